From an optimization exercise on the open Yosys and OpenROAD flow, aimed at small area, a short achievable clock period and few clock cycles; shortcuts taken in it are not production practice. Where RTL was checked, it was by simulation tests only, not by an equivalence proof against the original. Runs are listed by start time; runs that overlapped did not see each other's results, and the first one shown may already differ from the original design. Not every run is shown, and edits may drop behaviour that the tests do not exercise. Only the layout flow was run in runs 3 to 11, 16 and 20; the RTL was not checked for function there.

==> flow/design.v <==
module _and2(a, b, y);		 
	input a, b;
	output y;
	assign y = a & b;
endmodule
module _nand2(a, b, y);		 
	input a, b;
	output y;
	assign y = ~(a & b);
endmodule
module _or2(a, b, y);		 
	input a, b;
	output y;
	assign y = a | b;
endmodule
module _inv(a, y);		 
	input a;
	output y;
	assign y = ~a;
endmodule
module _xor2(a, b, y);		 
	input a, b;
	output y;
	wire inv_a, inv_b;
	wire w0, w1;
	_inv inv0(.a(a), .y(inv_a));
	_inv inv1(.a(b), .y(inv_b));
	_and2 ad20(a, inv_b, w0);
	_and2 ad21(b, inv_a, w1);
	_or2 or20(w0, w1, y);
endmodule
module _and3(a, b, c, y);		 
	input a, b, c;
	output y;
	assign y = a & b & c;
endmodule
module _and4(a, b, c, d, y);		 
	input a, b, c, d;
	output y;
	assign y = a & b & c & d;
endmodule
module _and5(a, b, c, d, e, y);		 
	input a, b, c, d, e;
	output y;
	assign y = a & b & c & d & e;
endmodule
module _or3(a, b, c, y);		 
	input a, b, c;
	output y;
	assign y = a | b | c;
endmodule
module _or4(a, b, c, d, y);		 
	input a, b, c, d;
	output y;
	assign y = a | b | c | d;
endmodule
module _or5(a, b, c, d, e, y);		 
	input a, b, c, d, e;
	output y;
	assign y = a | b | c | d | e;
endmodule
module _inv_4bits(a, y);		 
	input [3:0] a;
	output [3:0] y;
	assign y = ~a;
endmodule
module _and2_4bits(a, b, y);		 
	input [3:0] a, b;
	output [3:0] y;
	assign y = a & b;
endmodule
module _or2_4bits(a, b, y);		 
	input [3:0] a, b;
	output [3:0] y;
	assign y = a | b;
endmodule
module _xor2_4bits(a, b, y);		 
	input [3:0] a, b;
	output [3:0] y;
	_xor2 xor20(.a(a[0]), .b(b[0]), .y(y[0]));
	_xor2 xor21(.a(a[1]), .b(b[1]), .y(y[1]));
	_xor2 xor22(.a(a[2]), .b(b[2]), .y(y[2]));
	_xor2 xor23(.a(a[3]), .b(b[3]), .y(y[3]));
endmodule
module _xnor2_4bits(a, b, y);		 
	input [3:0] a, b;
	output [3:0] y;
	wire [3:0] w;
	_xor2_4bits xor20_4bits(.a(a), .b(b), .y(w));
	_inv_4bits inv_bits(.a(w), .y(y));
endmodule
module _inv_32bits(a, y);		 
	input [31:0] a;
	output [31:0] y;
	assign y = ~a;
endmodule
module _and2_32bits(a, b, y);		 
	input [31:0] a, b;
	output [31:0] y;
	assign y = a & b;
endmodule
module _or2_32bits(a, b, y);		 
	input [31:0] a, b;
	output [31:0] y;
	assign y = a | b;
endmodule
module _xor2_32bits(a, b, y);		 
	input [31:0] a, b;
	output [31:0] y;
	_xor2_4bits X0_xor2_4bits(.a(a[3:0]), .b(b[3:0]), .y(y[3:0]));
	_xor2_4bits X1_xor2_4bits(.a(a[7:4]), .b(b[7:4]), .y(y[7:4]));
	_xor2_4bits X2_xor2_4bits(.a(a[11:8]), .b(b[11:8]), .y(y[11:8]));
	_xor2_4bits X3_xor2_4bits(.a(a[15:12]), .b(b[15:12]), .y(y[15:12]));
	_xor2_4bits X4_xor2_4bits(.a(a[19:16]), .b(b[19:16]), .y(y[19:16]));
	_xor2_4bits X5_xor2_4bits(.a(a[23:20]), .b(b[23:20]), .y(y[23:20]));
	_xor2_4bits X6_xor2_4bits(.a(a[27:24]), .b(b[27:24]), .y(y[27:24]));
	_xor2_4bits X7_xor2_4bits(.a(a[31:28]), .b(b[31:28]), .y(y[31:28]));
endmodule
module _xnor2_32bits(a, b, y);		 
	input [31:0] a, b;
	output [31:0] y;
	_xnor2_4bits XN0_xnor2_4bits(.a(a[3:0]), .b(b[3:0]), .y(y[3:0]));
	_xnor2_4bits XN1_xnor2_4bits(.a(a[7:4]), .b(b[7:4]), .y(y[7:4]));
	_xnor2_4bits XN2_xnor2_4bits(.a(a[11:8]), .b(b[11:8]), .y(y[11:8]));
	_xnor2_4bits XN3_xnor2_4bits(.a(a[15:12]), .b(b[15:12]), .y(y[15:12]));
	_xnor2_4bits xN4_xnor2_4bits(.a(a[19:16]), .b(b[19:16]), .y(y[19:16]));
	_xnor2_4bits XN5_xnor2_4bits(.a(a[23:20]), .b(b[23:20]), .y(y[23:20]));
	_xnor2_4bits XN6_xnor2_4bits(.a(a[27:24]), .b(b[27:24]), .y(y[27:24]));
	_xnor2_4bits XN7_xnor2_4bits(.a(a[31:28]), .b(b[31:28]), .y(y[31:28]));
endmodule
module fa_v2(a, b, ci, s);
	input a, b, ci;
	output s;
	wire w0;
	_xor2 fa_xor20(.a(a), .b(b), .y(w0));
	_xor2 fa_xor21(.a(ci), .b(w0), .y(s));
endmodule
module clb4(a, b, ci, c1, c2 ,c3 ,co);
	input [3:0] a, b;
	input ci;
	output c1, c2, c3, co;
	wire [3:0] g, p;
	wire w0_c1;
	wire w0_c2, w1_c2;
	wire w0_c3, w1_c3, w2_c3;
	wire w0_co, w1_co, w2_co, w3_co;
	_and2 clb_and20(.a(a[0]), .b(b[0]), .y(g[0]));
	_and2 clb_and21(.a(a[1]), .b(b[1]), .y(g[1]));
	_and2 clb_and22(.a(a[2]), .b(b[2]), .y(g[2]));
	_and2 clb_and23(.a(a[3]), .b(b[3]), .y(g[3]));
	_or2 clb_or20(.a(a[0]), .b(b[0]), .y(p[0]));
	_or2 clb_or21(.a(a[1]), .b(b[1]), .y(p[1]));
	_or2 clb_or22(.a(a[2]), .b(b[2]), .y(p[2]));
	_or2 clb_or23(.a(a[3]), .b(b[3]), .y(p[3]));
	_and2 c1_and20(.a(p[0]), .b(ci), .y(w0_c1));
	_or2 c1_or20(.a(g[0]), .b(w0_c1), .y(c1));
	_and2 c2_and20(.a(p[1]), .b(g[0]), .y(w0_c2));
	_and3 c2_and30(.a(p[1]), .b(p[0]), .c(ci), .y(w1_c2));
	_or3 c2_or30(.a(g[1]), .b(w0_c2), .c(w1_c2), .y(c2));
	_and2 c3_and20(.a(p[2]), .b(g[1]), .y(w0_c3));
	_and3 c3_and30(.a(p[2]), .b(p[1]), .c(g[0]), .y(w1_c3));
	_and4 c3_and40(.a(p[2]), .b(p[1]), .c(p[0]), .d(ci), .y(w2_c3));
	_or4 c3_or40(.a(g[2]), .b(w0_c3), .c(w1_c3), .d(w2_c3), .y(c3));
	_and2 co_and20(.a(p[3]), .b(g[2]), .y(w0_co));
	_and3 co_and30(.a(p[3]), .b(p[2]), .c(g[1]), .y(w1_co));
	_and4 co_and40(.a(p[3]), .b(p[2]), .c(p[1]), .d(g[0]), .y(w2_co));
	_and5 co_and50(.a(p[3]), .b(p[2]), .c(p[1]), .d(p[0]), .e(ci), .y(w3_co));
	_or5 co_or50(.a(g[3]), .b(w0_co), .c(w1_co), .d(w2_co), .e(w3_co), .y(co));
endmodule
module cla4(a, b, ci, co, s);
	input [3:0] a, b;
	input ci;
	output co;
	output [3:0] s;
	wire [2:0] c;
	fa_v2 cla_fa0 (.a(a[0]), .b(b[0]), .ci(ci), .s(s[0]));
	fa_v2 cla_fa1 (.a(a[1]), .b(b[1]), .ci(c[0]), .s(s[1]));
	fa_v2 cla_fa2 (.a(a[2]), .b(b[2]), .ci(c[1]), .s(s[2]));
	fa_v2 cla_fa3 (.a(a[3]), .b(b[3]), .ci(c[2]), .s(s[3]));
	clb4 clb40(.a(a), .b(b), .ci(ci), .c1(c[0]), .c2(c[1]), .c3(c[2]), .co(co));
endmodule
module cla8(a, b, ci, co, s);
	input [7:0] a, b;
	input ci;
	output co;
	output [7:0] s;
	cla4 U0_cla4(.a(a[3:0]), .b(b[3:0]), .ci(ci), .co(c), .s(s[3:0]));
	cla4 U1_cla4(.a(a[7:4]), .b(b[7:4]), .ci(c), .co(co), .s(s[7:4]));
endmodule
module cla32(a, b, ci, co, s);
	input [31:0] a, b;
	input ci;
	output co;
	output [31:0] s;
	wire [6:0] c;
	cla4 cla40(.a(a[3:0]), .b(b[3:0]), .ci(ci), .co(c[0]), .s(s[3:0]));
	cla4 cla41(.a(a[7:4]), .b(b[7:4]), .ci(c[0]), .co(c[1]), .s(s[7:4]));
	cla4 cla42(.a(a[11:8]), .b(b[11:8]), .ci(c[1]), .co(c[2]), .s(s[11:8]));
	cla4 cla43(.a(a[15:12]), .b(b[15:12]), .ci(c[2]), .co(c[3]), .s(s[15:12]));
	cla4 cla44(.a(a[19:16]), .b(b[19:16]), .ci(c[3]), .co(c[4]), .s(s[19:16]));
	cla4 cla45(.a(a[23:20]), .b(b[23:20]), .ci(c[4]), .co(c[5]), .s(s[23:20]));
	cla4 cla46(.a(a[27:24]), .b(b[27:24]), .ci(c[5]), .co(c[6]), .s(s[27:24]));
	cla4 cla47(.a(a[31:28]), .b(b[31:28]), .ci(c[6]), .co(co), .s(s[31:28]));
endmodule
module cla64(a, b, ci, co, s);
	input [63:0] a, b;
	input ci;
	output co;
	output [63:0] s;
	wire c;
	cla32 U0_cla32(.a(a[31:0]), .b(b[31:0]), .ci(ci), .co(c), .s(s[31:0]));
	cla32 U1_cla32(.a(a[63:32]), .b(b[63:32]), .ci(c), .co(co), .s(s[63:32]));
endmodule
module ns_logic(clk, reset_n, op_start, op_clear, op_done, state, count);
	input clk, reset_n, op_start, op_clear, op_done;
	output state;
	output [6:0] count;
	reg state, next_state;
	reg [6:0] count, next_count;
	wire [7:0] added_cla;
	parameter IDLE_STATE = 1'b0;
	parameter MUL_STATE = 1'b1;
	cla8 U0_cla8(.a({1'b0, count}), .b(8'b0000_0001), .ci(1'b0), .s(added_cla));		 
	always @ (*) begin
		case(state)
		IDLE_STATE: begin
			if (op_start == 1'b1 && op_clear == 1'b0 && op_done == 1'b0) begin
				next_state = MUL_STATE;
				next_count = 7'b0;
			end
			else begin
				next_state = IDLE_STATE;
				next_count = count;
			end
			if (op_clear == 1'b1) begin
				next_state = IDLE_STATE;
				next_count = 7'b0;
			end
		end
		MUL_STATE: begin
			if (op_clear == 1'b1) begin
				next_state = IDLE_STATE;
				next_count = 7'b0;
			end
			else begin
				if (count == 7'b1000000) begin
					next_state = MUL_STATE;
					next_count = count;
				end
				else begin
					next_state = MUL_STATE;
					next_count = added_cla[6:0];
				end
			end
		end
		default: begin
			next_state = IDLE_STATE;
			next_count = 7'b0;
		end
		endcase
	end
	always @ (posedge clk or negedge reset_n) begin
		if(reset_n == 0) begin
			state <= IDLE_STATE;
			count <= 7'b0;
		end
		else begin
			state <= next_state;
			count <= next_count;
		end
	end
endmodule
module os_logic(clk, reset_n, op_clear, multiplier, multiplicand, count, state, op_done, result);
	input clk, reset_n, op_clear;
	input [63:0] multiplier, multiplicand;
	input [6:0] count;
	input state;
	output op_done;
	output [127:0] result;
	reg op_done;
	reg [127:0] result;
	reg [127:0] next_result, temp_result;		 
	reg m_bit, next_m_bit, sign_bit;		 
	reg [63:0] add, sub;		 
	reg add_sign, sub_sign;		 
	wire [63:0] w_add, w_sub;		 
	wire co_add, co_sub;		 
	parameter IDLE_STATE = 1'b0;
	parameter MUL_STATE = 1'b1;
	cla64 U0_cla64(.a(next_result[127:64]), .b(multiplicand[63:0]), .ci(1'b0), .co(co_add), .s(w_add));
	cla64 U1_cla64(.a(next_result[127:64]), .b(~multiplicand[63:0]), .ci(1'b1), .co(co_sub), .s(w_sub));
	always @ (posedge clk or negedge reset_n) begin
		if (reset_n == 0) begin
			result <= 128'b0;
			add <= 64'b0;
			sub <= 64'b0;
			add_sign <= 1'b0;
			sub_sign <= 1'b0;
			m_bit <= 1'b0;
		end
		else begin
			if (op_clear == 1) result <= 128'b0;
			else result <= next_result;
			add <= w_add;
			sub <= w_sub;
			add_sign <= next_result[127] ^ multiplicand[63] ^ co_add;		 
			sub_sign <= next_result[127] ^ ~multiplicand[63] ^ co_sub;		 
			m_bit <= next_m_bit;
		end
	end
	always @ (*) begin
		op_done = 1'b0;
		temp_result = 128'b0;
		sign_bit = 1'b0;
		next_m_bit = 1'b0;
		next_result = 128'b0;
		case (state)
		IDLE_STATE: begin
			op_done = 1'b0;
			if (op_clear == 1) next_result = 128'b0;		 
			else next_result = {64'b0, multiplier};		 
			temp_result = 128'b0;
			next_m_bit = 1'b0;
			sign_bit = 1'b0;
		end
		MUL_STATE: begin
			if (count == 7'b1000000) begin
				op_done = 1'b1;
				next_result = result;
				temp_result = 128'b0;
				next_m_bit = m_bit;
				sign_bit = 1'b0;
			end
			else begin	
				case ({result[0], m_bit})
				{1'b0, 1'b0}: begin
					temp_result = result;		 
					next_m_bit = result[0];		 
					sign_bit = temp_result[127];		 
					next_result = {sign_bit, temp_result[127:1]};		 
				end
				{1'b0, 1'b1}: begin
					temp_result[127:64] = add;
					temp_result[63:0] = result[63:0];
					next_m_bit = result[0];		 
					sign_bit = add_sign;		 
					next_result = {sign_bit, temp_result[127:1]};		 
				end
				{1'b1, 1'b0}: begin
					temp_result[127:64] = sub;
					temp_result[63:0] = result[63:0];
					next_m_bit = result[0];		 
					sign_bit = sub_sign;		 
					next_result = {sign_bit, temp_result[127:1]};		 
				end
				default: begin
					temp_result = result;		 
					next_m_bit = result[0];		 
					sign_bit = temp_result[127];		 
					next_result = {sign_bit, temp_result[127:1]};		 
				end
				endcase
			end
		end
		endcase
	end
endmodule
module booth_multiplier(clk, reset_n, multiplier, multiplicand, op_start, op_clear, op_done, result);
	input clk, reset_n, op_start, op_clear;
	input [63:0] multiplier, multiplicand;
	output op_done;
	output [127:0] result;
	wire state;
	wire [6:0] count;
	ns_logic Unit_ns_logic(.clk(clk), .reset_n(reset_n), .count(count), .op_start(op_start), .op_clear(op_clear), .op_done(op_done), .state(state));
	os_logic Unit_os_logic(.clk(clk), .reset_n(reset_n), .op_clear(op_clear), .multiplier(multiplier), .multiplicand(multiplicand), .count(count), .op_done(op_done), .state(state), .result(result));
endmodule
==> flow/run.sh <==
#!/bin/bash
# synth_recipe.tcl (not shown) runs the flow's synth.tcl, then flattens the netlist and writes it again
# the make line also repeats each setting of config.mk as NAME=value (left out here)
make -C /OpenROAD-flow-scripts/flow DESIGN_CONFIG=/design/flow/config.mk WORK_HOME=/design/flow/orfs CLKGATE_MAP_FILE= SYNTH_SCRIPT=/design/flow/synth_recipe.tcl finish
==> flow/config.mk <==
export PLATFORM = sky130hd
export DESIGN_NAME = booth_multiplier
export DESIGN_NICKNAME = booth_multiplier
export VERILOG_FILES = /design/flow/design.v
export SDC_FILE = /design/flow/constraint.sdc
export NUM_CORES = 4
export LEC_CHECK = 0
export CAP_MARGIN = 20
export CORE_MARGIN = 2
export CORE_UTILIZATION = 40
export PLACE_DENSITY = 0.6
export SLEW_MARGIN = 20
==> flow/constraint.sdc <==
create_clock -name core_clock -period 5.5 [get_ports {clk}]
set_input_delay 1.1000 -clock core_clock [delete_from_list [all_inputs] [get_ports {clk}]]
set_output_delay 1.1000 -clock core_clock [all_outputs]
set_load 0.01 [all_outputs]
==> impl_metrics.ini, run 1 <==
[outcome]
status = finished clean

[global_route]
grt_use_total_pct = 22.0
largest_net_degree_at_the_start_of_global_routing = 112
grt-ovfl-total = 0
grt_first_pass_wirelength_mm = 83.2
first_global_vias = 15242
antenna_violations_before_repair = 4

[logic_synthesis]
syn-instance-count = 2068
synth-edff-count = 0
synthTopCellsByCount = 269 x sky130_fd_sc_hd__nor2_1, 267 x sky130_fd_sc_hd__nand2_1, 266 x sky130_fd_sc_hd__dfrtp_1
synth_top_area_share_pct = 36.1
netlist_top_cells_area = sky130_fd_sc_hd__dfrtp_1 36%, sky130_fd_sc_hd__ha_1 18%, sky130_fd_sc_hd__nor2_1 5.5%, sky130_fd_sc_hd__nand2_1 5.4%, sky130_fd_sc_hd__inv_1 4.6%
post_synth_num_cell_types = 71
synth.yosys.seq_area_share_pct = 36.1
synth_area_leader_cell = sky130_fd_sc_hd__dfrtp_1
synth_area_mm2 = 0.0184
synth-async-reset-ratio_pct = 100
yosys_warnings = 3
yosys_register_bits = 266
synth_most_common_cell = sky130_fd_sc_hd__nor2_1
dominantRegCellSynth = sky130_fd_sc_hd__dfrtp_1
synth.avg_cell_area_um2 = 8.92

[finish]
final_net_count = 2741
synthToLayoutAreaGrowth_pct = 25.1
drive_above_1_share_pct = 6.11

[floorplan]
die_area_mm2 = 0.0478
initial_core_util_pct = 40.5
rows = 78
floorplan.die.width_um = 219
core-area_mm2 = 0.0455
floorplan.die.height_um = 219
io-pin-count = 261

[setup_path]
crit_path_max_fanout = 22
worst-endpoint-arrival_ns = 5.64
cp-startpoint = Unit_ns_logic.count[3]
setup.worst_path.start_class = flop
worst_setup_path_end_kind = flop
critPathKind = flop to flop
timing.critical_path.required_ns = 5.91
crit-reg2reg-launch = Unit_ns_logic.count[3]
reg2reg_depth = 19

[routing]
via_cell_ratio = 5.15
route.detailed.drc = 0
drt_pass1_iterations = 5
ant_nets = 0
routed_wl_per_cell_um = 18.1
totalWireLength_mm = 53.4
dr.first_iter.drc_count = 872
vias = 15146

[sta]
clock-skew-final_ns = 0.0187
worst_pin_slew_ns = 0.920
max_freq_ghz = 0.191
timing.final.crit_period_ns = 5.23
slew_violations = 0
final-setup-viol-count = 0
finalWorstSetupSlack_ns = 0.271
fin_crit_sh_pct = 95.1
slew_headroom_pct = 38.7
finalHoldViolations = 0
fin_setup_tns_ns = 0

[hold_path]
hold-path-cell-count = 2
worst_hold_path_type = flop to flop
hold_path_start = Unit_os_logic.result[27]

[clocking]
tritoncts_sinks = 266
clk_pin_slew_ns = 0.06
ctsRootBufferMaster = sky130_fd_sc_hd__clkbuf_16
tritoncts = done
clock_tree.htree_level_count = 2
clk-insertion-delay-late_ns = 0.54
hold_buffers = 0
cts_inserted_buffers = 35
clock_path_buffers = 3

[flow_run]
count_of_max_cap_constraint_violations = 0

[placed_design]
routabilityCongestion = 0.872
worst_setup_timing_slack_at_the_placement_stage_ns = 0.159
buffer_ports.inserted = 260
hpwl_mm = 38.2
==> state kept, by name, indices dropped and copies added (netlist names) <==
signal and cells:
Unit_os_logic.result 128, Unit_os_logic.add 64, Unit_os_logic.sub 63, Unit_ns_logic.count 7, Unit_ns_logic.state 1, Unit_os_logic.add_sign 1
Unit_os_logic.m_bit 1, Unit_os_logic.sub_sign 1
==> critical path, stage by stage, from the launching register on <==
cell and delay, ns:
sky130_fd_sc_hd__dfrtp_1 0.43, sky130_fd_sc_hd__nor4_4 0.52, sky130_fd_sc_hd__and3_2 0.66, sky130_fd_sc_hd__nand2_1 0.10
sky130_fd_sc_hd__o21ai_0 0.11, sky130_fd_sc_hd__nand2_1 0.12, sky130_fd_sc_hd__ha_1 0.27, sky130_fd_sc_hd__nor2b_1 0.17
sky130_fd_sc_hd__o21a_1 0.22, sky130_fd_sc_hd__o41ai_4 0.41, sky130_fd_sc_hd__a2111oi_4 0.16, sky130_fd_sc_hd__a211oi_2 0.34
sky130_fd_sc_hd__nor4b_1 0.12, sky130_fd_sc_hd__o21a_1 0.26, sky130_fd_sc_hd__o21a_2 0.28, sky130_fd_sc_hd__o22a_1 0.20
sky130_fd_sc_hd__nand2b_1 0.12, sky130_fd_sc_hd__a21oi_1 0.09, sky130_fd_sc_hd__fa_1 0.38, sky130_fd_sc_hd__xor2_1 0.15
==> cells by family after synthesis <==
family	Yosys count	synth area share (%)
buffers and inverters	319	6.50
xor gates and xnor gates	100	4.75
DFF	266	36.1
and+or+nand+nor	634	14.7
AOI/OAI and AO/OA	458	17.0
adders and majority gates	291	21.0
==> repair_timing <==
action | in CTS | in global routing
setup endpoints to repair | 0 | 5
gates resized for setup | 0 | 3
setup buffers | 0 | 1
==> routing by layer <==
metal / global-route usage (%) / vias to the layer above / wire, um
li1: - / 7351 / -
met1: 29.3 / 7336 / 24300
met2: 36.4 / 391 / 24600
met3: 3.74 / 68 / 3200
met4: 6.82 / 0 / 1270
met5: 0 / - / 0
==> worst paths after layout <==
| kind | slack, ns | end |
|---|---|---|
| setup / recovery | 0.27 | Unit_os_logic.sub[61] |
| hold / removal | 0.57 | Unit_os_logic.result[26] |
| setup reg to reg | 0.27 | Unit_os_logic.sub[61] |
| hold reg to reg | 0.57 | Unit_os_logic.result[26] |
| max in group asynchronous | 3.73 | Unit_os_logic.result[106] |
| min in group asynchronous | 0.61 | Unit_os_logic.result[40] |
==> cell type report <==
class                      instances  area [um2]
fill                            4273       22400
multi-input combinational       1485       10600
sequential                       266        6660
timing repair buffer             306        3000
clock buffer                      50        1050
inverter                         224         841
tap                              600         751
clock inverter                     8         115
antenna                            4        10.0
==> placed cells by master (no fill, tap or decap), types with 3 or more instances in the layout <==
master                              n
sky130_fd_sc_hd__o21bai_1          30
sky130_fd_sc_hd__xor2_1            72
sky130_fd_sc_hd__buf_4             43
sky130_fd_sc_hd__diode_2            4
sky130_fd_sc_hd__clkbuf_16         37
sky130_fd_sc_hd__dfrtp_1          265
sky130_fd_sc_hd__clkbuf_8           8
sky130_fd_sc_hd__a22oi_1           64
sky130_fd_sc_hd__a21boi_0           3
sky130_fd_sc_hd__nand2b_1           7
sky130_fd_sc_hd__o21ai_1            4
sky130_fd_sc_hd__o21ai_0           82
sky130_fd_sc_hd__nor2_1           269
sky130_fd_sc_hd__a311oi_1          63
sky130_fd_sc_hd__a211oi_1           3
sky130_fd_sc_hd__bufinv_16          3
sky130_fd_sc_hd__buf_12             4
sky130_fd_sc_hd__o211ai_1           7
sky130_fd_sc_hd__or2_2              4
sky130_fd_sc_hd__clkbuf_1           5
sky130_fd_sc_hd__o31ai_1            6
sky130_fd_sc_hd__clkinv_2           5
sky130_fd_sc_hd__fa_1              31
sky130_fd_sc_hd__nand2_1          267
sky130_fd_sc_hd__or3_1              5
sky130_fd_sc_hd__nand3_2            3
sky130_fd_sc_hd__nor3b_1            5
sky130_fd_sc_hd__ha_1             258
sky130_fd_sc_hd__nand3_1            8
sky130_fd_sc_hd__nor4_1             8
sky130_fd_sc_hd__o21a_1             6
sky130_fd_sc_hd__nor2b_1           16
sky130_fd_sc_hd__or4_1              8
sky130_fd_sc_hd__xnor2_1           28
sky130_fd_sc_hd__nor3_1            18
sky130_fd_sc_hd__a21oi_1          146
sky130_fd_sc_hd__a21o_1            10
sky130_fd_sc_hd__clkdlybuf4s50_1  258
sky130_fd_sc_hd__inv_1            224
==> through the flow <==
step | instances | area (um2) | hold slack [ns] | utilization (%)
after global routing | 2941 | 23100 | 0.596 | 50.7
after floorplan | 2068 | 18400 | 0.528 | -
after detailed placement | 2878 | 21800 | 0.557 | 48.0
final | 2943 | 23100 | 0.565 | 50.7
after CTS | 2936 | 23000 | 0.571 | 50.6
after global placement | 2878 | 21800 | 0.556 | 48.0
Testbench counts, summed over its fixed seeds: cycles 25,344.
Power of run 1 is not shown: the default activity estimate is doubtful for this run.
==> run 2, diff against run 1 <==
==> flow/design.v (replaced) <==
module booth_multiplier(clk, reset_n, multiplier, multiplicand, op_start, op_clear, op_done, result);
	input clk, reset_n, op_start, op_clear;
	input [63:0] multiplier, multiplicand;
	output op_done;
	output [127:0] result;
	reg run, done;
	reg [3:0] cnt;
	reg [63:0] a;             
	reg [3:0] one, two, neg;  
	reg [65:0] S, C;         
	reg [7:0] L0, L1;       
	reg n3;                    
	reg [1:0] lc;              
	reg [63:0] rlo;            
	assign op_done = done;
	assign result = {S[63:0], rlo};
	wire step = run & ~cnt[3];
	always @(posedge clk or negedge reset_n) begin
		if (!reset_n) begin
			run <= 1'b0;
			done <= 1'b0;
		end else if (op_clear) begin
			run <= 1'b0;
			done <= 1'b0;
		end else if (!run) begin
			run <= op_start;
		end else if (cnt[3]) begin
			done <= 1'b1;
		end
	end
	wire [2:0] m = run ? cnt[2:0] + 3'd1 : 3'd0;
	wire [64:0] bx = {multiplier, 1'b0};
	wire [8:0] chunk = bx[{m, 3'b000} +: 9];
	reg [3:0] one_n, two_n, neg_n;
	integer i;
	always @(*) begin
		for (i = 0; i < 4; i = i + 1) begin
			one_n[i] = chunk[2*i+1] ^ chunk[2*i];
			two_n[i] = (chunk[2*i+2] & ~chunk[2*i+1] & ~chunk[2*i]) | (~chunk[2*i+2] & chunk[2*i+1] & chunk[2*i]);
			neg_n[i] = chunk[2*i+2];
		end
	end
	wire [64:0] ae = {a[63], a};
	wire [65:0] ae1 = {a[63], a, 1'b0};
	wire [65:0] pp0;
	assign pp0[64:0] = (({65{one[0]}} & ae) | ({65{two[0]}} & ae1[64:0])) ^ {65{neg[0]}};
	assign pp0[65] = ~pp0[64];
	wire [65:0] pp1;
	assign pp1[64:0] = (({65{one[1]}} & ae) | ({65{two[1]}} & ae1[64:0])) ^ {65{neg[1]}};
	assign pp1[65] = ~pp1[64];
	wire [65:0] pp2;
	assign pp2[64:0] = (({65{one[2]}} & ae) | ({65{two[2]}} & ae1[64:0])) ^ {65{neg[2]}};
	assign pp2[65] = ~pp2[64];
	wire [65:0] pp3;
	assign pp3[64:0] = (({65{one[3]}} & ae) | ({65{two[3]}} & ae1[64:0])) ^ {65{neg[3]}};
	assign pp3[65] = ~pp3[64];
	wire fs0, fc0;
	assign fs0 = pp0[2] ^ pp1[0];
	assign fc0 = pp0[2] & pp1[0];
	wire fs1, fc1;
	assign fs1 = pp0[3] ^ pp1[1];
	assign fc1 = pp0[3] & pp1[1];
	wire fs2, fc2;
	assign fs2 = pp0[4] ^ pp1[2] ^ pp2[0];
	assign fc2 = (pp0[4] & pp1[2]) | (pp2[0] & (pp0[4] ^ pp1[2]));
	wire fs3, fc3;
	assign fs3 = neg[2] ^ S[4];
	assign fc3 = neg[2] & S[4];
	wire fs4, fc4;
	assign fs4 = pp0[5] ^ pp1[3] ^ pp2[1];
	assign fc4 = (pp0[5] & pp1[3]) | (pp2[1] & (pp0[5] ^ pp1[3]));
	wire fs5, fc5;
	assign fs5 = S[5] ^ C[5];
	assign fc5 = S[5] & C[5];
	wire fs6, fc6;
	assign fs6 = pp0[6] ^ pp1[4] ^ pp2[2];
	assign fc6 = (pp0[6] & pp1[4]) | (pp2[2] & (pp0[6] ^ pp1[4]));
	wire fs7, fc7;
	assign fs7 = pp3[0] ^ S[6] ^ C[6];
	assign fc7 = (pp3[0] & S[6]) | (C[6] & (pp3[0] ^ S[6]));
	wire fs8, fc8;
	assign fs8 = pp0[7] ^ pp1[5] ^ pp2[3];
	assign fc8 = (pp0[7] & pp1[5]) | (pp2[3] & (pp0[7] ^ pp1[5]));
	wire fs9, fc9;
	assign fs9 = pp3[1] ^ S[7] ^ C[7];
	assign fc9 = (pp3[1] & S[7]) | (C[7] & (pp3[1] ^ S[7]));
	wire fs10, fc10;
	assign fs10 = pp0[8] ^ pp1[6] ^ pp2[4];
	assign fc10 = (pp0[8] & pp1[6]) | (pp2[4] & (pp0[8] ^ pp1[6]));
	wire fs11, fc11;
	assign fs11 = pp3[2] ^ S[8] ^ C[8];
	assign fc11 = (pp3[2] & S[8]) | (C[8] & (pp3[2] ^ S[8]));
	wire fs12, fc12;
	assign fs12 = pp0[9] ^ pp1[7] ^ pp2[5];
	assign fc12 = (pp0[9] & pp1[7]) | (pp2[5] & (pp0[9] ^ pp1[7]));
	wire fs13, fc13;
	assign fs13 = pp3[3] ^ S[9] ^ C[9];
	assign fc13 = (pp3[3] & S[9]) | (C[9] & (pp3[3] ^ S[9]));
	wire fs14, fc14;
	assign fs14 = pp0[10] ^ pp1[8] ^ pp2[6];
	assign fc14 = (pp0[10] & pp1[8]) | (pp2[6] & (pp0[10] ^ pp1[8]));
	wire fs15, fc15;
	assign fs15 = pp3[4] ^ S[10] ^ C[10];
	assign fc15 = (pp3[4] & S[10]) | (C[10] & (pp3[4] ^ S[10]));
	wire fs16, fc16;
	assign fs16 = pp0[11] ^ pp1[9] ^ pp2[7];
	assign fc16 = (pp0[11] & pp1[9]) | (pp2[7] & (pp0[11] ^ pp1[9]));
	wire fs17, fc17;
	assign fs17 = pp3[5] ^ S[11] ^ C[11];
	assign fc17 = (pp3[5] & S[11]) | (C[11] & (pp3[5] ^ S[11]));
	wire fs18, fc18;
	assign fs18 = pp0[12] ^ pp1[10] ^ pp2[8];
	assign fc18 = (pp0[12] & pp1[10]) | (pp2[8] & (pp0[12] ^ pp1[10]));
	wire fs19, fc19;
	assign fs19 = pp3[6] ^ S[12] ^ C[12];
	assign fc19 = (pp3[6] & S[12]) | (C[12] & (pp3[6] ^ S[12]));
	wire fs20, fc20;
	assign fs20 = pp0[13] ^ pp1[11] ^ pp2[9];
	assign fc20 = (pp0[13] & pp1[11]) | (pp2[9] & (pp0[13] ^ pp1[11]));
	wire fs21, fc21;
	assign fs21 = pp3[7] ^ S[13] ^ C[13];
	assign fc21 = (pp3[7] & S[13]) | (C[13] & (pp3[7] ^ S[13]));
	wire fs22, fc22;
	assign fs22 = pp0[14] ^ pp1[12] ^ pp2[10];
	assign fc22 = (pp0[14] & pp1[12]) | (pp2[10] & (pp0[14] ^ pp1[12]));
	wire fs23, fc23;
	assign fs23 = pp3[8] ^ S[14] ^ C[14];
	assign fc23 = (pp3[8] & S[14]) | (C[14] & (pp3[8] ^ S[14]));
	wire fs24, fc24;
	assign fs24 = pp0[15] ^ pp1[13] ^ pp2[11];
	assign fc24 = (pp0[15] & pp1[13]) | (pp2[11] & (pp0[15] ^ pp1[13]));
	wire fs25, fc25;
	assign fs25 = pp3[9] ^ S[15] ^ C[15];
	assign fc25 = (pp3[9] & S[15]) | (C[15] & (pp3[9] ^ S[15]));
	wire fs26, fc26;
	assign fs26 = pp0[16] ^ pp1[14] ^ pp2[12];
	assign fc26 = (pp0[16] & pp1[14]) | (pp2[12] & (pp0[16] ^ pp1[14]));
	wire fs27, fc27;
	assign fs27 = pp3[10] ^ S[16] ^ C[16];
	assign fc27 = (pp3[10] & S[16]) | (C[16] & (pp3[10] ^ S[16]));
	wire fs28, fc28;
	assign fs28 = pp0[17] ^ pp1[15] ^ pp2[13];
	assign fc28 = (pp0[17] & pp1[15]) | (pp2[13] & (pp0[17] ^ pp1[15]));
	wire fs29, fc29;
	assign fs29 = pp3[11] ^ S[17] ^ C[17];
	assign fc29 = (pp3[11] & S[17]) | (C[17] & (pp3[11] ^ S[17]));
	wire fs30, fc30;
	assign fs30 = pp0[18] ^ pp1[16] ^ pp2[14];
	assign fc30 = (pp0[18] & pp1[16]) | (pp2[14] & (pp0[18] ^ pp1[16]));
	wire fs31, fc31;
	assign fs31 = pp3[12] ^ S[18] ^ C[18];
	assign fc31 = (pp3[12] & S[18]) | (C[18] & (pp3[12] ^ S[18]));
	wire fs32, fc32;
	assign fs32 = pp0[19] ^ pp1[17] ^ pp2[15];
	assign fc32 = (pp0[19] & pp1[17]) | (pp2[15] & (pp0[19] ^ pp1[17]));
	wire fs33, fc33;
	assign fs33 = pp3[13] ^ S[19] ^ C[19];
	assign fc33 = (pp3[13] & S[19]) | (C[19] & (pp3[13] ^ S[19]));
	wire fs34, fc34;
	assign fs34 = pp0[20] ^ pp1[18] ^ pp2[16];
	assign fc34 = (pp0[20] & pp1[18]) | (pp2[16] & (pp0[20] ^ pp1[18]));
	wire fs35, fc35;
	assign fs35 = pp3[14] ^ S[20] ^ C[20];
	assign fc35 = (pp3[14] & S[20]) | (C[20] & (pp3[14] ^ S[20]));
	wire fs36, fc36;
	assign fs36 = pp0[21] ^ pp1[19] ^ pp2[17];
	assign fc36 = (pp0[21] & pp1[19]) | (pp2[17] & (pp0[21] ^ pp1[19]));
	wire fs37, fc37;
	assign fs37 = pp3[15] ^ S[21] ^ C[21];
	assign fc37 = (pp3[15] & S[21]) | (C[21] & (pp3[15] ^ S[21]));
	wire fs38, fc38;
	assign fs38 = pp0[22] ^ pp1[20] ^ pp2[18];
	assign fc38 = (pp0[22] & pp1[20]) | (pp2[18] & (pp0[22] ^ pp1[20]));
	wire fs39, fc39;
	assign fs39 = pp3[16] ^ S[22] ^ C[22];
	assign fc39 = (pp3[16] & S[22]) | (C[22] & (pp3[16] ^ S[22]));
	wire fs40, fc40;
	assign fs40 = pp0[23] ^ pp1[21] ^ pp2[19];
	assign fc40 = (pp0[23] & pp1[21]) | (pp2[19] & (pp0[23] ^ pp1[21]));
	wire fs41, fc41;
	assign fs41 = pp3[17] ^ S[23] ^ C[23];
	assign fc41 = (pp3[17] & S[23]) | (C[23] & (pp3[17] ^ S[23]));
	wire fs42, fc42;
	assign fs42 = pp0[24] ^ pp1[22] ^ pp2[20];
	assign fc42 = (pp0[24] & pp1[22]) | (pp2[20] & (pp0[24] ^ pp1[22]));
	wire fs43, fc43;
	assign fs43 = pp3[18] ^ S[24] ^ C[24];
	assign fc43 = (pp3[18] & S[24]) | (C[24] & (pp3[18] ^ S[24]));
	wire fs44, fc44;
	assign fs44 = pp0[25] ^ pp1[23] ^ pp2[21];
	assign fc44 = (pp0[25] & pp1[23]) | (pp2[21] & (pp0[25] ^ pp1[23]));
	wire fs45, fc45;
	assign fs45 = pp3[19] ^ S[25] ^ C[25];
	assign fc45 = (pp3[19] & S[25]) | (C[25] & (pp3[19] ^ S[25]));
	wire fs46, fc46;
	assign fs46 = pp0[26] ^ pp1[24] ^ pp2[22];
	assign fc46 = (pp0[26] & pp1[24]) | (pp2[22] & (pp0[26] ^ pp1[24]));
	wire fs47, fc47;
	assign fs47 = pp3[20] ^ S[26] ^ C[26];
	assign fc47 = (pp3[20] & S[26]) | (C[26] & (pp3[20] ^ S[26]));
	wire fs48, fc48;
	assign fs48 = pp0[27] ^ pp1[25] ^ pp2[23];
	assign fc48 = (pp0[27] & pp1[25]) | (pp2[23] & (pp0[27] ^ pp1[25]));
	wire fs49, fc49;
	assign fs49 = pp3[21] ^ S[27] ^ C[27];
	assign fc49 = (pp3[21] & S[27]) | (C[27] & (pp3[21] ^ S[27]));
	wire fs50, fc50;
	assign fs50 = pp0[28] ^ pp1[26] ^ pp2[24];
	assign fc50 = (pp0[28] & pp1[26]) | (pp2[24] & (pp0[28] ^ pp1[26]));
	wire fs51, fc51;
	assign fs51 = pp3[22] ^ S[28] ^ C[28];
	assign fc51 = (pp3[22] & S[28]) | (C[28] & (pp3[22] ^ S[28]));
	wire fs52, fc52;
	assign fs52 = pp0[29] ^ pp1[27] ^ pp2[25];
	assign fc52 = (pp0[29] & pp1[27]) | (pp2[25] & (pp0[29] ^ pp1[27]));
	wire fs53, fc53;
	assign fs53 = pp3[23] ^ S[29] ^ C[29];
	assign fc53 = (pp3[23] & S[29]) | (C[29] & (pp3[23] ^ S[29]));
	wire fs54, fc54;
	assign fs54 = pp0[30] ^ pp1[28] ^ pp2[26];
	assign fc54 = (pp0[30] & pp1[28]) | (pp2[26] & (pp0[30] ^ pp1[28]));
	wire fs55, fc55;
	assign fs55 = pp3[24] ^ S[30] ^ C[30];
	assign fc55 = (pp3[24] & S[30]) | (C[30] & (pp3[24] ^ S[30]));
	wire fs56, fc56;
	assign fs56 = pp0[31] ^ pp1[29] ^ pp2[27];
	assign fc56 = (pp0[31] & pp1[29]) | (pp2[27] & (pp0[31] ^ pp1[29]));
	wire fs57, fc57;
	assign fs57 = pp3[25] ^ S[31] ^ C[31];
	assign fc57 = (pp3[25] & S[31]) | (C[31] & (pp3[25] ^ S[31]));
	wire fs58, fc58;
	assign fs58 = pp0[32] ^ pp1[30] ^ pp2[28];
	assign fc58 = (pp0[32] & pp1[30]) | (pp2[28] & (pp0[32] ^ pp1[30]));
	wire fs59, fc59;
	assign fs59 = pp3[26] ^ S[32] ^ C[32];
	assign fc59 = (pp3[26] & S[32]) | (C[32] & (pp3[26] ^ S[32]));
	wire fs60, fc60;
	assign fs60 = pp0[33] ^ pp1[31] ^ pp2[29];
	assign fc60 = (pp0[33] & pp1[31]) | (pp2[29] & (pp0[33] ^ pp1[31]));
	wire fs61, fc61;
	assign fs61 = pp3[27] ^ S[33] ^ C[33];
	assign fc61 = (pp3[27] & S[33]) | (C[33] & (pp3[27] ^ S[33]));
	wire fs62, fc62;
	assign fs62 = pp0[34] ^ pp1[32] ^ pp2[30];
	assign fc62 = (pp0[34] & pp1[32]) | (pp2[30] & (pp0[34] ^ pp1[32]));
	wire fs63, fc63;
	assign fs63 = pp3[28] ^ S[34] ^ C[34];
	assign fc63 = (pp3[28] & S[34]) | (C[34] & (pp3[28] ^ S[34]));
	wire fs64, fc64;
	assign fs64 = pp0[35] ^ pp1[33] ^ pp2[31];
	assign fc64 = (pp0[35] & pp1[33]) | (pp2[31] & (pp0[35] ^ pp1[33]));
	wire fs65, fc65;
	assign fs65 = pp3[29] ^ S[35] ^ C[35];
	assign fc65 = (pp3[29] & S[35]) | (C[35] & (pp3[29] ^ S[35]));
	wire fs66, fc66;
	assign fs66 = pp0[36] ^ pp1[34] ^ pp2[32];
	assign fc66 = (pp0[36] & pp1[34]) | (pp2[32] & (pp0[36] ^ pp1[34]));
	wire fs67, fc67;
	assign fs67 = pp3[30] ^ S[36] ^ C[36];
	assign fc67 = (pp3[30] & S[36]) | (C[36] & (pp3[30] ^ S[36]));
	wire fs68, fc68;
	assign fs68 = pp0[37] ^ pp1[35] ^ pp2[33];
	assign fc68 = (pp0[37] & pp1[35]) | (pp2[33] & (pp0[37] ^ pp1[35]));
	wire fs69, fc69;
	assign fs69 = pp3[31] ^ S[37] ^ C[37];
	assign fc69 = (pp3[31] & S[37]) | (C[37] & (pp3[31] ^ S[37]));
	wire fs70, fc70;
	assign fs70 = pp0[38] ^ pp1[36] ^ pp2[34];
	assign fc70 = (pp0[38] & pp1[36]) | (pp2[34] & (pp0[38] ^ pp1[36]));
	wire fs71, fc71;
	assign fs71 = pp3[32] ^ S[38] ^ C[38];
	assign fc71 = (pp3[32] & S[38]) | (C[38] & (pp3[32] ^ S[38]));
	wire fs72, fc72;
	assign fs72 = pp0[39] ^ pp1[37] ^ pp2[35];
	assign fc72 = (pp0[39] & pp1[37]) | (pp2[35] & (pp0[39] ^ pp1[37]));
	wire fs73, fc73;
	assign fs73 = pp3[33] ^ S[39] ^ C[39];
	assign fc73 = (pp3[33] & S[39]) | (C[39] & (pp3[33] ^ S[39]));
	wire fs74, fc74;
	assign fs74 = pp0[40] ^ pp1[38] ^ pp2[36];
	assign fc74 = (pp0[40] & pp1[38]) | (pp2[36] & (pp0[40] ^ pp1[38]));
	wire fs75, fc75;
	assign fs75 = pp3[34] ^ S[40] ^ C[40];
	assign fc75 = (pp3[34] & S[40]) | (C[40] & (pp3[34] ^ S[40]));
	wire fs76, fc76;
	assign fs76 = pp0[41] ^ pp1[39] ^ pp2[37];
	assign fc76 = (pp0[41] & pp1[39]) | (pp2[37] & (pp0[41] ^ pp1[39]));
	wire fs77, fc77;
	assign fs77 = pp3[35] ^ S[41] ^ C[41];
	assign fc77 = (pp3[35] & S[41]) | (C[41] & (pp3[35] ^ S[41]));
	wire fs78, fc78;
	assign fs78 = pp0[42] ^ pp1[40] ^ pp2[38];
	assign fc78 = (pp0[42] & pp1[40]) | (pp2[38] & (pp0[42] ^ pp1[40]));
	wire fs79, fc79;
	assign fs79 = pp3[36] ^ S[42] ^ C[42];
	assign fc79 = (pp3[36] & S[42]) | (C[42] & (pp3[36] ^ S[42]));
	wire fs80, fc80;
	assign fs80 = pp0[43] ^ pp1[41] ^ pp2[39];
	assign fc80 = (pp0[43] & pp1[41]) | (pp2[39] & (pp0[43] ^ pp1[41]));
	wire fs81, fc81;
	assign fs81 = pp3[37] ^ S[43] ^ C[43];
	assign fc81 = (pp3[37] & S[43]) | (C[43] & (pp3[37] ^ S[43]));
	wire fs82, fc82;
	assign fs82 = pp0[44] ^ pp1[42] ^ pp2[40];
	assign fc82 = (pp0[44] & pp1[42]) | (pp2[40] & (pp0[44] ^ pp1[42]));
	wire fs83, fc83;
	assign fs83 = pp3[38] ^ S[44] ^ C[44];
	assign fc83 = (pp3[38] & S[44]) | (C[44] & (pp3[38] ^ S[44]));
	wire fs84, fc84;
	assign fs84 = pp0[45] ^ pp1[43] ^ pp2[41];
	assign fc84 = (pp0[45] & pp1[43]) | (pp2[41] & (pp0[45] ^ pp1[43]));
	wire fs85, fc85;
	assign fs85 = pp3[39] ^ S[45] ^ C[45];
	assign fc85 = (pp3[39] & S[45]) | (C[45] & (pp3[39] ^ S[45]));
	wire fs86, fc86;
	assign fs86 = pp0[46] ^ pp1[44] ^ pp2[42];
	assign fc86 = (pp0[46] & pp1[44]) | (pp2[42] & (pp0[46] ^ pp1[44]));
	wire fs87, fc87;
	assign fs87 = pp3[40] ^ S[46] ^ C[46];
	assign fc87 = (pp3[40] & S[46]) | (C[46] & (pp3[40] ^ S[46]));
	wire fs88, fc88;
	assign fs88 = pp0[47] ^ pp1[45] ^ pp2[43];
	assign fc88 = (pp0[47] & pp1[45]) | (pp2[43] & (pp0[47] ^ pp1[45]));
	wire fs89, fc89;
	assign fs89 = pp3[41] ^ S[47] ^ C[47];
	assign fc89 = (pp3[41] & S[47]) | (C[47] & (pp3[41] ^ S[47]));
	wire fs90, fc90;
	assign fs90 = pp0[48] ^ pp1[46] ^ pp2[44];
	assign fc90 = (pp0[48] & pp1[46]) | (pp2[44] & (pp0[48] ^ pp1[46]));
	wire fs91, fc91;
	assign fs91 = pp3[42] ^ S[48] ^ C[48];
	assign fc91 = (pp3[42] & S[48]) | (C[48] & (pp3[42] ^ S[48]));
	wire fs92, fc92;
	assign fs92 = pp0[49] ^ pp1[47] ^ pp2[45];
	assign fc92 = (pp0[49] & pp1[47]) | (pp2[45] & (pp0[49] ^ pp1[47]));
	wire fs93, fc93;
	assign fs93 = pp3[43] ^ S[49] ^ C[49];
	assign fc93 = (pp3[43] & S[49]) | (C[49] & (pp3[43] ^ S[49]));
	wire fs94, fc94;
	assign fs94 = pp0[50] ^ pp1[48] ^ pp2[46];
	assign fc94 = (pp0[50] & pp1[48]) | (pp2[46] & (pp0[50] ^ pp1[48]));
	wire fs95, fc95;
	assign fs95 = pp3[44] ^ S[50] ^ C[50];
	assign fc95 = (pp3[44] & S[50]) | (C[50] & (pp3[44] ^ S[50]));
	wire fs96, fc96;
	assign fs96 = pp0[51] ^ pp1[49] ^ pp2[47];
	assign fc96 = (pp0[51] & pp1[49]) | (pp2[47] & (pp0[51] ^ pp1[49]));
	wire fs97, fc97;
	assign fs97 = pp3[45] ^ S[51] ^ C[51];
	assign fc97 = (pp3[45] & S[51]) | (C[51] & (pp3[45] ^ S[51]));
	wire fs98, fc98;
	assign fs98 = pp0[52] ^ pp1[50] ^ pp2[48];
	assign fc98 = (pp0[52] & pp1[50]) | (pp2[48] & (pp0[52] ^ pp1[50]));
	wire fs99, fc99;
	assign fs99 = pp3[46] ^ S[52] ^ C[52];
	assign fc99 = (pp3[46] & S[52]) | (C[52] & (pp3[46] ^ S[52]));
	wire fs100, fc100;
	assign fs100 = pp0[53] ^ pp1[51] ^ pp2[49];
	assign fc100 = (pp0[53] & pp1[51]) | (pp2[49] & (pp0[53] ^ pp1[51]));
	wire fs101, fc101;
	assign fs101 = pp3[47] ^ S[53] ^ C[53];
	assign fc101 = (pp3[47] & S[53]) | (C[53] & (pp3[47] ^ S[53]));
	wire fs102, fc102;
	assign fs102 = pp0[54] ^ pp1[52] ^ pp2[50];
	assign fc102 = (pp0[54] & pp1[52]) | (pp2[50] & (pp0[54] ^ pp1[52]));
	wire fs103, fc103;
	assign fs103 = pp3[48] ^ S[54] ^ C[54];
	assign fc103 = (pp3[48] & S[54]) | (C[54] & (pp3[48] ^ S[54]));
	wire fs104, fc104;
	assign fs104 = pp0[55] ^ pp1[53] ^ pp2[51];
	assign fc104 = (pp0[55] & pp1[53]) | (pp2[51] & (pp0[55] ^ pp1[53]));
	wire fs105, fc105;
	assign fs105 = pp3[49] ^ S[55] ^ C[55];
	assign fc105 = (pp3[49] & S[55]) | (C[55] & (pp3[49] ^ S[55]));
	wire fs106, fc106;
	assign fs106 = pp0[56] ^ pp1[54] ^ pp2[52];
	assign fc106 = (pp0[56] & pp1[54]) | (pp2[52] & (pp0[56] ^ pp1[54]));
	wire fs107, fc107;
	assign fs107 = pp3[50] ^ S[56] ^ C[56];
	assign fc107 = (pp3[50] & S[56]) | (C[56] & (pp3[50] ^ S[56]));
	wire fs108, fc108;
	assign fs108 = pp0[57] ^ pp1[55] ^ pp2[53];
	assign fc108 = (pp0[57] & pp1[55]) | (pp2[53] & (pp0[57] ^ pp1[55]));
	wire fs109, fc109;
	assign fs109 = pp3[51] ^ S[57] ^ C[57];
	assign fc109 = (pp3[51] & S[57]) | (C[57] & (pp3[51] ^ S[57]));
	wire fs110, fc110;
	assign fs110 = pp0[58] ^ pp1[56] ^ pp2[54];
	assign fc110 = (pp0[58] & pp1[56]) | (pp2[54] & (pp0[58] ^ pp1[56]));
	wire fs111, fc111;
	assign fs111 = pp3[52] ^ S[58] ^ C[58];
	assign fc111 = (pp3[52] & S[58]) | (C[58] & (pp3[52] ^ S[58]));
	wire fs112, fc112;
	assign fs112 = pp0[59] ^ pp1[57] ^ pp2[55];
	assign fc112 = (pp0[59] & pp1[57]) | (pp2[55] & (pp0[59] ^ pp1[57]));
	wire fs113, fc113;
	assign fs113 = pp3[53] ^ S[59] ^ C[59];
	assign fc113 = (pp3[53] & S[59]) | (C[59] & (pp3[53] ^ S[59]));
	wire fs114, fc114;
	assign fs114 = pp0[60] ^ pp1[58] ^ pp2[56];
	assign fc114 = (pp0[60] & pp1[58]) | (pp2[56] & (pp0[60] ^ pp1[58]));
	wire fs115, fc115;
	assign fs115 = pp3[54] ^ S[60] ^ C[60];
	assign fc115 = (pp3[54] & S[60]) | (C[60] & (pp3[54] ^ S[60]));
	wire fs116, fc116;
	assign fs116 = pp0[61] ^ pp1[59] ^ pp2[57];
	assign fc116 = (pp0[61] & pp1[59]) | (pp2[57] & (pp0[61] ^ pp1[59]));
	wire fs117, fc117;
	assign fs117 = pp3[55] ^ S[61] ^ C[61];
	assign fc117 = (pp3[55] & S[61]) | (C[61] & (pp3[55] ^ S[61]));
	wire fs118, fc118;
	assign fs118 = pp0[62] ^ pp1[60] ^ pp2[58];
	assign fc118 = (pp0[62] & pp1[60]) | (pp2[58] & (pp0[62] ^ pp1[60]));
	wire fs119, fc119;
	assign fs119 = pp3[56] ^ S[62] ^ C[62];
	assign fc119 = (pp3[56] & S[62]) | (C[62] & (pp3[56] ^ S[62]));
	wire fs120, fc120;
	assign fs120 = pp0[63] ^ pp1[61] ^ pp2[59];
	assign fc120 = (pp0[63] & pp1[61]) | (pp2[59] & (pp0[63] ^ pp1[61]));
	wire fs121, fc121;
	assign fs121 = pp3[57] ^ S[63] ^ C[63];
	assign fc121 = (pp3[57] & S[63]) | (C[63] & (pp3[57] ^ S[63]));
	wire fs122, fc122;
	assign fs122 = pp0[64] ^ pp1[62] ^ pp2[60];
	assign fc122 = (pp0[64] & pp1[62]) | (pp2[60] & (pp0[64] ^ pp1[62]));
	wire fs123, fc123;
	assign fs123 = pp3[58] ^ S[64];
	assign fc123 = pp3[58] & S[64];
	wire fs124, fc124;
	assign fs124 = pp0[65] ^ pp1[63] ^ pp2[61];
	assign fc124 = (pp0[65] & pp1[63]) | (pp2[61] & (pp0[65] ^ pp1[63]));
	wire fs125, fc125;
	assign fs125 = pp3[59] ^ S[65];
	assign fc125 = pp3[59] & S[65];
	wire fs126, fc126;
	assign fs126 = 1'b1 ^ pp1[64] ^ pp2[62];
	assign fc126 = (1'b1 & pp1[64]) | (pp2[62] & (1'b1 ^ pp1[64]));
	wire fs127, fc127;
	assign fs127 = pp0[0] ^ neg[0];
	assign fc127 = pp0[0] & neg[0];
	wire fs128, fc128;
	assign fs128 = pp0[1] ^ S[1];
	assign fc128 = pp0[1] & S[1];
	wire fs129, fc129;
	assign fs129 = fs0 ^ neg[1] ^ S[2];
	assign fc129 = (fs0 & neg[1]) | (S[2] & (fs0 ^ neg[1]));
	wire fs130, fc130;
	assign fs130 = fs1 ^ S[3] ^ C[3];
	assign fc130 = (fs1 & S[3]) | (C[3] & (fs1 ^ S[3]));
	wire fs131, fc131;
	assign fs131 = fs2 ^ fs3 ^ C[4];
	assign fc131 = (fs2 & fs3) | (C[4] & (fs2 ^ fs3));
	wire fs132, fc132;
	assign fs132 = fs4 ^ fs5 ^ fc2;
	assign fc132 = (fs4 & fs5) | (fc2 & (fs4 ^ fs5));
	wire fs133, fc133;
	assign fs133 = fs6 ^ fs7 ^ fc4;
	assign fc133 = (fs6 & fs7) | (fc4 & (fs6 ^ fs7));
	wire fs134, fc134;
	assign fs134 = fs8 ^ fs9 ^ fc6;
	assign fc134 = (fs8 & fs9) | (fc6 & (fs8 ^ fs9));
	wire fs135, fc135;
	assign fs135 = fs10 ^ fs11 ^ fc8;
	assign fc135 = (fs10 & fs11) | (fc8 & (fs10 ^ fs11));
	wire fs136, fc136;
	assign fs136 = fs12 ^ fs13 ^ fc10;
	assign fc136 = (fs12 & fs13) | (fc10 & (fs12 ^ fs13));
	wire fs137, fc137;
	assign fs137 = fs14 ^ fs15 ^ fc12;
	assign fc137 = (fs14 & fs15) | (fc12 & (fs14 ^ fs15));
	wire fs138, fc138;
	assign fs138 = fs16 ^ fs17 ^ fc14;
	assign fc138 = (fs16 & fs17) | (fc14 & (fs16 ^ fs17));
	wire fs139, fc139;
	assign fs139 = fs18 ^ fs19 ^ fc16;
	assign fc139 = (fs18 & fs19) | (fc16 & (fs18 ^ fs19));
	wire fs140, fc140;
	assign fs140 = fs20 ^ fs21 ^ fc18;
	assign fc140 = (fs20 & fs21) | (fc18 & (fs20 ^ fs21));
	wire fs141, fc141;
	assign fs141 = fs22 ^ fs23 ^ fc20;
	assign fc141 = (fs22 & fs23) | (fc20 & (fs22 ^ fs23));
	wire fs142, fc142;
	assign fs142 = fs24 ^ fs25 ^ fc22;
	assign fc142 = (fs24 & fs25) | (fc22 & (fs24 ^ fs25));
	wire fs143, fc143;
	assign fs143 = fs26 ^ fs27 ^ fc24;
	assign fc143 = (fs26 & fs27) | (fc24 & (fs26 ^ fs27));
	wire fs144, fc144;
	assign fs144 = fs28 ^ fs29 ^ fc26;
	assign fc144 = (fs28 & fs29) | (fc26 & (fs28 ^ fs29));
	wire fs145, fc145;
	assign fs145 = fs30 ^ fs31 ^ fc28;
	assign fc145 = (fs30 & fs31) | (fc28 & (fs30 ^ fs31));
	wire fs146, fc146;
	assign fs146 = fs32 ^ fs33 ^ fc30;
	assign fc146 = (fs32 & fs33) | (fc30 & (fs32 ^ fs33));
	wire fs147, fc147;
	assign fs147 = fs34 ^ fs35 ^ fc32;
	assign fc147 = (fs34 & fs35) | (fc32 & (fs34 ^ fs35));
	wire fs148, fc148;
	assign fs148 = fs36 ^ fs37 ^ fc34;
	assign fc148 = (fs36 & fs37) | (fc34 & (fs36 ^ fs37));
	wire fs149, fc149;
	assign fs149 = fs38 ^ fs39 ^ fc36;
	assign fc149 = (fs38 & fs39) | (fc36 & (fs38 ^ fs39));
	wire fs150, fc150;
	assign fs150 = fs40 ^ fs41 ^ fc38;
	assign fc150 = (fs40 & fs41) | (fc38 & (fs40 ^ fs41));
	wire fs151, fc151;
	assign fs151 = fs42 ^ fs43 ^ fc40;
	assign fc151 = (fs42 & fs43) | (fc40 & (fs42 ^ fs43));
	wire fs152, fc152;
	assign fs152 = fs44 ^ fs45 ^ fc42;
	assign fc152 = (fs44 & fs45) | (fc42 & (fs44 ^ fs45));
	wire fs153, fc153;
	assign fs153 = fs46 ^ fs47 ^ fc44;
	assign fc153 = (fs46 & fs47) | (fc44 & (fs46 ^ fs47));
	wire fs154, fc154;
	assign fs154 = fs48 ^ fs49 ^ fc46;
	assign fc154 = (fs48 & fs49) | (fc46 & (fs48 ^ fs49));
	wire fs155, fc155;
	assign fs155 = fs50 ^ fs51 ^ fc48;
	assign fc155 = (fs50 & fs51) | (fc48 & (fs50 ^ fs51));
	wire fs156, fc156;
	assign fs156 = fs52 ^ fs53 ^ fc50;
	assign fc156 = (fs52 & fs53) | (fc50 & (fs52 ^ fs53));
	wire fs157, fc157;
	assign fs157 = fs54 ^ fs55 ^ fc52;
	assign fc157 = (fs54 & fs55) | (fc52 & (fs54 ^ fs55));
	wire fs158, fc158;
	assign fs158 = fs56 ^ fs57 ^ fc54;
	assign fc158 = (fs56 & fs57) | (fc54 & (fs56 ^ fs57));
	wire fs159, fc159;
	assign fs159 = fs58 ^ fs59 ^ fc56;
	assign fc159 = (fs58 & fs59) | (fc56 & (fs58 ^ fs59));
	wire fs160, fc160;
	assign fs160 = fs60 ^ fs61 ^ fc58;
	assign fc160 = (fs60 & fs61) | (fc58 & (fs60 ^ fs61));
	wire fs161, fc161;
	assign fs161 = fs62 ^ fs63 ^ fc60;
	assign fc161 = (fs62 & fs63) | (fc60 & (fs62 ^ fs63));
	wire fs162, fc162;
	assign fs162 = fs64 ^ fs65 ^ fc62;
	assign fc162 = (fs64 & fs65) | (fc62 & (fs64 ^ fs65));
	wire fs163, fc163;
	assign fs163 = fs66 ^ fs67 ^ fc64;
	assign fc163 = (fs66 & fs67) | (fc64 & (fs66 ^ fs67));
	wire fs164, fc164;
	assign fs164 = fs68 ^ fs69 ^ fc66;
	assign fc164 = (fs68 & fs69) | (fc66 & (fs68 ^ fs69));
	wire fs165, fc165;
	assign fs165 = fs70 ^ fs71 ^ fc68;
	assign fc165 = (fs70 & fs71) | (fc68 & (fs70 ^ fs71));
	wire fs166, fc166;
	assign fs166 = fs72 ^ fs73 ^ fc70;
	assign fc166 = (fs72 & fs73) | (fc70 & (fs72 ^ fs73));
	wire fs167, fc167;
	assign fs167 = fs74 ^ fs75 ^ fc72;
	assign fc167 = (fs74 & fs75) | (fc72 & (fs74 ^ fs75));
	wire fs168, fc168;
	assign fs168 = fs76 ^ fs77 ^ fc74;
	assign fc168 = (fs76 & fs77) | (fc74 & (fs76 ^ fs77));
	wire fs169, fc169;
	assign fs169 = fs78 ^ fs79 ^ fc76;
	assign fc169 = (fs78 & fs79) | (fc76 & (fs78 ^ fs79));
	wire fs170, fc170;
	assign fs170 = fs80 ^ fs81 ^ fc78;
	assign fc170 = (fs80 & fs81) | (fc78 & (fs80 ^ fs81));
	wire fs171, fc171;
	assign fs171 = fs82 ^ fs83 ^ fc80;
	assign fc171 = (fs82 & fs83) | (fc80 & (fs82 ^ fs83));
	wire fs172, fc172;
	assign fs172 = fs84 ^ fs85 ^ fc82;
	assign fc172 = (fs84 & fs85) | (fc82 & (fs84 ^ fs85));
	wire fs173, fc173;
	assign fs173 = fs86 ^ fs87 ^ fc84;
	assign fc173 = (fs86 & fs87) | (fc84 & (fs86 ^ fs87));
	wire fs174, fc174;
	assign fs174 = fs88 ^ fs89 ^ fc86;
	assign fc174 = (fs88 & fs89) | (fc86 & (fs88 ^ fs89));
	wire fs175, fc175;
	assign fs175 = fs90 ^ fs91 ^ fc88;
	assign fc175 = (fs90 & fs91) | (fc88 & (fs90 ^ fs91));
	wire fs176, fc176;
	assign fs176 = fs92 ^ fs93 ^ fc90;
	assign fc176 = (fs92 & fs93) | (fc90 & (fs92 ^ fs93));
	wire fs177, fc177;
	assign fs177 = fs94 ^ fs95 ^ fc92;
	assign fc177 = (fs94 & fs95) | (fc92 & (fs94 ^ fs95));
	wire fs178, fc178;
	assign fs178 = fs96 ^ fs97 ^ fc94;
	assign fc178 = (fs96 & fs97) | (fc94 & (fs96 ^ fs97));
	wire fs179, fc179;
	assign fs179 = fs98 ^ fs99 ^ fc96;
	assign fc179 = (fs98 & fs99) | (fc96 & (fs98 ^ fs99));
	wire fs180, fc180;
	assign fs180 = fs100 ^ fs101 ^ fc98;
	assign fc180 = (fs100 & fs101) | (fc98 & (fs100 ^ fs101));
	wire fs181, fc181;
	assign fs181 = fs102 ^ fs103 ^ fc100;
	assign fc181 = (fs102 & fs103) | (fc100 & (fs102 ^ fs103));
	wire fs182, fc182;
	assign fs182 = fs104 ^ fs105 ^ fc102;
	assign fc182 = (fs104 & fs105) | (fc102 & (fs104 ^ fs105));
	wire fs183, fc183;
	assign fs183 = fs106 ^ fs107 ^ fc104;
	assign fc183 = (fs106 & fs107) | (fc104 & (fs106 ^ fs107));
	wire fs184, fc184;
	assign fs184 = fs108 ^ fs109 ^ fc106;
	assign fc184 = (fs108 & fs109) | (fc106 & (fs108 ^ fs109));
	wire fs185, fc185;
	assign fs185 = fs110 ^ fs111 ^ fc108;
	assign fc185 = (fs110 & fs111) | (fc108 & (fs110 ^ fs111));
	wire fs186, fc186;
	assign fs186 = fs112 ^ fs113 ^ fc110;
	assign fc186 = (fs112 & fs113) | (fc110 & (fs112 ^ fs113));
	wire fs187, fc187;
	assign fs187 = fs114 ^ fs115 ^ fc112;
	assign fc187 = (fs114 & fs115) | (fc112 & (fs114 ^ fs115));
	wire fs188, fc188;
	assign fs188 = fs116 ^ fs117 ^ fc114;
	assign fc188 = (fs116 & fs117) | (fc114 & (fs116 ^ fs117));
	wire fs189, fc189;
	assign fs189 = fs118 ^ fs119 ^ fc116;
	assign fc189 = (fs118 & fs119) | (fc116 & (fs118 ^ fs119));
	wire fs190, fc190;
	assign fs190 = fs120 ^ fs121 ^ fc118;
	assign fc190 = (fs120 & fs121) | (fc118 & (fs120 ^ fs121));
	wire fs191, fc191;
	assign fs191 = fs122 ^ fs123 ^ fc120;
	assign fc191 = (fs122 & fs123) | (fc120 & (fs122 ^ fs123));
	wire fs192, fc192;
	assign fs192 = fs124 ^ fs125 ^ fc122;
	assign fc192 = (fs124 & fs125) | (fc122 & (fs124 ^ fs125));
	wire fs193, fc193;
	assign fs193 = fs126 ^ pp3[60] ^ fc124;
	assign fc193 = (fs126 & pp3[60]) | (fc124 & (fs126 ^ pp3[60]));
	wire fs194, fc194;
	assign fs194 = pp1[65] ^ pp2[63] ^ pp3[61];
	assign fc194 = (pp1[65] & pp2[63]) | (pp3[61] & (pp1[65] ^ pp2[63]));
	wire fs195, fc195;
	assign fs195 = 1'b1 ^ pp2[64];
	assign fc195 = 1'b1 & pp2[64];
	wire fs196, fc196;
	assign fs196 = fs127 ^ S[0];
	assign fc196 = fs127 & S[0];
	wire fs197, fc197;
	assign fs197 = fs128 ^ C[1] ^ fc127;
	assign fc197 = (fs128 & C[1]) | (fc127 & (fs128 ^ C[1]));
	wire fs198, fc198;
	assign fs198 = fs129 ^ C[2] ^ fc128;
	assign fc198 = (fs129 & C[2]) | (fc128 & (fs129 ^ C[2]));
	wire fs199, fc199;
	assign fs199 = fs130 ^ fc0 ^ fc129;
	assign fc199 = (fs130 & fc0) | (fc129 & (fs130 ^ fc0));
	wire fs200, fc200;
	assign fs200 = fs131 ^ fc1 ^ fc130;
	assign fc200 = (fs131 & fc1) | (fc130 & (fs131 ^ fc1));
	wire fs201, fc201;
	assign fs201 = fs132 ^ fc3 ^ fc131;
	assign fc201 = (fs132 & fc3) | (fc131 & (fs132 ^ fc3));
	wire fs202, fc202;
	assign fs202 = fs133 ^ fc5 ^ fc132;
	assign fc202 = (fs133 & fc5) | (fc132 & (fs133 ^ fc5));
	wire fs203, fc203;
	assign fs203 = fs134 ^ fc7 ^ fc133;
	assign fc203 = (fs134 & fc7) | (fc133 & (fs134 ^ fc7));
	wire fs204, fc204;
	assign fs204 = fs135 ^ fc9 ^ fc134;
	assign fc204 = (fs135 & fc9) | (fc134 & (fs135 ^ fc9));
	wire fs205, fc205;
	assign fs205 = fs136 ^ fc11 ^ fc135;
	assign fc205 = (fs136 & fc11) | (fc135 & (fs136 ^ fc11));
	wire fs206, fc206;
	assign fs206 = fs137 ^ fc13 ^ fc136;
	assign fc206 = (fs137 & fc13) | (fc136 & (fs137 ^ fc13));
	wire fs207, fc207;
	assign fs207 = fs138 ^ fc15 ^ fc137;
	assign fc207 = (fs138 & fc15) | (fc137 & (fs138 ^ fc15));
	wire fs208, fc208;
	assign fs208 = fs139 ^ fc17 ^ fc138;
	assign fc208 = (fs139 & fc17) | (fc138 & (fs139 ^ fc17));
	wire fs209, fc209;
	assign fs209 = fs140 ^ fc19 ^ fc139;
	assign fc209 = (fs140 & fc19) | (fc139 & (fs140 ^ fc19));
	wire fs210, fc210;
	assign fs210 = fs141 ^ fc21 ^ fc140;
	assign fc210 = (fs141 & fc21) | (fc140 & (fs141 ^ fc21));
	wire fs211, fc211;
	assign fs211 = fs142 ^ fc23 ^ fc141;
	assign fc211 = (fs142 & fc23) | (fc141 & (fs142 ^ fc23));
	wire fs212, fc212;
	assign fs212 = fs143 ^ fc25 ^ fc142;
	assign fc212 = (fs143 & fc25) | (fc142 & (fs143 ^ fc25));
	wire fs213, fc213;
	assign fs213 = fs144 ^ fc27 ^ fc143;
	assign fc213 = (fs144 & fc27) | (fc143 & (fs144 ^ fc27));
	wire fs214, fc214;
	assign fs214 = fs145 ^ fc29 ^ fc144;
	assign fc214 = (fs145 & fc29) | (fc144 & (fs145 ^ fc29));
	wire fs215, fc215;
	assign fs215 = fs146 ^ fc31 ^ fc145;
	assign fc215 = (fs146 & fc31) | (fc145 & (fs146 ^ fc31));
	wire fs216, fc216;
	assign fs216 = fs147 ^ fc33 ^ fc146;
	assign fc216 = (fs147 & fc33) | (fc146 & (fs147 ^ fc33));
	wire fs217, fc217;
	assign fs217 = fs148 ^ fc35 ^ fc147;
	assign fc217 = (fs148 & fc35) | (fc147 & (fs148 ^ fc35));
	wire fs218, fc218;
	assign fs218 = fs149 ^ fc37 ^ fc148;
	assign fc218 = (fs149 & fc37) | (fc148 & (fs149 ^ fc37));
	wire fs219, fc219;
	assign fs219 = fs150 ^ fc39 ^ fc149;
	assign fc219 = (fs150 & fc39) | (fc149 & (fs150 ^ fc39));
	wire fs220, fc220;
	assign fs220 = fs151 ^ fc41 ^ fc150;
	assign fc220 = (fs151 & fc41) | (fc150 & (fs151 ^ fc41));
	wire fs221, fc221;
	assign fs221 = fs152 ^ fc43 ^ fc151;
	assign fc221 = (fs152 & fc43) | (fc151 & (fs152 ^ fc43));
	wire fs222, fc222;
	assign fs222 = fs153 ^ fc45 ^ fc152;
	assign fc222 = (fs153 & fc45) | (fc152 & (fs153 ^ fc45));
	wire fs223, fc223;
	assign fs223 = fs154 ^ fc47 ^ fc153;
	assign fc223 = (fs154 & fc47) | (fc153 & (fs154 ^ fc47));
	wire fs224, fc224;
	assign fs224 = fs155 ^ fc49 ^ fc154;
	assign fc224 = (fs155 & fc49) | (fc154 & (fs155 ^ fc49));
	wire fs225, fc225;
	assign fs225 = fs156 ^ fc51 ^ fc155;
	assign fc225 = (fs156 & fc51) | (fc155 & (fs156 ^ fc51));
	wire fs226, fc226;
	assign fs226 = fs157 ^ fc53 ^ fc156;
	assign fc226 = (fs157 & fc53) | (fc156 & (fs157 ^ fc53));
	wire fs227, fc227;
	assign fs227 = fs158 ^ fc55 ^ fc157;
	assign fc227 = (fs158 & fc55) | (fc157 & (fs158 ^ fc55));
	wire fs228, fc228;
	assign fs228 = fs159 ^ fc57 ^ fc158;
	assign fc228 = (fs159 & fc57) | (fc158 & (fs159 ^ fc57));
	wire fs229, fc229;
	assign fs229 = fs160 ^ fc59 ^ fc159;
	assign fc229 = (fs160 & fc59) | (fc159 & (fs160 ^ fc59));
	wire fs230, fc230;
	assign fs230 = fs161 ^ fc61 ^ fc160;
	assign fc230 = (fs161 & fc61) | (fc160 & (fs161 ^ fc61));
	wire fs231, fc231;
	assign fs231 = fs162 ^ fc63 ^ fc161;
	assign fc231 = (fs162 & fc63) | (fc161 & (fs162 ^ fc63));
	wire fs232, fc232;
	assign fs232 = fs163 ^ fc65 ^ fc162;
	assign fc232 = (fs163 & fc65) | (fc162 & (fs163 ^ fc65));
	wire fs233, fc233;
	assign fs233 = fs164 ^ fc67 ^ fc163;
	assign fc233 = (fs164 & fc67) | (fc163 & (fs164 ^ fc67));
	wire fs234, fc234;
	assign fs234 = fs165 ^ fc69 ^ fc164;
	assign fc234 = (fs165 & fc69) | (fc164 & (fs165 ^ fc69));
	wire fs235, fc235;
	assign fs235 = fs166 ^ fc71 ^ fc165;
	assign fc235 = (fs166 & fc71) | (fc165 & (fs166 ^ fc71));
	wire fs236, fc236;
	assign fs236 = fs167 ^ fc73 ^ fc166;
	assign fc236 = (fs167 & fc73) | (fc166 & (fs167 ^ fc73));
	wire fs237, fc237;
	assign fs237 = fs168 ^ fc75 ^ fc167;
	assign fc237 = (fs168 & fc75) | (fc167 & (fs168 ^ fc75));
	wire fs238, fc238;
	assign fs238 = fs169 ^ fc77 ^ fc168;
	assign fc238 = (fs169 & fc77) | (fc168 & (fs169 ^ fc77));
	wire fs239, fc239;
	assign fs239 = fs170 ^ fc79 ^ fc169;
	assign fc239 = (fs170 & fc79) | (fc169 & (fs170 ^ fc79));
	wire fs240, fc240;
	assign fs240 = fs171 ^ fc81 ^ fc170;
	assign fc240 = (fs171 & fc81) | (fc170 & (fs171 ^ fc81));
	wire fs241, fc241;
	assign fs241 = fs172 ^ fc83 ^ fc171;
	assign fc241 = (fs172 & fc83) | (fc171 & (fs172 ^ fc83));
	wire fs242, fc242;
	assign fs242 = fs173 ^ fc85 ^ fc172;
	assign fc242 = (fs173 & fc85) | (fc172 & (fs173 ^ fc85));
	wire fs243, fc243;
	assign fs243 = fs174 ^ fc87 ^ fc173;
	assign fc243 = (fs174 & fc87) | (fc173 & (fs174 ^ fc87));
	wire fs244, fc244;
	assign fs244 = fs175 ^ fc89 ^ fc174;
	assign fc244 = (fs175 & fc89) | (fc174 & (fs175 ^ fc89));
	wire fs245, fc245;
	assign fs245 = fs176 ^ fc91 ^ fc175;
	assign fc245 = (fs176 & fc91) | (fc175 & (fs176 ^ fc91));
	wire fs246, fc246;
	assign fs246 = fs177 ^ fc93 ^ fc176;
	assign fc246 = (fs177 & fc93) | (fc176 & (fs177 ^ fc93));
	wire fs247, fc247;
	assign fs247 = fs178 ^ fc95 ^ fc177;
	assign fc247 = (fs178 & fc95) | (fc177 & (fs178 ^ fc95));
	wire fs248, fc248;
	assign fs248 = fs179 ^ fc97 ^ fc178;
	assign fc248 = (fs179 & fc97) | (fc178 & (fs179 ^ fc97));
	wire fs249, fc249;
	assign fs249 = fs180 ^ fc99 ^ fc179;
	assign fc249 = (fs180 & fc99) | (fc179 & (fs180 ^ fc99));
	wire fs250, fc250;
	assign fs250 = fs181 ^ fc101 ^ fc180;
	assign fc250 = (fs181 & fc101) | (fc180 & (fs181 ^ fc101));
	wire fs251, fc251;
	assign fs251 = fs182 ^ fc103 ^ fc181;
	assign fc251 = (fs182 & fc103) | (fc181 & (fs182 ^ fc103));
	wire fs252, fc252;
	assign fs252 = fs183 ^ fc105 ^ fc182;
	assign fc252 = (fs183 & fc105) | (fc182 & (fs183 ^ fc105));
	wire fs253, fc253;
	assign fs253 = fs184 ^ fc107 ^ fc183;
	assign fc253 = (fs184 & fc107) | (fc183 & (fs184 ^ fc107));
	wire fs254, fc254;
	assign fs254 = fs185 ^ fc109 ^ fc184;
	assign fc254 = (fs185 & fc109) | (fc184 & (fs185 ^ fc109));
	wire fs255, fc255;
	assign fs255 = fs186 ^ fc111 ^ fc185;
	assign fc255 = (fs186 & fc111) | (fc185 & (fs186 ^ fc111));
	wire fs256, fc256;
	assign fs256 = fs187 ^ fc113 ^ fc186;
	assign fc256 = (fs187 & fc113) | (fc186 & (fs187 ^ fc113));
	wire fs257, fc257;
	assign fs257 = fs188 ^ fc115 ^ fc187;
	assign fc257 = (fs188 & fc115) | (fc187 & (fs188 ^ fc115));
	wire fs258, fc258;
	assign fs258 = fs189 ^ fc117 ^ fc188;
	assign fc258 = (fs189 & fc117) | (fc188 & (fs189 ^ fc117));
	wire fs259, fc259;
	assign fs259 = fs190 ^ fc119 ^ fc189;
	assign fc259 = (fs190 & fc119) | (fc189 & (fs190 ^ fc119));
	wire fs260, fc260;
	assign fs260 = fs191 ^ fc121 ^ fc190;
	assign fc260 = (fs191 & fc121) | (fc190 & (fs191 ^ fc121));
	wire fs261, fc261;
	assign fs261 = fs192 ^ fc123 ^ fc191;
	assign fc261 = (fs192 & fc123) | (fc191 & (fs192 ^ fc123));
	wire fs262, fc262;
	assign fs262 = fs193 ^ fc125 ^ fc192;
	assign fc262 = (fs193 & fc125) | (fc192 & (fs193 ^ fc125));
	wire fs263, fc263;
	assign fs263 = fs194 ^ fc126 ^ fc193;
	assign fc263 = (fs194 & fc126) | (fc193 & (fs194 ^ fc126));
	wire fs264, fc264;
	assign fs264 = fs195 ^ pp3[62] ^ fc194;
	assign fc264 = (fs195 & pp3[62]) | (fc194 & (fs195 ^ pp3[62]));
	wire fs265, fc265;
	assign fs265 = pp2[65] ^ pp3[63] ^ fc195;
	assign fc265 = (pp2[65] & pp3[63]) | (fc195 & (pp2[65] ^ pp3[63]));
	wire fs266, fc266;
	assign fs266 = 1'b1 ^ pp3[64];
	assign fc266 = 1'b1 & pp3[64];
	wire [73:0] tS, tC;
	assign tS[0] = fs196;
	assign tC[0] = C[0];
	assign tS[1] = fs197;
	assign tC[1] = fc196;
	assign tS[2] = fs198;
	assign tC[2] = fc197;
	assign tS[3] = fs199;
	assign tC[3] = fc198;
	assign tS[4] = fs200;
	assign tC[4] = fc199;
	assign tS[5] = fs201;
	assign tC[5] = fc200;
	assign tS[6] = fs202;
	assign tC[6] = fc201;
	assign tS[7] = fs203;
	assign tC[7] = fc202;
	assign tS[8] = fs204;
	assign tC[8] = fc203;
	assign tS[9] = fs205;
	assign tC[9] = fc204;
	assign tS[10] = fs206;
	assign tC[10] = fc205;
	assign tS[11] = fs207;
	assign tC[11] = fc206;
	assign tS[12] = fs208;
	assign tC[12] = fc207;
	assign tS[13] = fs209;
	assign tC[13] = fc208;
	assign tS[14] = fs210;
	assign tC[14] = fc209;
	assign tS[15] = fs211;
	assign tC[15] = fc210;
	assign tS[16] = fs212;
	assign tC[16] = fc211;
	assign tS[17] = fs213;
	assign tC[17] = fc212;
	assign tS[18] = fs214;
	assign tC[18] = fc213;
	assign tS[19] = fs215;
	assign tC[19] = fc214;
	assign tS[20] = fs216;
	assign tC[20] = fc215;
	assign tS[21] = fs217;
	assign tC[21] = fc216;
	assign tS[22] = fs218;
	assign tC[22] = fc217;
	assign tS[23] = fs219;
	assign tC[23] = fc218;
	assign tS[24] = fs220;
	assign tC[24] = fc219;
	assign tS[25] = fs221;
	assign tC[25] = fc220;
	assign tS[26] = fs222;
	assign tC[26] = fc221;
	assign tS[27] = fs223;
	assign tC[27] = fc222;
	assign tS[28] = fs224;
	assign tC[28] = fc223;
	assign tS[29] = fs225;
	assign tC[29] = fc224;
	assign tS[30] = fs226;
	assign tC[30] = fc225;
	assign tS[31] = fs227;
	assign tC[31] = fc226;
	assign tS[32] = fs228;
	assign tC[32] = fc227;
	assign tS[33] = fs229;
	assign tC[33] = fc228;
	assign tS[34] = fs230;
	assign tC[34] = fc229;
	assign tS[35] = fs231;
	assign tC[35] = fc230;
	assign tS[36] = fs232;
	assign tC[36] = fc231;
	assign tS[37] = fs233;
	assign tC[37] = fc232;
	assign tS[38] = fs234;
	assign tC[38] = fc233;
	assign tS[39] = fs235;
	assign tC[39] = fc234;
	assign tS[40] = fs236;
	assign tC[40] = fc235;
	assign tS[41] = fs237;
	assign tC[41] = fc236;
	assign tS[42] = fs238;
	assign tC[42] = fc237;
	assign tS[43] = fs239;
	assign tC[43] = fc238;
	assign tS[44] = fs240;
	assign tC[44] = fc239;
	assign tS[45] = fs241;
	assign tC[45] = fc240;
	assign tS[46] = fs242;
	assign tC[46] = fc241;
	assign tS[47] = fs243;
	assign tC[47] = fc242;
	assign tS[48] = fs244;
	assign tC[48] = fc243;
	assign tS[49] = fs245;
	assign tC[49] = fc244;
	assign tS[50] = fs246;
	assign tC[50] = fc245;
	assign tS[51] = fs247;
	assign tC[51] = fc246;
	assign tS[52] = fs248;
	assign tC[52] = fc247;
	assign tS[53] = fs249;
	assign tC[53] = fc248;
	assign tS[54] = fs250;
	assign tC[54] = fc249;
	assign tS[55] = fs251;
	assign tC[55] = fc250;
	assign tS[56] = fs252;
	assign tC[56] = fc251;
	assign tS[57] = fs253;
	assign tC[57] = fc252;
	assign tS[58] = fs254;
	assign tC[58] = fc253;
	assign tS[59] = fs255;
	assign tC[59] = fc254;
	assign tS[60] = fs256;
	assign tC[60] = fc255;
	assign tS[61] = fs257;
	assign tC[61] = fc256;
	assign tS[62] = fs258;
	assign tC[62] = fc257;
	assign tS[63] = fs259;
	assign tC[63] = fc258;
	assign tS[64] = fs260;
	assign tC[64] = fc259;
	assign tS[65] = fs261;
	assign tC[65] = fc260;
	assign tS[66] = fs262;
	assign tC[66] = fc261;
	assign tS[67] = fs263;
	assign tC[67] = fc262;
	assign tS[68] = fs264;
	assign tC[68] = fc263;
	assign tS[69] = fs265;
	assign tC[69] = fc264;
	assign tS[70] = fs266;
	assign tC[70] = fc265;
	assign tS[71] = pp3[65];
	assign tC[71] = fc266;
	assign tS[72] = 1'b1;
	assign tC[72] = 1'b0;
	assign tS[73] = 1'b0;
	assign tC[73] = 1'b0;
	wire [9:0] lo = L0 + L1 + {n3, 6'b0} + {8'b0, lc};
	wire [71:0] full = {S[63:0], L0} + {C[63:0], L1} + {n3, 6'b0} + {70'b0, lc};
	always @(posedge clk) begin
		a <= multiplicand;
		one <= one_n;
		two <= two_n;
		neg <= neg_n;
		cnt <= run ? cnt + {3'b0, ~cnt[3]} : 4'd0;
		if (step) begin
			S <= tS[73:8];
			C <= tC[73:8];
			L0 <= tS[7:0];
			L1 <= tC[7:0];
			n3 <= neg[3];
			lc <= lo[9:8];
		end else begin
			S <= run ? {2'b00, full[71:8]} : {2'b10, 64'd0};
			C <= 66'd0;
			L0 <= 8'd0;
			L1 <= 8'd0;
			n3 <= 1'b0;
			lc <= 2'b00;
		end
		if (!done) rlo <= {lo[7:0], rlo[63:8]};
	end
endmodule
==> run 2 against run 1 <==
Net effect:
- cell area rose by 28%
- via count increased by 32%
- wire length up 42%
- non-clock buffer count down 21
- core utilization shrank 4.6 points
- synthesized cell count up 33%
- sequential share of layout area fell by 6.6 points
==> impl_metrics.ini, run 2 <==
[sta]
fin_setup_tns_ns = 0
finalHoldViolations = 0
final-setup-viol-count = 0
slew_headroom_pct = 23.4
max_freq_ghz = 0.241
fin_crit_sh_pct = 75.4
clock-skew-final_ns = 0.0230
timing.final.crit_period_ns = 4.15
slew_violations = 0
rsz0062_at_grt = false
worst_pin_slew_ns = 1.15

[logic_synthesis]
synth_compound_gate_area_share_pct = 16.6
synth.avg_cell_area_um2 = 9.38
synth-async-reset-ratio_pct = 0.678
yosys.area_share.simple_pct = 7.49
muxShareOfSynthArea_pct = 0.815
synth.yosys.seq_area_share_pct = 25.4
dominantRegCellSynth = sky130_fd_sc_hd__dfxtp_1
synthTopCellsByCount = 405 x sky130_fd_sc_hd__inv_1, 258 x sky130_fd_sc_hd__fa_1, 253 x sky130_fd_sc_hd__a22oi_1
post_synth_num_cell_types = 79
yosys_warnings = 1
synth_most_common_cell = sky130_fd_sc_hd__inv_1
synth_top_area_share_pct = 20.0
yosys.area_share.xor_xnor_pct = 11.0
yosys.area_share.adder_pct = 27.4
yosys_register_bits = 295
synth_top_family_by_area = adder cells
synth-edff-count = 64
synth_area_mm2 = 0.0258
syn-instance-count = 2748
synth_area_leader_cell = sky130_fd_sc_hd__fa_1
netlist_top_cells_area = sky130_fd_sc_hd__fa_1 20%, sky130_fd_sc_hd__dfxtp_1 18%, sky130_fd_sc_hd__edfxtp_1 7.5%, sky130_fd_sc_hd__ha_1 7.4%, sky130_fd_sc_hd__a22oi_1 7.4%

[global_route]
grt-ovfl-total = 0
grt_use_total_pct = 22.5
antenna_violations_before_repair = 1
first_global_vias = 21010
largest_net_degree_at_the_start_of_global_routing = 68
grt_first_pass_wirelength_mm = 119

[setup_path]
worst_setup_path_end_kind = flop
slowest_delay_ns = 0.49
timing.critical_path.required_ns = 5.99
cp_cell_sequence = fa_1, ha_1, fa_1, a211oi_1, o211ai_1, a31oi_1, o22ai_1, o211ai_1, a21oi_1, nand2_1, mux2_2, a311oi_1
cp_num_buf_inv = 0
worst-endpoint-arrival_ns = 4.64
timing.critical_path.max_delay_family = compound AO/OA/AOI/OAI gates
crit_path_max_fanout = 4
setup.worst_path.start_class = flop
critPathKind = flop to flop
critical_path.slowest_cell = sky130_fd_sc_hd__fa_1

[finish]
final_common_cell = sky130_fd_sc_hd__inv_1
top_register = S
largest_register_ffs = 66
final_net_count = 3337
num_antenna_cells = 0
highest_count_cells_in_the_layout_ignoring_fill_and_taps = 404 x sky130_fd_sc_hd__inv_1, 260 x sky130_fd_sc_hd__clkdlybuf4s50_1, 258 x sky130_fd_sc_hd__fa_1
synthToLayoutAreaGrowth_pct = 14.6
layout.cell_area.non_filler_mm2 = 0.0295
drive_above_1_share_pct = 4.53
filler_cell_count_in_the_final_layout = 6019

[flow_run]
count_of_max_cap_constraint_violations = 0

[placed_design]
place_area_mm2 = 0.0283
buffer_ports.inserted = 260
routabilityCongestion = 0.946
hpwl_mm = 58.2

[floorplan]
floorplan.die.width_um = 258
core-area_mm2 = 0.0641
die_area_mm2 = 0.0665
io-pin-count = 261
rows = 93
initial_core_util_pct = 40.2
floorplan.die.height_um = 258

[routing]
via_cell_ratio = 5.45
drt_pass1_iterations = 6
vias = 20029
route.detailed.drc = 0
totalWireLength_mm = 75.7
ant_nets = 0
routed_wl_per_cell_um = 20.6
dr.first_iter.drc_count = 1763

[clocking]
ctsRootBufferMaster = sky130_fd_sc_hd__clkbuf_16
clock_tree.htree_level_count = 2
hold_buffers = 0
cts_inserted_buffers = 38
tritoncts = done
clk_pin_slew_ns = 0.07
clock_path_buffers = 3
clk-insertion-delay-late_ns = 0.58
cts_setup_buffers = 0
cts_repair_resize_count = 0
tritoncts_sinks = 295

[outcome]
status = finished clean

[hold_path]
worst_hold_path_type = flop to flop
[run 2: final cells by class]
| class | instances | area (um2) | share of cell area [%] |
|---|---|---|---|
| clock buffers | 46 | 1000 | 3.39 |
| inverters | 407 | 1530 | 5.17 |
| flip-flops and latches | 295 | 6590 | 22.3 |
| well taps | 855 | 1070 | 3.62 |
| repair buffers | 285 | 2790 | 9.44 |
| multi-input cells | 1768 | 16300 | 55.3 |
| clock inverters | 22 | 229 | 0.775 |
[run 2: layer usage]
layer  share of wire (%)  GRT usage (%)
met5               0.017              0
met3                 6.4           3.61
met1                  43           29.8
met4                 2.7           7.13
met2                  48           37.6
[run 2: cell families (layout without fill, tap and decap cells)]
logic type | after synthesis | after routing
muxes | 12 | 12
buffers and inverters | 685 | 760
DFF | 295 | 295
adders and majority gates | 410 | 410
xor gates and xnor gates | 324 | 324
and+or+nand+nor | 408 | 408
AOI/OAI and AO/OA | 614 | 614
[run 2: metrics by stage]
step	std cells	hold WS [ns]	util, %	setup slack, ns
2_1_floorplan	2748	0.472	-	1.99
3_3_place_gp	3610	0.432	44.1	1.55
3_5_place_dp	3610	0.434	44.1	1.43
4_1_cts	3678	0.444	46.1	1.39
5_1_grt	3678	0.463	46.1	1.11
6_report	3678	0.443	46.1	1.35
[run 2: final timing paths]
check	slack [ns]	start	cells past startpoint	end
worst max-delay path	1.35	L0[1]	12	S[61]
worst min-delay path	0.44	rlo[58]	0	rlo[50]
worst max register to register	1.35	L0[1]	12	S[61]
worst min register to register	0.44	rlo[58]	0	rlo[50]
max in group asynchronous	4.68	reset_n	1	run
min in group asynchronous	0.69	reset_n	1	done
Testbench counts for the RTL of run 2, summed over its fixed seeds: cycles 4,224.
Power of run 2 is not shown: the default activity estimate is doubtful for this run.
==> run 3, diff against run 2 <==
==> flow/design.v (replaced) <==
module booth_multiplier(clk, reset_n, multiplier, multiplicand, op_start, op_clear, op_done, result);
	input clk, reset_n, op_start, op_clear;
	input [63:0] multiplier, multiplicand;
	output op_done;
	output [127:0] result;
	reg run, done;
	reg [3:0] cnt;
	reg [63:0] a;             
	reg [3:0] one, two, neg;  
	reg [65:0] S, C;         
	reg [7:0] L0, L1;       
	reg lc;                    
	reg [63:0] rlo;            
	assign op_done = done;
	assign result = {S[63:0], rlo};
	wire last = (cnt == 4'd8);
	wire step = run & ~last;
	always @(posedge clk or negedge reset_n) begin
		if (!reset_n) begin
			run <= 1'b0;
			done <= 1'b0;
		end else if (op_clear) begin
			run <= 1'b0;
			done <= 1'b0;
		end else if (!run) begin
			run <= op_start;
		end else if (last) begin
			done <= 1'b1;
		end
	end
	wire [3:0] m = run ? cnt + 4'd1 : 4'd0;
	wire [64:0] bx = {{0{multiplier[63]}}, multiplier, 1'b0};
	reg [8:0] chunk;
	integer i;
	always @(*) begin
		chunk = 9'd0;
		for (i = 0; i < 8; i = i + 1)
			if (m == i) chunk = bx[8*i +: 9];
	end
	reg [3:0] one_n, two_n, neg_n;
	always @(*) begin
		for (i = 0; i < 4; i = i + 1) begin
			one_n[i] = chunk[2*i+1] ^ chunk[2*i];
			two_n[i] = (chunk[2*i+2] & ~chunk[2*i+1] & ~chunk[2*i]) | (~chunk[2*i+2] & chunk[2*i+1] & chunk[2*i]);
			neg_n[i] = chunk[2*i+2];
		end
	end
	wire [64:0] ae = {a[63], a};
	wire [65:0] ae1 = {a[63], a, 1'b0};
	wire [65:0] pp0;
	assign pp0[64:0] = (({65{one[0]}} & ae) | ({65{two[0]}} & ae1[64:0])) ^ {65{neg[0]}};
	assign pp0[65] = ~pp0[64];
	wire [65:0] pp1;
	assign pp1[64:0] = (({65{one[1]}} & ae) | ({65{two[1]}} & ae1[64:0])) ^ {65{neg[1]}};
	assign pp1[65] = ~pp1[64];
	wire [65:0] pp2;
	assign pp2[64:0] = (({65{one[2]}} & ae) | ({65{two[2]}} & ae1[64:0])) ^ {65{neg[2]}};
	assign pp2[65] = ~pp2[64];
	wire [65:0] pp3;
	assign pp3[64:0] = (({65{one[3]}} & ae) | ({65{two[3]}} & ae1[64:0])) ^ {65{neg[3]}};
	assign pp3[65] = ~pp3[64];
	wire fs0, fc0;
	bm_fa u_fa0(.a(neg[0]), .b(S[0]), .c(C[0]), .s(fs0), .co(fc0));
	wire fs1, fc1;
	bm_fa u_fa1(.a(S[1]), .b(C[1]), .c(pp0[1]), .s(fs1), .co(fc1));
	wire fs2, fc2;
	bm_fa u_fa2(.a(neg[1]), .b(S[2]), .c(C[2]), .s(fs2), .co(fc2));
	wire fs3, fc3;
	bm_fa u_fa3(.a(pp0[2]), .b(pp1[0]), .c(fs2), .s(fs3), .co(fc3));
	wire fs4, fc4;
	bm_fa u_fa4(.a(S[3]), .b(C[3]), .c(pp0[3]), .s(fs4), .co(fc4));
	wire fs5, fc5;
	bm_fa u_fa5(.a(pp1[1]), .b(fc2), .c(fc3), .s(fs5), .co(fc5));
	wire fs6, fc6;
	bm_fa u_fa6(.a(neg[2]), .b(S[4]), .c(C[4]), .s(fs6), .co(fc6));
	wire fs7, fc7;
	bm_fa u_fa7(.a(pp0[4]), .b(pp1[2]), .c(pp2[0]), .s(fs7), .co(fc7));
	wire fs8, fc8;
	bm_fa u_fa8(.a(fs6), .b(fc4), .c(fs7), .s(fs8), .co(fc8));
	wire fs9, fc9;
	bm_fa u_fa9(.a(S[5]), .b(C[5]), .c(pp0[5]), .s(fs9), .co(fc9));
	wire fs10, fc10;
	bm_fa u_fa10(.a(pp1[3]), .b(pp2[1]), .c(fc6), .s(fs10), .co(fc10));
	wire fs11, fc11;
	bm_fa u_fa11(.a(fc7), .b(fs9), .c(fs10), .s(fs11), .co(fc11));
	wire fs12, fc12;
	bm_fa u_fa12(.a(neg[3]), .b(S[6]), .c(C[6]), .s(fs12), .co(fc12));
	wire fs13, fc13;
	bm_fa u_fa13(.a(pp0[6]), .b(pp1[4]), .c(pp2[2]), .s(fs13), .co(fc13));
	wire fs14, fc14;
	bm_fa u_fa14(.a(pp3[0]), .b(fs12), .c(fc9), .s(fs14), .co(fc14));
	wire fs15, fc15;
	bm_fa u_fa15(.a(fc10), .b(fs13), .c(fc11), .s(fs15), .co(fc15));
	wire fs16, fc16;
	bm_fa u_fa16(.a(S[7]), .b(C[7]), .c(pp0[7]), .s(fs16), .co(fc16));
	wire fs17, fc17;
	bm_fa u_fa17(.a(pp1[5]), .b(pp2[3]), .c(pp3[1]), .s(fs17), .co(fc17));
	wire fs18, fc18;
	bm_fa u_fa18(.a(fc12), .b(fc13), .c(fs16), .s(fs18), .co(fc18));
	wire fs19, fc19;
	bm_fa u_fa19(.a(fs17), .b(fc14), .c(fs18), .s(fs19), .co(fc19));
	wire fs20, fc20;
	bm_fa u_fa20(.a(S[8]), .b(C[8]), .c(pp0[8]), .s(fs20), .co(fc20));
	wire fs21, fc21;
	bm_fa u_fa21(.a(pp1[6]), .b(pp2[4]), .c(pp3[2]), .s(fs21), .co(fc21));
	wire fs22, fc22;
	bm_fa u_fa22(.a(fc16), .b(fc17), .c(fs20), .s(fs22), .co(fc22));
	wire fs23, fc23;
	bm_fa u_fa23(.a(fs21), .b(fc18), .c(fs22), .s(fs23), .co(fc23));
	wire fs24, fc24;
	bm_fa u_fa24(.a(S[9]), .b(C[9]), .c(pp0[9]), .s(fs24), .co(fc24));
	wire fs25, fc25;
	bm_fa u_fa25(.a(pp1[7]), .b(pp2[5]), .c(pp3[3]), .s(fs25), .co(fc25));
	wire fs26, fc26;
	bm_fa u_fa26(.a(fc20), .b(fc21), .c(fs24), .s(fs26), .co(fc26));
	wire fs27, fc27;
	bm_fa u_fa27(.a(fs25), .b(fc22), .c(fs26), .s(fs27), .co(fc27));
	wire fs28, fc28;
	bm_fa u_fa28(.a(S[10]), .b(C[10]), .c(pp0[10]), .s(fs28), .co(fc28));
	wire fs29, fc29;
	bm_fa u_fa29(.a(pp1[8]), .b(pp2[6]), .c(pp3[4]), .s(fs29), .co(fc29));
	wire fs30, fc30;
	bm_fa u_fa30(.a(fc24), .b(fc25), .c(fs28), .s(fs30), .co(fc30));
	wire fs31, fc31;
	bm_fa u_fa31(.a(fs29), .b(fc26), .c(fs30), .s(fs31), .co(fc31));
	wire fs32, fc32;
	bm_fa u_fa32(.a(S[11]), .b(C[11]), .c(pp0[11]), .s(fs32), .co(fc32));
	wire fs33, fc33;
	bm_fa u_fa33(.a(pp1[9]), .b(pp2[7]), .c(pp3[5]), .s(fs33), .co(fc33));
	wire fs34, fc34;
	bm_fa u_fa34(.a(fc28), .b(fc29), .c(fs32), .s(fs34), .co(fc34));
	wire fs35, fc35;
	bm_fa u_fa35(.a(fs33), .b(fc30), .c(fs34), .s(fs35), .co(fc35));
	wire fs36, fc36;
	bm_fa u_fa36(.a(S[12]), .b(C[12]), .c(pp0[12]), .s(fs36), .co(fc36));
	wire fs37, fc37;
	bm_fa u_fa37(.a(pp1[10]), .b(pp2[8]), .c(pp3[6]), .s(fs37), .co(fc37));
	wire fs38, fc38;
	bm_fa u_fa38(.a(fc32), .b(fc33), .c(fs36), .s(fs38), .co(fc38));
	wire fs39, fc39;
	bm_fa u_fa39(.a(fs37), .b(fc34), .c(fs38), .s(fs39), .co(fc39));
	wire fs40, fc40;
	bm_fa u_fa40(.a(S[13]), .b(C[13]), .c(pp0[13]), .s(fs40), .co(fc40));
	wire fs41, fc41;
	bm_fa u_fa41(.a(pp1[11]), .b(pp2[9]), .c(pp3[7]), .s(fs41), .co(fc41));
	wire fs42, fc42;
	bm_fa u_fa42(.a(fc36), .b(fc37), .c(fs40), .s(fs42), .co(fc42));
	wire fs43, fc43;
	bm_fa u_fa43(.a(fs41), .b(fc38), .c(fs42), .s(fs43), .co(fc43));
	wire fs44, fc44;
	bm_fa u_fa44(.a(S[14]), .b(C[14]), .c(pp0[14]), .s(fs44), .co(fc44));
	wire fs45, fc45;
	bm_fa u_fa45(.a(pp1[12]), .b(pp2[10]), .c(pp3[8]), .s(fs45), .co(fc45));
	wire fs46, fc46;
	bm_fa u_fa46(.a(fc40), .b(fc41), .c(fs44), .s(fs46), .co(fc46));
	wire fs47, fc47;
	bm_fa u_fa47(.a(fs45), .b(fc42), .c(fs46), .s(fs47), .co(fc47));
	wire fs48, fc48;
	bm_fa u_fa48(.a(S[15]), .b(C[15]), .c(pp0[15]), .s(fs48), .co(fc48));
	wire fs49, fc49;
	bm_fa u_fa49(.a(pp1[13]), .b(pp2[11]), .c(pp3[9]), .s(fs49), .co(fc49));
	wire fs50, fc50;
	bm_fa u_fa50(.a(fc44), .b(fc45), .c(fs48), .s(fs50), .co(fc50));
	wire fs51, fc51;
	bm_fa u_fa51(.a(fs49), .b(fc46), .c(fs50), .s(fs51), .co(fc51));
	wire fs52, fc52;
	bm_fa u_fa52(.a(S[16]), .b(C[16]), .c(pp0[16]), .s(fs52), .co(fc52));
	wire fs53, fc53;
	bm_fa u_fa53(.a(pp1[14]), .b(pp2[12]), .c(pp3[10]), .s(fs53), .co(fc53));
	wire fs54, fc54;
	bm_fa u_fa54(.a(fc48), .b(fc49), .c(fs52), .s(fs54), .co(fc54));
	wire fs55, fc55;
	bm_fa u_fa55(.a(fs53), .b(fc50), .c(fs54), .s(fs55), .co(fc55));
	wire fs56, fc56;
	bm_fa u_fa56(.a(S[17]), .b(C[17]), .c(pp0[17]), .s(fs56), .co(fc56));
	wire fs57, fc57;
	bm_fa u_fa57(.a(pp1[15]), .b(pp2[13]), .c(pp3[11]), .s(fs57), .co(fc57));
	wire fs58, fc58;
	bm_fa u_fa58(.a(fc52), .b(fc53), .c(fs56), .s(fs58), .co(fc58));
	wire fs59, fc59;
	bm_fa u_fa59(.a(fs57), .b(fc54), .c(fs58), .s(fs59), .co(fc59));
	wire fs60, fc60;
	bm_fa u_fa60(.a(S[18]), .b(C[18]), .c(pp0[18]), .s(fs60), .co(fc60));
	wire fs61, fc61;
	bm_fa u_fa61(.a(pp1[16]), .b(pp2[14]), .c(pp3[12]), .s(fs61), .co(fc61));
	wire fs62, fc62;
	bm_fa u_fa62(.a(fc56), .b(fc57), .c(fs60), .s(fs62), .co(fc62));
	wire fs63, fc63;
	bm_fa u_fa63(.a(fs61), .b(fc58), .c(fs62), .s(fs63), .co(fc63));
	wire fs64, fc64;
	bm_fa u_fa64(.a(S[19]), .b(C[19]), .c(pp0[19]), .s(fs64), .co(fc64));
	wire fs65, fc65;
	bm_fa u_fa65(.a(pp1[17]), .b(pp2[15]), .c(pp3[13]), .s(fs65), .co(fc65));
	wire fs66, fc66;
	bm_fa u_fa66(.a(fc60), .b(fc61), .c(fs64), .s(fs66), .co(fc66));
	wire fs67, fc67;
	bm_fa u_fa67(.a(fs65), .b(fc62), .c(fs66), .s(fs67), .co(fc67));
	wire fs68, fc68;
	bm_fa u_fa68(.a(S[20]), .b(C[20]), .c(pp0[20]), .s(fs68), .co(fc68));
	wire fs69, fc69;
	bm_fa u_fa69(.a(pp1[18]), .b(pp2[16]), .c(pp3[14]), .s(fs69), .co(fc69));
	wire fs70, fc70;
	bm_fa u_fa70(.a(fc64), .b(fc65), .c(fs68), .s(fs70), .co(fc70));
	wire fs71, fc71;
	bm_fa u_fa71(.a(fs69), .b(fc66), .c(fs70), .s(fs71), .co(fc71));
	wire fs72, fc72;
	bm_fa u_fa72(.a(S[21]), .b(C[21]), .c(pp0[21]), .s(fs72), .co(fc72));
	wire fs73, fc73;
	bm_fa u_fa73(.a(pp1[19]), .b(pp2[17]), .c(pp3[15]), .s(fs73), .co(fc73));
	wire fs74, fc74;
	bm_fa u_fa74(.a(fc68), .b(fc69), .c(fs72), .s(fs74), .co(fc74));
	wire fs75, fc75;
	bm_fa u_fa75(.a(fs73), .b(fc70), .c(fs74), .s(fs75), .co(fc75));
	wire fs76, fc76;
	bm_fa u_fa76(.a(S[22]), .b(C[22]), .c(pp0[22]), .s(fs76), .co(fc76));
	wire fs77, fc77;
	bm_fa u_fa77(.a(pp1[20]), .b(pp2[18]), .c(pp3[16]), .s(fs77), .co(fc77));
	wire fs78, fc78;
	bm_fa u_fa78(.a(fc72), .b(fc73), .c(fs76), .s(fs78), .co(fc78));
	wire fs79, fc79;
	bm_fa u_fa79(.a(fs77), .b(fc74), .c(fs78), .s(fs79), .co(fc79));
	wire fs80, fc80;
	bm_fa u_fa80(.a(S[23]), .b(C[23]), .c(pp0[23]), .s(fs80), .co(fc80));
	wire fs81, fc81;
	bm_fa u_fa81(.a(pp1[21]), .b(pp2[19]), .c(pp3[17]), .s(fs81), .co(fc81));
	wire fs82, fc82;
	bm_fa u_fa82(.a(fc76), .b(fc77), .c(fs80), .s(fs82), .co(fc82));
	wire fs83, fc83;
	bm_fa u_fa83(.a(fs81), .b(fc78), .c(fs82), .s(fs83), .co(fc83));
	wire fs84, fc84;
	bm_fa u_fa84(.a(S[24]), .b(C[24]), .c(pp0[24]), .s(fs84), .co(fc84));
	wire fs85, fc85;
	bm_fa u_fa85(.a(pp1[22]), .b(pp2[20]), .c(pp3[18]), .s(fs85), .co(fc85));
	wire fs86, fc86;
	bm_fa u_fa86(.a(fc80), .b(fc81), .c(fs84), .s(fs86), .co(fc86));
	wire fs87, fc87;
	bm_fa u_fa87(.a(fs85), .b(fc82), .c(fs86), .s(fs87), .co(fc87));
	wire fs88, fc88;
	bm_fa u_fa88(.a(S[25]), .b(C[25]), .c(pp0[25]), .s(fs88), .co(fc88));
	wire fs89, fc89;
	bm_fa u_fa89(.a(pp1[23]), .b(pp2[21]), .c(pp3[19]), .s(fs89), .co(fc89));
	wire fs90, fc90;
	bm_fa u_fa90(.a(fc84), .b(fc85), .c(fs88), .s(fs90), .co(fc90));
	wire fs91, fc91;
	bm_fa u_fa91(.a(fs89), .b(fc86), .c(fs90), .s(fs91), .co(fc91));
	wire fs92, fc92;
	bm_fa u_fa92(.a(S[26]), .b(C[26]), .c(pp0[26]), .s(fs92), .co(fc92));
	wire fs93, fc93;
	bm_fa u_fa93(.a(pp1[24]), .b(pp2[22]), .c(pp3[20]), .s(fs93), .co(fc93));
	wire fs94, fc94;
	bm_fa u_fa94(.a(fc88), .b(fc89), .c(fs92), .s(fs94), .co(fc94));
	wire fs95, fc95;
	bm_fa u_fa95(.a(fs93), .b(fc90), .c(fs94), .s(fs95), .co(fc95));
	wire fs96, fc96;
	bm_fa u_fa96(.a(S[27]), .b(C[27]), .c(pp0[27]), .s(fs96), .co(fc96));
	wire fs97, fc97;
	bm_fa u_fa97(.a(pp1[25]), .b(pp2[23]), .c(pp3[21]), .s(fs97), .co(fc97));
	wire fs98, fc98;
	bm_fa u_fa98(.a(fc92), .b(fc93), .c(fs96), .s(fs98), .co(fc98));
	wire fs99, fc99;
	bm_fa u_fa99(.a(fs97), .b(fc94), .c(fs98), .s(fs99), .co(fc99));
	wire fs100, fc100;
	bm_fa u_fa100(.a(S[28]), .b(C[28]), .c(pp0[28]), .s(fs100), .co(fc100));
	wire fs101, fc101;
	bm_fa u_fa101(.a(pp1[26]), .b(pp2[24]), .c(pp3[22]), .s(fs101), .co(fc101));
	wire fs102, fc102;
	bm_fa u_fa102(.a(fc96), .b(fc97), .c(fs100), .s(fs102), .co(fc102));
	wire fs103, fc103;
	bm_fa u_fa103(.a(fs101), .b(fc98), .c(fs102), .s(fs103), .co(fc103));
	wire fs104, fc104;
	bm_fa u_fa104(.a(S[29]), .b(C[29]), .c(pp0[29]), .s(fs104), .co(fc104));
	wire fs105, fc105;
	bm_fa u_fa105(.a(pp1[27]), .b(pp2[25]), .c(pp3[23]), .s(fs105), .co(fc105));
	wire fs106, fc106;
	bm_fa u_fa106(.a(fc100), .b(fc101), .c(fs104), .s(fs106), .co(fc106));
	wire fs107, fc107;
	bm_fa u_fa107(.a(fs105), .b(fc102), .c(fs106), .s(fs107), .co(fc107));
	wire fs108, fc108;
	bm_fa u_fa108(.a(S[30]), .b(C[30]), .c(pp0[30]), .s(fs108), .co(fc108));
	wire fs109, fc109;
	bm_fa u_fa109(.a(pp1[28]), .b(pp2[26]), .c(pp3[24]), .s(fs109), .co(fc109));
	wire fs110, fc110;
	bm_fa u_fa110(.a(fc104), .b(fc105), .c(fs108), .s(fs110), .co(fc110));
	wire fs111, fc111;
	bm_fa u_fa111(.a(fs109), .b(fc106), .c(fs110), .s(fs111), .co(fc111));
	wire fs112, fc112;
	bm_fa u_fa112(.a(S[31]), .b(C[31]), .c(pp0[31]), .s(fs112), .co(fc112));
	wire fs113, fc113;
	bm_fa u_fa113(.a(pp1[29]), .b(pp2[27]), .c(pp3[25]), .s(fs113), .co(fc113));
	wire fs114, fc114;
	bm_fa u_fa114(.a(fc108), .b(fc109), .c(fs112), .s(fs114), .co(fc114));
	wire fs115, fc115;
	bm_fa u_fa115(.a(fs113), .b(fc110), .c(fs114), .s(fs115), .co(fc115));
	wire fs116, fc116;
	bm_fa u_fa116(.a(S[32]), .b(C[32]), .c(pp0[32]), .s(fs116), .co(fc116));
	wire fs117, fc117;
	bm_fa u_fa117(.a(pp1[30]), .b(pp2[28]), .c(pp3[26]), .s(fs117), .co(fc117));
	wire fs118, fc118;
	bm_fa u_fa118(.a(fc112), .b(fc113), .c(fs116), .s(fs118), .co(fc118));
	wire fs119, fc119;
	bm_fa u_fa119(.a(fs117), .b(fc114), .c(fs118), .s(fs119), .co(fc119));
	wire fs120, fc120;
	bm_fa u_fa120(.a(S[33]), .b(C[33]), .c(pp0[33]), .s(fs120), .co(fc120));
	wire fs121, fc121;
	bm_fa u_fa121(.a(pp1[31]), .b(pp2[29]), .c(pp3[27]), .s(fs121), .co(fc121));
	wire fs122, fc122;
	bm_fa u_fa122(.a(fc116), .b(fc117), .c(fs120), .s(fs122), .co(fc122));
	wire fs123, fc123;
	bm_fa u_fa123(.a(fs121), .b(fc118), .c(fs122), .s(fs123), .co(fc123));
	wire fs124, fc124;
	bm_fa u_fa124(.a(S[34]), .b(C[34]), .c(pp0[34]), .s(fs124), .co(fc124));
	wire fs125, fc125;
	bm_fa u_fa125(.a(pp1[32]), .b(pp2[30]), .c(pp3[28]), .s(fs125), .co(fc125));
	wire fs126, fc126;
	bm_fa u_fa126(.a(fc120), .b(fc121), .c(fs124), .s(fs126), .co(fc126));
	wire fs127, fc127;
	bm_fa u_fa127(.a(fs125), .b(fc122), .c(fs126), .s(fs127), .co(fc127));
	wire fs128, fc128;
	bm_fa u_fa128(.a(S[35]), .b(C[35]), .c(pp0[35]), .s(fs128), .co(fc128));
	wire fs129, fc129;
	bm_fa u_fa129(.a(pp1[33]), .b(pp2[31]), .c(pp3[29]), .s(fs129), .co(fc129));
	wire fs130, fc130;
	bm_fa u_fa130(.a(fc124), .b(fc125), .c(fs128), .s(fs130), .co(fc130));
	wire fs131, fc131;
	bm_fa u_fa131(.a(fs129), .b(fc126), .c(fs130), .s(fs131), .co(fc131));
	wire fs132, fc132;
	bm_fa u_fa132(.a(S[36]), .b(C[36]), .c(pp0[36]), .s(fs132), .co(fc132));
	wire fs133, fc133;
	bm_fa u_fa133(.a(pp1[34]), .b(pp2[32]), .c(pp3[30]), .s(fs133), .co(fc133));
	wire fs134, fc134;
	bm_fa u_fa134(.a(fc128), .b(fc129), .c(fs132), .s(fs134), .co(fc134));
	wire fs135, fc135;
	bm_fa u_fa135(.a(fs133), .b(fc130), .c(fs134), .s(fs135), .co(fc135));
	wire fs136, fc136;
	bm_fa u_fa136(.a(S[37]), .b(C[37]), .c(pp0[37]), .s(fs136), .co(fc136));
	wire fs137, fc137;
	bm_fa u_fa137(.a(pp1[35]), .b(pp2[33]), .c(pp3[31]), .s(fs137), .co(fc137));
	wire fs138, fc138;
	bm_fa u_fa138(.a(fc132), .b(fc133), .c(fs136), .s(fs138), .co(fc138));
	wire fs139, fc139;
	bm_fa u_fa139(.a(fs137), .b(fc134), .c(fs138), .s(fs139), .co(fc139));
	wire fs140, fc140;
	bm_fa u_fa140(.a(S[38]), .b(C[38]), .c(pp0[38]), .s(fs140), .co(fc140));
	wire fs141, fc141;
	bm_fa u_fa141(.a(pp1[36]), .b(pp2[34]), .c(pp3[32]), .s(fs141), .co(fc141));
	wire fs142, fc142;
	bm_fa u_fa142(.a(fc136), .b(fc137), .c(fs140), .s(fs142), .co(fc142));
	wire fs143, fc143;
	bm_fa u_fa143(.a(fs141), .b(fc138), .c(fs142), .s(fs143), .co(fc143));
	wire fs144, fc144;
	bm_fa u_fa144(.a(S[39]), .b(C[39]), .c(pp0[39]), .s(fs144), .co(fc144));
	wire fs145, fc145;
	bm_fa u_fa145(.a(pp1[37]), .b(pp2[35]), .c(pp3[33]), .s(fs145), .co(fc145));
	wire fs146, fc146;
	bm_fa u_fa146(.a(fc140), .b(fc141), .c(fs144), .s(fs146), .co(fc146));
	wire fs147, fc147;
	bm_fa u_fa147(.a(fs145), .b(fc142), .c(fs146), .s(fs147), .co(fc147));
	wire fs148, fc148;
	bm_fa u_fa148(.a(S[40]), .b(C[40]), .c(pp0[40]), .s(fs148), .co(fc148));
	wire fs149, fc149;
	bm_fa u_fa149(.a(pp1[38]), .b(pp2[36]), .c(pp3[34]), .s(fs149), .co(fc149));
	wire fs150, fc150;
	bm_fa u_fa150(.a(fc144), .b(fc145), .c(fs148), .s(fs150), .co(fc150));
	wire fs151, fc151;
	bm_fa u_fa151(.a(fs149), .b(fc146), .c(fs150), .s(fs151), .co(fc151));
	wire fs152, fc152;
	bm_fa u_fa152(.a(S[41]), .b(C[41]), .c(pp0[41]), .s(fs152), .co(fc152));
	wire fs153, fc153;
	bm_fa u_fa153(.a(pp1[39]), .b(pp2[37]), .c(pp3[35]), .s(fs153), .co(fc153));
	wire fs154, fc154;
	bm_fa u_fa154(.a(fc148), .b(fc149), .c(fs152), .s(fs154), .co(fc154));
	wire fs155, fc155;
	bm_fa u_fa155(.a(fs153), .b(fc150), .c(fs154), .s(fs155), .co(fc155));
	wire fs156, fc156;
	bm_fa u_fa156(.a(S[42]), .b(C[42]), .c(pp0[42]), .s(fs156), .co(fc156));
	wire fs157, fc157;
	bm_fa u_fa157(.a(pp1[40]), .b(pp2[38]), .c(pp3[36]), .s(fs157), .co(fc157));
	wire fs158, fc158;
	bm_fa u_fa158(.a(fc152), .b(fc153), .c(fs156), .s(fs158), .co(fc158));
	wire fs159, fc159;
	bm_fa u_fa159(.a(fs157), .b(fc154), .c(fs158), .s(fs159), .co(fc159));
	wire fs160, fc160;
	bm_fa u_fa160(.a(S[43]), .b(C[43]), .c(pp0[43]), .s(fs160), .co(fc160));
	wire fs161, fc161;
	bm_fa u_fa161(.a(pp1[41]), .b(pp2[39]), .c(pp3[37]), .s(fs161), .co(fc161));
	wire fs162, fc162;
	bm_fa u_fa162(.a(fc156), .b(fc157), .c(fs160), .s(fs162), .co(fc162));
	wire fs163, fc163;
	bm_fa u_fa163(.a(fs161), .b(fc158), .c(fs162), .s(fs163), .co(fc163));
	wire fs164, fc164;
	bm_fa u_fa164(.a(S[44]), .b(C[44]), .c(pp0[44]), .s(fs164), .co(fc164));
	wire fs165, fc165;
	bm_fa u_fa165(.a(pp1[42]), .b(pp2[40]), .c(pp3[38]), .s(fs165), .co(fc165));
	wire fs166, fc166;
	bm_fa u_fa166(.a(fc160), .b(fc161), .c(fs164), .s(fs166), .co(fc166));
	wire fs167, fc167;
	bm_fa u_fa167(.a(fs165), .b(fc162), .c(fs166), .s(fs167), .co(fc167));
	wire fs168, fc168;
	bm_fa u_fa168(.a(S[45]), .b(C[45]), .c(pp0[45]), .s(fs168), .co(fc168));
	wire fs169, fc169;
	bm_fa u_fa169(.a(pp1[43]), .b(pp2[41]), .c(pp3[39]), .s(fs169), .co(fc169));
	wire fs170, fc170;
	bm_fa u_fa170(.a(fc164), .b(fc165), .c(fs168), .s(fs170), .co(fc170));
	wire fs171, fc171;
	bm_fa u_fa171(.a(fs169), .b(fc166), .c(fs170), .s(fs171), .co(fc171));
	wire fs172, fc172;
	bm_fa u_fa172(.a(S[46]), .b(C[46]), .c(pp0[46]), .s(fs172), .co(fc172));
	wire fs173, fc173;
	bm_fa u_fa173(.a(pp1[44]), .b(pp2[42]), .c(pp3[40]), .s(fs173), .co(fc173));
	wire fs174, fc174;
	bm_fa u_fa174(.a(fc168), .b(fc169), .c(fs172), .s(fs174), .co(fc174));
	wire fs175, fc175;
	bm_fa u_fa175(.a(fs173), .b(fc170), .c(fs174), .s(fs175), .co(fc175));
	wire fs176, fc176;
	bm_fa u_fa176(.a(S[47]), .b(C[47]), .c(pp0[47]), .s(fs176), .co(fc176));
	wire fs177, fc177;
	bm_fa u_fa177(.a(pp1[45]), .b(pp2[43]), .c(pp3[41]), .s(fs177), .co(fc177));
	wire fs178, fc178;
	bm_fa u_fa178(.a(fc172), .b(fc173), .c(fs176), .s(fs178), .co(fc178));
	wire fs179, fc179;
	bm_fa u_fa179(.a(fs177), .b(fc174), .c(fs178), .s(fs179), .co(fc179));
	wire fs180, fc180;
	bm_fa u_fa180(.a(S[48]), .b(C[48]), .c(pp0[48]), .s(fs180), .co(fc180));
	wire fs181, fc181;
	bm_fa u_fa181(.a(pp1[46]), .b(pp2[44]), .c(pp3[42]), .s(fs181), .co(fc181));
	wire fs182, fc182;
	bm_fa u_fa182(.a(fc176), .b(fc177), .c(fs180), .s(fs182), .co(fc182));
	wire fs183, fc183;
	bm_fa u_fa183(.a(fs181), .b(fc178), .c(fs182), .s(fs183), .co(fc183));
	wire fs184, fc184;
	bm_fa u_fa184(.a(S[49]), .b(C[49]), .c(pp0[49]), .s(fs184), .co(fc184));
	wire fs185, fc185;
	bm_fa u_fa185(.a(pp1[47]), .b(pp2[45]), .c(pp3[43]), .s(fs185), .co(fc185));
	wire fs186, fc186;
	bm_fa u_fa186(.a(fc180), .b(fc181), .c(fs184), .s(fs186), .co(fc186));
	wire fs187, fc187;
	bm_fa u_fa187(.a(fs185), .b(fc182), .c(fs186), .s(fs187), .co(fc187));
	wire fs188, fc188;
	bm_fa u_fa188(.a(S[50]), .b(C[50]), .c(pp0[50]), .s(fs188), .co(fc188));
	wire fs189, fc189;
	bm_fa u_fa189(.a(pp1[48]), .b(pp2[46]), .c(pp3[44]), .s(fs189), .co(fc189));
	wire fs190, fc190;
	bm_fa u_fa190(.a(fc184), .b(fc185), .c(fs188), .s(fs190), .co(fc190));
	wire fs191, fc191;
	bm_fa u_fa191(.a(fs189), .b(fc186), .c(fs190), .s(fs191), .co(fc191));
	wire fs192, fc192;
	bm_fa u_fa192(.a(S[51]), .b(C[51]), .c(pp0[51]), .s(fs192), .co(fc192));
	wire fs193, fc193;
	bm_fa u_fa193(.a(pp1[49]), .b(pp2[47]), .c(pp3[45]), .s(fs193), .co(fc193));
	wire fs194, fc194;
	bm_fa u_fa194(.a(fc188), .b(fc189), .c(fs192), .s(fs194), .co(fc194));
	wire fs195, fc195;
	bm_fa u_fa195(.a(fs193), .b(fc190), .c(fs194), .s(fs195), .co(fc195));
	wire fs196, fc196;
	bm_fa u_fa196(.a(S[52]), .b(C[52]), .c(pp0[52]), .s(fs196), .co(fc196));
	wire fs197, fc197;
	bm_fa u_fa197(.a(pp1[50]), .b(pp2[48]), .c(pp3[46]), .s(fs197), .co(fc197));
	wire fs198, fc198;
	bm_fa u_fa198(.a(fc192), .b(fc193), .c(fs196), .s(fs198), .co(fc198));
	wire fs199, fc199;
	bm_fa u_fa199(.a(fs197), .b(fc194), .c(fs198), .s(fs199), .co(fc199));
	wire fs200, fc200;
	bm_fa u_fa200(.a(S[53]), .b(C[53]), .c(pp0[53]), .s(fs200), .co(fc200));
	wire fs201, fc201;
	bm_fa u_fa201(.a(pp1[51]), .b(pp2[49]), .c(pp3[47]), .s(fs201), .co(fc201));
	wire fs202, fc202;
	bm_fa u_fa202(.a(fc196), .b(fc197), .c(fs200), .s(fs202), .co(fc202));
	wire fs203, fc203;
	bm_fa u_fa203(.a(fs201), .b(fc198), .c(fs202), .s(fs203), .co(fc203));
	wire fs204, fc204;
	bm_fa u_fa204(.a(S[54]), .b(C[54]), .c(pp0[54]), .s(fs204), .co(fc204));
	wire fs205, fc205;
	bm_fa u_fa205(.a(pp1[52]), .b(pp2[50]), .c(pp3[48]), .s(fs205), .co(fc205));
	wire fs206, fc206;
	bm_fa u_fa206(.a(fc200), .b(fc201), .c(fs204), .s(fs206), .co(fc206));
	wire fs207, fc207;
	bm_fa u_fa207(.a(fs205), .b(fc202), .c(fs206), .s(fs207), .co(fc207));
	wire fs208, fc208;
	bm_fa u_fa208(.a(S[55]), .b(C[55]), .c(pp0[55]), .s(fs208), .co(fc208));
	wire fs209, fc209;
	bm_fa u_fa209(.a(pp1[53]), .b(pp2[51]), .c(pp3[49]), .s(fs209), .co(fc209));
	wire fs210, fc210;
	bm_fa u_fa210(.a(fc204), .b(fc205), .c(fs208), .s(fs210), .co(fc210));
	wire fs211, fc211;
	bm_fa u_fa211(.a(fs209), .b(fc206), .c(fs210), .s(fs211), .co(fc211));
	wire fs212, fc212;
	bm_fa u_fa212(.a(S[56]), .b(C[56]), .c(pp0[56]), .s(fs212), .co(fc212));
	wire fs213, fc213;
	bm_fa u_fa213(.a(pp1[54]), .b(pp2[52]), .c(pp3[50]), .s(fs213), .co(fc213));
	wire fs214, fc214;
	bm_fa u_fa214(.a(fc208), .b(fc209), .c(fs212), .s(fs214), .co(fc214));
	wire fs215, fc215;
	bm_fa u_fa215(.a(fs213), .b(fc210), .c(fs214), .s(fs215), .co(fc215));
	wire fs216, fc216;
	bm_fa u_fa216(.a(S[57]), .b(C[57]), .c(pp0[57]), .s(fs216), .co(fc216));
	wire fs217, fc217;
	bm_fa u_fa217(.a(pp1[55]), .b(pp2[53]), .c(pp3[51]), .s(fs217), .co(fc217));
	wire fs218, fc218;
	bm_fa u_fa218(.a(fc212), .b(fc213), .c(fs216), .s(fs218), .co(fc218));
	wire fs219, fc219;
	bm_fa u_fa219(.a(fs217), .b(fc214), .c(fs218), .s(fs219), .co(fc219));
	wire fs220, fc220;
	bm_fa u_fa220(.a(S[58]), .b(C[58]), .c(pp0[58]), .s(fs220), .co(fc220));
	wire fs221, fc221;
	bm_fa u_fa221(.a(pp1[56]), .b(pp2[54]), .c(pp3[52]), .s(fs221), .co(fc221));
	wire fs222, fc222;
	bm_fa u_fa222(.a(fc216), .b(fc217), .c(fs220), .s(fs222), .co(fc222));
	wire fs223, fc223;
	bm_fa u_fa223(.a(fs221), .b(fc218), .c(fs222), .s(fs223), .co(fc223));
	wire fs224, fc224;
	bm_fa u_fa224(.a(S[59]), .b(C[59]), .c(pp0[59]), .s(fs224), .co(fc224));
	wire fs225, fc225;
	bm_fa u_fa225(.a(pp1[57]), .b(pp2[55]), .c(pp3[53]), .s(fs225), .co(fc225));
	wire fs226, fc226;
	bm_fa u_fa226(.a(fc220), .b(fc221), .c(fs224), .s(fs226), .co(fc226));
	wire fs227, fc227;
	bm_fa u_fa227(.a(fs225), .b(fc222), .c(fs226), .s(fs227), .co(fc227));
	wire fs228, fc228;
	bm_fa u_fa228(.a(S[60]), .b(C[60]), .c(pp0[60]), .s(fs228), .co(fc228));
	wire fs229, fc229;
	bm_fa u_fa229(.a(pp1[58]), .b(pp2[56]), .c(pp3[54]), .s(fs229), .co(fc229));
	wire fs230, fc230;
	bm_fa u_fa230(.a(fc224), .b(fc225), .c(fs228), .s(fs230), .co(fc230));
	wire fs231, fc231;
	bm_fa u_fa231(.a(fs229), .b(fc226), .c(fs230), .s(fs231), .co(fc231));
	wire fs232, fc232;
	bm_fa u_fa232(.a(S[61]), .b(C[61]), .c(pp0[61]), .s(fs232), .co(fc232));
	wire fs233, fc233;
	bm_fa u_fa233(.a(pp1[59]), .b(pp2[57]), .c(pp3[55]), .s(fs233), .co(fc233));
	wire fs234, fc234;
	bm_fa u_fa234(.a(fc228), .b(fc229), .c(fs232), .s(fs234), .co(fc234));
	wire fs235, fc235;
	bm_fa u_fa235(.a(fs233), .b(fc230), .c(fs234), .s(fs235), .co(fc235));
	wire fs236, fc236;
	bm_fa u_fa236(.a(S[62]), .b(C[62]), .c(pp0[62]), .s(fs236), .co(fc236));
	wire fs237, fc237;
	bm_fa u_fa237(.a(pp1[60]), .b(pp2[58]), .c(pp3[56]), .s(fs237), .co(fc237));
	wire fs238, fc238;
	bm_fa u_fa238(.a(fc232), .b(fc233), .c(fs236), .s(fs238), .co(fc238));
	wire fs239, fc239;
	bm_fa u_fa239(.a(fs237), .b(fc234), .c(fs238), .s(fs239), .co(fc239));
	wire fs240, fc240;
	bm_fa u_fa240(.a(S[63]), .b(C[63]), .c(pp0[63]), .s(fs240), .co(fc240));
	wire fs241, fc241;
	bm_fa u_fa241(.a(pp1[61]), .b(pp2[59]), .c(pp3[57]), .s(fs241), .co(fc241));
	wire fs242, fc242;
	bm_fa u_fa242(.a(fc236), .b(fc237), .c(fs240), .s(fs242), .co(fc242));
	wire fs243, fc243;
	bm_fa u_fa243(.a(fs241), .b(fc238), .c(fs242), .s(fs243), .co(fc243));
	wire fs244, fc244;
	bm_fa u_fa244(.a(S[64]), .b(C[64]), .c(pp0[64]), .s(fs244), .co(fc244));
	wire fs245, fc245;
	bm_fa u_fa245(.a(pp1[62]), .b(pp2[60]), .c(pp3[58]), .s(fs245), .co(fc245));
	wire fs246, fc246;
	bm_fa u_fa246(.a(fc240), .b(fc241), .c(fs244), .s(fs246), .co(fc246));
	wire fs247, fc247;
	bm_fa u_fa247(.a(fs245), .b(fc242), .c(fs246), .s(fs247), .co(fc247));
	wire fs248, fc248;
	bm_fa u_fa248(.a(S[65]), .b(C[65]), .c(pp0[65]), .s(fs248), .co(fc248));
	wire fs249, fc249;
	bm_fa u_fa249(.a(pp1[63]), .b(pp2[61]), .c(pp3[59]), .s(fs249), .co(fc249));
	wire fs250, fc250;
	bm_fa u_fa250(.a(fc244), .b(fc245), .c(fs248), .s(fs250), .co(fc250));
	wire fs251, fc251;
	bm_fa u_fa251(.a(fs249), .b(fc246), .c(fs250), .s(fs251), .co(fc251));
	wire fs252, fc252;
	assign fs252 = ~(pp1[64] ^ pp2[62]);
	assign fc252 = pp1[64] | pp2[62];
	wire fs253, fc253;
	bm_fa u_fa253(.a(pp3[60]), .b(fc248), .c(fc249), .s(fs253), .co(fc253));
	wire fs254, fc254;
	bm_fa u_fa254(.a(fs252), .b(fc250), .c(fs253), .s(fs254), .co(fc254));
	wire fs255, fc255;
	bm_fa u_fa255(.a(pp1[65]), .b(pp2[63]), .c(pp3[61]), .s(fs255), .co(fc255));
	wire fs256, fc256;
	bm_fa u_fa256(.a(fc252), .b(fs255), .c(fc253), .s(fs256), .co(fc256));
	wire fs257, fc257;
	assign fs257 = ~(pp2[64] ^ pp3[62]);
	assign fc257 = pp2[64] | pp3[62];
	wire fs258, fc258;
	assign fs258 = fc255 ^ fs257;
	assign fc258 = fc255 & fs257;
	wire fs259, fc259;
	bm_fa u_fa259(.a(pp2[65]), .b(pp3[63]), .c(fc257), .s(fs259), .co(fc259));
	wire fs260, fc260;
	assign fs260 = ~(pp3[64] ^ fc259);
	assign fc260 = pp3[64] | fc259;
	wire [73:0] tS, tC;
	assign tS[0] = pp0[0];
	assign tC[0] = fs0;
	assign tS[1] = fc0;
	assign tC[1] = fs1;
	assign tS[2] = fc1;
	assign tC[2] = fs3;
	assign tS[3] = fs4;
	assign tC[3] = fs5;
	assign tS[4] = fc5;
	assign tC[4] = fs8;
	assign tS[5] = fc8;
	assign tC[5] = fs11;
	assign tS[6] = fs14;
	assign tC[6] = fs15;
	assign tS[7] = fc15;
	assign tC[7] = fs19;
	assign tS[8] = fc19;
	assign tC[8] = fs23;
	assign tS[9] = fc23;
	assign tC[9] = fs27;
	assign tS[10] = fc27;
	assign tC[10] = fs31;
	assign tS[11] = fc31;
	assign tC[11] = fs35;
	assign tS[12] = fc35;
	assign tC[12] = fs39;
	assign tS[13] = fc39;
	assign tC[13] = fs43;
	assign tS[14] = fc43;
	assign tC[14] = fs47;
	assign tS[15] = fc47;
	assign tC[15] = fs51;
	assign tS[16] = fc51;
	assign tC[16] = fs55;
	assign tS[17] = fc55;
	assign tC[17] = fs59;
	assign tS[18] = fc59;
	assign tC[18] = fs63;
	assign tS[19] = fc63;
	assign tC[19] = fs67;
	assign tS[20] = fc67;
	assign tC[20] = fs71;
	assign tS[21] = fc71;
	assign tC[21] = fs75;
	assign tS[22] = fc75;
	assign tC[22] = fs79;
	assign tS[23] = fc79;
	assign tC[23] = fs83;
	assign tS[24] = fc83;
	assign tC[24] = fs87;
	assign tS[25] = fc87;
	assign tC[25] = fs91;
	assign tS[26] = fc91;
	assign tC[26] = fs95;
	assign tS[27] = fc95;
	assign tC[27] = fs99;
	assign tS[28] = fc99;
	assign tC[28] = fs103;
	assign tS[29] = fc103;
	assign tC[29] = fs107;
	assign tS[30] = fc107;
	assign tC[30] = fs111;
	assign tS[31] = fc111;
	assign tC[31] = fs115;
	assign tS[32] = fc115;
	assign tC[32] = fs119;
	assign tS[33] = fc119;
	assign tC[33] = fs123;
	assign tS[34] = fc123;
	assign tC[34] = fs127;
	assign tS[35] = fc127;
	assign tC[35] = fs131;
	assign tS[36] = fc131;
	assign tC[36] = fs135;
	assign tS[37] = fc135;
	assign tC[37] = fs139;
	assign tS[38] = fc139;
	assign tC[38] = fs143;
	assign tS[39] = fc143;
	assign tC[39] = fs147;
	assign tS[40] = fc147;
	assign tC[40] = fs151;
	assign tS[41] = fc151;
	assign tC[41] = fs155;
	assign tS[42] = fc155;
	assign tC[42] = fs159;
	assign tS[43] = fc159;
	assign tC[43] = fs163;
	assign tS[44] = fc163;
	assign tC[44] = fs167;
	assign tS[45] = fc167;
	assign tC[45] = fs171;
	assign tS[46] = fc171;
	assign tC[46] = fs175;
	assign tS[47] = fc175;
	assign tC[47] = fs179;
	assign tS[48] = fc179;
	assign tC[48] = fs183;
	assign tS[49] = fc183;
	assign tC[49] = fs187;
	assign tS[50] = fc187;
	assign tC[50] = fs191;
	assign tS[51] = fc191;
	assign tC[51] = fs195;
	assign tS[52] = fc195;
	assign tC[52] = fs199;
	assign tS[53] = fc199;
	assign tC[53] = fs203;
	assign tS[54] = fc203;
	assign tC[54] = fs207;
	assign tS[55] = fc207;
	assign tC[55] = fs211;
	assign tS[56] = fc211;
	assign tC[56] = fs215;
	assign tS[57] = fc215;
	assign tC[57] = fs219;
	assign tS[58] = fc219;
	assign tC[58] = fs223;
	assign tS[59] = fc223;
	assign tC[59] = fs227;
	assign tS[60] = fc227;
	assign tC[60] = fs231;
	assign tS[61] = fc231;
	assign tC[61] = fs235;
	assign tS[62] = fc235;
	assign tC[62] = fs239;
	assign tS[63] = fc239;
	assign tC[63] = fs243;
	assign tS[64] = fc243;
	assign tC[64] = fs247;
	assign tS[65] = fc247;
	assign tC[65] = fs251;
	assign tS[66] = fc251;
	assign tC[66] = fs254;
	assign tS[67] = fc254;
	assign tC[67] = fs256;
	assign tS[68] = fc256;
	assign tC[68] = fs258;
	assign tS[69] = fc258;
	assign tC[69] = fs259;
	assign tS[70] = fs260;
	assign tC[70] = 1'b0;
	assign tS[71] = pp3[65];
	assign tC[71] = fc260;
	assign tS[72] = 1'b1;
	assign tC[72] = 1'b0;
	assign tS[73] = 1'b0;
	assign tC[73] = 1'b0;
	wire [8:0] lo = {1'b0, L0} + {1'b0, L1} + {8'b0, lc};
	wire [72:0] fullx = {S[63:0], L0, 1'b1} + {C[63:0], L1, lc};
	wire [71:0] full = fullx[72:1];
	always @(posedge clk) begin
		a <= multiplicand;
		one <= one_n;
		two <= two_n;
		neg <= neg_n;
		cnt <= run ? cnt + {3'b0, ~last} : 4'd0;
		if (step) begin
			S <= tS[73:8];
			C <= tC[73:8];
			L0 <= tS[7:0];
			L1 <= tC[7:0];
			lc <= lo[8];
		end else begin
			S <= run ? {2'b00, full[71:8]} : {2'b10, 64'd0};
			C <= 66'd0;
			L0 <= 8'd0;
			L1 <= 8'd0;
			lc <= 1'b0;
		end
		if (!done) rlo <= {lo[7:0], rlo[63:8]};
	end
endmodule
module bm_fa(a, b, c, s, co);
	input a, b, c;
	output s, co;
	assign s = a ^ b ^ c;
	assign co = (a & b) | (c & (a ^ b));
endmodule
--- a/flow/config.mk
+++ b/flow/config.mk
@@ -5,8 +5,11 @@
 export SDC_FILE = /design/flow/constraint.sdc
 export NUM_CORES = 4
 export LEC_CHECK = 0
+export ABC_CLOCK_PERIOD_IN_PS = 2500
 export CAP_MARGIN = 20
 export CORE_MARGIN = 2
-export CORE_UTILIZATION = 40
-export PLACE_DENSITY = 0.6
+export CORE_UTILIZATION = 50
+export PLACE_DENSITY = 0.65
+export SETUP_SLACK_MARGIN = 2.8
 export SLEW_MARGIN = 20
+export SYNTH_HIERARCHICAL = 1
==> run 3 against run 2 <==
Net effect:
- still clean on timing, DRC and antenna
- flip-flop and latch count down 3
- hold slack lost 0.0025 ns
- synthesized cell count shrank 15%
- via count rose by 1.0%
- setup slack improved by 1.2 ns
- non-clock buffer count is 155 higher
- clock skew is 0.0085 ns higher
- critical endpoint is now S[63]
- highest routed layer unchanged
==> impl_metrics.ini, run 3 <==
[outcome]
status = finished clean

[logic_synthesis]
synthTopCellsByCount = 304 x sky130_fd_sc_hd__xnor2_1, 270 x sky130_fd_sc_hd__a22oi_1, 259 x sky130_fd_sc_hd__fa_1
synth.avg_cell_area_um2 = 10.0
yosys_register_bits = 292
synth-async-reset-ratio_pct = 0.685
syn-instance-count = 2345
synth_top_area_share_pct = 22.0
synth_area_leader_cell = sky130_fd_sc_hd__fa_1
synth.yosys.seq_area_share_pct = 27.6
synth_most_common_cell = sky130_fd_sc_hd__xnor2_1
synth_area_mm2 = 0.0235
post_synth_num_cell_types = 67
synth-edff-count = 64
netlist_top_cells_area = sky130_fd_sc_hd__fa_1 22%, sky130_fd_sc_hd__dfxtp_1 19%, sky130_fd_sc_hd__xnor2_1 11%, sky130_fd_sc_hd__a22oi_1 8.6%, sky130_fd_sc_hd__edfxtp_1 8.2%
yosys_warnings = 7
dominantRegCellSynth = sky130_fd_sc_hd__dfxtp_1

[setup_path]
crit_path_max_fanout = 3
critPathKind = flop to flop
reg2reg_to = S[63]
cp_num_buf_inv = 1
cp_cell_sequence = fa_2, a211oi_2, o21ai_2, o2111ai_4, a2111oi_4, nor3_4, o41ai_4, buf_4, a31oi_4, o311ai_2, or3_1, nand3_1
setup.worst_path.start_class = flop
cp-startpoint = L1[0]
crit_cells = 12
worst_setup_path_end_kind = flop
critical_path.slowest_cell = sky130_fd_sc_hd__fa_2
crit-reg2reg-launch = L1[0]
setup.worst_path.end = S[63]
reg2reg_depth = 12
worst-endpoint-arrival_ns = 3.43
timing.critical_path.max_delay_family = compound AO/OA/AOI/OAI gates
timing.critical_path.required_ns = 5.99
slowest_delay_ns = 0.40
ff2ff_setup_slack_ns = 2.56

[finish]
final_common_cell = sky130_fd_sc_hd__clkdlybuf4s50_1
leading_registers_by_flop_count = S x66, a x64, rlo x64
finalNonFillerCells = 3176
filler_cell_count_in_the_final_layout = 3353
highest_count_cells_in_the_layout_ignoring_fill_and_taps = 247 x sky130_fd_sc_hd__clkdlybuf4s50_1, 245 x sky130_fd_sc_hd__xnor2_1, 189 x sky130_fd_sc_hd__a22oi_1
area_of_the_multi_input_gates_mm2 = 0.0179
area.sequential_mm2 = 0.00670
num_antenna_cells = 0
synthToLayoutAreaGrowth_pct = 35.1
final_net_count = 3011
top_register = S
largest_register_ffs = 66
drive_above_1_share_pct = 30.6
final_core_util_pct = 68.4

[sta]
clock-skew-final_ns = 0.0315
finalHoldViolations = 0
worst_pin_slew_ns = 0.872
final-setup-viol-count = 0
timing.final.crit_period_ns = 2.94
fin_setup_tns_ns = 0
fin_crit_sh_pct = 53.4
slew_violations = 0
rsz0062_at_grt = true
slew_headroom_pct = 41.9
max_freq_ghz = 0.340

[clocking]
clock_path_buffers = 3
ctsRootBufferMaster = sky130_fd_sc_hd__clkbuf_16
clk_pin_slew_ns = 0.07
tritoncts_sinks = 292
tritoncts = done
cts_inserted_buffers = 37
hold_buffers = 0
clock_tree.htree_level_count = 2
clk-insertion-delay-late_ns = 0.57

[global_route]
grt_first_pass_wirelength_mm = 125
largest_net_degree_at_the_start_of_global_routing = 66
grt-ovfl-total = 0
antenna_violations_before_repair = 2
grt_use_total_pct = 33.2
first_global_vias = 20252

[floorplan]
core-area_mm2 = 0.0465
io-pin-count = 261
initial_core_util_pct = 50.6
die_area_mm2 = 0.0488
floorplan.die.height_um = 221
rows = 79
floorplan.die.width_um = 221

[routing]
dr.first_iter.drc_count = 2213
route.detailed.drc = 0
totalWireLength_mm = 85.7
routed_wl_per_cell_um = 27.0
ant_nets = 0
vias = 20230
drt_pass1_iterations = 6
via_cell_ratio = 6.37

[placed_design]
buffer_ports.inserted = 260
routabilityCongestion = 0.948
placed_instances = 2949
hpwl_mm = 50.6

[flow_run]
count_of_max_cap_constraint_violations = 0

[hold_path]
worst_hold_path_type = flop to flop
hold_path_start = rlo[20]
run 3: cell types whose count changed after synthesis, moves of 16 or more:
| cell | before | now |
|---|---|---|
| sky130_fd_sc_hd__nor2_1 | 135 | 59 |
| sky130_fd_sc_hd__xnor2_1 | 177 | 304 |
| sky130_fd_sc_hd__ha_1 | 152 | 78 |
| sky130_fd_sc_hd__a22oi_1 | 253 | 270 |
| sky130_fd_sc_hd__a21oi_1 | 109 | 125 |
| sky130_fd_sc_hd__o22ai_1 | 32 | 3 |
| sky130_fd_sc_hd__inv_1 | 405 | 35 |
| sky130_fd_sc_hd__and3_1 | 32 | 85 |
| sky130_fd_sc_hd__o21ai_0 | 39 | 92 |
| sky130_fd_sc_hd__xor2_1 | 147 | 29 |
| sky130_fd_sc_hd__nand2_1 | 111 | 165 |
run 3: worst min path at each step:
stage | depth (start not counted) | endpoint
floorplan | 0 | rlo[0]
global placement | 0 | rlo[42]
detailed placement | 0 | rlo[6]
CTS | 0 | rlo[12]
global route | 0 | rlo[12]
finish | 0 | rlo[12]
run 3: layout make-up:
cell class                 count  area share (%)
clock buffer                  48            3.17
clock inverter                18           0.791
inverter                      37           0.461
multi-input combinational   1734            56.4
sequential                   292            21.1
tap                          607            2.39
timing repair buffer         440            15.7
run 3: routing by layer:
| metal | GRT usage (%) | part of all wire [%] |
|---|---|---|
| met1 | 42.8 | 38 |
| met2 | 51.3 | 46 |
| met3 | 9.49 | 11 |
| met4 | 16.3 | 4.9 |
| met5 | 0 | 0.015 |
run 3: what timing repair did:
item	CTS	global route
resized for setup	420	292
pin swaps	170	206
cloned	10	3
buffers inserted	108	40
endpoints found under the setup margin	196	147
run 3: kinds of logic after synthesis:
group,count (synthesis),share of synthesized area (%)
AO/OA/AOI/OAI,634,18.3
XOR/XNOR,333,12.4
adder cells (fa/ha/maj),337,26.2
buffers and inverters,321,6.52
flip-flops,292,27.6
multiplexers,6,0.271
other,1,0.0159
AND/OR/NAND/NOR,421,8.68
run 3: worst register-to-register path: cells and delay by family, from the launching register on:
| family | cells | cell delay, ns |
|---|---|---|
| AOI/OAI and AO/OA | 7 | 1.24 |
| adders and majority gates | 1 | 0.40 |
| buffers and inverters | 1 | 0.17 |
| DFF | 1 | 0.36 |
| and+or+nand+nor | 3 | 0.72 |
run 3: modules after synthesis (local to each module, per instance):
module,cells inside,copies in the design
bm_fa,1,257
booth_multiplier,2088,1
run 3: per-stage QoR:
| step | hold slack (ns) | instance area, um2 | setup slack, ns |
|---|---|---|---|
| after floorplan | 0.499 | 23600 | 2.76 |
| after global placement | 0.430 | 25700 | 1.91 |
| after detailed placement | 0.432 | 25700 | 1.87 |
| after CTS | 0.443 | 30200 | 2.63 |
| after global routing | 0.447 | 31800 | 2.48 |
| final | 0.441 | 31800 | 2.56 |
Power of run 3 is not shown: the default activity estimate is doubtful for this run.
==> run 4, diff against run 3 <==
--- a/flow/config.mk
+++ b/flow/config.mk
@@ -10,6 +10,5 @@
 export CORE_MARGIN = 2
 export CORE_UTILIZATION = 50
 export PLACE_DENSITY = 0.65
-export SETUP_SLACK_MARGIN = 2.8
 export SLEW_MARGIN = 20
 export SYNTH_HIERARCHICAL = 1
==> run 4 against run 3 <==
Net effect:
- critical path depth down 1
- register-to-register slack worse by 0.82 ns
- highest routed layer is now met4
- via count fell by 9.7%
- die area unchanged
- cell area shrank 15%
- first-iteration DRC count decreased by 15%
- setup slack got worse by 0.82 ns
- synthesized cell count did not move
- critical path type unchanged
- wire length is 21% lower
- cell count decreased by 5.0%
==> impl_metrics.ini, run 4 <==
[sta]
fin_setup_tns_ns = 0
max_freq_ghz = 0.266
slew_headroom_pct = 20.9
slew_violations = 0
finalHoldViolations = 0
finalWorstSetupSlack_ns = 1.74
clock-skew-final_ns = 0.0245
fin_crit_sh_pct = 68.3
worst_pin_slew_ns = 1.19
rsz0062_at_grt = false
final-setup-viol-count = 0
timing.final.crit_period_ns = 3.76

[hold_path]
hold_path_end = rlo[33]
worst_hold_path_type = flop to flop
hold_path_start = rlo[41]
hold-path-cell-count = 0

[setup_path]
slowest_delay_ns = 0.47
reg2reg_to = S[59]
worst-endpoint-arrival_ns = 4.19
critPathKind = flop to flop
crit_path_max_fanout = 5
ff2ff_setup_slack_ns = 1.74
timing.critical_path.required_ns = 5.93
cp_cell_sequence = fa_1, a211oi_1, o21ai_2, o2111ai_2, nand4_1, a21oi_1, o21bai_1, a31oi_1, o21ai_0, xnor2_1, o21ai_0
cp-startpoint = L0[0]
setup.worst_path.start_class = flop
critical_path.slowest_cell = sky130_fd_sc_hd__fa_1
reg2reg_depth = 11
worst_path_most_repeated_cell = sky130_fd_sc_hd__o21ai_0
crit-reg2reg-launch = L0[0]
worst_setup_path_end_kind = flop

[clocking]
clk-insertion-delay-late_ns = 0.57
clock_tree.htree_level_count = 2
clk_pin_slew_ns = 0.06
tritoncts = done
hold_buffers = 0
cts_inserted_buffers = 37
cts_repair_resize_count = 0
clock_path_buffers = 3
cts_setup_buffers = 0
ctsRootBufferMaster = sky130_fd_sc_hd__clkbuf_16
tritoncts_sinks = 292

[logic_synthesis]
synth_area_mm2 = 0.0235
synth-edff-count = 64
syn-instance-count = 2345
synth_most_common_cell = sky130_fd_sc_hd__xnor2_1
synth_area_leader_cell = sky130_fd_sc_hd__fa_1
synth-async-reset-ratio_pct = 0.685
yosys_warnings = 7
netlist_top_cells_area = sky130_fd_sc_hd__fa_1 22%, sky130_fd_sc_hd__dfxtp_1 19%, sky130_fd_sc_hd__xnor2_1 11%, sky130_fd_sc_hd__a22oi_1 8.6%, sky130_fd_sc_hd__edfxtp_1 8.2%
synthTopCellsByCount = 304 x sky130_fd_sc_hd__xnor2_1, 270 x sky130_fd_sc_hd__a22oi_1, 259 x sky130_fd_sc_hd__fa_1
synth.yosys.seq_area_share_pct = 27.6
post_synth_num_cell_types = 67
yosys_register_bits = 292
synth_top_area_share_pct = 22.0
synth.avg_cell_area_um2 = 10.0
dominantRegCellSynth = sky130_fd_sc_hd__dfxtp_1

[floorplan]
rows = 79
floorplan.die.width_um = 221
io-pin-count = 261
die_area_mm2 = 0.0488
floorplan.die.height_um = 221
core-area_mm2 = 0.0465
initial_core_util_pct = 50.6

[flow_run]
count_of_max_cap_constraint_violations = 0

[routing]
drt_pass1_iterations = 6
route.detailed.drc = 0
dr.first_iter.drc_count = 1880
routed_wl_per_cell_um = 22.6
vias = 18258
ant_nets = 0
via_cell_ratio = 6.05
totalWireLength_mm = 68.1

[outcome]
status = finished clean

[finish]
synthToLayoutAreaGrowth_pct = 14.7
top_register = S
drive_above_1_share_pct = 4.65
highest_count_cells_in_the_layout_ignoring_fill_and_taps = 304 x sky130_fd_sc_hd__xnor2_1, 270 x sky130_fd_sc_hd__a22oi_1, 260 x sky130_fd_sc_hd__clkdlybuf4s50_1
final_net_count = 2851
num_antenna_cells = 0
leading_registers_by_flop_count = S x66, a x64, rlo x64
largest_register_ffs = 66
final_common_cell = sky130_fd_sc_hd__xnor2_1

[placed_design]
routabilityCongestion = 0.937
worst_setup_timing_slack_at_the_placement_stage_ns = 1.82
hpwl_mm = 50.7
buffer_ports.inserted = 260

[global_route]
largest_net_degree_at_the_start_of_global_routing = 111
grt_use_total_pct = 27.7
first_global_vias = 18664
grt-ovfl-total = 0
grt_first_pass_wirelength_mm = 108
antenna_violations_before_repair = 0
run 4: cell types whose count changed in the layout (fill, tap and decap cells not counted), moves of 60 or more:
| cell | before | now |
|---|---|---|
| sky130_fd_sc_hd__fa_1 | 135 | 259 |
| sky130_fd_sc_hd__fa_2 | 124 | 0 |
| sky130_fd_sc_hd__dfxtp_1 | 129 | 214 |
| sky130_fd_sc_hd__a22oi_1 | 189 | 270 |
| sky130_fd_sc_hd__a22oi_2 | 81 | 0 |
| sky130_fd_sc_hd__buf_4 | 94 | 19 |
| sky130_fd_sc_hd__dfxtp_2 | 67 | 7 |
run 4: critical path: cells and delay by family (launching register included):
family                     cells  cell delay (ns)
AOI/OAI and AO/OA              8             2.30
xor gates and xnor gates       1             0.36
adders and majority gates      1             0.47
DFF                            1             0.34
and+or+nand+nor                1             0.15
run 4: logic make-up after synthesis:
kind of cell             count (synthesis)  synth area share [%]
flip-flops                             292                  27.6
adder cells (fa/ha/maj)                337                  26.2
buffers and inverters                  321                  6.52
XOR/XNOR                               333                  12.4
multiplexers                             6                 0.271
AND/OR/NAND/NOR                        421                  8.68
other                                    1                0.0159
AO/OA/AOI/OAI                          634                  18.3
run 4: through the flow:
step	hold WS (ns)	cell area, um2	util (%)	std cells
detailed placement	0.432	25700	55.3	2949
finish	0.445	27000	58.1	3017
global route	0.451	27000	58.1	3017
floorplan	0.499	23500	-	2347
global placement	0.428	25700	55.3	2949
CTS	0.447	27000	58.0	3016
run 4: worst max-delay path by stage:
stage / to / slack, ns / cells after the start
after floorplan: S[58] / 2.43 / 7
after global placement: S[59] / 1.84 / 11
after detailed placement: S[59] / 1.82 / 11
after CTS: S[59] / 1.79 / 11
after global routing: S[59] / 1.55 / 11
final: S[59] / 1.74 / 11
run 4: routing by layer:
metal,up-vias,track usage [%],wire (um)
met5,-,0,0
li1,8236,-,-
met1,9119,38.8,29600
met3,114,5.05,5160
met2,789,44.0,31500
met4,0,7.84,1810
run 4: layout make-up:
class | count | area [um2]
fill | 3993 | 19500
clock buffer | 47 | 1000
inverter | 37 | 139
timing repair buffer | 280 | 2770
multi-input combinational | 1734 | 15500
sequential | 292 | 6530
tap | 607 | 759
clock inverter | 20 | 283
run 4: Yosys stat by module (local to each module, per instance):
module,flip-flops and latches,times used
bm_fa,0,257
booth_multiplier,292,1
Power of run 4 is not shown: the default activity estimate is doubtful for this run.
==> run 5, diff against run 4 <==
--- a/flow/design.v
+++ b/flow/design.v
@@ -735,8 +735,439 @@
 	assign tS[73] = 1'b0;
 	assign tC[73] = 1'b0;
 	wire [8:0] lo = {1'b0, L0} + {1'b0, L1} + {8'b0, lc};
-	wire [72:0] fullx = {S[63:0], L0, 1'b1} + {C[63:0], L1, lc};
-	wire [71:0] full = fullx[72:1];
+	wire [71:0] xa = {S[63:0], L0};
+	wire [71:0] xb = {C[63:0], L1};
+	wire [71:0] xp = xa ^ xb;
+	wire [71:0] xg = xa & xb;
+	wire pg0_1_g = xg[0] | (xp[0] & lc);
+	wire pg0_3_g = xg[2] | (xp[2] & xg[1]);
+	wire pg0_3_p = xp[2] & xp[1];
+	wire pg0_5_g = xg[4] | (xp[4] & xg[3]);
+	wire pg0_5_p = xp[4] & xp[3];
+	wire pg0_7_g = xg[6] | (xp[6] & xg[5]);
+	wire pg0_7_p = xp[6] & xp[5];
+	wire pg0_9_g = xg[8] | (xp[8] & xg[7]);
+	wire pg0_9_p = xp[8] & xp[7];
+	wire pg0_11_g = xg[10] | (xp[10] & xg[9]);
+	wire pg0_11_p = xp[10] & xp[9];
+	wire pg0_13_g = xg[12] | (xp[12] & xg[11]);
+	wire pg0_13_p = xp[12] & xp[11];
+	wire pg0_15_g = xg[14] | (xp[14] & xg[13]);
+	wire pg0_15_p = xp[14] & xp[13];
+	wire pg0_17_g = xg[16] | (xp[16] & xg[15]);
+	wire pg0_17_p = xp[16] & xp[15];
+	wire pg0_19_g = xg[18] | (xp[18] & xg[17]);
+	wire pg0_19_p = xp[18] & xp[17];
+	wire pg0_21_g = xg[20] | (xp[20] & xg[19]);
+	wire pg0_21_p = xp[20] & xp[19];
+	wire pg0_23_g = xg[22] | (xp[22] & xg[21]);
+	wire pg0_23_p = xp[22] & xp[21];
+	wire pg0_25_g = xg[24] | (xp[24] & xg[23]);
+	wire pg0_25_p = xp[24] & xp[23];
+	wire pg0_27_g = xg[26] | (xp[26] & xg[25]);
+	wire pg0_27_p = xp[26] & xp[25];
+	wire pg0_29_g = xg[28] | (xp[28] & xg[27]);
+	wire pg0_29_p = xp[28] & xp[27];
+	wire pg0_31_g = xg[30] | (xp[30] & xg[29]);
+	wire pg0_31_p = xp[30] & xp[29];
+	wire pg0_33_g = xg[32] | (xp[32] & xg[31]);
+	wire pg0_33_p = xp[32] & xp[31];
+	wire pg0_35_g = xg[34] | (xp[34] & xg[33]);
+	wire pg0_35_p = xp[34] & xp[33];
+	wire pg0_37_g = xg[36] | (xp[36] & xg[35]);
+	wire pg0_37_p = xp[36] & xp[35];
+	wire pg0_39_g = xg[38] | (xp[38] & xg[37]);
+	wire pg0_39_p = xp[38] & xp[37];
+	wire pg0_41_g = xg[40] | (xp[40] & xg[39]);
+	wire pg0_41_p = xp[40] & xp[39];
+	wire pg0_43_g = xg[42] | (xp[42] & xg[41]);
+	wire pg0_43_p = xp[42] & xp[41];
+	wire pg0_45_g = xg[44] | (xp[44] & xg[43]);
+	wire pg0_45_p = xp[44] & xp[43];
+	wire pg0_47_g = xg[46] | (xp[46] & xg[45]);
+	wire pg0_47_p = xp[46] & xp[45];
+	wire pg0_49_g = xg[48] | (xp[48] & xg[47]);
+	wire pg0_49_p = xp[48] & xp[47];
+	wire pg0_51_g = xg[50] | (xp[50] & xg[49]);
+	wire pg0_51_p = xp[50] & xp[49];
+	wire pg0_53_g = xg[52] | (xp[52] & xg[51]);
+	wire pg0_53_p = xp[52] & xp[51];
+	wire pg0_55_g = xg[54] | (xp[54] & xg[53]);
+	wire pg0_55_p = xp[54] & xp[53];
+	wire pg0_57_g = xg[56] | (xp[56] & xg[55]);
+	wire pg0_57_p = xp[56] & xp[55];
+	wire pg0_59_g = xg[58] | (xp[58] & xg[57]);
+	wire pg0_59_p = xp[58] & xp[57];
+	wire pg0_61_g = xg[60] | (xp[60] & xg[59]);
+	wire pg0_61_p = xp[60] & xp[59];
+	wire pg0_63_g = xg[62] | (xp[62] & xg[61]);
+	wire pg0_63_p = xp[62] & xp[61];
+	wire pg0_65_g = xg[64] | (xp[64] & xg[63]);
+	wire pg0_65_p = xp[64] & xp[63];
+	wire pg0_67_g = xg[66] | (xp[66] & xg[65]);
+	wire pg0_67_p = xp[66] & xp[65];
+	wire pg0_69_g = xg[68] | (xp[68] & xg[67]);
+	wire pg0_69_p = xp[68] & xp[67];
+	wire pg0_71_g = xg[70] | (xp[70] & xg[69]);
+	wire pg0_71_p = xp[70] & xp[69];
+	wire pg1_2_g = xg[1] | (xp[1] & pg0_1_g);
+	wire pg1_3_g = pg0_3_g | (pg0_3_p & pg0_1_g);
+	wire pg1_6_g = xg[5] | (xp[5] & pg0_5_g);
+	wire pg1_6_p = xp[5] & pg0_5_p;
+	wire pg1_7_g = pg0_7_g | (pg0_7_p & pg0_5_g);
+	wire pg1_7_p = pg0_7_p & pg0_5_p;
+	wire pg1_10_g = xg[9] | (xp[9] & pg0_9_g);
+	wire pg1_10_p = xp[9] & pg0_9_p;
+	wire pg1_11_g = pg0_11_g | (pg0_11_p & pg0_9_g);
+	wire pg1_11_p = pg0_11_p & pg0_9_p;
+	wire pg1_14_g = xg[13] | (xp[13] & pg0_13_g);
+	wire pg1_14_p = xp[13] & pg0_13_p;
+	wire pg1_15_g = pg0_15_g | (pg0_15_p & pg0_13_g);
+	wire pg1_15_p = pg0_15_p & pg0_13_p;
+	wire pg1_18_g = xg[17] | (xp[17] & pg0_17_g);
+	wire pg1_18_p = xp[17] & pg0_17_p;
+	wire pg1_19_g = pg0_19_g | (pg0_19_p & pg0_17_g);
+	wire pg1_19_p = pg0_19_p & pg0_17_p;
+	wire pg1_22_g = xg[21] | (xp[21] & pg0_21_g);
+	wire pg1_22_p = xp[21] & pg0_21_p;
+	wire pg1_23_g = pg0_23_g | (pg0_23_p & pg0_21_g);
+	wire pg1_23_p = pg0_23_p & pg0_21_p;
+	wire pg1_26_g = xg[25] | (xp[25] & pg0_25_g);
+	wire pg1_26_p = xp[25] & pg0_25_p;
+	wire pg1_27_g = pg0_27_g | (pg0_27_p & pg0_25_g);
+	wire pg1_27_p = pg0_27_p & pg0_25_p;
+	wire pg1_30_g = xg[29] | (xp[29] & pg0_29_g);
+	wire pg1_30_p = xp[29] & pg0_29_p;
+	wire pg1_31_g = pg0_31_g | (pg0_31_p & pg0_29_g);
+	wire pg1_31_p = pg0_31_p & pg0_29_p;
+	wire pg1_34_g = xg[33] | (xp[33] & pg0_33_g);
+	wire pg1_34_p = xp[33] & pg0_33_p;
+	wire pg1_35_g = pg0_35_g | (pg0_35_p & pg0_33_g);
+	wire pg1_35_p = pg0_35_p & pg0_33_p;
+	wire pg1_38_g = xg[37] | (xp[37] & pg0_37_g);
+	wire pg1_38_p = xp[37] & pg0_37_p;
+	wire pg1_39_g = pg0_39_g | (pg0_39_p & pg0_37_g);
+	wire pg1_39_p = pg0_39_p & pg0_37_p;
+	wire pg1_42_g = xg[41] | (xp[41] & pg0_41_g);
+	wire pg1_42_p = xp[41] & pg0_41_p;
+	wire pg1_43_g = pg0_43_g | (pg0_43_p & pg0_41_g);
+	wire pg1_43_p = pg0_43_p & pg0_41_p;
+	wire pg1_46_g = xg[45] | (xp[45] & pg0_45_g);
+	wire pg1_46_p = xp[45] & pg0_45_p;
+	wire pg1_47_g = pg0_47_g | (pg0_47_p & pg0_45_g);
+	wire pg1_47_p = pg0_47_p & pg0_45_p;
+	wire pg1_50_g = xg[49] | (xp[49] & pg0_49_g);
+	wire pg1_50_p = xp[49] & pg0_49_p;
+	wire pg1_51_g = pg0_51_g | (pg0_51_p & pg0_49_g);
+	wire pg1_51_p = pg0_51_p & pg0_49_p;
+	wire pg1_54_g = xg[53] | (xp[53] & pg0_53_g);
+	wire pg1_54_p = xp[53] & pg0_53_p;
+	wire pg1_55_g = pg0_55_g | (pg0_55_p & pg0_53_g);
+	wire pg1_55_p = pg0_55_p & pg0_53_p;
+	wire pg1_58_g = xg[57] | (xp[57] & pg0_57_g);
+	wire pg1_58_p = xp[57] & pg0_57_p;
+	wire pg1_59_g = pg0_59_g | (pg0_59_p & pg0_57_g);
+	wire pg1_59_p = pg0_59_p & pg0_57_p;
+	wire pg1_62_g = xg[61] | (xp[61] & pg0_61_g);
+	wire pg1_62_p = xp[61] & pg0_61_p;
+	wire pg1_63_g = pg0_63_g | (pg0_63_p & pg0_61_g);
+	wire pg1_63_p = pg0_63_p & pg0_61_p;
+	wire pg1_66_g = xg[65] | (xp[65] & pg0_65_g);
+	wire pg1_66_p = xp[65] & pg0_65_p;
+	wire pg1_67_g = pg0_67_g | (pg0_67_p & pg0_65_g);
+	wire pg1_67_p = pg0_67_p & pg0_65_p;
+	wire pg1_70_g = xg[69] | (xp[69] & pg0_69_g);
+	wire pg1_70_p = xp[69] & pg0_69_p;
+	wire pg1_71_g = pg0_71_g | (pg0_71_p & pg0_69_g);
+	wire pg1_71_p = pg0_71_p & pg0_69_p;
+	wire pg2_4_g = xg[3] | (xp[3] & pg1_3_g);
+	wire pg2_5_g = pg0_5_g | (pg0_5_p & pg1_3_g);
+	wire pg2_6_g = pg1_6_g | (pg1_6_p & pg1_3_g);
+	wire pg2_7_g = pg1_7_g | (pg1_7_p & pg1_3_g);
+	wire pg2_12_g = xg[11] | (xp[11] & pg1_11_g);
+	wire pg2_12_p = xp[11] & pg1_11_p;
+	wire pg2_13_g = pg0_13_g | (pg0_13_p & pg1_11_g);
+	wire pg2_13_p = pg0_13_p & pg1_11_p;
+	wire pg2_14_g = pg1_14_g | (pg1_14_p & pg1_11_g);
+	wire pg2_14_p = pg1_14_p & pg1_11_p;
+	wire pg2_15_g = pg1_15_g | (pg1_15_p & pg1_11_g);
+	wire pg2_15_p = pg1_15_p & pg1_11_p;
+	wire pg2_20_g = xg[19] | (xp[19] & pg1_19_g);
+	wire pg2_20_p = xp[19] & pg1_19_p;
+	wire pg2_21_g = pg0_21_g | (pg0_21_p & pg1_19_g);
+	wire pg2_21_p = pg0_21_p & pg1_19_p;
+	wire pg2_22_g = pg1_22_g | (pg1_22_p & pg1_19_g);
+	wire pg2_22_p = pg1_22_p & pg1_19_p;
+	wire pg2_23_g = pg1_23_g | (pg1_23_p & pg1_19_g);
+	wire pg2_23_p = pg1_23_p & pg1_19_p;
+	wire pg2_28_g = xg[27] | (xp[27] & pg1_27_g);
+	wire pg2_28_p = xp[27] & pg1_27_p;
+	wire pg2_29_g = pg0_29_g | (pg0_29_p & pg1_27_g);
+	wire pg2_29_p = pg0_29_p & pg1_27_p;
+	wire pg2_30_g = pg1_30_g | (pg1_30_p & pg1_27_g);
+	wire pg2_30_p = pg1_30_p & pg1_27_p;
+	wire pg2_31_g = pg1_31_g | (pg1_31_p & pg1_27_g);
+	wire pg2_31_p = pg1_31_p & pg1_27_p;
+	wire pg2_36_g = xg[35] | (xp[35] & pg1_35_g);
+	wire pg2_36_p = xp[35] & pg1_35_p;
+	wire pg2_37_g = pg0_37_g | (pg0_37_p & pg1_35_g);
+	wire pg2_37_p = pg0_37_p & pg1_35_p;
+	wire pg2_38_g = pg1_38_g | (pg1_38_p & pg1_35_g);
+	wire pg2_38_p = pg1_38_p & pg1_35_p;
+	wire pg2_39_g = pg1_39_g | (pg1_39_p & pg1_35_g);
+	wire pg2_39_p = pg1_39_p & pg1_35_p;
+	wire pg2_44_g = xg[43] | (xp[43] & pg1_43_g);
+	wire pg2_44_p = xp[43] & pg1_43_p;
+	wire pg2_45_g = pg0_45_g | (pg0_45_p & pg1_43_g);
+	wire pg2_45_p = pg0_45_p & pg1_43_p;
+	wire pg2_46_g = pg1_46_g | (pg1_46_p & pg1_43_g);
+	wire pg2_46_p = pg1_46_p & pg1_43_p;
+	wire pg2_47_g = pg1_47_g | (pg1_47_p & pg1_43_g);
+	wire pg2_47_p = pg1_47_p & pg1_43_p;
+	wire pg2_52_g = xg[51] | (xp[51] & pg1_51_g);
+	wire pg2_52_p = xp[51] & pg1_51_p;
+	wire pg2_53_g = pg0_53_g | (pg0_53_p & pg1_51_g);
+	wire pg2_53_p = pg0_53_p & pg1_51_p;
+	wire pg2_54_g = pg1_54_g | (pg1_54_p & pg1_51_g);
+	wire pg2_54_p = pg1_54_p & pg1_51_p;
+	wire pg2_55_g = pg1_55_g | (pg1_55_p & pg1_51_g);
+	wire pg2_55_p = pg1_55_p & pg1_51_p;
+	wire pg2_60_g = xg[59] | (xp[59] & pg1_59_g);
+	wire pg2_60_p = xp[59] & pg1_59_p;
+	wire pg2_61_g = pg0_61_g | (pg0_61_p & pg1_59_g);
+	wire pg2_61_p = pg0_61_p & pg1_59_p;
+	wire pg2_62_g = pg1_62_g | (pg1_62_p & pg1_59_g);
+	wire pg2_62_p = pg1_62_p & pg1_59_p;
+	wire pg2_63_g = pg1_63_g | (pg1_63_p & pg1_59_g);
+	wire pg2_63_p = pg1_63_p & pg1_59_p;
+	wire pg2_68_g = xg[67] | (xp[67] & pg1_67_g);
+	wire pg2_68_p = xp[67] & pg1_67_p;
+	wire pg2_69_g = pg0_69_g | (pg0_69_p & pg1_67_g);
+	wire pg2_69_p = pg0_69_p & pg1_67_p;
+	wire pg2_70_g = pg1_70_g | (pg1_70_p & pg1_67_g);
+	wire pg2_70_p = pg1_70_p & pg1_67_p;
+	wire pg2_71_g = pg1_71_g | (pg1_71_p & pg1_67_g);
+	wire pg2_71_p = pg1_71_p & pg1_67_p;
+	wire pg3_8_g = xg[7] | (xp[7] & pg2_7_g);
+	wire pg3_9_g = pg0_9_g | (pg0_9_p & pg2_7_g);
+	wire pg3_10_g = pg1_10_g | (pg1_10_p & pg2_7_g);
+	wire pg3_11_g = pg1_11_g | (pg1_11_p & pg2_7_g);
+	wire pg3_12_g = pg2_12_g | (pg2_12_p & pg2_7_g);
+	wire pg3_13_g = pg2_13_g | (pg2_13_p & pg2_7_g);
+	wire pg3_14_g = pg2_14_g | (pg2_14_p & pg2_7_g);
+	wire pg3_15_g = pg2_15_g | (pg2_15_p & pg2_7_g);
+	wire pg3_24_g = xg[23] | (xp[23] & pg2_23_g);
+	wire pg3_24_p = xp[23] & pg2_23_p;
+	wire pg3_25_g = pg0_25_g | (pg0_25_p & pg2_23_g);
+	wire pg3_25_p = pg0_25_p & pg2_23_p;
+	wire pg3_26_g = pg1_26_g | (pg1_26_p & pg2_23_g);
+	wire pg3_26_p = pg1_26_p & pg2_23_p;
+	wire pg3_27_g = pg1_27_g | (pg1_27_p & pg2_23_g);
+	wire pg3_27_p = pg1_27_p & pg2_23_p;
+	wire pg3_28_g = pg2_28_g | (pg2_28_p & pg2_23_g);
+	wire pg3_28_p = pg2_28_p & pg2_23_p;
+	wire pg3_29_g = pg2_29_g | (pg2_29_p & pg2_23_g);
+	wire pg3_29_p = pg2_29_p & pg2_23_p;
+	wire pg3_30_g = pg2_30_g | (pg2_30_p & pg2_23_g);
+	wire pg3_30_p = pg2_30_p & pg2_23_p;
+	wire pg3_31_g = pg2_31_g | (pg2_31_p & pg2_23_g);
+	wire pg3_31_p = pg2_31_p & pg2_23_p;
+	wire pg3_40_g = xg[39] | (xp[39] & pg2_39_g);
+	wire pg3_40_p = xp[39] & pg2_39_p;
+	wire pg3_41_g = pg0_41_g | (pg0_41_p & pg2_39_g);
+	wire pg3_41_p = pg0_41_p & pg2_39_p;
+	wire pg3_42_g = pg1_42_g | (pg1_42_p & pg2_39_g);
+	wire pg3_42_p = pg1_42_p & pg2_39_p;
+	wire pg3_43_g = pg1_43_g | (pg1_43_p & pg2_39_g);
+	wire pg3_43_p = pg1_43_p & pg2_39_p;
+	wire pg3_44_g = pg2_44_g | (pg2_44_p & pg2_39_g);
+	wire pg3_44_p = pg2_44_p & pg2_39_p;
+	wire pg3_45_g = pg2_45_g | (pg2_45_p & pg2_39_g);
+	wire pg3_45_p = pg2_45_p & pg2_39_p;
+	wire pg3_46_g = pg2_46_g | (pg2_46_p & pg2_39_g);
+	wire pg3_46_p = pg2_46_p & pg2_39_p;
+	wire pg3_47_g = pg2_47_g | (pg2_47_p & pg2_39_g);
+	wire pg3_47_p = pg2_47_p & pg2_39_p;
+	wire pg3_56_g = xg[55] | (xp[55] & pg2_55_g);
+	wire pg3_56_p = xp[55] & pg2_55_p;
+	wire pg3_57_g = pg0_57_g | (pg0_57_p & pg2_55_g);
+	wire pg3_57_p = pg0_57_p & pg2_55_p;
+	wire pg3_58_g = pg1_58_g | (pg1_58_p & pg2_55_g);
+	wire pg3_58_p = pg1_58_p & pg2_55_p;
+	wire pg3_59_g = pg1_59_g | (pg1_59_p & pg2_55_g);
+	wire pg3_59_p = pg1_59_p & pg2_55_p;
+	wire pg3_60_g = pg2_60_g | (pg2_60_p & pg2_55_g);
+	wire pg3_60_p = pg2_60_p & pg2_55_p;
+	wire pg3_61_g = pg2_61_g | (pg2_61_p & pg2_55_g);
+	wire pg3_61_p = pg2_61_p & pg2_55_p;
+	wire pg3_62_g = pg2_62_g | (pg2_62_p & pg2_55_g);
+	wire pg3_62_p = pg2_62_p & pg2_55_p;
+	wire pg3_63_g = pg2_63_g | (pg2_63_p & pg2_55_g);
+	wire pg3_63_p = pg2_63_p & pg2_55_p;
+	wire pg3_72_g = xg[71] | (xp[71] & pg2_71_g);
+	wire pg3_72_p = xp[71] & pg2_71_p;
+	wire pg4_16_g = xg[15] | (xp[15] & pg3_15_g);
+	wire pg4_17_g = pg0_17_g | (pg0_17_p & pg3_15_g);
+	wire pg4_18_g = pg1_18_g | (pg1_18_p & pg3_15_g);
+	wire pg4_19_g = pg1_19_g | (pg1_19_p & pg3_15_g);
+	wire pg4_20_g = pg2_20_g | (pg2_20_p & pg3_15_g);
+	wire pg4_21_g = pg2_21_g | (pg2_21_p & pg3_15_g);
+	wire pg4_22_g = pg2_22_g | (pg2_22_p & pg3_15_g);
+	wire pg4_23_g = pg2_23_g | (pg2_23_p & pg3_15_g);
+	wire pg4_24_g = pg3_24_g | (pg3_24_p & pg3_15_g);
+	wire pg4_25_g = pg3_25_g | (pg3_25_p & pg3_15_g);
+	wire pg4_26_g = pg3_26_g | (pg3_26_p & pg3_15_g);
+	wire pg4_27_g = pg3_27_g | (pg3_27_p & pg3_15_g);
+	wire pg4_28_g = pg3_28_g | (pg3_28_p & pg3_15_g);
+	wire pg4_29_g = pg3_29_g | (pg3_29_p & pg3_15_g);
+	wire pg4_30_g = pg3_30_g | (pg3_30_p & pg3_15_g);
+	wire pg4_31_g = pg3_31_g | (pg3_31_p & pg3_15_g);
+	wire pg4_48_g = xg[47] | (xp[47] & pg3_47_g);
+	wire pg4_48_p = xp[47] & pg3_47_p;
+	wire pg4_49_g = pg0_49_g | (pg0_49_p & pg3_47_g);
+	wire pg4_49_p = pg0_49_p & pg3_47_p;
+	wire pg4_50_g = pg1_50_g | (pg1_50_p & pg3_47_g);
+	wire pg4_50_p = pg1_50_p & pg3_47_p;
+	wire pg4_51_g = pg1_51_g | (pg1_51_p & pg3_47_g);
+	wire pg4_51_p = pg1_51_p & pg3_47_p;
+	wire pg4_52_g = pg2_52_g | (pg2_52_p & pg3_47_g);
+	wire pg4_52_p = pg2_52_p & pg3_47_p;
+	wire pg4_53_g = pg2_53_g | (pg2_53_p & pg3_47_g);
+	wire pg4_53_p = pg2_53_p & pg3_47_p;
+	wire pg4_54_g = pg2_54_g | (pg2_54_p & pg3_47_g);
+	wire pg4_54_p = pg2_54_p & pg3_47_p;
+	wire pg4_55_g = pg2_55_g | (pg2_55_p & pg3_47_g);
+	wire pg4_55_p = pg2_55_p & pg3_47_p;
+	wire pg4_56_g = pg3_56_g | (pg3_56_p & pg3_47_g);
+	wire pg4_56_p = pg3_56_p & pg3_47_p;
+	wire pg4_57_g = pg3_57_g | (pg3_57_p & pg3_47_g);
+	wire pg4_57_p = pg3_57_p & pg3_47_p;
+	wire pg4_58_g = pg3_58_g | (pg3_58_p & pg3_47_g);
+	wire pg4_58_p = pg3_58_p & pg3_47_p;
+	wire pg4_59_g = pg3_59_g | (pg3_59_p & pg3_47_g);
+	wire pg4_59_p = pg3_59_p & pg3_47_p;
+	wire pg4_60_g = pg3_60_g | (pg3_60_p & pg3_47_g);
+	wire pg4_60_p = pg3_60_p & pg3_47_p;
+	wire pg4_61_g = pg3_61_g | (pg3_61_p & pg3_47_g);
+	wire pg4_61_p = pg3_61_p & pg3_47_p;
+	wire pg4_62_g = pg3_62_g | (pg3_62_p & pg3_47_g);
+	wire pg4_62_p = pg3_62_p & pg3_47_p;
+	wire pg4_63_g = pg3_63_g | (pg3_63_p & pg3_47_g);
+	wire pg4_63_p = pg3_63_p & pg3_47_p;
+	wire pg5_32_g = xg[31] | (xp[31] & pg4_31_g);
+	wire pg5_33_g = pg0_33_g | (pg0_33_p & pg4_31_g);
+	wire pg5_34_g = pg1_34_g | (pg1_34_p & pg4_31_g);
+	wire pg5_35_g = pg1_35_g | (pg1_35_p & pg4_31_g);
+	wire pg5_36_g = pg2_36_g | (pg2_36_p & pg4_31_g);
+	wire pg5_37_g = pg2_37_g | (pg2_37_p & pg4_31_g);
+	wire pg5_38_g = pg2_38_g | (pg2_38_p & pg4_31_g);
+	wire pg5_39_g = pg2_39_g | (pg2_39_p & pg4_31_g);
+	wire pg5_40_g = pg3_40_g | (pg3_40_p & pg4_31_g);
+	wire pg5_41_g = pg3_41_g | (pg3_41_p & pg4_31_g);
+	wire pg5_42_g = pg3_42_g | (pg3_42_p & pg4_31_g);
+	wire pg5_43_g = pg3_43_g | (pg3_43_p & pg4_31_g);
+	wire pg5_44_g = pg3_44_g | (pg3_44_p & pg4_31_g);
+	wire pg5_45_g = pg3_45_g | (pg3_45_p & pg4_31_g);
+	wire pg5_46_g = pg3_46_g | (pg3_46_p & pg4_31_g);
+	wire pg5_47_g = pg3_47_g | (pg3_47_p & pg4_31_g);
+	wire pg5_48_g = pg4_48_g | (pg4_48_p & pg4_31_g);
+	wire pg5_49_g = pg4_49_g | (pg4_49_p & pg4_31_g);
+	wire pg5_50_g = pg4_50_g | (pg4_50_p & pg4_31_g);
+	wire pg5_51_g = pg4_51_g | (pg4_51_p & pg4_31_g);
+	wire pg5_52_g = pg4_52_g | (pg4_52_p & pg4_31_g);
+	wire pg5_53_g = pg4_53_g | (pg4_53_p & pg4_31_g);
+	wire pg5_54_g = pg4_54_g | (pg4_54_p & pg4_31_g);
+	wire pg5_55_g = pg4_55_g | (pg4_55_p & pg4_31_g);
+	wire pg5_56_g = pg4_56_g | (pg4_56_p & pg4_31_g);
+	wire pg5_57_g = pg4_57_g | (pg4_57_p & pg4_31_g);
+	wire pg5_58_g = pg4_58_g | (pg4_58_p & pg4_31_g);
+	wire pg5_59_g = pg4_59_g | (pg4_59_p & pg4_31_g);
+	wire pg5_60_g = pg4_60_g | (pg4_60_p & pg4_31_g);
+	wire pg5_61_g = pg4_61_g | (pg4_61_p & pg4_31_g);
+	wire pg5_62_g = pg4_62_g | (pg4_62_p & pg4_31_g);
+	wire pg5_63_g = pg4_63_g | (pg4_63_p & pg4_31_g);
+	wire pg6_64_g = xg[63] | (xp[63] & pg5_63_g);
+	wire pg6_65_g = pg0_65_g | (pg0_65_p & pg5_63_g);
+	wire pg6_66_g = pg1_66_g | (pg1_66_p & pg5_63_g);
+	wire pg6_67_g = pg1_67_g | (pg1_67_p & pg5_63_g);
+	wire pg6_68_g = pg2_68_g | (pg2_68_p & pg5_63_g);
+	wire pg6_69_g = pg2_69_g | (pg2_69_p & pg5_63_g);
+	wire pg6_70_g = pg2_70_g | (pg2_70_p & pg5_63_g);
+	wire pg6_71_g = pg2_71_g | (pg2_71_p & pg5_63_g);
+	wire pg6_72_g = pg3_72_g | (pg3_72_p & pg5_63_g);
+	wire [71:0] full;
+	assign full[0] = xp[0] ^ lc;
+	assign full[1] = xp[1] ^ pg0_1_g;
+	assign full[2] = xp[2] ^ pg1_2_g;
+	assign full[3] = xp[3] ^ pg1_3_g;
+	assign full[4] = xp[4] ^ pg2_4_g;
+	assign full[5] = xp[5] ^ pg2_5_g;
+	assign full[6] = xp[6] ^ pg2_6_g;
+	assign full[7] = xp[7] ^ pg2_7_g;
+	assign full[8] = xp[8] ^ pg3_8_g;
+	assign full[9] = xp[9] ^ pg3_9_g;
+	assign full[10] = xp[10] ^ pg3_10_g;
+	assign full[11] = xp[11] ^ pg3_11_g;
+	assign full[12] = xp[12] ^ pg3_12_g;
+	assign full[13] = xp[13] ^ pg3_13_g;
+	assign full[14] = xp[14] ^ pg3_14_g;
+	assign full[15] = xp[15] ^ pg3_15_g;
+	assign full[16] = xp[16] ^ pg4_16_g;
+	assign full[17] = xp[17] ^ pg4_17_g;
+	assign full[18] = xp[18] ^ pg4_18_g;
+	assign full[19] = xp[19] ^ pg4_19_g;
+	assign full[20] = xp[20] ^ pg4_20_g;
+	assign full[21] = xp[21] ^ pg4_21_g;
+	assign full[22] = xp[22] ^ pg4_22_g;
+	assign full[23] = xp[23] ^ pg4_23_g;
+	assign full[24] = xp[24] ^ pg4_24_g;
+	assign full[25] = xp[25] ^ pg4_25_g;
+	assign full[26] = xp[26] ^ pg4_26_g;
+	assign full[27] = xp[27] ^ pg4_27_g;
+	assign full[28] = xp[28] ^ pg4_28_g;
+	assign full[29] = xp[29] ^ pg4_29_g;
+	assign full[30] = xp[30] ^ pg4_30_g;
+	assign full[31] = xp[31] ^ pg4_31_g;
+	assign full[32] = xp[32] ^ pg5_32_g;
+	assign full[33] = xp[33] ^ pg5_33_g;
+	assign full[34] = xp[34] ^ pg5_34_g;
+	assign full[35] = xp[35] ^ pg5_35_g;
+	assign full[36] = xp[36] ^ pg5_36_g;
+	assign full[37] = xp[37] ^ pg5_37_g;
+	assign full[38] = xp[38] ^ pg5_38_g;
+	assign full[39] = xp[39] ^ pg5_39_g;
+	assign full[40] = xp[40] ^ pg5_40_g;
+	assign full[41] = xp[41] ^ pg5_41_g;
+	assign full[42] = xp[42] ^ pg5_42_g;
+	assign full[43] = xp[43] ^ pg5_43_g;
+	assign full[44] = xp[44] ^ pg5_44_g;
+	assign full[45] = xp[45] ^ pg5_45_g;
+	assign full[46] = xp[46] ^ pg5_46_g;
+	assign full[47] = xp[47] ^ pg5_47_g;
+	assign full[48] = xp[48] ^ pg5_48_g;
+	assign full[49] = xp[49] ^ pg5_49_g;
+	assign full[50] = xp[50] ^ pg5_50_g;
+	assign full[51] = xp[51] ^ pg5_51_g;
+	assign full[52] = xp[52] ^ pg5_52_g;
+	assign full[53] = xp[53] ^ pg5_53_g;
+	assign full[54] = xp[54] ^ pg5_54_g;
+	assign full[55] = xp[55] ^ pg5_55_g;
+	assign full[56] = xp[56] ^ pg5_56_g;
+	assign full[57] = xp[57] ^ pg5_57_g;
+	assign full[58] = xp[58] ^ pg5_58_g;
+	assign full[59] = xp[59] ^ pg5_59_g;
+	assign full[60] = xp[60] ^ pg5_60_g;
+	assign full[61] = xp[61] ^ pg5_61_g;
+	assign full[62] = xp[62] ^ pg5_62_g;
+	assign full[63] = xp[63] ^ pg5_63_g;
+	assign full[64] = xp[64] ^ pg6_64_g;
+	assign full[65] = xp[65] ^ pg6_65_g;
+	assign full[66] = xp[66] ^ pg6_66_g;
+	assign full[67] = xp[67] ^ pg6_67_g;
+	assign full[68] = xp[68] ^ pg6_68_g;
+	assign full[69] = xp[69] ^ pg6_69_g;
+	assign full[70] = xp[70] ^ pg6_70_g;
+	assign full[71] = xp[71] ^ pg6_71_g;
 	always @(posedge clk) begin
 		a <= multiplicand;
 		one <= one_n;
==> run 5 against run 4 <==
Net effect:
- non-clock buffer count grew 8
- fmax grew 0.66%
- core utilization grew 0.20 points
- area after synthesis shrank 5.7%
- register-to-register slack gained 0.02 ns
- setup slack gained 0.025 ns
- sequential share of layout area grew 1.3 points
- largest cell class unchanged
- synthesized cell count shrank 12%
- clock skew shrank 0.0053 ns
- hold slack is essentially flat
- critical path depth grew 1
==> impl_metrics.ini, run 5 <==
[global_route]
globalRouteMet2Util_pct = 41.1
first_global_vias = 16513
gr-usage-met1_pct = 38.4
grt_use_total_pct = 26.5
grt-ovfl-total = 0
antenna_violations_before_repair = 0
groute.layer.met3.usage_pct = 4.51
gr-max-usage-layer = met2
largest_net_degree_at_the_start_of_global_routing = 68
grt_first_pass_wirelength_mm = 96.2

[logic_synthesis]
synth_area_leader_cell = sky130_fd_sc_hd__fa_1
synth.yosys.seq_area_share_pct = 29.3
synthTopCellsByCount = 277 x sky130_fd_sc_hd__xnor2_1, 266 x sky130_fd_sc_hd__a22oi_1, 263 x sky130_fd_sc_hd__fa_1
synth-async-reset-ratio_pct = 0.685
synth_top_area_share_pct = 23.7
synth_area_mm2 = 0.0222
yosys_warnings = 7
dominantRegCellSynth = sky130_fd_sc_hd__dfxtp_1
netlist_top_cells_area = sky130_fd_sc_hd__fa_1 24%, sky130_fd_sc_hd__dfxtp_1 20%, sky130_fd_sc_hd__xnor2_1 11%, sky130_fd_sc_hd__a22oi_1 9.0%, sky130_fd_sc_hd__edfxtp_1 8.7%
post_synth_num_cell_types = 74
syn-instance-count = 2074
synth_most_common_cell = sky130_fd_sc_hd__xnor2_1
synth.avg_cell_area_um2 = 10.7
synth-edff-count = 64
yosys_register_bits = 292

[sta]
final-setup-viol-count = 0
slew_violations = 0
finalHoldViolations = 0
timing.final.crit_period_ns = 3.73
slew_headroom_pct = 26.9
rsz0062_at_grt = false
worst_pin_slew_ns = 1.10
max_freq_ghz = 0.268
hold-worst-slack_ns = 0.445
fin_setup_tns_ns = 0
fin_crit_sh_pct = 67.9
clock-skew-final_ns = 0.0193

[routing]
dr.first_iter.drc_count = 1322
ant_nets = 0
via_cell_ratio = 5.87
drt_pass1_iterations = 8
vias = 16254
route.detailed.drc = 0
routed_wl_per_cell_um = 22.1
totalWireLength_mm = 61.1

[finish]
synthToLayoutAreaGrowth_pct = 15.7
top_register = S
largest_register_ffs = 66
final_common_cell = sky130_fd_sc_hd__xnor2_1
num_antenna_cells = 0
filler_cell_count_in_the_final_layout = 3680
drive_above_1_share_pct = 5.42
leading_registers_by_flop_count = S x66, a x64, rlo x64
highest_count_cells_in_the_layout_ignoring_fill_and_taps = 277 x sky130_fd_sc_hd__xnor2_1, 266 x sky130_fd_sc_hd__a22oi_1, 263 x sky130_fd_sc_hd__fa_1
final_net_count = 2623

[floorplan]
floorplan.die.width_um = 215
die_area_mm2 = 0.0461
floorplan.die.height_um = 215
io-pin-count = 261
core-area_mm2 = 0.0440
initial_core_util_pct = 50.4
rows = 77

[clocking]
ctsRootBufferMaster = sky130_fd_sc_hd__clkbuf_16
tritoncts_sinks = 292
cts_inserted_buffers = 36
cts_repair_resize_count = 0
clk_pin_slew_ns = 0.06
tritoncts = done
clk-insertion-delay-late_ns = 0.56
clock_path_buffers = 3
clock_tree.htree_level_count = 2
hold_buffers = 0
cts_setup_buffers = 0

[setup_path]
worst-endpoint-arrival_ns = 4.23
timing.critical_path.required_ns = 6.00
crit-reg2reg-launch = L0[0]
worst_setup_path_end_kind = flop
setup.worst_path.start_class = flop
cp-startpoint = L0[0]
critPathKind = flop to flop
crit_path_max_fanout = 8

[placed_design]
routabilityCongestion = 0.875
buffer_ports.inserted = 260
hpwl_mm = 45.1

[flow_run]
count_of_max_cap_constraint_violations = 0

[outcome]
status = finished clean

[hold_path]
worst_hold_path_type = flop to flop
hold_path_start = rlo[21]
run 5: cell types whose count changed in the layout (fill, tap and decap cells not counted), sizes merged, moves of 8 or more:
| cell | previous run | this run |
|---|---|---|
| nor2 | 59 | 41 |
| o21bai | 19 | 2 |
| xnor2 | 304 | 277 |
| nor2b | 14 | 4 |
| nand4 | 28 | 13 |
| a21oi | 125 | 71 |
| buf | 20 | 28 |
| mux2i | 3 | 13 |
| nand2 | 165 | 106 |
| or3 | 3 | 12 |
| a21o | 35 | 24 |
| o21ai | 98 | 66 |
run 5: layer usage:
| metal | routed length [um] | vias up | part of all wire, % |
|---|---|---|---|
| li1 | - | 7352 | - |
| met1 | 27400 | 8169 | 45 |
| met2 | 27900 | 641 | 46 |
| met3 | 4370 | 92 | 7.2 |
| met4 | 1460 | 0 | 2.4 |
| met5 | 0 | - | 0 |
run 5: area by class of cell:
cell class,count,area [um2],area share [%]
Clock buffer,51,1010,3.93
Clock inverter,12,121,0.473
Inverter,35,133,0.517
Multi-Input combinational cell,1498,14300,55.8
Sequential cell,292,6530,25.4
Tap cell,592,741,2.89
Timing Repair Buffer,288,2810,11.0
run 5: critical path, stage by stage (launching register included):
cell                        delay [ns]
sky130_fd_sc_hd__dfxtp_1          0.31
sky130_fd_sc_hd__inv_1            0.05
sky130_fd_sc_hd__fa_1             0.43
sky130_fd_sc_hd__nand2b_1         0.18
sky130_fd_sc_hd__a21oi_1          0.26
sky130_fd_sc_hd__o21ai_1          0.21
sky130_fd_sc_hd__a21bo_4          0.28
sky130_fd_sc_hd__a2111oi_4        0.41
sky130_fd_sc_hd__o21ai_2          0.19
sky130_fd_sc_hd__o41ai_4          0.53
sky130_fd_sc_hd__a211oi_2         0.18
sky130_fd_sc_hd__or4_1            0.55
sky130_fd_sc_hd__nand3_1          0.09
run 5: worst paths after layout:
path / cells after the start / slack (ns) / endpoint
min in group asynchronous: 1 / 0.72 / done
hold / removal: 0 / 0.45 / rlo[13]
hold reg to reg: 0 / 0.45 / rlo[13]
setup / recovery: 12 / 1.77 / S[63]
max in group asynchronous: 1 / 4.64 / run
setup reg to reg: 12 / 1.77 / S[63]
run 5: Yosys stat by module, one instance, submodules excluded:
module,flip-flops and latches,cell area (um2)
booth_multiplier,292,17000
bm_fa,0,20.0
run 5: logic make-up (layout without fill, tap and decap cells):
| group | Yosys count | count (layout) | share of synthesized area (%) |
|---|---|---|---|
| and+or+nand+nor | 330 | 330 | 7.55 |
| AOI/OAI and AO/OA | 499 | 499 | 15.8 |
| other | 1 | 3 | 0.0169 |
| xor gates and xnor gates | 309 | 309 | 12.2 |
| muxes | 17 | 17 | 0.790 |
| buffers and inverters | 286 | 386 | 6.26 |
| DFF | 292 | 292 | 29.3 |
| adders and majority gates | 340 | 340 | 28.1 |
run 5: through the flow:
step / util (%) / cells / setup slack, ns / instance area, um2
after floorplan: - / 2076 / 2.33 / 22200
after detailed placement: 55.7 / 2705 / 1.83 / 24500
after global placement: 55.7 / 2705 / 1.93 / 24500
after global routing: 58.3 / 2768 / 1.55 / 25700
final: 58.3 / 2768 / 1.77 / 25700
after CTS: 58.3 / 2768 / 1.80 / 25700
Power of run 5 is not shown: the default activity estimate is doubtful for this run.
==> run 6, diff against run 5 <==
--- a/flow/config.mk
+++ b/flow/config.mk
@@ -10,5 +10,6 @@
 export CORE_MARGIN = 2
 export CORE_UTILIZATION = 50
 export PLACE_DENSITY = 0.65
+export SETUP_SLACK_MARGIN = 3.0
 export SLEW_MARGIN = 20
 export SYNTH_HIERARCHICAL = 1
==> run 6 against run 5 <==
Net effect:
- register-to-register slack improved by 0.62 ns
- die area unchanged
- clock skew increased by 0.0060 ns
- first-iteration DRC count increased by 45%
- critical path depth unchanged
- fmax increased by 20%
- hold slack got worse by 0.0067 ns
- non-clock buffer count increased by 157
- cell area increased by 19%
- global-route usage increased by 9.4 points
- core utilization increased by 11 points
- critical path type unchanged
==> impl_metrics.ini, run 6 <==
[setup_path]
ff2ff_setup_slack_ns = 2.38
crit_path_max_fanout = 5
worst_setup_path_end_kind = flop
setup.worst_path.start_class = flop
timing.critical_path.required_ns = 6.01
slowest_delay_ns = 0.51
critPathKind = flop to flop
critical_path.slowest_cell = sky130_fd_sc_hd__or4_1
cp-startpoint = S[2]
worst-endpoint-arrival_ns = 3.63
cp_cell_sequence = ha_4, nand4_1, a211oi_2, o21ai_4, a21bo_4, a2111oi_4, o21ai_2, o41ai_4, buf_6, a211oi_4, or4_1, nand3_1
crit-reg2reg-launch = S[2]

[finish]
synthToLayoutAreaGrowth_pct = 38.1
highest_count_cells_in_the_layout_ignoring_fill_and_taps = 214 x sky130_fd_sc_hd__xnor2_1, 159 x sky130_fd_sc_hd__fa_2, 136 x sky130_fd_sc_hd__a22oi_1
final_common_cell = sky130_fd_sc_hd__xnor2_1
layout.cell_area.non_filler_mm2 = 0.0306
leading_registers_by_flop_count = S x66, a x64, rlo x64
num_antenna_cells = 0
finalNonFillerCells = 2932
top_register = S
largest_register_ffs = 66
drive_above_1_share_pct = 36.5
final_net_count = 2782

[floorplan]
rows = 77
die_area_mm2 = 0.0461
initial_core_util_pct = 50.4
floorplan.die.height_um = 215
core-area_mm2 = 0.0440
io-pin-count = 261
floorplan.die.width_um = 215

[hold_path]
hold_path_start = rlo[61]
worst_hold_path_type = flop to flop

[logic_synthesis]
post_synth_num_cell_types = 74
dominantRegCellSynth = sky130_fd_sc_hd__dfxtp_1
synth_area_mm2 = 0.0222
synthTopCellsByCount = 277 x sky130_fd_sc_hd__xnor2_1, 266 x sky130_fd_sc_hd__a22oi_1, 263 x sky130_fd_sc_hd__fa_1
yosys_warnings = 7
yosys_register_bits = 292
synth_area_leader_cell = sky130_fd_sc_hd__fa_1
synth.avg_cell_area_um2 = 10.7
syn-instance-count = 2074
synth-edff-count = 64
netlist_top_cells_area = sky130_fd_sc_hd__fa_1 24%, sky130_fd_sc_hd__dfxtp_1 20%, sky130_fd_sc_hd__xnor2_1 11%, sky130_fd_sc_hd__a22oi_1 9.0%, sky130_fd_sc_hd__edfxtp_1 8.7%
synth_most_common_cell = sky130_fd_sc_hd__xnor2_1
synth.yosys.seq_area_share_pct = 29.3
synth-async-reset-ratio_pct = 0.685
synth_top_area_share_pct = 23.7

[placed_design]
hpwl_mm = 47.0
place_area_mm2 = 0.0252
routabilityCongestion = 0.888
placed_instances = 2698
buffer_ports.inserted = 260

[flow_run]
count_of_max_cap_constraint_violations = 0

[global_route]
largest_net_degree_at_the_start_of_global_routing = 77
grt_first_pass_wirelength_mm = 124
first_global_vias = 19188
antenna_violations_before_repair = 1
grt-ovfl-total = 0
grt_use_total_pct = 35.9

[clocking]
clock_tree.htree_level_count = 2
hold_buffers = 0
cts_inserted_buffers = 38
clk-insertion-delay-late_ns = 0.58
ctsRootBufferMaster = sky130_fd_sc_hd__clkbuf_16
tritoncts = done
tritoncts_sinks = 292
clock_path_buffers = 3
clk_pin_slew_ns = 0.07

[routing]
totalWireLength_mm = 84.2
via_cell_ratio = 6.32
vias = 18544
routed_wl_per_cell_um = 28.7
route.detailed.drc = 0
ant_nets = 0
dr.first_iter.drc_count = 1912
drt_pass1_iterations = 7

[sta]
max_freq_ghz = 0.321
slew_violations = 0
finalHoldViolations = 0
fin_setup_tns_ns = 0
clock-skew-final_ns = 0.0253
final-setup-viol-count = 0
timing.final.crit_period_ns = 3.12
worst_pin_slew_ns = 0.836
slew_headroom_pct = 44.3
fin_crit_sh_pct = 56.7
rsz0062_at_grt = true

[outcome]
status = finished clean
run 6: Yosys stat by module (local to each module, per instance):
module,cells inside,flip-flops and latches,area (um2),copies in the design
bm_fa,1,0,20.0,257
booth_multiplier,1817,292,17000,1
run 6: through the flow:
stage | worst slack, ns | utilization [%] | hold WS (ns)
3_5_place_dp | 1.87 | 57.1 | 0.431
4_1_cts | 2.30 | 67.7 | 0.441
3_3_place_gp | 1.92 | 57.1 | 0.430
5_1_grt | 2.28 | 69.6 | 0.448
6_report | 2.38 | 69.6 | 0.439
2_1_floorplan | 2.45 | - | 0.499
run 6: per-layer routing:
layer,track usage [%],share of wire [%],up-vias
met5,0,0,-
met4,19.0,6.3,0
li1,-,-,7705
met2,56.7,46,1166
met3,8.34,11,297
met1,46.1,37,9376
run 6: repair_timing:
action | in CTS | in global routing
buffers inserted | 123 | 19
endpoints found under the setup margin | 287 | 143
pin swaps | 210 | 127
gates cloned | 22 | 0
resized for setup | 542 | 162
run 6: cell families after synthesis:
logic type	Yosys count	share of synthesized area, %
flops	292	29.3
fa+ha+maj	340	28.1
mux	17	0.790
buf+inv	286	6.26
other cells	1	0.0169
compound gates	499	15.8
simple gates	330	7.55
xor+xnor	309	12.2
run 6: worst paths after layout:
path | depth (start not counted) | endpoint
worst max-delay path | 12 | S[63]
worst min register to register | 0 | rlo[53]
min in group asynchronous | 1 | run
worst min-delay path | 0 | rlo[53]
max in group asynchronous | 1 | run
worst max register to register | 12 | S[63]
run 6: worst max-delay path: cells and delay by family (launching register included):
family	cells	cell delay [ns]
compound gates	7	1.47
fa+ha+maj	1	0.29
buf+inv	1	0.18
flops	1	0.36
simple gates	3	0.73
run 6: final cells by class:
| cell class | instances | area [um2] |
|---|---|---|
| multi-input cells | 1498 | 16600 |
| fillers | 3131 | 13400 |
| flip-flops and latches | 292 | 6680 |
| repair buffers | 445 | 5110 |
| clock buffers | 46 | 1040 |
| well taps | 592 | 741 |
| clock inverters | 24 | 292 |
| inverters | 35 | 134 |
Power of run 6 is not shown: the default activity estimate is doubtful for this run.
--- run 7: outline of the changes from run 6 ---
flow/design.v: 1198 -> 1358 lines; modules unchanged: 1
  booth_multiplier: edited, 1192 -> 1330 lines, shown in part
  bm_gpn: new, 6 lines
  bm_gpp: new, 6 lines
  bm_gn: new, 5 lines
  bm_gp: new, 5 lines
==> module booth_multiplier as of run 7, first 58 of 1330 lines <==
module booth_multiplier(clk, reset_n, multiplier, multiplicand, op_start, op_clear, op_done, result);
	input clk, reset_n, op_start, op_clear;
	input [63:0] multiplier, multiplicand;
	output op_done;
	output [127:0] result;
	reg run, done;
	reg [3:0] cnt;
	reg [63:0] a;             
	reg [3:0] one, two, neg;  
	reg [65:0] S, C;         
	reg [7:0] L0, L1;       
	reg lc;                    
	reg [63:0] rlo;            
	assign op_done = done;
	assign result = {S[63:0], rlo};
	wire last = (cnt == 4'd8);
	wire step = run & ~last;
	always @(posedge clk or negedge reset_n) begin
		if (!reset_n) begin
			run <= 1'b0;
			done <= 1'b0;
		end else if (op_clear) begin
			run <= 1'b0;
			done <= 1'b0;
		end else if (!run) begin
			run <= op_start;
		end else if (last) begin
			done <= 1'b1;
		end
	end
	wire [3:0] m = run ? cnt + 4'd1 : 4'd0;
	wire [64:0] bx = {{0{multiplier[63]}}, multiplier, 1'b0};
	reg [8:0] chunk;
	integer i;
	always @(*) begin
		chunk = 9'd0;
		for (i = 0; i < 8; i = i + 1)
			if (m == i) chunk = bx[8*i +: 9];
	end
	reg [3:0] one_n, two_n, neg_n;
	always @(*) begin
		for (i = 0; i < 4; i = i + 1) begin
			one_n[i] = chunk[2*i+1] ^ chunk[2*i];
			two_n[i] = (chunk[2*i+2] & ~chunk[2*i+1] & ~chunk[2*i]) | (~chunk[2*i+2] & chunk[2*i+1] & chunk[2*i]);
			neg_n[i] = chunk[2*i+2];
		end
	end
	wire [64:0] ae = {a[63], a};
	wire [65:0] ae1 = {a[63], a, 1'b0};
	wire [65:0] pp0;
	assign pp0[64:0] = (({65{one[0]}} & ae) | ({65{two[0]}} & ae1[64:0])) ^ {65{neg[0]}};
	assign pp0[65] = ~pp0[64];
	wire [65:0] pp1;
	assign pp1[64:0] = (({65{one[1]}} & ae) | ({65{two[1]}} & ae1[64:0])) ^ {65{neg[1]}};
	assign pp1[65] = ~pp1[64];
	wire [65:0] pp2;
	assign pp2[64:0] = (({65{one[2]}} & ae) | ({65{two[2]}} & ae1[64:0])) ^ {65{neg[2]}};
	assign pp2[65] = ~pp2[64];
==> module bm_gpn as of run 7 <==
module bm_gpn(g1, p1, g0, p0, gn, pn);
	input g1, p1, g0, p0;
	output gn, pn;
	assign gn = ~(g1 | (p1 & g0));
	assign pn = ~(p1 & p0);
endmodule
==> module bm_gpp as of run 7 <==
module bm_gpp(gn1, pn1, gn0, pn0, g, p);
	input gn1, pn1, gn0, pn0;
	output g, p;
	assign g = ~(gn1 & (pn1 | gn0));
	assign p = ~(pn1 | pn0);
endmodule
==> module bm_gn as of run 7 <==
module bm_gn(g1, p1, g0, gn);
	input g1, p1, g0;
	output gn;
	assign gn = ~(g1 | (p1 & g0));
endmodule
==> module bm_gp as of run 7 <==
module bm_gp(gn1, pn1, gn0, g);
	input gn1, pn1, gn0;
	output g;
	assign g = ~(gn1 & (pn1 | gn0));
endmodule
--- a/flow/config.mk
+++ b/flow/config.mk
@@ -10,6 +10,5 @@
 export CORE_MARGIN = 2
 export CORE_UTILIZATION = 50
 export PLACE_DENSITY = 0.65
-export SETUP_SLACK_MARGIN = 3.0
 export SLEW_MARGIN = 20
 export SYNTH_HIERARCHICAL = 1
==> run 7 against run 6 <==
Net effect:
- clock-buffer cell count shrank 7
- synthesized cell count is 12% higher
- global-route usage shrank 9.1 points
- sequential share of layout area increased by 2.1 points
- clock skew decreased by 0.011 ns
==> impl_metrics.ini, run 7 <==
[clocking]
clk-insertion-delay-late_ns = 0.56
cts_setup_buffers = 0
cts_repair_resize_count = 0
tritoncts = done
cts_inserted_buffers = 35
clock_path_buffers = 3
clock_tree.htree_level_count = 2
clk_pin_slew_ns = 0.06
hold_buffers = 0
tritoncts_sinks = 292
ctsRootBufferMaster = sky130_fd_sc_hd__clkbuf_16

[logic_synthesis]
synthTopCellsByCount = 324 x sky130_fd_sc_hd__xnor2_1, 259 x sky130_fd_sc_hd__fa_1, 253 x sky130_fd_sc_hd__a22oi_1
synth_area_mm2 = 0.0238
synth_top_area_share_pct = 21.8
synth_top_family_by_area = adder cells
muxShareOfSynthArea_pct = 0.615
synth-async-reset-ratio_pct = 0.685
synth_most_common_cell = sky130_fd_sc_hd__xnor2_1
synth.avg_cell_area_um2 = 10.2
yosys.area_share.xor_xnor_pct = 12.4
synth_compound_gate_area_share_pct = 19.6
yosys_register_bits = 292
synth-edff-count = 64
yosys.area_share.adder_pct = 25.9
yosys.area_share.simple_pct = 7.32
synth.yosys.seq_area_share_pct = 27.3
post_synth_num_cell_types = 60
netlist_top_cells_area = sky130_fd_sc_hd__fa_1 22%, sky130_fd_sc_hd__dfxtp_1 19%, sky130_fd_sc_hd__xnor2_1 12%, sky130_fd_sc_hd__edfxtp_1 8.1%, sky130_fd_sc_hd__a22oi_1 8.0%
yosys_warnings = 7
synth_area_leader_cell = sky130_fd_sc_hd__fa_1
syn-instance-count = 2329
dominantRegCellSynth = sky130_fd_sc_hd__dfxtp_1

[setup_path]
worst-endpoint-arrival_ns = 4.13
critPathKind = flop to flop
critical_path.slowest_cell = sky130_fd_sc_hd__o21ai_1
cp-startpoint = S[23]
cp_cell_sequence = ha_1, nand2_1, nor2_1, nand2_1, nor2_1, buf_4, nand2_1, o21ai_1, inv_1, o21ai_1, xnor2_1, xnor2_1, nand2_1, a21oi_1
worst_path_most_repeated_cell = sky130_fd_sc_hd__nand2_1
slowest_delay_ns = 0.62
setup.worst_path.start_class = flop
crit-reg2reg-launch = S[23]
crit_path_max_fanout = 10
ff2ff_setup_slack_ns = 1.85
worst_setup_path_end_kind = flop
timing.critical_path.required_ns = 5.98

[floorplan]
io-pin-count = 261
core-area_mm2 = 0.0468
die_area_mm2 = 0.0494
floorplan.die.width_um = 222
rows = 79
floorplan.die.height_um = 222
initial_core_util_pct = 50.9

[placed_design]
hpwl_mm = 49.4
buffer_ports.inserted = 260
routabilityCongestion = 0.887

[finish]
largest_register_ffs = 66
synthToLayoutAreaGrowth_pct = 14.7
final_common_cell = sky130_fd_sc_hd__xnor2_1
leading_registers_by_flop_count = S x66, a x64, rlo x64
drive_above_1_share_pct = 12.1
highest_count_cells_in_the_layout_ignoring_fill_and_taps = 324 x sky130_fd_sc_hd__xnor2_1, 260 x sky130_fd_sc_hd__clkdlybuf4s50_1, 259 x sky130_fd_sc_hd__fa_1
final_net_count = 2859
filler_cell_count_in_the_final_layout = 4017
top_register = S

[hold_path]
worst_hold_path_type = flop to flop
hold_path_start = rlo[27]

[sta]
final-setup-viol-count = 0
clock-skew-final_ns = 0.0139
slew_headroom_pct = 26.6
fin_setup_tns_ns = 0
slew_violations = 0
timing.final.crit_period_ns = 3.65
max_freq_ghz = 0.274
worst_pin_slew_ns = 1.10
rsz0062_at_grt = false
fin_crit_sh_pct = 66.3
finalHoldViolations = 0

[global_route]
grt_use_total_pct = 26.9
antenna_violations_before_repair = 4
grt_first_pass_wirelength_mm = 105
grt-ovfl-total = 0
largest_net_degree_at_the_start_of_global_routing = 96
first_global_vias = 18177

[routing]
route.detailed.drc = 0
via_cell_ratio = 5.83
drt_pass1_iterations = 7
routed_wl_per_cell_um = 21.9
dr.first_iter.drc_count = 1652
ant_nets = 0
totalWireLength_mm = 66.2
vias = 17627

[flow_run]
count_of_max_cap_constraint_violations = 0

[outcome]
status = finished clean
## run 7: kinds of logic after synthesis
family,Yosys count
xor+xnor,336
simple gates,390
buf+inv,344
compound gates,615
other cells,1
fa+ha+maj,337
mux,14
flops,292
## run 7: worst paths after layout
path | endpoint | cells after the start
max | S[63] | 14
min | rlo[19] | 0
max reg2reg | S[63] | 14
min reg2reg | rlo[19] | 0
max in group asynchronous | run | 1
min in group asynchronous | done | 1
## run 7: area by class of cell
type,count,area [um2],area share (%)
Clock buffer,39,921,3.37
Sequential cell,292,6530,23.9
Clock inverter,24,324,1.19
Antenna cell,3,7.51,0.0275
Timing Repair Buffer,284,2790,10.2
Tap cell,607,759,2.78
Inverter,81,304,1.11
Multi-Input combinational cell,1696,15700,57.4
## run 7: through the flow
stage / util, % / instances / hold slack, ns / cell area, um2 / worst slack [ns]
2_1_floorplan: - / 2332 / 0.499 / 23800 / 2.12
3_3_place_gp: 55.7 / 2959 / 0.430 / 26000 / 1.96
3_5_place_dp: 55.7 / 2959 / 0.432 / 26000 / 1.88
4_1_cts: 58.3 / 3022 / 0.446 / 27300 / 1.87
5_1_grt: 58.4 / 3026 / 0.449 / 27300 / 1.62
6_report: 58.4 / 3026 / 0.444 / 27300 / 1.85
## run 7: routing by layer
| metal | track usage, % | vias to the layer above | routed length [um] |
|---|---|---|---|
| met3 | 4.31 | 71 | 4430 |
| met4 | 5.58 | 0 | 1040 |
| met1 | 38.1 | 8813 | 29200 |
| met2 | 43.6 | 685 | 31400 |
| met5 | 0 | - | 0 |
| li1 | - | 8058 | - |
## run 7: worst max-delay path, delay by kind of cell (launching register included)
family | cells | cell delay, ns
flip-flops | 1 | 0.35
XOR/XNOR | 2 | 0.28
buffers and inverters | 2 | 0.43
AO/OA/AOI/OAI | 3 | 1.01
adder cells (fa/ha/maj) | 1 | 0.39
AND/OR/NAND/NOR | 6 | 1.08
## run 7: modules after synthesis (local to each module, per instance)
module            flip-flops and latches  area [um2]
booth_multiplier                     292       16400
bm_fa                                  0        20.0
bm_gpn                                 0        12.5
bm_gpp                                 0        12.5
bm_gn                                  0        8.76
bm_gp                                  0        5.00
Power of run 7 is not shown: the default activity estimate is doubtful for this run.
==> run 8, diff against run 7 <==
--- a/flow/config.mk
+++ b/flow/config.mk
@@ -10,5 +10,6 @@
 export CORE_MARGIN = 2
 export CORE_UTILIZATION = 50
 export PLACE_DENSITY = 0.65
+export SETUP_SLACK_MARGIN = 3.0
 export SLEW_MARGIN = 20
 export SYNTH_HIERARCHICAL = 1
==> run 8 against run 7 <==
Net effect:
- still clean on timing, DRC and antenna
- fmax increased by 30%
- critical endpoint is now C[44]
- register-to-register slack better by 0.85 ns
- hold slack worse by 0.011 ns
- clock-buffer cell count rose by 9
- non-clock buffer count increased by 98
- critical path type unchanged
- largest cell class unchanged
==> impl_metrics.ini, run 8 <==
[outcome]
status = finished clean

[finish]
final_common_cell = sky130_fd_sc_hd__xnor2_1
highest_count_cells_in_the_layout_ignoring_fill_and_taps = 273 x sky130_fd_sc_hd__xnor2_1, 170 x sky130_fd_sc_hd__a22oi_1, 162 x sky130_fd_sc_hd__fa_1
leading_registers_by_flop_count = S x66, a x64, rlo x64
largest_register_ffs = 66
drive_above_1_share_pct = 32.4
final_net_count = 2958
synthToLayoutAreaGrowth_pct = 28.9
top_register = S
final_core_util_pct = 65.6

[hold_path]
hold-path-cell-count = 0
hold_path_start = rlo[33]
worst_hold_path_type = flop to flop
hold_path_end = rlo[25]

[floorplan]
floorplan.die.width_um = 222
die_area_mm2 = 0.0494
io-pin-count = 261
core-area_mm2 = 0.0468
initial_core_util_pct = 50.9
floorplan.die.height_um = 222
rows = 79

[logic_synthesis]
syn-instance-count = 2329
dominantRegCellSynth = sky130_fd_sc_hd__dfxtp_1
synth.yosys.seq_area_share_pct = 27.3
synth-edff-count = 64
synthTopCellsByCount = 324 x sky130_fd_sc_hd__xnor2_1, 259 x sky130_fd_sc_hd__fa_1, 253 x sky130_fd_sc_hd__a22oi_1
post_synth_num_cell_types = 60
synth_most_common_cell = sky130_fd_sc_hd__xnor2_1
netlist_top_cells_area = sky130_fd_sc_hd__fa_1 22%, sky130_fd_sc_hd__dfxtp_1 19%, sky130_fd_sc_hd__xnor2_1 12%, sky130_fd_sc_hd__edfxtp_1 8.1%, sky130_fd_sc_hd__a22oi_1 8.0%
synth_top_area_share_pct = 21.8
synth-async-reset-ratio_pct = 0.685
synth_area_mm2 = 0.0238
synth_area_leader_cell = sky130_fd_sc_hd__fa_1
yosys_warnings = 7
yosys_register_bits = 292
synth.avg_cell_area_um2 = 10.2

[routing]
drt_pass1_iterations = 6
dr.first_iter.drc_count = 1536
via_cell_ratio = 5.98
totalWireLength_mm = 75.5
route.detailed.drc = 0
vias = 18708
routed_wl_per_cell_um = 24.1
ant_nets = 0

[sta]
rsz0062_at_grt = true
clock-skew-final_ns = 0.0182
slew_headroom_pct = 28.4
finalHoldViolations = 0
worst_pin_slew_ns = 1.07
max_freq_ghz = 0.357
timing.final.crit_period_ns = 2.80
slew_violations = 0
fin_crit_sh_pct = 50.9
final-setup-viol-count = 0
fin_setup_tns_ns = 0

[setup_path]
worst_path_most_repeated_cell = sky130_fd_sc_hd__fa_1
critical_path.slowest_cell = sky130_fd_sc_hd__fa_1
setup.worst_path.start_class = flop
critPathKind = flop to flop
ff2ff_setup_slack_ns = 2.70
crit-reg2reg-launch = one[0]
worst-endpoint-arrival_ns = 3.26
crit_path_max_fanout = 3
reg2reg_depth = 8
reg2reg_to = C[44]
timing.critical_path.required_ns = 5.96
worst_setup_path_end_kind = flop
slowest_delay_ns = 0.55
cp_cell_sequence = buf_12, buf_6, a22oi_2, xnor2_2, fa_1, fa_1, fa_2, and3_1

[global_route]
grt-ovfl-total = 0
largest_net_degree_at_the_start_of_global_routing = 65
grt_first_pass_wirelength_mm = 114
antenna_violations_before_repair = 8
first_global_vias = 19025
grt_use_total_pct = 29.7

[clocking]
ctsRootBufferMaster = sky130_fd_sc_hd__clkbuf_16
tritoncts = done
tritoncts_sinks = 292
clock_path_buffers = 3
cts_inserted_buffers = 35
clock_tree.htree_level_count = 2
clk_pin_slew_ns = 0.07
clk-insertion-delay-late_ns = 0.57
hold_buffers = 0

[placed_design]
buffer_ports.inserted = 260
routabilityCongestion = 0.874
hpwl_mm = 49.8

[flow_run]
count_of_max_cap_constraint_violations = 0
-- run 8: final cells by class --
class | instances | area (um2)
flip-flops and latches | 292 | 6650
inverters | 81 | 324
clock buffers | 48 | 975
fillers | 3583 | 16100
repair buffers | 382 | 4070
diodes | 6 | 15.0
clock inverters | 15 | 195
well taps | 607 | 759
multi-input cells | 1697 | 17700
-- run 8: repair_timing --
| action | 4_1_cts | 5_1_grt |
|---|---|---|
| setup buffers | 54 | 41 |
| resized for setup | 361 | 233 |
| gates cloned | 5 | 4 |
| pin swaps | 48 | 131 |
| setup endpoints to repair | 289 | 133 |
-- run 8: logic make-up (layout without fill, tap and decap cells) --
kind of cell | after synthesis | after routing | synth area share (%)
buffers and inverters | 344 | 526 | 6.95
xor gates and xnor gates | 336 | 336 | 12.4
DFF | 292 | 292 | 27.3
other | 1 | 10 | 0.0158
adders and majority gates | 337 | 337 | 25.9
muxes | 14 | 14 | 0.615
AOI/OAI and AO/OA | 615 | 615 | 19.6
and+or+nand+nor | 390 | 391 | 7.32
-- run 8: routing by layer --
layer,global-route usage [%],wire length (um),up-vias
met5,0,27,-
met4,9.55,2120,4
met3,5.45,5500,145
met1,39.6,31200,9477
li1,-,-,8276
met2,49.0,36600,806
-- run 8: metrics by stage --
stage / std cells / hold WS (ns) / instance area [um2] / setup WS [ns]
after global placement: 2955 / 0.429 / 26500 / 1.87
final: 3128 / 0.433 / 30700 / 2.70
after floorplan: 2332 / 0.499 / 24600 / 2.87
after global routing: 3127 / 0.447 / 30700 / 2.64
after CTS: 3077 / 0.438 / 29200 / 2.74
after detailed placement: 2955 / 0.434 / 26500 / 1.85
-- run 8: worst max-delay path by stage --
stage / start / endpoint / cells past startpoint
after floorplan: L1[5] / S[44] / 11
after global placement: one[0] / S[10] / 8
after detailed placement: one[0] / S[10] / 8
after CTS: one[0] / C[47] / 7
after global routing: one[1] / C[47] / 8
final: one[0] / C[44] / 8
-- run 8: Yosys stat by module (local to each module, per instance) --
module | cells | area, um2
bm_gn | 1 | 8.76
bm_fa | 1 | 20.0
bm_gpp | 2 | 12.5
booth_multiplier | 1725 | 16400
bm_gp | 1 | 5.00
bm_gpn | 2 | 12.5
-- run 8: critical path: cells and delay by family, from the launching register on --
| kind | cells | cell delay [ns] |
|---|---|---|
| buffers and inverters | 2 | 0.27 |
| adder cells (fa/ha/maj) | 3 | 1.47 |
| AO/OA/AOI/OAI | 1 | 0.24 |
| AND/OR/NAND/NOR | 1 | 0.17 |
| XOR/XNOR | 1 | 0.16 |
| flip-flops | 1 | 0.38 |
Power of run 8 is not shown: the default activity estimate is doubtful for this run.
==> run 9, diff against run 8 <==
==> flow/flow/run.sh (new file) <==
#!/bin/bash
# The standard synthesis and layout, with the port buffers the standard flow's flow adds made from
# sky130_fd_sc_hd__buf_1 instead of the cell buffer_ports picks by itself.
set -euo pipefail
bash standard.sh synth > synth.log 2>&1
export BUFFER_PORTS_ARGS="-buffer_cell sky130_fd_sc_hd__buf_1"
bash standard.sh > layout.log 2>&1
==> flow/standard.sh (new file) <==
#!/bin/bash
# synth_recipe.tcl (not shown) runs the flow's synth.tcl, then flattens the netlist and writes it again
# the make line also repeats each setting of config.mk as NAME=value (left out here)
make -C /OpenROAD-flow-scripts/flow DESIGN_CONFIG=/design/flow/config.mk WORK_HOME=/design/flow/orfs CLKGATE_MAP_FILE= SYNTH_SCRIPT=/design/flow/synth_recipe.tcl "${@:-finish}"
removed: flow/run.sh
==> run 9 against run 8 <==
Net effect:
- die area is the same
- synthesized cell count did not move
- register-to-register slack worse by 0.03 ns
- critical endpoint is now C[26]
- highest routed layer unchanged
==> impl_metrics.ini, run 9 <==
[sta]
clock-skew-final_ns = 0.0163
slew_headroom_pct = 23.2
fin_setup_tns_ns = 0
timing.final.crit_period_ns = 2.83
final-setup-viol-count = 0
finalHoldViolations = 0
rsz0062_at_grt = true
fin_crit_sh_pct = 51.5
max_freq_ghz = 0.353
slew_violations = 0
worst_pin_slew_ns = 1.15

[routing]
vias = 19042
dr.first_iter.drc_count = 1503
totalWireLength_mm = 76.7
route.detailed.drc = 0
via_cell_ratio = 6.04
drt_pass1_iterations = 5
ant_nets = 0
routed_wl_per_cell_um = 24.3

[global_route]
first_global_vias = 19141
grt_first_pass_wirelength_mm = 114
antenna_violations_before_repair = 9
grt-ovfl-total = 0
largest_net_degree_at_the_start_of_global_routing = 65
grt_use_total_pct = 29.9

[setup_path]
ff2ff_setup_slack_ns = 2.67
setup.worst_path.start_class = flop
worst_path_most_repeated_cell = sky130_fd_sc_hd__fa_2
crit_path_max_fanout = 7
cp-startpoint = two[0]
crit_cells = 8
worst_setup_path_end_kind = flop
timing.critical_path.max_delay_family = adder cells
cp_num_buf_inv = 2
worst-endpoint-arrival_ns = 3.28
reg2reg_depth = 8
timing.critical_path.required_ns = 5.94
critPathKind = flop to flop
slowest_delay_ns = 0.55
crit-reg2reg-launch = two[0]
critical_path.slowest_cell = sky130_fd_sc_hd__fa_2
setup.worst_path.end = C[26]
reg2reg_to = C[26]
cp_cell_sequence = buf_12, buf_16, a22oi_2, xnor2_1, fa_2, fa_2, fa_2, and3_1

[finish]
highest_count_cells_in_the_layout_ignoring_fill_and_taps = 278 x sky130_fd_sc_hd__xnor2_1, 260 x sky130_fd_sc_hd__buf_1, 174 x sky130_fd_sc_hd__a22oi_1
synthToLayoutAreaGrowth_pct = 25.4
largest_register_ffs = 66
final_net_count = 2985
final_common_cell = sky130_fd_sc_hd__xnor2_1
drive_above_1_share_pct = 33.6
leading_registers_by_flop_count = S x66, a x64, rlo x64
area.sequential_mm2 = 0.00667
top_register = S
area_of_the_multi_input_gates_mm2 = 0.0179
filler_cell_count_in_the_final_layout = 3689
layout.cell_area.non_filler_mm2 = 0.0298

[floorplan]
rows = 79
die_area_mm2 = 0.0494
floorplan.die.width_um = 222
initial_core_util_pct = 50.9
core-area_mm2 = 0.0468
floorplan.die.height_um = 222
io-pin-count = 261

[placed_design]
hpwl_mm = 48.6
buffer_ports.inserted = 260
place_area_mm2 = 0.0249
routabilityCongestion = 0.890

[flow_run]
count_of_max_cap_constraint_violations = 0

[clocking]
tritoncts = done
clk-insertion-delay-late_ns = 0.57
ctsRootBufferMaster = sky130_fd_sc_hd__clkbuf_16
clk_pin_slew_ns = 0.06
hold_buffers = 0
clock_tree.htree_level_count = 2
cts_inserted_buffers = 36
tritoncts_sinks = 292
clock_path_buffers = 3

[logic_synthesis]
syn-instance-count = 2329
synthTopCellsByCount = 324 x sky130_fd_sc_hd__xnor2_1, 259 x sky130_fd_sc_hd__fa_1, 253 x sky130_fd_sc_hd__a22oi_1
synth_top_area_share_pct = 21.8
synth_area_leader_cell = sky130_fd_sc_hd__fa_1
synth_most_common_cell = sky130_fd_sc_hd__xnor2_1
dominantRegCellSynth = sky130_fd_sc_hd__dfxtp_1
post_synth_num_cell_types = 60
synth.yosys.seq_area_share_pct = 27.3
yosys_warnings = 7
synth-async-reset-ratio_pct = 0.685
netlist_top_cells_area = sky130_fd_sc_hd__fa_1 22%, sky130_fd_sc_hd__dfxtp_1 19%, sky130_fd_sc_hd__xnor2_1 12%, sky130_fd_sc_hd__edfxtp_1 8.1%, sky130_fd_sc_hd__a22oi_1 8.0%
yosys_register_bits = 292
synth.avg_cell_area_um2 = 10.2
synth_area_mm2 = 0.0238
synth-edff-count = 64

[hold_path]
worst_hold_path_type = primary input to asynchronous set/reset pin

[outcome]
status = finished clean
[run 9: layout make-up]
class	count	area share [%]
Multi-Input combinational cell	1698	60.1
Antenna cell	4	0.0335
Clock buffer	43	3.14
Timing Repair Buffer	407	9.76
Sequential cell	292	22.4
Clock inverter	23	0.977
Inverter	81	1.11
Tap cell	607	2.54
[run 9: worst min-delay path by stage]
stage / from / to / slack, ns / cells past startpoint
finish: reset_n / done / 0.32 / 1
global route: reset_n / run / 0.30 / 1
CTS: reset_n / run / 0.30 / 1
detailed placement: rlo[8] / rlo[0] / 0.43 / 0
global placement: rlo[18] / rlo[10] / 0.43 / 0
floorplan: rlo[8] / rlo[0] / 0.50 / 0
[run 9: metal layers]
metal | up-vias | global-route usage, % | wire (um)
li1 | 8352 | - | -
met1 | 9536 | 39.4 | 30800
met2 | 925 | 49.2 | 36700
met3 | 219 | 5.73 | 5940
met4 | 10 | 11.2 | 3180
met5 | - | 0 | 64
[run 9: per-module statistics from Yosys, one instance, submodules excluded]
module	flops+latches	cell area, um2	cells	times used
bm_gpp	0	12.5	2	53
bm_gp	0	5.00	1	33
bm_gn	0	8.76	1	34
bm_fa	0	20.0	1	257
bm_gpn	0	12.5	2	87
booth_multiplier	292	16400	1725	1
[run 9: cell families (layout without fill, tap and decap cells)]
kind of cell / Yosys count / in the layout / share of synthesized area (%)
xor gates and xnor gates: 336 / 336 / 12.4
buffers and inverters: 344 / 554 / 6.95
muxes: 14 / 14 / 0.615
and+or+nand+nor: 390 / 392 / 7.32
adders and majority gates: 337 / 337 / 25.9
AOI/OAI and AO/OA: 615 / 615 / 19.6
other: 1 / 8 / 0.0158
DFF: 292 / 292 / 27.3
[run 9: through the flow]
stage | utilization [%] | hold slack (ns) | std cells | setup WS (ns)
after floorplan | - | 0.499 | 2332 | 2.87
after global placement | 53.2 | 0.428 | 2955 | 1.96
after detailed placement | 53.2 | 0.431 | 2955 | 1.93
after CTS | 61.0 | 0.296 | 3108 | 2.74
after global routing | 63.8 | 0.302 | 3155 | 2.62
final | 63.8 | 0.322 | 3155 | 2.67
[run 9: repair_timing]
action / 4_1_cts / 5_1_grt
buffers inserted: 74 / 40
gates resized for setup: 242 / 229
pin swaps: 92 / 116
endpoints found under the setup margin: 160 / 136
gates cloned: 13 / 3
Power of run 9 is not shown: the default activity estimate is doubtful for this run.
==> run 10, diff against run 9 <==
==> flow/run.sh (new file) <==
#!/bin/bash
# synth_recipe.tcl (not shown) runs the flow's synth.tcl, then flattens the netlist and writes it again
# the make line also repeats each setting of config.mk as NAME=value (left out here)
make -C /OpenROAD-flow-scripts/flow DESIGN_CONFIG=/design/flow/config.mk WORK_HOME=/design/flow/orfs CLKGATE_MAP_FILE= SYNTH_SCRIPT=/design/flow/synth_recipe.tcl finish
--- a/flow/config.mk
+++ b/flow/config.mk
@@ -10,6 +10,6 @@
 export CORE_MARGIN = 2
 export CORE_UTILIZATION = 50
 export PLACE_DENSITY = 0.65
-export SETUP_SLACK_MARGIN = 3.0
+export SETUP_SLACK_MARGIN = 2.5
 export SLEW_MARGIN = 20
 export SYNTH_HIERARCHICAL = 1
removed: flow/flow/run.sh
removed: flow/standard.sh
==> run 10 against run 9 <==
Net effect:
- still clean on timing, DRC and antenna
- area after synthesis stayed put
- critical path depth unchanged
- global-route usage decreased by 1.4 points
- fmax shrank 3.5%
- cell count decreased by 2.8%
- clock skew rose by 0.00055 ns
- sequential share of layout area increased by 1.0 points
- highest routed layer is now met4
==> impl_metrics.ini, run 10 <==
[outcome]
status = finished clean

[global_route]
grt-ovfl-total = 0
grt_first_pass_wirelength_mm = 110
antenna_violations_before_repair = 1
grt_use_total_pct = 28.6
largest_net_degree_at_the_start_of_global_routing = 65
first_global_vias = 18650

[hold_path]
hold_path_end = rlo[42]
hold_path_start = rlo[50]
hold-path-cell-count = 0
worst_hold_path_type = flop to flop

[finish]
final_common_cell = sky130_fd_sc_hd__xnor2_1
final_net_count = 2900
finalNonFillerCells = 3066
area_of_the_multi_input_gates_mm2 = 0.0158
synthToLayoutAreaGrowth_pct = 17.6
drive_above_1_share_pct = 14.4
highest_count_cells_in_the_layout_ignoring_fill_and_taps = 324 x sky130_fd_sc_hd__xnor2_1, 260 x sky130_fd_sc_hd__clkdlybuf4s50_1, 259 x sky130_fd_sc_hd__fa_1
area.sequential_mm2 = 0.00655
filler_cell_count_in_the_final_layout = 3960
leading_registers_by_flop_count = S x66, a x64, rlo x64
largest_register_ffs = 66
top_register = S
layout.cell_area.non_filler_mm2 = 0.0280

[setup_path]
cp_cell_sequence = buf_4, a22oi_1, xnor2_1, fa_1, fa_1, fa_1, nor2_1, a211oi_1
ff2ff_setup_slack_ns = 2.56
reg2reg_to = S[43]
timing.critical_path.required_ns = 5.91
setup.worst_path.start_class = flop
cp_num_buf_inv = 1
reg2reg_depth = 8
critPathKind = flop to flop
worst-endpoint-arrival_ns = 3.35
worst_setup_path_end_kind = flop
worst_path_most_repeated_cell = sky130_fd_sc_hd__fa_1
crit_path_max_fanout = 27
crit-reg2reg-launch = two[3]
timing.critical_path.max_delay_family = adder cells
critical_path.slowest_cell = sky130_fd_sc_hd__dfxtp_4
slowest_delay_ns = 0.62

[sta]
worst_pin_slew_ns = 0.814
timing.final.crit_period_ns = 2.94
max_freq_ghz = 0.340
final-setup-viol-count = 0
finalHoldViolations = 0
fin_crit_sh_pct = 53.4
slew_headroom_pct = 45.7
slew_violations = 0
clock-skew-final_ns = 0.0168
rsz0062_at_grt = true
fin_setup_tns_ns = 0

[logic_synthesis]
yosys_warnings = 7
synth.avg_cell_area_um2 = 10.2
synth.yosys.seq_area_share_pct = 27.3
dominantRegCellSynth = sky130_fd_sc_hd__dfxtp_1
synth_area_mm2 = 0.0238
synthTopCellsByCount = 324 x sky130_fd_sc_hd__xnor2_1, 259 x sky130_fd_sc_hd__fa_1, 253 x sky130_fd_sc_hd__a22oi_1
synth_top_area_share_pct = 21.8
synth-edff-count = 64
netlist_top_cells_area = sky130_fd_sc_hd__fa_1 22%, sky130_fd_sc_hd__dfxtp_1 19%, sky130_fd_sc_hd__xnor2_1 12%, sky130_fd_sc_hd__edfxtp_1 8.1%, sky130_fd_sc_hd__a22oi_1 8.0%
synth_most_common_cell = sky130_fd_sc_hd__xnor2_1
post_synth_num_cell_types = 60
yosys_register_bits = 292
syn-instance-count = 2329
synth-async-reset-ratio_pct = 0.685
synth_area_leader_cell = sky130_fd_sc_hd__fa_1

[clocking]
clock_tree.htree_level_count = 2
tritoncts_sinks = 292
tritoncts = done
clk_pin_slew_ns = 0.06
clock_path_buffers = 3
cts_inserted_buffers = 36
hold_buffers = 0
ctsRootBufferMaster = sky130_fd_sc_hd__clkbuf_16
clk-insertion-delay-late_ns = 0.57

[routing]
routed_wl_per_cell_um = 23.3
dr.first_iter.drc_count = 1704
ant_nets = 0
vias = 18321
route.detailed.drc = 0
drt_pass1_iterations = 6
totalWireLength_mm = 71.4
via_cell_ratio = 5.98

[floorplan]
floorplan.die.height_um = 222
rows = 79
initial_core_util_pct = 50.9
core-area_mm2 = 0.0468
io-pin-count = 261
die_area_mm2 = 0.0494
floorplan.die.width_um = 222

[placed_design]
routabilityCongestion = 0.908
placed_instances = 2960
place_area_mm2 = 0.0260
buffer_ports.inserted = 260
hpwl_mm = 50.0

[flow_run]
count_of_max_cap_constraint_violations = 0
run 10: cell type report:
| type | count | share of cell area, % |
|---|---|---|
| Multi-Input combinational cell | 1696 | 56.5 |
| Sequential cell | 292 | 23.4 |
| Timing Repair Buffer | 324 | 12.0 |
| Clock buffer | 46 | 3.46 |
| Tap cell | 607 | 2.71 |
| Inverter | 81 | 1.12 |
| Clock inverter | 19 | 0.800 |
| Antenna cell | 1 | 0.00894 |
run 10: per-stage QoR:
stage	setup slack, ns	hold slack, ns	utilization (%)
2_1_floorplan	2.50	0.499	-
3_3_place_gp	1.95	0.430	55.7
3_5_place_dp	1.84	0.431	55.7
4_1_cts	2.50	0.441	59.1
5_1_grt	2.47	0.449	59.9
6_report	2.56	0.440	59.9
run 10: cell families after synthesis:
logic type	share of synthesized area (%)
XOR/XNOR	12.4
flip-flops	27.3
other	0.0158
AND/OR/NAND/NOR	7.32
buffers and inverters	6.95
adder cells (fa/ha/maj)	25.9
multiplexers	0.615
AO/OA/AOI/OAI	19.6
run 10: worst max-delay path by stage:
stage | end | cells after the start | slack (ns) | from
2_1_floorplan | C[19] | 7 | 2.50 | neg[1]
3_3_place_gp | S[47] | 12 | 1.95 | S[1]
3_5_place_dp | S[44] | 12 | 1.84 | S[1]
4_1_cts | S[63] | 14 | 2.50 | S[9]
5_1_grt | S[63] | 14 | 2.47 | S[31]
6_report | S[43] | 8 | 2.56 | two[3]
run 10: Yosys stat by module (local to each module, per instance):
module            flip-flops and latches  cell area, um2
bm_fa                                  0            20.0
bm_gn                                  0            8.76
bm_gp                                  0            5.00
bm_gpn                                 0            12.5
bm_gpp                                 0            12.5
booth_multiplier                     292           16400
run 10: what timing repair did:
item / in CTS / in global routing
endpoints found under the setup margin: 134 / 107
pin swaps: 2 / 2
buffers inserted: 18 / 22
resized for setup: 24 / 34
run 10: metal layers:
layer / vias to the layer above / GRT usage [%] / wire length [um]
li1: 8150 / - / -
met1: 9223 / 40.2 / 30600
met2: 834 / 46.2 / 33600
met3: 114 / 4.26 / 5530
met4: 0 / 7.63 / 1730
met5: - / 0 / 0
Power of run 10 is not shown: the default activity estimate is doubtful for this run.
==> run 11, diff against run 10 <==
--- a/flow/config.mk
+++ b/flow/config.mk
@@ -10,6 +10,6 @@
 export CORE_MARGIN = 2
 export CORE_UTILIZATION = 50
 export PLACE_DENSITY = 0.65
-export SETUP_SLACK_MARGIN = 2.5
+export SETUP_SLACK_MARGIN = 2.2
 export SLEW_MARGIN = 20
 export SYNTH_HIERARCHICAL = 1
==> run 11 against run 10 <==
Net effect:
- still clean on timing, DRC and antenna
- critical path depth fell by 1
- synthesized cell count did not move
- wire length fell by 4.9%
- register-to-register slack got worse by 0.23 ns
- flip-flop and latch count did not move
- setup slack got worse by 0.23 ns
- global-route usage fell by 0.98 points
- area after synthesis did not move
- core utilization fell by 1.1 points
- critical path type unchanged
==> impl_metrics.ini, run 11 <==
[logic_synthesis]
synth-edff-count = 64
syn-instance-count = 2329
synth_top_area_share_pct = 21.8
post_synth_num_cell_types = 60
netlist_top_cells_area = sky130_fd_sc_hd__fa_1 22%, sky130_fd_sc_hd__dfxtp_1 19%, sky130_fd_sc_hd__xnor2_1 12%, sky130_fd_sc_hd__edfxtp_1 8.1%, sky130_fd_sc_hd__a22oi_1 8.0%
synth_area_leader_cell = sky130_fd_sc_hd__fa_1
synth-async-reset-ratio_pct = 0.685
dominantRegCellSynth = sky130_fd_sc_hd__dfxtp_1
synthTopCellsByCount = 324 x sky130_fd_sc_hd__xnor2_1, 259 x sky130_fd_sc_hd__fa_1, 253 x sky130_fd_sc_hd__a22oi_1
synth_most_common_cell = sky130_fd_sc_hd__xnor2_1
yosys_warnings = 7
synth_area_mm2 = 0.0238
synth.yosys.seq_area_share_pct = 27.3
yosys_register_bits = 292
synth.avg_cell_area_um2 = 10.2

[global_route]
first_global_vias = 18464
largest_net_degree_at_the_start_of_global_routing = 66
grt_use_total_pct = 27.6
grt-ovfl-total = 0
antenna_violations_before_repair = 4
grt_first_pass_wirelength_mm = 107

[placed_design]
buffer_ports.inserted = 260
hpwl_mm = 49.8
routabilityCongestion = 0.866
worst_setup_timing_slack_at_the_placement_stage_ns = 1.95
place_area_mm2 = 0.0260

[setup_path]
critPathKind = flop to flop
timing.critical_path.max_delay_family = adder cells
cp_cell_sequence = buf_4, a22oi_1, xnor2_1, fa_1, fa_1, fa_1, and3_1
critical_path.slowest_cell = sky130_fd_sc_hd__dfxtp_4
crit_path_max_fanout = 50
worst_setup_path_end_kind = flop
worst-endpoint-arrival_ns = 3.63
setup.worst_path.start_class = flop
slowest_delay_ns = 0.74
timing.critical_path.required_ns = 5.95
worst_path_most_repeated_cell = sky130_fd_sc_hd__fa_1
cp_num_buf_inv = 1

[sta]
fin_setup_tns_ns = 0
finalHoldViolations = 0
fin_crit_sh_pct = 57.6
worst_pin_slew_ns = 0.886
final-setup-viol-count = 0
finalWorstSetupSlack_ns = 2.33
clock-skew-final_ns = 0.0176
rsz0062_at_grt = true
slew_headroom_pct = 40.9
timing.final.crit_period_ns = 3.17
max_freq_ghz = 0.315
slew_violations = 0

[routing]
drt_pass1_iterations = 6
dr.first_iter.drc_count = 1512
vias = 17860
ant_nets = 0
totalWireLength_mm = 67.9
routed_wl_per_cell_um = 22.4
via_cell_ratio = 5.89
route.detailed.drc = 0

[floorplan]
floorplan.die.width_um = 222
io-pin-count = 261
rows = 79
die_area_mm2 = 0.0494
initial_core_util_pct = 50.9
floorplan.die.height_um = 222
core-area_mm2 = 0.0468

[clocking]
clk_pin_slew_ns = 0.06
ctsRootBufferMaster = sky130_fd_sc_hd__clkbuf_16
cts_inserted_buffers = 35
clk-insertion-delay-late_ns = 0.57
clock_tree.htree_level_count = 2
clock_path_buffers = 3
tritoncts_sinks = 292
tritoncts = done

[finish]
final_net_count = 2863
area.sequential_mm2 = 0.00654
top_register = S
leading_registers_by_flop_count = S x66, a x64, rlo x64
highest_count_cells_in_the_layout_ignoring_fill_and_taps = 324 x sky130_fd_sc_hd__xnor2_1, 260 x sky130_fd_sc_hd__clkdlybuf4s50_1, 259 x sky130_fd_sc_hd__fa_1
final_common_cell = sky130_fd_sc_hd__xnor2_1
filler_cell_count_in_the_final_layout = 3984
layout.cell_area.non_filler_mm2 = 0.0275
largest_register_ffs = 66
synthToLayoutAreaGrowth_pct = 15.4
drive_above_1_share_pct = 12.7
area_of_the_multi_input_gates_mm2 = 0.0157

[flow_run]
count_of_max_cap_constraint_violations = 0

[outcome]
status = finished clean

[hold_path]
worst_hold_path_type = flop to flop
## run 11: cell counts after synthesis
No cell type changed its count.
## run 11: path summary, 6_finish.rpt
| check | startpoint | endpoint | slack [ns] | depth (start not counted) |
|---|---|---|---|---|
| min | rlo[35] | rlo[27] | 0.44 | 0 |
| min reg2reg | rlo[35] | rlo[27] | 0.44 | 0 |
| max | two[2] | C[2] | 2.33 | 7 |
| max reg2reg | two[2] | C[2] | 2.33 | 7 |
| min in group asynchronous | reset_n | run | 0.69 | 1 |
| max in group asynchronous | reset_n | run | 4.67 | 1 |
## run 11: repair_timing
| action | in CTS | in global routing |
|---|---|---|
| hold buffers | 0 | 0 |
| resized for setup | 11 | 15 |
| endpoints found under the setup margin | 100 | 37 |
| pin swaps | 0 | 1 |
| buffers inserted | 4 | 2 |
## run 11: modules after synthesis, one instance, submodules excluded
module / flops+latches / cells / times used
bm_gpp: 0 / 2 / 53
bm_fa: 0 / 1 / 257
bm_gpn: 0 / 2 / 87
booth_multiplier: 292 / 1725 / 1
bm_gn: 0 / 1 / 34
bm_gp: 0 / 1 / 33
## run 11: worst register-to-register path: stages (launching register included)
cell and delay [ns]:
sky130_fd_sc_hd__dfxtp_4 0.74, sky130_fd_sc_hd__buf_4 0.34, sky130_fd_sc_hd__a22oi_1 0.11, sky130_fd_sc_hd__xnor2_1 0.17, sky130_fd_sc_hd__fa_1 0.50, sky130_fd_sc_hd__fa_1 0.60, sky130_fd_sc_hd__fa_1 0.42, sky130_fd_sc_hd__and3_1 0.19
## run 11: cell families after synthesis
kind of cell               share of synthesized area, %
buffers and inverters                              6.95
adders and majority gates                          25.9
other                                            0.0158
DFF                                                27.3
muxes                                             0.615
and+or+nand+nor                                    7.32
xor gates and xnor gates                           12.4
AOI/OAI and AO/OA                                  19.6
## run 11: area by class of cell
class	instances	area share [%]
inverter	81	1.13
clock inverter	22	0.989
multi-input combinational	1696	57.2
antenna	4	0.0364
sequential	292	23.8
timing repair buffer	288	10.6
tap	607	2.77
clock buffer	42	3.43
## run 11: per-layer routing
metal	GRT usage, %	part of all wire [%]
met3	5.20	7.6
met4	7.45	2.6
met2	44.4	47
met5	0	0
met1	38.2	43
## run 11: metrics by stage
step | util (%) | cells | hold slack (ns)
2_1_floorplan | - | 2332 | 0.499
3_3_place_gp | 55.7 | 2958 | 0.430
3_5_place_dp | 55.7 | 2958 | 0.433
4_1_cts | 58.5 | 3026 | 0.446
5_1_grt | 58.7 | 3032 | 0.448
6_report | 58.7 | 3032 | 0.444
Power of run 11 is not shown: the default activity estimate is doubtful for this run.
==> run 12, diff against run 11 <==
--- a/flow/design.v
+++ b/flow/design.v
@@ -5,7 +5,6 @@
 	output [127:0] result;
 	reg run, done;
 	reg [3:0] cnt;
-	reg [63:0] a;             
 	reg [3:0] one, two, neg;  
 	reg [65:0] S, C;         
 	reg [7:0] L0, L1;       
@@ -45,8 +44,8 @@
 			neg_n[i] = chunk[2*i+2];
 		end
 	end
-	wire [64:0] ae = {a[63], a};
-	wire [65:0] ae1 = {a[63], a, 1'b0};
+	wire [64:0] ae = {multiplicand[63], multiplicand};
+	wire [65:0] ae1 = {multiplicand[63], multiplicand, 1'b0};
 	wire [65:0] pp0;
 	assign pp0[64:0] = (({65{one[0]}} & ae) | ({65{two[0]}} & ae1[64:0])) ^ {65{neg[0]}};
 	assign pp0[65] = ~pp0[64];
@@ -1307,7 +1306,6 @@
 	assign full[70] = ~(xp[70] ^ pg6_70_g);
 	assign full[71] = xp[71] ^ pg6_71_g;
 	always @(posedge clk) begin
-		a <= multiplicand;
 		one <= one_n;
 		two <= two_n;
 		neg <= neg_n;
--- a/flow/config.mk
+++ b/flow/config.mk
@@ -10,6 +10,6 @@
 export CORE_MARGIN = 2
 export CORE_UTILIZATION = 50
 export PLACE_DENSITY = 0.65
-export SETUP_SLACK_MARGIN = 2.2
+export SETUP_SLACK_MARGIN = 2.5
 export SLEW_MARGIN = 20
 export SYNTH_HIERARCHICAL = 1
==> run 12 against run 11 <==
Net effect:
- still clean on timing, DRC and antenna
- cell count shrank 1.7%
- clock-buffer cell count is 7 lower
- synthesized cell count shrank 2.7%
- global-route usage rose by 0.68 points
- sequential share of layout area down 4.1 points
- register-to-register slack gained 0.18 ns
- flip-flop and latch count is 64 lower
- fmax grew 6.1%
- non-clock buffer count grew 37
- via count down 1.2%
- wire length shrank 0.89%
- highest routed layer is now met5
==> impl_metrics.ini, run 12 <==
[finish]
final_net_count = 2829
largest_register_ffs = 66
synthToLayoutAreaGrowth_pct = 18.8
drive_above_1_share_pct = 20.8
top_register = S
final_common_cell = sky130_fd_sc_hd__xnor2_1
leading_registers_by_flop_count = S x66, rlo x64, C x63
highest_count_cells_in_the_layout_ignoring_fill_and_taps = 322 x sky130_fd_sc_hd__xnor2_1, 235 x sky130_fd_sc_hd__fa_1, 196 x sky130_fd_sc_hd__clkdlybuf4s50_1
finalNonFillerCells = 2980

[sta]
timing.final.crit_period_ns = 2.99
slew_headroom_pct = 48.5
finalHoldViolations = 0
rsz0062_at_grt = true
fin_setup_tns_ns = 0
slew_violations = 0
clock-skew-final_ns = 0.0432
max_freq_ghz = 0.335
final-setup-viol-count = 0
fin_crit_sh_pct = 54.3
finalWorstSetupSlack_ns = 2.51
worst_pin_slew_ns = 0.773

[logic_synthesis]
synth_top_area_share_pct = 23.0
yosys_register_bits = 228
synth-async-reset-ratio_pct = 0.877
post_synth_num_cell_types = 60
synth.yosys.seq_area_share_pct = 23.2
synth_most_common_cell = sky130_fd_sc_hd__xnor2_1
synth_area_mm2 = 0.0225
synthTopCellsByCount = 324 x sky130_fd_sc_hd__xnor2_1, 259 x sky130_fd_sc_hd__fa_1, 253 x sky130_fd_sc_hd__a22oi_1
synth.avg_cell_area_um2 = 9.94
syn-instance-count = 2265
netlist_top_cells_area = sky130_fd_sc_hd__fa_1 23%, sky130_fd_sc_hd__dfxtp_1 14%, sky130_fd_sc_hd__xnor2_1 13%, sky130_fd_sc_hd__edfxtp_1 8.5%, sky130_fd_sc_hd__a22oi_1 8.4%
dominantRegCellSynth = sky130_fd_sc_hd__dfxtp_1
yosys_warnings = 7
synth-edff-count = 64
synth_area_leader_cell = sky130_fd_sc_hd__fa_1

[routing]
dr.first_iter.drc_count = 1498
ant_nets = 0
vias = 17651
totalWireLength_mm = 67.3
via_cell_ratio = 5.92
drt_pass1_iterations = 6
routed_wl_per_cell_um = 22.6
route.detailed.drc = 0

[placed_design]
buffer_ports.inserted = 260
placed_instances = 2881
hpwl_mm = 47.7
routabilityCongestion = 0.877
worst_setup_timing_slack_at_the_placement_stage_ns = 1.52

[global_route]
grt_first_pass_wirelength_mm = 104
first_global_vias = 17990
largest_net_degree_at_the_start_of_global_routing = 67
grt-ovfl-total = 0
grt_use_total_pct = 28.3
antenna_violations_before_repair = 8

[setup_path]
worst_setup_path_end_kind = flop
cp-startpoint = C[4]
worst-endpoint-arrival_ns = 3.52
worst_path_most_repeated_cell = sky130_fd_sc_hd__nand2_1
critPathKind = flop to flop
crit_cells = 15
cp_num_buf_inv = 3
setup.worst_path.start_class = flop
critical_path.slowest_cell = sky130_fd_sc_hd__ha_1
setup.worst_path.end = S[63]
ff2ff_setup_slack_ns = 2.51
timing.critical_path.max_delay_family = compound AO/OA/AOI/OAI gates
reg2reg_to = S[63]
cp_cell_sequence = ha_1, nand2_1, nor2_1, nand2_1, o21ai_2, buf_4, a21oi_2, buf_12, o21ai_4, inv_1, o21ai_1, xnor2_1, xnor2_1, nand2_1, a21oi_1
reg2reg_depth = 15
crit_path_max_fanout = 16
crit-reg2reg-launch = C[4]
slowest_delay_ns = 0.41
timing.critical_path.required_ns = 6.03

[floorplan]
io-pin-count = 261
rows = 77
initial_core_util_pct = 50.8
floorplan.die.width_um = 216
floorplan.die.height_um = 216
die_area_mm2 = 0.0468
core-area_mm2 = 0.0443

[clocking]
tritoncts = done
tritoncts_sinks = 228
cts_inserted_buffers = 28
hold_buffers = 0
clk_pin_slew_ns = 0.07
clock_tree.htree_level_count = 1
clk-insertion-delay-late_ns = 0.60
clock_path_buffers = 3
ctsRootBufferMaster = sky130_fd_sc_hd__clkbuf_16

[outcome]
status = finished clean

[hold_path]
worst_hold_path_type = flop to flop

[flow_run]
count_of_max_cap_constraint_violations = 0
==> run 12: cell types whose count changed in the layout (fill, tap and decap cells not counted), moves of 5 or more <==
cell / before / now
sky130_fd_sc_hd__clkbuf_16: 35 / 28
sky130_fd_sc_hd__a22oi_2: 0 / 65
sky130_fd_sc_hd__buf_6: 2 / 8
sky130_fd_sc_hd__buf_16: 1 / 7
sky130_fd_sc_hd__dfxtp_2: 1 / 8
sky130_fd_sc_hd__a21oi_4: 1 / 6
sky130_fd_sc_hd__dfxtp_1: 214 / 143
sky130_fd_sc_hd__clkdlybuf4s15_2: 0 / 23
sky130_fd_sc_hd__fa_1: 259 / 235
sky130_fd_sc_hd__clkbuf_2: 0 / 33
sky130_fd_sc_hd__buf_4: 18 / 37
sky130_fd_sc_hd__fa_2: 0 / 24
sky130_fd_sc_hd__clkdlybuf4s50_1: 260 / 196
sky130_fd_sc_hd__a22oi_1: 253 / 188
==> run 12: layout make-up <==
type                       instances  area (um2)
antenna                            7        17.5
clock buffer                      35         757
clock inverter                    16         211
fill                            3761       17600
inverter                          81         314
multi-input combinational       1696       16200
sequential                       228        5270
tap                              592         741
timing repair buffer             325        3260
==> run 12: metrics by stage <==
stage | instance area (um2) | hold slack [ns] | utilization (%)
final | 26800 | 0.439 | 60.4
after global routing | 26800 | 0.443 | 60.4
after CTS | 26400 | 0.443 | 59.6
after detailed placement | 25000 | 0.431 | 56.3
after global placement | 25000 | 0.429 | 56.3
after floorplan | 22900 | 0.499 | -
==> run 12: modules after synthesis, one instance, submodules excluded <==
module | flops+latches | cells | copies in the design
bm_fa | 0 | 1 | 257
bm_gpp | 0 | 2 | 53
bm_gpn | 0 | 2 | 87
bm_gn | 0 | 1 | 34
booth_multiplier | 228 | 1661 | 1
bm_gp | 0 | 1 | 33
==> run 12: cells by family after synthesis <==
| family | count (synthesis) | share of synthesized area [%] |
|---|---|---|
| AO/OA/AOI/OAI | 615 | 20.7 |
| flip-flops | 228 | 23.2 |
| multiplexers | 14 | 0.650 |
| adder cells (fa/ha/maj) | 337 | 27.4 |
| buffers and inverters | 344 | 7.36 |
| XOR/XNOR | 336 | 13.1 |
| AND/OR/NAND/NOR | 390 | 7.74 |
| other | 1 | 0.0166 |
==> run 12: per-layer routing <==
metal  track usage, %  vias to the layer above  part of all wire [%]
met4             9.04                        4                   2.8
met1             38.2                     8888                    42
met5                0                        -                 0.034
met3             4.04                      123                   6.7
met2             47.0                      672                    49
li1                 -                     7964                     -
==> run 12: worst min-delay path by stage <==
| stage | startpoint | to | cells past startpoint |
|---|---|---|---|
| finish | rlo[60] | rlo[52] | 0 |
| global route | rlo[49] | rlo[41] | 0 |
| CTS | rlo[60] | rlo[52] | 0 |
| detailed placement | rlo[50] | rlo[42] | 0 |
| global placement | rlo[25] | rlo[17] | 0 |
| floorplan | rlo[8] | rlo[0] | 0 |
==> run 12: repair_timing <==
| item | CTS | global route |
|---|---|---|
| setup endpoints to repair | 137 | 121 |
| resized for setup | 153 | 127 |
| pin swaps | 2 | 6 |
| buffers inserted | 18 | 23 |
Testbench counts for the RTL of run 12, summed over its fixed seeds: cycles 4,224.
Power of run 12 is not shown: the default activity estimate is doubtful for this run.
==> run 13, diff against run 12 <==
==> flow/flow/run.sh (new file) <==
#!/bin/bash
# The standard synthesis and layout, with the port buffers the standard flow's flow adds made from
# sky130_fd_sc_hd__buf_1 instead of the cell buffer_ports picks by itself.
set -euo pipefail
bash standard.sh synth > synth.log 2>&1
export BUFFER_PORTS_ARGS="-buffer_cell sky130_fd_sc_hd__buf_1"
bash standard.sh > layout.log 2>&1
==> flow/standard.sh (new file) <==
#!/bin/bash
# synth_recipe.tcl (not shown) runs the flow's synth.tcl, then flattens the netlist and writes it again
# the make line also repeats each setting of config.mk as NAME=value (left out here)
make -C /OpenROAD-flow-scripts/flow DESIGN_CONFIG=/design/flow/config.mk WORK_HOME=/design/flow/orfs CLKGATE_MAP_FILE= SYNTH_SCRIPT=/design/flow/synth_recipe.tcl "${@:-finish}"
removed: flow/run.sh
==> run 13 against run 12 <==
Net effect:
- clock skew shrank 0.030 ns
- clock-buffer cell count decreased by 3
- first-iteration DRC count shrank 2.8%
- non-clock buffer count shrank 5
- area after synthesis did not move
- setup slack gained 0.039 ns
- die area is the same
- synthesized cell count unchanged
- cell count down 0.27%
- critical path depth fell by 9
- fmax up 1.3%
- wire length fell by 3.1%
==> impl_metrics.ini, run 13 <==
[setup_path]
slowest_delay_ns = 0.61
worst_path_most_repeated_cell = sky130_fd_sc_hd__fa_1
timing.critical_path.max_delay_family = adder cells
critPathKind = flop to flop
setup.worst_path.start_class = flop
crit_path_max_fanout = 15
cp_cell_sequence = buf_4, xnor2_1, fa_1, fa_1, fa_1, and3_1
worst-endpoint-arrival_ns = 3.41
worst_setup_path_end_kind = flop
timing.critical_path.required_ns = 5.96
critical_path.slowest_cell = sky130_fd_sc_hd__dfxtp_4
cp_num_buf_inv = 1

[logic_synthesis]
syn-instance-count = 2265
netlist_top_cells_area = sky130_fd_sc_hd__fa_1 23%, sky130_fd_sc_hd__dfxtp_1 14%, sky130_fd_sc_hd__xnor2_1 13%, sky130_fd_sc_hd__edfxtp_1 8.5%, sky130_fd_sc_hd__a22oi_1 8.4%
yosys_register_bits = 228
synth_area_leader_cell = sky130_fd_sc_hd__fa_1
synth_top_area_share_pct = 23.0
synth_most_common_cell = sky130_fd_sc_hd__xnor2_1
synth-edff-count = 64
synth_area_mm2 = 0.0225
yosys_warnings = 7
synth-async-reset-ratio_pct = 0.877
synth.yosys.seq_area_share_pct = 23.2
synth.avg_cell_area_um2 = 9.94
synthTopCellsByCount = 324 x sky130_fd_sc_hd__xnor2_1, 259 x sky130_fd_sc_hd__fa_1, 253 x sky130_fd_sc_hd__a22oi_1
post_synth_num_cell_types = 60
dominantRegCellSynth = sky130_fd_sc_hd__dfxtp_1

[finish]
final_common_cell = sky130_fd_sc_hd__xnor2_1
drive_above_1_share_pct = 18.4
final_net_count = 2822
largest_register_ffs = 66
synthToLayoutAreaGrowth_pct = 10.8
leading_registers_by_flop_count = S x66, rlo x64, C x63
finalNonFillerCells = 2972
filler_cell_count_in_the_final_layout = 3916
highest_count_cells_in_the_layout_ignoring_fill_and_taps = 323 x sky130_fd_sc_hd__xnor2_1, 236 x sky130_fd_sc_hd__fa_1, 220 x sky130_fd_sc_hd__a22oi_1
top_register = S

[clocking]
clk_pin_slew_ns = 0.07
tritoncts = done
clock_path_buffers = 3
clk-insertion-delay-late_ns = 0.58
clock_tree.htree_level_count = 1
ctsRootBufferMaster = sky130_fd_sc_hd__clkbuf_16
tritoncts_sinks = 228
cts_inserted_buffers = 26
hold_buffers = 0

[sta]
timing.final.crit_period_ns = 2.95
clock-skew-final_ns = 0.0129
fin_setup_tns_ns = 0
slew_violations = 0
rsz0062_at_grt = true
fin_crit_sh_pct = 53.6
worst_pin_slew_ns = 1.04
finalHoldViolations = 0
finalWorstSetupSlack_ns = 2.55
hold-worst-slack_ns = 0.310
slew_headroom_pct = 30.9
max_freq_ghz = 0.339
final-setup-viol-count = 0

[routing]
drt_pass1_iterations = 7
vias = 17420
routed_wl_per_cell_um = 21.9
via_cell_ratio = 5.86
totalWireLength_mm = 65.2
route.detailed.drc = 0
dr.first_iter.drc_count = 1456
ant_nets = 0

[floorplan]
initial_core_util_pct = 50.8
die_area_mm2 = 0.0468
floorplan.die.height_um = 216
floorplan.die.width_um = 216
io-pin-count = 261
core-area_mm2 = 0.0443
rows = 77

[global_route]
first_global_vias = 17913
grt-ovfl-total = 0
grt_first_pass_wirelength_mm = 103
grt_use_total_pct = 27.7
largest_net_degree_at_the_start_of_global_routing = 95
antenna_violations_before_repair = 11

[placed_design]
routabilityCongestion = 0.891
placed_instances = 2880
buffer_ports.inserted = 260
worst_setup_timing_slack_at_the_placement_stage_ns = 1.77
hpwl_mm = 46.7

[flow_run]
count_of_max_cap_constraint_violations = 0

[hold_path]
worst_hold_path_type = primary input to asynchronous set/reset pin

[outcome]
status = finished clean
## run 13: cells by family (layout without fill, tap and decap cells)
group           after synthesis  in the layout  synth area share (%)
compound gates              615            615                  20.7
simple gates                390            390                  7.74
flops                       228            228                  23.2
fa+ha+maj                   337            337                  27.4
buf+inv                     344            447                  7.36
mux                          14             14                 0.650
other cells                   1             13                0.0166
xor+xnor                    336            336                  13.1
## run 13: through the flow
| stage | util [%] | instance area, um2 |
|---|---|---|
| 2_1_floorplan | - | 22900 |
| 3_5_place_dp | 52.6 | 23300 |
| 3_3_place_gp | 52.6 | 23300 |
| 6_report | 56.3 | 24900 |
| 4_1_cts | 55.4 | 24600 |
| 5_1_grt | 56.3 | 24900 |
## run 13: path summary, 6_finish.rpt
path | from | endpoint | slack (ns) | cells after the start
max | neg[0] | C[25] | 2.55 | 6
min | reset_n | run | 0.31 | 1
max reg2reg | neg[0] | C[25] | 2.55 | 6
min reg2reg | rlo[42] | rlo[34] | 0.44 | 0
max in group asynchronous | reset_n | run | 5.04 | 1
min in group core_clock | rlo[42] | rlo[34] | 0.44 | 0
## run 13: routing by layer
layer	share of wire (%)	GRT usage, %
met5	0.028	0
met4	2.8	8.63
met3	7.0	4.45
met2	48	45.5
met1	42	37.6
## run 13: per-module statistics from Yosys, one instance, submodules excluded
module | flip-flops and latches | cells inside | times used
bm_gpn | 0 | 2 | 87
bm_fa | 0 | 1 | 257
bm_gn | 0 | 1 | 34
bm_gpp | 0 | 2 | 53
booth_multiplier | 228 | 1661 | 1
bm_gp | 0 | 1 | 33
## run 13: worst register-to-register path, stage by stage (launching register included)
cell	delay, ns
sky130_fd_sc_hd__dfxtp_4	0.61
sky130_fd_sc_hd__buf_4	0.39
sky130_fd_sc_hd__xnor2_1	0.19
sky130_fd_sc_hd__fa_1	0.47
sky130_fd_sc_hd__fa_1	0.52
sky130_fd_sc_hd__fa_1	0.46
sky130_fd_sc_hd__and3_1	0.19
## run 13: final cells by class
class	instances	area (um2)	share of cell area, %
Sequential cell	228	5260	21.1
Clock buffer	32	693	2.78
Inverter	81	312	1.25
Antenna cell	9	22.5	0.0903
Clock inverter	14	163	0.652
Multi-Input combinational cell	1696	16000	64.1
Tap cell	592	741	2.97
Timing Repair Buffer	320	1760	7.04
## run 13: what timing repair did
action / CTS / global route
resized for setup: 28 / 72
buffers inserted: 15 / 21
setup endpoints to repair: 137 / 116
pin swaps: 1 / 2
Power of run 13 is not shown: the default activity estimate is doubtful for this run.
==> run 14, diff against run 13 <==
--- a/flow/config.mk
+++ b/flow/config.mk
@@ -8,8 +8,8 @@
 export ABC_CLOCK_PERIOD_IN_PS = 2500
 export CAP_MARGIN = 20
 export CORE_MARGIN = 2
-export CORE_UTILIZATION = 50
-export PLACE_DENSITY = 0.65
+export CORE_UTILIZATION = 60
+export PLACE_DENSITY = 0.72
 export SETUP_SLACK_MARGIN = 2.5
 export SLEW_MARGIN = 20
 export SYNTH_HIERARCHICAL = 1
==> run 14 against run 13 <==
Net effect:
- flip-flop and latch count unchanged
- sequential share of layout area increased by 0.064 points
- register-to-register slack about the same
- via count increased by 2.8%
- hold slack improved by 0.013 ns
- area after synthesis unchanged
- die area decreased by 16%
- largest cell class unchanged
- setup slack got worse by 0.018 ns
- core utilization increased by 11 points
- cell area decreased by 0.21%
==> impl_metrics.ini, run 14 <==
[outcome]
status = finished clean

[global_route]
antenna_violations_before_repair = 9
grt_use_total_pct = 33.5
grt-ovfl-total = 0
grt_first_pass_wirelength_mm = 102
largest_net_degree_at_the_start_of_global_routing = 65
first_global_vias = 18246

[hold_path]
worst_hold_path_type = primary input to asynchronous set/reset pin

[floorplan]
rows = 70
io-pin-count = 261
floorplan.die.width_um = 198
core-area_mm2 = 0.0368
floorplan.die.height_um = 198
die_area_mm2 = 0.0391
initial_core_util_pct = 61.2

[logic_synthesis]
syn-instance-count = 2265
synth-async-reset-ratio_pct = 0.877
synthTopCellsByCount = 324 x sky130_fd_sc_hd__xnor2_1, 259 x sky130_fd_sc_hd__fa_1, 253 x sky130_fd_sc_hd__a22oi_1
synth_area_leader_cell = sky130_fd_sc_hd__fa_1
synth_top_area_share_pct = 23.0
post_synth_num_cell_types = 60
yosys_warnings = 7
synth-edff-count = 64
synth_most_common_cell = sky130_fd_sc_hd__xnor2_1
synth.avg_cell_area_um2 = 9.94
netlist_top_cells_area = sky130_fd_sc_hd__fa_1 23%, sky130_fd_sc_hd__dfxtp_1 14%, sky130_fd_sc_hd__xnor2_1 13%, sky130_fd_sc_hd__edfxtp_1 8.5%, sky130_fd_sc_hd__a22oi_1 8.4%
yosys_register_bits = 228
dominantRegCellSynth = sky130_fd_sc_hd__dfxtp_1
synth.yosys.seq_area_share_pct = 23.2
synth_area_mm2 = 0.0225

[sta]
fin_setup_tns_ns = 0
timing.final.crit_period_ns = 2.97
fin_crit_sh_pct = 54.0
rsz0062_at_grt = true
slew_headroom_pct = 35.0
max_freq_ghz = 0.337
clock-skew-final_ns = 0.0242
slew_violations = 0
finalHoldViolations = 0
final-setup-viol-count = 0
worst_pin_slew_ns = 0.973

[finish]
area_of_the_multi_input_gates_mm2 = 0.0160
drive_above_1_share_pct = 18.4
finalNonFillerCells = 2844
leading_registers_by_flop_count = S x66, rlo x64, C x63
largest_register_ffs = 66
highest_count_cells_in_the_layout_ignoring_fill_and_taps = 322 x sky130_fd_sc_hd__xnor2_1, 236 x sky130_fd_sc_hd__fa_1, 220 x sky130_fd_sc_hd__a22oi_1
area.sequential_mm2 = 0.00526
filler_cell_count_in_the_final_layout = 2896
top_register = S
final_net_count = 2818
synthToLayoutAreaGrowth_pct = 10.5
layout.cell_area.non_filler_mm2 = 0.0249
final_common_cell = sky130_fd_sc_hd__xnor2_1

[setup_path]
worst-endpoint-arrival_ns = 3.43
setup.worst_path.start_class = primary input
crit_path_max_fanout = 8
cp_num_buf_inv = 2
worst_path_most_repeated_cell = sky130_fd_sc_hd__fa_1
slowest_delay_ns = 0.59
reg2reg_depth = 6
worst_setup_path_end_kind = flop
ff2ff_setup_slack_ns = 2.55
reg2reg_to = C[5]
cp_cell_sequence = buf_2, o21ai_0, xnor2_1, buf_4, fa_1, fa_1, fa_1, and3_1
critical_path.slowest_cell = sky130_fd_sc_hd__fa_1
timing.critical_path.max_delay_family = adder cells
timing.critical_path.required_ns = 5.96
critPathKind = primary input to flop
crit-reg2reg-launch = neg[0]

[clocking]
clk_pin_slew_ns = 0.06
clock_path_buffers = 3
clk-insertion-delay-late_ns = 0.57
hold_buffers = 0
cts_inserted_buffers = 26
ctsRootBufferMaster = sky130_fd_sc_hd__clkbuf_16
tritoncts_sinks = 228
tritoncts = done
clock_tree.htree_level_count = 1

[routing]
via_cell_ratio = 6.30
routed_wl_per_cell_um = 23.1
totalWireLength_mm = 65.7
dr.first_iter.drc_count = 1927
vias = 17911
route.detailed.drc = 0
drt_pass1_iterations = 7
ant_nets = 0

[placed_design]
routabilityCongestion = 0.915
place_area_mm2 = 0.0232
hpwl_mm = 45.4
buffer_ports.inserted = 260
placed_instances = 2755

[flow_run]
count_of_max_cap_constraint_violations = 0
## run 14: per-layer routing
layer,global-route usage [%],vias up,routed length [um]
met5,0,-,23
met1,45.4,8949,26600
li1,-,7919,-
met3,7.70,143,6480
met2,53.7,896,30600
met4,10.6,4,1870
## run 14: metrics by stage
stage | utilization [%] | hold slack [ns] | worst slack, ns
after floorplan | - | 0.499 | 2.31
after global placement | 63.0 | 0.427 | 1.67
after detailed placement | 63.0 | 0.430 | 1.58
after CTS | 67.0 | 0.304 | 2.51
after global routing | 67.7 | 0.310 | 2.38
final | 67.7 | 0.323 | 2.53
## run 14: cell type report
cell class | instances | area share (%)
inverter | 81 | 1.26
antenna | 7 | 0.0704
clock buffer | 28 | 2.64
multi-input combinational | 1696 | 64.2
timing repair buffer | 316 | 7.07
clock inverter | 20 | 1.22
sequential | 228 | 21.1
tap | 468 | 2.35
## run 14: cells by family (layout without fill, tap and decap cells)
logic type | after synthesis | count (layout) | share of synthesized area, %
compound gates | 615 | 615 | 20.7
xor+xnor | 336 | 336 | 13.1
flops | 228 | 228 | 23.2
other cells | 1 | 11 | 0.0166
buf+inv | 344 | 445 | 7.36
mux | 14 | 14 | 0.650
fa+ha+maj | 337 | 337 | 27.4
simple gates | 390 | 390 | 7.74
## run 14: worst max path at each step
| stage | start | to | slack (ns) | cells past startpoint |
|---|---|---|---|---|
| after detailed placement | L0[2] | S[24] | 1.58 | 12 |
| after floorplan | multiplicand[18] | C[10] | 2.31 | 7 |
| final | multiplicand[63] | C[56] | 2.53 | 8 |
| after global placement | L0[2] | S[27] | 1.67 | 12 |
| after global routing | S[29] | S[63] | 2.38 | 14 |
| after CTS | multiplicand[25] | S[19] | 2.51 | 8 |
## run 14: modules after synthesis (local to each module, per instance)
module / area (um2) / copies in the design / flops+latches
bm_gpn: 12.5 / 87 / 0
bm_gp: 5.00 / 33 / 0
bm_gpp: 12.5 / 53 / 0
bm_fa: 20.0 / 257 / 0
bm_gn: 8.76 / 34 / 0
booth_multiplier: 15200 / 1 / 228
## run 14: repair_timing
item	CTS	global route
resized for setup	54	49
endpoints found under the setup margin	144	117
hold endpoints to repair	0	0
cloned	0	0
pin swaps	1	2
buffers inserted	19	15
Power of run 14 is not shown: the default activity estimate is doubtful for this run.
==> run 15, diff against run 14 <==
==> flow/flow/run.sh (replaced) <==
#!/bin/bash
# The standard synthesis and layout, with the port buffers the standard flow's flow adds made from
# sky130_fd_sc_hd__buf_1 instead of the cell buffer_ports picks by itself, and ORFS's
# power recovery (downsizing gates off the critical paths) after global routing.
set -euo pipefail
bash standard.sh synth > synth.log 2>&1
export BUFFER_PORTS_ARGS="-buffer_cell sky130_fd_sc_hd__buf_1"
export RECOVER_POWER=50
bash standard.sh > layout.log 2>&1
--- a/flow/config.mk
+++ b/flow/config.mk
@@ -8,8 +8,8 @@
 export ABC_CLOCK_PERIOD_IN_PS = 2500
 export CAP_MARGIN = 20
 export CORE_MARGIN = 2
-export CORE_UTILIZATION = 60
-export PLACE_DENSITY = 0.72
+export CORE_UTILIZATION = 50
+export PLACE_DENSITY = 0.65
 export SETUP_SLACK_MARGIN = 2.5
 export SLEW_MARGIN = 20
 export SYNTH_HIERARCHICAL = 1
==> run 15 against run 14 <==
Net effect:
- now fails the layout checks on max-capacitance violations, max-slew violations
- setup slack got worse by 0.73 ns
- global-route usage shrank 5.9 points
- via count is 2.7% lower
- sequential share of layout area shrank 0.051 points
- flip-flop and latch count unchanged
- critical path depth did not move
- first-iteration DRC count shrank 27%
- synthesized cell count did not move
- hold slack got worse by 0.012 ns
- non-clock buffer count increased by 4
- cell area rose by 0.10%
- core utilization fell by 11 points
- critical path type is now flop to flop
==> impl_metrics.ini, run 15 <==
[outcome]
status = complete, but fails checks
so_faults = max-capacitance violations, max-slew violations

[global_route]
gr-usage-met1_pct = 37.6
antenna_violations_before_repair = 11
globalRouteMet2Util_pct = 45.5
first_global_vias = 17913
grt-ovfl-total = 0
groute.layer.met3.usage_pct = 4.45
grt_first_pass_wirelength_mm = 103
grt_use_total_pct = 27.7
gr-max-usage-layer = met2
largest_net_degree_at_the_start_of_global_routing = 95

[routing]
drt_pass1_iterations = 8
totalWireLength_mm = 65.2
vias = 17428
via_cell_ratio = 5.86
dr.first_iter.drc_count = 1416
route.detailed.drc = 0
ant_nets = 0
routed_wl_per_cell_um = 21.9

[floorplan]
rows = 77
die_area_mm2 = 0.0468
initial_core_util_pct = 50.8
floorplan.die.width_um = 216
io-pin-count = 261
core-area_mm2 = 0.0443
floorplan.die.height_um = 216

[finish]
highest_count_cells_in_the_layout_ignoring_fill_and_taps = 323 x sky130_fd_sc_hd__xnor2_1, 236 x sky130_fd_sc_hd__fa_1, 220 x sky130_fd_sc_hd__a22oi_1
largest_register_ffs = 66
synthToLayoutAreaGrowth_pct = 10.6
top_register = S
area.sequential_mm2 = 0.00526
final_common_cell = sky130_fd_sc_hd__xnor2_1
drive_above_1_share_pct = 18.1
final_net_count = 2822
leading_registers_by_flop_count = S x66, rlo x64, C x63
area_of_the_multi_input_gates_mm2 = 0.0160
layout.cell_area.non_filler_mm2 = 0.0249
filler_cell_count_in_the_final_layout = 3924

[sta]
clock-skew-final_ns = 0.0136
worst_pin_slew_ns = 3.22
hold-worst-slack_ns = 0.310
rsz0062_at_grt = true
fin_crit_sh_pct = 67.3
finalHoldViolations = 0
final-setup-viol-count = 0
slew_headroom_pct = -115
slew_violations = 166
max_freq_ghz = 0.270
fin_setup_tns_ns = 0
timing.final.crit_period_ns = 3.70

[setup_path]
reg2reg_depth = 8
setup.worst_path.start_class = flop
worst-endpoint-arrival_ns = 4.08
worst_setup_path_end_kind = flop
cp_cell_sequence = clkbuf_1, a22oi_1, xnor2_1, fa_1, fa_1, fa_1, nor2_1, a211oi_1
slowest_delay_ns = 0.99
worst_path_most_repeated_cell = sky130_fd_sc_hd__fa_1
crit_cells = 8
cp_num_buf_inv = 1
timing.critical_path.max_delay_family = adder cells
critical_path.slowest_cell = sky130_fd_sc_hd__clkbuf_1
crit_path_max_fanout = 27
timing.critical_path.required_ns = 5.88
critPathKind = flop to flop

[clocking]
clock_tree.htree_level_count = 1
ctsRootBufferMaster = sky130_fd_sc_hd__clkbuf_16
tritoncts = done
clk_pin_slew_ns = 0.07
clock_path_buffers = 3
clk-insertion-delay-late_ns = 0.58
cts_inserted_buffers = 26
tritoncts_sinks = 228

[flow_run]
count_of_max_cap_constraint_violations = 3

[placed_design]
hpwl_mm = 46.7
place_area_mm2 = 0.0233
routabilityCongestion = 0.891
buffer_ports.inserted = 260

[logic_synthesis]
synth_area_mm2 = 0.0225
dominantRegCellSynth = sky130_fd_sc_hd__dfxtp_1
synthTopCellsByCount = 324 x sky130_fd_sc_hd__xnor2_1, 259 x sky130_fd_sc_hd__fa_1, 253 x sky130_fd_sc_hd__a22oi_1
synth_area_leader_cell = sky130_fd_sc_hd__fa_1
netlist_top_cells_area = sky130_fd_sc_hd__fa_1 23%, sky130_fd_sc_hd__dfxtp_1 14%, sky130_fd_sc_hd__xnor2_1 13%, sky130_fd_sc_hd__edfxtp_1 8.5%, sky130_fd_sc_hd__a22oi_1 8.4%
yosys_register_bits = 228
synth-edff-count = 64
post_synth_num_cell_types = 60
synth_most_common_cell = sky130_fd_sc_hd__xnor2_1
synth-async-reset-ratio_pct = 0.877
syn-instance-count = 2265
synth_top_area_share_pct = 23.0
synth.yosys.seq_area_share_pct = 23.2
yosys_warnings = 7
synth.avg_cell_area_um2 = 9.94

[hold_path]
worst_hold_path_type = primary input to asynchronous set/reset pin
-- run 15: cell counts after synthesis --
No cell type changed its count.
-- run 15: per-module statistics from Yosys (local to each module, per instance) --
module / times used / cell area [um2] / cells / flops+latches
booth_multiplier: 1 / 15200 / 1661 / 228
bm_gpp: 53 / 12.5 / 2 / 0
bm_gn: 34 / 8.76 / 1 / 0
bm_fa: 257 / 20.0 / 1 / 0
bm_gpn: 87 / 12.5 / 2 / 0
bm_gp: 33 / 5.00 / 1 / 0
-- run 15: path summary, 6_finish.rpt --
kind / start / endpoint / slack, ns
max in group asynchronous: reset_n / run / 5.04
setup / recovery: two[2] / S[46] / 1.80
hold / removal: reset_n / run / 0.31
setup reg to reg: two[2] / S[46] / 1.80
min in group core_clock: rlo[20] / rlo[12] / 0.45
hold reg to reg: rlo[20] / rlo[12] / 0.45
-- run 15: cell families (layout without fill, tap and decap cells) --
group                      count (synthesis)  count (layout)  share of synthesized area (%)
AOI/OAI and AO/OA                        615             615                           20.7
and+or+nand+nor                          390             390                           7.74
buffers and inverters                    344             447                           7.36
adders and majority gates                337             337                           27.4
xor gates and xnor gates                 336             336                           13.1
DFF                                      228             228                           23.2
muxes                                     14              14                          0.650
other                                      1              13                         0.0166
-- run 15: metrics by stage --
stage	setup slack, ns	utilization (%)	cells
detailed placement	1.77	52.6	2880
global route	1.67	56.2	2971
global placement	1.79	52.6	2880
CTS	2.38	55.4	2941
finish	1.80	56.2	2972
floorplan	2.31	-	2268
-- run 15: area by class of cell --
type	instances	share of cell area, %
inverters	81	1.25
repair buffers	320	7.00
well taps	592	2.97
clock inverters	14	0.653
multi-input cells	1696	64.2
clock buffers	32	2.78
flip-flops and latches	228	21.1
diodes	9	0.0904
-- run 15: layer usage --
layer / up-vias / routed length (um)
met5: - / 18
met4: 4 / 1940
met3: 123 / 4440
met2: 647 / 31000
met1: 8721 / 27800
li1: 7933 / -
-- run 15: what timing repair did --
item                                    CTS  global route
pin swaps                                 1             2
hold buffers                              0             0
setup buffers                            15            21
resized for setup                        28            72
endpoints found under the setup margin  137           116
Power of run 15 is not shown: the default activity estimate is doubtful for this run.
## Run 16: large edit since run 15, in outline
flow/design.v: 1356 -> 2137 lines; modules unchanged: 5
  booth_multiplier: edited, 1328 -> 2099 lines, shown in part
  bm_xor2: new, 5 lines
  bm_maj: new, 5 lines
==> module booth_multiplier, changes in run 16, first 44 of 1557 lines <==
@@ -59,520 +59,1288 @@
 	assign pp3[64:0] = (({65{one[3]}} & ae) | ({65{two[3]}} & ae1[64:0])) ^ {65{neg[3]}};
 	assign pp3[65] = ~pp3[64];
 	wire fs0, fc0;
-	bm_fa u_fa0(.a(neg[0]), .b(S[0]), .c(C[0]), .s(fs0), .co(fc0));
+	wire fx0;
+	bm_xor2 u_fx0(.a(neg[0]), .b(S[0]), .y(fx0));
+	bm_xor2 u_fs0(.a(fx0), .b(C[0]), .y(fs0));
+	bm_maj u_fc0(.a(neg[0]), .b(S[0]), .c(C[0]), .y(fc0));
 	wire fs1, fc1;
-	bm_fa u_fa1(.a(S[1]), .b(C[1]), .c(pp0[1]), .s(fs1), .co(fc1));
+	wire fx1;
+	bm_xor2 u_fx1(.a(S[1]), .b(C[1]), .y(fx1));
+	bm_xor2 u_fs1(.a(fx1), .b(pp0[1]), .y(fs1));
+	bm_maj u_fc1(.a(S[1]), .b(C[1]), .c(pp0[1]), .y(fc1));
 	wire fs2, fc2;
-	bm_fa u_fa2(.a(neg[1]), .b(S[2]), .c(C[2]), .s(fs2), .co(fc2));
+	wire fx2;
+	bm_xor2 u_fx2(.a(neg[1]), .b(S[2]), .y(fx2));
+	bm_xor2 u_fs2(.a(fx2), .b(C[2]), .y(fs2));
+	bm_maj u_fc2(.a(neg[1]), .b(S[2]), .c(C[2]), .y(fc2));
 	wire fs3, fc3;
-	bm_fa u_fa3(.a(pp0[2]), .b(pp1[0]), .c(fs2), .s(fs3), .co(fc3));
+	wire fx3;
+	bm_xor2 u_fx3(.a(pp0[2]), .b(pp1[0]), .y(fx3));
+	bm_xor2 u_fs3(.a(fx3), .b(fs2), .y(fs3));
+	bm_maj u_fc3(.a(pp0[2]), .b(pp1[0]), .c(fs2), .y(fc3));
 	wire fs4, fc4;
-	bm_fa u_fa4(.a(S[3]), .b(C[3]), .c(pp0[3]), .s(fs4), .co(fc4));
+	wire fx4;
+	bm_xor2 u_fx4(.a(S[3]), .b(C[3]), .y(fx4));
+	bm_xor2 u_fs4(.a(fx4), .b(pp0[3]), .y(fs4));
+	bm_maj u_fc4(.a(S[3]), .b(C[3]), .c(pp0[3]), .y(fc4));
 	wire fs5, fc5;
-	bm_fa u_fa5(.a(pp1[1]), .b(fc2), .c(fc3), .s(fs5), .co(fc5));
+	wire fx5;
+	bm_xor2 u_fx5(.a(pp1[1]), .b(fc2), .y(fx5));
+	bm_xor2 u_fs5(.a(fx5), .b(fc3), .y(fs5));
+	bm_maj u_fc5(.a(pp1[1]), .b(fc2), .c(fc3), .y(fc5));
 	wire fs6, fc6;
-	bm_fa u_fa6(.a(neg[2]), .b(S[4]), .c(C[4]), .s(fs6), .co(fc6));
+	wire fx6;
+	bm_xor2 u_fx6(.a(neg[2]), .b(S[4]), .y(fx6));
+	bm_xor2 u_fs6(.a(fx6), .b(C[4]), .y(fs6));
==> module bm_xor2 as of run 16 <==
module bm_xor2(a, b, y);
	input a, b;
	output y;
	assign y = a ^ b;
endmodule
==> module bm_maj as of run 16 <==
module bm_maj(a, b, c, y);
	input a, b, c;
	output y;
	assign y = (a & b) | (c & (a | b));
endmodule
==> flow/flow/run.sh (replaced) <==
#!/bin/bash
# The standard synthesis and layout, with the port buffers the standard flow's flow adds made from
# sky130_fd_sc_hd__buf_1 instead of the cell buffer_ports picks by itself.
set -euo pipefail
bash standard.sh synth > synth.log 2>&1
export BUFFER_PORTS_ARGS="-buffer_cell sky130_fd_sc_hd__buf_1"
bash standard.sh > layout.log 2>&1
==> run 16 against run 15 <==
Net effect:
- largest cell class unchanged
- synthesized cell count grew 22%
- the run now finishes clean
- highest routed layer unchanged
- flip-flop and latch count is the same
- non-clock buffer count shrank 20
- clock-buffer cell count is the same
- wire length grew 12%
==> impl_metrics.ini, run 16 <==
[sta]
fin_setup_tns_ns = 0
timing.final.crit_period_ns = 2.87
slew_violations = 0
max_freq_ghz = 0.348
fin_crit_sh_pct = 52.2
clock-skew-final_ns = 0.0158
slew_headroom_pct = 34.6
final-setup-viol-count = 0
finalHoldViolations = 0
hold-worst-slack_ns = 0.300
rsz0062_at_grt = false
worst_pin_slew_ns = 0.981

[global_route]
grt-ovfl-total = 0
antenna_violations_before_repair = 8
first_global_vias = 20173
grt_first_pass_wirelength_mm = 112
largest_net_degree_at_the_start_of_global_routing = 105
grt_use_total_pct = 27.4

[logic_synthesis]
netlist_top_cells_area = sky130_fd_sc_hd__xor2_1 20%, sky130_fd_sc_hd__dfxtp_1 13%, sky130_fd_sc_hd__maj3_2 12%, sky130_fd_sc_hd__xnor2_1 11%, sky130_fd_sc_hd__a22oi_1 7.9%
synth.yosys.seq_area_share_pct = 21.2
yosys_warnings = 7
synth_top_area_share_pct = 19.8
dominantRegCellSynth = sky130_fd_sc_hd__dfxtp_1
synth-edff-count = 64
synth_area_mm2 = 0.0246
synth_most_common_cell = sky130_fd_sc_hd__xor2_1
synth-async-reset-ratio_pct = 0.877
synth_area_leader_cell = sky130_fd_sc_hd__xor2_1
syn-instance-count = 2773
yosys_register_bits = 228
synth.avg_cell_area_um2 = 8.89
synthTopCellsByCount = 556 x sky130_fd_sc_hd__xor2_1, 296 x sky130_fd_sc_hd__xnor2_1, 258 x sky130_fd_sc_hd__a22oi_1
post_synth_num_cell_types = 58

[floorplan]
io-pin-count = 261
rows = 81
floorplan.die.height_um = 226
die_area_mm2 = 0.0511
floorplan.die.width_um = 226
initial_core_util_pct = 50.5
core-area_mm2 = 0.0488

[setup_path]
crit-reg2reg-launch = C[2]
worst-endpoint-arrival_ns = 3.37
worst_setup_path_end_kind = flop
critPathKind = flop to flop
timing.critical_path.required_ns = 5.99
reg2reg_to = S[63]
reg2reg_depth = 15
setup.worst_path.start_class = flop
ff2ff_setup_slack_ns = 2.63
crit_path_max_fanout = 10

[clocking]
hold_buffers = 0
clock_path_buffers = 3
tritoncts = done
clk_pin_slew_ns = 0.06
ctsRootBufferMaster = sky130_fd_sc_hd__clkbuf_16
tritoncts_sinks = 228
clock_tree.htree_level_count = 1
cts_inserted_buffers = 27
clk-insertion-delay-late_ns = 0.58

[placed_design]
hpwl_mm = 51.8
buffer_ports.inserted = 260
place_area_mm2 = 0.0254
routabilityCongestion = 0.987

[finish]
final_core_util_pct = 55.0
largest_register_ffs = 66
synthToLayoutAreaGrowth_pct = 9.01
layout.cell_area.non_filler_mm2 = 0.0269
final_net_count = 3061
highest_count_cells_in_the_layout_ignoring_fill_and_taps = 556 x sky130_fd_sc_hd__xor2_1, 295 x sky130_fd_sc_hd__xnor2_1, 259 x sky130_fd_sc_hd__buf_1
filler_cell_count_in_the_final_layout = 4534
leading_registers_by_flop_count = S x66, rlo x64, C x63
top_register = S
drive_above_1_share_pct = 19.8
final_common_cell = sky130_fd_sc_hd__xor2_1

[routing]
ant_nets = 0
dr.first_iter.drc_count = 1636
route.detailed.drc = 0
totalWireLength_mm = 72.8
routed_wl_per_cell_um = 20.6
via_cell_ratio = 5.89
drt_pass1_iterations = 6
vias = 20834

[flow_run]
count_of_max_cap_constraint_violations = 0

[hold_path]
worst_hold_path_type = primary input to asynchronous set/reset pin

[outcome]
status = finished clean
-- run 16: cell count changes in the layout (fill, tap and decap cells not counted), sizes merged, moves of 11 or more --
cell	before	now
nor2	111	166
nand2	176	108
clkbuf	81	34
maj3	0	257
fa	259	2
nand2b	1	12
xor2	12	556
buf	271	298
xnor2	324	296
-- run 16: what timing repair did --
action | CTS | global route
endpoints found under the setup margin | 117 | 70
gates resized for setup | 24 | 40
pin swaps | 2 | 4
buffers inserted | 10 | 10
-- run 16: Yosys stat by module, one instance, submodules excluded --
module	flip-flops and latches	area, um2	copies in the design
bm_maj	0	11.3	257
bm_gpn	0	12.5	87
bm_gp	0	5.00	33
bm_xor2	0	8.76	514
bm_gpp	0	12.5	53
bm_gn	0	8.76	34
booth_multiplier	228	15000	1
-- run 16: critical path, stage by stage, from the launching register on --
cell and delay (ns):
sky130_fd_sc_hd__dfxtp_1 0.36, sky130_fd_sc_hd__ha_1 0.38, sky130_fd_sc_hd__nand2_1 0.16, sky130_fd_sc_hd__nor2_4 0.19
sky130_fd_sc_hd__nand2_1 0.08, sky130_fd_sc_hd__o21ai_2 0.17, sky130_fd_sc_hd__buf_6 0.20, sky130_fd_sc_hd__a21oi_2 0.09
sky130_fd_sc_hd__buf_6 0.15, sky130_fd_sc_hd__o21ai_4 0.18, sky130_fd_sc_hd__inv_1 0.12, sky130_fd_sc_hd__o21ai_1 0.18
sky130_fd_sc_hd__xnor2_1 0.15, sky130_fd_sc_hd__xnor2_1 0.14, sky130_fd_sc_hd__nand2_1 0.06, sky130_fd_sc_hd__a21oi_1 0.17
-- run 16: worst max-delay path by stage --
stage                         to  slack [ns]   start
final                      S[63]        2.63    C[2]
after CTS                 two[1]        2.52  cnt[0]
after global routing       S[63]        2.48    C[2]
after floorplan            S[24]        2.53    C[8]
after detailed placement   S[63]        2.09   S[25]
after global placement     S[63]        2.13   S[25]
-- run 16: layout make-up --
type	count	area, um2	share of cell area [%]
Sequential cell	228	5270	19.6
Clock buffer	32	704	2.62
Inverter	89	347	1.29
Clock inverter	17	208	0.773
Timing Repair Buffer	300	1460	5.44
Tap cell	664	831	3.09
Antenna cell	7	17.5	0.0652
Multi-Input combinational cell	2203	18000	67.1
-- run 16: cell families (layout without fill, tap and decap cells) --
family	count (synthesis)	count (layout)	synth area share [%]
other	1	14	0.0152
buffers and inverters	348	438	6.63
DFF	228	228	21.2
xor gates and xnor gates	852	852	30.3
adders and majority gates	337	337	15.9
AOI/OAI and AO/OA	598	598	18.3
and+or+nand+nor	401	401	7.42
muxes	8	8	0.340
-- run 16: per-layer routing --
metal  routed length (um)  vias to the layer above  GRT usage (%)  share of wire [%]
li1                     -                     9715              -                  -
met3                 4870                      163           3.72                6.7
met4                 2370                        2           9.38                3.3
met5                   11                        -              0              0.015
met1                30700                    10133           35.7                 42
met2                34900                      821           46.3                 48
-- run 16: stage by stage --
step	worst slack, ns	cells
final	2.63	3540
after global routing	2.48	3540
after CTS	2.52	3523
after detailed placement	2.09	3464
after global placement	2.13	3464
after floorplan	2.53	2779
Power of run 16 is not shown: the default activity estimate is doubtful for this run.
==> run 17, diff against run 16 <==
==> flow/design.v: back to that of run 12 <==
--- a/flow/config.mk
+++ b/flow/config.mk
@@ -10,6 +10,6 @@
 export CORE_MARGIN = 2
 export CORE_UTILIZATION = 50
 export PLACE_DENSITY = 0.65
-export SETUP_SLACK_MARGIN = 2.5
+export SETUP_SLACK_MARGIN = 2.3
 export SLEW_MARGIN = 20
 export SYNTH_HIERARCHICAL = 1
==> run 17 against run 16 <==
Net effect:
- still clean on timing, DRC and antenna
- register-to-register slack got worse by 0.25 ns
- wire length is 8.4% lower
- global-route usage up 0.32 points
- critical path depth fell by 7
- first-iteration DRC count grew 1.7%
- core utilization hardly changed
==> impl_metrics.ini, run 17 <==
[floorplan]
floorplan.die.width_um = 216
io-pin-count = 261
core-area_mm2 = 0.0443
rows = 77
floorplan.die.height_um = 216
initial_core_util_pct = 50.8
die_area_mm2 = 0.0468

[finish]
final_core_util_pct = 55.0
largest_register_ffs = 66
highest_count_cells_in_the_layout_ignoring_fill_and_taps = 324 x sky130_fd_sc_hd__xnor2_1, 259 x sky130_fd_sc_hd__fa_1, 259 x sky130_fd_sc_hd__buf_1
leading_registers_by_flop_count = S x66, rlo x64, C x63
drive_above_1_share_pct = 12.8
final_common_cell = sky130_fd_sc_hd__xnor2_1
final_net_count = 2798
synthToLayoutAreaGrowth_pct = 8.21
top_register = S

[setup_path]
worst_setup_path_end_kind = flop
timing.critical_path.required_ns = 5.91
reg2reg_to = S[45]
reg2reg_depth = 8
crit_path_max_fanout = 24
cp-startpoint = two[1]
setup.worst_path.start_class = flop
worst-endpoint-arrival_ns = 3.53
critPathKind = flop to flop
crit-reg2reg-launch = two[1]
ff2ff_setup_slack_ns = 2.38

[clocking]
tritoncts = done
clk-insertion-delay-late_ns = 0.57
tritoncts_sinks = 228
clock_tree.htree_level_count = 1
clk_pin_slew_ns = 0.06
clock_path_buffers = 3
cts_inserted_buffers = 27
ctsRootBufferMaster = sky130_fd_sc_hd__clkbuf_16

[global_route]
grt-ovfl-total = 0
grt_use_total_pct = 27.7
largest_net_degree_at_the_start_of_global_routing = 65
first_global_vias = 17973
grt_first_pass_wirelength_mm = 103
antenna_violations_before_repair = 10

[logic_synthesis]
muxShareOfSynthArea_pct = 0.650
post_synth_num_cell_types = 60
synth_top_area_share_pct = 23.0
synth_top_family_by_area = adder cells
yosys_register_bits = 228
synth-async-reset-ratio_pct = 0.877
syn-instance-count = 2265
synth_area_mm2 = 0.0225
netlist_top_cells_area = sky130_fd_sc_hd__fa_1 23%, sky130_fd_sc_hd__dfxtp_1 14%, sky130_fd_sc_hd__xnor2_1 13%, sky130_fd_sc_hd__edfxtp_1 8.5%, sky130_fd_sc_hd__a22oi_1 8.4%
yosys.area_share.simple_pct = 7.74
dominantRegCellSynth = sky130_fd_sc_hd__dfxtp_1
synth.yosys.seq_area_share_pct = 23.2
yosys.area_share.adder_pct = 27.4
synth_compound_gate_area_share_pct = 20.7
yosys.area_share.xor_xnor_pct = 13.1
yosys_warnings = 7
synthTopCellsByCount = 324 x sky130_fd_sc_hd__xnor2_1, 259 x sky130_fd_sc_hd__fa_1, 253 x sky130_fd_sc_hd__a22oi_1
synth_most_common_cell = sky130_fd_sc_hd__xnor2_1
synth-edff-count = 64
synth_area_leader_cell = sky130_fd_sc_hd__fa_1
synth.avg_cell_area_um2 = 9.94

[sta]
fin_crit_sh_pct = 56.7
max_freq_ghz = 0.321
slew_headroom_pct = 45.4
rsz0062_at_grt = false
worst_pin_slew_ns = 0.818
clock-skew-final_ns = 0.0243
fin_setup_tns_ns = 0
final-setup-viol-count = 0
timing.final.crit_period_ns = 3.12
slew_violations = 0
finalHoldViolations = 0

[routing]
routed_wl_per_cell_um = 22.6
drt_pass1_iterations = 6
vias = 17678
ant_nets = 0
route.detailed.drc = 0
totalWireLength_mm = 66.7
via_cell_ratio = 5.99
dr.first_iter.drc_count = 1664

[placed_design]
routabilityCongestion = 0.875
buffer_ports.inserted = 260
hpwl_mm = 47.4

[outcome]
status = finished clean

[flow_run]
count_of_max_cap_constraint_violations = 0

[hold_path]
worst_hold_path_type = primary input to asynchronous set/reset pin
-- run 17: changes by cell type after synthesis, moves of 9 or more --
cell | before | now
sky130_fd_sc_hd__nand3_1 | 13 | 4
sky130_fd_sc_hd__o22ai_1 | 3 | 12
sky130_fd_sc_hd__clkbuf_1 | 89 | 73
sky130_fd_sc_hd__maj3_2 | 257 | 0
sky130_fd_sc_hd__xnor2_1 | 296 | 324
sky130_fd_sc_hd__nor2_1 | 166 | 109
sky130_fd_sc_hd__xor2_1 | 556 | 12
sky130_fd_sc_hd__fa_1 | 2 | 259
sky130_fd_sc_hd__inv_1 | 88 | 79
sky130_fd_sc_hd__nand2_1 | 108 | 176
sky130_fd_sc_hd__nand2b_1 | 12 | 1
sky130_fd_sc_hd__buf_1 | 36 | 47
-- run 17: final cells by class --
type	instances	area, um2
sequential	228	5260
clock inverter	17	180
clock buffer	32	714
tap	592	741
multi-input combinational	1696	15700
timing repair buffer	295	1410
antenna	9	22.5
inverter	81	310
fill	3975	19900
-- run 17: stage by stage --
stage / cells / area, um2 / setup WS [ns] / hold WS, ns
after floorplan: 2268 / 22500 / 2.31 / 0.499
after detailed placement: 2880 / 23100 / 1.81 / 0.430
after global routing: 2949 / 24400 / 2.30 / 0.319
after CTS: 2936 / 24200 / 2.26 / 0.317
final: 2950 / 24400 / 2.38 / 0.334
after global placement: 2880 / 23100 / 1.85 / 0.427
-- run 17: worst max-delay path, cell delays in order, from the launching register on --
cell,delay [ns]
sky130_fd_sc_hd__dfxtp_4,0.61
sky130_fd_sc_hd__buf_4,0.37
sky130_fd_sc_hd__a22oi_1,0.13
sky130_fd_sc_hd__xnor2_1,0.19
sky130_fd_sc_hd__fa_1,0.49
sky130_fd_sc_hd__fa_1,0.49
sky130_fd_sc_hd__fa_1,0.39
sky130_fd_sc_hd__nor2_1,0.20
sky130_fd_sc_hd__a211oi_1,0.08
-- run 17: repair_timing --
| item | in CTS | in global routing |
|---|---|---|
| endpoints found under the setup margin | 128 | 91 |
| setup buffers | 7 | 5 |
| pin swaps | 1 | 2 |
| hold buffers | 0 | 0 |
| resized for setup | 15 | 13 |
-- run 17: cells by family (layout without fill, tap and decap cells) --
family / Yosys count / in the layout
AO/OA/AOI/OAI: 615 / 615
XOR/XNOR: 336 / 336
adder cells (fa/ha/maj): 337 / 337
buffers and inverters: 344 / 425
flip-flops: 228 / 228
multiplexers: 14 / 14
other: 1 / 13
AND/OR/NAND/NOR: 390 / 390
-- run 17: routing by layer --
metal / track usage (%) / up-vias / routed length [um]
met5: 0 / - / 23
met4: 7.99 / 4 / 1730
met3: 4.14 / 114 / 4730
met2: 46.2 / 770 / 32500
met1: 37.5 / 8907 / 27800
li1: - / 7883 / -
-- run 17: modules after synthesis, one instance, submodules excluded --
module,area [um2],cells,flip-flops and latches,copies in the design
bm_fa,20.0,1,0,257
bm_gn,8.76,1,0,34
booth_multiplier,15200,1661,228,1
bm_gpp,12.5,2,0,53
bm_gpn,12.5,2,0,87
bm_gp,5.00,1,0,33
-- run 17: how the worst max path moves through the flow --
stage,depth (start not counted),end
floorplan,7,C[0]
global placement,14,S[63]
detailed placement,14,S[63]
CTS,14,S[63]
global route,8,S[35]
finish,8,S[45]
Testbench counts for the RTL of run 17, summed over its fixed seeds: cycles 4,224.
Power of run 17 is not shown: the default activity estimate is doubtful for this run.
==> run 18, diff against run 17 <==
--- a/flow/config.mk
+++ b/flow/config.mk
@@ -10,6 +10,6 @@
 export CORE_MARGIN = 2
 export CORE_UTILIZATION = 50
 export PLACE_DENSITY = 0.65
-export SETUP_SLACK_MARGIN = 2.3
+export SETUP_SLACK_MARGIN = 2.4
 export SLEW_MARGIN = 20
 export SYNTH_HIERARCHICAL = 1
==> run 18 against run 17 <==
Net effect:
- critical endpoint is now S[7]
- critical path type is now primary input to flop
- largest cell class unchanged
- global-route usage barely moved
- sequential share of layout area down 0.31 points
- still clean on timing, DRC and antenna
- clock-buffer cell count is 1 higher
- register-to-register slack better by 0.11 ns
==> impl_metrics.ini, run 18 <==
[sta]
timing.final.crit_period_ns = 3.07
finalWorstSetupSlack_ns = 2.43
worst_pin_slew_ns = 1.15
max_freq_ghz = 0.325
finalHoldViolations = 0
fin_setup_tns_ns = 0
fin_crit_sh_pct = 55.9
final-setup-viol-count = 0
slew_violations = 0
rsz0062_at_grt = true
clock-skew-final_ns = 0.0115
slew_headroom_pct = 23.2

[outcome]
status = finished clean

[logic_synthesis]
synth_area_leader_cell = sky130_fd_sc_hd__fa_1
yosys.area_share.adder_pct = 27.4
yosys.area_share.xor_xnor_pct = 13.1
synth-edff-count = 64
synth-async-reset-ratio_pct = 0.877
dominantRegCellSynth = sky130_fd_sc_hd__dfxtp_1
synth.yosys.seq_area_share_pct = 23.2
synthTopCellsByCount = 324 x sky130_fd_sc_hd__xnor2_1, 259 x sky130_fd_sc_hd__fa_1, 253 x sky130_fd_sc_hd__a22oi_1
synth_most_common_cell = sky130_fd_sc_hd__xnor2_1
syn-instance-count = 2265
synth_compound_gate_area_share_pct = 20.7
yosys_warnings = 7
synth_area_mm2 = 0.0225
synth_top_area_share_pct = 23.0
post_synth_num_cell_types = 60
netlist_top_cells_area = sky130_fd_sc_hd__fa_1 23%, sky130_fd_sc_hd__dfxtp_1 14%, sky130_fd_sc_hd__xnor2_1 13%, sky130_fd_sc_hd__edfxtp_1 8.5%, sky130_fd_sc_hd__a22oi_1 8.4%
muxShareOfSynthArea_pct = 0.650
synth_top_family_by_area = adder cells
yosys.area_share.simple_pct = 7.74
yosys_register_bits = 228
synth.avg_cell_area_um2 = 9.94

[finish]
final_common_cell = sky130_fd_sc_hd__xnor2_1
finalNonFillerCells = 2967
leading_registers_by_flop_count = S x66, rlo x64, C x63
final_core_util_pct = 55.8
largest_register_ffs = 66
drive_above_1_share_pct = 14.5
final_net_count = 2815
synthToLayoutAreaGrowth_pct = 9.79
filler_cell_count_in_the_final_layout = 3954
highest_count_cells_in_the_layout_ignoring_fill_and_taps = 324 x sky130_fd_sc_hd__xnor2_1, 254 x sky130_fd_sc_hd__fa_1, 252 x sky130_fd_sc_hd__a22oi_1
top_register = S

[routing]
vias = 17753
dr.first_iter.drc_count = 1686
totalWireLength_mm = 68.3
via_cell_ratio = 5.98
length_of_routed_wiring_on_met1_mm = 28.5
ant_nets = 0
route.top_layer_used = met5
route.detailed.drc = 0
drt_pass1_iterations = 6
met2_wirelength_mm = 32.7
met3RoutedLength_mm = 5.05
routed_wl_per_cell_um = 23.0

[floorplan]
floorplan.die.height_um = 216
die_area_mm2 = 0.0468
rows = 77
io-pin-count = 261
core-area_mm2 = 0.0443
initial_core_util_pct = 50.8
floorplan.die.width_um = 216

[placed_design]
hpwl_mm = 46.6
placed_instances = 2878
buffer_ports.inserted = 260
routabilityCongestion = 0.902
worst_setup_timing_slack_at_the_placement_stage_ns = 1.73

[setup_path]
worst-endpoint-arrival_ns = 3.46
slowest_delay_ns = 0.49
reg2reg_depth = 8
crit_path_max_fanout = 8
worst_path_most_repeated_cell = sky130_fd_sc_hd__fa_1
setup.worst_path.end = S[7]
crit-reg2reg-launch = one[3]
worst_setup_path_end_kind = flop
setup.worst_path.start_class = primary input
ff2ff_setup_slack_ns = 2.49
cp-startpoint = multiplicand[11]
timing.critical_path.required_ns = 5.89
cp_cell_sequence = buf_1, a22oi_1, xnor2_1, fa_1, fa_1, fa_1, nor2_1, a211oi_1
timing.critical_path.max_delay_family = adder cells
critical_path.slowest_cell = sky130_fd_sc_hd__fa_1
reg2reg_to = S[35]
crit_cells = 8
cp_num_buf_inv = 1
critPathKind = primary input to flop

[hold_path]
worst_hold_path_type = primary input to asynchronous set/reset pin

[clocking]
clock_tree.htree_level_count = 1
cts_inserted_buffers = 27
clk-insertion-delay-late_ns = 0.56
clock_path_buffers = 3
tritoncts = done
clk_pin_slew_ns = 0.06
ctsRootBufferMaster = sky130_fd_sc_hd__clkbuf_16
tritoncts_sinks = 228
hold_buffers = 0

[global_route]
antenna_violations_before_repair = 9
largest_net_degree_at_the_start_of_global_routing = 96
grt_first_pass_wirelength_mm = 102
grt-ovfl-total = 0
first_global_vias = 17784
grt_use_total_pct = 27.7

[flow_run]
count_of_max_cap_constraint_violations = 0
## run 18: cell counts after synthesis
No cell type changed its count.
## run 18: repair_timing
action / in CTS / in global routing
pin swaps: 1 / 2
resized for setup: 16 / 33
setup buffers: 11 / 20
endpoints found under the setup margin: 136 / 110
gates cloned: 0 / 0
## run 18: kinds of logic (layout without fill, tap and decap cells)
family | after synthesis | after routing
compound gates | 615 | 615
flops | 228 | 228
simple gates | 390 | 390
buf+inv | 344 | 442
mux | 14 | 14
fa+ha+maj | 337 | 337
xor+xnor | 336 | 336
other cells | 1 | 13
## run 18: per-module statistics from Yosys (local to each module, per instance)
| module | area, um2 | times used | cells inside |
|---|---|---|---|
| bm_fa | 20.0 | 257 | 1 |
| bm_gn | 8.76 | 34 | 1 |
| bm_gp | 5.00 | 33 | 1 |
| bm_gpn | 12.5 | 87 | 2 |
| bm_gpp | 12.5 | 53 | 2 |
| booth_multiplier | 15200 | 1 | 1661 |
## run 18: per-stage QoR
stage	cell area, um2	hold WS [ns]
global route	24700	0.307
global placement	23100	0.428
finish	24700	0.318
CTS	24400	0.302
floorplan	22600	0.499
detailed placement	23100	0.432
## run 18: cell type report
type	count	area [um2]	share of cell area, %
well taps	592	741	3.00
repair buffers	312	1660	6.72
inverters	81	312	1.26
diodes	9	22.5	0.0911
flip-flops and latches	228	5260	21.3
clock buffers	33	748	3.03
clock inverters	16	223	0.901
multi-input cells	1696	15800	63.7
## run 18: how the worst min path moves through the flow
stage / end / slack, ns / depth (start not counted)
3_5_place_dp: rlo[10] / 0.43 / 0
3_3_place_gp: rlo[9] / 0.43 / 0
4_1_cts: done / 0.30 / 1
5_1_grt: done / 0.31 / 1
2_1_floorplan: rlo[0] / 0.50 / 0
6_report: run / 0.32 / 1
## run 18: layer usage
layer,global-route usage [%],vias to the layer above
li1,-,7937
met1,37.5,8856
met2,46.0,814
met3,4.07,144
met4,8.65,2
met5,0,-
## run 18: worst reg2reg max path: cells and delay by family (launching register included)
family	cells	cell delay (ns)
buffers and inverters	1	0.37
AND/OR/NAND/NOR	1	0.19
flip-flops	1	0.54
adder cells (fa/ha/maj)	3	1.30
AO/OA/AOI/OAI	2	0.27
XOR/XNOR	1	0.17
Power of run 18 is not shown: the default activity estimate is doubtful for this run.
==> run 19, diff against run 18 <==
--- a/flow/config.mk
+++ b/flow/config.mk
@@ -10,6 +10,6 @@
 export CORE_MARGIN = 2
 export CORE_UTILIZATION = 50
 export PLACE_DENSITY = 0.65
-export SETUP_SLACK_MARGIN = 2.4
+export SETUP_SLACK_MARGIN = 2.6
 export SLEW_MARGIN = 20
 export SYNTH_HIERARCHICAL = 1
==> run 19 against run 18 <==
Net effect:
- core utilization increased by 1.3 points
- area after synthesis unchanged
- register-to-register slack better by 0.13 ns
- flip-flop and latch count is the same
- wire length shrank 1.9%
- critical path depth is the same
- still clean on timing, DRC and antenna
==> impl_metrics.ini, run 19 <==
[logic_synthesis]
netlist_top_cells_area = sky130_fd_sc_hd__fa_1 23%, sky130_fd_sc_hd__dfxtp_1 14%, sky130_fd_sc_hd__xnor2_1 13%, sky130_fd_sc_hd__edfxtp_1 8.5%, sky130_fd_sc_hd__a22oi_1 8.4%
synth.avg_cell_area_um2 = 9.94
yosys_register_bits = 228
yosys_warnings = 7
synthTopCellsByCount = 324 x sky130_fd_sc_hd__xnor2_1, 259 x sky130_fd_sc_hd__fa_1, 253 x sky130_fd_sc_hd__a22oi_1
synth-async-reset-ratio_pct = 0.877
synth-edff-count = 64
synth_most_common_cell = sky130_fd_sc_hd__xnor2_1
syn-instance-count = 2265
dominantRegCellSynth = sky130_fd_sc_hd__dfxtp_1
synth_top_area_share_pct = 23.0
synth_area_leader_cell = sky130_fd_sc_hd__fa_1
post_synth_num_cell_types = 60
synth_area_mm2 = 0.0225
synth.yosys.seq_area_share_pct = 23.2

[routing]
ant_nets = 0
vias = 17760
dr.first_iter.drc_count = 1453
via_cell_ratio = 5.92
route.detailed.drc = 0
drt_pass1_iterations = 6
routed_wl_per_cell_um = 22.3
totalWireLength_mm = 67.0

[clocking]
clock_path_buffers = 3
hold_buffers = 0
cts_inserted_buffers = 27
clock_tree.htree_level_count = 1
clk_pin_slew_ns = 0.06
tritoncts_sinks = 228
tritoncts = done
clk-insertion-delay-late_ns = 0.59
ctsRootBufferMaster = sky130_fd_sc_hd__clkbuf_16

[sta]
hold-worst-slack_ns = 0.322
fin_setup_tns_ns = 0
fin_crit_sh_pct = 52.9
timing.final.crit_period_ns = 2.91
rsz0062_at_grt = true
final-setup-viol-count = 0
finalHoldViolations = 0
max_freq_ghz = 0.344
clock-skew-final_ns = 0.0273
slew_headroom_pct = 38.2
worst_pin_slew_ns = 0.927
slew_violations = 0

[floorplan]
floorplan.die.width_um = 216
core-area_mm2 = 0.0443
floorplan.die.height_um = 216
initial_core_util_pct = 50.8
io-pin-count = 261
rows = 77
die_area_mm2 = 0.0468

[finish]
filler_cell_count_in_the_final_layout = 3934
final_net_count = 2842
area_of_the_multi_input_gates_mm2 = 0.0162
largest_register_ffs = 66
finalNonFillerCells = 2998
leading_registers_by_flop_count = S x66, rlo x64, C x63
highest_count_cells_in_the_layout_ignoring_fill_and_taps = 322 x sky130_fd_sc_hd__xnor2_1, 234 x sky130_fd_sc_hd__fa_1, 215 x sky130_fd_sc_hd__a22oi_1
final_common_cell = sky130_fd_sc_hd__xnor2_1
synthToLayoutAreaGrowth_pct = 12.4
top_register = S
area.sequential_mm2 = 0.00526
drive_above_1_share_pct = 20.3

[setup_path]
timing.critical_path.required_ns = 5.91
setup.worst_path.start_class = primary input
crit_path_max_fanout = 8
worst_setup_path_end_kind = flop
worst-endpoint-arrival_ns = 3.32
ff2ff_setup_slack_ns = 2.62
critPathKind = primary input to flop

[global_route]
grt-ovfl-total = 0
grt_first_pass_wirelength_mm = 104
globalRouteMet2Util_pct = 44.8
largest_net_degree_at_the_start_of_global_routing = 95
first_global_vias = 18122
groute.layer.met3.usage_pct = 5.91
gr-max-usage-layer = met2
antenna_violations_before_repair = 17
grt_use_total_pct = 28.0
gr-usage-met1_pct = 37.9

[placed_design]
routabilityCongestion = 0.918
placed_instances = 2880
buffer_ports.inserted = 260
hpwl_mm = 47.4

[hold_path]
worst_hold_path_type = primary input to asynchronous set/reset pin

[flow_run]
count_of_max_cap_constraint_violations = 0

[outcome]
status = finished clean
[run 19: cell count changes in the layout (fill, tap and decap cells not counted), moves of 20 or more]
cell and delta:
sky130_fd_sc_hd__buf_1 -49, sky130_fd_sc_hd__buf_2 +42, sky130_fd_sc_hd__buf_4 +22, sky130_fd_sc_hd__a22oi_2 +37, sky130_fd_sc_hd__fa_2 +20, sky130_fd_sc_hd__fa_1 -20, sky130_fd_sc_hd__a22oi_1 -37
[run 19: per-layer routing]
| layer | vias up | wire length, um | share of wire, % |
|---|---|---|---|
| li1 | 7975 | - | - |
| met1 | 8951 | 28500 | 42 |
| met2 | 701 | 31700 | 47 |
| met3 | 125 | 4730 | 7.1 |
| met4 | 8 | 2030 | 3.0 |
| met5 | - | 46 | 0.069 |
[run 19: worst paths after layout]
check                      depth (start not counted)  endpoint             start
setup / recovery                                   8      S[7]  multiplicand[14]
hold / removal                                     1      done           reset_n
setup reg to reg                                   8      S[7]            one[0]
min in group core_clock                            0   rlo[14]           rlo[22]
max in group asynchronous                          1       run           reset_n
hold reg to reg                                    0   rlo[14]           rlo[22]
[run 19: critical path, stage by stage]
cell                       delay [ns]
sky130_fd_sc_hd__buf_2           0.20
sky130_fd_sc_hd__a22oi_2         0.11
sky130_fd_sc_hd__xnor2_1         0.24
sky130_fd_sc_hd__fa_1            0.51
sky130_fd_sc_hd__fa_1            0.49
sky130_fd_sc_hd__fa_1            0.38
sky130_fd_sc_hd__nor2_1          0.21
sky130_fd_sc_hd__a211oi_1        0.08
[run 19: logic make-up after synthesis]
logic type | after synthesis | synth area share, %
and+or+nand+nor | 390 | 7.74
adders and majority gates | 337 | 27.4
other | 1 | 0.0166
DFF | 228 | 23.2
buffers and inverters | 344 | 7.36
AOI/OAI and AO/OA | 615 | 20.7
muxes | 14 | 0.650
xor gates and xnor gates | 336 | 13.1
[run 19: final cells by class]
type,instances,area share [%]
Clock inverter,7,0.420
Inverter,81,1.25
Clock buffer,42,2.97
Tap cell,592,2.93
Sequential cell,228,20.8
Multi-Input combinational cell,1696,63.8
Antenna cell,13,0.129
Timing Repair Buffer,339,7.69
[run 19: what timing repair did]
item	in CTS	in global routing
setup buffers	25	30
gates cloned	0	1
pin swaps	2	10
resized for setup	87	75
hold endpoints to repair	0	0
setup endpoints to repair	139	142
[run 19: stage by stage]
step | setup slack (ns) | instance area, um2 | utilization [%]
6_report | 2.59 | 25300 | 57.1
5_1_grt | 2.50 | 25300 | 57.1
4_1_cts | 2.45 | 24800 | 55.8
3_5_place_dp | 1.57 | 23300 | 52.6
3_3_place_gp | 1.74 | 23300 | 52.6
2_1_floorplan | 2.31 | 23000 | -
[run 19: Yosys stat by module (local to each module, per instance)]
module            cell area (um2)  flip-flops and latches  times used
bm_gp                        5.00                       0          33
bm_fa                        20.0                       0         257
booth_multiplier            15200                     228           1
bm_gn                        8.76                       0          34
bm_gpn                       12.5                       0          87
bm_gpp                       12.5                       0          53
Power of run 19 is not shown: the default activity estimate is doubtful for this run.
==> run 20, diff against run 19 <==
--- a/flow/design.v
+++ b/flow/design.v
@@ -9,6 +9,7 @@
 	reg [65:0] S, C;         
 	reg [7:0] L0, L1;       
 	reg lc;                    
+	reg g;                     
 	reg [63:0] rlo;            
 	assign op_done = done;
 	assign result = {S[63:0], rlo};
@@ -59,31 +60,31 @@
 	assign pp3[64:0] = (({65{one[3]}} & ae) | ({65{two[3]}} & ae1[64:0])) ^ {65{neg[3]}};
 	assign pp3[65] = ~pp3[64];
 	wire fs0, fc0;
-	bm_fa u_fa0(.a(neg[0]), .b(S[0]), .c(C[0]), .s(fs0), .co(fc0));
+	bm_fa u_fa0(.a(neg[0]), .b(Se[0]), .c(Ce[0]), .s(fs0), .co(fc0));
 	wire fs1, fc1;
-	bm_fa u_fa1(.a(S[1]), .b(C[1]), .c(pp0[1]), .s(fs1), .co(fc1));
+	bm_fa u_fa1(.a(Se[1]), .b(Ce[1]), .c(pp0[1]), .s(fs1), .co(fc1));
 	wire fs2, fc2;
-	bm_fa u_fa2(.a(neg[1]), .b(S[2]), .c(C[2]), .s(fs2), .co(fc2));
+	bm_fa u_fa2(.a(neg[1]), .b(Se[2]), .c(Ce[2]), .s(fs2), .co(fc2));
 	wire fs3, fc3;
 	bm_fa u_fa3(.a(pp0[2]), .b(pp1[0]), .c(fs2), .s(fs3), .co(fc3));
 	wire fs4, fc4;
-	bm_fa u_fa4(.a(S[3]), .b(C[3]), .c(pp0[3]), .s(fs4), .co(fc4));
+	bm_fa u_fa4(.a(Se[3]), .b(Ce[3]), .c(pp0[3]), .s(fs4), .co(fc4));
 	wire fs5, fc5;
 	bm_fa u_fa5(.a(pp1[1]), .b(fc2), .c(fc3), .s(fs5), .co(fc5));
 	wire fs6, fc6;
-	bm_fa u_fa6(.a(neg[2]), .b(S[4]), .c(C[4]), .s(fs6), .co(fc6));
+	bm_fa u_fa6(.a(neg[2]), .b(Se[4]), .c(Ce[4]), .s(fs6), .co(fc6));
 	wire fs7, fc7;
 	bm_fa u_fa7(.a(pp0[4]), .b(pp1[2]), .c(pp2[0]), .s(fs7), .co(fc7));
 	wire fs8, fc8;
 	bm_fa u_fa8(.a(fs6), .b(fc4), .c(fs7), .s(fs8), .co(fc8));
 	wire fs9, fc9;
-	bm_fa u_fa9(.a(S[5]), .b(C[5]), .c(pp0[5]), .s(fs9), .co(fc9));
+	bm_fa u_fa9(.a(Se[5]), .b(Ce[5]), .c(pp0[5]), .s(fs9), .co(fc9));
 	wire fs10, fc10;
 	bm_fa u_fa10(.a(pp1[3]), .b(pp2[1]), .c(fc6), .s(fs10), .co(fc10));
 	wire fs11, fc11;
 	bm_fa u_fa11(.a(fc7), .b(fs9), .c(fs10), .s(fs11), .co(fc11));
 	wire fs12, fc12;
-	bm_fa u_fa12(.a(neg[3]), .b(S[6]), .c(C[6]), .s(fs12), .co(fc12));
+	bm_fa u_fa12(.a(neg[3]), .b(Se[6]), .c(Ce[6]), .s(fs12), .co(fc12));
 	wire fs13, fc13;
 	bm_fa u_fa13(.a(pp0[6]), .b(pp1[4]), .c(pp2[2]), .s(fs13), .co(fc13));
 	wire fs14, fc14;
@@ -91,7 +92,7 @@
 	wire fs15, fc15;
 	bm_fa u_fa15(.a(fc10), .b(fs13), .c(fc11), .s(fs15), .co(fc15));
 	wire fs16, fc16;
-	bm_fa u_fa16(.a(S[7]), .b(C[7]), .c(pp0[7]), .s(fs16), .co(fc16));
+	bm_fa u_fa16(.a(Se[7]), .b(Ce[7]), .c(pp0[7]), .s(fs16), .co(fc16));
 	wire fs17, fc17;
 	bm_fa u_fa17(.a(pp1[5]), .b(pp2[3]), .c(pp3[1]), .s(fs17), .co(fc17));
 	wire fs18, fc18;
@@ -99,7 +100,7 @@
 	wire fs19, fc19;
 	bm_fa u_fa19(.a(fs17), .b(fc14), .c(fs18), .s(fs19), .co(fc19));
 	wire fs20, fc20;
-	bm_fa u_fa20(.a(S[8]), .b(C[8]), .c(pp0[8]), .s(fs20), .co(fc20));
+	bm_fa u_fa20(.a(Se[8]), .b(Ce[8]), .c(pp0[8]), .s(fs20), .co(fc20));
 	wire fs21, fc21;
 	bm_fa u_fa21(.a(pp1[6]), .b(pp2[4]), .c(pp3[2]), .s(fs21), .co(fc21));
 	wire fs22, fc22;
@@ -107,7 +108,7 @@
 	wire fs23, fc23;
 	bm_fa u_fa23(.a(fs21), .b(fc18), .c(fs22), .s(fs23), .co(fc23));
 	wire fs24, fc24;
-	bm_fa u_fa24(.a(S[9]), .b(C[9]), .c(pp0[9]), .s(fs24), .co(fc24));
+	bm_fa u_fa24(.a(Se[9]), .b(Ce[9]), .c(pp0[9]), .s(fs24), .co(fc24));
 	wire fs25, fc25;
 	bm_fa u_fa25(.a(pp1[7]), .b(pp2[5]), .c(pp3[3]), .s(fs25), .co(fc25));
 	wire fs26, fc26;
@@ -115,7 +116,7 @@
 	wire fs27, fc27;
 	bm_fa u_fa27(.a(fs25), .b(fc22), .c(fs26), .s(fs27), .co(fc27));
 	wire fs28, fc28;
-	bm_fa u_fa28(.a(S[10]), .b(C[10]), .c(pp0[10]), .s(fs28), .co(fc28));
+	bm_fa u_fa28(.a(Se[10]), .b(Ce[10]), .c(pp0[10]), .s(fs28), .co(fc28));
 	wire fs29, fc29;
 	bm_fa u_fa29(.a(pp1[8]), .b(pp2[6]), .c(pp3[4]), .s(fs29), .co(fc29));
 	wire fs30, fc30;
@@ -123,7 +124,7 @@
 	wire fs31, fc31;
 	bm_fa u_fa31(.a(fs29), .b(fc26), .c(fs30), .s(fs31), .co(fc31));
 	wire fs32, fc32;
-	bm_fa u_fa32(.a(S[11]), .b(C[11]), .c(pp0[11]), .s(fs32), .co(fc32));
+	bm_fa u_fa32(.a(Se[11]), .b(Ce[11]), .c(pp0[11]), .s(fs32), .co(fc32));
 	wire fs33, fc33;
 	bm_fa u_fa33(.a(pp1[9]), .b(pp2[7]), .c(pp3[5]), .s(fs33), .co(fc33));
 	wire fs34, fc34;
@@ -131,7 +132,7 @@
 	wire fs35, fc35;
 	bm_fa u_fa35(.a(fs33), .b(fc30), .c(fs34), .s(fs35), .co(fc35));
 	wire fs36, fc36;
-	bm_fa u_fa36(.a(S[12]), .b(C[12]), .c(pp0[12]), .s(fs36), .co(fc36));
+	bm_fa u_fa36(.a(Se[12]), .b(Ce[12]), .c(pp0[12]), .s(fs36), .co(fc36));
 	wire fs37, fc37;
 	bm_fa u_fa37(.a(pp1[10]), .b(pp2[8]), .c(pp3[6]), .s(fs37), .co(fc37));
 	wire fs38, fc38;
@@ -139,7 +140,7 @@
 	wire fs39, fc39;
 	bm_fa u_fa39(.a(fs37), .b(fc34), .c(fs38), .s(fs39), .co(fc39));
 	wire fs40, fc40;
-	bm_fa u_fa40(.a(S[13]), .b(C[13]), .c(pp0[13]), .s(fs40), .co(fc40));
+	bm_fa u_fa40(.a(Se[13]), .b(Ce[13]), .c(pp0[13]), .s(fs40), .co(fc40));
 	wire fs41, fc41;
 	bm_fa u_fa41(.a(pp1[11]), .b(pp2[9]), .c(pp3[7]), .s(fs41), .co(fc41));
 	wire fs42, fc42;
@@ -147,7 +148,7 @@
 	wire fs43, fc43;
 	bm_fa u_fa43(.a(fs41), .b(fc38), .c(fs42), .s(fs43), .co(fc43));
 	wire fs44, fc44;
-	bm_fa u_fa44(.a(S[14]), .b(C[14]), .c(pp0[14]), .s(fs44), .co(fc44));
+	bm_fa u_fa44(.a(Se[14]), .b(Ce[14]), .c(pp0[14]), .s(fs44), .co(fc44));
 	wire fs45, fc45;
 	bm_fa u_fa45(.a(pp1[12]), .b(pp2[10]), .c(pp3[8]), .s(fs45), .co(fc45));
 	wire fs46, fc46;
@@ -155,7 +156,7 @@
 	wire fs47, fc47;
 	bm_fa u_fa47(.a(fs45), .b(fc42), .c(fs46), .s(fs47), .co(fc47));
 	wire fs48, fc48;
-	bm_fa u_fa48(.a(S[15]), .b(C[15]), .c(pp0[15]), .s(fs48), .co(fc48));
+	bm_fa u_fa48(.a(Se[15]), .b(Ce[15]), .c(pp0[15]), .s(fs48), .co(fc48));
 	wire fs49, fc49;
 	bm_fa u_fa49(.a(pp1[13]), .b(pp2[11]), .c(pp3[9]), .s(fs49), .co(fc49));
 	wire fs50, fc50;
@@ -163,7 +164,7 @@
 	wire fs51, fc51;
 	bm_fa u_fa51(.a(fs49), .b(fc46), .c(fs50), .s(fs51), .co(fc51));
 	wire fs52, fc52;
-	bm_fa u_fa52(.a(S[16]), .b(C[16]), .c(pp0[16]), .s(fs52), .co(fc52));
+	bm_fa u_fa52(.a(Se[16]), .b(Ce[16]), .c(pp0[16]), .s(fs52), .co(fc52));
 	wire fs53, fc53;
 	bm_fa u_fa53(.a(pp1[14]), .b(pp2[12]), .c(pp3[10]), .s(fs53), .co(fc53));
 	wire fs54, fc54;
@@ -171,7 +172,7 @@
 	wire fs55, fc55;
 	bm_fa u_fa55(.a(fs53), .b(fc50), .c(fs54), .s(fs55), .co(fc55));
 	wire fs56, fc56;
-	bm_fa u_fa56(.a(S[17]), .b(C[17]), .c(pp0[17]), .s(fs56), .co(fc56));
+	bm_fa u_fa56(.a(Se[17]), .b(Ce[17]), .c(pp0[17]), .s(fs56), .co(fc56));
 	wire fs57, fc57;
 	bm_fa u_fa57(.a(pp1[15]), .b(pp2[13]), .c(pp3[11]), .s(fs57), .co(fc57));
 	wire fs58, fc58;
@@ -179,7 +180,7 @@
 	wire fs59, fc59;
 	bm_fa u_fa59(.a(fs57), .b(fc54), .c(fs58), .s(fs59), .co(fc59));
 	wire fs60, fc60;
-	bm_fa u_fa60(.a(S[18]), .b(C[18]), .c(pp0[18]), .s(fs60), .co(fc60));
+	bm_fa u_fa60(.a(Se[18]), .b(Ce[18]), .c(pp0[18]), .s(fs60), .co(fc60));
 	wire fs61, fc61;
 	bm_fa u_fa61(.a(pp1[16]), .b(pp2[14]), .c(pp3[12]), .s(fs61), .co(fc61));
 	wire fs62, fc62;
@@ -187,7 +188,7 @@
 	wire fs63, fc63;
 	bm_fa u_fa63(.a(fs61), .b(fc58), .c(fs62), .s(fs63), .co(fc63));
 	wire fs64, fc64;
-	bm_fa u_fa64(.a(S[19]), .b(C[19]), .c(pp0[19]), .s(fs64), .co(fc64));
+	bm_fa u_fa64(.a(Se[19]), .b(Ce[19]), .c(pp0[19]), .s(fs64), .co(fc64));
 	wire fs65, fc65;
 	bm_fa u_fa65(.a(pp1[17]), .b(pp2[15]), .c(pp3[13]), .s(fs65), .co(fc65));
 	wire fs66, fc66;
@@ -195,7 +196,7 @@
 	wire fs67, fc67;
 	bm_fa u_fa67(.a(fs65), .b(fc62), .c(fs66), .s(fs67), .co(fc67));
 	wire fs68, fc68;
-	bm_fa u_fa68(.a(S[20]), .b(C[20]), .c(pp0[20]), .s(fs68), .co(fc68));
+	bm_fa u_fa68(.a(Se[20]), .b(Ce[20]), .c(pp0[20]), .s(fs68), .co(fc68));
 	wire fs69, fc69;
 	bm_fa u_fa69(.a(pp1[18]), .b(pp2[16]), .c(pp3[14]), .s(fs69), .co(fc69));
 	wire fs70, fc70;
@@ -203,7 +204,7 @@
 	wire fs71, fc71;
 	bm_fa u_fa71(.a(fs69), .b(fc66), .c(fs70), .s(fs71), .co(fc71));
 	wire fs72, fc72;
-	bm_fa u_fa72(.a(S[21]), .b(C[21]), .c(pp0[21]), .s(fs72), .co(fc72));
+	bm_fa u_fa72(.a(Se[21]), .b(Ce[21]), .c(pp0[21]), .s(fs72), .co(fc72));
 	wire fs73, fc73;
 	bm_fa u_fa73(.a(pp1[19]), .b(pp2[17]), .c(pp3[15]), .s(fs73), .co(fc73));
 	wire fs74, fc74;
@@ -211,7 +212,7 @@
 	wire fs75, fc75;
 	bm_fa u_fa75(.a(fs73), .b(fc70), .c(fs74), .s(fs75), .co(fc75));
 	wire fs76, fc76;
-	bm_fa u_fa76(.a(S[22]), .b(C[22]), .c(pp0[22]), .s(fs76), .co(fc76));
+	bm_fa u_fa76(.a(Se[22]), .b(Ce[22]), .c(pp0[22]), .s(fs76), .co(fc76));
 	wire fs77, fc77;
 	bm_fa u_fa77(.a(pp1[20]), .b(pp2[18]), .c(pp3[16]), .s(fs77), .co(fc77));
 	wire fs78, fc78;
@@ -219,7 +220,7 @@
 	wire fs79, fc79;
 	bm_fa u_fa79(.a(fs77), .b(fc74), .c(fs78), .s(fs79), .co(fc79));
 	wire fs80, fc80;
-	bm_fa u_fa80(.a(S[23]), .b(C[23]), .c(pp0[23]), .s(fs80), .co(fc80));
+	bm_fa u_fa80(.a(Se[23]), .b(Ce[23]), .c(pp0[23]), .s(fs80), .co(fc80));
 	wire fs81, fc81;
 	bm_fa u_fa81(.a(pp1[21]), .b(pp2[19]), .c(pp3[17]), .s(fs81), .co(fc81));
 	wire fs82, fc82;
@@ -227,7 +228,7 @@
 	wire fs83, fc83;
 	bm_fa u_fa83(.a(fs81), .b(fc78), .c(fs82), .s(fs83), .co(fc83));
 	wire fs84, fc84;
-	bm_fa u_fa84(.a(S[24]), .b(C[24]), .c(pp0[24]), .s(fs84), .co(fc84));
+	bm_fa u_fa84(.a(Se[24]), .b(Ce[24]), .c(pp0[24]), .s(fs84), .co(fc84));
 	wire fs85, fc85;
 	bm_fa u_fa85(.a(pp1[22]), .b(pp2[20]), .c(pp3[18]), .s(fs85), .co(fc85));
 	wire fs86, fc86;
@@ -235,7 +236,7 @@
 	wire fs87, fc87;
 	bm_fa u_fa87(.a(fs85), .b(fc82), .c(fs86), .s(fs87), .co(fc87));
 	wire fs88, fc88;
-	bm_fa u_fa88(.a(S[25]), .b(C[25]), .c(pp0[25]), .s(fs88), .co(fc88));
+	bm_fa u_fa88(.a(Se[25]), .b(Ce[25]), .c(pp0[25]), .s(fs88), .co(fc88));
 	wire fs89, fc89;
 	bm_fa u_fa89(.a(pp1[23]), .b(pp2[21]), .c(pp3[19]), .s(fs89), .co(fc89));
 	wire fs90, fc90;
@@ -243,7 +244,7 @@
 	wire fs91, fc91;
 	bm_fa u_fa91(.a(fs89), .b(fc86), .c(fs90), .s(fs91), .co(fc91));
 	wire fs92, fc92;
-	bm_fa u_fa92(.a(S[26]), .b(C[26]), .c(pp0[26]), .s(fs92), .co(fc92));
+	bm_fa u_fa92(.a(Se[26]), .b(Ce[26]), .c(pp0[26]), .s(fs92), .co(fc92));
 	wire fs93, fc93;
 	bm_fa u_fa93(.a(pp1[24]), .b(pp2[22]), .c(pp3[20]), .s(fs93), .co(fc93));
 	wire fs94, fc94;
@@ -251,7 +252,7 @@
 	wire fs95, fc95;
 	bm_fa u_fa95(.a(fs93), .b(fc90), .c(fs94), .s(fs95), .co(fc95));
 	wire fs96, fc96;
-	bm_fa u_fa96(.a(S[27]), .b(C[27]), .c(pp0[27]), .s(fs96), .co(fc96));
+	bm_fa u_fa96(.a(Se[27]), .b(Ce[27]), .c(pp0[27]), .s(fs96), .co(fc96));
 	wire fs97, fc97;
 	bm_fa u_fa97(.a(pp1[25]), .b(pp2[23]), .c(pp3[21]), .s(fs97), .co(fc97));
 	wire fs98, fc98;
@@ -259,7 +260,7 @@
 	wire fs99, fc99;
 	bm_fa u_fa99(.a(fs97), .b(fc94), .c(fs98), .s(fs99), .co(fc99));
 	wire fs100, fc100;
-	bm_fa u_fa100(.a(S[28]), .b(C[28]), .c(pp0[28]), .s(fs100), .co(fc100));
+	bm_fa u_fa100(.a(Se[28]), .b(Ce[28]), .c(pp0[28]), .s(fs100), .co(fc100));
 	wire fs101, fc101;
 	bm_fa u_fa101(.a(pp1[26]), .b(pp2[24]), .c(pp3[22]), .s(fs101), .co(fc101));
 	wire fs102, fc102;
@@ -267,7 +268,7 @@
 	wire fs103, fc103;
 	bm_fa u_fa103(.a(fs101), .b(fc98), .c(fs102), .s(fs103), .co(fc103));
 	wire fs104, fc104;
-	bm_fa u_fa104(.a(S[29]), .b(C[29]), .c(pp0[29]), .s(fs104), .co(fc104));
+	bm_fa u_fa104(.a(Se[29]), .b(Ce[29]), .c(pp0[29]), .s(fs104), .co(fc104));
 	wire fs105, fc105;
 	bm_fa u_fa105(.a(pp1[27]), .b(pp2[25]), .c(pp3[23]), .s(fs105), .co(fc105));
 	wire fs106, fc106;
@@ -275,7 +276,7 @@
 	wire fs107, fc107;
 	bm_fa u_fa107(.a(fs105), .b(fc102), .c(fs106), .s(fs107), .co(fc107));
 	wire fs108, fc108;
-	bm_fa u_fa108(.a(S[30]), .b(C[30]), .c(pp0[30]), .s(fs108), .co(fc108));
+	bm_fa u_fa108(.a(Se[30]), .b(Ce[30]), .c(pp0[30]), .s(fs108), .co(fc108));
 	wire fs109, fc109;
 	bm_fa u_fa109(.a(pp1[28]), .b(pp2[26]), .c(pp3[24]), .s(fs109), .co(fc109));
 	wire fs110, fc110;
@@ -283,7 +284,7 @@
 	wire fs111, fc111;
 	bm_fa u_fa111(.a(fs109), .b(fc106), .c(fs110), .s(fs111), .co(fc111));
 	wire fs112, fc112;
-	bm_fa u_fa112(.a(S[31]), .b(C[31]), .c(pp0[31]), .s(fs112), .co(fc112));
+	bm_fa u_fa112(.a(Se[31]), .b(Ce[31]), .c(pp0[31]), .s(fs112), .co(fc112));
 	wire fs113, fc113;
 	bm_fa u_fa113(.a(pp1[29]), .b(pp2[27]), .c(pp3[25]), .s(fs113), .co(fc113));
 	wire fs114, fc114;
@@ -291,7 +292,7 @@
 	wire fs115, fc115;
 	bm_fa u_fa115(.a(fs113), .b(fc110), .c(fs114), .s(fs115), .co(fc115));
 	wire fs116, fc116;
-	bm_fa u_fa116(.a(S[32]), .b(C[32]), .c(pp0[32]), .s(fs116), .co(fc116));
+	bm_fa u_fa116(.a(Se[32]), .b(Ce[32]), .c(pp0[32]), .s(fs116), .co(fc116));
 	wire fs117, fc117;
 	bm_fa u_fa117(.a(pp1[30]), .b(pp2[28]), .c(pp3[26]), .s(fs117), .co(fc117));
 	wire fs118, fc118;
@@ -299,7 +300,7 @@
 	wire fs119, fc119;
 	bm_fa u_fa119(.a(fs117), .b(fc114), .c(fs118), .s(fs119), .co(fc119));
 	wire fs120, fc120;
-	bm_fa u_fa120(.a(S[33]), .b(C[33]), .c(pp0[33]), .s(fs120), .co(fc120));
+	bm_fa u_fa120(.a(Se[33]), .b(Ce[33]), .c(pp0[33]), .s(fs120), .co(fc120));
 	wire fs121, fc121;
 	bm_fa u_fa121(.a(pp1[31]), .b(pp2[29]), .c(pp3[27]), .s(fs121), .co(fc121));
 	wire fs122, fc122;
@@ -307,7 +308,7 @@
 	wire fs123, fc123;
 	bm_fa u_fa123(.a(fs121), .b(fc118), .c(fs122), .s(fs123), .co(fc123));
 	wire fs124, fc124;
-	bm_fa u_fa124(.a(S[34]), .b(C[34]), .c(pp0[34]), .s(fs124), .co(fc124));
+	bm_fa u_fa124(.a(Se[34]), .b(Ce[34]), .c(pp0[34]), .s(fs124), .co(fc124));
 	wire fs125, fc125;
 	bm_fa u_fa125(.a(pp1[32]), .b(pp2[30]), .c(pp3[28]), .s(fs125), .co(fc125));
 	wire fs126, fc126;
@@ -315,7 +316,7 @@
 	wire fs127, fc127;
 	bm_fa u_fa127(.a(fs125), .b(fc122), .c(fs126), .s(fs127), .co(fc127));
 	wire fs128, fc128;
-	bm_fa u_fa128(.a(S[35]), .b(C[35]), .c(pp0[35]), .s(fs128), .co(fc128));
+	bm_fa u_fa128(.a(Se[35]), .b(Ce[35]), .c(pp0[35]), .s(fs128), .co(fc128));
 	wire fs129, fc129;
 	bm_fa u_fa129(.a(pp1[33]), .b(pp2[31]), .c(pp3[29]), .s(fs129), .co(fc129));
 	wire fs130, fc130;
@@ -323,7 +324,7 @@
 	wire fs131, fc131;
 	bm_fa u_fa131(.a(fs129), .b(fc126), .c(fs130), .s(fs131), .co(fc131));
 	wire fs132, fc132;
-	bm_fa u_fa132(.a(S[36]), .b(C[36]), .c(pp0[36]), .s(fs132), .co(fc132));
+	bm_fa u_fa132(.a(Se[36]), .b(Ce[36]), .c(pp0[36]), .s(fs132), .co(fc132));
 	wire fs133, fc133;
 	bm_fa u_fa133(.a(pp1[34]), .b(pp2[32]), .c(pp3[30]), .s(fs133), .co(fc133));
 	wire fs134, fc134;
@@ -331,7 +332,7 @@
 	wire fs135, fc135;
 	bm_fa u_fa135(.a(fs133), .b(fc130), .c(fs134), .s(fs135), .co(fc135));
 	wire fs136, fc136;
-	bm_fa u_fa136(.a(S[37]), .b(C[37]), .c(pp0[37]), .s(fs136), .co(fc136));
+	bm_fa u_fa136(.a(Se[37]), .b(Ce[37]), .c(pp0[37]), .s(fs136), .co(fc136));
 	wire fs137, fc137;
 	bm_fa u_fa137(.a(pp1[35]), .b(pp2[33]), .c(pp3[31]), .s(fs137), .co(fc137));
 	wire fs138, fc138;
@@ -339,7 +340,7 @@
 	wire fs139, fc139;
 	bm_fa u_fa139(.a(fs137), .b(fc134), .c(fs138), .s(fs139), .co(fc139));
 	wire fs140, fc140;
-	bm_fa u_fa140(.a(S[38]), .b(C[38]), .c(pp0[38]), .s(fs140), .co(fc140));
+	bm_fa u_fa140(.a(Se[38]), .b(Ce[38]), .c(pp0[38]), .s(fs140), .co(fc140));
 	wire fs141, fc141;
 	bm_fa u_fa141(.a(pp1[36]), .b(pp2[34]), .c(pp3[32]), .s(fs141), .co(fc141));
 	wire fs142, fc142;
@@ -347,7 +348,7 @@
 	wire fs143, fc143;
 	bm_fa u_fa143(.a(fs141), .b(fc138), .c(fs142), .s(fs143), .co(fc143));
 	wire fs144, fc144;
-	bm_fa u_fa144(.a(S[39]), .b(C[39]), .c(pp0[39]), .s(fs144), .co(fc144));
+	bm_fa u_fa144(.a(Se[39]), .b(Ce[39]), .c(pp0[39]), .s(fs144), .co(fc144));
 	wire fs145, fc145;
 	bm_fa u_fa145(.a(pp1[37]), .b(pp2[35]), .c(pp3[33]), .s(fs145), .co(fc145));
 	wire fs146, fc146;
@@ -355,7 +356,7 @@
 	wire fs147, fc147;
 	bm_fa u_fa147(.a(fs145), .b(fc142), .c(fs146), .s(fs147), .co(fc147));
 	wire fs148, fc148;
-	bm_fa u_fa148(.a(S[40]), .b(C[40]), .c(pp0[40]), .s(fs148), .co(fc148));
+	bm_fa u_fa148(.a(Se[40]), .b(Ce[40]), .c(pp0[40]), .s(fs148), .co(fc148));
 	wire fs149, fc149;
 	bm_fa u_fa149(.a(pp1[38]), .b(pp2[36]), .c(pp3[34]), .s(fs149), .co(fc149));
 	wire fs150, fc150;
@@ -363,7 +364,7 @@
 	wire fs151, fc151;
 	bm_fa u_fa151(.a(fs149), .b(fc146), .c(fs150), .s(fs151), .co(fc151));
 	wire fs152, fc152;
-	bm_fa u_fa152(.a(S[41]), .b(C[41]), .c(pp0[41]), .s(fs152), .co(fc152));
+	bm_fa u_fa152(.a(Se[41]), .b(Ce[41]), .c(pp0[41]), .s(fs152), .co(fc152));
 	wire fs153, fc153;
 	bm_fa u_fa153(.a(pp1[39]), .b(pp2[37]), .c(pp3[35]), .s(fs153), .co(fc153));
 	wire fs154, fc154;
@@ -371,7 +372,7 @@
 	wire fs155, fc155;
 	bm_fa u_fa155(.a(fs153), .b(fc150), .c(fs154), .s(fs155), .co(fc155));
 	wire fs156, fc156;
-	bm_fa u_fa156(.a(S[42]), .b(C[42]), .c(pp0[42]), .s(fs156), .co(fc156));
+	bm_fa u_fa156(.a(Se[42]), .b(Ce[42]), .c(pp0[42]), .s(fs156), .co(fc156));
 	wire fs157, fc157;
 	bm_fa u_fa157(.a(pp1[40]), .b(pp2[38]), .c(pp3[36]), .s(fs157), .co(fc157));
 	wire fs158, fc158;
@@ -379,7 +380,7 @@
 	wire fs159, fc159;
 	bm_fa u_fa159(.a(fs157), .b(fc154), .c(fs158), .s(fs159), .co(fc159));
 	wire fs160, fc160;
-	bm_fa u_fa160(.a(S[43]), .b(C[43]), .c(pp0[43]), .s(fs160), .co(fc160));
+	bm_fa u_fa160(.a(Se[43]), .b(Ce[43]), .c(pp0[43]), .s(fs160), .co(fc160));
 	wire fs161, fc161;
 	bm_fa u_fa161(.a(pp1[41]), .b(pp2[39]), .c(pp3[37]), .s(fs161), .co(fc161));
 	wire fs162, fc162;
@@ -387,7 +388,7 @@
 	wire fs163, fc163;
 	bm_fa u_fa163(.a(fs161), .b(fc158), .c(fs162), .s(fs163), .co(fc163));
 	wire fs164, fc164;
-	bm_fa u_fa164(.a(S[44]), .b(C[44]), .c(pp0[44]), .s(fs164), .co(fc164));
+	bm_fa u_fa164(.a(Se[44]), .b(Ce[44]), .c(pp0[44]), .s(fs164), .co(fc164));
 	wire fs165, fc165;
 	bm_fa u_fa165(.a(pp1[42]), .b(pp2[40]), .c(pp3[38]), .s(fs165), .co(fc165));
 	wire fs166, fc166;
@@ -395,7 +396,7 @@
 	wire fs167, fc167;
 	bm_fa u_fa167(.a(fs165), .b(fc162), .c(fs166), .s(fs167), .co(fc167));
 	wire fs168, fc168;
-	bm_fa u_fa168(.a(S[45]), .b(C[45]), .c(pp0[45]), .s(fs168), .co(fc168));
+	bm_fa u_fa168(.a(Se[45]), .b(Ce[45]), .c(pp0[45]), .s(fs168), .co(fc168));
 	wire fs169, fc169;
 	bm_fa u_fa169(.a(pp1[43]), .b(pp2[41]), .c(pp3[39]), .s(fs169), .co(fc169));
 	wire fs170, fc170;
@@ -403,7 +404,7 @@
 	wire fs171, fc171;
 	bm_fa u_fa171(.a(fs169), .b(fc166), .c(fs170), .s(fs171), .co(fc171));
 	wire fs172, fc172;
-	bm_fa u_fa172(.a(S[46]), .b(C[46]), .c(pp0[46]), .s(fs172), .co(fc172));
+	bm_fa u_fa172(.a(Se[46]), .b(Ce[46]), .c(pp0[46]), .s(fs172), .co(fc172));
 	wire fs173, fc173;
 	bm_fa u_fa173(.a(pp1[44]), .b(pp2[42]), .c(pp3[40]), .s(fs173), .co(fc173));
 	wire fs174, fc174;
@@ -411,7 +412,7 @@
 	wire fs175, fc175;
 	bm_fa u_fa175(.a(fs173), .b(fc170), .c(fs174), .s(fs175), .co(fc175));
 	wire fs176, fc176;
-	bm_fa u_fa176(.a(S[47]), .b(C[47]), .c(pp0[47]), .s(fs176), .co(fc176));
+	bm_fa u_fa176(.a(Se[47]), .b(Ce[47]), .c(pp0[47]), .s(fs176), .co(fc176));
 	wire fs177, fc177;
 	bm_fa u_fa177(.a(pp1[45]), .b(pp2[43]), .c(pp3[41]), .s(fs177), .co(fc177));
 	wire fs178, fc178;
@@ -419,7 +420,7 @@
 	wire fs179, fc179;
 	bm_fa u_fa179(.a(fs177), .b(fc174), .c(fs178), .s(fs179), .co(fc179));
 	wire fs180, fc180;
-	bm_fa u_fa180(.a(S[48]), .b(C[48]), .c(pp0[48]), .s(fs180), .co(fc180));
+	bm_fa u_fa180(.a(Se[48]), .b(Ce[48]), .c(pp0[48]), .s(fs180), .co(fc180));
 	wire fs181, fc181;
 	bm_fa u_fa181(.a(pp1[46]), .b(pp2[44]), .c(pp3[42]), .s(fs181), .co(fc181));
 	wire fs182, fc182;
@@ -427,7 +428,7 @@
 	wire fs183, fc183;
 	bm_fa u_fa183(.a(fs181), .b(fc178), .c(fs182), .s(fs183), .co(fc183));
 	wire fs184, fc184;
-	bm_fa u_fa184(.a(S[49]), .b(C[49]), .c(pp0[49]), .s(fs184), .co(fc184));
+	bm_fa u_fa184(.a(Se[49]), .b(Ce[49]), .c(pp0[49]), .s(fs184), .co(fc184));
 	wire fs185, fc185;
 	bm_fa u_fa185(.a(pp1[47]), .b(pp2[45]), .c(pp3[43]), .s(fs185), .co(fc185));
 	wire fs186, fc186;
@@ -435,7 +436,7 @@
 	wire fs187, fc187;
 	bm_fa u_fa187(.a(fs185), .b(fc182), .c(fs186), .s(fs187), .co(fc187));
 	wire fs188, fc188;
-	bm_fa u_fa188(.a(S[50]), .b(C[50]), .c(pp0[50]), .s(fs188), .co(fc188));
+	bm_fa u_fa188(.a(Se[50]), .b(Ce[50]), .c(pp0[50]), .s(fs188), .co(fc188));
 	wire fs189, fc189;
 	bm_fa u_fa189(.a(pp1[48]), .b(pp2[46]), .c(pp3[44]), .s(fs189), .co(fc189));
 	wire fs190, fc190;
@@ -443,7 +444,7 @@
 	wire fs191, fc191;
 	bm_fa u_fa191(.a(fs189), .b(fc186), .c(fs190), .s(fs191), .co(fc191));
 	wire fs192, fc192;
-	bm_fa u_fa192(.a(S[51]), .b(C[51]), .c(pp0[51]), .s(fs192), .co(fc192));
+	bm_fa u_fa192(.a(Se[51]), .b(Ce[51]), .c(pp0[51]), .s(fs192), .co(fc192));
 	wire fs193, fc193;
 	bm_fa u_fa193(.a(pp1[49]), .b(pp2[47]), .c(pp3[45]), .s(fs193), .co(fc193));
 	wire fs194, fc194;
@@ -451,7 +452,7 @@
 	wire fs195, fc195;
 	bm_fa u_fa195(.a(fs193), .b(fc190), .c(fs194), .s(fs195), .co(fc195));
 	wire fs196, fc196;
-	bm_fa u_fa196(.a(S[52]), .b(C[52]), .c(pp0[52]), .s(fs196), .co(fc196));
+	bm_fa u_fa196(.a(Se[52]), .b(Ce[52]), .c(pp0[52]), .s(fs196), .co(fc196));
 	wire fs197, fc197;
 	bm_fa u_fa197(.a(pp1[50]), .b(pp2[48]), .c(pp3[46]), .s(fs197), .co(fc197));
 	wire fs198, fc198;
@@ -459,7 +460,7 @@
 	wire fs199, fc199;
 	bm_fa u_fa199(.a(fs197), .b(fc194), .c(fs198), .s(fs199), .co(fc199));
 	wire fs200, fc200;
-	bm_fa u_fa200(.a(S[53]), .b(C[53]), .c(pp0[53]), .s(fs200), .co(fc200));
+	bm_fa u_fa200(.a(Se[53]), .b(Ce[53]), .c(pp0[53]), .s(fs200), .co(fc200));
 	wire fs201, fc201;
 	bm_fa u_fa201(.a(pp1[51]), .b(pp2[49]), .c(pp3[47]), .s(fs201), .co(fc201));
 	wire fs202, fc202;
@@ -467,7 +468,7 @@
 	wire fs203, fc203;
 	bm_fa u_fa203(.a(fs201), .b(fc198), .c(fs202), .s(fs203), .co(fc203));
 	wire fs204, fc204;
-	bm_fa u_fa204(.a(S[54]), .b(C[54]), .c(pp0[54]), .s(fs204), .co(fc204));
+	bm_fa u_fa204(.a(Se[54]), .b(Ce[54]), .c(pp0[54]), .s(fs204), .co(fc204));
 	wire fs205, fc205;
 	bm_fa u_fa205(.a(pp1[52]), .b(pp2[50]), .c(pp3[48]), .s(fs205), .co(fc205));
 	wire fs206, fc206;
@@ -475,7 +476,7 @@
 	wire fs207, fc207;
 	bm_fa u_fa207(.a(fs205), .b(fc202), .c(fs206), .s(fs207), .co(fc207));
 	wire fs208, fc208;
-	bm_fa u_fa208(.a(S[55]), .b(C[55]), .c(pp0[55]), .s(fs208), .co(fc208));
+	bm_fa u_fa208(.a(Se[55]), .b(Ce[55]), .c(pp0[55]), .s(fs208), .co(fc208));
 	wire fs209, fc209;
 	bm_fa u_fa209(.a(pp1[53]), .b(pp2[51]), .c(pp3[49]), .s(fs209), .co(fc209));
 	wire fs210, fc210;
@@ -483,7 +484,7 @@
 	wire fs211, fc211;
 	bm_fa u_fa211(.a(fs209), .b(fc206), .c(fs210), .s(fs211), .co(fc211));
 	wire fs212, fc212;
-	bm_fa u_fa212(.a(S[56]), .b(C[56]), .c(pp0[56]), .s(fs212), .co(fc212));
+	bm_fa u_fa212(.a(Se[56]), .b(Ce[56]), .c(pp0[56]), .s(fs212), .co(fc212));
 	wire fs213, fc213;
 	bm_fa u_fa213(.a(pp1[54]), .b(pp2[52]), .c(pp3[50]), .s(fs213), .co(fc213));
 	wire fs214, fc214;
@@ -491,7 +492,7 @@
 	wire fs215, fc215;
 	bm_fa u_fa215(.a(fs213), .b(fc210), .c(fs214), .s(fs215), .co(fc215));
 	wire fs216, fc216;
-	bm_fa u_fa216(.a(S[57]), .b(C[57]), .c(pp0[57]), .s(fs216), .co(fc216));
+	bm_fa u_fa216(.a(Se[57]), .b(Ce[57]), .c(pp0[57]), .s(fs216), .co(fc216));
 	wire fs217, fc217;
 	bm_fa u_fa217(.a(pp1[55]), .b(pp2[53]), .c(pp3[51]), .s(fs217), .co(fc217));
 	wire fs218, fc218;
@@ -499,7 +500,7 @@
 	wire fs219, fc219;
 	bm_fa u_fa219(.a(fs217), .b(fc214), .c(fs218), .s(fs219), .co(fc219));
 	wire fs220, fc220;
-	bm_fa u_fa220(.a(S[58]), .b(C[58]), .c(pp0[58]), .s(fs220), .co(fc220));
+	bm_fa u_fa220(.a(Se[58]), .b(Ce[58]), .c(pp0[58]), .s(fs220), .co(fc220));
 	wire fs221, fc221;
 	bm_fa u_fa221(.a(pp1[56]), .b(pp2[54]), .c(pp3[52]), .s(fs221), .co(fc221));
 	wire fs222, fc222;
@@ -507,7 +508,7 @@
 	wire fs223, fc223;
 	bm_fa u_fa223(.a(fs221), .b(fc218), .c(fs222), .s(fs223), .co(fc223));
 	wire fs224, fc224;
-	bm_fa u_fa224(.a(S[59]), .b(C[59]), .c(pp0[59]), .s(fs224), .co(fc224));
+	bm_fa u_fa224(.a(Se[59]), .b(Ce[59]), .c(pp0[59]), .s(fs224), .co(fc224));
 	wire fs225, fc225;
 	bm_fa u_fa225(.a(pp1[57]), .b(pp2[55]), .c(pp3[53]), .s(fs225), .co(fc225));
 	wire fs226, fc226;
@@ -515,7 +516,7 @@
 	wire fs227, fc227;
 	bm_fa u_fa227(.a(fs225), .b(fc222), .c(fs226), .s(fs227), .co(fc227));
 	wire fs228, fc228;
-	bm_fa u_fa228(.a(S[60]), .b(C[60]), .c(pp0[60]), .s(fs228), .co(fc228));
+	bm_fa u_fa228(.a(Se[60]), .b(Ce[60]), .c(pp0[60]), .s(fs228), .co(fc228));
 	wire fs229, fc229;
 	bm_fa u_fa229(.a(pp1[58]), .b(pp2[56]), .c(pp3[54]), .s(fs229), .co(fc229));
 	wire fs230, fc230;
@@ -523,7 +524,7 @@
 	wire fs231, fc231;
 	bm_fa u_fa231(.a(fs229), .b(fc226), .c(fs230), .s(fs231), .co(fc231));
 	wire fs232, fc232;
-	bm_fa u_fa232(.a(S[61]), .b(C[61]), .c(pp0[61]), .s(fs232), .co(fc232));
+	bm_fa u_fa232(.a(Se[61]), .b(Ce[61]), .c(pp0[61]), .s(fs232), .co(fc232));
 	wire fs233, fc233;
 	bm_fa u_fa233(.a(pp1[59]), .b(pp2[57]), .c(pp3[55]), .s(fs233), .co(fc233));
 	wire fs234, fc234;
@@ -531,7 +532,7 @@
 	wire fs235, fc235;
 	bm_fa u_fa235(.a(fs233), .b(fc230), .c(fs234), .s(fs235), .co(fc235));
 	wire fs236, fc236;
-	bm_fa u_fa236(.a(S[62]), .b(C[62]), .c(pp0[62]), .s(fs236), .co(fc236));
+	bm_fa u_fa236(.a(Se[62]), .b(Ce[62]), .c(pp0[62]), .s(fs236), .co(fc236));
 	wire fs237, fc237;
 	bm_fa u_fa237(.a(pp1[60]), .b(pp2[58]), .c(pp3[56]), .s(fs237), .co(fc237));
 	wire fs238, fc238;
@@ -539,7 +540,7 @@
 	wire fs239, fc239;
 	bm_fa u_fa239(.a(fs237), .b(fc234), .c(fs238), .s(fs239), .co(fc239));
 	wire fs240, fc240;
-	bm_fa u_fa240(.a(S[63]), .b(C[63]), .c(pp0[63]), .s(fs240), .co(fc240));
+	bm_fa u_fa240(.a(Se[63]), .b(Ce[63]), .c(pp0[63]), .s(fs240), .co(fc240));
 	wire fs241, fc241;
 	bm_fa u_fa241(.a(pp1[61]), .b(pp2[59]), .c(pp3[57]), .s(fs241), .co(fc241));
 	wire fs242, fc242;
@@ -547,7 +548,7 @@
 	wire fs243, fc243;
 	bm_fa u_fa243(.a(fs241), .b(fc238), .c(fs242), .s(fs243), .co(fc243));
 	wire fs244, fc244;
-	bm_fa u_fa244(.a(S[64]), .b(C[64]), .c(pp0[64]), .s(fs244), .co(fc244));
+	bm_fa u_fa244(.a(Se[64]), .b(Ce[64]), .c(pp0[64]), .s(fs244), .co(fc244));
 	wire fs245, fc245;
 	bm_fa u_fa245(.a(pp1[62]), .b(pp2[60]), .c(pp3[58]), .s(fs245), .co(fc245));
 	wire fs246, fc246;
@@ -555,7 +556,7 @@
 	wire fs247, fc247;
 	bm_fa u_fa247(.a(fs245), .b(fc242), .c(fs246), .s(fs247), .co(fc247));
 	wire fs248, fc248;
-	bm_fa u_fa248(.a(S[65]), .b(C[65]), .c(pp0[65]), .s(fs248), .co(fc248));
+	bm_fa u_fa248(.a(Se[65]), .b(Ce[65]), .c(pp0[65]), .s(fs248), .co(fc248));
 	wire fs249, fc249;
 	bm_fa u_fa249(.a(pp1[63]), .b(pp2[61]), .c(pp3[59]), .s(fs249), .co(fc249));
 	wire fs250, fc250;
@@ -733,13 +734,18 @@
 	assign tC[72] = 1'b0;
 	assign tS[73] = 1'b0;
 	assign tC[73] = 1'b0;
-	wire [8:0] lo = {1'b0, L0} + {1'b0, L1} + {8'b0, lc};
-	wire [71:0] xa = {S[63:0], L0};
-	wire [71:0] xb = {C[63:0], L1};
+	wire [65:0] Se = {S[65] | ~g, S[64:0] & {65{g}}};
+	wire [65:0] Ce = C & {66{g}};
+	wire [7:0] L0e = L0 & {8{g}};
+	wire [7:0] L1e = L1 & {8{g}};
+	wire lce = lc & g;
+	wire [8:0] lo = {1'b0, L0e} + {1'b0, L1e} + {8'b0, lce};
+	wire [71:0] xa = {S[63:0], L0e};
+	wire [71:0] xb = {Ce[63:0], L1e};
 	wire [71:0] xp = xa ^ xb;
 	wire [71:0] xg = xa & xb;
 	wire pg0_1_g, pg0_1_p;
-	bm_gn u_pg0_1(.g1(xg[0]), .p1(xp[0]), .g0(lc), .gn(pg0_1_g));
+	bm_gn u_pg0_1(.g1(xg[0]), .p1(xp[0]), .g0(lce), .gn(pg0_1_g));
 	wire pg0_3_g, pg0_3_p;
 	bm_gpn u_pg0_3(.g1(xg[2]), .p1(xp[2]), .g0(xg[1]), .p0(xp[1]), .gn(pg0_3_g), .pn(pg0_3_p));
 	wire pg0_5_g, pg0_5_p;
@@ -1233,7 +1239,7 @@
 	wire pg6_72_g, pg6_72_p;
 	bm_gp u_pg6_72(.gn1(pg3_72_g), .pn1(pg3_72_p), .gn0(iv_65), .g(pg6_72_g));
 	wire [71:0] full;
-	assign full[0] = xp[0] ^ lc;
+	assign full[0] = xp[0] ^ lce;
 	assign full[1] = ~(xp[1] ^ pg0_1_g);
 	assign full[2] = ~(xp[2] ^ pg1_2_g);
 	assign full[3] = xp[3] ^ pg1_3_g;
@@ -1310,19 +1316,13 @@
 		two <= two_n;
 		neg <= neg_n;
 		cnt <= run ? cnt + {3'b0, ~last} : 4'd0;
-		if (step) begin
-			S <= tS[73:8];
-			C <= tC[73:8];
-			L0 <= tS[7:0];
-			L1 <= tC[7:0];
-			lc <= lo[8];
-		end else begin
-			S <= run ? {2'b00, full[71:8]} : {2'b10, 64'd0};
-			C <= 66'd0;
-			L0 <= 8'd0;
-			L1 <= 8'd0;
-			lc <= 1'b0;
-		end
+		g <= step & ~op_clear;
+		S[65:64] <= tS[73:72];
+		S[63:0] <= step ? tS[71:8] : full[71:8];
+		C <= tC[73:8];
+		L0 <= tS[7:0];
+		L1 <= tC[7:0];
+		lc <= lo[8];
 		if (!done) rlo <= {lo[7:0], rlo[63:8]};
 	end
 endmodule
--- a/flow/config.mk
+++ b/flow/config.mk
@@ -10,6 +10,6 @@
 export CORE_MARGIN = 2
 export CORE_UTILIZATION = 50
 export PLACE_DENSITY = 0.65
-export SETUP_SLACK_MARGIN = 2.6
+export SETUP_SLACK_MARGIN = 2.5
 export SLEW_MARGIN = 20
 export SYNTH_HIERARCHICAL = 1
==> run 20 against run 19 <==
Net effect:
- hold slack got worse by 0.052 ns
- die area fell by 1.8%
- setup slack got worse by 0.097 ns
- first-iteration DRC count decreased by 9.9%
- synthesized cell count down 1.9%
- cell count is 0.83% higher
- via count shrank 0.69%
- flip-flop and latch count down 1
- non-clock buffer count fell by 3
- cell area is 5.9% higher
- fmax is 3.2% lower
- clock skew is 0.020 ns higher
==> impl_metrics.ini, run 20 <==
[routing]
vias = 17637
route.detailed.drc = 0
dr.first_iter.drc_count = 1309
drt_pass1_iterations = 7
via_cell_ratio = 5.83
ant_nets = 0
totalWireLength_mm = 69.5
routed_wl_per_cell_um = 23.0

[setup_path]
worst_setup_path_end_kind = flop
cp-startpoint = g
cp_cell_sequence = buf_16, and2_2, ha_4, nand2_1, o21ai_2, a21oi_4, buf_12, o21ai_4, a21oi_2, o21ai_4, inv_2, o21ai_2, xnor2_1, xnor2_1, mux2_2
critical_path.slowest_cell = sky130_fd_sc_hd__dfxtp_4
critPathKind = flop to flop
crit-reg2reg-launch = g
setup.worst_path.start_class = flop
slowest_delay_ns = 0.41
crit_path_max_fanout = 29
worst-endpoint-arrival_ns = 3.50
timing.critical_path.required_ns = 5.99

[clocking]
ctsRootBufferMaster = sky130_fd_sc_hd__clkbuf_16
clock_tree.htree_level_count = 1
tritoncts_sinks = 227
tritoncts = done
hold_buffers = 0
cts_inserted_buffers = 28
clk-insertion-delay-late_ns = 0.61
clock_path_buffers = 3
clk_pin_slew_ns = 0.06

[hold_path]
worst_hold_path_type = primary input to asynchronous set/reset pin

[sta]
finalHoldViolations = 0
worst_pin_slew_ns = 0.895
final-setup-viol-count = 0
slew_violations = 0
fin_crit_sh_pct = 54.7
slew_headroom_pct = 40.3
timing.final.crit_period_ns = 3.01
rsz0062_at_grt = true
clock-skew-final_ns = 0.0470
fin_setup_tns_ns = 0
max_freq_ghz = 0.333

[finish]
filler_cell_count_in_the_final_layout = 3689
final_core_util_pct = 61.0
final_net_count = 2868
highest_count_cells_in_the_layout_ignoring_fill_and_taps = 293 x sky130_fd_sc_hd__xnor2_1, 206 x sky130_fd_sc_hd__fa_1, 202 x sky130_fd_sc_hd__buf_1
area.sequential_mm2 = 0.00524
finalNonFillerCells = 3023
final_common_cell = sky130_fd_sc_hd__xnor2_1
layout.cell_area.non_filler_mm2 = 0.0268
leading_registers_by_flop_count = S x64, rlo x64, C x63
synthToLayoutAreaGrowth_pct = 21.3
area_of_the_multi_input_gates_mm2 = 0.0174
drive_above_1_share_pct = 28.0

[placed_design]
routabilityCongestion = 0.926
hpwl_mm = 46.6
placed_instances = 2902
buffer_ports.inserted = 260
place_area_mm2 = 0.0244

[logic_synthesis]
dominantRegCellSynth = sky130_fd_sc_hd__dfxtp_1
yosys_warnings = 7
yosys_register_bits = 227
synth_most_common_cell = sky130_fd_sc_hd__xnor2_1
synth_area_mm2 = 0.0221
synth.yosys.seq_area_share_pct = 23.5
synth-async-reset-ratio_pct = 0.881
synth-edff-count = 64
netlist_top_cells_area = sky130_fd_sc_hd__fa_1 23%, sky130_fd_sc_hd__dfxtp_1 15%, sky130_fd_sc_hd__xnor2_1 12%, sky130_fd_sc_hd__edfxtp_1 8.7%, sky130_fd_sc_hd__a22oi_1 8.6%
syn-instance-count = 2221
post_synth_num_cell_types = 58
synth.avg_cell_area_um2 = 9.95
synthTopCellsByCount = 295 x sky130_fd_sc_hd__xnor2_1, 259 x sky130_fd_sc_hd__fa_1, 253 x sky130_fd_sc_hd__a22oi_1
synth_area_leader_cell = sky130_fd_sc_hd__fa_1
synth_top_area_share_pct = 23.5

[floorplan]
die_area_mm2 = 0.0459
initial_core_util_pct = 50.3
core-area_mm2 = 0.0439
floorplan.die.height_um = 214
io-pin-count = 261
rows = 77
floorplan.die.width_um = 214

[global_route]
first_global_vias = 18130
grt-ovfl-total = 0
largest_net_degree_at_the_start_of_global_routing = 72
antenna_violations_before_repair = 14
grt_first_pass_wirelength_mm = 106
grt_use_total_pct = 29.4

[outcome]
status = finished clean

[flow_run]
count_of_max_cap_constraint_violations = 0
==> run 20: changes by cell type in the layout (fill, tap and decap cells not counted), sizes merged, moves of 4 or more <==
| cell | before | now |
|---|---|---|
| xnor2 | 324 | 295 |
| and2 | 4 | 145 |
| a21oi | 170 | 198 |
| a211oi | 35 | 5 |
| buf | 316 | 302 |
| nand2 | 176 | 120 |
| nor2 | 111 | 139 |
| xor2 | 12 | 41 |
| a22o | 4 | 0 |
| and3 | 79 | 0 |
| clkbuf | 65 | 73 |
==> run 20: repair_timing <==
action / CTS / global route
cloned: 0 / 1
endpoints found under the setup margin: 129 / 64
setup buffers: 32 / 26
resized for setup: 69 / 97
pin swaps: 8 / 13
==> run 20: worst paths after layout <==
kind	slack, ns	cells after the start	to
setup reg to reg	2.49	15	S[63]
setup / recovery	2.49	15	S[63]
min in group core_clock	0.45	0	rlo[36]
hold / removal	0.27	1	run
hold reg to reg	0.45	0	rlo[36]
max in group asynchronous	5.11	1	done
==> run 20: routing by layer <==
| metal | vias to the layer above | global-route usage [%] | part of all wire (%) |
|---|---|---|---|
| li1 | 7943 | - | - |
| met3 | 155 | 5.12 | 6.9 |
| met1 | 8862 | 40.5 | 43 |
| met5 | - | 0 | 0.055 |
| met2 | 671 | 47.0 | 47 |
| met4 | 6 | 10.0 | 3.7 |
==> run 20: Yosys stat by module (local to each module, per instance) <==
module	flops+latches	cell area [um2]	cells inside
booth_multiplier	227	14700	1617
bm_fa	0	20.0	1
bm_gpn	0	12.5	2
bm_gpp	0	12.5	2
bm_gn	0	8.76	1
bm_gp	0	5.00	1
==> run 20: cells by family after synthesis <==
| kind of cell | after synthesis | share of synthesized area [%] |
|---|---|---|
| flops | 227 | 23.5 |
| other cells | 1 | 0.0170 |
| mux | 14 | 0.674 |
| compound gates | 609 | 20.4 |
| fa+ha+maj | 337 | 27.9 |
| buf+inv | 273 | 5.12 |
| xor+xnor | 336 | 13.3 |
| simple gates | 424 | 9.11 |
==> run 20: area by class of cell <==
cell class                      count  area share [%]
Clock buffer                       39            2.92
Sequential cell                   227            19.6
Tap cell                          592            2.76
Antenna cell                       10          0.0934
Inverter                           82            1.19
Clock inverter                     13           0.658
Timing Repair Buffer              336            7.84
Multi-Input combinational cell   1724            65.0
==> run 20: worst max-delay path, delay by kind of cell (launching register included) <==
| family | cells | cell delay, ns |
|---|---|---|
| xor gates and xnor gates | 2 | 0.21 |
| muxes | 1 | 0.25 |
| adders and majority gates | 1 | 0.30 |
| buffers and inverters | 3 | 0.41 |
| AOI/OAI and AO/OA | 6 | 0.95 |
| and+or+nand+nor | 2 | 0.34 |
| DFF | 1 | 0.41 |
==> run 20: stage by stage <==
| step | hold WS (ns) | setup slack (ns) |
|---|---|---|
| floorplan | 0.499 | 2.37 |
| global placement | 0.427 | 1.52 |
| detailed placement | 0.432 | 1.48 |
| CTS | 0.243 | 2.46 |
| global route | 0.263 | 2.38 |
| finish | 0.270 | 2.49 |
Power of run 20 is not shown: the default activity estimate is doubtful for this run.
==> run 21, diff against run 20 <==
==> flow/design.v: back to that of run 12 <==
--- a/flow/config.mk
+++ b/flow/config.mk
@@ -8,8 +8,8 @@
 export ABC_CLOCK_PERIOD_IN_PS = 2500
 export CAP_MARGIN = 20
 export CORE_MARGIN = 2
-export CORE_UTILIZATION = 50
-export PLACE_DENSITY = 0.65
+export CORE_UTILIZATION = 55
+export PLACE_DENSITY = 0.75
 export SETUP_SLACK_MARGIN = 2.5
 export SLEW_MARGIN = 20
 export SYNTH_HIERARCHICAL = 1
==> run 21 against run 20 <==
Net effect:
- critical path type is now primary input to flop
- first-iteration DRC count grew 27%
- still clean on timing, DRC and antenna
- clock-buffer cell count decreased by 10
- largest cell class unchanged
- area after synthesis increased by 1.9%
- flip-flop and latch count is 1 higher
- core utilization up 0.35 points
- sequential share of layout area rose by 1.5 points
- clock skew fell by 0.034 ns
- setup slack better by 0.017 ns
- global-route usage grew 0.35 points
- critical endpoint is now C[46]
==> impl_metrics.ini, run 21 <==
[outcome]
status = finished clean

[setup_path]
timing.critical_path.required_ns = 5.97
worst_path_most_repeated_cell = sky130_fd_sc_hd__fa_1
worst_setup_path_end_kind = flop
crit_path_max_fanout = 8
cp_cell_sequence = buf_1, a22oi_1, xnor2_1, fa_1, fa_1, fa_1, and3_1
critical_path.slowest_cell = sky130_fd_sc_hd__fa_1
worst-endpoint-arrival_ns = 3.46
setup.worst_path.start_class = primary input
slowest_delay_ns = 0.53
critPathKind = primary input to flop

[placed_design]
routabilityCongestion = 0.921
buffer_ports.inserted = 260
hpwl_mm = 45.9

[clocking]
ctsRootBufferMaster = sky130_fd_sc_hd__clkbuf_16
clk_pin_slew_ns = 0.06
clock_path_buffers = 3
tritoncts = done
clk-insertion-delay-late_ns = 0.58
cts_inserted_buffers = 26
tritoncts_sinks = 228
hold_buffers = 0
clock_tree.htree_level_count = 1

[logic_synthesis]
yosys_register_bits = 228
post_synth_num_cell_types = 60
netlist_top_cells_area = sky130_fd_sc_hd__fa_1 23%, sky130_fd_sc_hd__dfxtp_1 14%, sky130_fd_sc_hd__xnor2_1 13%, sky130_fd_sc_hd__edfxtp_1 8.5%, sky130_fd_sc_hd__a22oi_1 8.4%
synth_most_common_cell = sky130_fd_sc_hd__xnor2_1
synth_area_leader_cell = sky130_fd_sc_hd__fa_1
synth.avg_cell_area_um2 = 9.94
synth_top_area_share_pct = 23.0
dominantRegCellSynth = sky130_fd_sc_hd__dfxtp_1
synth-edff-count = 64
syn-instance-count = 2265
synth.yosys.seq_area_share_pct = 23.2
synth-async-reset-ratio_pct = 0.877
yosys_warnings = 7
synthTopCellsByCount = 324 x sky130_fd_sc_hd__xnor2_1, 259 x sky130_fd_sc_hd__fa_1, 253 x sky130_fd_sc_hd__a22oi_1
synth_area_mm2 = 0.0225

[finish]
final_core_util_pct = 61.4
final_net_count = 2819
leading_registers_by_flop_count = S x66, rlo x64, C x63
filler_cell_count_in_the_final_layout = 3273
drive_above_1_share_pct = 18.2
highest_count_cells_in_the_layout_ignoring_fill_and_taps = 324 x sky130_fd_sc_hd__xnor2_1, 236 x sky130_fd_sc_hd__fa_1, 220 x sky130_fd_sc_hd__a22oi_1
final_common_cell = sky130_fd_sc_hd__xnor2_1
top_register = S
synthToLayoutAreaGrowth_pct = 10.7
largest_register_ffs = 66

[global_route]
grt-ovfl-total = 0
antenna_violations_before_repair = 12
largest_net_degree_at_the_start_of_global_routing = 108
grt_use_total_pct = 29.7
grt_first_pass_wirelength_mm = 99.4
first_global_vias = 18116

[routing]
vias = 18081
route.detailed.drc = 0
via_cell_ratio = 6.21
routed_wl_per_cell_um = 22.7
totalWireLength_mm = 66.0
drt_pass1_iterations = 8
dr.first_iter.drc_count = 1660
ant_nets = 0

[floorplan]
initial_core_util_pct = 55.4
floorplan.die.height_um = 206
floorplan.die.width_um = 206
io-pin-count = 261
rows = 74
die_area_mm2 = 0.0426
core-area_mm2 = 0.0406

[hold_path]
worst_hold_path_type = primary input to asynchronous set/reset pin

[sta]
fin_setup_tns_ns = 0
rsz0062_at_grt = true
max_freq_ghz = 0.334
clock-skew-final_ns = 0.0130
hold-worst-slack_ns = 0.301
finalHoldViolations = 0
timing.final.crit_period_ns = 2.99
slew_headroom_pct = 29.3
worst_pin_slew_ns = 1.06
fin_crit_sh_pct = 54.4
slew_violations = 0
final-setup-viol-count = 0

[flow_run]
count_of_max_cap_constraint_violations = 0
-- run 21: routing by layer --
metal | GRT usage, % | vias up | part of all wire [%]
met5 | 0 | - | 0.035
met4 | 11.8 | 4 | 4.6
met3 | 4.90 | 191 | 8.3
met2 | 48.3 | 982 | 47
met1 | 39.8 | 8979 | 40
li1 | - | 7925 | -
-- run 21: worst max-delay path: cells and delay by family --
kind	cells	cell delay, ns
adders and majority gates	3	1.44
xor gates and xnor gates	1	0.26
AOI/OAI and AO/OA	1	0.17
and+or+nand+nor	1	0.17
buffers and inverters	1	0.31
-- run 21: modules after synthesis, one instance, submodules excluded --
| module | cell area, um2 | flops+latches | times used | cells inside |
|---|---|---|---|---|
| booth_multiplier | 15200 | 228 | 1 | 1661 |
| bm_fa | 20.0 | 0 | 257 | 1 |
| bm_gpn | 12.5 | 0 | 87 | 2 |
| bm_gpp | 12.5 | 0 | 53 | 2 |
| bm_gn | 8.76 | 0 | 34 | 1 |
| bm_gp | 5.00 | 0 | 33 | 1 |
-- run 21: layout make-up --
cell class	count	area [um2]	share of cell area [%]
multi-input cells	1696	16100	64.4
repair buffers	317	1770	7.08
clock inverters	18	180	0.722
clock buffers	29	662	2.65
flip-flops and latches	228	5260	21.1
well taps	532	666	2.67
inverters	81	314	1.26
diodes	10	25.0	0.100
-- run 21: path summary, 6_finish.rpt --
| path | startpoint | slack, ns | end | cells after the start |
|---|---|---|---|---|
| min in group core_clock | rlo[41] | 0.44 | rlo[33] | 0 |
| max in group asynchronous | reset_n | 5.06 | run | 1 |
| worst max register to register | two[0] | 2.54 | C[0] | 7 |
| worst min register to register | rlo[41] | 0.44 | rlo[33] | 0 |
| worst min-delay path | reset_n | 0.30 | done | 1 |
| worst max-delay path | multiplicand[54] | 2.51 | C[46] | 7 |
-- run 21: logic make-up (layout without fill, tap and decap cells) --
family,after synthesis,count (layout),share of synthesized area (%)
xor+xnor,336,336,13.1
compound gates,615,615,20.7
buf+inv,344,445,7.36
fa+ha+maj,337,337,27.4
flops,228,228,23.2
simple gates,390,390,7.74
mux,14,14,0.650
other cells,1,14,0.0166
-- run 21: what timing repair did --
item                                    in CTS  in global routing
resized for setup                           29                 71
setup buffers                               13                 23
cloned                                       0                  0
pin swaps                                    2                  2
endpoints found under the setup margin     151                127
-- run 21: per-stage QoR --
stage          area [um2]  std cells  setup slack [ns]
6_report            24900       2911              2.51
5_1_grt             24900       2909              2.48
4_1_cts             24500       2878              2.45
3_5_place_dp        23200       2818              1.83
3_3_place_gp        23200       2818              1.87
2_1_floorplan       22900       2268              2.31
Testbench counts for the RTL of run 21, summed over its fixed seeds: cycles 4,224.
Power of run 21 is not shown: the default activity estimate is doubtful for this run.
==> run 22, diff against run 21 <==
--- a/flow/config.mk
+++ b/flow/config.mk
@@ -8,8 +8,9 @@
 export ABC_CLOCK_PERIOD_IN_PS = 2500
 export CAP_MARGIN = 20
 export CORE_MARGIN = 2
-export CORE_UTILIZATION = 55
-export PLACE_DENSITY = 0.75
+export CORE_UTILIZATION = 50
+export GPL_TIMING_DRIVEN = 0
+export PLACE_DENSITY = 0.65
 export SETUP_SLACK_MARGIN = 2.5
 export SLEW_MARGIN = 20
 export SYNTH_HIERARCHICAL = 1
==> run 22 against run 21 <==
Net effect:
- still clean on timing, DRC and antenna
- area after synthesis did not move
- setup slack got worse by 0.0098 ns
- clock-buffer cell count rose by 7
- core utilization fell by 2.9 points
- cell area rose by 3.9%
- critical endpoint is now S[10]
==> impl_metrics.ini, run 22 <==
[finish]
final_common_cell = sky130_fd_sc_hd__xnor2_1
drive_above_1_share_pct = 21.9
leading_registers_by_flop_count = S x66, rlo x64, C x63
synthToLayoutAreaGrowth_pct = 15.0
highest_count_cells_in_the_layout_ignoring_fill_and_taps = 324 x sky130_fd_sc_hd__xnor2_1, 235 x sky130_fd_sc_hd__fa_1, 220 x sky130_fd_sc_hd__a22oi_1
top_register = S
final_net_count = 2976
largest_register_ffs = 66
filler_cell_count_in_the_final_layout = 3925
area.sequential_mm2 = 0.00522
area_of_the_multi_input_gates_mm2 = 0.0160

[logic_synthesis]
synth-async-reset-ratio_pct = 0.877
synthTopCellsByCount = 324 x sky130_fd_sc_hd__xnor2_1, 259 x sky130_fd_sc_hd__fa_1, 253 x sky130_fd_sc_hd__a22oi_1
synth_top_area_share_pct = 23.0
netlist_top_cells_area = sky130_fd_sc_hd__fa_1 23%, sky130_fd_sc_hd__dfxtp_1 14%, sky130_fd_sc_hd__xnor2_1 13%, sky130_fd_sc_hd__edfxtp_1 8.5%, sky130_fd_sc_hd__a22oi_1 8.4%
yosys_warnings = 7
post_synth_num_cell_types = 60
synth.avg_cell_area_um2 = 9.94
yosys_register_bits = 228
synth_area_mm2 = 0.0225
synth_area_leader_cell = sky130_fd_sc_hd__fa_1
dominantRegCellSynth = sky130_fd_sc_hd__dfxtp_1
synth_most_common_cell = sky130_fd_sc_hd__xnor2_1
syn-instance-count = 2265
synth.yosys.seq_area_share_pct = 23.2
synth-edff-count = 64

[sta]
fin_setup_tns_ns = 0
worst_pin_slew_ns = 1.01
max_freq_ghz = 0.333
timing.final.crit_period_ns = 3.00
slew_violations = 0
slew_headroom_pct = 32.4
final-setup-viol-count = 0
clock-skew-final_ns = 0.0196
rsz0062_at_grt = true
fin_crit_sh_pct = 54.6
finalHoldViolations = 0

[floorplan]
core-area_mm2 = 0.0443
floorplan.die.width_um = 216
initial_core_util_pct = 50.8
die_area_mm2 = 0.0468
io-pin-count = 261
rows = 77
floorplan.die.height_um = 216

[clocking]
tritoncts = done
ctsRootBufferMaster = sky130_fd_sc_hd__clkbuf_16
cts_inserted_buffers = 27
clock_tree.htree_level_count = 1
clock_path_buffers = 3
clk-insertion-delay-late_ns = 0.58
tritoncts_sinks = 228
clk_pin_slew_ns = 0.06
hold_buffers = 0

[setup_path]
timing.critical_path.max_delay_family = adder cells
critical_path.slowest_cell = sky130_fd_sc_hd__fa_1
worst_setup_path_end_kind = flop
critPathKind = flop to flop
worst_path_most_repeated_cell = sky130_fd_sc_hd__fa_1
cp-startpoint = two[0]
slowest_delay_ns = 0.51
setup.worst_path.start_class = flop
timing.critical_path.required_ns = 5.92
ff2ff_setup_slack_ns = 2.50
cp_num_buf_inv = 2
worst-endpoint-arrival_ns = 3.42
crit-reg2reg-launch = two[0]
cp_cell_sequence = buf_4, clkbuf_4, a22oi_1, xnor2_1, fa_1, fa_1, fa_1, nor2_1, a211oi_1
crit_path_max_fanout = 10

[routing]
totalWireLength_mm = 70.3
routed_wl_per_cell_um = 22.5
ant_nets = 0
via_cell_ratio = 5.83
dr.first_iter.drc_count = 1548
route.detailed.drc = 0
drt_pass1_iterations = 6
vias = 18205

[hold_path]
worst_hold_path_type = primary input to asynchronous set/reset pin

[placed_design]
routabilityCongestion = 0.928
hpwl_mm = 54.8
buffer_ports.inserted = 197

[global_route]
grt-ovfl-total = 0
first_global_vias = 18605
grt_use_total_pct = 29.7
antenna_violations_before_repair = 5
largest_net_degree_at_the_start_of_global_routing = 65
grt_first_pass_wirelength_mm = 108

[outcome]
status = finished clean

[flow_run]
count_of_max_cap_constraint_violations = 0
[run 22: area by class of cell]
class	count	share of cell area (%)
Buffer	263	6.85
Clock inverter	14	0.942
Sequential cell	228	20.1
Clock buffer	36	2.85
Inverter	81	1.20
Antenna cell	5	0.0483
Tap cell	592	2.86
Multi-Input combinational cell	1696	61.8
Timing Repair Buffer	210	3.29
[run 22: worst register-to-register path: stages (launching register included)]
cell and delay, ns:
sky130_fd_sc_hd__dfxtp_1 0.32, sky130_fd_sc_hd__buf_4 0.23, sky130_fd_sc_hd__clkbuf_4 0.26, sky130_fd_sc_hd__a22oi_1 0.10, sky130_fd_sc_hd__xnor2_1 0.27, sky130_fd_sc_hd__fa_1 0.51, sky130_fd_sc_hd__fa_1 0.46, sky130_fd_sc_hd__fa_1 0.38
sky130_fd_sc_hd__nor2_1 0.24, sky130_fd_sc_hd__a211oi_1 0.08
[run 22: routing by layer]
layer  vias to the layer above  part of all wire, %  GRT usage [%]  wire length (um)
li1                       8239                    -              -                 -
met1                      9032                   42           39.6             29400
met2                       785                   47           48.5             33200
met3                       149                  7.2           5.05              5080
met4                         0                  3.8           11.4              2650
met5                         -                    0              0                 0
[run 22: stage by stage]
stage	hold WS (ns)	std cells	cell area, um2	util (%)	setup slack, ns
floorplan	0.499	2268	22900	-	2.31
global placement	0.427	3057	24400	55.1	1.08
detailed placement	0.431	3057	24400	55.1	1.11
CTS	0.292	3117	25700	58.0	2.47
finish	0.311	3125	25900	58.5	2.50
global route	0.311	3125	25900	58.5	2.42
[run 22: logic make-up after synthesis]
kind of cell / count (synthesis) / share of synthesized area [%]
AO/OA/AOI/OAI: 615 / 20.7
XOR/XNOR: 336 / 13.1
adder cells (fa/ha/maj): 337 / 27.4
buffers and inverters: 344 / 7.36
flip-flops: 228 / 23.2
multiplexers: 14 / 0.650
other: 1 / 0.0166
AND/OR/NAND/NOR: 390 / 7.74
[run 22: per-module statistics from Yosys (local to each module, per instance)]
module,copies in the design,flops+latches
bm_gn,34,0
bm_fa,257,0
bm_gpn,87,0
bm_gp,33,0
booth_multiplier,1,228
bm_gpp,53,0
[run 22: timing repair]
item                                    CTS  global route
pin swaps                                 4             3
buffers inserted                         10             3
gates resized for setup                 116            82
endpoints found under the setup margin  130           111
[run 22: worst paths after layout]
| check | endpoint | depth (start not counted) |
|---|---|---|
| max | S[10] | 9 |
| min | run | 1 |
| max reg2reg | S[10] | 9 |
| min reg2reg | rlo[8] | 0 |
| max in group asynchronous | done | 1 |
| min in group core_clock | rlo[8] | 0 |
Power of run 22 is not shown: the default activity estimate is doubtful for this run.
==> run 23, diff against run 22 <==
--- a/flow/config.mk
+++ b/flow/config.mk
@@ -9,7 +9,8 @@
 export CAP_MARGIN = 20
 export CORE_MARGIN = 2
 export CORE_UTILIZATION = 50
-export GPL_TIMING_DRIVEN = 0
+export CTS_CLUSTER_DIAMETER = 50
+export CTS_CLUSTER_SIZE = 40
 export PLACE_DENSITY = 0.65
 export SETUP_SLACK_MARGIN = 2.5
 export SLEW_MARGIN = 20
==> run 23 against run 22 <==
Net effect:
- via count decreased by 3.5%
- clock skew increased by 0.018 ns
- clock-buffer cell count decreased by 5
- die area unchanged
- sequential share of layout area increased by 0.83 points
- non-clock buffer count decreased by 151
- largest cell class unchanged
==> impl_metrics.ini, run 23 <==
[finish]
top_register = S
synthToLayoutAreaGrowth_pct = 11.4
final_common_cell = sky130_fd_sc_hd__xnor2_1
leading_registers_by_flop_count = S x66, rlo x64, C x63
highest_count_cells_in_the_layout_ignoring_fill_and_taps = 324 x sky130_fd_sc_hd__xnor2_1, 236 x sky130_fd_sc_hd__fa_1, 220 x sky130_fd_sc_hd__a22oi_1
largest_register_ffs = 66
final_net_count = 2826
filler_cell_count_in_the_final_layout = 3876
drive_above_1_share_pct = 18.5

[logic_synthesis]
synth-async-reset-ratio_pct = 0.877
yosys_register_bits = 228
synthTopCellsByCount = 324 x sky130_fd_sc_hd__xnor2_1, 259 x sky130_fd_sc_hd__fa_1, 253 x sky130_fd_sc_hd__a22oi_1
synth_most_common_cell = sky130_fd_sc_hd__xnor2_1
post_synth_num_cell_types = 60
synth.avg_cell_area_um2 = 9.94
synth_area_mm2 = 0.0225
syn-instance-count = 2265
yosys_warnings = 7
dominantRegCellSynth = sky130_fd_sc_hd__dfxtp_1
synth-edff-count = 64
synth_top_area_share_pct = 23.0
synth_area_leader_cell = sky130_fd_sc_hd__fa_1
synth.yosys.seq_area_share_pct = 23.2
netlist_top_cells_area = sky130_fd_sc_hd__fa_1 23%, sky130_fd_sc_hd__dfxtp_1 14%, sky130_fd_sc_hd__xnor2_1 13%, sky130_fd_sc_hd__edfxtp_1 8.5%, sky130_fd_sc_hd__a22oi_1 8.4%

[clocking]
tritoncts = done
clk-insertion-delay-late_ns = 0.60
clk_pin_slew_ns = 0.07
cts_inserted_buffers = 28
clock_tree.htree_level_count = 1
clock_path_buffers = 3
tritoncts_sinks = 228
ctsRootBufferMaster = sky130_fd_sc_hd__clkbuf_16

[setup_path]
worst_path_most_repeated_cell = sky130_fd_sc_hd__fa_1
worst_setup_path_end_kind = flop
setup.worst_path.start_class = primary input
crit_path_max_fanout = 8
timing.critical_path.required_ns = 5.96
slowest_delay_ns = 0.52
critPathKind = primary input to flop
cp_cell_sequence = buf_1, a22oi_1, xnor2_1, fa_1, fa_1, fa_1, and3_1
critical_path.slowest_cell = sky130_fd_sc_hd__fa_1
worst-endpoint-arrival_ns = 3.39

[global_route]
grt_use_total_pct = 27.8
largest_net_degree_at_the_start_of_global_routing = 95
first_global_vias = 17924
grt_first_pass_wirelength_mm = 103
antenna_violations_before_repair = 12
grt-ovfl-total = 0

[floorplan]
core-area_mm2 = 0.0443
rows = 77
initial_core_util_pct = 50.8
floorplan.die.height_um = 216
die_area_mm2 = 0.0468
floorplan.die.width_um = 216
io-pin-count = 261

[outcome]
status = finished clean

[routing]
route.detailed.drc = 0
totalWireLength_mm = 65.3
ant_nets = 0
dr.first_iter.drc_count = 1627
drt_pass1_iterations = 8
routed_wl_per_cell_um = 21.9
via_cell_ratio = 5.89
vias = 17568

[sta]
clock-skew-final_ns = 0.0371
max_freq_ghz = 0.341
slew_headroom_pct = 31.4
timing.final.crit_period_ns = 2.93
fin_setup_tns_ns = 0
fin_crit_sh_pct = 53.3
rsz0062_at_grt = true
slew_violations = 0
finalHoldViolations = 0
final-setup-viol-count = 0
worst_pin_slew_ns = 1.03

[placed_design]
hpwl_mm = 46.7
routabilityCongestion = 0.891
buffer_ports.inserted = 260

[hold_path]
worst_hold_path_type = primary input to asynchronous set/reset pin

[flow_run]
count_of_max_cap_constraint_violations = 0
run 23: cell counts after synthesis:
No cell type changed its count.
run 23: kinds of logic after synthesis:
logic type / synth area share [%]
buf+inv: 7.36
fa+ha+maj: 27.4
mux: 0.650
xor+xnor: 13.1
compound gates: 20.7
flops: 23.2
simple gates: 7.74
other cells: 0.0166
run 23: timing repair:
action,4_1_cts,5_1_grt
buffers inserted,15,23
endpoints found under the setup margin,137,114
gates resized for setup,27,69
hold buffers,0,0
pin swaps,1,2
run 23: modules after synthesis (local to each module, per instance):
module            flip-flops and latches  cells  copies in the design
bm_fa                                  0      1                   257
booth_multiplier                     228   1661                     1
bm_gpn                                 0      2                    87
bm_gp                                  0      1                    33
bm_gn                                  0      1                    34
bm_gpp                                 0      2                    53
run 23: metrics by stage:
| step | instances | area, um2 | utilization, % | worst slack (ns) | hold slack, ns |
|---|---|---|---|---|---|
| after CTS | 2946 | 24700 | 55.7 | 2.40 | 0.264 |
| after global placement | 2880 | 23300 | 52.6 | 1.79 | 0.427 |
| after detailed placement | 2880 | 23300 | 52.6 | 1.77 | 0.431 |
| after floorplan | 2268 | 22900 | - | 2.31 | 0.499 |
| final | 2981 | 25100 | 56.6 | 2.57 | 0.282 |
| after global routing | 2979 | 25100 | 56.6 | 2.37 | 0.277 |
run 23: path summary, 6_finish.rpt:
path / startpoint / end / slack (ns) / cells after the start
hold reg to reg: rlo[57] / rlo[49] / 0.44 / 0
setup reg to reg: neg[2] / C[45] / 2.58 / 6
setup / recovery: multiplicand[52] / C[44] / 2.57 / 7
hold / removal: reset_n / run / 0.28 / 1
min in group core_clock: rlo[57] / rlo[49] / 0.44 / 0
max in group asynchronous: reset_n / run / 5.07 / 1
run 23: per-layer routing:
layer | vias to the layer above | part of all wire (%) | track usage, % | wire length [um]
li1 | 7959 | - | - | -
met1 | 8811 | 42 | 37.6 | 27600
met2 | 683 | 48 | 45.7 | 31400
met3 | 111 | 6.9 | 4.27 | 4490
met4 | 4 | 2.8 | 9.13 | 1800
met5 | - | 0.034 | 0 | 22
run 23: area by class of cell:
cell class                 instances  area (um2)  area share [%]
clock inverter                    20         263            1.05
timing repair buffer             322        1760            7.03
sequential                       228        5260            21.0
inverter                          81         312            1.24
antenna                           11        27.5           0.110
clock buffer                      31         722            2.88
tap                              592         741            2.95
multi-input combinational       1696       16000            63.8
run 23: worst max-delay path, delay by kind of cell:
| kind | cells | cell delay (ns) |
|---|---|---|
| buffers and inverters | 1 | 0.28 |
| adders and majority gates | 3 | 1.42 |
| xor gates and xnor gates | 1 | 0.23 |
| and+or+nand+nor | 1 | 0.19 |
| AOI/OAI and AO/OA | 1 | 0.17 |
Power of run 23 is not shown: the default activity estimate is doubtful for this run.
==> run 24, diff against run 23 <==
--- a/flow/config.mk
+++ b/flow/config.mk
@@ -9,8 +9,8 @@
 export CAP_MARGIN = 20
 export CORE_MARGIN = 2
 export CORE_UTILIZATION = 50
-export CTS_CLUSTER_DIAMETER = 50
-export CTS_CLUSTER_SIZE = 40
+export CTS_CLUSTER_DIAMETER = 60
+export CTS_CLUSTER_SIZE = 30
 export PLACE_DENSITY = 0.65
 export SETUP_SLACK_MARGIN = 2.5
 export SLEW_MARGIN = 20
==> run 24 against run 23 <==
Net effect:
- critical path type unchanged
- hold slack gained 0.0032 ns
- highest routed layer unchanged
- still clean on timing, DRC and antenna
- first-iteration DRC count shrank 1.4%
- cell area is essentially flat
- wire length grew 0.32%
- clock-buffer cell count shrank 6
- global-route usage is essentially flat
- largest cell class unchanged
==> impl_metrics.ini, run 24 <==
[logic_synthesis]
synth-async-reset-ratio_pct = 0.877
muxShareOfSynthArea_pct = 0.650
synthTopCellsByCount = 324 x sky130_fd_sc_hd__xnor2_1, 259 x sky130_fd_sc_hd__fa_1, 253 x sky130_fd_sc_hd__a22oi_1
netlist_top_cells_area = sky130_fd_sc_hd__fa_1 23%, sky130_fd_sc_hd__dfxtp_1 14%, sky130_fd_sc_hd__xnor2_1 13%, sky130_fd_sc_hd__edfxtp_1 8.5%, sky130_fd_sc_hd__a22oi_1 8.4%
synth-edff-count = 64
yosys.area_share.xor_xnor_pct = 13.1
syn-instance-count = 2265
synth_compound_gate_area_share_pct = 20.7
dominantRegCellSynth = sky130_fd_sc_hd__dfxtp_1
post_synth_num_cell_types = 60
yosys_register_bits = 228
synth_area_leader_cell = sky130_fd_sc_hd__fa_1
yosys_warnings = 7
synth.yosys.seq_area_share_pct = 23.2
yosys.area_share.adder_pct = 27.4
synth_most_common_cell = sky130_fd_sc_hd__xnor2_1
synth_top_area_share_pct = 23.0
synth.avg_cell_area_um2 = 9.94
synth_area_mm2 = 0.0225
synth_top_family_by_area = adder cells
yosys.area_share.simple_pct = 7.74

[clocking]
clock_tree.htree_level_count = 1
clk-insertion-delay-late_ns = 0.59
tritoncts = done
cts_inserted_buffers = 23
hold_buffers = 0
clock_path_buffers = 3
clk_pin_slew_ns = 0.10
ctsRootBufferMaster = sky130_fd_sc_hd__clkbuf_16
tritoncts_sinks = 228

[setup_path]
worst_setup_path_end_kind = flop
cp_num_buf_inv = 1
timing.critical_path.required_ns = 5.95
crit-reg2reg-launch = neg[3]
slowest_delay_ns = 0.51
critical_path.slowest_cell = sky130_fd_sc_hd__fa_1
timing.critical_path.max_delay_family = adder cells
crit_path_max_fanout = 8
critPathKind = primary input to flop
worst_path_most_repeated_cell = sky130_fd_sc_hd__fa_1
cp_cell_sequence = buf_1, a22oi_1, xnor2_1, fa_1, fa_1, fa_1, and3_1
reg2reg_to = C[45]
setup.worst_path.start_class = primary input
ff2ff_setup_slack_ns = 2.61
worst-endpoint-arrival_ns = 3.37
reg2reg_depth = 6

[sta]
max_freq_ghz = 0.342
fin_crit_sh_pct = 53.1
rsz0062_at_grt = true
timing.final.crit_period_ns = 2.92
worst_pin_slew_ns = 1.03
slew_violations = 0
fin_setup_tns_ns = 0
finalHoldViolations = 0
slew_headroom_pct = 31.2
clock-skew-final_ns = 0.0403
final-setup-viol-count = 0
finalWorstSetupSlack_ns = 2.58
hold-worst-slack_ns = 0.285

[placed_design]
hpwl_mm = 46.7
place_area_mm2 = 0.0233
worst_setup_timing_slack_at_the_placement_stage_ns = 1.77
routabilityCongestion = 0.891
buffer_ports.inserted = 260

[finish]
largest_register_ffs = 66
leading_registers_by_flop_count = S x66, rlo x64, C x63
final_net_count = 2822
filler_cell_count_in_the_final_layout = 3873
drive_above_1_share_pct = 18.5
final_common_cell = sky130_fd_sc_hd__xnor2_1
layout.cell_area.non_filler_mm2 = 0.0251
synthToLayoutAreaGrowth_pct = 11.4
top_register = S
highest_count_cells_in_the_layout_ignoring_fill_and_taps = 324 x sky130_fd_sc_hd__xnor2_1, 236 x sky130_fd_sc_hd__fa_1, 220 x sky130_fd_sc_hd__a22oi_1

[global_route]
antenna_violations_before_repair = 12
first_global_vias = 17975
grt_use_total_pct = 27.8
grt-ovfl-total = 0
largest_net_degree_at_the_start_of_global_routing = 95
grt_first_pass_wirelength_mm = 103

[hold_path]
worst_hold_path_type = primary input to asynchronous set/reset pin

[floorplan]
floorplan.die.width_um = 216
io-pin-count = 261
die_area_mm2 = 0.0468
core-area_mm2 = 0.0443
floorplan.die.height_um = 216
rows = 77
initial_core_util_pct = 50.8

[routing]
route.detailed.drc = 0
dr.first_iter.drc_count = 1605
routed_wl_per_cell_um = 22.0
drt_pass1_iterations = 6
via_cell_ratio = 5.89
totalWireLength_mm = 65.5
vias = 17497
ant_nets = 0

[flow_run]
count_of_max_cap_constraint_violations = 0

[outcome]
status = finished clean
[run 24: stage by stage]
stage,util [%],std cells
finish,56.6,2973
global route,56.6,2971
CTS,55.7,2942
detailed placement,52.6,2880
global placement,52.6,2880
floorplan,-,2268
[run 24: repair_timing]
item | in CTS | in global routing
gates cloned | 0 | 0
resized for setup | 27 | 78
setup buffers | 20 | 19
hold endpoints to repair | 0 | 0
setup endpoints to repair | 137 | 115
pin swaps | 2 | 1
[run 24: kinds of logic (layout without fill, tap and decap cells)]
logic type      after synthesis  in the layout
compound gates              615            615
fa+ha+maj                   337            337
other cells                   1             15
flops                       228            228
simple gates                390            390
buf+inv                     344            446
xor+xnor                    336            336
mux                          14             14
[run 24: final cells by class]
cell class | instances | area, um2 | area share [%]
inverters | 81 | 314 | 1.25
flip-flops and latches | 228 | 5260 | 21.0
clock inverters | 17 | 334 | 1.33
repair buffers | 323 | 1830 | 7.30
well taps | 592 | 741 | 2.95
diodes | 11 | 27.5 | 0.110
clock buffers | 25 | 604 | 2.41
multi-input cells | 1696 | 16000 | 63.7
[run 24: how the worst max path moves through the flow]
stage | from | endpoint | slack [ns] | cells past startpoint
after floorplan | multiplicand[18] | C[10] | 2.31 | 7
after global placement | S[1] | S[63] | 1.79 | 14
after detailed placement | S[1] | S[63] | 1.77 | 14
after CTS | S[9] | S[63] | 2.37 | 14
after global routing | S[31] | S[63] | 2.40 | 14
final | multiplicand[23] | C[16] | 2.58 | 7
[run 24: modules after synthesis (local to each module, per instance)]
module / cells inside / copies in the design
bm_gpn: 2 / 87
bm_fa: 1 / 257
bm_gpp: 2 / 53
booth_multiplier: 1661 / 1
bm_gp: 1 / 33
bm_gn: 1 / 34
[run 24: per-layer routing]
metal	GRT usage [%]	up-vias	routed length (um)
li1	-	7928	-
met1	37.6	8753	27800
met2	45.4	702	31300
met3	4.22	110	4530
met4	9.89	4	1900
met5	0	-	22
Power of run 24 is not shown: the default activity estimate is doubtful for this run.
==> run 25, diff against run 24 <==
--- a/flow/config.mk
+++ b/flow/config.mk
@@ -9,9 +9,7 @@
 export CAP_MARGIN = 20
 export CORE_MARGIN = 2
 export CORE_UTILIZATION = 50
-export CTS_CLUSTER_DIAMETER = 60
-export CTS_CLUSTER_SIZE = 30
-export PLACE_DENSITY = 0.65
+export PLACE_DENSITY = 0.55
 export SETUP_SLACK_MARGIN = 2.5
 export SLEW_MARGIN = 20
 export SYNTH_HIERARCHICAL = 1
==> run 25 against run 24 <==
Net effect:
- fmax fell by 1.1%
- still clean
- clock-buffer cell count increased by 9
- highest routed layer unchanged
- via count rose by 0.59%
- sequential share of layout area shrank 0.10 points
- area after synthesis stayed put
==> impl_metrics.ini, run 25 <==
[outcome]
status = finished clean

[floorplan]
die_area_mm2 = 0.0468
floorplan.die.width_um = 216
initial_core_util_pct = 50.8
core-area_mm2 = 0.0443
rows = 77
floorplan.die.height_um = 216
io-pin-count = 261

[clocking]
tritoncts = done
tritoncts_sinks = 228
cts_inserted_buffers = 29
hold_buffers = 0
clk-insertion-delay-late_ns = 0.58
clock_path_buffers = 3
ctsRootBufferMaster = sky130_fd_sc_hd__clkbuf_16
clock_tree.htree_level_count = 1
clk_pin_slew_ns = 0.06

[placed_design]
place_area_mm2 = 0.0234
hpwl_mm = 49.5
worst_setup_timing_slack_at_the_placement_stage_ns = 1.69
buffer_ports.inserted = 260
routabilityCongestion = 0.883

[sta]
fin_crit_sh_pct = 53.7
hold-worst-slack_ns = 0.294
slew_headroom_pct = 48.4
timing.final.crit_period_ns = 2.95
rsz0062_at_grt = false
final-setup-viol-count = 0
finalWorstSetupSlack_ns = 2.55
worst_pin_slew_ns = 0.775
max_freq_ghz = 0.339
clock-skew-final_ns = 0.0186
fin_setup_tns_ns = 0
finalHoldViolations = 0
slew_violations = 0

[logic_synthesis]
yosys.area_share.simple_pct = 7.74
yosys_warnings = 7
netlist_top_cells_area = sky130_fd_sc_hd__fa_1 23%, sky130_fd_sc_hd__dfxtp_1 14%, sky130_fd_sc_hd__xnor2_1 13%, sky130_fd_sc_hd__edfxtp_1 8.5%, sky130_fd_sc_hd__a22oi_1 8.4%
dominantRegCellSynth = sky130_fd_sc_hd__dfxtp_1
yosys.area_share.xor_xnor_pct = 13.1
synth_area_mm2 = 0.0225
synthTopCellsByCount = 324 x sky130_fd_sc_hd__xnor2_1, 259 x sky130_fd_sc_hd__fa_1, 253 x sky130_fd_sc_hd__a22oi_1
synth_compound_gate_area_share_pct = 20.7
synth_area_leader_cell = sky130_fd_sc_hd__fa_1
yosys.area_share.adder_pct = 27.4
muxShareOfSynthArea_pct = 0.650
synth_most_common_cell = sky130_fd_sc_hd__xnor2_1
synth_top_area_share_pct = 23.0
post_synth_num_cell_types = 60
yosys_register_bits = 228
synth.yosys.seq_area_share_pct = 23.2
synth-edff-count = 64
synth.avg_cell_area_um2 = 9.94
syn-instance-count = 2265
synth-async-reset-ratio_pct = 0.877
synth_top_family_by_area = adder cells

[finish]
leading_registers_by_flop_count = S x66, rlo x64, C x63
final_common_cell = sky130_fd_sc_hd__xnor2_1
highest_count_cells_in_the_layout_ignoring_fill_and_taps = 324 x sky130_fd_sc_hd__xnor2_1, 236 x sky130_fd_sc_hd__fa_1, 220 x sky130_fd_sc_hd__a22oi_1
layout.cell_area.non_filler_mm2 = 0.0253
drive_above_1_share_pct = 19.1
final_net_count = 2828
synthToLayoutAreaGrowth_pct = 12.2
largest_register_ffs = 66
filler_cell_count_in_the_final_layout = 4081
top_register = S

[setup_path]
worst_setup_path_end_kind = flop
ff2ff_setup_slack_ns = 2.58
setup.worst_path.end = C[40]
crit-reg2reg-launch = one[3]
crit_path_max_fanout = 8
reg2reg_depth = 7
critPathKind = primary input to flop
worst-endpoint-arrival_ns = 3.42
timing.critical_path.required_ns = 5.97
setup.worst_path.start_class = primary input
cp-startpoint = multiplicand[48]
reg2reg_to = C[48]

[routing]
via_cell_ratio = 5.91
met3RoutedLength_mm = 4.95
length_of_routed_wiring_on_met1_mm = 30.6
vias = 17600
ant_nets = 0
drt_pass1_iterations = 6
route.top_layer_used = met5
met2_wirelength_mm = 32.6
route.detailed.drc = 0
totalWireLength_mm = 70.0
routed_wl_per_cell_um = 23.5
dr.first_iter.drc_count = 1386

[global_route]
largest_net_degree_at_the_start_of_global_routing = 66
grt_first_pass_wirelength_mm = 105
grt-ovfl-total = 0
grt_use_total_pct = 29.0
antenna_violations_before_repair = 13
first_global_vias = 17774

[hold_path]
worst_hold_path_type = primary input to asynchronous set/reset pin

[flow_run]
count_of_max_cap_constraint_violations = 0
-- run 25: cell types whose count changed in the layout (fill, tap and decap cells not counted), sizes merged --
cell / change
clkinvlp: +2
inv: -6
buf: -3
bufinv: +5
clkbuf: +12
diode: -5
clkinv: +2
-- run 25: worst min path at each step --
stage / slack (ns) / cells past startpoint / to
after floorplan: 0.50 / 0 / rlo[0]
after global placement: 0.43 / 0 / rlo[2]
after detailed placement: 0.43 / 0 / rlo[52]
after CTS: 0.27 / 1 / run
after global routing: 0.27 / 1 / run
final: 0.29 / 1 / run
-- run 25: layout make-up --
type                    count  area [um2]  share of cell area, %
inverters                  81         327                   1.29
flip-flops and latches    228        5270                   20.8
repair buffers            323        1840                   7.27
diodes                      6        15.0                 0.0594
multi-input cells        1696       16000                   63.5
well taps                 592         741                   2.93
clock buffers              34         754                   2.99
clock inverters            20         274                   1.08
-- run 25: kinds of logic (layout without fill, tap and decap cells) --
logic type | Yosys count | after routing
other | 1 | 10
adder cells (fa/ha/maj) | 337 | 337
multiplexers | 14 | 14
buffers and inverters | 344 | 458
flip-flops | 228 | 228
AND/OR/NAND/NOR | 390 | 390
XOR/XNOR | 336 | 336
AO/OA/AOI/OAI | 615 | 615
-- run 25: timing repair --
| action | CTS | global route |
|---|---|---|
| resized for setup | 33 | 90 |
| endpoints found under the setup margin | 150 | 112 |
| cloned | 0 | 3 |
| buffers inserted | 14 | 15 |
| pin swaps | 2 | 4 |
-- run 25: stage by stage --
step / std cells / util (%)
final: 2980 / 57.0
after global routing: 2977 / 57.0
after CTS: 2956 / 55.9
after detailed placement: 2888 / 52.8
after global placement: 2888 / 52.8
after floorplan: 2268 / -
-- run 25: worst max-delay path, cell delays in order --
cell and delay, ns:
sky130_fd_sc_hd__buf_1 0.31, sky130_fd_sc_hd__a22oi_1 0.19, sky130_fd_sc_hd__xnor2_1 0.24, sky130_fd_sc_hd__fa_1 0.48, sky130_fd_sc_hd__fa_1 0.52, sky130_fd_sc_hd__fa_1 0.40, sky130_fd_sc_hd__and3_1 0.17
-- run 25: per-layer routing --
metal	vias to the layer above	track usage [%]
met5	-	0
met4	14	7.26
met3	128	5.75
met2	636	46.3
met1	8879	40.6
li1	7943	-
-- run 25: Yosys stat by module (local to each module, per instance) --
module	area (um2)	copies in the design
booth_multiplier	15200	1
bm_fa	20.0	257
bm_gpn	12.5	87
bm_gpp	12.5	53
bm_gn	8.76	34
bm_gp	5.00	33
Power of run 25 is not shown: the default activity estimate is doubtful for this run.
==> run 26, diff against run 25 <==
--- a/flow/config.mk
+++ b/flow/config.mk
@@ -8,8 +8,8 @@
 export ABC_CLOCK_PERIOD_IN_PS = 2500
 export CAP_MARGIN = 20
 export CORE_MARGIN = 2
-export CORE_UTILIZATION = 50
-export PLACE_DENSITY = 0.55
+export CORE_UTILIZATION = 45
+export PLACE_DENSITY = 0.6
 export SETUP_SLACK_MARGIN = 2.5
 export SLEW_MARGIN = 20
 export SYNTH_HIERARCHICAL = 1
==> run 26 against run 25 <==
Net effect:
- clock skew up 0.031 ns
- global-route usage down 3.5 points
- core utilization down 5.8 points
- via count down 0.44%
- die area up 11%
- critical path type unchanged
==> impl_metrics.ini, run 26 <==
[logic_synthesis]
post_synth_num_cell_types = 60
yosys_warnings = 7
synth.yosys.seq_area_share_pct = 23.2
synth-edff-count = 64
synth-async-reset-ratio_pct = 0.877
synth_top_family_by_area = adder cells
synth.avg_cell_area_um2 = 9.94
syn-instance-count = 2265
synthTopCellsByCount = 324 x sky130_fd_sc_hd__xnor2_1, 259 x sky130_fd_sc_hd__fa_1, 253 x sky130_fd_sc_hd__a22oi_1
synth_area_mm2 = 0.0225
yosys.area_share.xor_xnor_pct = 13.1
yosys.area_share.simple_pct = 7.74
muxShareOfSynthArea_pct = 0.650
synth_top_area_share_pct = 23.0
synth_most_common_cell = sky130_fd_sc_hd__xnor2_1
yosys.area_share.adder_pct = 27.4
netlist_top_cells_area = sky130_fd_sc_hd__fa_1 23%, sky130_fd_sc_hd__dfxtp_1 14%, sky130_fd_sc_hd__xnor2_1 13%, sky130_fd_sc_hd__edfxtp_1 8.5%, sky130_fd_sc_hd__a22oi_1 8.4%
yosys_register_bits = 228
synth_area_leader_cell = sky130_fd_sc_hd__fa_1
synth_compound_gate_area_share_pct = 20.7
dominantRegCellSynth = sky130_fd_sc_hd__dfxtp_1

[clocking]
ctsRootBufferMaster = sky130_fd_sc_hd__clkbuf_16
tritoncts_sinks = 228
cts_inserted_buffers = 28
clk-insertion-delay-late_ns = 0.60
hold_buffers = 0
clock_path_buffers = 3
tritoncts = done
clk_pin_slew_ns = 0.06
clock_tree.htree_level_count = 1

[global_route]
first_global_vias = 18152
antenna_violations_before_repair = 16
grt_first_pass_wirelength_mm = 106
grt_use_total_pct = 25.6
largest_net_degree_at_the_start_of_global_routing = 108
grt-ovfl-total = 0

[sta]
final-setup-viol-count = 0
clock-skew-final_ns = 0.0493
fin_crit_sh_pct = 54.0
slew_violations = 0
finalWorstSetupSlack_ns = 2.53
fin_setup_tns_ns = 0
rsz0062_at_grt = true
slew_headroom_pct = 27.5
timing.final.crit_period_ns = 2.97
finalHoldViolations = 0
max_freq_ghz = 0.336
worst_pin_slew_ns = 1.09

[floorplan]
floorplan.die.width_um = 228
core-area_mm2 = 0.0492
initial_core_util_pct = 45.8
rows = 81
floorplan.die.height_um = 228
die_area_mm2 = 0.0519
io-pin-count = 261

[setup_path]
worst_setup_path_end_kind = flop
timing.critical_path.required_ns = 6.00
cp_cell_sequence = buf_1, a22oi_1, xnor2_1, fa_1, fa_1, fa_1, and3_1
worst-endpoint-arrival_ns = 3.47
worst_path_most_repeated_cell = sky130_fd_sc_hd__fa_1
slowest_delay_ns = 0.52
setup.worst_path.start_class = primary input
crit_path_max_fanout = 8
critical_path.slowest_cell = sky130_fd_sc_hd__fa_1
critPathKind = primary input to flop

[finish]
filler_cell_count_in_the_final_layout = 4548
drive_above_1_share_pct = 18.5
final_common_cell = sky130_fd_sc_hd__xnor2_1
highest_count_cells_in_the_layout_ignoring_fill_and_taps = 324 x sky130_fd_sc_hd__xnor2_1, 236 x sky130_fd_sc_hd__fa_1, 220 x sky130_fd_sc_hd__a22oi_1
final_net_count = 2826
finalNonFillerCells = 3052
largest_register_ffs = 66
top_register = S
final_core_util_pct = 51.3
leading_registers_by_flop_count = S x66, rlo x64, C x63
synthToLayoutAreaGrowth_pct = 11.8

[routing]
routed_wl_per_cell_um = 22.2
via_cell_ratio = 5.74
dr.first_iter.drc_count = 1175
drt_pass1_iterations = 8
totalWireLength_mm = 67.8
route.detailed.drc = 0
vias = 17523
ant_nets = 0

[placed_design]
hpwl_mm = 48.8
placed_instances = 2954
worst_setup_timing_slack_at_the_placement_stage_ns = 1.79
routabilityCongestion = 0.895
buffer_ports.inserted = 260

[outcome]
status = finished clean

[hold_path]
worst_hold_path_type = primary input to asynchronous set/reset pin

[flow_run]
count_of_max_cap_constraint_violations = 0
-- run 26: cell counts after synthesis --
Identical to the previous run, type by type.
-- run 26: modules after synthesis, one instance, submodules excluded --
module | cells inside | flip-flops and latches
bm_gpn | 2 | 0
bm_fa | 1 | 0
bm_gpp | 2 | 0
bm_gp | 1 | 0
booth_multiplier | 1661 | 228
bm_gn | 1 | 0
-- run 26: critical path: cells and delay by family --
family                     cells  cell delay, ns
AOI/OAI and AO/OA              1            0.18
and+or+nand+nor                1            0.17
buffers and inverters          1            0.35
adders and majority gates      3            1.42
xor gates and xnor gates       1            0.24
-- run 26: cell families after synthesis --
group	count (synthesis)
fa+ha+maj	337
flops	228
simple gates	390
xor+xnor	336
buf+inv	344
mux	14
compound gates	615
other cells	1
-- run 26: per-layer routing --
metal | vias up | track usage [%] | part of all wire [%]
li1 | 7935 | - | -
met1 | 8813 | 35.3 | 43
met2 | 655 | 40.9 | 47
met3 | 108 | 3.98 | 7.0
met4 | 12 | 8.80 | 2.7
met5 | - | 0 | 0.10
-- run 26: timing repair --
| action | 4_1_cts | 5_1_grt |
|---|---|---|
| setup endpoints to repair | 139 | 105 |
| resized for setup | 39 | 74 |
| setup buffers | 14 | 23 |
| pin swaps | 1 | 4 |
-- run 26: worst paths after layout --
| kind | startpoint | endpoint | slack [ns] | depth (start not counted) |
|---|---|---|---|---|
| setup / recovery | multiplicand[58] | C[50] | 2.53 | 7 |
| hold / removal | reset_n | run | 0.28 | 1 |
| setup reg to reg | one[0] | C[47] | 2.56 | 7 |
| hold reg to reg | rlo[16] | rlo[8] | 0.45 | 0 |
| max in group asynchronous | reset_n | run | 5.08 | 1 |
| min in group core_clock | rlo[16] | rlo[8] | 0.45 | 0 |
-- run 26: layout make-up --
| class | count | area, um2 | share of cell area, % |
|---|---|---|---|
| flip-flops and latches | 228 | 5260 | 20.9 |
| well taps | 664 | 831 | 3.30 |
| clock buffers | 32 | 716 | 2.84 |
| multi-input cells | 1696 | 16000 | 63.4 |
| diodes | 10 | 25.0 | 0.0993 |
| clock inverters | 19 | 268 | 1.06 |
| repair buffers | 322 | 1800 | 7.14 |
| inverters | 81 | 312 | 1.24 |
-- run 26: per-stage QoR --
| stage | hold WS [ns] | instance area, um2 |
|---|---|---|
| finish | 0.281 | 25200 |
| floorplan | 0.499 | 22900 |
| detailed placement | 0.434 | 23400 |
| global route | 0.283 | 25200 |
| CTS | 0.255 | 24800 |
| global placement | 0.426 | 23400 |
Power of run 26 is not shown: the default activity estimate is doubtful for this run.
==> run 27, diff against run 26 <==
==> flow/flow/run.sh (replaced) <==
#!/bin/bash
# The standard synthesis and layout, with the port buffers the standard flow's flow adds made from
# sky130_fd_sc_hd__buf_2 instead of the cell buffer_ports picks by itself.
set -euo pipefail
bash standard.sh synth > synth.log 2>&1
export BUFFER_PORTS_ARGS="-buffer_cell sky130_fd_sc_hd__buf_2"
bash standard.sh > layout.log 2>&1
--- a/flow/config.mk
+++ b/flow/config.mk
@@ -8,8 +8,8 @@
 export ABC_CLOCK_PERIOD_IN_PS = 2500
 export CAP_MARGIN = 20
 export CORE_MARGIN = 2
-export CORE_UTILIZATION = 45
-export PLACE_DENSITY = 0.6
+export CORE_UTILIZATION = 50
+export PLACE_DENSITY = 0.65
 export SETUP_SLACK_MARGIN = 2.5
 export SLEW_MARGIN = 20
 export SYNTH_HIERARCHICAL = 1
==> run 27 against run 26 <==
Net effect:
- still clean on timing, DRC and antenna
- flip-flop and latch count is the same
- area after synthesis is the same
- clock skew shrank 0.025 ns
- highest routed layer unchanged
==> impl_metrics.ini, run 27 <==
[outcome]
status = finished clean

[placed_design]
hpwl_mm = 47.8
buffer_ports.inserted = 260
place_area_mm2 = 0.0237
routabilityCongestion = 0.901
worst_setup_timing_slack_at_the_placement_stage_ns = 1.62

[logic_synthesis]
yosys.area_share.adder_pct = 27.4
synth-async-reset-ratio_pct = 0.877
synth_compound_gate_area_share_pct = 20.7
yosys_warnings = 7
dominantRegCellSynth = sky130_fd_sc_hd__dfxtp_1
synth.avg_cell_area_um2 = 9.94
yosys_register_bits = 228
netlist_top_cells_area = sky130_fd_sc_hd__fa_1 23%, sky130_fd_sc_hd__dfxtp_1 14%, sky130_fd_sc_hd__xnor2_1 13%, sky130_fd_sc_hd__edfxtp_1 8.5%, sky130_fd_sc_hd__a22oi_1 8.4%
synth_area_leader_cell = sky130_fd_sc_hd__fa_1
syn-instance-count = 2265
yosys.area_share.xor_xnor_pct = 13.1
synth.yosys.seq_area_share_pct = 23.2
synth-edff-count = 64
synth_area_mm2 = 0.0225
yosys.area_share.simple_pct = 7.74
post_synth_num_cell_types = 60
synthTopCellsByCount = 324 x sky130_fd_sc_hd__xnor2_1, 259 x sky130_fd_sc_hd__fa_1, 253 x sky130_fd_sc_hd__a22oi_1
synth_top_family_by_area = adder cells
synth_most_common_cell = sky130_fd_sc_hd__xnor2_1
muxShareOfSynthArea_pct = 0.650
synth_top_area_share_pct = 23.0

[setup_path]
worst_setup_path_end_kind = flop
reg2reg_depth = 7
reg2reg_to = C[23]
crit-reg2reg-launch = two[0]
worst-endpoint-arrival_ns = 3.43
timing.critical_path.required_ns = 5.97
crit_path_max_fanout = 24
critPathKind = flop to flop
ff2ff_setup_slack_ns = 2.54
setup.worst_path.start_class = flop

[global_route]
grt_use_total_pct = 28.9
antenna_violations_before_repair = 14
grt_first_pass_wirelength_mm = 105
largest_net_degree_at_the_start_of_global_routing = 96
first_global_vias = 18269
grt-ovfl-total = 0

[flow_run]
count_of_max_cap_constraint_violations = 0

[sta]
finalWorstSetupSlack_ns = 2.54
clock-skew-final_ns = 0.0246
finalHoldViolations = 0
rsz0062_at_grt = false
timing.final.crit_period_ns = 2.96
max_freq_ghz = 0.338
slew_violations = 0
fin_crit_sh_pct = 53.8
fin_setup_tns_ns = 0
final-setup-viol-count = 0
worst_pin_slew_ns = 0.920
slew_headroom_pct = 38.7

[clocking]
hold_buffers = 0
tritoncts = done
clk-insertion-delay-late_ns = 0.57
cts_inserted_buffers = 26
clock_tree.htree_level_count = 1
tritoncts_sinks = 228
ctsRootBufferMaster = sky130_fd_sc_hd__clkbuf_16
clock_path_buffers = 3
clk_pin_slew_ns = 0.07

[finish]
filler_cell_count_in_the_final_layout = 3912
leading_registers_by_flop_count = S x66, rlo x64, C x63
largest_register_ffs = 66
final_net_count = 2833
highest_count_cells_in_the_layout_ignoring_fill_and_taps = 321 x sky130_fd_sc_hd__xnor2_1, 260 x sky130_fd_sc_hd__buf_2, 236 x sky130_fd_sc_hd__fa_1
final_common_cell = sky130_fd_sc_hd__xnor2_1
synthToLayoutAreaGrowth_pct = 12.8
area.sequential_mm2 = 0.00526
top_register = S
final_core_util_pct = 57.3
layout.cell_area.non_filler_mm2 = 0.0254
drive_above_1_share_pct = 27.6
area_of_the_multi_input_gates_mm2 = 0.0160

[floorplan]
initial_core_util_pct = 50.8
core-area_mm2 = 0.0443
rows = 77
die_area_mm2 = 0.0468
io-pin-count = 261
floorplan.die.height_um = 216
floorplan.die.width_um = 216

[routing]
dr.first_iter.drc_count = 1529
routed_wl_per_cell_um = 22.8
via_cell_ratio = 5.94
ant_nets = 0
route.detailed.drc = 0
totalWireLength_mm = 68.1
vias = 17745
drt_pass1_iterations = 6

[hold_path]
worst_hold_path_type = primary input to asynchronous set/reset pin
## run 27: changes by cell type in the layout (fill, tap and decap cells not counted), moves of 4 or more
cell	previous run	this run
sky130_fd_sc_hd__buf_2	5	260
sky130_fd_sc_hd__buf_1	208	0
sky130_fd_sc_hd__clkbuf_2	47	0
sky130_fd_sc_hd__buf_4	31	44
sky130_fd_sc_hd__nor2_4	1	5
## run 27: through the flow
| step | std cells | hold slack (ns) |
|---|---|---|
| floorplan | 2268 | 0.499 |
| global placement | 2882 | 0.424 |
| detailed placement | 2882 | 0.428 |
| CTS | 2946 | 0.302 |
| global route | 2987 | 0.305 |
| finish | 2988 | 0.326 |
## run 27: worst max-delay path by stage
stage               cells past startpoint              from  slack, ns    end
floorplan                               7  multiplicand[18]       2.31  C[10]
global placement                       14              S[1]       1.66  S[63]
detailed placement                     14              S[1]       1.62  S[63]
CTS                                     7            one[0]       2.52   C[7]
global route                           14              S[3]       2.48  S[63]
finish                                  7            two[0]       2.54  C[23]
## run 27: critical path, stage by stage, from the launching register on
cell	delay, ns
sky130_fd_sc_hd__dfxtp_4	0.47
sky130_fd_sc_hd__buf_6	0.26
sky130_fd_sc_hd__a22oi_1	0.13
sky130_fd_sc_hd__xnor2_1	0.31
sky130_fd_sc_hd__fa_1	0.53
sky130_fd_sc_hd__fa_1	0.54
sky130_fd_sc_hd__fa_1	0.43
sky130_fd_sc_hd__and3_1	0.18
## run 27: cells by family (layout without fill, tap and decap cells)
family / Yosys count / after routing
simple gates: 390 / 390
xor+xnor: 336 / 336
flops: 228 / 228
compound gates: 615 / 615
buf+inv: 344 / 460
mux: 14 / 14
other cells: 1 / 16
fa+ha+maj: 337 / 337
## run 27: Yosys stat by module, one instance, submodules excluded
module | cells | area, um2 | flip-flops and latches
bm_fa | 1 | 20.0 | 0
bm_gn | 1 | 8.76 | 0
bm_gp | 1 | 5.00 | 0
bm_gpp | 2 | 12.5 | 0
booth_multiplier | 1661 | 15200 | 228
bm_gpn | 2 | 12.5 | 0
## run 27: per-layer routing
metal | global-route usage [%] | wire length [um]
met1 | 38.6 | 28400
met4 | 11.3 | 2040
met2 | 46.2 | 32200
met3 | 6.06 | 5410
met5 | 0 | 22
## run 27: timing repair
action,in CTS,in global routing
setup endpoints to repair,127,72
setup buffers,16,29
gates cloned,0,1
pin swaps,3,5
gates resized for setup,26,30
## run 27: cell type report
type	instances	area share (%)
clock inverter	16	0.862
antenna	12	0.118
multi-input combinational	1696	63.1
clock buffer	32	2.73
timing repair buffer	331	8.35
inverter	81	1.21
tap	592	2.92
sequential	228	20.7
Power of run 27 is not shown: the default activity estimate is doubtful for this run.
==> run 28, diff against run 27 <==
==> flow/flow/run.sh (replaced) <==
#!/bin/bash
# The standard synthesis and layout, with the port buffers the standard flow's flow adds made from
# sky130_fd_sc_hd__buf_1 instead of the cell buffer_ports picks by itself.
set -euo pipefail
bash standard.sh synth > synth.log 2>&1
export BUFFER_PORTS_ARGS="-buffer_cell sky130_fd_sc_hd__buf_1"
bash standard.sh > layout.log 2>&1
--- a/flow/config.mk
+++ b/flow/config.mk
@@ -9,7 +9,7 @@
 export CAP_MARGIN = 20
 export CORE_MARGIN = 2
 export CORE_UTILIZATION = 50
-export PLACE_DENSITY = 0.65
+export PLACE_DENSITY = 0.7
 export SETUP_SLACK_MARGIN = 2.5
 export SLEW_MARGIN = 20
 export SYNTH_HIERARCHICAL = 1
==> run 28 against run 27 <==
Net effect:
- core utilization decreased by 0.91 points
- critical path depth unchanged
- largest cell class unchanged
- non-clock buffer count fell by 15
- flip-flop and latch count did not move
- clock-buffer cell count unchanged
- setup slack worse by 0.012 ns
- clock skew fell by 0.0063 ns
- sequential share of layout area is 0.35 points higher
- register-to-register slack improved by 0.02 ns
- critical path type is now primary input to flop
- via count rose by 1.8%
- global-route usage down 0.27 points
- synthesized cell count is the same
- highest routed layer unchanged
==> impl_metrics.ini, run 28 <==
[placed_design]
worst_setup_timing_slack_at_the_placement_stage_ns = 1.74
hpwl_mm = 46.8
routabilityCongestion = 0.898
buffer_ports.inserted = 260
place_area_mm2 = 0.0233

[finish]
largest_register_ffs = 66
top_register = S
synthToLayoutAreaGrowth_pct = 11.0
final_net_count = 2819
highest_count_cells_in_the_layout_ignoring_fill_and_taps = 323 x sky130_fd_sc_hd__xnor2_1, 235 x sky130_fd_sc_hd__fa_1, 220 x sky130_fd_sc_hd__a22oi_1
final_common_cell = sky130_fd_sc_hd__xnor2_1
layout.cell_area.non_filler_mm2 = 0.0250
leading_registers_by_flop_count = S x66, rlo x64, C x63
drive_above_1_share_pct = 17.9

[setup_path]
crit_path_max_fanout = 8
ff2ff_setup_slack_ns = 2.56
reg2reg_to = S[37]
reg2reg_depth = 7
slowest_delay_ns = 0.52
critical_path.slowest_cell = sky130_fd_sc_hd__fa_1
timing.critical_path.required_ns = 5.97
cp_cell_sequence = buf_1, a22oi_1, xnor2_1, fa_1, fa_1, fa_1, and3_1
critPathKind = primary input to flop
setup.worst_path.end = C[9]
worst-endpoint-arrival_ns = 3.44
cp-startpoint = multiplicand[17]
timing.critical_path.max_delay_family = adder cells
crit-reg2reg-launch = neg[1]
worst_setup_path_end_kind = flop
cp_num_buf_inv = 1
setup.worst_path.start_class = primary input
crit_cells = 7
worst_path_most_repeated_cell = sky130_fd_sc_hd__fa_1

[logic_synthesis]
synth.yosys.seq_area_share_pct = 23.2
syn-instance-count = 2265
yosys_register_bits = 228
synthTopCellsByCount = 324 x sky130_fd_sc_hd__xnor2_1, 259 x sky130_fd_sc_hd__fa_1, 253 x sky130_fd_sc_hd__a22oi_1
synth_area_mm2 = 0.0225
yosys_warnings = 7
netlist_top_cells_area = sky130_fd_sc_hd__fa_1 23%, sky130_fd_sc_hd__dfxtp_1 14%, sky130_fd_sc_hd__xnor2_1 13%, sky130_fd_sc_hd__edfxtp_1 8.5%, sky130_fd_sc_hd__a22oi_1 8.4%
synth-async-reset-ratio_pct = 0.877
synth_most_common_cell = sky130_fd_sc_hd__xnor2_1
dominantRegCellSynth = sky130_fd_sc_hd__dfxtp_1
synth-edff-count = 64
synth_area_leader_cell = sky130_fd_sc_hd__fa_1
synth.avg_cell_area_um2 = 9.94
synth_top_area_share_pct = 23.0
post_synth_num_cell_types = 60

[clocking]
cts_inserted_buffers = 27
ctsRootBufferMaster = sky130_fd_sc_hd__clkbuf_16
tritoncts_sinks = 228
clk-insertion-delay-late_ns = 0.58
clk_pin_slew_ns = 0.06
tritoncts = done
clock_tree.htree_level_count = 1
clock_path_buffers = 3

[routing]
routed_wl_per_cell_um = 23.1
totalWireLength_mm = 68.7
ant_nets = 0
dr.first_iter.drc_count = 1867
drt_pass1_iterations = 8
route.detailed.drc = 0
vias = 18072
via_cell_ratio = 6.08

[outcome]
status = finished clean

[sta]
max_freq_ghz = 0.337
fin_crit_sh_pct = 54.0
fin_setup_tns_ns = 0
clock-skew-final_ns = 0.0183
finalWorstSetupSlack_ns = 2.53
worst_pin_slew_ns = 0.836
final-setup-viol-count = 0
slew_violations = 0
finalHoldViolations = 0
slew_headroom_pct = 44.2
timing.final.crit_period_ns = 2.97
rsz0062_at_grt = true
hold-worst-slack_ns = 0.311

[global_route]
grt_use_total_pct = 28.6
first_global_vias = 18499
largest_net_degree_at_the_start_of_global_routing = 66
grt_first_pass_wirelength_mm = 106
antenna_violations_before_repair = 11
grt-ovfl-total = 0

[hold_path]
worst_hold_path_type = primary input to asynchronous set/reset pin

[flow_run]
count_of_max_cap_constraint_violations = 0

[floorplan]
floorplan.die.width_um = 216
die_area_mm2 = 0.0468
initial_core_util_pct = 50.8
io-pin-count = 261
rows = 77
floorplan.die.height_um = 216
core-area_mm2 = 0.0443
[run 28: cell count changes in the layout (fill, tap and decap cells not counted), moves of 3 or more]
cell                       change
sky130_fd_sc_hd__a21oi_2       -4
sky130_fd_sc_hd__clkinv_2      -3
sky130_fd_sc_hd__clkbuf_2     +39
sky130_fd_sc_hd__nor2_4        -4
sky130_fd_sc_hd__buf_4        -13
sky130_fd_sc_hd__buf_8         +3
sky130_fd_sc_hd__buf_2       -256
sky130_fd_sc_hd__nor2_1        +3
sky130_fd_sc_hd__buf_6         -4
sky130_fd_sc_hd__a21oi_4       +4
sky130_fd_sc_hd__buf_1       +217
[run 28: per-stage QoR]
stage | utilization (%) | std cells
after floorplan | - | 2268
after global placement | 52.6 | 2879
after detailed placement | 52.6 | 2879
after CTS | 55.8 | 2950
after global routing | 56.4 | 2972
final | 56.4 | 2974
[run 28: routing by layer]
metal  vias to the layer above  track usage [%]  routed length, um  share of wire, %
met4                         4             11.8               2750               4.0
met1                      9031             37.8              27500                40
met2                       924             46.5              32600                47
met3                       182             5.26               5850               8.5
li1                       7931                -                  -                 -
met5                         -                0                 23             0.033
[run 28: cell families after synthesis]
| logic type | count (synthesis) | share of synthesized area, % |
|---|---|---|
| AOI/OAI and AO/OA | 615 | 20.7 |
| muxes | 14 | 0.650 |
| buffers and inverters | 344 | 7.36 |
| other | 1 | 0.0166 |
| adders and majority gates | 337 | 27.4 |
| xor gates and xnor gates | 336 | 13.1 |
| DFF | 228 | 23.2 |
| and+or+nand+nor | 390 | 7.74 |
[run 28: timing repair]
action,CTS,global route
setup buffers,21,13
gates cloned,0,0
setup endpoints to repair,142,117
pin swaps,4,3
resized for setup,35,58
endpoints found under the hold margin,0,0
hold buffers,0,0
[run 28: layout make-up]
class	count	area [um2]
diodes	11	27.5
clock buffers	32	704
clock inverters	18	223
fillers	3826	19300
inverters	81	314
multi-input cells	1696	16000
flip-flops and latches	228	5260
well taps	592	741
repair buffers	316	1710
[run 28: worst reg2reg max path, cell delays in order (launching register included)]
cell and delay [ns]:
sky130_fd_sc_hd__dfxtp_4 0.64, sky130_fd_sc_hd__buf_4 0.36, sky130_fd_sc_hd__xnor2_1 0.15, sky130_fd_sc_hd__fa_1 0.49, sky130_fd_sc_hd__fa_1 0.51, sky130_fd_sc_hd__fa_1 0.39
sky130_fd_sc_hd__nor2_1 0.18, sky130_fd_sc_hd__a211oi_1 0.07
[run 28: how the worst min path moves through the flow]
| stage | endpoint | slack [ns] | depth (start not counted) |
|---|---|---|---|
| 2_1_floorplan | rlo[0] | 0.50 | 0 |
| 3_3_place_gp | rlo[10] | 0.43 | 0 |
| 3_5_place_dp | rlo[38] | 0.43 | 0 |
| 4_1_cts | run | 0.29 | 1 |
| 5_1_grt | run | 0.30 | 1 |
| 6_report | run | 0.31 | 1 |
[run 28: modules after synthesis, one instance, submodules excluded]
module	flops+latches	area (um2)	copies in the design	cells inside
bm_gpp	0	12.5	53	2
bm_gp	0	5.00	33	1
bm_gpn	0	12.5	87	2
bm_gn	0	8.76	34	1
booth_multiplier	228	15200	1	1661
bm_fa	0	20.0	257	1
Power of run 28 is not shown: the default activity estimate is doubtful for this run.
==> run 29, diff against run 28 <==
--- a/flow/config.mk
+++ b/flow/config.mk
@@ -5,11 +5,11 @@
 export SDC_FILE = /design/flow/constraint.sdc
 export NUM_CORES = 4
 export LEC_CHECK = 0
-export ABC_CLOCK_PERIOD_IN_PS = 2500
+export ABC_AREA = 1
 export CAP_MARGIN = 20
 export CORE_MARGIN = 2
 export CORE_UTILIZATION = 50
-export PLACE_DENSITY = 0.7
+export PLACE_DENSITY = 0.65
 export SETUP_SLACK_MARGIN = 2.5
 export SLEW_MARGIN = 20
 export SYNTH_HIERARCHICAL = 1
==> run 29 against run 28 <==
Net effect:
- core utilization is 0.41 points higher
- sequential share of layout area increased by 0.36 points
- register-to-register slack about the same
- critical path depth rose by 2
- synthesized cell count is 3.4% higher
- critical path type unchanged
- cell count is 4.7% higher
==> impl_metrics.ini, run 29 <==
[logic_synthesis]
synth_area_mm2 = 0.0219
dominantRegCellSynth = sky130_fd_sc_hd__dfxtp_1
synth-edff-count = 64
synth_most_common_cell = sky130_fd_sc_hd__xor2_1
synth_area_leader_cell = sky130_fd_sc_hd__fa_1
yosys_register_bits = 228
synth.avg_cell_area_um2 = 9.34
synth_top_area_share_pct = 23.7
syn-instance-count = 2341
netlist_top_cells_area = sky130_fd_sc_hd__fa_1 24%, sky130_fd_sc_hd__dfxtp_1 15%, sky130_fd_sc_hd__xor2_1 12%, sky130_fd_sc_hd__edfxtp_1 8.8%, sky130_fd_sc_hd__o22ai_1 7.2%
synth-async-reset-ratio_pct = 0.877
synth.yosys.seq_area_share_pct = 23.9
yosys_warnings = 7
synthTopCellsByCount = 297 x sky130_fd_sc_hd__xor2_1, 259 x sky130_fd_sc_hd__fa_1, 253 x sky130_fd_sc_hd__o22ai_1
post_synth_num_cell_types = 35

[routing]
dr.first_iter.drc_count = 1547
totalWireLength_mm = 64.9
route.detailed.drc = 0
drt_pass1_iterations = 7
via_cell_ratio = 5.73
vias = 17841
ant_nets = 0
routed_wl_per_cell_um = 20.8

[setup_path]
timing.critical_path.required_ns = 5.92
setup.worst_path.start_class = primary input
critPathKind = primary input to flop
worst-endpoint-arrival_ns = 3.40
crit_path_max_fanout = 8
worst_setup_path_end_kind = flop

[floorplan]
rows = 76
floorplan.die.width_um = 213
floorplan.die.height_um = 213
die_area_mm2 = 0.0454
initial_core_util_pct = 50.7
io-pin-count = 261
core-area_mm2 = 0.0431

[placed_design]
routabilityCongestion = 0.904
hpwl_mm = 45.8
placed_instances = 3033
buffer_ports.inserted = 260

[clocking]
clk_pin_slew_ns = 0.07
clk-insertion-delay-late_ns = 0.57
tritoncts = done
clock_path_buffers = 3
cts_inserted_buffers = 26
hold_buffers = 0
ctsRootBufferMaster = sky130_fd_sc_hd__clkbuf_16
clock_tree.htree_level_count = 1
tritoncts_sinks = 228

[sta]
finalHoldViolations = 0
clock-skew-final_ns = 0.0141
rsz0062_at_grt = true
slew_violations = 0
final-setup-viol-count = 0
timing.final.crit_period_ns = 2.98
worst_pin_slew_ns = 0.852
fin_setup_tns_ns = 0
max_freq_ghz = 0.336
slew_headroom_pct = 43.2
fin_crit_sh_pct = 54.2

[flow_run]
count_of_max_cap_constraint_violations = 0

[finish]
largest_register_ffs = 66
drive_above_1_share_pct = 15.0
final_core_util_pct = 56.8
final_common_cell = sky130_fd_sc_hd__xor2_1
highest_count_cells_in_the_layout_ignoring_fill_and_taps = 292 x sky130_fd_sc_hd__xor2_1, 259 x sky130_fd_sc_hd__buf_1, 257 x sky130_fd_sc_hd__fa_1
final_net_count = 2974
synthToLayoutAreaGrowth_pct = 12.0
leading_registers_by_flop_count = S x66, rlo x64, C x63
top_register = S
finalNonFillerCells = 3115

[outcome]
status = finished clean

[global_route]
antenna_violations_before_repair = 5
grt_first_pass_wirelength_mm = 98.7
grt-ovfl-total = 0
first_global_vias = 17896
grt_use_total_pct = 27.9
largest_net_degree_at_the_start_of_global_routing = 66

[hold_path]
worst_hold_path_type = primary input to asynchronous set/reset pin
==> run 29: path summary, 6_finish.rpt <==
path                                  start  endpoint  slack [ns]  depth (start not counted)
max                        multiplicand[10]      S[3]        2.52                          9
min                                 reset_n      done        0.30                          1
max reg2reg                          two[0]     C[30]        2.55                          9
min reg2reg                         rlo[42]   rlo[34]        0.44                          0
max in group asynchronous           reset_n       run        5.08                          1
min in group core_clock             rlo[42]   rlo[34]        0.44                          0
==> run 29: cell families (layout without fill, tap and decap cells) <==
family | count (synthesis) | after routing | synth area share [%]
other cells | 1 | 9 | 0.0172
flops | 228 | 228 | 23.9
fa+ha+maj | 337 | 337 | 28.2
buf+inv | 434 | 615 | 8.66
compound gates | 547 | 547 | 17.1
xor+xnor | 335 | 335 | 13.4
simple gates | 459 | 459 | 8.78
==> run 29: Yosys stat by module (local to each module, per instance) <==
module	area (um2)	flops+latches
booth_multiplier	14500	228
bm_fa	20.0	0
bm_gpn	12.5	0
bm_gpp	12.5	0
bm_gp	5.00	0
bm_gn	8.76	0
==> run 29: final cells by class <==
type | instances | area, um2
multi-input combinational | 1682 | 15000
inverter | 265 | 1110
tap | 585 | 732
fill | 3805 | 18600
sequential | 228 | 5240
clock inverter | 17 | 226
timing repair inverter | 3 | 26.3
timing repair buffer | 299 | 1430
antenna | 5 | 12.5
clock buffer | 31 | 699
==> run 29: per-stage QoR <==
step	area, um2	setup WS (ns)	hold WS (ns)
final	24500	2.52	0.296
after detailed placement	22900	1.84	0.431
after CTS	24000	2.49	0.272
after floorplan	21900	2.38	0.472
after global placement	22800	1.92	0.427
after global routing	24500	2.47	0.303
==> run 29: critical path, stage by stage <==
cell and delay (ns):
sky130_fd_sc_hd__buf_1 0.16, sky130_fd_sc_hd__inv_2 0.12, sky130_fd_sc_hd__o22ai_1 0.23, sky130_fd_sc_hd__xor2_1 0.20, sky130_fd_sc_hd__fa_1 0.49, sky130_fd_sc_hd__fa_1 0.48
sky130_fd_sc_hd__fa_1 0.40, sky130_fd_sc_hd__nand2_1 0.11, sky130_fd_sc_hd__o21ai_0 0.11
==> run 29: layer usage <==
layer / GRT usage (%) / wire length (um) / vias up
met5: 0 / 0 / -
met4: 8.90 / 2050 / 0
met3: 4.27 / 5050 / 143
met2: 44.5 / 30100 / 812
met1: 39.0 / 27700 / 8854
li1: - / - / 8032
==> run 29: repair_timing <==
| item | in CTS | in global routing |
|---|---|---|
| setup buffers | 9 | 17 |
| cloned | 0 | 3 |
| pin swaps | 1 | 8 |
| setup endpoints to repair | 127 | 118 |
| gates resized for setup | 28 | 87 |
Power of run 29 is not shown: the default activity estimate is doubtful for this run.
==> run 30, diff against run 29 <==
--- a/flow/config.mk
+++ b/flow/config.mk
@@ -10,6 +10,6 @@
 export CORE_MARGIN = 2
 export CORE_UTILIZATION = 50
 export PLACE_DENSITY = 0.65
-export SETUP_SLACK_MARGIN = 2.5
+export SETUP_SLACK_MARGIN = 2.7
 export SLEW_MARGIN = 20
 export SYNTH_HIERARCHICAL = 1
==> run 30 against run 29 <==
Net effect:
- still clean on timing, DRC and antenna
- first-iteration DRC count increased by 8.9%
- cell area increased by 6.5%
- register-to-register slack improved by 0.08 ns
- critical path type unchanged
- largest cell class unchanged
==> impl_metrics.ini, run 30 <==
[finish]
drive_above_1_share_pct = 25.3
largest_register_ffs = 66
final_common_cell = sky130_fd_sc_hd__xor2_1
synthToLayoutAreaGrowth_pct = 19.2
layout.cell_area.non_filler_mm2 = 0.0261
final_net_count = 3024
highest_count_cells_in_the_layout_ignoring_fill_and_taps = 273 x sky130_fd_sc_hd__xor2_1, 226 x sky130_fd_sc_hd__buf_1, 209 x sky130_fd_sc_hd__nand2_1
top_register = S
leading_registers_by_flop_count = S x66, rlo x64, C x63

[routing]
vias = 18429
ant_nets = 0
routed_wl_per_cell_um = 21.7
route.detailed.drc = 0
drt_pass1_iterations = 5
via_cell_ratio = 5.82
totalWireLength_mm = 68.7
dr.first_iter.drc_count = 1685

[placed_design]
routabilityCongestion = 0.911
worst_setup_timing_slack_at_the_placement_stage_ns = 1.80
buffer_ports.inserted = 260
place_area_mm2 = 0.0228
hpwl_mm = 45.2

[setup_path]
critPathKind = primary input to flop
worst_setup_path_end_kind = flop
timing.critical_path.required_ns = 5.93
worst-endpoint-arrival_ns = 3.30
crit_path_max_fanout = 8
setup.worst_path.start_class = primary input

[sta]
slew_headroom_pct = 33.0
slew_violations = 0
worst_pin_slew_ns = 1.00
timing.final.crit_period_ns = 2.87
finalHoldViolations = 0
hold-worst-slack_ns = 0.302
finalWorstSetupSlack_ns = 2.63
fin_setup_tns_ns = 0
clock-skew-final_ns = 0.0137
max_freq_ghz = 0.348
final-setup-viol-count = 0
fin_crit_sh_pct = 52.2
rsz0062_at_grt = true

[global_route]
antenna_violations_before_repair = 5
groute.layer.met3.usage_pct = 4.46
grt-ovfl-total = 0
gr-usage-met1_pct = 39.9
grt_use_total_pct = 28.7
largest_net_degree_at_the_start_of_global_routing = 66
globalRouteMet2Util_pct = 44.7
grt_first_pass_wirelength_mm = 100
gr-max-usage-layer = met2
first_global_vias = 17890

[logic_synthesis]
synthTopCellsByCount = 297 x sky130_fd_sc_hd__xor2_1, 259 x sky130_fd_sc_hd__fa_1, 253 x sky130_fd_sc_hd__o22ai_1
synth.yosys.seq_area_share_pct = 23.9
netlist_top_cells_area = sky130_fd_sc_hd__fa_1 24%, sky130_fd_sc_hd__dfxtp_1 15%, sky130_fd_sc_hd__xor2_1 12%, sky130_fd_sc_hd__edfxtp_1 8.8%, sky130_fd_sc_hd__o22ai_1 7.2%
syn-instance-count = 2341
synth.avg_cell_area_um2 = 9.34
dominantRegCellSynth = sky130_fd_sc_hd__dfxtp_1
synth_area_mm2 = 0.0219
synth-async-reset-ratio_pct = 0.877
yosys_register_bits = 228
synth_top_area_share_pct = 23.7
synth_most_common_cell = sky130_fd_sc_hd__xor2_1
post_synth_num_cell_types = 35
yosys_warnings = 7
synth_area_leader_cell = sky130_fd_sc_hd__fa_1
synth-edff-count = 64

[clocking]
cts_inserted_buffers = 26
ctsRootBufferMaster = sky130_fd_sc_hd__clkbuf_16
clock_tree.htree_level_count = 1
clk_pin_slew_ns = 0.06
tritoncts = done
tritoncts_sinks = 228
clk-insertion-delay-late_ns = 0.58
clock_path_buffers = 3

[floorplan]
core-area_mm2 = 0.0431
floorplan.die.width_um = 213
floorplan.die.height_um = 213
io-pin-count = 261
die_area_mm2 = 0.0454
rows = 76
initial_core_util_pct = 50.7

[flow_run]
count_of_max_cap_constraint_violations = 0

[hold_path]
worst_hold_path_type = primary input to asynchronous set/reset pin

[outcome]
status = finished clean
==> run 30: logic make-up after synthesis <==
| family | Yosys count | synth area share [%] |
|---|---|---|
| AND/OR/NAND/NOR | 459 | 8.78 |
| buffers and inverters | 434 | 8.66 |
| other | 1 | 0.0172 |
| flip-flops | 228 | 23.9 |
| XOR/XNOR | 335 | 13.4 |
| adder cells (fa/ha/maj) | 337 | 28.2 |
| AO/OA/AOI/OAI | 547 | 17.1 |
==> run 30: timing repair <==
action | in CTS | in global routing
endpoints found under the hold margin | 0 | 0
setup endpoints to repair | 129 | 133
gates resized for setup | 181 | 264
setup buffers | 42 | 27
hold buffers | 0 | 0
pin swaps | 36 | 84
gates cloned | 2 | 9
==> run 30: cell type report <==
cell class | instances | area (um2)
Antenna cell | 5 | 12.5
Clock buffer | 27 | 664
Clock inverter | 21 | 228
Fill cell | 3654 | 17000
Inverter | 265 | 1240
Multi-Input combinational cell | 1682 | 15800
Sequential cell | 228 | 5260
Tap cell | 585 | 732
Timing Repair Buffer | 342 | 1960
Timing Repair inverter | 10 | 126
==> run 30: final timing paths <==
path | endpoint | depth (start not counted) | start | slack (ns)
min in group core_clock | rlo[20] | 0 | rlo[28] | 0.44
min reg2reg | rlo[20] | 0 | rlo[28] | 0.44
max | C[5] | 9 | multiplicand[13] | 2.63
max in group asynchronous | done | 1 | reset_n | 5.07
max reg2reg | L1[7] | 10 | one[0] | 2.63
min | run | 1 | reset_n | 0.30
==> run 30: per-stage QoR <==
step / util (%) / instances
2_1_floorplan: - / 2344
3_3_place_gp: 53.0 / 3032
3_5_place_dp: 53.0 / 3032
4_1_cts: 57.1 / 3124
5_1_grt: 60.5 / 3165
6_report: 60.5 / 3165
==> run 30: critical path: stages <==
cell	delay [ns]
sky130_fd_sc_hd__buf_2	0.11
sky130_fd_sc_hd__inv_2	0.08
sky130_fd_sc_hd__o22ai_1	0.21
sky130_fd_sc_hd__xor2_1	0.23
sky130_fd_sc_hd__fa_1	0.47
sky130_fd_sc_hd__fa_1	0.55
sky130_fd_sc_hd__fa_2	0.44
sky130_fd_sc_hd__inv_1	0.06
sky130_fd_sc_hd__nor2_1	0.04
==> run 30: per-layer routing <==
metal  share of wire (%)  vias up
li1                    -     8119
met1                  41     9086
met2                  46     1019
met3                 8.7      205
met4                 4.0        0
met5                   0        -
==> run 30: per-module statistics from Yosys, one instance, submodules excluded <==
module,times used,cells,area (um2),flops+latches
booth_multiplier,1,1737,14500,228
bm_gpn,87,2,12.5,0
bm_gpp,53,2,12.5,0
bm_gp,33,1,5.00,0
bm_gn,34,1,8.76,0
bm_fa,257,1,20.0,0
Power of run 30 is not shown: the default activity estimate is doubtful for this run.

==> separate check: timing with driven ports <==
Ports are ideal in the flow. The routed layouts listed here were re-timed in OpenROAD.
Step 1 (the two cells are an assumption about what drives the block):
set clk [get_ports {clk}]
set_driving_cell -lib_cell sky130_fd_sc_hd__clkbuf_16 $clk
set_driving_cell -lib_cell sky130_fd_sc_hd__buf_2 [delete_from_list [all_inputs] $clk]
Step 2 times the ports against the registers' clock, not the clock port: input delays grow and output delays shrink by t, the midpoint of the rising clock arrivals with the driver on.
Three values: no drivers, after step 1, after step 2; two values: the first two.
| run | shift t [ns] | setup slack, ns | hold slack, ns | latest minus earliest clock arrival (ns) | worst slew at a driven data input, ns |
|---|---|---|---|---|---|
| run 1 | 0.586 | 0.271 / 0.271 / 0.224 | 0.565 / 0.565 / 0.565 | 0.018 / 0.018 | 0.13 |
| run 2 | 0.634 | 1.351 / 1.351 / 1.351 | 0.443 / 0.443 / 0.443 | 0.024 / 0.024 | 0.13 |
| run 3 | 0.609 | 2.563 / 2.563 / 2.531 | 0.441 / 0.441 / 0.441 | 0.038 / 0.038 | 0.07 |
| run 4 | 0.614 | 1.741 / 1.741 / 1.741 | 0.445 / 0.445 / 0.445 | 0.026 / 0.026 | 0.07 |
| run 5 | 0.607 | 1.766 / 1.766 / 1.766 | 0.445 / 0.445 / 0.445 | 0.020 / 0.021 | 0.07 |
| run 6 | 0.629 | 2.384 / 2.384 / 2.384 | 0.439 / 0.439 / 0.439 | 0.026 / 0.027 | 0.07 |
| run 7 | 0.612 | 1.853 / 1.853 / 1.853 | 0.444 / 0.444 / 0.444 | 0.014 / 0.014 | 0.10 |
| run 8 | 0.614 | 2.700 / 2.700 / 2.517 | 0.433 / 0.433 / 0.433 | 0.018 / 0.018 | 0.11 |
| run 9 | 0.615 | 2.666 / 2.666 / 2.666 | 0.322 / 0.287 / 0.441 | 0.017 / 0.017 | 0.12 |
| run 10 | 0.614 | 2.562 / 2.562 / 2.562 | 0.440 / 0.440 / 0.440 | 0.017 / 0.018 | 0.10 |
| run 11 | 0.614 | 2.330 / 2.330 / 2.330 | 0.444 / 0.444 / 0.444 | 0.018 / 0.018 | 0.11 |
| run 12 | 0.641 | 2.511 / 2.511 / 1.877 | 0.439 / 0.439 / 0.439 | 0.043 / 0.043 | 0.10 |
| run 13 | 0.623 | 2.550 / 2.550 / 1.934 | 0.310 / 0.277 / 0.444 | 0.013 / 0.013 | 0.11 |
| run 14 | 0.616 | 2.532 / 2.538 / 1.922 | 0.323 / 0.288 / 0.444 | 0.027 / 0.026 | 0.10 |
| run 15 | 0.622 | 1.798 / 1.798 / 1.798 | 0.310 / 0.278 / 0.446 | 0.014 / 0.014 | 0.11 |
| run 16 | 0.631 | 2.628 / 2.628 / 2.093 | 0.300 / 0.268 / 0.444 | 0.016 / 0.015 | 0.10 |
| run 17 | 0.613 | 2.382 / 2.382 / 1.811 | 0.334 / 0.302 / 0.443 | 0.025 / 0.025 | 0.10 |
| run 18 | 0.607 | 2.428 / 2.381 / 1.774 | 0.318 / 0.291 / 0.446 | 0.011 / 0.012 | 0.11 |
| run 19 | 0.628 | 2.590 / 2.577 / 1.949 | 0.322 / 0.291 / 0.441 | 0.028 / 0.028 | 0.11 |
| run 20 | 0.641 | 2.493 / 2.493 / 1.907 | 0.270 / 0.249 / 0.445 | 0.047 / 0.047 | 0.12 |
| run 21 | 0.632 | 2.509 / 2.481 / 1.849 | 0.301 / 0.268 / 0.441 | 0.013 / 0.012 | 0.10 |
| run 22 | 0.618 | 2.499 / 2.499 / 1.917 | 0.311 / 0.282 / 0.443 | 0.021 / 0.020 | 0.15 |
| run 23 | 0.641 | 2.567 / 2.529 / 1.888 | 0.282 / 0.248 / 0.439 | 0.038 / 0.039 | 0.11 |
| run 24 | 0.629 | 2.580 / 2.585 / 1.955 | 0.285 / 0.249 / 0.448 | 0.041 / 0.041 | 0.11 |
| run 25 | 0.633 | 2.549 / 2.581 / 1.949 | 0.294 / 0.256 / 0.446 | 0.018 / 0.018 | 0.10 |
| run 26 | 0.637 | 2.528 / 2.540 / 1.904 | 0.281 / 0.272 / 0.447 | 0.049 / 0.049 | 0.11 |
| run 27 | 0.610 | 2.542 / 2.514 / 1.904 | 0.326 / 0.293 / 0.440 | 0.027 / 0.026 | 0.11 |
| run 28 | 0.627 | 2.530 / 2.529 / 1.902 | 0.311 / 0.278 / 0.447 | 0.020 / 0.020 | 0.11 |
| run 29 | 0.623 | 2.520 / 2.539 / 1.916 | 0.296 / 0.264 / 0.444 | 0.014 / 0.014 | 0.09 |
| run 30 | 0.633 | 2.630 / 2.632 / 2.011 | 0.302 / 0.266 / 0.444 | 0.014 / 0.013 | 0.09 |
The setup slack of run 23, which loses most, moves by -0.038 ns with the drivers and by -0.679 ns with both steps.
